This design comes from an exercise in tuning for small area, a short achievable clock period and few clock cycles on the open sky130 flow, not from production work. Only simulation tests tie the RTL to the original design; equivalence was not proved. The runs stand in the order in which they began. Some may have run side by side, so a run need not build on the results above it, and the first need not be the original design. The series may have gaps, and a smaller design here may also do less where the tests do not look.

<file path="design/flow/design.v">
module CHIP(clk,
            rst_n,
            mem_wen_D,
            mem_addr_D,
            mem_wdata_D,
            mem_rdata_D,
            mem_addr_I,
            mem_rdata_I
    );
    input         clk, rst_n ;
    output        mem_wen_D  ;   
    output [31:0] mem_addr_D ;   
    output [31:0] mem_wdata_D;   
    input  [31:0] mem_rdata_D;   
    output [31:0] mem_addr_I ;
    input  [31:0] mem_rdata_I;
    reg    [31:0] PC          ;              
    wire   [31:0] PC_nxt      ;              
    wire          regWrite    ;              
    wire   [ 4:0] rs1, rs2, rd;              
    wire   [31:0] rs1_data    ;              
    wire   [31:0] rs2_data    ;              
    wire   [31:0] rd_data     ;              
    wire [31:0] imme, imme_shifted;
    wire [ 6:0] opcode;
    wire [ 9:0] control;
    wire [ 1:0] ALUOp;
    wire [31:0] ALU_rs1, ALU_rs2;
    wire ALUSrc, MemtoReg, RegWrite, Branch, AUIPC;
    wire [ 3:0] ALU_ctrl;
    wire [31:0] ALU_result_single, ALU_result_multi, ALU_result;
    wire branch_ctrl;
    wire ready;
    wire multi;        
    wire Jal, Jalr;
    wire [ 1:0] mul_mode;   
    reg_file reg0(                           
        .clk(clk),                           
        .rst_n(rst_n),                       
        .wen(regWrite),                      
        .a1(rs1),                            
        .a2(rs2),                            
        .aw(rd),                             
        .d(rd_data),                         
        .q1(rs1_data),                       
        .q2(rs2_data));                      
    InstructionDecoder U0 (.instruction(mem_rdata_I), .opcode(opcode), .R1(rs1), .R2(rs2), .RD(rd));
    Control            U1 (.opcode(opcode), .control(control));
    ImmediateGenerator U2 (.In(mem_rdata_I), .Out(imme));
    ALUControl         U3 (.ALUOp(ALUOp), .funct7({mem_rdata_I[30], mem_rdata_I[25]}), .funct3(mem_rdata_I[14:12]), .Control(ALU_ctrl));
    ALU_Single_Cycle   U4 (.a(ALU_rs1), .b(ALU_rs2), .ALU_ctrl(ALU_ctrl), .ALU_result(ALU_result_single), .branch_ctrl(branch_ctrl));   
    ALU_Multi_Cycle    U5 (.clk(clk), .rst_n(rst_n), .valid(multi), .ready(ready), .mode(mul_mode), .in_A(rs1_data), .in_B(rs2_data), .out(ALU_result_multi));  
    assign mem_addr_I = PC;
    assign ALUSrc = control[9];
    assign MemtoReg = control[8];
    assign regWrite = (ready || control[7]);
    assign mem_wen_D = control[6];
    assign Branch = control[5];
    assign Jal = control[4];
    assign Jalr = control[3];
    assign AUIPC = control[2];
    assign ALUOp[1] = control[1];
    assign ALUOp[0] = control[0];
    assign ALU_rs1 = (Jal || Jalr || AUIPC) ? PC : rs1_data;
    assign ALU_rs2 = ALUSrc ? imme : ((Jal || Jalr) ? 32'd4 : rs2_data);
    assign multi = ((ALU_ctrl == 4'b0111 || ALU_ctrl == 4'b1000) && (!ready));
    assign mul_mode = (ALU_ctrl == 4'b1000) ? 2'd1 : 2'd0;
    assign ALU_result = (ready)? ALU_result_multi : ALU_result_single;
    assign rd_data = MemtoReg ? mem_rdata_D : ALU_result;
    assign PC_nxt = ((Branch && branch_ctrl) || Jal) ? (PC + imme_shifted) : (Jalr ? (rs1_data + imme) : (multi ? PC : PC + 32'd4));
    assign imme_shifted = imme << 1;
    assign mem_addr_D = ALU_result;
    assign mem_wdata_D = rs2_data;
    always @(posedge clk or negedge rst_n) begin
        if (!rst_n) begin
            PC <= 32'h00400000;  
        end
        else begin
            PC <= PC_nxt; 
        end
    end
endmodule
module InstructionDecoder(
 input  [31:0] instruction,
 output [6:0]  opcode,
 output [4:0]  R1,
 output [4:0]  R2,
 output [4:0]  RD
);
 assign opcode = instruction[6:0];
 assign R1     = instruction[19:15];
 assign R2     = instruction[24:20];
 assign RD     = instruction[11:7];
endmodule
module Control(
    input [6:0] opcode,
    output reg [9:0] control
);
    always @(*) begin
        case(opcode)
        7'b0110011 : control = 10'b0010000010;  
        7'b0010111 : control = 10'b1010000100;  
        7'b0100011 : control = 10'b1001000000;  
        7'b0000011 : control = 10'b1110000000;  
        7'b1100011 : control = 10'b0000100001;  
        7'b1100111 : control = 10'b0010001000;  
        7'b1101111 : control = 10'b0010010000;  
        7'b0010011 : control = 10'b1010000011;  
        default :    control = 10'b0000000000;
        endcase
    end
endmodule
module ImmediateGenerator(
    input [31:0] In,
    output reg [31:0] Out);
    always @(*) begin
        case(In[6:0]) 
            7'b0010111 : Out = {In[31:12], 12'b0};   
            7'b1101111 : Out = {{12{In[31]}} ,In[31], In[19:12], In[20], In[30:21]};  
            7'b1100111 : Out = {{20{In[31]}},In[31:20]}; 
            7'b1100011 : Out = {{20{In[31]}},In[31], In[7], In[30:25], In[11:8]};  
            7'b0000011 : Out = {{20{In[31]}},In[31:20]}; 
            7'b0100011 : Out = {{20{In[31]}},In[31:25],In[11:7]}; 
            7'b0010011 : 
                begin
                case (In[12])
                    1'b0 : Out = {{20{In[31]}},In[31:20]};
                    1'b1 : Out = {27'b0, In[24:20]};
                    default : Out = 32'b0;
                endcase                  
                end
            default : Out = {32'b0};
        endcase
    end
endmodule
module ALUControl(
    input [1:0] ALUOp,
    input [1:0]funct7,
    input [2:0] funct3, 
    output reg [3:0] Control
    );
    always @(*) begin
        case (ALUOp)
            2'b00 : Control = 4'b0000;  
            2'b01 : begin
                case(funct3)
                    3'b000 : Control = 4'b0010; 
                    3'b101 : Control = 4'b0011; 
                    default : Control = 4'bxxxx;
                endcase
            end
            2'b10 : begin 
                case({funct7,funct3})
                    5'b00000 : Control = 4'b0000; 
                    5'b10000 : Control = 4'b0010; 
                    5'b00100 : Control = 4'b0100; 
                    5'b01000 : Control = 4'b0111; 
                    5'b01100 : Control = 4'b1000; 
                    default : Control = 4'bxxxx;
                endcase
            end
            2'b11 : begin
                case(funct3)
                    3'b000 : Control = 4'b0000; 
                    3'b010 : Control = 4'b0001; 
                    3'b001 : Control = 4'b0110; 
                    3'b101 : Control = 4'b0101; 
                    default : Control = 4'bxxxx;
                endcase
            end
            default: Control = 4'bxxxx;
        endcase
    end
endmodule
module ALU_Single_Cycle(a, b, ALU_ctrl, ALU_result, branch_ctrl);
    input  [31:0] a, b;
    input  [ 3:0] ALU_ctrl;
    output reg [31:0] ALU_result;
    output branch_ctrl;
    parameter add  = 4'b0000;
    parameter slti = 4'b0001;
    parameter sub1 = 4'b0010;
    parameter sub2 = 4'b0011;
    parameter xor1 = 4'b0100;
    parameter srai = 4'b0101;
    parameter slli = 4'b0110;
    parameter mul  = 4'b0111;
    parameter auipc = 4'b1000;
    always @(*) begin
        case (ALU_ctrl)
            add:  ALU_result = a + b;
            sub1: ALU_result = a - b;
            xor1: ALU_result = a ^ b;
            srai: ALU_result = $signed(a) >>> b[4:0];
            slli: ALU_result = a << b[4:0];
            slti: ALU_result = ($signed(a) < $signed(b)) ? 32'b1 : 32'b0;              
            sub2: ALU_result = a - b;
            auipc: ALU_result = b + a;
            default: ALU_result = 32'b0;
        endcase
    end
    assign branch_ctrl = ((ALU_ctrl == sub1 && a == b) || (ALU_ctrl == sub2 && $signed(a) >= $signed(b)));
endmodule
module ALU_Multi_Cycle(clk, rst_n, valid, ready, mode, in_A, in_B, out);
    input         clk, rst_n;
    input         valid;
    input  [1:0]  mode;  
    output        ready;
    input  [31:0] in_A, in_B;
    output [63:0] out;
    parameter IDLE = 3'd0;
    parameter MUL  = 3'd1;
    parameter DIV  = 3'd2;
    parameter SHIFT = 3'd3;
    parameter AVG = 3'd4;
    parameter OUT  = 3'd5;
    reg  [ 2:0] state, state_nxt;
    reg  [ 4:0] counter, counter_nxt;
    reg  [63:0] shreg, shreg_nxt;
    reg  [31:0] alu_in, alu_in_nxt;
    reg  [32:0] alu_out;
    wire [63:0] out;
    assign out = shreg;
    assign ready = (state == OUT) ? 1 : 0;
    always @(*) begin
        case(state)
            IDLE: begin
                if      (valid == 0)              state_nxt = IDLE;
                else if (valid == 1 && mode == 0) state_nxt = MUL;
                else if (valid == 1 && mode == 1) state_nxt = DIV;
                else if (valid == 1 && mode == 2) state_nxt = SHIFT;
                else                              state_nxt = AVG;    
            end
            MUL :
                if (counter == 31) state_nxt = OUT;
                else               state_nxt = MUL;
            DIV :
                if (counter == 31) state_nxt = OUT;
                else               state_nxt = DIV;
            SHIFT :
                state_nxt = OUT;
            AVG : 
                state_nxt = OUT;
            OUT : 
                state_nxt = IDLE;
            default :
                state_nxt = IDLE;
        endcase
    end
    always @(*) begin
        if (state == MUL || state == DIV) counter_nxt = counter + 1'b1;
        else                              counter_nxt = 0; 
        end
    always @(*) begin
        case(state)
            IDLE: begin
                if (valid) alu_in_nxt = in_B;
                else       alu_in_nxt = 0;
            end
            OUT : alu_in_nxt = 0;
            default: alu_in_nxt = alu_in;
        endcase
    end
    wire [32:0] MUL_tmp;
    assign MUL_tmp = (shreg[0] == 1) ? (shreg[63:32] + alu_in) : shreg[63:32];
    always @(*) begin
        if      (state == MUL)   alu_out = MUL_tmp;
        else if (state == DIV)   alu_out = shreg[62:31] - alu_in;
        else                     alu_out = alu_in;
    end
    wire [32:0] AVG_tmp;
    wire [63:0] DIV_tmp;
    assign AVG_tmp = shreg[31:0] + alu_in;
    assign DIV_tmp = (alu_out[32] == 1) ? (shreg << 1) : {alu_out[31:0],shreg[30:0], 1'b1};
    always @(*) begin
        if      (state == IDLE && valid == 1) shreg_nxt = {32'b0, in_A};
        else if (state == MUL)                shreg_nxt = {alu_out, shreg[31:1]};
        else if (state == DIV)                shreg_nxt = DIV_tmp;
        else if (state == SHIFT)              shreg_nxt = {32'b0, shreg[31:0] >> alu_in[2:0]};
        else if (state == AVG)                shreg_nxt = {32'b0, AVG_tmp >> 1};
        else                                  shreg_nxt = 64'b0;
    end
    always @(posedge clk or negedge rst_n) begin
        if (!rst_n) begin
            state   <= IDLE;
            counter <= 0;
            alu_in  <= 0; 
            shreg   <= 0;
        end
        else begin
            state   <= state_nxt;
            counter <= counter_nxt;
            alu_in  <= alu_in_nxt;
            shreg   <= shreg_nxt;
        end
    end
endmodule
module reg_file(clk, rst_n, wen, a1, a2, aw, d, q1, q2);
    parameter BITS = 32;
    parameter word_depth = 32;
    parameter addr_width = 5;  
    input clk, rst_n, wen;  
    input [BITS-1:0] d;
    input [addr_width-1:0] a1, a2, aw;
    output [BITS-1:0] q1, q2;
    reg [BITS-1:0] mem [0:word_depth-1];
    reg [BITS-1:0] mem_nxt [0:word_depth-1];
    integer i;
    assign q1 = mem[a1];
    assign q2 = mem[a2];
    always @(*) begin
        for (i=0; i<word_depth; i=i+1)
            mem_nxt[i] = (wen && (aw == i)) ? d : mem[i];
    end
    always @(posedge clk or negedge rst_n) begin
        if (!rst_n) begin
            mem[0] <= 0;  
            for (i=1; i<word_depth; i=i+1) begin
                case(i)
                    32'd2: mem[i] <= 32'h7fffeffc;  
                    32'd3: mem[i] <= 32'h10008000;  
                    default: mem[i] <= 32'h0;
                endcase
            end
        end
        else begin
            mem[0] <= 0;
            for (i=1; i<word_depth; i=i+1)
                mem[i] <= mem_nxt[i];
        end
    end
endmodule
</file>
<file path="design/flow/run.sh">
#!/bin/bash
# synth_recipe.tcl (not shown) runs the flow's synth.tcl, then flattens the netlist and writes it again
# the make line also repeats each setting of config.mk as NAME=value (left out here)
make -C /OpenROAD-flow-scripts/flow DESIGN_CONFIG=/design/flow/config.mk WORK_HOME=/design/flow/orfs CLKGATE_MAP_FILE= SYNTH_SCRIPT=/design/flow/synth_recipe.tcl finish
</file>
<file path="design/flow/config.mk">
export PLATFORM = sky130hd
export DESIGN_NAME = CHIP
export DESIGN_NICKNAME = CHIP
export VERILOG_FILES = /design/flow/design.v
export SDC_FILE = /design/flow/constraint.sdc
export NUM_CORES = 8
export LEC_CHECK = 0
export CAP_MARGIN = 20
export CORE_MARGIN = 2
export CORE_UTILIZATION = 40
export SLEW_MARGIN = 20
</file>
<file path="design/flow/constraint.sdc">
create_clock -name core_clock -period 16.5 [get_ports {clk}]
set_input_delay 3.3000 -clock core_clock [delete_from_list [all_inputs] [get_ports {clk}]]
set_output_delay 3.3000 -clock core_clock [all_outputs]
set_load 0.01 [all_outputs]
</file>
==> reports/qor.csv, run 1 <==
stage;metric;value;unit
outcome;status;complete, no violations;
global_route;grt_pass1_wl;650000;um
yosys;yosysSeqAreaShare;37.6;%
floorplan;ioPinCount;163;
setup_path;crit_type;in2out;
global_route;grt_pass1_vias;75600;
floorplan;placementRows;159;
clock_tree;cts_setup_buffers;0;
setup_path;crit_path_start;mem_rdata_I[23];
global_route;grt_max_degree;159;
yosys;synth_cell_types;122;
clock_tree;numCtsBuffers;134;
timing;final.setup.tns;0;ns
global_route;track_usage;48.8;%
setup_path;cp_data_arrival_time;13.01;ns
clock_tree;clk_latency;0.87;ns
yosys;syn_area;75100;um2
yosys;netlist_instances;9028;
placed_design;portBuffers;162;
floorplan;coreArea;187000;um2
setup_path;critical_path.max_fanout;16;
clock_tree;tritoncts;built;
routing;ant_nets;0;
clock_tree;hold_buffers;0;
yosys;synth-edff-count;0;
run;drv_cap;0;
finish;fill_cells;18500;
clock_tree;cts.sinks;1128;
routing;num_vias;82500;
finish;most-common-layout-cells;1,245 x nand2_1, 1,096 x dfrtp_1, 890 x o21ai_0;
timing;period_share;98.9;%
timing;finalSetupViolations;0;
setup_path;end_kind;primary output;
hold_path;hp-class;reg2reg;
routing;first_pass_iters;12;
setup_path;required;13.20;ns
setup_path;r2r_slack;8.13;ns
floorplan;die_h;437;um
timing;worst_slew_pin_slew;1.29;ns
clock_tree;cts_max_level;4;
finish;synthToLayoutAreaGrowth;13.6;%
finish;nets;9242;
clock_tree;cts_resized;0;
setup_path;r2r-start;reg0.mem[26][18]$_DFFE_PN0P_;
timing;slew_viol_final;0;
yosys;synth_ff_type;dfrtp_1;
global_route;grt_overflow;0;
yosys;ys_seq_elements;1128;
global_route;antenna_found_initial;35;
routing;drt_iter0_drc;14200;
timing;relSlewSlack;13.7;%
setup_path;critPathLaunchType;primary input;
timing;finalCriticalPeriod;16.31;ns
timing;max_freq;61.3;MHz
timing;whs;0.472;ns
routing;post_drt_wl_per_cell;41.6;um
routing;avgViaCountPerCell;7.13;
yosys;yosys_warnings;10;
placed_design;finalWeightedCongestion;1.09;
yosys;synth_nets;9325;
floorplan;die_w;437;um
timing;finalClockSkew;0.0914;ns
timing;hold_viol_final;0;
hold_path;min_from;U5.counter[0]$_DFF_PN0_;
floorplan;start_util;40.1;%
clock_tree;root_buffer;clkbuf_16;
finish;drive_gt1_share;11.0;%
placed_design;dp_hpwl;344000;um
clock_tree;clk_pin_slew;0.05;ns
routing;routed_wl;482000;um
floorplan;dieArea;191000;um2
yosys;syn_area_per_cell;8.32;um2
routing;drc;0;
clock_tree;cts_buffer_depth;3;
yosys;synthArstFlopShare;100;%
timing;rsz0062_at_grt;false;
finish;layout.cells.most_common;nand2_1;
## cell families after synthesis
group           Yosys count  synth area share [%]
simple gates           3193                  20.5
mux                     201                  3.08
fa+ha+maj               231                  3.92
buf+inv                 946                  5.25
xor+xnor                161                  1.88
flops                  1128                  37.6
compound gates         3168                  27.8
## flip-flops by register name, indices dropped and copies added, names as in the netlist
| signal | cells |
|---|---|
| U5.state | 3 |
| U5.counter | 5 |
| U5.alu_in | 32 |
| U5.shreg | 64 |
| PC | 32 |
| reg0.mem | 992 |
## layer usage
layer  track usage (%)  vias up  share of wire [%]
met4              40.6       22                 10
li1                  -    33300                  -
met5             0.277        -              0.042
met2              69.3     6909                 41
met1              60.0    40200                 37
met3              16.0     2101                 12
## through the flow
step	area (um2)	instances	util (%)	setup slack (ns)
floorplan	75100	9028	-	4.72
global placement	80400	11300	43.0	0.624
detailed placement	80600	11300	43.0	1.03
CTS	85200	11500	45.5	0.982
global route	85300	11600	45.6	0.662
finish	85400	11600	45.6	0.185
## layout make-up
class | instances | area [um2] | area share, %
diodes | 32 | 80.1 | 0.0938
clock buffers | 187 | 3840 | 4.50
clock inverters | 59 | 792 | 0.928
inverters | 173 | 656 | 0.768
multi-input cells | 6954 | 43800 | 51.3
flip-flops and latches | 1128 | 28300 | 33.1
well taps | 2495 | 3120 | 3.66
repair buffers | 554 | 4790 | 5.61
## critical path, cell delays in order
cell	delay, ns
clkdlybuf4s50_1	0.89
or3b_2	0.81
nor2_4	0.90
buf_4	0.48
a22oi_1	0.14
nand4_1	0.15
or4_1	0.98
nand2_1	0.10
o21ai_0	0.42
ha_1	0.50
nor2_1	0.52
a21oi_1	0.33
nor3b_1	0.62
nor4b_1	0.16
or2_2	0.40
o21ai_0	0.71
nor4_1	0.19
a31oi_1	0.66
clkdlybuf4s50_1	0.68
## synthesized netlist by cell type (41+ instances only)
library cell | instances | area (um2)
a31oi_1 | 62 | 388
a21oi_1 | 511 | 2560
a221oi_1 | 83 | 727
clkbuf_1 | 535 | 2010
and3_1 | 472 | 2950
inv_1 | 162 | 608
o21ai_0 | 890 | 4450
nand3_1 | 195 | 976
a211oi_1 | 47 | 353
xor2_1 | 65 | 569
a21o_1 | 127 | 953
a22oi_1 | 550 | 4130
nand2b_1 | 46 | 288
o21ai_1 | 121 | 606
and2_1 | 47 | 294
nand2_1 | 1262 | 4740
nor2_1 | 616 | 2310
mux2i_1 | 142 | 1420
nand4_1 | 122 | 763
o22ai_1 | 77 | 482
ha_1 | 224 | 2800
o211ai_1 | 95 | 713
buf_2 | 118 | 591
and4_1 | 41 | 359
a22o_1 | 74 | 648
nor3_1 | 79 | 395
xnor2_1 | 96 | 841
nor4_1 | 49 | 307
a2111oi_0 | 98 | 858
dfrtp_1 | 1097 | 27500
buf_1 | 55 | 206
## path summary, 6_finish.rpt
path	endpoint	cells past startpoint
worst min-delay path	U5.counter[0]$_DFF_PN0_	1
min in group asynchronous	reg0.mem[18][20]$_DFFE_PN0P_	1
worst max-delay path	mem_addr_D[30]	19
worst max register to register	reg0.mem[14][30]$_DFFE_PN0P_	19
worst min register to register	U5.counter[0]$_DFF_PN0_	1
max in group asynchronous	reg0.mem[25][8]$_DFFE_PN0P_	4
Testbench counts, summed over its fixed seeds: cycles 66,991.
Power of run 1 is not shown: the default activity estimate is doubtful for this run.
==> run 2, diff against run 1 <==
==> design/flow/design.v (replaced) <==
module CHIP(clk,
            rst_n,
            mem_wen_D,
            mem_addr_D,
            mem_wdata_D,
            mem_rdata_D,
            mem_addr_I,
            mem_rdata_I
    );
    input         clk, rst_n ;
    output        mem_wen_D  ;
    output [31:0] mem_addr_D ;
    output [31:0] mem_wdata_D;
    input  [31:0] mem_rdata_D;
    output [31:0] mem_addr_I ;
    input  [31:0] mem_rdata_I;
    reg  [31:0] pcF;
    reg  [31:0] irD;
    reg         vD;
    reg  [32:0] A;
    reg  [31:0] B, S;
    reg  [ 4:0] rdE;
    reg         wE, eAdd, eSub, eXor, eSlt, eSll, eSra, eLnk;
    reg         ldE, stE, brE, geE, jrE, mulE, divE;
    reg         dRun;           
    reg  [ 4:0] dCnt;
    reg  [31:0] R, WD;
    reg  [ 4:0] rdM;
    reg         wM, stM, ldM, mulM;
    assign mem_addr_I  = pcF;
    assign mem_addr_D  = R;
    assign mem_wdata_D = WD;
    assign mem_wen_D   = stM;
    wire [6:0] op  = irD[6:0];
    wire [2:0] f3  = irD[14:12];
    wire [4:0] rs1 = irD[19:15];
    wire [4:0] rs2 = irD[24:20];
    wire [4:0] rd  = irD[11:7];
    wire dJal   = op[3];
    wire dJalr  = op[6] & op[2] & ~op[3];
    wire dBr    = op[6] & ~op[2];
    wire dAuipc = ~op[6] & op[2];
    wire dR     = ~op[6] & op[5] & op[4];
    wire dSt    = ~op[6] & op[5] & ~op[4];
    wire dI     = ~op[6] & ~op[5] & op[4] & ~op[2];
    wire dLd    = ~op[6] & ~op[5] & ~op[4] & ~op[2];
    wire dMD    = dR & irD[25];
    wire dMul   = dMD & ~f3[2];
    wire dDiv   = dMD & f3[2];
    wire useRs1 = ~(dJal | dAuipc);
    wire useRs2 = dR | dSt | dBr;
    wire dWr    = ~(dSt | dBr) & (rd != 5'd0);
    wire [31:0] immI = {{20{irD[31]}}, irD[31:20]};
    wire [31:0] immS = {{20{irD[31]}}, irD[31:25], irD[11:7]};
    wire [31:0] immB = {{20{irD[31]}}, irD[7], irD[30:25], irD[11:8], 1'b0};
    wire [31:0] immJ = {{12{irD[31]}}, irD[19:12], irD[20], irD[30:21], 1'b0};
    wire [31:0] immU = {irD[31:12], 12'b0};
    wire [31:0] pcD  = pcF - 32'd4;
    wire [31:0] immP = dBr ? immB : (dJal ? immJ : immU);
    wire [31:0] tgtD = pcD + immP;
    reg  [31:0] rf [1:31];
    reg  [31:1] rfv;
    wire [31:0] mres;
    function [31:0] rfread;
        input [4:0] a;
        input [31:0] q;
        input        v;
        begin
            if (v)                 rfread = q;
            else if (a == 5'd2)    rfread = 32'h7fffeffc;
            else if (a == 5'd3)    rfread = 32'h10008000;
            else                   rfread = 32'd0;
        end
    endfunction
    wire [31:0] rfq1 = (rs1 == 5'd0) ? 32'd0 : rf[rs1];
    wire [31:0] rfq2 = (rs2 == 5'd0) ? 32'd0 : rf[rs2];
    wire        rfv1 = (rs1 == 5'd0) ? 1'b0 : rfv[rs1];
    wire        rfv2 = (rs2 == 5'd0) ? 1'b0 : rfv[rs2];
    wire [31:0] q1 = rfread(rs1, rfq1, rfv1);
    wire [31:0] q2 = rfread(rs2, rfq2, rfv2);
    wire [31:0] eRes;
    wire e1 = wE & (rdE == rs1);
    wire e2 = wE & (rdE == rs2);
    wire m1 = wM & (rdM == rs1);
    wire m2 = wM & (rdM == rs2);
    wire [31:0] rs1v = e1 ? eRes : (m1 ? mres : q1);
    wire [31:0] rs2v = e2 ? eRes : (m2 ? mres : q2);
    wire eSlow   = ldE | mulE;
    wire dHaz    = vD & ((useRs1 & e1 & eSlow) | (useRs2 & e2 & eSlow));
    wire divLast;
    wire eHold   = divE & ~divLast;
    wire stallD  = eHold | dHaz;
    wire redirE;
    wire [31:0] tgtE;
    wire redirD  = vD & dJal & ~stallD & ~redirE;
    wire issue   = vD & ~stallD & ~redirE;      
    always @(posedge clk or negedge rst_n) begin
        if (!rst_n) begin
            pcF <= 32'h00400000;
            vD  <= 1'b0;
        end else begin
            if (redirE) begin
                pcF <= tgtE;
                vD  <= 1'b0;
            end else if (!stallD) begin
                if (redirD) begin
                    pcF <= tgtD;
                    vD  <= 1'b0;
                end else begin
                    pcF <= pcF + 32'd4;
                    vD  <= 1'b1;
                end
            end
        end
    end
    always @(posedge clk) begin
        if (!stallD) irD <= mem_rdata_I;
    end
    wire [33:0] sum = {1'b0, A} + {1'b0, eSub ? ~{1'b0, B} : {1'b0, B}} + {33'd0, eSub};
    wire [31:0] xorv = A[31:0] ^ B;
    wire        eq   = (xorv == 32'd0);
    wire        lt   = (A[31] ^ B[31]) ? A[31] : sum[31];
    wire [31:0] sll  = A[31:0] << B[4:0];
    wire [31:0] sra  = $signed(A[31:0]) >>> B[4:0];
    assign redirE = brE & (geE ? ~lt : eq) | jrE;
    assign tgtE   = jrE ? sum[31:0] : S;
    function [5:0] clz;
        input [31:0] x;
        integer k;
        begin
            clz = 6'd32;
            for (k = 0; k < 32; k = k + 1)
                if (x[k]) clz = 6'd31 - k[5:0];
        end
    endfunction
    wire [5:0]  za    = clz(A[31:0]);
    wire [5:0]  zb    = clz(B);
    wire [5:0]  dsh   = zb - za;
    wire        bZero = zb[5];
    wire        aLess = (za > zb);
    wire        dFast = ~dRun & (bZero | aLess);
    assign      divLast = dRun ? (dCnt == 5'd0) : dFast;
    wire        ge    = sum[33];
    wire [31:0] divRes = dRun ? {S[30:0], ge} : {32{bZero}};
    assign eRes = ({32{eAdd}} & sum[31:0])
                | ({32{eXor}} & xorv)
                | ({32{eSlt}} & {31'd0, lt})
                | ({32{eSll}} & sll)
                | ({32{eSra}} & sra)
                | ({32{eLnk}} & S)
                | ({32{divE}} & divRes);
    wire [31:0] ms, mc;
    mul_cs u_mul(.a(A[31:0]), .b(B), .s(ms), .c(mc));
    wire [31:0] nB = (dI | dLd | dSt | dJalr) ? (dSt ? immS : immI) : rs2v;
    wire [31:0] nS = (dBr | dAuipc) ? tgtD : ((dJal | dJalr) ? pcF : rs2v);
    always @(posedge clk or negedge rst_n) begin
        if (!rst_n) begin
            wE <= 1'b0; eAdd <= 1'b0; eSub <= 1'b0; eXor <= 1'b0; eSlt <= 1'b0;
            eSll <= 1'b0; eSra <= 1'b0; eLnk <= 1'b0; ldE <= 1'b0; stE <= 1'b0;
            brE <= 1'b0; geE <= 1'b0; jrE <= 1'b0; mulE <= 1'b0; divE <= 1'b0;
            dRun <= 1'b0;
        end else if (eHold) begin
            dRun <= 1'b1;
        end else begin
            dRun <= 1'b0;
            wE   <= issue & dWr;
            eAdd <= issue & ((dR & ~irD[25] & ~f3[2]) | (dI & f3 == 3'b000) | dLd | dSt);
            eSub <= issue & ((dR & irD[30]) | (dI & f3 == 3'b010) | dBr | dDiv);
            eXor <= issue & dR & ~irD[25] & f3[2];
            eSlt <= issue & dI & (f3 == 3'b010);
            eSll <= issue & dI & (f3 == 3'b001);
            eSra <= issue & dI & (f3 == 3'b101);
            eLnk <= issue & (dJal | dJalr | dAuipc);
            ldE  <= issue & dLd;
            stE  <= issue & dSt;
            brE  <= issue & dBr;
            geE  <= f3[0];
            jrE  <= issue & dJalr;
            mulE <= issue & dMul;
            divE <= issue & dDiv;
        end
    end
    always @(posedge clk) begin
        if (eHold) begin
            if (!dRun) begin
                B    <= B << dsh[4:0];
                A    <= {1'b0, A[31:0]};
                S    <= 32'd0;
                dCnt <= dsh[4:0];
            end else begin
                A    <= {(ge ? sum[31:0] : A[31:0]), 1'b0};
                S    <= {S[30:0], ge};
                dCnt <= dCnt - 5'd1;
            end
        end else begin
            rdE <= rd;
            A   <= {1'b0, rs1v};
            B   <= nB;
            S   <= nS;
        end
    end
    always @(posedge clk or negedge rst_n) begin
        if (!rst_n) begin
            wM <= 1'b0; stM <= 1'b0; ldM <= 1'b0; mulM <= 1'b0;
        end else begin
            wM   <= wE & ~eHold;
            stM  <= stE;
            ldM  <= ldE;
            mulM <= mulE;
        end
    end
    always @(posedge clk) begin
        rdM <= rdE;
        R   <= mulE ? ms : eRes;
        WD  <= mulE ? mc : S;
    end
    assign mres = ldM ? mem_rdata_D : (mulM ? (R + WD) : R);
    integer i;
    always @(posedge clk or negedge rst_n) begin
        if (!rst_n) begin
            rfv <= 31'd0;
        end else if (wM) begin
            rfv[rdM] <= 1'b1;
        end
    end
    always @(posedge clk) begin
        if (wM) rf[rdM] <= mres;
    end
endmodule
module mul_cs(input [31:0] a, input [31:0] b, output [31:0] s, output [31:0] c);
  wire p0_0 = a[0] & b[0];
  wire p0_1 = a[0] & b[1];
  wire p0_2 = a[0] & b[2];
  wire p0_3 = a[0] & b[3];
  wire p0_4 = a[0] & b[4];
  wire p0_5 = a[0] & b[5];
  wire p0_6 = a[0] & b[6];
  wire p0_7 = a[0] & b[7];
  wire p0_8 = a[0] & b[8];
  wire p0_9 = a[0] & b[9];
  wire p0_10 = a[0] & b[10];
  wire p0_11 = a[0] & b[11];
  wire p0_12 = a[0] & b[12];
  wire p0_13 = a[0] & b[13];
  wire p0_14 = a[0] & b[14];
  wire p0_15 = a[0] & b[15];
  wire p0_16 = a[0] & b[16];
  wire p0_17 = a[0] & b[17];
  wire p0_18 = a[0] & b[18];
  wire p0_19 = a[0] & b[19];
  wire p0_20 = a[0] & b[20];
  wire p0_21 = a[0] & b[21];
  wire p0_22 = a[0] & b[22];
  wire p0_23 = a[0] & b[23];
  wire p0_24 = a[0] & b[24];
  wire p0_25 = a[0] & b[25];
  wire p0_26 = a[0] & b[26];
  wire p0_27 = a[0] & b[27];
  wire p0_28 = a[0] & b[28];
  wire p0_29 = a[0] & b[29];
  wire p0_30 = a[0] & b[30];
  wire p0_31 = a[0] & b[31];
  wire p1_0 = a[1] & b[0];
  wire p1_1 = a[1] & b[1];
  wire p1_2 = a[1] & b[2];
  wire p1_3 = a[1] & b[3];
  wire p1_4 = a[1] & b[4];
  wire p1_5 = a[1] & b[5];
  wire p1_6 = a[1] & b[6];
  wire p1_7 = a[1] & b[7];
  wire p1_8 = a[1] & b[8];
  wire p1_9 = a[1] & b[9];
  wire p1_10 = a[1] & b[10];
  wire p1_11 = a[1] & b[11];
  wire p1_12 = a[1] & b[12];
  wire p1_13 = a[1] & b[13];
  wire p1_14 = a[1] & b[14];
  wire p1_15 = a[1] & b[15];
  wire p1_16 = a[1] & b[16];
  wire p1_17 = a[1] & b[17];
  wire p1_18 = a[1] & b[18];
  wire p1_19 = a[1] & b[19];
  wire p1_20 = a[1] & b[20];
  wire p1_21 = a[1] & b[21];
  wire p1_22 = a[1] & b[22];
  wire p1_23 = a[1] & b[23];
  wire p1_24 = a[1] & b[24];
  wire p1_25 = a[1] & b[25];
  wire p1_26 = a[1] & b[26];
  wire p1_27 = a[1] & b[27];
  wire p1_28 = a[1] & b[28];
  wire p1_29 = a[1] & b[29];
  wire p1_30 = a[1] & b[30];
  wire p2_0 = a[2] & b[0];
  wire p2_1 = a[2] & b[1];
  wire p2_2 = a[2] & b[2];
  wire p2_3 = a[2] & b[3];
  wire p2_4 = a[2] & b[4];
  wire p2_5 = a[2] & b[5];
  wire p2_6 = a[2] & b[6];
  wire p2_7 = a[2] & b[7];
  wire p2_8 = a[2] & b[8];
  wire p2_9 = a[2] & b[9];
  wire p2_10 = a[2] & b[10];
  wire p2_11 = a[2] & b[11];
  wire p2_12 = a[2] & b[12];
  wire p2_13 = a[2] & b[13];
  wire p2_14 = a[2] & b[14];
  wire p2_15 = a[2] & b[15];
  wire p2_16 = a[2] & b[16];
  wire p2_17 = a[2] & b[17];
  wire p2_18 = a[2] & b[18];
  wire p2_19 = a[2] & b[19];
  wire p2_20 = a[2] & b[20];
  wire p2_21 = a[2] & b[21];
  wire p2_22 = a[2] & b[22];
  wire p2_23 = a[2] & b[23];
  wire p2_24 = a[2] & b[24];
  wire p2_25 = a[2] & b[25];
  wire p2_26 = a[2] & b[26];
  wire p2_27 = a[2] & b[27];
  wire p2_28 = a[2] & b[28];
  wire p2_29 = a[2] & b[29];
  wire p3_0 = a[3] & b[0];
  wire p3_1 = a[3] & b[1];
  wire p3_2 = a[3] & b[2];
  wire p3_3 = a[3] & b[3];
  wire p3_4 = a[3] & b[4];
  wire p3_5 = a[3] & b[5];
  wire p3_6 = a[3] & b[6];
  wire p3_7 = a[3] & b[7];
  wire p3_8 = a[3] & b[8];
  wire p3_9 = a[3] & b[9];
  wire p3_10 = a[3] & b[10];
  wire p3_11 = a[3] & b[11];
  wire p3_12 = a[3] & b[12];
  wire p3_13 = a[3] & b[13];
  wire p3_14 = a[3] & b[14];
  wire p3_15 = a[3] & b[15];
  wire p3_16 = a[3] & b[16];
  wire p3_17 = a[3] & b[17];
  wire p3_18 = a[3] & b[18];
  wire p3_19 = a[3] & b[19];
  wire p3_20 = a[3] & b[20];
  wire p3_21 = a[3] & b[21];
  wire p3_22 = a[3] & b[22];
  wire p3_23 = a[3] & b[23];
  wire p3_24 = a[3] & b[24];
  wire p3_25 = a[3] & b[25];
  wire p3_26 = a[3] & b[26];
  wire p3_27 = a[3] & b[27];
  wire p3_28 = a[3] & b[28];
  wire p4_0 = a[4] & b[0];
  wire p4_1 = a[4] & b[1];
  wire p4_2 = a[4] & b[2];
  wire p4_3 = a[4] & b[3];
  wire p4_4 = a[4] & b[4];
  wire p4_5 = a[4] & b[5];
  wire p4_6 = a[4] & b[6];
  wire p4_7 = a[4] & b[7];
  wire p4_8 = a[4] & b[8];
  wire p4_9 = a[4] & b[9];
  wire p4_10 = a[4] & b[10];
  wire p4_11 = a[4] & b[11];
  wire p4_12 = a[4] & b[12];
  wire p4_13 = a[4] & b[13];
  wire p4_14 = a[4] & b[14];
  wire p4_15 = a[4] & b[15];
  wire p4_16 = a[4] & b[16];
  wire p4_17 = a[4] & b[17];
  wire p4_18 = a[4] & b[18];
  wire p4_19 = a[4] & b[19];
  wire p4_20 = a[4] & b[20];
  wire p4_21 = a[4] & b[21];
  wire p4_22 = a[4] & b[22];
  wire p4_23 = a[4] & b[23];
  wire p4_24 = a[4] & b[24];
  wire p4_25 = a[4] & b[25];
  wire p4_26 = a[4] & b[26];
  wire p4_27 = a[4] & b[27];
  wire p5_0 = a[5] & b[0];
  wire p5_1 = a[5] & b[1];
  wire p5_2 = a[5] & b[2];
  wire p5_3 = a[5] & b[3];
  wire p5_4 = a[5] & b[4];
  wire p5_5 = a[5] & b[5];
  wire p5_6 = a[5] & b[6];
  wire p5_7 = a[5] & b[7];
  wire p5_8 = a[5] & b[8];
  wire p5_9 = a[5] & b[9];
  wire p5_10 = a[5] & b[10];
  wire p5_11 = a[5] & b[11];
  wire p5_12 = a[5] & b[12];
  wire p5_13 = a[5] & b[13];
  wire p5_14 = a[5] & b[14];
  wire p5_15 = a[5] & b[15];
  wire p5_16 = a[5] & b[16];
  wire p5_17 = a[5] & b[17];
  wire p5_18 = a[5] & b[18];
  wire p5_19 = a[5] & b[19];
  wire p5_20 = a[5] & b[20];
  wire p5_21 = a[5] & b[21];
  wire p5_22 = a[5] & b[22];
  wire p5_23 = a[5] & b[23];
  wire p5_24 = a[5] & b[24];
  wire p5_25 = a[5] & b[25];
  wire p5_26 = a[5] & b[26];
  wire p6_0 = a[6] & b[0];
  wire p6_1 = a[6] & b[1];
  wire p6_2 = a[6] & b[2];
  wire p6_3 = a[6] & b[3];
  wire p6_4 = a[6] & b[4];
  wire p6_5 = a[6] & b[5];
  wire p6_6 = a[6] & b[6];
  wire p6_7 = a[6] & b[7];
  wire p6_8 = a[6] & b[8];
  wire p6_9 = a[6] & b[9];
  wire p6_10 = a[6] & b[10];
  wire p6_11 = a[6] & b[11];
  wire p6_12 = a[6] & b[12];
  wire p6_13 = a[6] & b[13];
  wire p6_14 = a[6] & b[14];
  wire p6_15 = a[6] & b[15];
  wire p6_16 = a[6] & b[16];
  wire p6_17 = a[6] & b[17];
  wire p6_18 = a[6] & b[18];
  wire p6_19 = a[6] & b[19];
  wire p6_20 = a[6] & b[20];
  wire p6_21 = a[6] & b[21];
  wire p6_22 = a[6] & b[22];
  wire p6_23 = a[6] & b[23];
  wire p6_24 = a[6] & b[24];
  wire p6_25 = a[6] & b[25];
  wire p7_0 = a[7] & b[0];
  wire p7_1 = a[7] & b[1];
  wire p7_2 = a[7] & b[2];
  wire p7_3 = a[7] & b[3];
  wire p7_4 = a[7] & b[4];
  wire p7_5 = a[7] & b[5];
  wire p7_6 = a[7] & b[6];
  wire p7_7 = a[7] & b[7];
  wire p7_8 = a[7] & b[8];
  wire p7_9 = a[7] & b[9];
  wire p7_10 = a[7] & b[10];
  wire p7_11 = a[7] & b[11];
  wire p7_12 = a[7] & b[12];
  wire p7_13 = a[7] & b[13];
  wire p7_14 = a[7] & b[14];
  wire p7_15 = a[7] & b[15];
  wire p7_16 = a[7] & b[16];
  wire p7_17 = a[7] & b[17];
  wire p7_18 = a[7] & b[18];
  wire p7_19 = a[7] & b[19];
  wire p7_20 = a[7] & b[20];
  wire p7_21 = a[7] & b[21];
  wire p7_22 = a[7] & b[22];
  wire p7_23 = a[7] & b[23];
  wire p7_24 = a[7] & b[24];
  wire p8_0 = a[8] & b[0];
  wire p8_1 = a[8] & b[1];
  wire p8_2 = a[8] & b[2];
  wire p8_3 = a[8] & b[3];
  wire p8_4 = a[8] & b[4];
  wire p8_5 = a[8] & b[5];
  wire p8_6 = a[8] & b[6];
  wire p8_7 = a[8] & b[7];
  wire p8_8 = a[8] & b[8];
  wire p8_9 = a[8] & b[9];
  wire p8_10 = a[8] & b[10];
  wire p8_11 = a[8] & b[11];
  wire p8_12 = a[8] & b[12];
  wire p8_13 = a[8] & b[13];
  wire p8_14 = a[8] & b[14];
  wire p8_15 = a[8] & b[15];
  wire p8_16 = a[8] & b[16];
  wire p8_17 = a[8] & b[17];
  wire p8_18 = a[8] & b[18];
  wire p8_19 = a[8] & b[19];
  wire p8_20 = a[8] & b[20];
  wire p8_21 = a[8] & b[21];
  wire p8_22 = a[8] & b[22];
  wire p8_23 = a[8] & b[23];
  wire p9_0 = a[9] & b[0];
  wire p9_1 = a[9] & b[1];
  wire p9_2 = a[9] & b[2];
  wire p9_3 = a[9] & b[3];
  wire p9_4 = a[9] & b[4];
  wire p9_5 = a[9] & b[5];
  wire p9_6 = a[9] & b[6];
  wire p9_7 = a[9] & b[7];
  wire p9_8 = a[9] & b[8];
  wire p9_9 = a[9] & b[9];
  wire p9_10 = a[9] & b[10];
  wire p9_11 = a[9] & b[11];
  wire p9_12 = a[9] & b[12];
  wire p9_13 = a[9] & b[13];
  wire p9_14 = a[9] & b[14];
  wire p9_15 = a[9] & b[15];
  wire p9_16 = a[9] & b[16];
  wire p9_17 = a[9] & b[17];
  wire p9_18 = a[9] & b[18];
  wire p9_19 = a[9] & b[19];
  wire p9_20 = a[9] & b[20];
  wire p9_21 = a[9] & b[21];
  wire p9_22 = a[9] & b[22];
  wire p10_0 = a[10] & b[0];
  wire p10_1 = a[10] & b[1];
  wire p10_2 = a[10] & b[2];
  wire p10_3 = a[10] & b[3];
  wire p10_4 = a[10] & b[4];
  wire p10_5 = a[10] & b[5];
  wire p10_6 = a[10] & b[6];
  wire p10_7 = a[10] & b[7];
  wire p10_8 = a[10] & b[8];
  wire p10_9 = a[10] & b[9];
  wire p10_10 = a[10] & b[10];
  wire p10_11 = a[10] & b[11];
  wire p10_12 = a[10] & b[12];
  wire p10_13 = a[10] & b[13];
  wire p10_14 = a[10] & b[14];
  wire p10_15 = a[10] & b[15];
  wire p10_16 = a[10] & b[16];
  wire p10_17 = a[10] & b[17];
  wire p10_18 = a[10] & b[18];
  wire p10_19 = a[10] & b[19];
  wire p10_20 = a[10] & b[20];
  wire p10_21 = a[10] & b[21];
  wire p11_0 = a[11] & b[0];
  wire p11_1 = a[11] & b[1];
  wire p11_2 = a[11] & b[2];
  wire p11_3 = a[11] & b[3];
  wire p11_4 = a[11] & b[4];
  wire p11_5 = a[11] & b[5];
  wire p11_6 = a[11] & b[6];
  wire p11_7 = a[11] & b[7];
  wire p11_8 = a[11] & b[8];
  wire p11_9 = a[11] & b[9];
  wire p11_10 = a[11] & b[10];
  wire p11_11 = a[11] & b[11];
  wire p11_12 = a[11] & b[12];
  wire p11_13 = a[11] & b[13];
  wire p11_14 = a[11] & b[14];
  wire p11_15 = a[11] & b[15];
  wire p11_16 = a[11] & b[16];
  wire p11_17 = a[11] & b[17];
  wire p11_18 = a[11] & b[18];
  wire p11_19 = a[11] & b[19];
  wire p11_20 = a[11] & b[20];
  wire p12_0 = a[12] & b[0];
  wire p12_1 = a[12] & b[1];
  wire p12_2 = a[12] & b[2];
  wire p12_3 = a[12] & b[3];
  wire p12_4 = a[12] & b[4];
  wire p12_5 = a[12] & b[5];
  wire p12_6 = a[12] & b[6];
  wire p12_7 = a[12] & b[7];
  wire p12_8 = a[12] & b[8];
  wire p12_9 = a[12] & b[9];
  wire p12_10 = a[12] & b[10];
  wire p12_11 = a[12] & b[11];
  wire p12_12 = a[12] & b[12];
  wire p12_13 = a[12] & b[13];
  wire p12_14 = a[12] & b[14];
  wire p12_15 = a[12] & b[15];
  wire p12_16 = a[12] & b[16];
  wire p12_17 = a[12] & b[17];
  wire p12_18 = a[12] & b[18];
  wire p12_19 = a[12] & b[19];
  wire p13_0 = a[13] & b[0];
  wire p13_1 = a[13] & b[1];
  wire p13_2 = a[13] & b[2];
  wire p13_3 = a[13] & b[3];
  wire p13_4 = a[13] & b[4];
  wire p13_5 = a[13] & b[5];
  wire p13_6 = a[13] & b[6];
  wire p13_7 = a[13] & b[7];
  wire p13_8 = a[13] & b[8];
  wire p13_9 = a[13] & b[9];
  wire p13_10 = a[13] & b[10];
  wire p13_11 = a[13] & b[11];
  wire p13_12 = a[13] & b[12];
  wire p13_13 = a[13] & b[13];
  wire p13_14 = a[13] & b[14];
  wire p13_15 = a[13] & b[15];
  wire p13_16 = a[13] & b[16];
  wire p13_17 = a[13] & b[17];
  wire p13_18 = a[13] & b[18];
  wire p14_0 = a[14] & b[0];
  wire p14_1 = a[14] & b[1];
  wire p14_2 = a[14] & b[2];
  wire p14_3 = a[14] & b[3];
  wire p14_4 = a[14] & b[4];
  wire p14_5 = a[14] & b[5];
  wire p14_6 = a[14] & b[6];
  wire p14_7 = a[14] & b[7];
  wire p14_8 = a[14] & b[8];
  wire p14_9 = a[14] & b[9];
  wire p14_10 = a[14] & b[10];
  wire p14_11 = a[14] & b[11];
  wire p14_12 = a[14] & b[12];
  wire p14_13 = a[14] & b[13];
  wire p14_14 = a[14] & b[14];
  wire p14_15 = a[14] & b[15];
  wire p14_16 = a[14] & b[16];
  wire p14_17 = a[14] & b[17];
  wire p15_0 = a[15] & b[0];
  wire p15_1 = a[15] & b[1];
  wire p15_2 = a[15] & b[2];
  wire p15_3 = a[15] & b[3];
  wire p15_4 = a[15] & b[4];
  wire p15_5 = a[15] & b[5];
  wire p15_6 = a[15] & b[6];
  wire p15_7 = a[15] & b[7];
  wire p15_8 = a[15] & b[8];
  wire p15_9 = a[15] & b[9];
  wire p15_10 = a[15] & b[10];
  wire p15_11 = a[15] & b[11];
  wire p15_12 = a[15] & b[12];
  wire p15_13 = a[15] & b[13];
  wire p15_14 = a[15] & b[14];
  wire p15_15 = a[15] & b[15];
  wire p15_16 = a[15] & b[16];
  wire p16_0 = a[16] & b[0];
  wire p16_1 = a[16] & b[1];
  wire p16_2 = a[16] & b[2];
  wire p16_3 = a[16] & b[3];
  wire p16_4 = a[16] & b[4];
  wire p16_5 = a[16] & b[5];
  wire p16_6 = a[16] & b[6];
  wire p16_7 = a[16] & b[7];
  wire p16_8 = a[16] & b[8];
  wire p16_9 = a[16] & b[9];
  wire p16_10 = a[16] & b[10];
  wire p16_11 = a[16] & b[11];
  wire p16_12 = a[16] & b[12];
  wire p16_13 = a[16] & b[13];
  wire p16_14 = a[16] & b[14];
  wire p16_15 = a[16] & b[15];
  wire p17_0 = a[17] & b[0];
  wire p17_1 = a[17] & b[1];
  wire p17_2 = a[17] & b[2];
  wire p17_3 = a[17] & b[3];
  wire p17_4 = a[17] & b[4];
  wire p17_5 = a[17] & b[5];
  wire p17_6 = a[17] & b[6];
  wire p17_7 = a[17] & b[7];
  wire p17_8 = a[17] & b[8];
  wire p17_9 = a[17] & b[9];
  wire p17_10 = a[17] & b[10];
  wire p17_11 = a[17] & b[11];
  wire p17_12 = a[17] & b[12];
  wire p17_13 = a[17] & b[13];
  wire p17_14 = a[17] & b[14];
  wire p18_0 = a[18] & b[0];
  wire p18_1 = a[18] & b[1];
  wire p18_2 = a[18] & b[2];
  wire p18_3 = a[18] & b[3];
  wire p18_4 = a[18] & b[4];
  wire p18_5 = a[18] & b[5];
  wire p18_6 = a[18] & b[6];
  wire p18_7 = a[18] & b[7];
  wire p18_8 = a[18] & b[8];
  wire p18_9 = a[18] & b[9];
  wire p18_10 = a[18] & b[10];
  wire p18_11 = a[18] & b[11];
  wire p18_12 = a[18] & b[12];
  wire p18_13 = a[18] & b[13];
  wire p19_0 = a[19] & b[0];
  wire p19_1 = a[19] & b[1];
  wire p19_2 = a[19] & b[2];
  wire p19_3 = a[19] & b[3];
  wire p19_4 = a[19] & b[4];
  wire p19_5 = a[19] & b[5];
  wire p19_6 = a[19] & b[6];
  wire p19_7 = a[19] & b[7];
  wire p19_8 = a[19] & b[8];
  wire p19_9 = a[19] & b[9];
  wire p19_10 = a[19] & b[10];
  wire p19_11 = a[19] & b[11];
  wire p19_12 = a[19] & b[12];
  wire p20_0 = a[20] & b[0];
  wire p20_1 = a[20] & b[1];
  wire p20_2 = a[20] & b[2];
  wire p20_3 = a[20] & b[3];
  wire p20_4 = a[20] & b[4];
  wire p20_5 = a[20] & b[5];
  wire p20_6 = a[20] & b[6];
  wire p20_7 = a[20] & b[7];
  wire p20_8 = a[20] & b[8];
  wire p20_9 = a[20] & b[9];
  wire p20_10 = a[20] & b[10];
  wire p20_11 = a[20] & b[11];
  wire p21_0 = a[21] & b[0];
  wire p21_1 = a[21] & b[1];
  wire p21_2 = a[21] & b[2];
  wire p21_3 = a[21] & b[3];
  wire p21_4 = a[21] & b[4];
  wire p21_5 = a[21] & b[5];
  wire p21_6 = a[21] & b[6];
  wire p21_7 = a[21] & b[7];
  wire p21_8 = a[21] & b[8];
  wire p21_9 = a[21] & b[9];
  wire p21_10 = a[21] & b[10];
  wire p22_0 = a[22] & b[0];
  wire p22_1 = a[22] & b[1];
  wire p22_2 = a[22] & b[2];
  wire p22_3 = a[22] & b[3];
  wire p22_4 = a[22] & b[4];
  wire p22_5 = a[22] & b[5];
  wire p22_6 = a[22] & b[6];
  wire p22_7 = a[22] & b[7];
  wire p22_8 = a[22] & b[8];
  wire p22_9 = a[22] & b[9];
  wire p23_0 = a[23] & b[0];
  wire p23_1 = a[23] & b[1];
  wire p23_2 = a[23] & b[2];
  wire p23_3 = a[23] & b[3];
  wire p23_4 = a[23] & b[4];
  wire p23_5 = a[23] & b[5];
  wire p23_6 = a[23] & b[6];
  wire p23_7 = a[23] & b[7];
  wire p23_8 = a[23] & b[8];
  wire p24_0 = a[24] & b[0];
  wire p24_1 = a[24] & b[1];
  wire p24_2 = a[24] & b[2];
  wire p24_3 = a[24] & b[3];
  wire p24_4 = a[24] & b[4];
  wire p24_5 = a[24] & b[5];
  wire p24_6 = a[24] & b[6];
  wire p24_7 = a[24] & b[7];
  wire p25_0 = a[25] & b[0];
  wire p25_1 = a[25] & b[1];
  wire p25_2 = a[25] & b[2];
  wire p25_3 = a[25] & b[3];
  wire p25_4 = a[25] & b[4];
  wire p25_5 = a[25] & b[5];
  wire p25_6 = a[25] & b[6];
  wire p26_0 = a[26] & b[0];
  wire p26_1 = a[26] & b[1];
  wire p26_2 = a[26] & b[2];
  wire p26_3 = a[26] & b[3];
  wire p26_4 = a[26] & b[4];
  wire p26_5 = a[26] & b[5];
  wire p27_0 = a[27] & b[0];
  wire p27_1 = a[27] & b[1];
  wire p27_2 = a[27] & b[2];
  wire p27_3 = a[27] & b[3];
  wire p27_4 = a[27] & b[4];
  wire p28_0 = a[28] & b[0];
  wire p28_1 = a[28] & b[1];
  wire p28_2 = a[28] & b[2];
  wire p28_3 = a[28] & b[3];
  wire p29_0 = a[29] & b[0];
  wire p29_1 = a[29] & b[1];
  wire p29_2 = a[29] & b[2];
  wire p30_0 = a[30] & b[0];
  wire p30_1 = a[30] & b[1];
  wire p31_0 = a[31] & b[0];
  wire hs1 = p0_28 ^ p1_27;
  wire hc2 = p0_28 & p1_27;
  wire fs3 = p0_29 ^ p1_28 ^ p2_27;
  wire fc4 = (p0_29 & p1_28) | (p0_29 & p2_27) | (p1_28 & p2_27);
  wire hs5 = p3_26 ^ p4_25;
  wire hc6 = p3_26 & p4_25;
  wire fs7 = p0_30 ^ p1_29 ^ p2_28;
  wire fc8 = (p0_30 & p1_29) | (p0_30 & p2_28) | (p1_29 & p2_28);
  wire fs9 = p3_27 ^ p4_26 ^ p5_25;
  wire fc10 = (p3_27 & p4_26) | (p3_27 & p5_25) | (p4_26 & p5_25);
  wire hs11 = p6_24 ^ p7_23;
  wire hc12 = p6_24 & p7_23;
  wire fs13 = p0_31 ^ p1_30 ^ p2_29;
  wire fc14 = (p0_31 & p1_30) | (p0_31 & p2_29) | (p1_30 & p2_29);
  wire fs15 = p3_28 ^ p4_27 ^ p5_26;
  wire fc16 = (p3_28 & p4_27) | (p3_28 & p5_26) | (p4_27 & p5_26);
  wire fs17 = p6_25 ^ p7_24 ^ p8_23;
  wire fc18 = (p6_25 & p7_24) | (p6_25 & p8_23) | (p7_24 & p8_23);
  wire hs19 = p9_22 ^ p10_21;
  wire hc20 = p9_22 & p10_21;
  wire hs21 = p0_19 ^ p1_18;
  wire hc22 = p0_19 & p1_18;
  wire fs23 = p0_20 ^ p1_19 ^ p2_18;
  wire fc24 = (p0_20 & p1_19) | (p0_20 & p2_18) | (p1_19 & p2_18);
  wire hs25 = p3_17 ^ p4_16;
  wire hc26 = p3_17 & p4_16;
  wire fs27 = p0_21 ^ p1_20 ^ p2_19;
  wire fc28 = (p0_21 & p1_20) | (p0_21 & p2_19) | (p1_20 & p2_19);
  wire fs29 = p3_18 ^ p4_17 ^ p5_16;
  wire fc30 = (p3_18 & p4_17) | (p3_18 & p5_16) | (p4_17 & p5_16);
  wire hs31 = p6_15 ^ p7_14;
  wire hc32 = p6_15 & p7_14;
  wire fs33 = p0_22 ^ p1_21 ^ p2_20;
  wire fc34 = (p0_22 & p1_21) | (p0_22 & p2_20) | (p1_21 & p2_20);
  wire fs35 = p3_19 ^ p4_18 ^ p5_17;
  wire fc36 = (p3_19 & p4_18) | (p3_19 & p5_17) | (p4_18 & p5_17);
  wire fs37 = p6_16 ^ p7_15 ^ p8_14;
  wire fc38 = (p6_16 & p7_15) | (p6_16 & p8_14) | (p7_15 & p8_14);
  wire hs39 = p9_13 ^ p10_12;
  wire hc40 = p9_13 & p10_12;
  wire fs41 = p0_23 ^ p1_22 ^ p2_21;
  wire fc42 = (p0_23 & p1_22) | (p0_23 & p2_21) | (p1_22 & p2_21);
  wire fs43 = p3_20 ^ p4_19 ^ p5_18;
  wire fc44 = (p3_20 & p4_19) | (p3_20 & p5_18) | (p4_19 & p5_18);
  wire fs45 = p6_17 ^ p7_16 ^ p8_15;
  wire fc46 = (p6_17 & p7_16) | (p6_17 & p8_15) | (p7_16 & p8_15);
  wire fs47 = p9_14 ^ p10_13 ^ p11_12;
  wire fc48 = (p9_14 & p10_13) | (p9_14 & p11_12) | (p10_13 & p11_12);
  wire hs49 = p12_11 ^ p13_10;
  wire hc50 = p12_11 & p13_10;
  wire fs51 = p0_24 ^ p1_23 ^ p2_22;
  wire fc52 = (p0_24 & p1_23) | (p0_24 & p2_22) | (p1_23 & p2_22);
  wire fs53 = p3_21 ^ p4_20 ^ p5_19;
  wire fc54 = (p3_21 & p4_20) | (p3_21 & p5_19) | (p4_20 & p5_19);
  wire fs55 = p6_18 ^ p7_17 ^ p8_16;
  wire fc56 = (p6_18 & p7_17) | (p6_18 & p8_16) | (p7_17 & p8_16);
  wire fs57 = p9_15 ^ p10_14 ^ p11_13;
  wire fc58 = (p9_15 & p10_14) | (p9_15 & p11_13) | (p10_14 & p11_13);
  wire fs59 = p12_12 ^ p13_11 ^ p14_10;
  wire fc60 = (p12_12 & p13_11) | (p12_12 & p14_10) | (p13_11 & p14_10);
  wire hs61 = p15_9 ^ p16_8;
  wire hc62 = p15_9 & p16_8;
  wire fs63 = p0_25 ^ p1_24 ^ p2_23;
  wire fc64 = (p0_25 & p1_24) | (p0_25 & p2_23) | (p1_24 & p2_23);
  wire fs65 = p3_22 ^ p4_21 ^ p5_20;
  wire fc66 = (p3_22 & p4_21) | (p3_22 & p5_20) | (p4_21 & p5_20);
  wire fs67 = p6_19 ^ p7_18 ^ p8_17;
  wire fc68 = (p6_19 & p7_18) | (p6_19 & p8_17) | (p7_18 & p8_17);
  wire fs69 = p9_16 ^ p10_15 ^ p11_14;
  wire fc70 = (p9_16 & p10_15) | (p9_16 & p11_14) | (p10_15 & p11_14);
  wire fs71 = p12_13 ^ p13_12 ^ p14_11;
  wire fc72 = (p12_13 & p13_12) | (p12_13 & p14_11) | (p13_12 & p14_11);
  wire fs73 = p15_10 ^ p16_9 ^ p17_8;
  wire fc74 = (p15_10 & p16_9) | (p15_10 & p17_8) | (p16_9 & p17_8);
  wire hs75 = p18_7 ^ p19_6;
  wire hc76 = p18_7 & p19_6;
  wire fs77 = p0_26 ^ p1_25 ^ p2_24;
  wire fc78 = (p0_26 & p1_25) | (p0_26 & p2_24) | (p1_25 & p2_24);
  wire fs79 = p3_23 ^ p4_22 ^ p5_21;
  wire fc80 = (p3_23 & p4_22) | (p3_23 & p5_21) | (p4_22 & p5_21);
  wire fs81 = p6_20 ^ p7_19 ^ p8_18;
  wire fc82 = (p6_20 & p7_19) | (p6_20 & p8_18) | (p7_19 & p8_18);
  wire fs83 = p9_17 ^ p10_16 ^ p11_15;
  wire fc84 = (p9_17 & p10_16) | (p9_17 & p11_15) | (p10_16 & p11_15);
  wire fs85 = p12_14 ^ p13_13 ^ p14_12;
  wire fc86 = (p12_14 & p13_13) | (p12_14 & p14_12) | (p13_13 & p14_12);
  wire fs87 = p15_11 ^ p16_10 ^ p17_9;
  wire fc88 = (p15_11 & p16_10) | (p15_11 & p17_9) | (p16_10 & p17_9);
  wire fs89 = p18_8 ^ p19_7 ^ p20_6;
  wire fc90 = (p18_8 & p19_7) | (p18_8 & p20_6) | (p19_7 & p20_6);
  wire hs91 = p21_5 ^ p22_4;
  wire hc92 = p21_5 & p22_4;
  wire fs93 = p0_27 ^ p1_26 ^ p2_25;
  wire fc94 = (p0_27 & p1_26) | (p0_27 & p2_25) | (p1_26 & p2_25);
  wire fs95 = p3_24 ^ p4_23 ^ p5_22;
  wire fc96 = (p3_24 & p4_23) | (p3_24 & p5_22) | (p4_23 & p5_22);
  wire fs97 = p6_21 ^ p7_20 ^ p8_19;
  wire fc98 = (p6_21 & p7_20) | (p6_21 & p8_19) | (p7_20 & p8_19);
  wire fs99 = p9_18 ^ p10_17 ^ p11_16;
  wire fc100 = (p9_18 & p10_17) | (p9_18 & p11_16) | (p10_17 & p11_16);
  wire fs101 = p12_15 ^ p13_14 ^ p14_13;
  wire fc102 = (p12_15 & p13_14) | (p12_15 & p14_13) | (p13_14 & p14_13);
  wire fs103 = p15_12 ^ p16_11 ^ p17_10;
  wire fc104 = (p15_12 & p16_11) | (p15_12 & p17_10) | (p16_11 & p17_10);
  wire fs105 = p18_9 ^ p19_8 ^ p20_7;
  wire fc106 = (p18_9 & p19_8) | (p18_9 & p20_7) | (p19_8 & p20_7);
  wire fs107 = p21_6 ^ p22_5 ^ p23_4;
  wire fc108 = (p21_6 & p22_5) | (p21_6 & p23_4) | (p22_5 & p23_4);
  wire hs109 = p24_3 ^ p25_2;
  wire hc110 = p24_3 & p25_2;
  wire fs111 = p2_26 ^ p3_25 ^ p4_24;
  wire fc112 = (p2_26 & p3_25) | (p2_26 & p4_24) | (p3_25 & p4_24);
  wire fs113 = p5_23 ^ p6_22 ^ p7_21;
  wire fc114 = (p5_23 & p6_22) | (p5_23 & p7_21) | (p6_22 & p7_21);
  wire fs115 = p8_20 ^ p9_19 ^ p10_18;
  wire fc116 = (p8_20 & p9_19) | (p8_20 & p10_18) | (p9_19 & p10_18);
  wire fs117 = p11_17 ^ p12_16 ^ p13_15;
  wire fc118 = (p11_17 & p12_16) | (p11_17 & p13_15) | (p12_16 & p13_15);
  wire fs119 = p14_14 ^ p15_13 ^ p16_12;
  wire fc120 = (p14_14 & p15_13) | (p14_14 & p16_12) | (p15_13 & p16_12);
  wire fs121 = p17_11 ^ p18_10 ^ p19_9;
  wire fc122 = (p17_11 & p18_10) | (p17_11 & p19_9) | (p18_10 & p19_9);
  wire fs123 = p20_8 ^ p21_7 ^ p22_6;
  wire fc124 = (p20_8 & p21_7) | (p20_8 & p22_6) | (p21_7 & p22_6);
  wire fs125 = p23_5 ^ p24_4 ^ p25_3;
  wire fc126 = (p23_5 & p24_4) | (p23_5 & p25_3) | (p24_4 & p25_3);
  wire fs127 = p26_2 ^ p27_1 ^ p28_0;
  wire fc128 = (p26_2 & p27_1) | (p26_2 & p28_0) | (p27_1 & p28_0);
  wire fs129 = p5_24 ^ p6_23 ^ p7_22;
  wire fc130 = (p5_24 & p6_23) | (p5_24 & p7_22) | (p6_23 & p7_22);
  wire fs131 = p8_21 ^ p9_20 ^ p10_19;
  wire fc132 = (p8_21 & p9_20) | (p8_21 & p10_19) | (p9_20 & p10_19);
  wire fs133 = p11_18 ^ p12_17 ^ p13_16;
  wire fc134 = (p11_18 & p12_17) | (p11_18 & p13_16) | (p12_17 & p13_16);
  wire fs135 = p14_15 ^ p15_14 ^ p16_13;
  wire fc136 = (p14_15 & p15_14) | (p14_15 & p16_13) | (p15_14 & p16_13);
  wire fs137 = p17_12 ^ p18_11 ^ p19_10;
  wire fc138 = (p17_12 & p18_11) | (p17_12 & p19_10) | (p18_11 & p19_10);
  wire fs139 = p20_9 ^ p21_8 ^ p22_7;
  wire fc140 = (p20_9 & p21_8) | (p20_9 & p22_7) | (p21_8 & p22_7);
  wire fs141 = p23_6 ^ p24_5 ^ p25_4;
  wire fc142 = (p23_6 & p24_5) | (p23_6 & p25_4) | (p24_5 & p25_4);
  wire fs143 = p26_3 ^ p27_2 ^ p28_1;
  wire fc144 = (p26_3 & p27_2) | (p26_3 & p28_1) | (p27_2 & p28_1);
  wire fs145 = p29_0 ^ hc2 ^ fs3;
  wire fc146 = (p29_0 & hc2) | (p29_0 & fs3) | (hc2 & fs3);
  wire fs147 = p8_22 ^ p9_21 ^ p10_20;
  wire fc148 = (p8_22 & p9_21) | (p8_22 & p10_20) | (p9_21 & p10_20);
  wire fs149 = p11_19 ^ p12_18 ^ p13_17;
  wire fc150 = (p11_19 & p12_18) | (p11_19 & p13_17) | (p12_18 & p13_17);
  wire fs151 = p14_16 ^ p15_15 ^ p16_14;
  wire fc152 = (p14_16 & p15_15) | (p14_16 & p16_14) | (p15_15 & p16_14);
  wire fs153 = p17_13 ^ p18_12 ^ p19_11;
  wire fc154 = (p17_13 & p18_12) | (p17_13 & p19_11) | (p18_12 & p19_11);
  wire fs155 = p20_10 ^ p21_9 ^ p22_8;
  wire fc156 = (p20_10 & p21_9) | (p20_10 & p22_8) | (p21_9 & p22_8);
  wire fs157 = p23_7 ^ p24_6 ^ p25_5;
  wire fc158 = (p23_7 & p24_6) | (p23_7 & p25_5) | (p24_6 & p25_5);
  wire fs159 = p26_4 ^ p27_3 ^ p28_2;
  wire fc160 = (p26_4 & p27_3) | (p26_4 & p28_2) | (p27_3 & p28_2);
  wire fs161 = p29_1 ^ p30_0 ^ fc4;
  wire fc162 = (p29_1 & p30_0) | (p29_1 & fc4) | (p30_0 & fc4);
  wire fs163 = hc6 ^ fs7 ^ fs9;
  wire fc164 = (hc6 & fs7) | (hc6 & fs9) | (fs7 & fs9);
  wire fs165 = p11_20 ^ p12_19 ^ p13_18;
  wire fc166 = (p11_20 & p12_19) | (p11_20 & p13_18) | (p12_19 & p13_18);
  wire fs167 = p14_17 ^ p15_16 ^ p16_15;
  wire fc168 = (p14_17 & p15_16) | (p14_17 & p16_15) | (p15_16 & p16_15);
  wire fs169 = p17_14 ^ p18_13 ^ p19_12;
  wire fc170 = (p17_14 & p18_13) | (p17_14 & p19_12) | (p18_13 & p19_12);
  wire fs171 = p20_11 ^ p21_10 ^ p22_9;
  wire fc172 = (p20_11 & p21_10) | (p20_11 & p22_9) | (p21_10 & p22_9);
  wire fs173 = p23_8 ^ p24_7 ^ p25_6;
  wire fc174 = (p23_8 & p24_7) | (p23_8 & p25_6) | (p24_7 & p25_6);
  wire fs175 = p26_5 ^ p27_4 ^ p28_3;
  wire fc176 = (p26_5 & p27_4) | (p26_5 & p28_3) | (p27_4 & p28_3);
  wire fs177 = p29_2 ^ p30_1 ^ p31_0;
  wire fc178 = (p29_2 & p30_1) | (p29_2 & p31_0) | (p30_1 & p31_0);
  wire fs179 = fc8 ^ fc10 ^ hc12;
  wire fc180 = (fc8 & fc10) | (fc8 & hc12) | (fc10 & hc12);
  wire fs181 = fs13 ^ fs15 ^ fs17;
  wire fc182 = (fs13 & fs15) | (fs13 & fs17) | (fs15 & fs17);
  wire hs183 = p0_13 ^ p1_12;
  wire hc184 = p0_13 & p1_12;
  wire fs185 = p0_14 ^ p1_13 ^ p2_12;
  wire fc186 = (p0_14 & p1_13) | (p0_14 & p2_12) | (p1_13 & p2_12);
  wire hs187 = p3_11 ^ p4_10;
  wire hc188 = p3_11 & p4_10;
  wire fs189 = p0_15 ^ p1_14 ^ p2_13;
  wire fc190 = (p0_15 & p1_14) | (p0_15 & p2_13) | (p1_14 & p2_13);
  wire fs191 = p3_12 ^ p4_11 ^ p5_10;
  wire fc192 = (p3_12 & p4_11) | (p3_12 & p5_10) | (p4_11 & p5_10);
  wire hs193 = p6_9 ^ p7_8;
  wire hc194 = p6_9 & p7_8;
  wire fs195 = p0_16 ^ p1_15 ^ p2_14;
  wire fc196 = (p0_16 & p1_15) | (p0_16 & p2_14) | (p1_15 & p2_14);
  wire fs197 = p3_13 ^ p4_12 ^ p5_11;
  wire fc198 = (p3_13 & p4_12) | (p3_13 & p5_11) | (p4_12 & p5_11);
  wire fs199 = p6_10 ^ p7_9 ^ p8_8;
  wire fc200 = (p6_10 & p7_9) | (p6_10 & p8_8) | (p7_9 & p8_8);
  wire hs201 = p9_7 ^ p10_6;
  wire hc202 = p9_7 & p10_6;
  wire fs203 = p0_17 ^ p1_16 ^ p2_15;
  wire fc204 = (p0_17 & p1_16) | (p0_17 & p2_15) | (p1_16 & p2_15);
  wire fs205 = p3_14 ^ p4_13 ^ p5_12;
  wire fc206 = (p3_14 & p4_13) | (p3_14 & p5_12) | (p4_13 & p5_12);
  wire fs207 = p6_11 ^ p7_10 ^ p8_9;
  wire fc208 = (p6_11 & p7_10) | (p6_11 & p8_9) | (p7_10 & p8_9);
  wire fs209 = p9_8 ^ p10_7 ^ p11_6;
  wire fc210 = (p9_8 & p10_7) | (p9_8 & p11_6) | (p10_7 & p11_6);
  wire hs211 = p12_5 ^ p13_4;
  wire hc212 = p12_5 & p13_4;
  wire fs213 = p0_18 ^ p1_17 ^ p2_16;
  wire fc214 = (p0_18 & p1_17) | (p0_18 & p2_16) | (p1_17 & p2_16);
  wire fs215 = p3_15 ^ p4_14 ^ p5_13;
  wire fc216 = (p3_15 & p4_14) | (p3_15 & p5_13) | (p4_14 & p5_13);
  wire fs217 = p6_12 ^ p7_11 ^ p8_10;
  wire fc218 = (p6_12 & p7_11) | (p6_12 & p8_10) | (p7_11 & p8_10);
  wire fs219 = p9_9 ^ p10_8 ^ p11_7;
  wire fc220 = (p9_9 & p10_8) | (p9_9 & p11_7) | (p10_8 & p11_7);
  wire fs221 = p12_6 ^ p13_5 ^ p14_4;
  wire fc222 = (p12_6 & p13_5) | (p12_6 & p14_4) | (p13_5 & p14_4);
  wire hs223 = p15_3 ^ p16_2;
  wire hc224 = p15_3 & p16_2;
  wire fs225 = p2_17 ^ p3_16 ^ p4_15;
  wire fc226 = (p2_17 & p3_16) | (p2_17 & p4_15) | (p3_16 & p4_15);
  wire fs227 = p5_14 ^ p6_13 ^ p7_12;
  wire fc228 = (p5_14 & p6_13) | (p5_14 & p7_12) | (p6_13 & p7_12);
  wire fs229 = p8_11 ^ p9_10 ^ p10_9;
  wire fc230 = (p8_11 & p9_10) | (p8_11 & p10_9) | (p9_10 & p10_9);
  wire fs231 = p11_8 ^ p12_7 ^ p13_6;
  wire fc232 = (p11_8 & p12_7) | (p11_8 & p13_6) | (p12_7 & p13_6);
  wire fs233 = p14_5 ^ p15_4 ^ p16_3;
  wire fc234 = (p14_5 & p15_4) | (p14_5 & p16_3) | (p15_4 & p16_3);
  wire fs235 = p17_2 ^ p18_1 ^ p19_0;
  wire fc236 = (p17_2 & p18_1) | (p17_2 & p19_0) | (p18_1 & p19_0);
  wire fs237 = p5_15 ^ p6_14 ^ p7_13;
  wire fc238 = (p5_15 & p6_14) | (p5_15 & p7_13) | (p6_14 & p7_13);
  wire fs239 = p8_12 ^ p9_11 ^ p10_10;
  wire fc240 = (p8_12 & p9_11) | (p8_12 & p10_10) | (p9_11 & p10_10);
  wire fs241 = p11_9 ^ p12_8 ^ p13_7;
  wire fc242 = (p11_9 & p12_8) | (p11_9 & p13_7) | (p12_8 & p13_7);
  wire fs243 = p14_6 ^ p15_5 ^ p16_4;
  wire fc244 = (p14_6 & p15_5) | (p14_6 & p16_4) | (p15_5 & p16_4);
  wire fs245 = p17_3 ^ p18_2 ^ p19_1;
  wire fc246 = (p17_3 & p18_2) | (p17_3 & p19_1) | (p18_2 & p19_1);
  wire fs247 = p20_0 ^ hc22 ^ fs23;
  wire fc248 = (p20_0 & hc22) | (p20_0 & fs23) | (hc22 & fs23);
  wire fs249 = p8_13 ^ p9_12 ^ p10_11;
  wire fc250 = (p8_13 & p9_12) | (p8_13 & p10_11) | (p9_12 & p10_11);
  wire fs251 = p11_10 ^ p12_9 ^ p13_8;
  wire fc252 = (p11_10 & p12_9) | (p11_10 & p13_8) | (p12_9 & p13_8);
  wire fs253 = p14_7 ^ p15_6 ^ p16_5;
  wire fc254 = (p14_7 & p15_6) | (p14_7 & p16_5) | (p15_6 & p16_5);
  wire fs255 = p17_4 ^ p18_3 ^ p19_2;
  wire fc256 = (p17_4 & p18_3) | (p17_4 & p19_2) | (p18_3 & p19_2);
  wire fs257 = p20_1 ^ p21_0 ^ fc24;
  wire fc258 = (p20_1 & p21_0) | (p20_1 & fc24) | (p21_0 & fc24);
  wire fs259 = hc26 ^ fs27 ^ fs29;
  wire fc260 = (hc26 & fs27) | (hc26 & fs29) | (fs27 & fs29);
  wire fs261 = p11_11 ^ p12_10 ^ p13_9;
  wire fc262 = (p11_11 & p12_10) | (p11_11 & p13_9) | (p12_10 & p13_9);
  wire fs263 = p14_8 ^ p15_7 ^ p16_6;
  wire fc264 = (p14_8 & p15_7) | (p14_8 & p16_6) | (p15_7 & p16_6);
  wire fs265 = p17_5 ^ p18_4 ^ p19_3;
  wire fc266 = (p17_5 & p18_4) | (p17_5 & p19_3) | (p18_4 & p19_3);
  wire fs267 = p20_2 ^ p21_1 ^ p22_0;
  wire fc268 = (p20_2 & p21_1) | (p20_2 & p22_0) | (p21_1 & p22_0);
  wire fs269 = fc28 ^ fc30 ^ hc32;
  wire fc270 = (fc28 & fc30) | (fc28 & hc32) | (fc30 & hc32);
  wire fs271 = fs33 ^ fs35 ^ fs37;
  wire fc272 = (fs33 & fs35) | (fs33 & fs37) | (fs35 & fs37);
  wire fs273 = p14_9 ^ p15_8 ^ p16_7;
  wire fc274 = (p14_9 & p15_8) | (p14_9 & p16_7) | (p15_8 & p16_7);
  wire fs275 = p17_6 ^ p18_5 ^ p19_4;
  wire fc276 = (p17_6 & p18_5) | (p17_6 & p19_4) | (p18_5 & p19_4);
  wire fs277 = p20_3 ^ p21_2 ^ p22_1;
  wire fc278 = (p20_3 & p21_2) | (p20_3 & p22_1) | (p21_2 & p22_1);
  wire fs279 = p23_0 ^ fc34 ^ fc36;
  wire fc280 = (p23_0 & fc34) | (p23_0 & fc36) | (fc34 & fc36);
  wire fs281 = fc38 ^ hc40 ^ fs41;
  wire fc282 = (fc38 & hc40) | (fc38 & fs41) | (hc40 & fs41);
  wire fs283 = fs43 ^ fs45 ^ fs47;
  wire fc284 = (fs43 & fs45) | (fs43 & fs47) | (fs45 & fs47);
  wire fs285 = p17_7 ^ p18_6 ^ p19_5;
  wire fc286 = (p17_7 & p18_6) | (p17_7 & p19_5) | (p18_6 & p19_5);
  wire fs287 = p20_4 ^ p21_3 ^ p22_2;
  wire fc288 = (p20_4 & p21_3) | (p20_4 & p22_2) | (p21_3 & p22_2);
  wire fs289 = p23_1 ^ p24_0 ^ fc42;
  wire fc290 = (p23_1 & p24_0) | (p23_1 & fc42) | (p24_0 & fc42);
  wire fs291 = fc44 ^ fc46 ^ fc48;
  wire fc292 = (fc44 & fc46) | (fc44 & fc48) | (fc46 & fc48);
  wire fs293 = hc50 ^ fs51 ^ fs53;
  wire fc294 = (hc50 & fs51) | (hc50 & fs53) | (fs51 & fs53);
  wire fs295 = fs55 ^ fs57 ^ fs59;
  wire fc296 = (fs55 & fs57) | (fs55 & fs59) | (fs57 & fs59);
  wire fs297 = p20_5 ^ p21_4 ^ p22_3;
  wire fc298 = (p20_5 & p21_4) | (p20_5 & p22_3) | (p21_4 & p22_3);
  wire fs299 = p23_2 ^ p24_1 ^ p25_0;
  wire fc300 = (p23_2 & p24_1) | (p23_2 & p25_0) | (p24_1 & p25_0);
  wire fs301 = fc52 ^ fc54 ^ fc56;
  wire fc302 = (fc52 & fc54) | (fc52 & fc56) | (fc54 & fc56);
  wire fs303 = fc58 ^ fc60 ^ hc62;
  wire fc304 = (fc58 & fc60) | (fc58 & hc62) | (fc60 & hc62);
  wire fs305 = fs63 ^ fs65 ^ fs67;
  wire fc306 = (fs63 & fs65) | (fs63 & fs67) | (fs65 & fs67);
  wire fs307 = fs69 ^ fs71 ^ fs73;
  wire fc308 = (fs69 & fs71) | (fs69 & fs73) | (fs71 & fs73);
  wire fs309 = p23_3 ^ p24_2 ^ p25_1;
  wire fc310 = (p23_3 & p24_2) | (p23_3 & p25_1) | (p24_2 & p25_1);
  wire fs311 = p26_0 ^ fc64 ^ fc66;
  wire fc312 = (p26_0 & fc64) | (p26_0 & fc66) | (fc64 & fc66);
  wire fs313 = fc68 ^ fc70 ^ fc72;
  wire fc314 = (fc68 & fc70) | (fc68 & fc72) | (fc70 & fc72);
  wire fs315 = fc74 ^ hc76 ^ fs77;
  wire fc316 = (fc74 & hc76) | (fc74 & fs77) | (hc76 & fs77);
  wire fs317 = fs79 ^ fs81 ^ fs83;
  wire fc318 = (fs79 & fs81) | (fs79 & fs83) | (fs81 & fs83);
  wire fs319 = fs85 ^ fs87 ^ fs89;
  wire fc320 = (fs85 & fs87) | (fs85 & fs89) | (fs87 & fs89);
  wire fs321 = p26_1 ^ p27_0 ^ fc78;
  wire fc322 = (p26_1 & p27_0) | (p26_1 & fc78) | (p27_0 & fc78);
  wire fs323 = fc80 ^ fc82 ^ fc84;
  wire fc324 = (fc80 & fc82) | (fc80 & fc84) | (fc82 & fc84);
  wire fs325 = fc86 ^ fc88 ^ fc90;
  wire fc326 = (fc86 & fc88) | (fc86 & fc90) | (fc88 & fc90);
  wire fs327 = hc92 ^ fs93 ^ fs95;
  wire fc328 = (hc92 & fs93) | (hc92 & fs95) | (fs93 & fs95);
  wire fs329 = fs97 ^ fs99 ^ fs101;
  wire fc330 = (fs97 & fs99) | (fs97 & fs101) | (fs99 & fs101);
  wire fs331 = fs103 ^ fs105 ^ fs107;
  wire fc332 = (fs103 & fs105) | (fs103 & fs107) | (fs105 & fs107);
  wire fs333 = hs1 ^ fc94 ^ fc96;
  wire fc334 = (hs1 & fc94) | (hs1 & fc96) | (fc94 & fc96);
  wire fs335 = fc98 ^ fc100 ^ fc102;
  wire fc336 = (fc98 & fc100) | (fc98 & fc102) | (fc100 & fc102);
  wire fs337 = fc104 ^ fc106 ^ fc108;
  wire fc338 = (fc104 & fc106) | (fc104 & fc108) | (fc106 & fc108);
  wire fs339 = hc110 ^ fs111 ^ fs113;
  wire fc340 = (hc110 & fs111) | (hc110 & fs113) | (fs111 & fs113);
  wire fs341 = fs115 ^ fs117 ^ fs119;
  wire fc342 = (fs115 & fs117) | (fs115 & fs119) | (fs117 & fs119);
  wire fs343 = fs121 ^ fs123 ^ fs125;
  wire fc344 = (fs121 & fs123) | (fs121 & fs125) | (fs123 & fs125);
  wire fs345 = hs5 ^ fc112 ^ fc114;
  wire fc346 = (hs5 & fc112) | (hs5 & fc114) | (fc112 & fc114);
  wire fs347 = fc116 ^ fc118 ^ fc120;
  wire fc348 = (fc116 & fc118) | (fc116 & fc120) | (fc118 & fc120);
  wire fs349 = fc122 ^ fc124 ^ fc126;
  wire fc350 = (fc122 & fc124) | (fc122 & fc126) | (fc124 & fc126);
  wire fs351 = fc128 ^ fs129 ^ fs131;
  wire fc352 = (fc128 & fs129) | (fc128 & fs131) | (fs129 & fs131);
  wire fs353 = fs133 ^ fs135 ^ fs137;
  wire fc354 = (fs133 & fs135) | (fs133 & fs137) | (fs135 & fs137);
  wire fs355 = fs139 ^ fs141 ^ fs143;
  wire fc356 = (fs139 & fs141) | (fs139 & fs143) | (fs141 & fs143);
  wire fs357 = hs11 ^ fc130 ^ fc132;
  wire fc358 = (hs11 & fc130) | (hs11 & fc132) | (fc130 & fc132);
  wire fs359 = fc134 ^ fc136 ^ fc138;
  wire fc360 = (fc134 & fc136) | (fc134 & fc138) | (fc136 & fc138);
  wire fs361 = fc140 ^ fc142 ^ fc144;
  wire fc362 = (fc140 & fc142) | (fc140 & fc144) | (fc142 & fc144);
  wire fs363 = fc146 ^ fs147 ^ fs149;
  wire fc364 = (fc146 & fs147) | (fc146 & fs149) | (fs147 & fs149);
  wire fs365 = fs151 ^ fs153 ^ fs155;
  wire fc366 = (fs151 & fs153) | (fs151 & fs155) | (fs153 & fs155);
  wire fs367 = fs157 ^ fs159 ^ fs161;
  wire fc368 = (fs157 & fs159) | (fs157 & fs161) | (fs159 & fs161);
  wire fs369 = hs19 ^ fc148 ^ fc150;
  wire fc370 = (hs19 & fc148) | (hs19 & fc150) | (fc148 & fc150);
  wire fs371 = fc152 ^ fc154 ^ fc156;
  wire fc372 = (fc152 & fc154) | (fc152 & fc156) | (fc154 & fc156);
  wire fs373 = fc158 ^ fc160 ^ fc162;
  wire fc374 = (fc158 & fc160) | (fc158 & fc162) | (fc160 & fc162);
  wire fs375 = fc164 ^ fs165 ^ fs167;
  wire fc376 = (fc164 & fs165) | (fc164 & fs167) | (fs165 & fs167);
  wire fs377 = fs169 ^ fs171 ^ fs173;
  wire fc378 = (fs169 & fs171) | (fs169 & fs173) | (fs171 & fs173);
  wire fs379 = fs175 ^ fs177 ^ fs179;
  wire fc380 = (fs175 & fs177) | (fs175 & fs179) | (fs177 & fs179);
  wire hs381 = p0_9 ^ p1_8;
  wire hc382 = p0_9 & p1_8;
  wire fs383 = p0_10 ^ p1_9 ^ p2_8;
  wire fc384 = (p0_10 & p1_9) | (p0_10 & p2_8) | (p1_9 & p2_8);
  wire hs385 = p3_7 ^ p4_6;
  wire hc386 = p3_7 & p4_6;
  wire fs387 = p0_11 ^ p1_10 ^ p2_9;
  wire fc388 = (p0_11 & p1_10) | (p0_11 & p2_9) | (p1_10 & p2_9);
  wire fs389 = p3_8 ^ p4_7 ^ p5_6;
  wire fc390 = (p3_8 & p4_7) | (p3_8 & p5_6) | (p4_7 & p5_6);
  wire hs391 = p6_5 ^ p7_4;
  wire hc392 = p6_5 & p7_4;
  wire fs393 = p0_12 ^ p1_11 ^ p2_10;
  wire fc394 = (p0_12 & p1_11) | (p0_12 & p2_10) | (p1_11 & p2_10);
  wire fs395 = p3_9 ^ p4_8 ^ p5_7;
  wire fc396 = (p3_9 & p4_8) | (p3_9 & p5_7) | (p4_8 & p5_7);
  wire fs397 = p6_6 ^ p7_5 ^ p8_4;
  wire fc398 = (p6_6 & p7_5) | (p6_6 & p8_4) | (p7_5 & p8_4);
  wire hs399 = p9_3 ^ p10_2;
  wire hc400 = p9_3 & p10_2;
  wire fs401 = p2_11 ^ p3_10 ^ p4_9;
  wire fc402 = (p2_11 & p3_10) | (p2_11 & p4_9) | (p3_10 & p4_9);
  wire fs403 = p5_8 ^ p6_7 ^ p7_6;
  wire fc404 = (p5_8 & p6_7) | (p5_8 & p7_6) | (p6_7 & p7_6);
  wire fs405 = p8_5 ^ p9_4 ^ p10_3;
  wire fc406 = (p8_5 & p9_4) | (p8_5 & p10_3) | (p9_4 & p10_3);
  wire fs407 = p11_2 ^ p12_1 ^ p13_0;
  wire fc408 = (p11_2 & p12_1) | (p11_2 & p13_0) | (p12_1 & p13_0);
  wire fs409 = p5_9 ^ p6_8 ^ p7_7;
  wire fc410 = (p5_9 & p6_8) | (p5_9 & p7_7) | (p6_8 & p7_7);
  wire fs411 = p8_6 ^ p9_5 ^ p10_4;
  wire fc412 = (p8_6 & p9_5) | (p8_6 & p10_4) | (p9_5 & p10_4);
  wire fs413 = p11_3 ^ p12_2 ^ p13_1;
  wire fc414 = (p11_3 & p12_2) | (p11_3 & p13_1) | (p12_2 & p13_1);
  wire fs415 = p14_0 ^ hc184 ^ fs185;
  wire fc416 = (p14_0 & hc184) | (p14_0 & fs185) | (hc184 & fs185);
  wire fs417 = p8_7 ^ p9_6 ^ p10_5;
  wire fc418 = (p8_7 & p9_6) | (p8_7 & p10_5) | (p9_6 & p10_5);
  wire fs419 = p11_4 ^ p12_3 ^ p13_2;
  wire fc420 = (p11_4 & p12_3) | (p11_4 & p13_2) | (p12_3 & p13_2);
  wire fs421 = p14_1 ^ p15_0 ^ fc186;
  wire fc422 = (p14_1 & p15_0) | (p14_1 & fc186) | (p15_0 & fc186);
  wire fs423 = hc188 ^ fs189 ^ fs191;
  wire fc424 = (hc188 & fs189) | (hc188 & fs191) | (fs189 & fs191);
  wire fs425 = p11_5 ^ p12_4 ^ p13_3;
  wire fc426 = (p11_5 & p12_4) | (p11_5 & p13_3) | (p12_4 & p13_3);
  wire fs427 = p14_2 ^ p15_1 ^ p16_0;
  wire fc428 = (p14_2 & p15_1) | (p14_2 & p16_0) | (p15_1 & p16_0);
  wire fs429 = fc190 ^ fc192 ^ hc194;
  wire fc430 = (fc190 & fc192) | (fc190 & hc194) | (fc192 & hc194);
  wire fs431 = fs195 ^ fs197 ^ fs199;
  wire fc432 = (fs195 & fs197) | (fs195 & fs199) | (fs197 & fs199);
  wire fs433 = p14_3 ^ p15_2 ^ p16_1;
  wire fc434 = (p14_3 & p15_2) | (p14_3 & p16_1) | (p15_2 & p16_1);
  wire fs435 = p17_0 ^ fc196 ^ fc198;
  wire fc436 = (p17_0 & fc196) | (p17_0 & fc198) | (fc196 & fc198);
  wire fs437 = fc200 ^ hc202 ^ fs203;
  wire fc438 = (fc200 & hc202) | (fc200 & fs203) | (hc202 & fs203);
  wire fs439 = fs205 ^ fs207 ^ fs209;
  wire fc440 = (fs205 & fs207) | (fs205 & fs209) | (fs207 & fs209);
  wire fs441 = p17_1 ^ p18_0 ^ fc204;
  wire fc442 = (p17_1 & p18_0) | (p17_1 & fc204) | (p18_0 & fc204);
  wire fs443 = fc206 ^ fc208 ^ fc210;
  wire fc444 = (fc206 & fc208) | (fc206 & fc210) | (fc208 & fc210);
  wire fs445 = hc212 ^ fs213 ^ fs215;
  wire fc446 = (hc212 & fs213) | (hc212 & fs215) | (fs213 & fs215);
  wire fs447 = fs217 ^ fs219 ^ fs221;
  wire fc448 = (fs217 & fs219) | (fs217 & fs221) | (fs219 & fs221);
  wire fs449 = hs21 ^ fc214 ^ fc216;
  wire fc450 = (hs21 & fc214) | (hs21 & fc216) | (fc214 & fc216);
  wire fs451 = fc218 ^ fc220 ^ fc222;
  wire fc452 = (fc218 & fc220) | (fc218 & fc222) | (fc220 & fc222);
  wire fs453 = hc224 ^ fs225 ^ fs227;
  wire fc454 = (hc224 & fs225) | (hc224 & fs227) | (fs225 & fs227);
  wire fs455 = fs229 ^ fs231 ^ fs233;
  wire fc456 = (fs229 & fs231) | (fs229 & fs233) | (fs231 & fs233);
  wire fs457 = hs25 ^ fc226 ^ fc228;
  wire fc458 = (hs25 & fc226) | (hs25 & fc228) | (fc226 & fc228);
  wire fs459 = fc230 ^ fc232 ^ fc234;
  wire fc460 = (fc230 & fc232) | (fc230 & fc234) | (fc232 & fc234);
  wire fs461 = fc236 ^ fs237 ^ fs239;
  wire fc462 = (fc236 & fs237) | (fc236 & fs239) | (fs237 & fs239);
  wire fs463 = fs241 ^ fs243 ^ fs245;
  wire fc464 = (fs241 & fs243) | (fs241 & fs245) | (fs243 & fs245);
  wire fs465 = hs31 ^ fc238 ^ fc240;
  wire fc466 = (hs31 & fc238) | (hs31 & fc240) | (fc238 & fc240);
  wire fs467 = fc242 ^ fc244 ^ fc246;
  wire fc468 = (fc242 & fc244) | (fc242 & fc246) | (fc244 & fc246);
  wire fs469 = fc248 ^ fs249 ^ fs251;
  wire fc470 = (fc248 & fs249) | (fc248 & fs251) | (fs249 & fs251);
  wire fs471 = fs253 ^ fs255 ^ fs257;
  wire fc472 = (fs253 & fs255) | (fs253 & fs257) | (fs255 & fs257);
  wire fs473 = hs39 ^ fc250 ^ fc252;
  wire fc474 = (hs39 & fc250) | (hs39 & fc252) | (fc250 & fc252);
  wire fs475 = fc254 ^ fc256 ^ fc258;
  wire fc476 = (fc254 & fc256) | (fc254 & fc258) | (fc256 & fc258);
  wire fs477 = fc260 ^ fs261 ^ fs263;
  wire fc478 = (fc260 & fs261) | (fc260 & fs263) | (fs261 & fs263);
  wire fs479 = fs265 ^ fs267 ^ fs269;
  wire fc480 = (fs265 & fs267) | (fs265 & fs269) | (fs267 & fs269);
  wire fs481 = hs49 ^ fc262 ^ fc264;
  wire fc482 = (hs49 & fc262) | (hs49 & fc264) | (fc262 & fc264);
  wire fs483 = fc266 ^ fc268 ^ fc270;
  wire fc484 = (fc266 & fc268) | (fc266 & fc270) | (fc268 & fc270);
  wire fs485 = fc272 ^ fs273 ^ fs275;
  wire fc486 = (fc272 & fs273) | (fc272 & fs275) | (fs273 & fs275);
  wire fs487 = fs277 ^ fs279 ^ fs281;
  wire fc488 = (fs277 & fs279) | (fs277 & fs281) | (fs279 & fs281);
  wire fs489 = hs61 ^ fc274 ^ fc276;
  wire fc490 = (hs61 & fc274) | (hs61 & fc276) | (fc274 & fc276);
  wire fs491 = fc278 ^ fc280 ^ fc282;
  wire fc492 = (fc278 & fc280) | (fc278 & fc282) | (fc280 & fc282);
  wire fs493 = fc284 ^ fs285 ^ fs287;
  wire fc494 = (fc284 & fs285) | (fc284 & fs287) | (fs285 & fs287);
  wire fs495 = fs289 ^ fs291 ^ fs293;
  wire fc496 = (fs289 & fs291) | (fs289 & fs293) | (fs291 & fs293);
  wire fs497 = hs75 ^ fc286 ^ fc288;
  wire fc498 = (hs75 & fc286) | (hs75 & fc288) | (fc286 & fc288);
  wire fs499 = fc290 ^ fc292 ^ fc294;
  wire fc500 = (fc290 & fc292) | (fc290 & fc294) | (fc292 & fc294);
  wire fs501 = fc296 ^ fs297 ^ fs299;
  wire fc502 = (fc296 & fs297) | (fc296 & fs299) | (fs297 & fs299);
  wire fs503 = fs301 ^ fs303 ^ fs305;
  wire fc504 = (fs301 & fs303) | (fs301 & fs305) | (fs303 & fs305);
  wire fs505 = hs91 ^ fc298 ^ fc300;
  wire fc506 = (hs91 & fc298) | (hs91 & fc300) | (fc298 & fc300);
  wire fs507 = fc302 ^ fc304 ^ fc306;
  wire fc508 = (fc302 & fc304) | (fc302 & fc306) | (fc304 & fc306);
  wire fs509 = fc308 ^ fs309 ^ fs311;
  wire fc510 = (fc308 & fs309) | (fc308 & fs311) | (fs309 & fs311);
  wire fs511 = fs313 ^ fs315 ^ fs317;
  wire fc512 = (fs313 & fs315) | (fs313 & fs317) | (fs315 & fs317);
  wire fs513 = hs109 ^ fc310 ^ fc312;
  wire fc514 = (hs109 & fc310) | (hs109 & fc312) | (fc310 & fc312);
  wire fs515 = fc314 ^ fc316 ^ fc318;
  wire fc516 = (fc314 & fc316) | (fc314 & fc318) | (fc316 & fc318);
  wire fs517 = fc320 ^ fs321 ^ fs323;
  wire fc518 = (fc320 & fs321) | (fc320 & fs323) | (fs321 & fs323);
  wire fs519 = fs325 ^ fs327 ^ fs329;
  wire fc520 = (fs325 & fs327) | (fs325 & fs329) | (fs327 & fs329);
  wire fs521 = fs127 ^ fc322 ^ fc324;
  wire fc522 = (fs127 & fc322) | (fs127 & fc324) | (fc322 & fc324);
  wire fs523 = fc326 ^ fc328 ^ fc330;
  wire fc524 = (fc326 & fc328) | (fc326 & fc330) | (fc328 & fc330);
  wire fs525 = fc332 ^ fs333 ^ fs335;
  wire fc526 = (fc332 & fs333) | (fc332 & fs335) | (fs333 & fs335);
  wire fs527 = fs337 ^ fs339 ^ fs341;
  wire fc528 = (fs337 & fs339) | (fs337 & fs341) | (fs339 & fs341);
  wire fs529 = fs145 ^ fc334 ^ fc336;
  wire fc530 = (fs145 & fc334) | (fs145 & fc336) | (fc334 & fc336);
  wire fs531 = fc338 ^ fc340 ^ fc342;
  wire fc532 = (fc338 & fc340) | (fc338 & fc342) | (fc340 & fc342);
  wire fs533 = fc344 ^ fs345 ^ fs347;
  wire fc534 = (fc344 & fs345) | (fc344 & fs347) | (fs345 & fs347);
  wire fs535 = fs349 ^ fs351 ^ fs353;
  wire fc536 = (fs349 & fs351) | (fs349 & fs353) | (fs351 & fs353);
  wire fs537 = fs163 ^ fc346 ^ fc348;
  wire fc538 = (fs163 & fc346) | (fs163 & fc348) | (fc346 & fc348);
  wire fs539 = fc350 ^ fc352 ^ fc354;
  wire fc540 = (fc350 & fc352) | (fc350 & fc354) | (fc352 & fc354);
  wire fs541 = fc356 ^ fs357 ^ fs359;
  wire fc542 = (fc356 & fs357) | (fc356 & fs359) | (fs357 & fs359);
  wire fs543 = fs361 ^ fs363 ^ fs365;
  wire fc544 = (fs361 & fs363) | (fs361 & fs365) | (fs363 & fs365);
  wire fs545 = fs181 ^ fc358 ^ fc360;
  wire fc546 = (fs181 & fc358) | (fs181 & fc360) | (fc358 & fc360);
  wire fs547 = fc362 ^ fc364 ^ fc366;
  wire fc548 = (fc362 & fc364) | (fc362 & fc366) | (fc364 & fc366);
  wire fs549 = fc368 ^ fs369 ^ fs371;
  wire fc550 = (fc368 & fs369) | (fc368 & fs371) | (fs369 & fs371);
  wire fs551 = fs373 ^ fs375 ^ fs377;
  wire fc552 = (fs373 & fs375) | (fs373 & fs377) | (fs375 & fs377);
  wire hs553 = p0_6 ^ p1_5;
  wire hc554 = p0_6 & p1_5;
  wire fs555 = p0_7 ^ p1_6 ^ p2_5;
  wire fc556 = (p0_7 & p1_6) | (p0_7 & p2_5) | (p1_6 & p2_5);
  wire hs557 = p3_4 ^ p4_3;
  wire hc558 = p3_4 & p4_3;
  wire fs559 = p0_8 ^ p1_7 ^ p2_6;
  wire fc560 = (p0_8 & p1_7) | (p0_8 & p2_6) | (p1_7 & p2_6);
  wire fs561 = p3_5 ^ p4_4 ^ p5_3;
  wire fc562 = (p3_5 & p4_4) | (p3_5 & p5_3) | (p4_4 & p5_3);
  wire hs563 = p6_2 ^ p7_1;
  wire hc564 = p6_2 & p7_1;
  wire fs565 = p2_7 ^ p3_6 ^ p4_5;
  wire fc566 = (p2_7 & p3_6) | (p2_7 & p4_5) | (p3_6 & p4_5);
  wire fs567 = p5_4 ^ p6_3 ^ p7_2;
  wire fc568 = (p5_4 & p6_3) | (p5_4 & p7_2) | (p6_3 & p7_2);
  wire fs569 = p8_1 ^ p9_0 ^ hs381;
  wire fc570 = (p8_1 & p9_0) | (p8_1 & hs381) | (p9_0 & hs381);
  wire fs571 = p5_5 ^ p6_4 ^ p7_3;
  wire fc572 = (p5_5 & p6_4) | (p5_5 & p7_3) | (p6_4 & p7_3);
  wire fs573 = p8_2 ^ p9_1 ^ p10_0;
  wire fc574 = (p8_2 & p9_1) | (p8_2 & p10_0) | (p9_1 & p10_0);
  wire fs575 = hc382 ^ fs383 ^ hs385;
  wire fc576 = (hc382 & fs383) | (hc382 & hs385) | (fs383 & hs385);
  wire fs577 = p8_3 ^ p9_2 ^ p10_1;
  wire fc578 = (p8_3 & p9_2) | (p8_3 & p10_1) | (p9_2 & p10_1);
  wire fs579 = p11_0 ^ fc384 ^ hc386;
  wire fc580 = (p11_0 & fc384) | (p11_0 & hc386) | (fc384 & hc386);
  wire fs581 = fs387 ^ fs389 ^ hs391;
  wire fc582 = (fs387 & fs389) | (fs387 & hs391) | (fs389 & hs391);
  wire fs583 = p11_1 ^ p12_0 ^ fc388;
  wire fc584 = (p11_1 & p12_0) | (p11_1 & fc388) | (p12_0 & fc388);
  wire fs585 = fc390 ^ hc392 ^ fs393;
  wire fc586 = (fc390 & hc392) | (fc390 & fs393) | (hc392 & fs393);
  wire fs587 = fs395 ^ fs397 ^ hs399;
  wire fc588 = (fs395 & fs397) | (fs395 & hs399) | (fs397 & hs399);
  wire fs589 = hs183 ^ fc394 ^ fc396;
  wire fc590 = (hs183 & fc394) | (hs183 & fc396) | (fc394 & fc396);
  wire fs591 = fc398 ^ hc400 ^ fs401;
  wire fc592 = (fc398 & hc400) | (fc398 & fs401) | (hc400 & fs401);
  wire fs593 = fs403 ^ fs405 ^ fs407;
  wire fc594 = (fs403 & fs405) | (fs403 & fs407) | (fs405 & fs407);
  wire fs595 = hs187 ^ fc402 ^ fc404;
  wire fc596 = (hs187 & fc402) | (hs187 & fc404) | (fc402 & fc404);
  wire fs597 = fc406 ^ fc408 ^ fs409;
  wire fc598 = (fc406 & fc408) | (fc406 & fs409) | (fc408 & fs409);
  wire fs599 = fs411 ^ fs413 ^ fs415;
  wire fc600 = (fs411 & fs413) | (fs411 & fs415) | (fs413 & fs415);
  wire fs601 = hs193 ^ fc410 ^ fc412;
  wire fc602 = (hs193 & fc410) | (hs193 & fc412) | (fc410 & fc412);
  wire fs603 = fc414 ^ fc416 ^ fs417;
  wire fc604 = (fc414 & fc416) | (fc414 & fs417) | (fc416 & fs417);
  wire fs605 = fs419 ^ fs421 ^ fs423;
  wire fc606 = (fs419 & fs421) | (fs419 & fs423) | (fs421 & fs423);
  wire fs607 = hs201 ^ fc418 ^ fc420;
  wire fc608 = (hs201 & fc418) | (hs201 & fc420) | (fc418 & fc420);
  wire fs609 = fc422 ^ fc424 ^ fs425;
  wire fc610 = (fc422 & fc424) | (fc422 & fs425) | (fc424 & fs425);
  wire fs611 = fs427 ^ fs429 ^ fs431;
  wire fc612 = (fs427 & fs429) | (fs427 & fs431) | (fs429 & fs431);
  wire fs613 = hs211 ^ fc426 ^ fc428;
  wire fc614 = (hs211 & fc426) | (hs211 & fc428) | (fc426 & fc428);
  wire fs615 = fc430 ^ fc432 ^ fs433;
  wire fc616 = (fc430 & fc432) | (fc430 & fs433) | (fc432 & fs433);
  wire fs617 = fs435 ^ fs437 ^ fs439;
  wire fc618 = (fs435 & fs437) | (fs435 & fs439) | (fs437 & fs439);
  wire fs619 = hs223 ^ fc434 ^ fc436;
  wire fc620 = (hs223 & fc434) | (hs223 & fc436) | (fc434 & fc436);
  wire fs621 = fc438 ^ fc440 ^ fs441;
  wire fc622 = (fc438 & fc440) | (fc438 & fs441) | (fc440 & fs441);
  wire fs623 = fs443 ^ fs445 ^ fs447;
  wire fc624 = (fs443 & fs445) | (fs443 & fs447) | (fs445 & fs447);
  wire fs625 = fs235 ^ fc442 ^ fc444;
  wire fc626 = (fs235 & fc442) | (fs235 & fc444) | (fc442 & fc444);
  wire fs627 = fc446 ^ fc448 ^ fs449;
  wire fc628 = (fc446 & fc448) | (fc446 & fs449) | (fc448 & fs449);
  wire fs629 = fs451 ^ fs453 ^ fs455;
  wire fc630 = (fs451 & fs453) | (fs451 & fs455) | (fs453 & fs455);
  wire fs631 = fs247 ^ fc450 ^ fc452;
  wire fc632 = (fs247 & fc450) | (fs247 & fc452) | (fc450 & fc452);
  wire fs633 = fc454 ^ fc456 ^ fs457;
  wire fc634 = (fc454 & fc456) | (fc454 & fs457) | (fc456 & fs457);
  wire fs635 = fs459 ^ fs461 ^ fs463;
  wire fc636 = (fs459 & fs461) | (fs459 & fs463) | (fs461 & fs463);
  wire fs637 = fs259 ^ fc458 ^ fc460;
  wire fc638 = (fs259 & fc458) | (fs259 & fc460) | (fc458 & fc460);
  wire fs639 = fc462 ^ fc464 ^ fs465;
  wire fc640 = (fc462 & fc464) | (fc462 & fs465) | (fc464 & fs465);
  wire fs641 = fs467 ^ fs469 ^ fs471;
  wire fc642 = (fs467 & fs469) | (fs467 & fs471) | (fs469 & fs471);
  wire fs643 = fs271 ^ fc466 ^ fc468;
  wire fc644 = (fs271 & fc466) | (fs271 & fc468) | (fc466 & fc468);
  wire fs645 = fc470 ^ fc472 ^ fs473;
  wire fc646 = (fc470 & fc472) | (fc470 & fs473) | (fc472 & fs473);
  wire fs647 = fs475 ^ fs477 ^ fs479;
  wire fc648 = (fs475 & fs477) | (fs475 & fs479) | (fs477 & fs479);
  wire fs649 = fs283 ^ fc474 ^ fc476;
  wire fc650 = (fs283 & fc474) | (fs283 & fc476) | (fc474 & fc476);
  wire fs651 = fc478 ^ fc480 ^ fs481;
  wire fc652 = (fc478 & fc480) | (fc478 & fs481) | (fc480 & fs481);
  wire fs653 = fs483 ^ fs485 ^ fs487;
  wire fc654 = (fs483 & fs485) | (fs483 & fs487) | (fs485 & fs487);
  wire fs655 = fs295 ^ fc482 ^ fc484;
  wire fc656 = (fs295 & fc482) | (fs295 & fc484) | (fc482 & fc484);
  wire fs657 = fc486 ^ fc488 ^ fs489;
  wire fc658 = (fc486 & fc488) | (fc486 & fs489) | (fc488 & fs489);
  wire fs659 = fs491 ^ fs493 ^ fs495;
  wire fc660 = (fs491 & fs493) | (fs491 & fs495) | (fs493 & fs495);
  wire fs661 = fs307 ^ fc490 ^ fc492;
  wire fc662 = (fs307 & fc490) | (fs307 & fc492) | (fc490 & fc492);
  wire fs663 = fc494 ^ fc496 ^ fs497;
  wire fc664 = (fc494 & fc496) | (fc494 & fs497) | (fc496 & fs497);
  wire fs665 = fs499 ^ fs501 ^ fs503;
  wire fc666 = (fs499 & fs501) | (fs499 & fs503) | (fs501 & fs503);
  wire fs667 = fs319 ^ fc498 ^ fc500;
  wire fc668 = (fs319 & fc498) | (fs319 & fc500) | (fc498 & fc500);
  wire fs669 = fc502 ^ fc504 ^ fs505;
  wire fc670 = (fc502 & fc504) | (fc502 & fs505) | (fc504 & fs505);
  wire fs671 = fs507 ^ fs509 ^ fs511;
  wire fc672 = (fs507 & fs509) | (fs507 & fs511) | (fs509 & fs511);
  wire fs673 = fs331 ^ fc506 ^ fc508;
  wire fc674 = (fs331 & fc506) | (fs331 & fc508) | (fc506 & fc508);
  wire fs675 = fc510 ^ fc512 ^ fs513;
  wire fc676 = (fc510 & fc512) | (fc510 & fs513) | (fc512 & fs513);
  wire fs677 = fs515 ^ fs517 ^ fs519;
  wire fc678 = (fs515 & fs517) | (fs515 & fs519) | (fs517 & fs519);
  wire fs679 = fs343 ^ fc514 ^ fc516;
  wire fc680 = (fs343 & fc514) | (fs343 & fc516) | (fc514 & fc516);
  wire fs681 = fc518 ^ fc520 ^ fs521;
  wire fc682 = (fc518 & fc520) | (fc518 & fs521) | (fc520 & fs521);
  wire fs683 = fs523 ^ fs525 ^ fs527;
  wire fc684 = (fs523 & fs525) | (fs523 & fs527) | (fs525 & fs527);
  wire fs685 = fs355 ^ fc522 ^ fc524;
  wire fc686 = (fs355 & fc522) | (fs355 & fc524) | (fc522 & fc524);
  wire fs687 = fc526 ^ fc528 ^ fs529;
  wire fc688 = (fc526 & fc528) | (fc526 & fs529) | (fc528 & fs529);
  wire fs689 = fs531 ^ fs533 ^ fs535;
  wire fc690 = (fs531 & fs533) | (fs531 & fs535) | (fs533 & fs535);
  wire fs691 = fs367 ^ fc530 ^ fc532;
  wire fc692 = (fs367 & fc530) | (fs367 & fc532) | (fc530 & fc532);
  wire fs693 = fc534 ^ fc536 ^ fs537;
  wire fc694 = (fc534 & fc536) | (fc534 & fs537) | (fc536 & fs537);
  wire fs695 = fs539 ^ fs541 ^ fs543;
  wire fc696 = (fs539 & fs541) | (fs539 & fs543) | (fs541 & fs543);
  wire fs697 = fs379 ^ fc538 ^ fc540;
  wire fc698 = (fs379 & fc538) | (fs379 & fc540) | (fc538 & fc540);
  wire fs699 = fc542 ^ fc544 ^ fs545;
  wire fc700 = (fc542 & fc544) | (fc542 & fs545) | (fc544 & fs545);
  wire fs701 = fs547 ^ fs549 ^ fs551;
  wire fc702 = (fs547 & fs549) | (fs547 & fs551) | (fs549 & fs551);
  wire hs703 = p0_4 ^ p1_3;
  wire hc704 = p0_4 & p1_3;
  wire fs705 = p0_5 ^ p1_4 ^ p2_3;
  wire fc706 = (p0_5 & p1_4) | (p0_5 & p2_3) | (p1_4 & p2_3);
  wire hs707 = p3_2 ^ p4_1;
  wire hc708 = p3_2 & p4_1;
  wire fs709 = p2_4 ^ p3_3 ^ p4_2;
  wire fc710 = (p2_4 & p3_3) | (p2_4 & p4_2) | (p3_3 & p4_2);
  wire fs711 = p5_1 ^ p6_0 ^ hs553;
  wire fc712 = (p5_1 & p6_0) | (p5_1 & hs553) | (p6_0 & hs553);
  wire fs713 = p5_2 ^ p6_1 ^ p7_0;
  wire fc714 = (p5_2 & p6_1) | (p5_2 & p7_0) | (p6_1 & p7_0);
  wire fs715 = hc554 ^ fs555 ^ hs557;
  wire fc716 = (hc554 & fs555) | (hc554 & hs557) | (fs555 & hs557);
  wire fs717 = p8_0 ^ fc556 ^ hc558;
  wire fc718 = (p8_0 & fc556) | (p8_0 & hc558) | (fc556 & hc558);
  wire fs719 = fs559 ^ fs561 ^ hs563;
  wire fc720 = (fs559 & fs561) | (fs559 & hs563) | (fs561 & hs563);
  wire fs721 = fc560 ^ fc562 ^ hc564;
  wire fc722 = (fc560 & fc562) | (fc560 & hc564) | (fc562 & hc564);
  wire fs723 = fs565 ^ fs567 ^ fs569;
  wire fc724 = (fs565 & fs567) | (fs565 & fs569) | (fs567 & fs569);
  wire fs725 = fc566 ^ fc568 ^ fc570;
  wire fc726 = (fc566 & fc568) | (fc566 & fc570) | (fc568 & fc570);
  wire fs727 = fs571 ^ fs573 ^ fs575;
  wire fc728 = (fs571 & fs573) | (fs571 & fs575) | (fs573 & fs575);
  wire fs729 = fc572 ^ fc574 ^ fc576;
  wire fc730 = (fc572 & fc574) | (fc572 & fc576) | (fc574 & fc576);
  wire fs731 = fs577 ^ fs579 ^ fs581;
  wire fc732 = (fs577 & fs579) | (fs577 & fs581) | (fs579 & fs581);
  wire fs733 = fc578 ^ fc580 ^ fc582;
  wire fc734 = (fc578 & fc580) | (fc578 & fc582) | (fc580 & fc582);
  wire fs735 = fs583 ^ fs585 ^ fs587;
  wire fc736 = (fs583 & fs585) | (fs583 & fs587) | (fs585 & fs587);
  wire fs737 = fc584 ^ fc586 ^ fc588;
  wire fc738 = (fc584 & fc586) | (fc584 & fc588) | (fc586 & fc588);
  wire fs739 = fs589 ^ fs591 ^ fs593;
  wire fc740 = (fs589 & fs591) | (fs589 & fs593) | (fs591 & fs593);
  wire fs741 = fc590 ^ fc592 ^ fc594;
  wire fc742 = (fc590 & fc592) | (fc590 & fc594) | (fc592 & fc594);
  wire fs743 = fs595 ^ fs597 ^ fs599;
  wire fc744 = (fs595 & fs597) | (fs595 & fs599) | (fs597 & fs599);
  wire fs745 = fc596 ^ fc598 ^ fc600;
  wire fc746 = (fc596 & fc598) | (fc596 & fc600) | (fc598 & fc600);
  wire fs747 = fs601 ^ fs603 ^ fs605;
  wire fc748 = (fs601 & fs603) | (fs601 & fs605) | (fs603 & fs605);
  wire fs749 = fc602 ^ fc604 ^ fc606;
  wire fc750 = (fc602 & fc604) | (fc602 & fc606) | (fc604 & fc606);
  wire fs751 = fs607 ^ fs609 ^ fs611;
  wire fc752 = (fs607 & fs609) | (fs607 & fs611) | (fs609 & fs611);
  wire fs753 = fc608 ^ fc610 ^ fc612;
  wire fc754 = (fc608 & fc610) | (fc608 & fc612) | (fc610 & fc612);
  wire fs755 = fs613 ^ fs615 ^ fs617;
  wire fc756 = (fs613 & fs615) | (fs613 & fs617) | (fs615 & fs617);
  wire fs757 = fc614 ^ fc616 ^ fc618;
  wire fc758 = (fc614 & fc616) | (fc614 & fc618) | (fc616 & fc618);
  wire fs759 = fs619 ^ fs621 ^ fs623;
  wire fc760 = (fs619 & fs621) | (fs619 & fs623) | (fs621 & fs623);
  wire fs761 = fc620 ^ fc622 ^ fc624;
  wire fc762 = (fc620 & fc622) | (fc620 & fc624) | (fc622 & fc624);
  wire fs763 = fs625 ^ fs627 ^ fs629;
  wire fc764 = (fs625 & fs627) | (fs625 & fs629) | (fs627 & fs629);
  wire fs765 = fc626 ^ fc628 ^ fc630;
  wire fc766 = (fc626 & fc628) | (fc626 & fc630) | (fc628 & fc630);
  wire fs767 = fs631 ^ fs633 ^ fs635;
  wire fc768 = (fs631 & fs633) | (fs631 & fs635) | (fs633 & fs635);
  wire fs769 = fc632 ^ fc634 ^ fc636;
  wire fc770 = (fc632 & fc634) | (fc632 & fc636) | (fc634 & fc636);
  wire fs771 = fs637 ^ fs639 ^ fs641;
  wire fc772 = (fs637 & fs639) | (fs637 & fs641) | (fs639 & fs641);
  wire fs773 = fc638 ^ fc640 ^ fc642;
  wire fc774 = (fc638 & fc640) | (fc638 & fc642) | (fc640 & fc642);
  wire fs775 = fs643 ^ fs645 ^ fs647;
  wire fc776 = (fs643 & fs645) | (fs643 & fs647) | (fs645 & fs647);
  wire fs777 = fc644 ^ fc646 ^ fc648;
  wire fc778 = (fc644 & fc646) | (fc644 & fc648) | (fc646 & fc648);
  wire fs779 = fs649 ^ fs651 ^ fs653;
  wire fc780 = (fs649 & fs651) | (fs649 & fs653) | (fs651 & fs653);
  wire fs781 = fc650 ^ fc652 ^ fc654;
  wire fc782 = (fc650 & fc652) | (fc650 & fc654) | (fc652 & fc654);
  wire fs783 = fs655 ^ fs657 ^ fs659;
  wire fc784 = (fs655 & fs657) | (fs655 & fs659) | (fs657 & fs659);
  wire fs785 = fc656 ^ fc658 ^ fc660;
  wire fc786 = (fc656 & fc658) | (fc656 & fc660) | (fc658 & fc660);
  wire fs787 = fs661 ^ fs663 ^ fs665;
  wire fc788 = (fs661 & fs663) | (fs661 & fs665) | (fs663 & fs665);
  wire fs789 = fc662 ^ fc664 ^ fc666;
  wire fc790 = (fc662 & fc664) | (fc662 & fc666) | (fc664 & fc666);
  wire fs791 = fs667 ^ fs669 ^ fs671;
  wire fc792 = (fs667 & fs669) | (fs667 & fs671) | (fs669 & fs671);
  wire fs793 = fc668 ^ fc670 ^ fc672;
  wire fc794 = (fc668 & fc670) | (fc668 & fc672) | (fc670 & fc672);
  wire fs795 = fs673 ^ fs675 ^ fs677;
  wire fc796 = (fs673 & fs675) | (fs673 & fs677) | (fs675 & fs677);
  wire fs797 = fc674 ^ fc676 ^ fc678;
  wire fc798 = (fc674 & fc676) | (fc674 & fc678) | (fc676 & fc678);
  wire fs799 = fs679 ^ fs681 ^ fs683;
  wire fc800 = (fs679 & fs681) | (fs679 & fs683) | (fs681 & fs683);
  wire fs801 = fc680 ^ fc682 ^ fc684;
  wire fc802 = (fc680 & fc682) | (fc680 & fc684) | (fc682 & fc684);
  wire fs803 = fs685 ^ fs687 ^ fs689;
  wire fc804 = (fs685 & fs687) | (fs685 & fs689) | (fs687 & fs689);
  wire fs805 = fc686 ^ fc688 ^ fc690;
  wire fc806 = (fc686 & fc688) | (fc686 & fc690) | (fc688 & fc690);
  wire fs807 = fs691 ^ fs693 ^ fs695;
  wire fc808 = (fs691 & fs693) | (fs691 & fs695) | (fs693 & fs695);
  wire fs809 = fc692 ^ fc694 ^ fc696;
  wire fc810 = (fc692 & fc694) | (fc692 & fc696) | (fc694 & fc696);
  wire fs811 = fs697 ^ fs699 ^ fs701;
  wire fc812 = (fs697 & fs699) | (fs697 & fs701) | (fs699 & fs701);
  wire hs813 = p0_3 ^ p1_2;
  wire hc814 = p0_3 & p1_2;
  wire fs815 = p2_2 ^ p3_1 ^ p4_0;
  wire fc816 = (p2_2 & p3_1) | (p2_2 & p4_0) | (p3_1 & p4_0);
  wire fs817 = p5_0 ^ hc704 ^ fs705;
  wire fc818 = (p5_0 & hc704) | (p5_0 & fs705) | (hc704 & fs705);
  wire fs819 = fc706 ^ hc708 ^ fs709;
  wire fc820 = (fc706 & hc708) | (fc706 & fs709) | (hc708 & fs709);
  wire fs821 = fc710 ^ fc712 ^ fs713;
  wire fc822 = (fc710 & fc712) | (fc710 & fs713) | (fc712 & fs713);
  wire fs823 = fc714 ^ fc716 ^ fs717;
  wire fc824 = (fc714 & fc716) | (fc714 & fs717) | (fc716 & fs717);
  wire fs825 = fc718 ^ fc720 ^ fs721;
  wire fc826 = (fc718 & fc720) | (fc718 & fs721) | (fc720 & fs721);
  wire fs827 = fc722 ^ fc724 ^ fs725;
  wire fc828 = (fc722 & fc724) | (fc722 & fs725) | (fc724 & fs725);
  wire fs829 = fc726 ^ fc728 ^ fs729;
  wire fc830 = (fc726 & fc728) | (fc726 & fs729) | (fc728 & fs729);
  wire fs831 = fc730 ^ fc732 ^ fs733;
  wire fc832 = (fc730 & fc732) | (fc730 & fs733) | (fc732 & fs733);
  wire fs833 = fc734 ^ fc736 ^ fs737;
  wire fc834 = (fc734 & fc736) | (fc734 & fs737) | (fc736 & fs737);
  wire fs835 = fc738 ^ fc740 ^ fs741;
  wire fc836 = (fc738 & fc740) | (fc738 & fs741) | (fc740 & fs741);
  wire fs837 = fc742 ^ fc744 ^ fs745;
  wire fc838 = (fc742 & fc744) | (fc742 & fs745) | (fc744 & fs745);
  wire fs839 = fc746 ^ fc748 ^ fs749;
  wire fc840 = (fc746 & fc748) | (fc746 & fs749) | (fc748 & fs749);
  wire fs841 = fc750 ^ fc752 ^ fs753;
  wire fc842 = (fc750 & fc752) | (fc750 & fs753) | (fc752 & fs753);
  wire fs843 = fc754 ^ fc756 ^ fs757;
  wire fc844 = (fc754 & fc756) | (fc754 & fs757) | (fc756 & fs757);
  wire fs845 = fc758 ^ fc760 ^ fs761;
  wire fc846 = (fc758 & fc760) | (fc758 & fs761) | (fc760 & fs761);
  wire fs847 = fc762 ^ fc764 ^ fs765;
  wire fc848 = (fc762 & fc764) | (fc762 & fs765) | (fc764 & fs765);
  wire fs849 = fc766 ^ fc768 ^ fs769;
  wire fc850 = (fc766 & fc768) | (fc766 & fs769) | (fc768 & fs769);
  wire fs851 = fc770 ^ fc772 ^ fs773;
  wire fc852 = (fc770 & fc772) | (fc770 & fs773) | (fc772 & fs773);
  wire fs853 = fc774 ^ fc776 ^ fs777;
  wire fc854 = (fc774 & fc776) | (fc774 & fs777) | (fc776 & fs777);
  wire fs855 = fc778 ^ fc780 ^ fs781;
  wire fc856 = (fc778 & fc780) | (fc778 & fs781) | (fc780 & fs781);
  wire fs857 = fc782 ^ fc784 ^ fs785;
  wire fc858 = (fc782 & fc784) | (fc782 & fs785) | (fc784 & fs785);
  wire fs859 = fc786 ^ fc788 ^ fs789;
  wire fc860 = (fc786 & fc788) | (fc786 & fs789) | (fc788 & fs789);
  wire fs861 = fc790 ^ fc792 ^ fs793;
  wire fc862 = (fc790 & fc792) | (fc790 & fs793) | (fc792 & fs793);
  wire fs863 = fc794 ^ fc796 ^ fs797;
  wire fc864 = (fc794 & fc796) | (fc794 & fs797) | (fc796 & fs797);
  wire fs865 = fc798 ^ fc800 ^ fs801;
  wire fc866 = (fc798 & fc800) | (fc798 & fs801) | (fc800 & fs801);
  wire fs867 = fc802 ^ fc804 ^ fs805;
  wire fc868 = (fc802 & fc804) | (fc802 & fs805) | (fc804 & fs805);
  wire fs869 = fc806 ^ fc808 ^ fs809;
  wire fc870 = (fc806 & fc808) | (fc806 & fs809) | (fc808 & fs809);
  wire hs871 = p0_2 ^ p1_1;
  wire hc872 = p0_2 & p1_1;
  wire fs873 = p2_1 ^ p3_0 ^ hs813;
  wire fc874 = (p2_1 & p3_0) | (p2_1 & hs813) | (p3_0 & hs813);
  wire fs875 = hs703 ^ hc814 ^ fs815;
  wire fc876 = (hs703 & hc814) | (hs703 & fs815) | (hc814 & fs815);
  wire fs877 = hs707 ^ fc816 ^ fs817;
  wire fc878 = (hs707 & fc816) | (hs707 & fs817) | (fc816 & fs817);
  wire fs879 = fs711 ^ fc818 ^ fs819;
  wire fc880 = (fs711 & fc818) | (fs711 & fs819) | (fc818 & fs819);
  wire fs881 = fs715 ^ fc820 ^ fs821;
  wire fc882 = (fs715 & fc820) | (fs715 & fs821) | (fc820 & fs821);
  wire fs883 = fs719 ^ fc822 ^ fs823;
  wire fc884 = (fs719 & fc822) | (fs719 & fs823) | (fc822 & fs823);
  wire fs885 = fs723 ^ fc824 ^ fs825;
  wire fc886 = (fs723 & fc824) | (fs723 & fs825) | (fc824 & fs825);
  wire fs887 = fs727 ^ fc826 ^ fs827;
  wire fc888 = (fs727 & fc826) | (fs727 & fs827) | (fc826 & fs827);
  wire fs889 = fs731 ^ fc828 ^ fs829;
  wire fc890 = (fs731 & fc828) | (fs731 & fs829) | (fc828 & fs829);
  wire fs891 = fs735 ^ fc830 ^ fs831;
  wire fc892 = (fs735 & fc830) | (fs735 & fs831) | (fc830 & fs831);
  wire fs893 = fs739 ^ fc832 ^ fs833;
  wire fc894 = (fs739 & fc832) | (fs739 & fs833) | (fc832 & fs833);
  wire fs895 = fs743 ^ fc834 ^ fs835;
  wire fc896 = (fs743 & fc834) | (fs743 & fs835) | (fc834 & fs835);
  wire fs897 = fs747 ^ fc836 ^ fs837;
  wire fc898 = (fs747 & fc836) | (fs747 & fs837) | (fc836 & fs837);
  wire fs899 = fs751 ^ fc838 ^ fs839;
  wire fc900 = (fs751 & fc838) | (fs751 & fs839) | (fc838 & fs839);
  wire fs901 = fs755 ^ fc840 ^ fs841;
  wire fc902 = (fs755 & fc840) | (fs755 & fs841) | (fc840 & fs841);
  wire fs903 = fs759 ^ fc842 ^ fs843;
  wire fc904 = (fs759 & fc842) | (fs759 & fs843) | (fc842 & fs843);
  wire fs905 = fs763 ^ fc844 ^ fs845;
  wire fc906 = (fs763 & fc844) | (fs763 & fs845) | (fc844 & fs845);
  wire fs907 = fs767 ^ fc846 ^ fs847;
  wire fc908 = (fs767 & fc846) | (fs767 & fs847) | (fc846 & fs847);
  wire fs909 = fs771 ^ fc848 ^ fs849;
  wire fc910 = (fs771 & fc848) | (fs771 & fs849) | (fc848 & fs849);
  wire fs911 = fs775 ^ fc850 ^ fs851;
  wire fc912 = (fs775 & fc850) | (fs775 & fs851) | (fc850 & fs851);
  wire fs913 = fs779 ^ fc852 ^ fs853;
  wire fc914 = (fs779 & fc852) | (fs779 & fs853) | (fc852 & fs853);
  wire fs915 = fs783 ^ fc854 ^ fs855;
  wire fc916 = (fs783 & fc854) | (fs783 & fs855) | (fc854 & fs855);
  wire fs917 = fs787 ^ fc856 ^ fs857;
  wire fc918 = (fs787 & fc856) | (fs787 & fs857) | (fc856 & fs857);
  wire fs919 = fs791 ^ fc858 ^ fs859;
  wire fc920 = (fs791 & fc858) | (fs791 & fs859) | (fc858 & fs859);
  wire fs921 = fs795 ^ fc860 ^ fs861;
  wire fc922 = (fs795 & fc860) | (fs795 & fs861) | (fc860 & fs861);
  wire fs923 = fs799 ^ fc862 ^ fs863;
  wire fc924 = (fs799 & fc862) | (fs799 & fs863) | (fc862 & fs863);
  wire fs925 = fs803 ^ fc864 ^ fs865;
  wire fc926 = (fs803 & fc864) | (fs803 & fs865) | (fc864 & fs865);
  wire fs927 = fs807 ^ fc866 ^ fs867;
  wire fc928 = (fs807 & fc866) | (fs807 & fs867) | (fc866 & fs867);
  wire fs929 = fs811 ^ fc868 ^ fs869;
  wire fc930 = (fs811 & fc868) | (fs811 & fs869) | (fc868 & fs869);
  assign s[0] = p0_0;
  assign c[0] = 1'b0;
  assign s[1] = p0_1;
  assign c[1] = p1_0;
  assign s[2] = p2_0;
  assign c[2] = hs871;
  assign s[3] = hc872;
  assign c[3] = fs873;
  assign s[4] = fc874;
  assign c[4] = fs875;
  assign s[5] = fc876;
  assign c[5] = fs877;
  assign s[6] = fc878;
  assign c[6] = fs879;
  assign s[7] = fc880;
  assign c[7] = fs881;
  assign s[8] = fc882;
  assign c[8] = fs883;
  assign s[9] = fc884;
  assign c[9] = fs885;
  assign s[10] = fc886;
  assign c[10] = fs887;
  assign s[11] = fc888;
  assign c[11] = fs889;
  assign s[12] = fc890;
  assign c[12] = fs891;
  assign s[13] = fc892;
  assign c[13] = fs893;
  assign s[14] = fc894;
  assign c[14] = fs895;
  assign s[15] = fc896;
  assign c[15] = fs897;
  assign s[16] = fc898;
  assign c[16] = fs899;
  assign s[17] = fc900;
  assign c[17] = fs901;
  assign s[18] = fc902;
  assign c[18] = fs903;
  assign s[19] = fc904;
  assign c[19] = fs905;
  assign s[20] = fc906;
  assign c[20] = fs907;
  assign s[21] = fc908;
  assign c[21] = fs909;
  assign s[22] = fc910;
  assign c[22] = fs911;
  assign s[23] = fc912;
  assign c[23] = fs913;
  assign s[24] = fc914;
  assign c[24] = fs915;
  assign s[25] = fc916;
  assign c[25] = fs917;
  assign s[26] = fc918;
  assign c[26] = fs919;
  assign s[27] = fc920;
  assign c[27] = fs921;
  assign s[28] = fc922;
  assign c[28] = fs923;
  assign s[29] = fc924;
  assign c[29] = fs925;
  assign s[30] = fc926;
  assign c[30] = fs927;
  assign s[31] = fc928;
  assign c[31] = fs929;
endmodule
==> run 2 against run 1 <==
  * Die area is 19% higher
  * Sequential share of layout area is 4.4 points higher
  * Critical path depth is 3 higher
==> reports/qor.csv, run 2 <==
stage;metric;value;unit;change
routing;post_drt_wl_per_cell;34.7;um;-17%
clock_tree;clk_latency;0.84;ns;-0.03 ns
floorplan;die_h;477;um;+9.1%
outcome;status;complete, no violations;;
setup_path;end_kind;flop;;
clock_tree;cts_max_level;4;;unchanged
yosys;yosys_warnings;1;;-9
timing;hold_viol_final;0;;unchanged
finish;nets;7955;;-14%
yosys;syn_area;89600;um2;+19%
placed_design;portBuffers;160;;-1.2%
timing;period_share;49.9;%;-49 points
global_route;grt_max_degree;115;;-28%
yosys;synth_top_area_share;36.7;%;+0.21 points
yosys;synth_nets;7972;;-15%
routing;drt_iter0_drc;8799;;-38%
yosys;netlist_instances;7295;;-19%
setup_path;slowest_stage;o41ai_2;;
yosys;syn_area_per_cell;12.3;um2;+48%
routing;drc;0;;unchanged
setup_path;required;17.01;ns;+3.81 ns
clock_tree;clk_pin_slew;0.07;ns;+0.02 ns
yosys;yosysMostFrequentCell;edfxtp_1;;
yosys;synth-edff-count;1096;;+1,096
clock_tree;tritoncts;built;;
floorplan;start_util;40.2;%;+0.11 points
placed_design;finalWeightedCongestion;1.04;;-4.4%
timing;relSlewSlack;11.6;%;-2.1 points
finish;most-common-layout-cells;1,096 x edfxtp_1, 657 x mux4_2, 566 x inv_1;;
setup_path;cp_data_arrival_time;8.74;ns;-4.27 ns
clock_tree;cts_setup_buffers;0;;unchanged
setup_path;crit_type;reg2reg;;
yosys;yosys-top-cells-count;1,096 x edfxtp_1, 657 x mux4_2, 568 x inv_1, 516 x nand2_1, 410 x fa_1;;
hold_path;min_path_cells;0;;-1
timing;finalSetupViolations;0;;unchanged
timing;max_freq;122;MHz;+98%
yosys;synth_cell_types;104;;-15%
routing;first_pass_iters;10;;-2
yosys;yosysSeqAreaShare;41.6;%;+4.0 points
yosys;yosys.area.top_type;edfxtp_1;;
timing;final.setup.tns;0;ns;unchanged
clock_tree;root_buffer;clkbuf_16;;
setup_path;path_cells;buf_4 -> inv_1 -> a21oi_1 -> o21bai_1 -> a211oi_1 -> o41ai_2 -> a21oi_1 -> o21a_1 -> ha_1 -> buf_4 -> inv_1 -> or3_1 -> o21ai_0 -> nand2_1 -> buf_4 -> nand2_2 -> clkinv_2 -> buf_4 -> buf_4 -> o211ai_1 -> a21oi_1 -> a211oi_1;;
setup_path;cpMostUsedCell;buf_4;;
setup_path;worst-path-buf-inv;8;;+5
timing;finalCriticalPeriod;8.23;ns;-8.09 ns
setup_path;r2r-start;A[8]$_DFFE_PP_;;
global_route;track_usage;31.2;%;-18 points
hold_path;min_from;stE$_DFFE_PN0P_;;
finish;fill_cells;20200;;+9.5%
finish;synthToLayoutAreaGrowth;11.1;%;
placed_design;dp_hpwl;236000;um;-31%
clock_tree;cts_buffer_depth;3;;unchanged
finish;top_regs;rf: 992 flops, A: 33 flops;;
setup_path;r2r_slack;8.27;ns;+0.14 ns
floorplan;placementRows;173;;+8.8%
clock_tree;hold_buffers;0;;unchanged
setup_path;critPathLaunchType;flop;;
clock_tree;cts_resized;0;;unchanged
timing;slew_viol_final;0;;unchanged
clock_tree;cts.sinks;1292;;+15%
global_route;grt_pass1_vias;67000;;-11%
routing;avgViaCountPerCell;6.47;;-9.2%
clock_tree;numCtsBuffers;140;;+4.5%
setup_path;r2r-end;A[20]$_DFFE_PP_;;
routing;routed_wl;360000;um;-25%
floorplan;die_w;477;um;+9.1%
setup_path;path_delay_family;buffers and inverters;;
hold_path;hp-class;reg2reg;;
floorplan;coreArea;223000;um2;+19%
hold_path;min_to;stM$_DFF_PN0_;;
floorplan;dieArea;228000;um2;+19%
yosys;synthTopCellsByArea;edfxtp_1 37%, mux4_2 17%, fa_1 9.2%, mux2i_1 3.1%, ha_1 2.8%;;
setup_path;critPathMaxStageDelay;0.89;ns;-0.09 ns
global_route;grt_overflow;0;;unchanged
setup_path;critical_path.max_fanout;64;;+48
finish;layout.cells.most_common;edfxtp_1;;
timing;worst_slew_pin_slew;1.33;ns;+0.0320 ns
timing;finalClockSkew;0.0697;ns;-0.0217 ns
yosys;synth_ff_type;edfxtp_1;;
timing;rsz0062_at_grt;false;;
yosys;synthArstFlopShare;6.50;%;-93 points
global_route;antenna_found_initial;15;;-57%
finish;largest_reg_flops;992;;unchanged
setup_path;ff2ff_path_depth;22;;+3
run;drv_cap;0;;unchanged
finish;drive_gt1_share;17.7;%;+6.7 points
routing;num_vias;67100;;-19%
yosys;ys_seq_elements;1292;;+15%
finish;top_register;rf;;
routing;ant_nets;0;;unchanged
floorplan;ioPinCount;163;;unchanged
global_route;grt_pass1_wl;505000;um;-22%
==> run 2: cell types whose count changed after synthesis, moves of 317 or more <==
cell	delta
fa_1	+403
o21ai_0	-615
and3_1	-438
mux4_2	+644
inv_1	+406
edfxtp_1	+1096
and2_1	+317
nand2_1	-746
a22oi_1	-524
dfrtp_1	-1014
==> run 2: layout make-up <==
type / count / area (um2) / area share [%]
antenna: 14 / 35.0 / 0.0352
clock buffer: 184 / 3780 / 3.80
clock inverter: 68 / 773 / 0.777
inverter: 576 / 2160 / 2.17
multi-input combinational: 4867 / 48200 / 48.5
sequential: 1292 / 37300 / 37.5
tap: 2975 / 3720 / 3.74
timing repair buffer: 401 / 3480 / 3.50
==> run 2: worst max-delay path by stage <==
stage / from / to / depth (start not counted)
3_5_place_dp: A[0]$_SDFFCE_PN0P_ / A[20]$_DFFE_PP_ / 24
3_3_place_gp: A[0]$_SDFFCE_PN0P_ / A[20]$_DFFE_PP_ / 24
4_1_cts: A[8]$_DFFE_PP_ / A[20]$_DFFE_PP_ / 22
2_1_floorplan: B[1]$_DFFE_PP_ / WD[31]$_DFF_P_ / 23
6_report: A[8]$_DFFE_PP_ / A[20]$_DFFE_PP_ / 22
5_1_grt: A[0]$_SDFFCE_PN0P_ / A[20]$_DFFE_PP_ / 24
==> run 2: through the flow <==
stage | worst slack [ns] | hold slack, ns | area, um2 | utilization [%] | std cells
final | 8.27 | 0.384 | 99500 | 44.7 | 10400
after global routing | 8.27 | 0.402 | 99500 | 44.7 | 10400
after CTS | 8.68 | 0.386 | 99400 | 44.7 | 10400
after detailed placement | 8.73 | 0.376 | 94900 | 42.6 | 10100
after global placement | 8.73 | 0.368 | 94900 | 42.6 | 10100
after floorplan | 10.40 | 0.354 | 89600 | - | 7295
==> run 2: layer usage <==
metal	global-route usage [%]	routed length, um	vias to the layer above
met5	0	183	-
met4	20.1	28200	22
met3	7.41	35500	1139
met2	49.2	166000	4267
met1	38.4	130000	34600
li1	-	-	27100
==> run 2: logic make-up after synthesis <==
group / Yosys count / share of synthesized area [%]
XOR/XNOR: 210 / 2.06
buffers and inverters: 1136 / 4.98
AND/OR/NAND/NOR: 1740 / 9.43
AO/OA/AOI/OAI: 1301 / 9.45
flip-flops: 1292 / 41.6
multiplexers: 1005 / 20.5
adder cells (fa/ha/maj): 611 / 12.0
Testbench counts for the RTL of run 2, summed over its fixed seeds: cycles 30,122.
Power of run 2 is not shown: the default activity estimate is doubtful for this run.
==> run 3, diff against run 2 <==
==> design/flow/design.v (replaced) <==
module CHIP(clk,
            rst_n,
            mem_wen_D,
            mem_addr_D,
            mem_wdata_D,
            mem_rdata_D,
            mem_addr_I,
            mem_rdata_I
    );
    input         clk, rst_n ;
    output        mem_wen_D  ;
    output [31:0] mem_addr_D ;
    output [31:0] mem_wdata_D;
    input  [31:0] mem_rdata_D;
    output [31:0] mem_addr_I ;
    input  [31:0] mem_rdata_I;
    reg  [31:0] pcF;
    reg  [31:0] irD;
    reg         vD;
    reg  [32:0] A;
    reg  [31:0] B, S;
    reg  [ 4:0] rdE;
    reg         wE, eAdd, eSub, eXor, eSlt, eSll, eSra, eLnk;
    reg         ldE, stE, brE, geE, jrE, mulE, divE;
    reg         fA, fB, fS;     
    reg         fA2, fB2;       
    reg         kE;             
    reg         dRun;           
    reg         dLast;          
    reg         dFast;          
    reg         dZero;          
    reg         dAl;            
    reg  [ 4:0] dCnt;
    reg  [31:0] R, AD, WD;      
    reg  [ 4:0] rdM;
    reg         wM, stM, ldM, mulM;
    assign mem_addr_I  = pcF;
    assign mem_addr_D  = AD;
    assign mem_wdata_D = WD;
    assign mem_wen_D   = stM;
    wire [6:0] op  = irD[6:0];
    wire [2:0] f3  = irD[14:12];
    wire [4:0] rs1 = irD[19:15];
    wire [4:0] rs2 = irD[24:20];
    wire [4:0] rd  = irD[11:7];
    wire dJal   = op[3];
    wire dJalr  = op[6] & op[2] & ~op[3];
    wire dBr    = op[6] & ~op[2];
    wire dAuipc = ~op[6] & op[2];
    wire dR     = ~op[6] & op[5] & op[4];
    wire dSt    = ~op[6] & op[5] & ~op[4];
    wire dI     = ~op[6] & ~op[5] & op[4] & ~op[2];
    wire dLd    = ~op[6] & ~op[5] & ~op[4] & ~op[2];
    wire dMD    = dR & irD[25];
    wire dMul   = dMD & ~f3[2];
    wire dDiv   = dMD & f3[2];
    wire useRs1 = ~(dJal | dAuipc);
    wire useRs2 = dR | dSt | dBr;
    wire dImm   = dI | dLd | dSt | dJalr;
    wire dWr    = ~(dSt | dBr) & (rd != 5'd0);
    wire [31:0] immI = {{20{irD[31]}}, irD[31:20]};
    wire [31:0] immS = {{20{irD[31]}}, irD[31:25], irD[11:7]};
    wire [31:0] immB = {{20{irD[31]}}, irD[7], irD[30:25], irD[11:8], 1'b0};
    wire [31:0] immJ = {{12{irD[31]}}, irD[19:12], irD[20], irD[30:21], 1'b0};
    wire [31:0] immU = {irD[31:12], 12'b0};
    wire [31:0] pcD  = pcF - 32'd4;
    wire [31:0] immP = dBr ? immB : (dJal ? immJ : immU);
    wire [31:0] tgtD = pcD + immP;
    reg  [31:0] rf [1:31];
    reg  [31:1] rfv;            
    wire [31:0] mres;
    reg [31:0] q1, q2;
    integer j;
    always @(*) begin
        q1 = 32'd0;
        q2 = 32'd0;
        for (j = 1; j < 32; j = j + 1) begin
            q1 = q1 | ({32{(rs1 == j) & rfv[j]}} & rf[j]);
            q2 = q2 | ({32{(rs2 == j) & rfv[j]}} & rf[j]);
        end
        q1 = q1 | ({32{(rs1 == 5'd2) & ~rfv[2]}} & 32'h7fffeffc)
                | ({32{(rs1 == 5'd3) & ~rfv[3]}} & 32'h10008000);
        q2 = q2 | ({32{(rs2 == 5'd2) & ~rfv[2]}} & 32'h7fffeffc)
                | ({32{(rs2 == 5'd3) & ~rfv[3]}} & 32'h10008000);
    end
    wire m1 = wM & (rdM == rs1);
    wire m2 = wM & (rdM == rs2);
    wire mm1 = m1 & mulM & useRs1;
    wire mm2 = m2 & mulM & useRs2;
    wire wEk = wE & ~kE;
    wire eL1 = wEk & (rdE == rs1);
    wire eL2 = wEk & (rdE == rs2);
    wire s1  = eL1 & eLnk;
    wire s2  = eL2 & eLnk;
    wire [31:0] rs1v = s1 ? S : (m1 ? mres : q1);
    wire [31:0] rs2v = s2 ? S : (m2 ? mres : q2);
    wire e1 = eL1 & ~eLnk & useRs1;             
    wire e2 = eL2 & ~eLnk & useRs2;
    wire dHaz    = vD & (((e1 | e2) & (ldE | mulE | dMD | dJalr)) | mm1 | mm2);
    wire eHold   = divE & ~kE & ~(dRun & dLast);
    wire stallD  = eHold | dHaz;
    wire redirE;
    wire [31:0] tgtE;
    wire redirD  = vD & dJal & ~stallD;
    wire issue   = vD & ~stallD;                
    always @(posedge clk or negedge rst_n) begin
        if (!rst_n) begin
            pcF <= 32'h00400000;
            vD  <= 1'b0;
        end else begin
            if (redirE) begin
                pcF <= tgtE;
                vD  <= 1'b0;
            end else if (!stallD) begin
                if (redirD) begin
                    pcF <= tgtD;
                    vD  <= 1'b0;
                end else begin
                    pcF <= pcF + 32'd4;
                    vD  <= 1'b1;
                end
            end
        end
    end
    always @(posedge clk) begin
        if (!stallD) irD <= mem_rdata_I;
    end
    wire [31:0] opA = {fA2 ? R[31:16] : A[31:16], fA ? R[15:0] : A[15:0]};
    wire [31:0] opB = {fB2 ? R[31:16] : B[31:16], fB ? R[15:0] : B[15:0]};
    wire [32:0] sum  = {1'b0, opA} + {1'b0, eSub ? ~opB : opB} + {32'd0, eSub};
    wire [31:0] xorv = opA ^ opB;
    wire        lt   = (opA[31] ^ opB[31]) ? opA[31] : sum[31];
    wire        eqAB = (A[31:0] == B);
    wire        eqRB = (R == B);
    wire        eqAR = (A[31:0] == R);
    wire        ltAB = $signed(A[31:0]) < $signed(B);
    wire        ltRB = $signed(R) < $signed(B);
    wire        ltAR = $signed(A[31:0]) < $signed(R);
    wire        bEq  = fA ? (fB | eqRB) : (fB ? eqAR : eqAB);
    wire        bLt  = fA ? (~fB & ltRB) : (fB ? ltAR : ltAB);
    wire [31:0] jt   = A[31:0] + B;
    wire [31:0] sll  = opA << opB[4:0];
    wire [31:0] sra  = $signed(opA) >>> opB[4:0];
    assign redirE = ~kE & (brE & (geE ? ~bLt : bEq) | jrE);
    assign tgtE   = jrE ? jt : S;
    function [5:0] clz;
        input [31:0] x;
        reg [15:0] u16;
        reg [7:0]  u8;
        reg [3:0]  u4;
        reg [1:0]  u2;
        reg z16, z8, z4, z2;
        begin
            z16 = ~|x[31:16]; u16 = z16 ? x[15:0]  : x[31:16];
            z8  = ~|u16[15:8]; u8 = z8  ? u16[7:0] : u16[15:8];
            z4  = ~|u8[7:4];   u4 = z4  ? u8[3:0]  : u8[7:4];
            z2  = ~|u4[3:2];   u2 = z2  ? u4[1:0]  : u4[3:2];
            clz = (x == 32'd0) ? 6'd32 : {1'b0, z16, z8, z4, z2, ~u2[1]};
        end
    endfunction
    wire [5:0]  za    = clz(A[31:0]);
    wire [5:0]  zb    = clz(B);
    wire [5:0]  dsh   = zb - za;
    wire        bZero = zb[5];
    wire        aLess = (za > zb);
    wire [32:0] dd    = A - {1'b0, B};       
    wire        ge    = ~dd[32];
    wire [31:0] divRes = dFast ? {32{dZero}} : {S[30:0], ge};
    wire [31:0] eRes = ({32{eAdd}} & sum[31:0])
                     | ({32{eXor}} & xorv)
                     | ({32{eSlt}} & {31'd0, lt})
                     | ({32{eSll}} & sll)
                     | ({32{eSra}} & sra)
                     | ({32{eLnk}} & S)
                     | ({32{divE}} & divRes);
    wire [31:0] ms, mc;
    mul_cs u_mul(.a(A[31:0]), .b(B), .s(ms), .c(mc));
    wire [31:0] nB = dImm ? (dSt ? immS : immI) : rs2v;
    wire [31:0] nS = (dBr | dAuipc) ? tgtD : ((dJal | dJalr) ? pcF : rs2v);
    always @(posedge clk or negedge rst_n) begin
        if (!rst_n) begin
            wE <= 1'b0; eAdd <= 1'b0; eSub <= 1'b0; eXor <= 1'b0; eSlt <= 1'b0;
            eSll <= 1'b0; eSra <= 1'b0; eLnk <= 1'b0; ldE <= 1'b0; stE <= 1'b0;
            brE <= 1'b0; geE <= 1'b0; jrE <= 1'b0; mulE <= 1'b0; divE <= 1'b0;
            fA <= 1'b0; fB <= 1'b0; fS <= 1'b0; kE <= 1'b0;
            fA2 <= 1'b1; fB2 <= 1'b1;
            dRun <= 1'b0; dLast <= 1'b0; dFast <= 1'b0; dZero <= 1'b0; dAl <= 1'b0;
        end else if (eHold) begin
            dRun <= 1'b1;
            if (!dRun) begin
                dFast <= bZero | aLess;
                dZero <= bZero;
                dLast <= bZero | aLess;
                dAl   <= ~(bZero | aLess);
            end else if (dAl) begin
                dAl   <= 1'b0;
                dLast <= (dCnt == 5'd0);
            end else begin
                dLast <= (dCnt == 5'd1);
            end
        end else begin
            dRun <= 1'b0;
            wE   <= issue & dWr;
            eAdd <= issue & ((dR & ~irD[25] & ~f3[2]) | (dI & f3 == 3'b000) | dLd | dSt);
            eSub <= issue & ((dR & irD[30]) | (dI & f3 == 3'b010));
            eXor <= issue & dR & ~irD[25] & f3[2];
            eSlt <= issue & dI & (f3 == 3'b010);
            eSll <= issue & dI & (f3 == 3'b001);
            eSra <= issue & dI & (f3 == 3'b101);
            eLnk <= issue & (dJal | dJalr | dAuipc);
            ldE  <= issue & dLd;
            stE  <= issue & dSt;
            brE  <= issue & dBr;
            geE  <= f3[0];
            jrE  <= issue & dJalr;
            mulE <= issue & dMul;
            divE <= issue & dDiv;
            kE   <= redirE;
            fA   <= e1;
            fB   <= e2 & ~dImm;
            fA2  <= e1;
            fB2  <= e2 & ~dImm;
            fS   <= e2 & dSt;
        end
    end
    always @(posedge clk) begin
        if (eHold) begin
            if (!dRun) begin
                dCnt <= dsh[4:0];
            end else if (dAl) begin
                B    <= B << dCnt;
                S    <= 32'd0;
            end else begin
                A    <= {(ge ? dd[31:0] : A[31:0]), 1'b0};
                S    <= {S[30:0], ge};
                dCnt <= dCnt - 5'd1;
            end
        end else begin
            rdE <= rd;
            A   <= {1'b0, rs1v};
            B   <= nB;
            S   <= nS;
        end
    end
    always @(posedge clk or negedge rst_n) begin
        if (!rst_n) begin
            wM <= 1'b0; stM <= 1'b0; ldM <= 1'b0; mulM <= 1'b0;
        end else begin
            wM   <= wEk & ~eHold;
            stM  <= stE & ~kE;
            ldM  <= ldE;
            mulM <= mulE;
        end
    end
    always @(posedge clk) begin
        rdM <= rdE;
        R   <= mulE ? ms : eRes;
        AD  <= mulE ? mc : eRes;
        WD  <= fS ? R : S;
    end
    assign mres = ldM ? mem_rdata_D : R;
    wire [31:0] wres = mulM ? (R + AD) : mres;
    always @(posedge clk or negedge rst_n) begin
        if (!rst_n) begin
            rfv <= 31'd0;
        end else if (wM) begin
            rfv[rdM] <= 1'b1;
        end
    end
    always @(posedge clk) begin
        if (wM) rf[rdM] <= wres;
    end
endmodule
module mul_cs(input [31:0] a, input [31:0] b, output [31:0] s, output [31:0] c);
  wire p0_0 = a[0] & b[0];
  wire p0_1 = a[0] & b[1];
  wire p0_2 = a[0] & b[2];
  wire p0_3 = a[0] & b[3];
  wire p0_4 = a[0] & b[4];
  wire p0_5 = a[0] & b[5];
  wire p0_6 = a[0] & b[6];
  wire p0_7 = a[0] & b[7];
  wire p0_8 = a[0] & b[8];
  wire p0_9 = a[0] & b[9];
  wire p0_10 = a[0] & b[10];
  wire p0_11 = a[0] & b[11];
  wire p0_12 = a[0] & b[12];
  wire p0_13 = a[0] & b[13];
  wire p0_14 = a[0] & b[14];
  wire p0_15 = a[0] & b[15];
  wire p0_16 = a[0] & b[16];
  wire p0_17 = a[0] & b[17];
  wire p0_18 = a[0] & b[18];
  wire p0_19 = a[0] & b[19];
  wire p0_20 = a[0] & b[20];
  wire p0_21 = a[0] & b[21];
  wire p0_22 = a[0] & b[22];
  wire p0_23 = a[0] & b[23];
  wire p0_24 = a[0] & b[24];
  wire p0_25 = a[0] & b[25];
  wire p0_26 = a[0] & b[26];
  wire p0_27 = a[0] & b[27];
  wire p0_28 = a[0] & b[28];
  wire p0_29 = a[0] & b[29];
  wire p0_30 = a[0] & b[30];
  wire p0_31 = a[0] & b[31];
  wire p1_0 = a[1] & b[0];
  wire p1_1 = a[1] & b[1];
  wire p1_2 = a[1] & b[2];
  wire p1_3 = a[1] & b[3];
  wire p1_4 = a[1] & b[4];
  wire p1_5 = a[1] & b[5];
  wire p1_6 = a[1] & b[6];
  wire p1_7 = a[1] & b[7];
  wire p1_8 = a[1] & b[8];
  wire p1_9 = a[1] & b[9];
  wire p1_10 = a[1] & b[10];
  wire p1_11 = a[1] & b[11];
  wire p1_12 = a[1] & b[12];
  wire p1_13 = a[1] & b[13];
  wire p1_14 = a[1] & b[14];
  wire p1_15 = a[1] & b[15];
  wire p1_16 = a[1] & b[16];
  wire p1_17 = a[1] & b[17];
  wire p1_18 = a[1] & b[18];
  wire p1_19 = a[1] & b[19];
  wire p1_20 = a[1] & b[20];
  wire p1_21 = a[1] & b[21];
  wire p1_22 = a[1] & b[22];
  wire p1_23 = a[1] & b[23];
  wire p1_24 = a[1] & b[24];
  wire p1_25 = a[1] & b[25];
  wire p1_26 = a[1] & b[26];
  wire p1_27 = a[1] & b[27];
  wire p1_28 = a[1] & b[28];
  wire p1_29 = a[1] & b[29];
  wire p1_30 = a[1] & b[30];
  wire p2_0 = a[2] & b[0];
  wire p2_1 = a[2] & b[1];
  wire p2_2 = a[2] & b[2];
  wire p2_3 = a[2] & b[3];
  wire p2_4 = a[2] & b[4];
  wire p2_5 = a[2] & b[5];
  wire p2_6 = a[2] & b[6];
  wire p2_7 = a[2] & b[7];
  wire p2_8 = a[2] & b[8];
  wire p2_9 = a[2] & b[9];
  wire p2_10 = a[2] & b[10];
  wire p2_11 = a[2] & b[11];
  wire p2_12 = a[2] & b[12];
  wire p2_13 = a[2] & b[13];
  wire p2_14 = a[2] & b[14];
  wire p2_15 = a[2] & b[15];
  wire p2_16 = a[2] & b[16];
  wire p2_17 = a[2] & b[17];
  wire p2_18 = a[2] & b[18];
  wire p2_19 = a[2] & b[19];
  wire p2_20 = a[2] & b[20];
  wire p2_21 = a[2] & b[21];
  wire p2_22 = a[2] & b[22];
  wire p2_23 = a[2] & b[23];
  wire p2_24 = a[2] & b[24];
  wire p2_25 = a[2] & b[25];
  wire p2_26 = a[2] & b[26];
  wire p2_27 = a[2] & b[27];
  wire p2_28 = a[2] & b[28];
  wire p2_29 = a[2] & b[29];
  wire p3_0 = a[3] & b[0];
  wire p3_1 = a[3] & b[1];
  wire p3_2 = a[3] & b[2];
  wire p3_3 = a[3] & b[3];
  wire p3_4 = a[3] & b[4];
  wire p3_5 = a[3] & b[5];
  wire p3_6 = a[3] & b[6];
  wire p3_7 = a[3] & b[7];
  wire p3_8 = a[3] & b[8];
  wire p3_9 = a[3] & b[9];
  wire p3_10 = a[3] & b[10];
  wire p3_11 = a[3] & b[11];
  wire p3_12 = a[3] & b[12];
  wire p3_13 = a[3] & b[13];
  wire p3_14 = a[3] & b[14];
  wire p3_15 = a[3] & b[15];
  wire p3_16 = a[3] & b[16];
  wire p3_17 = a[3] & b[17];
  wire p3_18 = a[3] & b[18];
  wire p3_19 = a[3] & b[19];
  wire p3_20 = a[3] & b[20];
  wire p3_21 = a[3] & b[21];
  wire p3_22 = a[3] & b[22];
  wire p3_23 = a[3] & b[23];
  wire p3_24 = a[3] & b[24];
  wire p3_25 = a[3] & b[25];
  wire p3_26 = a[3] & b[26];
  wire p3_27 = a[3] & b[27];
  wire p3_28 = a[3] & b[28];
  wire p4_0 = a[4] & b[0];
  wire p4_1 = a[4] & b[1];
  wire p4_2 = a[4] & b[2];
  wire p4_3 = a[4] & b[3];
  wire p4_4 = a[4] & b[4];
  wire p4_5 = a[4] & b[5];
  wire p4_6 = a[4] & b[6];
  wire p4_7 = a[4] & b[7];
  wire p4_8 = a[4] & b[8];
  wire p4_9 = a[4] & b[9];
  wire p4_10 = a[4] & b[10];
  wire p4_11 = a[4] & b[11];
  wire p4_12 = a[4] & b[12];
  wire p4_13 = a[4] & b[13];
  wire p4_14 = a[4] & b[14];
  wire p4_15 = a[4] & b[15];
  wire p4_16 = a[4] & b[16];
  wire p4_17 = a[4] & b[17];
  wire p4_18 = a[4] & b[18];
  wire p4_19 = a[4] & b[19];
  wire p4_20 = a[4] & b[20];
  wire p4_21 = a[4] & b[21];
  wire p4_22 = a[4] & b[22];
  wire p4_23 = a[4] & b[23];
  wire p4_24 = a[4] & b[24];
  wire p4_25 = a[4] & b[25];
  wire p4_26 = a[4] & b[26];
  wire p4_27 = a[4] & b[27];
  wire p5_0 = a[5] & b[0];
  wire p5_1 = a[5] & b[1];
  wire p5_2 = a[5] & b[2];
  wire p5_3 = a[5] & b[3];
  wire p5_4 = a[5] & b[4];
  wire p5_5 = a[5] & b[5];
  wire p5_6 = a[5] & b[6];
  wire p5_7 = a[5] & b[7];
  wire p5_8 = a[5] & b[8];
  wire p5_9 = a[5] & b[9];
  wire p5_10 = a[5] & b[10];
  wire p5_11 = a[5] & b[11];
  wire p5_12 = a[5] & b[12];
  wire p5_13 = a[5] & b[13];
  wire p5_14 = a[5] & b[14];
  wire p5_15 = a[5] & b[15];
  wire p5_16 = a[5] & b[16];
  wire p5_17 = a[5] & b[17];
  wire p5_18 = a[5] & b[18];
  wire p5_19 = a[5] & b[19];
  wire p5_20 = a[5] & b[20];
  wire p5_21 = a[5] & b[21];
  wire p5_22 = a[5] & b[22];
  wire p5_23 = a[5] & b[23];
  wire p5_24 = a[5] & b[24];
  wire p5_25 = a[5] & b[25];
  wire p5_26 = a[5] & b[26];
  wire p6_0 = a[6] & b[0];
  wire p6_1 = a[6] & b[1];
  wire p6_2 = a[6] & b[2];
  wire p6_3 = a[6] & b[3];
  wire p6_4 = a[6] & b[4];
  wire p6_5 = a[6] & b[5];
  wire p6_6 = a[6] & b[6];
  wire p6_7 = a[6] & b[7];
  wire p6_8 = a[6] & b[8];
  wire p6_9 = a[6] & b[9];
  wire p6_10 = a[6] & b[10];
  wire p6_11 = a[6] & b[11];
  wire p6_12 = a[6] & b[12];
  wire p6_13 = a[6] & b[13];
  wire p6_14 = a[6] & b[14];
  wire p6_15 = a[6] & b[15];
  wire p6_16 = a[6] & b[16];
  wire p6_17 = a[6] & b[17];
  wire p6_18 = a[6] & b[18];
  wire p6_19 = a[6] & b[19];
  wire p6_20 = a[6] & b[20];
  wire p6_21 = a[6] & b[21];
  wire p6_22 = a[6] & b[22];
  wire p6_23 = a[6] & b[23];
  wire p6_24 = a[6] & b[24];
  wire p6_25 = a[6] & b[25];
  wire p7_0 = a[7] & b[0];
  wire p7_1 = a[7] & b[1];
  wire p7_2 = a[7] & b[2];
  wire p7_3 = a[7] & b[3];
  wire p7_4 = a[7] & b[4];
  wire p7_5 = a[7] & b[5];
  wire p7_6 = a[7] & b[6];
  wire p7_7 = a[7] & b[7];
  wire p7_8 = a[7] & b[8];
  wire p7_9 = a[7] & b[9];
  wire p7_10 = a[7] & b[10];
  wire p7_11 = a[7] & b[11];
  wire p7_12 = a[7] & b[12];
  wire p7_13 = a[7] & b[13];
  wire p7_14 = a[7] & b[14];
  wire p7_15 = a[7] & b[15];
  wire p7_16 = a[7] & b[16];
  wire p7_17 = a[7] & b[17];
  wire p7_18 = a[7] & b[18];
  wire p7_19 = a[7] & b[19];
  wire p7_20 = a[7] & b[20];
  wire p7_21 = a[7] & b[21];
  wire p7_22 = a[7] & b[22];
  wire p7_23 = a[7] & b[23];
  wire p7_24 = a[7] & b[24];
  wire p8_0 = a[8] & b[0];
  wire p8_1 = a[8] & b[1];
  wire p8_2 = a[8] & b[2];
  wire p8_3 = a[8] & b[3];
  wire p8_4 = a[8] & b[4];
  wire p8_5 = a[8] & b[5];
  wire p8_6 = a[8] & b[6];
  wire p8_7 = a[8] & b[7];
  wire p8_8 = a[8] & b[8];
  wire p8_9 = a[8] & b[9];
  wire p8_10 = a[8] & b[10];
  wire p8_11 = a[8] & b[11];
  wire p8_12 = a[8] & b[12];
  wire p8_13 = a[8] & b[13];
  wire p8_14 = a[8] & b[14];
  wire p8_15 = a[8] & b[15];
  wire p8_16 = a[8] & b[16];
  wire p8_17 = a[8] & b[17];
  wire p8_18 = a[8] & b[18];
  wire p8_19 = a[8] & b[19];
  wire p8_20 = a[8] & b[20];
  wire p8_21 = a[8] & b[21];
  wire p8_22 = a[8] & b[22];
  wire p8_23 = a[8] & b[23];
  wire p9_0 = a[9] & b[0];
  wire p9_1 = a[9] & b[1];
  wire p9_2 = a[9] & b[2];
  wire p9_3 = a[9] & b[3];
  wire p9_4 = a[9] & b[4];
  wire p9_5 = a[9] & b[5];
  wire p9_6 = a[9] & b[6];
  wire p9_7 = a[9] & b[7];
  wire p9_8 = a[9] & b[8];
  wire p9_9 = a[9] & b[9];
  wire p9_10 = a[9] & b[10];
  wire p9_11 = a[9] & b[11];
  wire p9_12 = a[9] & b[12];
  wire p9_13 = a[9] & b[13];
  wire p9_14 = a[9] & b[14];
  wire p9_15 = a[9] & b[15];
  wire p9_16 = a[9] & b[16];
  wire p9_17 = a[9] & b[17];
  wire p9_18 = a[9] & b[18];
  wire p9_19 = a[9] & b[19];
  wire p9_20 = a[9] & b[20];
  wire p9_21 = a[9] & b[21];
  wire p9_22 = a[9] & b[22];
  wire p10_0 = a[10] & b[0];
  wire p10_1 = a[10] & b[1];
  wire p10_2 = a[10] & b[2];
  wire p10_3 = a[10] & b[3];
  wire p10_4 = a[10] & b[4];
  wire p10_5 = a[10] & b[5];
  wire p10_6 = a[10] & b[6];
  wire p10_7 = a[10] & b[7];
  wire p10_8 = a[10] & b[8];
  wire p10_9 = a[10] & b[9];
  wire p10_10 = a[10] & b[10];
  wire p10_11 = a[10] & b[11];
  wire p10_12 = a[10] & b[12];
  wire p10_13 = a[10] & b[13];
  wire p10_14 = a[10] & b[14];
  wire p10_15 = a[10] & b[15];
  wire p10_16 = a[10] & b[16];
  wire p10_17 = a[10] & b[17];
  wire p10_18 = a[10] & b[18];
  wire p10_19 = a[10] & b[19];
  wire p10_20 = a[10] & b[20];
  wire p10_21 = a[10] & b[21];
  wire p11_0 = a[11] & b[0];
  wire p11_1 = a[11] & b[1];
  wire p11_2 = a[11] & b[2];
  wire p11_3 = a[11] & b[3];
  wire p11_4 = a[11] & b[4];
  wire p11_5 = a[11] & b[5];
  wire p11_6 = a[11] & b[6];
  wire p11_7 = a[11] & b[7];
  wire p11_8 = a[11] & b[8];
  wire p11_9 = a[11] & b[9];
  wire p11_10 = a[11] & b[10];
  wire p11_11 = a[11] & b[11];
  wire p11_12 = a[11] & b[12];
  wire p11_13 = a[11] & b[13];
  wire p11_14 = a[11] & b[14];
  wire p11_15 = a[11] & b[15];
  wire p11_16 = a[11] & b[16];
  wire p11_17 = a[11] & b[17];
  wire p11_18 = a[11] & b[18];
  wire p11_19 = a[11] & b[19];
  wire p11_20 = a[11] & b[20];
  wire p12_0 = a[12] & b[0];
  wire p12_1 = a[12] & b[1];
  wire p12_2 = a[12] & b[2];
  wire p12_3 = a[12] & b[3];
  wire p12_4 = a[12] & b[4];
  wire p12_5 = a[12] & b[5];
  wire p12_6 = a[12] & b[6];
  wire p12_7 = a[12] & b[7];
  wire p12_8 = a[12] & b[8];
  wire p12_9 = a[12] & b[9];
  wire p12_10 = a[12] & b[10];
  wire p12_11 = a[12] & b[11];
  wire p12_12 = a[12] & b[12];
  wire p12_13 = a[12] & b[13];
  wire p12_14 = a[12] & b[14];
  wire p12_15 = a[12] & b[15];
  wire p12_16 = a[12] & b[16];
  wire p12_17 = a[12] & b[17];
  wire p12_18 = a[12] & b[18];
  wire p12_19 = a[12] & b[19];
  wire p13_0 = a[13] & b[0];
  wire p13_1 = a[13] & b[1];
  wire p13_2 = a[13] & b[2];
  wire p13_3 = a[13] & b[3];
  wire p13_4 = a[13] & b[4];
  wire p13_5 = a[13] & b[5];
  wire p13_6 = a[13] & b[6];
  wire p13_7 = a[13] & b[7];
  wire p13_8 = a[13] & b[8];
  wire p13_9 = a[13] & b[9];
  wire p13_10 = a[13] & b[10];
  wire p13_11 = a[13] & b[11];
  wire p13_12 = a[13] & b[12];
  wire p13_13 = a[13] & b[13];
  wire p13_14 = a[13] & b[14];
  wire p13_15 = a[13] & b[15];
  wire p13_16 = a[13] & b[16];
  wire p13_17 = a[13] & b[17];
  wire p13_18 = a[13] & b[18];
  wire p14_0 = a[14] & b[0];
  wire p14_1 = a[14] & b[1];
  wire p14_2 = a[14] & b[2];
  wire p14_3 = a[14] & b[3];
  wire p14_4 = a[14] & b[4];
  wire p14_5 = a[14] & b[5];
  wire p14_6 = a[14] & b[6];
  wire p14_7 = a[14] & b[7];
  wire p14_8 = a[14] & b[8];
  wire p14_9 = a[14] & b[9];
  wire p14_10 = a[14] & b[10];
  wire p14_11 = a[14] & b[11];
  wire p14_12 = a[14] & b[12];
  wire p14_13 = a[14] & b[13];
  wire p14_14 = a[14] & b[14];
  wire p14_15 = a[14] & b[15];
  wire p14_16 = a[14] & b[16];
  wire p14_17 = a[14] & b[17];
  wire p15_0 = a[15] & b[0];
  wire p15_1 = a[15] & b[1];
  wire p15_2 = a[15] & b[2];
  wire p15_3 = a[15] & b[3];
  wire p15_4 = a[15] & b[4];
  wire p15_5 = a[15] & b[5];
  wire p15_6 = a[15] & b[6];
  wire p15_7 = a[15] & b[7];
  wire p15_8 = a[15] & b[8];
  wire p15_9 = a[15] & b[9];
  wire p15_10 = a[15] & b[10];
  wire p15_11 = a[15] & b[11];
  wire p15_12 = a[15] & b[12];
  wire p15_13 = a[15] & b[13];
  wire p15_14 = a[15] & b[14];
  wire p15_15 = a[15] & b[15];
  wire p15_16 = a[15] & b[16];
  wire p16_0 = a[16] & b[0];
  wire p16_1 = a[16] & b[1];
  wire p16_2 = a[16] & b[2];
  wire p16_3 = a[16] & b[3];
  wire p16_4 = a[16] & b[4];
  wire p16_5 = a[16] & b[5];
  wire p16_6 = a[16] & b[6];
  wire p16_7 = a[16] & b[7];
  wire p16_8 = a[16] & b[8];
  wire p16_9 = a[16] & b[9];
  wire p16_10 = a[16] & b[10];
  wire p16_11 = a[16] & b[11];
  wire p16_12 = a[16] & b[12];
  wire p16_13 = a[16] & b[13];
  wire p16_14 = a[16] & b[14];
  wire p16_15 = a[16] & b[15];
  wire p17_0 = a[17] & b[0];
  wire p17_1 = a[17] & b[1];
  wire p17_2 = a[17] & b[2];
  wire p17_3 = a[17] & b[3];
  wire p17_4 = a[17] & b[4];
  wire p17_5 = a[17] & b[5];
  wire p17_6 = a[17] & b[6];
  wire p17_7 = a[17] & b[7];
  wire p17_8 = a[17] & b[8];
  wire p17_9 = a[17] & b[9];
  wire p17_10 = a[17] & b[10];
  wire p17_11 = a[17] & b[11];
  wire p17_12 = a[17] & b[12];
  wire p17_13 = a[17] & b[13];
  wire p17_14 = a[17] & b[14];
  wire p18_0 = a[18] & b[0];
  wire p18_1 = a[18] & b[1];
  wire p18_2 = a[18] & b[2];
  wire p18_3 = a[18] & b[3];
  wire p18_4 = a[18] & b[4];
  wire p18_5 = a[18] & b[5];
  wire p18_6 = a[18] & b[6];
  wire p18_7 = a[18] & b[7];
  wire p18_8 = a[18] & b[8];
  wire p18_9 = a[18] & b[9];
  wire p18_10 = a[18] & b[10];
  wire p18_11 = a[18] & b[11];
  wire p18_12 = a[18] & b[12];
  wire p18_13 = a[18] & b[13];
  wire p19_0 = a[19] & b[0];
  wire p19_1 = a[19] & b[1];
  wire p19_2 = a[19] & b[2];
  wire p19_3 = a[19] & b[3];
  wire p19_4 = a[19] & b[4];
  wire p19_5 = a[19] & b[5];
  wire p19_6 = a[19] & b[6];
  wire p19_7 = a[19] & b[7];
  wire p19_8 = a[19] & b[8];
  wire p19_9 = a[19] & b[9];
  wire p19_10 = a[19] & b[10];
  wire p19_11 = a[19] & b[11];
  wire p19_12 = a[19] & b[12];
  wire p20_0 = a[20] & b[0];
  wire p20_1 = a[20] & b[1];
  wire p20_2 = a[20] & b[2];
  wire p20_3 = a[20] & b[3];
  wire p20_4 = a[20] & b[4];
  wire p20_5 = a[20] & b[5];
  wire p20_6 = a[20] & b[6];
  wire p20_7 = a[20] & b[7];
  wire p20_8 = a[20] & b[8];
  wire p20_9 = a[20] & b[9];
  wire p20_10 = a[20] & b[10];
  wire p20_11 = a[20] & b[11];
  wire p21_0 = a[21] & b[0];
  wire p21_1 = a[21] & b[1];
  wire p21_2 = a[21] & b[2];
  wire p21_3 = a[21] & b[3];
  wire p21_4 = a[21] & b[4];
  wire p21_5 = a[21] & b[5];
  wire p21_6 = a[21] & b[6];
  wire p21_7 = a[21] & b[7];
  wire p21_8 = a[21] & b[8];
  wire p21_9 = a[21] & b[9];
  wire p21_10 = a[21] & b[10];
  wire p22_0 = a[22] & b[0];
  wire p22_1 = a[22] & b[1];
  wire p22_2 = a[22] & b[2];
  wire p22_3 = a[22] & b[3];
  wire p22_4 = a[22] & b[4];
  wire p22_5 = a[22] & b[5];
  wire p22_6 = a[22] & b[6];
  wire p22_7 = a[22] & b[7];
  wire p22_8 = a[22] & b[8];
  wire p22_9 = a[22] & b[9];
  wire p23_0 = a[23] & b[0];
  wire p23_1 = a[23] & b[1];
  wire p23_2 = a[23] & b[2];
  wire p23_3 = a[23] & b[3];
  wire p23_4 = a[23] & b[4];
  wire p23_5 = a[23] & b[5];
  wire p23_6 = a[23] & b[6];
  wire p23_7 = a[23] & b[7];
  wire p23_8 = a[23] & b[8];
  wire p24_0 = a[24] & b[0];
  wire p24_1 = a[24] & b[1];
  wire p24_2 = a[24] & b[2];
  wire p24_3 = a[24] & b[3];
  wire p24_4 = a[24] & b[4];
  wire p24_5 = a[24] & b[5];
  wire p24_6 = a[24] & b[6];
  wire p24_7 = a[24] & b[7];
  wire p25_0 = a[25] & b[0];
  wire p25_1 = a[25] & b[1];
  wire p25_2 = a[25] & b[2];
  wire p25_3 = a[25] & b[3];
  wire p25_4 = a[25] & b[4];
  wire p25_5 = a[25] & b[5];
  wire p25_6 = a[25] & b[6];
  wire p26_0 = a[26] & b[0];
  wire p26_1 = a[26] & b[1];
  wire p26_2 = a[26] & b[2];
  wire p26_3 = a[26] & b[3];
  wire p26_4 = a[26] & b[4];
  wire p26_5 = a[26] & b[5];
  wire p27_0 = a[27] & b[0];
  wire p27_1 = a[27] & b[1];
  wire p27_2 = a[27] & b[2];
  wire p27_3 = a[27] & b[3];
  wire p27_4 = a[27] & b[4];
  wire p28_0 = a[28] & b[0];
  wire p28_1 = a[28] & b[1];
  wire p28_2 = a[28] & b[2];
  wire p28_3 = a[28] & b[3];
  wire p29_0 = a[29] & b[0];
  wire p29_1 = a[29] & b[1];
  wire p29_2 = a[29] & b[2];
  wire p30_0 = a[30] & b[0];
  wire p30_1 = a[30] & b[1];
  wire p31_0 = a[31] & b[0];
  wire hs1 = p0_28 ^ p1_27;
  wire hc2 = p0_28 & p1_27;
  wire fs3 = p0_29 ^ p1_28 ^ p2_27;
  wire fc4 = (p0_29 & p1_28) | (p0_29 & p2_27) | (p1_28 & p2_27);
  wire hs5 = p3_26 ^ p4_25;
  wire hc6 = p3_26 & p4_25;
  wire fs7 = p0_30 ^ p1_29 ^ p2_28;
  wire fc8 = (p0_30 & p1_29) | (p0_30 & p2_28) | (p1_29 & p2_28);
  wire fs9 = p3_27 ^ p4_26 ^ p5_25;
  wire fc10 = (p3_27 & p4_26) | (p3_27 & p5_25) | (p4_26 & p5_25);
  wire hs11 = p6_24 ^ p7_23;
  wire hc12 = p6_24 & p7_23;
  wire hs13 = p0_19 ^ p1_18;
  wire hc14 = p0_19 & p1_18;
  wire fs15 = p0_20 ^ p1_19 ^ p2_18;
  wire fc16 = (p0_20 & p1_19) | (p0_20 & p2_18) | (p1_19 & p2_18);
  wire hs17 = p3_17 ^ p4_16;
  wire hc18 = p3_17 & p4_16;
  wire fs19 = p0_21 ^ p1_20 ^ p2_19;
  wire fc20 = (p0_21 & p1_20) | (p0_21 & p2_19) | (p1_20 & p2_19);
  wire fs21 = p3_18 ^ p4_17 ^ p5_16;
  wire fc22 = (p3_18 & p4_17) | (p3_18 & p5_16) | (p4_17 & p5_16);
  wire hs23 = p6_15 ^ p7_14;
  wire hc24 = p6_15 & p7_14;
  wire fs25 = p0_22 ^ p1_21 ^ p2_20;
  wire fc26 = (p0_22 & p1_21) | (p0_22 & p2_20) | (p1_21 & p2_20);
  wire fs27 = p3_19 ^ p4_18 ^ p5_17;
  wire fc28 = (p3_19 & p4_18) | (p3_19 & p5_17) | (p4_18 & p5_17);
  wire fs29 = p6_16 ^ p7_15 ^ p8_14;
  wire fc30 = (p6_16 & p7_15) | (p6_16 & p8_14) | (p7_15 & p8_14);
  wire hs31 = p9_13 ^ p10_12;
  wire hc32 = p9_13 & p10_12;
  wire fs33 = p0_23 ^ p1_22 ^ p2_21;
  wire fc34 = (p0_23 & p1_22) | (p0_23 & p2_21) | (p1_22 & p2_21);
  wire fs35 = p3_20 ^ p4_19 ^ p5_18;
  wire fc36 = (p3_20 & p4_19) | (p3_20 & p5_18) | (p4_19 & p5_18);
  wire fs37 = p6_17 ^ p7_16 ^ p8_15;
  wire fc38 = (p6_17 & p7_16) | (p6_17 & p8_15) | (p7_16 & p8_15);
  wire fs39 = p9_14 ^ p10_13 ^ p11_12;
  wire fc40 = (p9_14 & p10_13) | (p9_14 & p11_12) | (p10_13 & p11_12);
  wire hs41 = p12_11 ^ p13_10;
  wire hc42 = p12_11 & p13_10;
  wire fs43 = p0_24 ^ p1_23 ^ p2_22;
  wire fc44 = (p0_24 & p1_23) | (p0_24 & p2_22) | (p1_23 & p2_22);
  wire fs45 = p3_21 ^ p4_20 ^ p5_19;
  wire fc46 = (p3_21 & p4_20) | (p3_21 & p5_19) | (p4_20 & p5_19);
  wire fs47 = p6_18 ^ p7_17 ^ p8_16;
  wire fc48 = (p6_18 & p7_17) | (p6_18 & p8_16) | (p7_17 & p8_16);
  wire fs49 = p9_15 ^ p10_14 ^ p11_13;
  wire fc50 = (p9_15 & p10_14) | (p9_15 & p11_13) | (p10_14 & p11_13);
  wire fs51 = p12_12 ^ p13_11 ^ p14_10;
  wire fc52 = (p12_12 & p13_11) | (p12_12 & p14_10) | (p13_11 & p14_10);
  wire hs53 = p15_9 ^ p16_8;
  wire hc54 = p15_9 & p16_8;
  wire fs55 = p0_25 ^ p1_24 ^ p2_23;
  wire fc56 = (p0_25 & p1_24) | (p0_25 & p2_23) | (p1_24 & p2_23);
  wire fs57 = p3_22 ^ p4_21 ^ p5_20;
  wire fc58 = (p3_22 & p4_21) | (p3_22 & p5_20) | (p4_21 & p5_20);
  wire fs59 = p6_19 ^ p7_18 ^ p8_17;
  wire fc60 = (p6_19 & p7_18) | (p6_19 & p8_17) | (p7_18 & p8_17);
  wire fs61 = p9_16 ^ p10_15 ^ p11_14;
  wire fc62 = (p9_16 & p10_15) | (p9_16 & p11_14) | (p10_15 & p11_14);
  wire fs63 = p12_13 ^ p13_12 ^ p14_11;
  wire fc64 = (p12_13 & p13_12) | (p12_13 & p14_11) | (p13_12 & p14_11);
  wire fs65 = p15_10 ^ p16_9 ^ p17_8;
  wire fc66 = (p15_10 & p16_9) | (p15_10 & p17_8) | (p16_9 & p17_8);
  wire hs67 = p18_7 ^ p19_6;
  wire hc68 = p18_7 & p19_6;
  wire fs69 = p0_26 ^ p1_25 ^ p2_24;
  wire fc70 = (p0_26 & p1_25) | (p0_26 & p2_24) | (p1_25 & p2_24);
  wire fs71 = p3_23 ^ p4_22 ^ p5_21;
  wire fc72 = (p3_23 & p4_22) | (p3_23 & p5_21) | (p4_22 & p5_21);
  wire fs73 = p6_20 ^ p7_19 ^ p8_18;
  wire fc74 = (p6_20 & p7_19) | (p6_20 & p8_18) | (p7_19 & p8_18);
  wire fs75 = p9_17 ^ p10_16 ^ p11_15;
  wire fc76 = (p9_17 & p10_16) | (p9_17 & p11_15) | (p10_16 & p11_15);
  wire fs77 = p12_14 ^ p13_13 ^ p14_12;
  wire fc78 = (p12_14 & p13_13) | (p12_14 & p14_12) | (p13_13 & p14_12);
  wire fs79 = p15_11 ^ p16_10 ^ p17_9;
  wire fc80 = (p15_11 & p16_10) | (p15_11 & p17_9) | (p16_10 & p17_9);
  wire fs81 = p18_8 ^ p19_7 ^ p20_6;
  wire fc82 = (p18_8 & p19_7) | (p18_8 & p20_6) | (p19_7 & p20_6);
  wire hs83 = p21_5 ^ p22_4;
  wire hc84 = p21_5 & p22_4;
  wire fs85 = p0_27 ^ p1_26 ^ p2_25;
  wire fc86 = (p0_27 & p1_26) | (p0_27 & p2_25) | (p1_26 & p2_25);
  wire fs87 = p3_24 ^ p4_23 ^ p5_22;
  wire fc88 = (p3_24 & p4_23) | (p3_24 & p5_22) | (p4_23 & p5_22);
  wire fs89 = p6_21 ^ p7_20 ^ p8_19;
  wire fc90 = (p6_21 & p7_20) | (p6_21 & p8_19) | (p7_20 & p8_19);
  wire fs91 = p9_18 ^ p10_17 ^ p11_16;
  wire fc92 = (p9_18 & p10_17) | (p9_18 & p11_16) | (p10_17 & p11_16);
  wire fs93 = p12_15 ^ p13_14 ^ p14_13;
  wire fc94 = (p12_15 & p13_14) | (p12_15 & p14_13) | (p13_14 & p14_13);
  wire fs95 = p15_12 ^ p16_11 ^ p17_10;
  wire fc96 = (p15_12 & p16_11) | (p15_12 & p17_10) | (p16_11 & p17_10);
  wire fs97 = p18_9 ^ p19_8 ^ p20_7;
  wire fc98 = (p18_9 & p19_8) | (p18_9 & p20_7) | (p19_8 & p20_7);
  wire fs99 = p21_6 ^ p22_5 ^ p23_4;
  wire fc100 = (p21_6 & p22_5) | (p21_6 & p23_4) | (p22_5 & p23_4);
  wire hs101 = p24_3 ^ p25_2;
  wire hc102 = p24_3 & p25_2;
  wire fs103 = p2_26 ^ p3_25 ^ p4_24;
  wire fc104 = (p2_26 & p3_25) | (p2_26 & p4_24) | (p3_25 & p4_24);
  wire fs105 = p5_23 ^ p6_22 ^ p7_21;
  wire fc106 = (p5_23 & p6_22) | (p5_23 & p7_21) | (p6_22 & p7_21);
  wire fs107 = p8_20 ^ p9_19 ^ p10_18;
  wire fc108 = (p8_20 & p9_19) | (p8_20 & p10_18) | (p9_19 & p10_18);
  wire fs109 = p11_17 ^ p12_16 ^ p13_15;
  wire fc110 = (p11_17 & p12_16) | (p11_17 & p13_15) | (p12_16 & p13_15);
  wire fs111 = p14_14 ^ p15_13 ^ p16_12;
  wire fc112 = (p14_14 & p15_13) | (p14_14 & p16_12) | (p15_13 & p16_12);
  wire fs113 = p17_11 ^ p18_10 ^ p19_9;
  wire fc114 = (p17_11 & p18_10) | (p17_11 & p19_9) | (p18_10 & p19_9);
  wire fs115 = p20_8 ^ p21_7 ^ p22_6;
  wire fc116 = (p20_8 & p21_7) | (p20_8 & p22_6) | (p21_7 & p22_6);
  wire fs117 = p23_5 ^ p24_4 ^ p25_3;
  wire fc118 = (p23_5 & p24_4) | (p23_5 & p25_3) | (p24_4 & p25_3);
  wire fs119 = p26_2 ^ p27_1 ^ p28_0;
  wire fc120 = (p26_2 & p27_1) | (p26_2 & p28_0) | (p27_1 & p28_0);
  wire fs121 = p5_24 ^ p6_23 ^ p7_22;
  wire fc122 = (p5_24 & p6_23) | (p5_24 & p7_22) | (p6_23 & p7_22);
  wire fs123 = p8_21 ^ p9_20 ^ p10_19;
  wire fc124 = (p8_21 & p9_20) | (p8_21 & p10_19) | (p9_20 & p10_19);
  wire fs125 = p11_18 ^ p12_17 ^ p13_16;
  wire fc126 = (p11_18 & p12_17) | (p11_18 & p13_16) | (p12_17 & p13_16);
  wire fs127 = p14_15 ^ p15_14 ^ p16_13;
  wire fc128 = (p14_15 & p15_14) | (p14_15 & p16_13) | (p15_14 & p16_13);
  wire fs129 = p17_12 ^ p18_11 ^ p19_10;
  wire fc130 = (p17_12 & p18_11) | (p17_12 & p19_10) | (p18_11 & p19_10);
  wire fs131 = p20_9 ^ p21_8 ^ p22_7;
  wire fc132 = (p20_9 & p21_8) | (p20_9 & p22_7) | (p21_8 & p22_7);
  wire fs133 = p23_6 ^ p24_5 ^ p25_4;
  wire fc134 = (p23_6 & p24_5) | (p23_6 & p25_4) | (p24_5 & p25_4);
  wire fs135 = p26_3 ^ p27_2 ^ p28_1;
  wire fc136 = (p26_3 & p27_2) | (p26_3 & p28_1) | (p27_2 & p28_1);
  wire fs137 = p29_0 ^ hc2 ^ fs3;
  wire fc138 = (p29_0 & hc2) | (p29_0 & fs3) | (hc2 & fs3);
  wire fs139 = p8_22 ^ p9_21 ^ p10_20;
  wire fc140 = (p8_22 & p9_21) | (p8_22 & p10_20) | (p9_21 & p10_20);
  wire fs141 = p11_19 ^ p12_18 ^ p13_17;
  wire fc142 = (p11_19 & p12_18) | (p11_19 & p13_17) | (p12_18 & p13_17);
  wire fs143 = p14_16 ^ p15_15 ^ p16_14;
  wire fc144 = (p14_16 & p15_15) | (p14_16 & p16_14) | (p15_15 & p16_14);
  wire fs145 = p17_13 ^ p18_12 ^ p19_11;
  wire fc146 = (p17_13 & p18_12) | (p17_13 & p19_11) | (p18_12 & p19_11);
  wire fs147 = p20_10 ^ p21_9 ^ p22_8;
  wire fc148 = (p20_10 & p21_9) | (p20_10 & p22_8) | (p21_9 & p22_8);
  wire fs149 = p23_7 ^ p24_6 ^ p25_5;
  wire fc150 = (p23_7 & p24_6) | (p23_7 & p25_5) | (p24_6 & p25_5);
  wire fs151 = p26_4 ^ p27_3 ^ p28_2;
  wire fc152 = (p26_4 & p27_3) | (p26_4 & p28_2) | (p27_3 & p28_2);
  wire fs153 = p29_1 ^ p30_0 ^ fc4;
  wire fc154 = (p29_1 & p30_0) | (p29_1 & fc4) | (p30_0 & fc4);
  wire fs155 = hc6 ^ fs7 ^ fs9;
  wire fc156 = (hc6 & fs7) | (hc6 & fs9) | (fs7 & fs9);
  wire hs157 = p0_13 ^ p1_12;
  wire hc158 = p0_13 & p1_12;
  wire fs159 = p0_14 ^ p1_13 ^ p2_12;
  wire fc160 = (p0_14 & p1_13) | (p0_14 & p2_12) | (p1_13 & p2_12);
  wire hs161 = p3_11 ^ p4_10;
  wire hc162 = p3_11 & p4_10;
  wire fs163 = p0_15 ^ p1_14 ^ p2_13;
  wire fc164 = (p0_15 & p1_14) | (p0_15 & p2_13) | (p1_14 & p2_13);
  wire fs165 = p3_12 ^ p4_11 ^ p5_10;
  wire fc166 = (p3_12 & p4_11) | (p3_12 & p5_10) | (p4_11 & p5_10);
  wire hs167 = p6_9 ^ p7_8;
  wire hc168 = p6_9 & p7_8;
  wire fs169 = p0_16 ^ p1_15 ^ p2_14;
  wire fc170 = (p0_16 & p1_15) | (p0_16 & p2_14) | (p1_15 & p2_14);
  wire fs171 = p3_13 ^ p4_12 ^ p5_11;
  wire fc172 = (p3_13 & p4_12) | (p3_13 & p5_11) | (p4_12 & p5_11);
  wire fs173 = p6_10 ^ p7_9 ^ p8_8;
  wire fc174 = (p6_10 & p7_9) | (p6_10 & p8_8) | (p7_9 & p8_8);
  wire hs175 = p9_7 ^ p10_6;
  wire hc176 = p9_7 & p10_6;
  wire fs177 = p0_17 ^ p1_16 ^ p2_15;
  wire fc178 = (p0_17 & p1_16) | (p0_17 & p2_15) | (p1_16 & p2_15);
  wire fs179 = p3_14 ^ p4_13 ^ p5_12;
  wire fc180 = (p3_14 & p4_13) | (p3_14 & p5_12) | (p4_13 & p5_12);
  wire fs181 = p6_11 ^ p7_10 ^ p8_9;
  wire fc182 = (p6_11 & p7_10) | (p6_11 & p8_9) | (p7_10 & p8_9);
  wire fs183 = p9_8 ^ p10_7 ^ p11_6;
  wire fc184 = (p9_8 & p10_7) | (p9_8 & p11_6) | (p10_7 & p11_6);
  wire hs185 = p12_5 ^ p13_4;
  wire hc186 = p12_5 & p13_4;
  wire fs187 = p0_18 ^ p1_17 ^ p2_16;
  wire fc188 = (p0_18 & p1_17) | (p0_18 & p2_16) | (p1_17 & p2_16);
  wire fs189 = p3_15 ^ p4_14 ^ p5_13;
  wire fc190 = (p3_15 & p4_14) | (p3_15 & p5_13) | (p4_14 & p5_13);
  wire fs191 = p6_12 ^ p7_11 ^ p8_10;
  wire fc192 = (p6_12 & p7_11) | (p6_12 & p8_10) | (p7_11 & p8_10);
  wire fs193 = p9_9 ^ p10_8 ^ p11_7;
  wire fc194 = (p9_9 & p10_8) | (p9_9 & p11_7) | (p10_8 & p11_7);
  wire fs195 = p12_6 ^ p13_5 ^ p14_4;
  wire fc196 = (p12_6 & p13_5) | (p12_6 & p14_4) | (p13_5 & p14_4);
  wire hs197 = p15_3 ^ p16_2;
  wire hc198 = p15_3 & p16_2;
  wire fs199 = p2_17 ^ p3_16 ^ p4_15;
  wire fc200 = (p2_17 & p3_16) | (p2_17 & p4_15) | (p3_16 & p4_15);
  wire fs201 = p5_14 ^ p6_13 ^ p7_12;
  wire fc202 = (p5_14 & p6_13) | (p5_14 & p7_12) | (p6_13 & p7_12);
  wire fs203 = p8_11 ^ p9_10 ^ p10_9;
  wire fc204 = (p8_11 & p9_10) | (p8_11 & p10_9) | (p9_10 & p10_9);
  wire fs205 = p11_8 ^ p12_7 ^ p13_6;
  wire fc206 = (p11_8 & p12_7) | (p11_8 & p13_6) | (p12_7 & p13_6);
  wire fs207 = p14_5 ^ p15_4 ^ p16_3;
  wire fc208 = (p14_5 & p15_4) | (p14_5 & p16_3) | (p15_4 & p16_3);
  wire fs209 = p17_2 ^ p18_1 ^ p19_0;
  wire fc210 = (p17_2 & p18_1) | (p17_2 & p19_0) | (p18_1 & p19_0);
  wire fs211 = p5_15 ^ p6_14 ^ p7_13;
  wire fc212 = (p5_15 & p6_14) | (p5_15 & p7_13) | (p6_14 & p7_13);
  wire fs213 = p8_12 ^ p9_11 ^ p10_10;
  wire fc214 = (p8_12 & p9_11) | (p8_12 & p10_10) | (p9_11 & p10_10);
  wire fs215 = p11_9 ^ p12_8 ^ p13_7;
  wire fc216 = (p11_9 & p12_8) | (p11_9 & p13_7) | (p12_8 & p13_7);
  wire fs217 = p14_6 ^ p15_5 ^ p16_4;
  wire fc218 = (p14_6 & p15_5) | (p14_6 & p16_4) | (p15_5 & p16_4);
  wire fs219 = p17_3 ^ p18_2 ^ p19_1;
  wire fc220 = (p17_3 & p18_2) | (p17_3 & p19_1) | (p18_2 & p19_1);
  wire fs221 = p20_0 ^ hc14 ^ fs15;
  wire fc222 = (p20_0 & hc14) | (p20_0 & fs15) | (hc14 & fs15);
  wire fs223 = p8_13 ^ p9_12 ^ p10_11;
  wire fc224 = (p8_13 & p9_12) | (p8_13 & p10_11) | (p9_12 & p10_11);
  wire fs225 = p11_10 ^ p12_9 ^ p13_8;
  wire fc226 = (p11_10 & p12_9) | (p11_10 & p13_8) | (p12_9 & p13_8);
  wire fs227 = p14_7 ^ p15_6 ^ p16_5;
  wire fc228 = (p14_7 & p15_6) | (p14_7 & p16_5) | (p15_6 & p16_5);
  wire fs229 = p17_4 ^ p18_3 ^ p19_2;
  wire fc230 = (p17_4 & p18_3) | (p17_4 & p19_2) | (p18_3 & p19_2);
  wire fs231 = p20_1 ^ p21_0 ^ fc16;
  wire fc232 = (p20_1 & p21_0) | (p20_1 & fc16) | (p21_0 & fc16);
  wire fs233 = hc18 ^ fs19 ^ fs21;
  wire fc234 = (hc18 & fs19) | (hc18 & fs21) | (fs19 & fs21);
  wire fs235 = p11_11 ^ p12_10 ^ p13_9;
  wire fc236 = (p11_11 & p12_10) | (p11_11 & p13_9) | (p12_10 & p13_9);
  wire fs237 = p14_8 ^ p15_7 ^ p16_6;
  wire fc238 = (p14_8 & p15_7) | (p14_8 & p16_6) | (p15_7 & p16_6);
  wire fs239 = p17_5 ^ p18_4 ^ p19_3;
  wire fc240 = (p17_5 & p18_4) | (p17_5 & p19_3) | (p18_4 & p19_3);
  wire fs241 = p20_2 ^ p21_1 ^ p22_0;
  wire fc242 = (p20_2 & p21_1) | (p20_2 & p22_0) | (p21_1 & p22_0);
  wire fs243 = fc20 ^ fc22 ^ hc24;
  wire fc244 = (fc20 & fc22) | (fc20 & hc24) | (fc22 & hc24);
  wire fs245 = fs25 ^ fs27 ^ fs29;
  wire fc246 = (fs25 & fs27) | (fs25 & fs29) | (fs27 & fs29);
  wire fs247 = p14_9 ^ p15_8 ^ p16_7;
  wire fc248 = (p14_9 & p15_8) | (p14_9 & p16_7) | (p15_8 & p16_7);
  wire fs249 = p17_6 ^ p18_5 ^ p19_4;
  wire fc250 = (p17_6 & p18_5) | (p17_6 & p19_4) | (p18_5 & p19_4);
  wire fs251 = p20_3 ^ p21_2 ^ p22_1;
  wire fc252 = (p20_3 & p21_2) | (p20_3 & p22_1) | (p21_2 & p22_1);
  wire fs253 = p23_0 ^ fc26 ^ fc28;
  wire fc254 = (p23_0 & fc26) | (p23_0 & fc28) | (fc26 & fc28);
  wire fs255 = fc30 ^ hc32 ^ fs33;
  wire fc256 = (fc30 & hc32) | (fc30 & fs33) | (hc32 & fs33);
  wire fs257 = fs35 ^ fs37 ^ fs39;
  wire fc258 = (fs35 & fs37) | (fs35 & fs39) | (fs37 & fs39);
  wire fs259 = p17_7 ^ p18_6 ^ p19_5;
  wire fc260 = (p17_7 & p18_6) | (p17_7 & p19_5) | (p18_6 & p19_5);
  wire fs261 = p20_4 ^ p21_3 ^ p22_2;
  wire fc262 = (p20_4 & p21_3) | (p20_4 & p22_2) | (p21_3 & p22_2);
  wire fs263 = p23_1 ^ p24_0 ^ fc34;
  wire fc264 = (p23_1 & p24_0) | (p23_1 & fc34) | (p24_0 & fc34);
  wire fs265 = fc36 ^ fc38 ^ fc40;
  wire fc266 = (fc36 & fc38) | (fc36 & fc40) | (fc38 & fc40);
  wire fs267 = hc42 ^ fs43 ^ fs45;
  wire fc268 = (hc42 & fs43) | (hc42 & fs45) | (fs43 & fs45);
  wire fs269 = fs47 ^ fs49 ^ fs51;
  wire fc270 = (fs47 & fs49) | (fs47 & fs51) | (fs49 & fs51);
  wire fs271 = p20_5 ^ p21_4 ^ p22_3;
  wire fc272 = (p20_5 & p21_4) | (p20_5 & p22_3) | (p21_4 & p22_3);
  wire fs273 = p23_2 ^ p24_1 ^ p25_0;
  wire fc274 = (p23_2 & p24_1) | (p23_2 & p25_0) | (p24_1 & p25_0);
  wire fs275 = fc44 ^ fc46 ^ fc48;
  wire fc276 = (fc44 & fc46) | (fc44 & fc48) | (fc46 & fc48);
  wire fs277 = fc50 ^ fc52 ^ hc54;
  wire fc278 = (fc50 & fc52) | (fc50 & hc54) | (fc52 & hc54);
  wire fs279 = fs55 ^ fs57 ^ fs59;
  wire fc280 = (fs55 & fs57) | (fs55 & fs59) | (fs57 & fs59);
  wire fs281 = fs61 ^ fs63 ^ fs65;
  wire fc282 = (fs61 & fs63) | (fs61 & fs65) | (fs63 & fs65);
  wire fs283 = p23_3 ^ p24_2 ^ p25_1;
  wire fc284 = (p23_3 & p24_2) | (p23_3 & p25_1) | (p24_2 & p25_1);
  wire fs285 = p26_0 ^ fc56 ^ fc58;
  wire fc286 = (p26_0 & fc56) | (p26_0 & fc58) | (fc56 & fc58);
  wire fs287 = fc60 ^ fc62 ^ fc64;
  wire fc288 = (fc60 & fc62) | (fc60 & fc64) | (fc62 & fc64);
  wire fs289 = fc66 ^ hc68 ^ fs69;
  wire fc290 = (fc66 & hc68) | (fc66 & fs69) | (hc68 & fs69);
  wire fs291 = fs71 ^ fs73 ^ fs75;
  wire fc292 = (fs71 & fs73) | (fs71 & fs75) | (fs73 & fs75);
  wire fs293 = fs77 ^ fs79 ^ fs81;
  wire fc294 = (fs77 & fs79) | (fs77 & fs81) | (fs79 & fs81);
  wire fs295 = p26_1 ^ p27_0 ^ fc70;
  wire fc296 = (p26_1 & p27_0) | (p26_1 & fc70) | (p27_0 & fc70);
  wire fs297 = fc72 ^ fc74 ^ fc76;
  wire fc298 = (fc72 & fc74) | (fc72 & fc76) | (fc74 & fc76);
  wire fs299 = fc78 ^ fc80 ^ fc82;
  wire fc300 = (fc78 & fc80) | (fc78 & fc82) | (fc80 & fc82);
  wire fs301 = hc84 ^ fs85 ^ fs87;
  wire fc302 = (hc84 & fs85) | (hc84 & fs87) | (fs85 & fs87);
  wire fs303 = fs89 ^ fs91 ^ fs93;
  wire fc304 = (fs89 & fs91) | (fs89 & fs93) | (fs91 & fs93);
  wire fs305 = fs95 ^ fs97 ^ fs99;
  wire fc306 = (fs95 & fs97) | (fs95 & fs99) | (fs97 & fs99);
  wire fs307 = hs1 ^ fc86 ^ fc88;
  wire fc308 = (hs1 & fc86) | (hs1 & fc88) | (fc86 & fc88);
  wire fs309 = fc90 ^ fc92 ^ fc94;
  wire fc310 = (fc90 & fc92) | (fc90 & fc94) | (fc92 & fc94);
  wire fs311 = fc96 ^ fc98 ^ fc100;
  wire fc312 = (fc96 & fc98) | (fc96 & fc100) | (fc98 & fc100);
  wire fs313 = hc102 ^ fs103 ^ fs105;
  wire fc314 = (hc102 & fs103) | (hc102 & fs105) | (fs103 & fs105);
  wire fs315 = fs107 ^ fs109 ^ fs111;
  wire fc316 = (fs107 & fs109) | (fs107 & fs111) | (fs109 & fs111);
  wire fs317 = fs113 ^ fs115 ^ fs117;
  wire fc318 = (fs113 & fs115) | (fs113 & fs117) | (fs115 & fs117);
  wire fs319 = hs5 ^ fc104 ^ fc106;
  wire fc320 = (hs5 & fc104) | (hs5 & fc106) | (fc104 & fc106);
  wire fs321 = fc108 ^ fc110 ^ fc112;
  wire fc322 = (fc108 & fc110) | (fc108 & fc112) | (fc110 & fc112);
  wire fs323 = fc114 ^ fc116 ^ fc118;
  wire fc324 = (fc114 & fc116) | (fc114 & fc118) | (fc116 & fc118);
  wire fs325 = fc120 ^ fs121 ^ fs123;
  wire fc326 = (fc120 & fs121) | (fc120 & fs123) | (fs121 & fs123);
  wire fs327 = fs125 ^ fs127 ^ fs129;
  wire fc328 = (fs125 & fs127) | (fs125 & fs129) | (fs127 & fs129);
  wire fs329 = fs131 ^ fs133 ^ fs135;
  wire fc330 = (fs131 & fs133) | (fs131 & fs135) | (fs133 & fs135);
  wire fs331 = hs11 ^ fc122 ^ fc124;
  wire fc332 = (hs11 & fc122) | (hs11 & fc124) | (fc122 & fc124);
  wire fs333 = fc126 ^ fc128 ^ fc130;
  wire fc334 = (fc126 & fc128) | (fc126 & fc130) | (fc128 & fc130);
  wire fs335 = fc132 ^ fc134 ^ fc136;
  wire fc336 = (fc132 & fc134) | (fc132 & fc136) | (fc134 & fc136);
  wire fs337 = fc138 ^ fs139 ^ fs141;
  wire fc338 = (fc138 & fs139) | (fc138 & fs141) | (fs139 & fs141);
  wire fs339 = fs143 ^ fs145 ^ fs147;
  wire fc340 = (fs143 & fs145) | (fs143 & fs147) | (fs145 & fs147);
  wire fs341 = fs149 ^ fs151 ^ fs153;
  wire fc342 = (fs149 & fs151) | (fs149 & fs153) | (fs151 & fs153);
  wire hs343 = p0_9 ^ p1_8;
  wire hc344 = p0_9 & p1_8;
  wire fs345 = p0_10 ^ p1_9 ^ p2_8;
  wire fc346 = (p0_10 & p1_9) | (p0_10 & p2_8) | (p1_9 & p2_8);
  wire hs347 = p3_7 ^ p4_6;
  wire hc348 = p3_7 & p4_6;
  wire fs349 = p0_11 ^ p1_10 ^ p2_9;
  wire fc350 = (p0_11 & p1_10) | (p0_11 & p2_9) | (p1_10 & p2_9);
  wire fs351 = p3_8 ^ p4_7 ^ p5_6;
  wire fc352 = (p3_8 & p4_7) | (p3_8 & p5_6) | (p4_7 & p5_6);
  wire hs353 = p6_5 ^ p7_4;
  wire hc354 = p6_5 & p7_4;
  wire fs355 = p0_12 ^ p1_11 ^ p2_10;
  wire fc356 = (p0_12 & p1_11) | (p0_12 & p2_10) | (p1_11 & p2_10);
  wire fs357 = p3_9 ^ p4_8 ^ p5_7;
  wire fc358 = (p3_9 & p4_8) | (p3_9 & p5_7) | (p4_8 & p5_7);
  wire fs359 = p6_6 ^ p7_5 ^ p8_4;
  wire fc360 = (p6_6 & p7_5) | (p6_6 & p8_4) | (p7_5 & p8_4);
  wire hs361 = p9_3 ^ p10_2;
  wire hc362 = p9_3 & p10_2;
  wire fs363 = p2_11 ^ p3_10 ^ p4_9;
  wire fc364 = (p2_11 & p3_10) | (p2_11 & p4_9) | (p3_10 & p4_9);
  wire fs365 = p5_8 ^ p6_7 ^ p7_6;
  wire fc366 = (p5_8 & p6_7) | (p5_8 & p7_6) | (p6_7 & p7_6);
  wire fs367 = p8_5 ^ p9_4 ^ p10_3;
  wire fc368 = (p8_5 & p9_4) | (p8_5 & p10_3) | (p9_4 & p10_3);
  wire fs369 = p11_2 ^ p12_1 ^ p13_0;
  wire fc370 = (p11_2 & p12_1) | (p11_2 & p13_0) | (p12_1 & p13_0);
  wire fs371 = p5_9 ^ p6_8 ^ p7_7;
  wire fc372 = (p5_9 & p6_8) | (p5_9 & p7_7) | (p6_8 & p7_7);
  wire fs373 = p8_6 ^ p9_5 ^ p10_4;
  wire fc374 = (p8_6 & p9_5) | (p8_6 & p10_4) | (p9_5 & p10_4);
  wire fs375 = p11_3 ^ p12_2 ^ p13_1;
  wire fc376 = (p11_3 & p12_2) | (p11_3 & p13_1) | (p12_2 & p13_1);
  wire fs377 = p14_0 ^ hc158 ^ fs159;
  wire fc378 = (p14_0 & hc158) | (p14_0 & fs159) | (hc158 & fs159);
  wire fs379 = p8_7 ^ p9_6 ^ p10_5;
  wire fc380 = (p8_7 & p9_6) | (p8_7 & p10_5) | (p9_6 & p10_5);
  wire fs381 = p11_4 ^ p12_3 ^ p13_2;
  wire fc382 = (p11_4 & p12_3) | (p11_4 & p13_2) | (p12_3 & p13_2);
  wire fs383 = p14_1 ^ p15_0 ^ fc160;
  wire fc384 = (p14_1 & p15_0) | (p14_1 & fc160) | (p15_0 & fc160);
  wire fs385 = hc162 ^ fs163 ^ fs165;
  wire fc386 = (hc162 & fs163) | (hc162 & fs165) | (fs163 & fs165);
  wire fs387 = p11_5 ^ p12_4 ^ p13_3;
  wire fc388 = (p11_5 & p12_4) | (p11_5 & p13_3) | (p12_4 & p13_3);
  wire fs389 = p14_2 ^ p15_1 ^ p16_0;
  wire fc390 = (p14_2 & p15_1) | (p14_2 & p16_0) | (p15_1 & p16_0);
  wire fs391 = fc164 ^ fc166 ^ hc168;
  wire fc392 = (fc164 & fc166) | (fc164 & hc168) | (fc166 & hc168);
  wire fs393 = fs169 ^ fs171 ^ fs173;
  wire fc394 = (fs169 & fs171) | (fs169 & fs173) | (fs171 & fs173);
  wire fs395 = p14_3 ^ p15_2 ^ p16_1;
  wire fc396 = (p14_3 & p15_2) | (p14_3 & p16_1) | (p15_2 & p16_1);
  wire fs397 = p17_0 ^ fc170 ^ fc172;
  wire fc398 = (p17_0 & fc170) | (p17_0 & fc172) | (fc170 & fc172);
  wire fs399 = fc174 ^ hc176 ^ fs177;
  wire fc400 = (fc174 & hc176) | (fc174 & fs177) | (hc176 & fs177);
  wire fs401 = fs179 ^ fs181 ^ fs183;
  wire fc402 = (fs179 & fs181) | (fs179 & fs183) | (fs181 & fs183);
  wire fs403 = p17_1 ^ p18_0 ^ fc178;
  wire fc404 = (p17_1 & p18_0) | (p17_1 & fc178) | (p18_0 & fc178);
  wire fs405 = fc180 ^ fc182 ^ fc184;
  wire fc406 = (fc180 & fc182) | (fc180 & fc184) | (fc182 & fc184);
  wire fs407 = hc186 ^ fs187 ^ fs189;
  wire fc408 = (hc186 & fs187) | (hc186 & fs189) | (fs187 & fs189);
  wire fs409 = fs191 ^ fs193 ^ fs195;
  wire fc410 = (fs191 & fs193) | (fs191 & fs195) | (fs193 & fs195);
  wire fs411 = hs13 ^ fc188 ^ fc190;
  wire fc412 = (hs13 & fc188) | (hs13 & fc190) | (fc188 & fc190);
  wire fs413 = fc192 ^ fc194 ^ fc196;
  wire fc414 = (fc192 & fc194) | (fc192 & fc196) | (fc194 & fc196);
  wire fs415 = hc198 ^ fs199 ^ fs201;
  wire fc416 = (hc198 & fs199) | (hc198 & fs201) | (fs199 & fs201);
  wire fs417 = fs203 ^ fs205 ^ fs207;
  wire fc418 = (fs203 & fs205) | (fs203 & fs207) | (fs205 & fs207);
  wire fs419 = hs17 ^ fc200 ^ fc202;
  wire fc420 = (hs17 & fc200) | (hs17 & fc202) | (fc200 & fc202);
  wire fs421 = fc204 ^ fc206 ^ fc208;
  wire fc422 = (fc204 & fc206) | (fc204 & fc208) | (fc206 & fc208);
  wire fs423 = fc210 ^ fs211 ^ fs213;
  wire fc424 = (fc210 & fs211) | (fc210 & fs213) | (fs211 & fs213);
  wire fs425 = fs215 ^ fs217 ^ fs219;
  wire fc426 = (fs215 & fs217) | (fs215 & fs219) | (fs217 & fs219);
  wire fs427 = hs23 ^ fc212 ^ fc214;
  wire fc428 = (hs23 & fc212) | (hs23 & fc214) | (fc212 & fc214);
  wire fs429 = fc216 ^ fc218 ^ fc220;
  wire fc430 = (fc216 & fc218) | (fc216 & fc220) | (fc218 & fc220);
  wire fs431 = fc222 ^ fs223 ^ fs225;
  wire fc432 = (fc222 & fs223) | (fc222 & fs225) | (fs223 & fs225);
  wire fs433 = fs227 ^ fs229 ^ fs231;
  wire fc434 = (fs227 & fs229) | (fs227 & fs231) | (fs229 & fs231);
  wire fs435 = hs31 ^ fc224 ^ fc226;
  wire fc436 = (hs31 & fc224) | (hs31 & fc226) | (fc224 & fc226);
  wire fs437 = fc228 ^ fc230 ^ fc232;
  wire fc438 = (fc228 & fc230) | (fc228 & fc232) | (fc230 & fc232);
  wire fs439 = fc234 ^ fs235 ^ fs237;
  wire fc440 = (fc234 & fs235) | (fc234 & fs237) | (fs235 & fs237);
  wire fs441 = fs239 ^ fs241 ^ fs243;
  wire fc442 = (fs239 & fs241) | (fs239 & fs243) | (fs241 & fs243);
  wire fs443 = hs41 ^ fc236 ^ fc238;
  wire fc444 = (hs41 & fc236) | (hs41 & fc238) | (fc236 & fc238);
  wire fs445 = fc240 ^ fc242 ^ fc244;
  wire fc446 = (fc240 & fc242) | (fc240 & fc244) | (fc242 & fc244);
  wire fs447 = fc246 ^ fs247 ^ fs249;
  wire fc448 = (fc246 & fs247) | (fc246 & fs249) | (fs247 & fs249);
  wire fs449 = fs251 ^ fs253 ^ fs255;
  wire fc450 = (fs251 & fs253) | (fs251 & fs255) | (fs253 & fs255);
  wire fs451 = hs53 ^ fc248 ^ fc250;
  wire fc452 = (hs53 & fc248) | (hs53 & fc250) | (fc248 & fc250);
  wire fs453 = fc252 ^ fc254 ^ fc256;
  wire fc454 = (fc252 & fc254) | (fc252 & fc256) | (fc254 & fc256);
  wire fs455 = fc258 ^ fs259 ^ fs261;
  wire fc456 = (fc258 & fs259) | (fc258 & fs261) | (fs259 & fs261);
  wire fs457 = fs263 ^ fs265 ^ fs267;
  wire fc458 = (fs263 & fs265) | (fs263 & fs267) | (fs265 & fs267);
  wire fs459 = hs67 ^ fc260 ^ fc262;
  wire fc460 = (hs67 & fc260) | (hs67 & fc262) | (fc260 & fc262);
  wire fs461 = fc264 ^ fc266 ^ fc268;
  wire fc462 = (fc264 & fc266) | (fc264 & fc268) | (fc266 & fc268);
  wire fs463 = fc270 ^ fs271 ^ fs273;
  wire fc464 = (fc270 & fs271) | (fc270 & fs273) | (fs271 & fs273);
  wire fs465 = fs275 ^ fs277 ^ fs279;
  wire fc466 = (fs275 & fs277) | (fs275 & fs279) | (fs277 & fs279);
  wire fs467 = hs83 ^ fc272 ^ fc274;
  wire fc468 = (hs83 & fc272) | (hs83 & fc274) | (fc272 & fc274);
  wire fs469 = fc276 ^ fc278 ^ fc280;
  wire fc470 = (fc276 & fc278) | (fc276 & fc280) | (fc278 & fc280);
  wire fs471 = fc282 ^ fs283 ^ fs285;
  wire fc472 = (fc282 & fs283) | (fc282 & fs285) | (fs283 & fs285);
  wire fs473 = fs287 ^ fs289 ^ fs291;
  wire fc474 = (fs287 & fs289) | (fs287 & fs291) | (fs289 & fs291);
  wire fs475 = hs101 ^ fc284 ^ fc286;
  wire fc476 = (hs101 & fc284) | (hs101 & fc286) | (fc284 & fc286);
  wire fs477 = fc288 ^ fc290 ^ fc292;
  wire fc478 = (fc288 & fc290) | (fc288 & fc292) | (fc290 & fc292);
  wire fs479 = fc294 ^ fs295 ^ fs297;
  wire fc480 = (fc294 & fs295) | (fc294 & fs297) | (fs295 & fs297);
  wire fs481 = fs299 ^ fs301 ^ fs303;
  wire fc482 = (fs299 & fs301) | (fs299 & fs303) | (fs301 & fs303);
  wire fs483 = fs119 ^ fc296 ^ fc298;
  wire fc484 = (fs119 & fc296) | (fs119 & fc298) | (fc296 & fc298);
  wire fs485 = fc300 ^ fc302 ^ fc304;
  wire fc486 = (fc300 & fc302) | (fc300 & fc304) | (fc302 & fc304);
  wire fs487 = fc306 ^ fs307 ^ fs309;
  wire fc488 = (fc306 & fs307) | (fc306 & fs309) | (fs307 & fs309);
  wire fs489 = fs311 ^ fs313 ^ fs315;
  wire fc490 = (fs311 & fs313) | (fs311 & fs315) | (fs313 & fs315);
  wire fs491 = fs137 ^ fc308 ^ fc310;
  wire fc492 = (fs137 & fc308) | (fs137 & fc310) | (fc308 & fc310);
  wire fs493 = fc312 ^ fc314 ^ fc316;
  wire fc494 = (fc312 & fc314) | (fc312 & fc316) | (fc314 & fc316);
  wire fs495 = fc318 ^ fs319 ^ fs321;
  wire fc496 = (fc318 & fs319) | (fc318 & fs321) | (fs319 & fs321);
  wire fs497 = fs323 ^ fs325 ^ fs327;
  wire fc498 = (fs323 & fs325) | (fs323 & fs327) | (fs325 & fs327);
  wire fs499 = fs155 ^ fc320 ^ fc322;
  wire fc500 = (fs155 & fc320) | (fs155 & fc322) | (fc320 & fc322);
  wire fs501 = fc324 ^ fc326 ^ fc328;
  wire fc502 = (fc324 & fc326) | (fc324 & fc328) | (fc326 & fc328);
  wire fs503 = fc330 ^ fs331 ^ fs333;
  wire fc504 = (fc330 & fs331) | (fc330 & fs333) | (fs331 & fs333);
  wire fs505 = fs335 ^ fs337 ^ fs339;
  wire fc506 = (fs335 & fs337) | (fs335 & fs339) | (fs337 & fs339);
  wire hs507 = p0_6 ^ p1_5;
  wire hc508 = p0_6 & p1_5;
  wire fs509 = p0_7 ^ p1_6 ^ p2_5;
  wire fc510 = (p0_7 & p1_6) | (p0_7 & p2_5) | (p1_6 & p2_5);
  wire hs511 = p3_4 ^ p4_3;
  wire hc512 = p3_4 & p4_3;
  wire fs513 = p0_8 ^ p1_7 ^ p2_6;
  wire fc514 = (p0_8 & p1_7) | (p0_8 & p2_6) | (p1_7 & p2_6);
  wire fs515 = p3_5 ^ p4_4 ^ p5_3;
  wire fc516 = (p3_5 & p4_4) | (p3_5 & p5_3) | (p4_4 & p5_3);
  wire hs517 = p6_2 ^ p7_1;
  wire hc518 = p6_2 & p7_1;
  wire fs519 = p2_7 ^ p3_6 ^ p4_5;
  wire fc520 = (p2_7 & p3_6) | (p2_7 & p4_5) | (p3_6 & p4_5);
  wire fs521 = p5_4 ^ p6_3 ^ p7_2;
  wire fc522 = (p5_4 & p6_3) | (p5_4 & p7_2) | (p6_3 & p7_2);
  wire fs523 = p8_1 ^ p9_0 ^ hs343;
  wire fc524 = (p8_1 & p9_0) | (p8_1 & hs343) | (p9_0 & hs343);
  wire fs525 = p5_5 ^ p6_4 ^ p7_3;
  wire fc526 = (p5_5 & p6_4) | (p5_5 & p7_3) | (p6_4 & p7_3);
  wire fs527 = p8_2 ^ p9_1 ^ p10_0;
  wire fc528 = (p8_2 & p9_1) | (p8_2 & p10_0) | (p9_1 & p10_0);
  wire fs529 = hc344 ^ fs345 ^ hs347;
  wire fc530 = (hc344 & fs345) | (hc344 & hs347) | (fs345 & hs347);
  wire fs531 = p8_3 ^ p9_2 ^ p10_1;
  wire fc532 = (p8_3 & p9_2) | (p8_3 & p10_1) | (p9_2 & p10_1);
  wire fs533 = p11_0 ^ fc346 ^ hc348;
  wire fc534 = (p11_0 & fc346) | (p11_0 & hc348) | (fc346 & hc348);
  wire fs535 = fs349 ^ fs351 ^ hs353;
  wire fc536 = (fs349 & fs351) | (fs349 & hs353) | (fs351 & hs353);
  wire fs537 = p11_1 ^ p12_0 ^ fc350;
  wire fc538 = (p11_1 & p12_0) | (p11_1 & fc350) | (p12_0 & fc350);
  wire fs539 = fc352 ^ hc354 ^ fs355;
  wire fc540 = (fc352 & hc354) | (fc352 & fs355) | (hc354 & fs355);
  wire fs541 = fs357 ^ fs359 ^ hs361;
  wire fc542 = (fs357 & fs359) | (fs357 & hs361) | (fs359 & hs361);
  wire fs543 = hs157 ^ fc356 ^ fc358;
  wire fc544 = (hs157 & fc356) | (hs157 & fc358) | (fc356 & fc358);
  wire fs545 = fc360 ^ hc362 ^ fs363;
  wire fc546 = (fc360 & hc362) | (fc360 & fs363) | (hc362 & fs363);
  wire fs547 = fs365 ^ fs367 ^ fs369;
  wire fc548 = (fs365 & fs367) | (fs365 & fs369) | (fs367 & fs369);
  wire fs549 = hs161 ^ fc364 ^ fc366;
  wire fc550 = (hs161 & fc364) | (hs161 & fc366) | (fc364 & fc366);
  wire fs551 = fc368 ^ fc370 ^ fs371;
  wire fc552 = (fc368 & fc370) | (fc368 & fs371) | (fc370 & fs371);
  wire fs553 = fs373 ^ fs375 ^ fs377;
  wire fc554 = (fs373 & fs375) | (fs373 & fs377) | (fs375 & fs377);
  wire fs555 = hs167 ^ fc372 ^ fc374;
  wire fc556 = (hs167 & fc372) | (hs167 & fc374) | (fc372 & fc374);
  wire fs557 = fc376 ^ fc378 ^ fs379;
  wire fc558 = (fc376 & fc378) | (fc376 & fs379) | (fc378 & fs379);
  wire fs559 = fs381 ^ fs383 ^ fs385;
  wire fc560 = (fs381 & fs383) | (fs381 & fs385) | (fs383 & fs385);
  wire fs561 = hs175 ^ fc380 ^ fc382;
  wire fc562 = (hs175 & fc380) | (hs175 & fc382) | (fc380 & fc382);
  wire fs563 = fc384 ^ fc386 ^ fs387;
  wire fc564 = (fc384 & fc386) | (fc384 & fs387) | (fc386 & fs387);
  wire fs565 = fs389 ^ fs391 ^ fs393;
  wire fc566 = (fs389 & fs391) | (fs389 & fs393) | (fs391 & fs393);
  wire fs567 = hs185 ^ fc388 ^ fc390;
  wire fc568 = (hs185 & fc388) | (hs185 & fc390) | (fc388 & fc390);
  wire fs569 = fc392 ^ fc394 ^ fs395;
  wire fc570 = (fc392 & fc394) | (fc392 & fs395) | (fc394 & fs395);
  wire fs571 = fs397 ^ fs399 ^ fs401;
  wire fc572 = (fs397 & fs399) | (fs397 & fs401) | (fs399 & fs401);
  wire fs573 = hs197 ^ fc396 ^ fc398;
  wire fc574 = (hs197 & fc396) | (hs197 & fc398) | (fc396 & fc398);
  wire fs575 = fc400 ^ fc402 ^ fs403;
  wire fc576 = (fc400 & fc402) | (fc400 & fs403) | (fc402 & fs403);
  wire fs577 = fs405 ^ fs407 ^ fs409;
  wire fc578 = (fs405 & fs407) | (fs405 & fs409) | (fs407 & fs409);
  wire fs579 = fs209 ^ fc404 ^ fc406;
  wire fc580 = (fs209 & fc404) | (fs209 & fc406) | (fc404 & fc406);
  wire fs581 = fc408 ^ fc410 ^ fs411;
  wire fc582 = (fc408 & fc410) | (fc408 & fs411) | (fc410 & fs411);
  wire fs583 = fs413 ^ fs415 ^ fs417;
  wire fc584 = (fs413 & fs415) | (fs413 & fs417) | (fs415 & fs417);
  wire fs585 = fs221 ^ fc412 ^ fc414;
  wire fc586 = (fs221 & fc412) | (fs221 & fc414) | (fc412 & fc414);
  wire fs587 = fc416 ^ fc418 ^ fs419;
  wire fc588 = (fc416 & fc418) | (fc416 & fs419) | (fc418 & fs419);
  wire fs589 = fs421 ^ fs423 ^ fs425;
  wire fc590 = (fs421 & fs423) | (fs421 & fs425) | (fs423 & fs425);
  wire fs591 = fs233 ^ fc420 ^ fc422;
  wire fc592 = (fs233 & fc420) | (fs233 & fc422) | (fc420 & fc422);
  wire fs593 = fc424 ^ fc426 ^ fs427;
  wire fc594 = (fc424 & fc426) | (fc424 & fs427) | (fc426 & fs427);
  wire fs595 = fs429 ^ fs431 ^ fs433;
  wire fc596 = (fs429 & fs431) | (fs429 & fs433) | (fs431 & fs433);
  wire fs597 = fs245 ^ fc428 ^ fc430;
  wire fc598 = (fs245 & fc428) | (fs245 & fc430) | (fc428 & fc430);
  wire fs599 = fc432 ^ fc434 ^ fs435;
  wire fc600 = (fc432 & fc434) | (fc432 & fs435) | (fc434 & fs435);
  wire fs601 = fs437 ^ fs439 ^ fs441;
  wire fc602 = (fs437 & fs439) | (fs437 & fs441) | (fs439 & fs441);
  wire fs603 = fs257 ^ fc436 ^ fc438;
  wire fc604 = (fs257 & fc436) | (fs257 & fc438) | (fc436 & fc438);
  wire fs605 = fc440 ^ fc442 ^ fs443;
  wire fc606 = (fc440 & fc442) | (fc440 & fs443) | (fc442 & fs443);
  wire fs607 = fs445 ^ fs447 ^ fs449;
  wire fc608 = (fs445 & fs447) | (fs445 & fs449) | (fs447 & fs449);
  wire fs609 = fs269 ^ fc444 ^ fc446;
  wire fc610 = (fs269 & fc444) | (fs269 & fc446) | (fc444 & fc446);
  wire fs611 = fc448 ^ fc450 ^ fs451;
  wire fc612 = (fc448 & fc450) | (fc448 & fs451) | (fc450 & fs451);
  wire fs613 = fs453 ^ fs455 ^ fs457;
  wire fc614 = (fs453 & fs455) | (fs453 & fs457) | (fs455 & fs457);
  wire fs615 = fs281 ^ fc452 ^ fc454;
  wire fc616 = (fs281 & fc452) | (fs281 & fc454) | (fc452 & fc454);
  wire fs617 = fc456 ^ fc458 ^ fs459;
  wire fc618 = (fc456 & fc458) | (fc456 & fs459) | (fc458 & fs459);
  wire fs619 = fs461 ^ fs463 ^ fs465;
  wire fc620 = (fs461 & fs463) | (fs461 & fs465) | (fs463 & fs465);
  wire fs621 = fs293 ^ fc460 ^ fc462;
  wire fc622 = (fs293 & fc460) | (fs293 & fc462) | (fc460 & fc462);
  wire fs623 = fc464 ^ fc466 ^ fs467;
  wire fc624 = (fc464 & fc466) | (fc464 & fs467) | (fc466 & fs467);
  wire fs625 = fs469 ^ fs471 ^ fs473;
  wire fc626 = (fs469 & fs471) | (fs469 & fs473) | (fs471 & fs473);
  wire fs627 = fs305 ^ fc468 ^ fc470;
  wire fc628 = (fs305 & fc468) | (fs305 & fc470) | (fc468 & fc470);
  wire fs629 = fc472 ^ fc474 ^ fs475;
  wire fc630 = (fc472 & fc474) | (fc472 & fs475) | (fc474 & fs475);
  wire fs631 = fs477 ^ fs479 ^ fs481;
  wire fc632 = (fs477 & fs479) | (fs477 & fs481) | (fs479 & fs481);
  wire fs633 = fs317 ^ fc476 ^ fc478;
  wire fc634 = (fs317 & fc476) | (fs317 & fc478) | (fc476 & fc478);
  wire fs635 = fc480 ^ fc482 ^ fs483;
  wire fc636 = (fc480 & fc482) | (fc480 & fs483) | (fc482 & fs483);
  wire fs637 = fs485 ^ fs487 ^ fs489;
  wire fc638 = (fs485 & fs487) | (fs485 & fs489) | (fs487 & fs489);
  wire fs639 = fs329 ^ fc484 ^ fc486;
  wire fc640 = (fs329 & fc484) | (fs329 & fc486) | (fc484 & fc486);
  wire fs641 = fc488 ^ fc490 ^ fs491;
  wire fc642 = (fc488 & fc490) | (fc488 & fs491) | (fc490 & fs491);
  wire fs643 = fs493 ^ fs495 ^ fs497;
  wire fc644 = (fs493 & fs495) | (fs493 & fs497) | (fs495 & fs497);
  wire fs645 = fs341 ^ fc492 ^ fc494;
  wire fc646 = (fs341 & fc492) | (fs341 & fc494) | (fc492 & fc494);
  wire fs647 = fc496 ^ fc498 ^ fs499;
  wire fc648 = (fc496 & fc498) | (fc496 & fs499) | (fc498 & fs499);
  wire fs649 = fs501 ^ fs503 ^ fs505;
  wire fc650 = (fs501 & fs503) | (fs501 & fs505) | (fs503 & fs505);
  wire hs651 = p0_4 ^ p1_3;
  wire hc652 = p0_4 & p1_3;
  wire fs653 = p0_5 ^ p1_4 ^ p2_3;
  wire fc654 = (p0_5 & p1_4) | (p0_5 & p2_3) | (p1_4 & p2_3);
  wire hs655 = p3_2 ^ p4_1;
  wire hc656 = p3_2 & p4_1;
  wire fs657 = p2_4 ^ p3_3 ^ p4_2;
  wire fc658 = (p2_4 & p3_3) | (p2_4 & p4_2) | (p3_3 & p4_2);
  wire fs659 = p5_1 ^ p6_0 ^ hs507;
  wire fc660 = (p5_1 & p6_0) | (p5_1 & hs507) | (p6_0 & hs507);
  wire fs661 = p5_2 ^ p6_1 ^ p7_0;
  wire fc662 = (p5_2 & p6_1) | (p5_2 & p7_0) | (p6_1 & p7_0);
  wire fs663 = hc508 ^ fs509 ^ hs511;
  wire fc664 = (hc508 & fs509) | (hc508 & hs511) | (fs509 & hs511);
  wire fs665 = p8_0 ^ fc510 ^ hc512;
  wire fc666 = (p8_0 & fc510) | (p8_0 & hc512) | (fc510 & hc512);
  wire fs667 = fs513 ^ fs515 ^ hs517;
  wire fc668 = (fs513 & fs515) | (fs513 & hs517) | (fs515 & hs517);
  wire fs669 = fc514 ^ fc516 ^ hc518;
  wire fc670 = (fc514 & fc516) | (fc514 & hc518) | (fc516 & hc518);
  wire fs671 = fs519 ^ fs521 ^ fs523;
  wire fc672 = (fs519 & fs521) | (fs519 & fs523) | (fs521 & fs523);
  wire fs673 = fc520 ^ fc522 ^ fc524;
  wire fc674 = (fc520 & fc522) | (fc520 & fc524) | (fc522 & fc524);
  wire fs675 = fs525 ^ fs527 ^ fs529;
  wire fc676 = (fs525 & fs527) | (fs525 & fs529) | (fs527 & fs529);
  wire fs677 = fc526 ^ fc528 ^ fc530;
  wire fc678 = (fc526 & fc528) | (fc526 & fc530) | (fc528 & fc530);
  wire fs679 = fs531 ^ fs533 ^ fs535;
  wire fc680 = (fs531 & fs533) | (fs531 & fs535) | (fs533 & fs535);
  wire fs681 = fc532 ^ fc534 ^ fc536;
  wire fc682 = (fc532 & fc534) | (fc532 & fc536) | (fc534 & fc536);
  wire fs683 = fs537 ^ fs539 ^ fs541;
  wire fc684 = (fs537 & fs539) | (fs537 & fs541) | (fs539 & fs541);
  wire fs685 = fc538 ^ fc540 ^ fc542;
  wire fc686 = (fc538 & fc540) | (fc538 & fc542) | (fc540 & fc542);
  wire fs687 = fs543 ^ fs545 ^ fs547;
  wire fc688 = (fs543 & fs545) | (fs543 & fs547) | (fs545 & fs547);
  wire fs689 = fc544 ^ fc546 ^ fc548;
  wire fc690 = (fc544 & fc546) | (fc544 & fc548) | (fc546 & fc548);
  wire fs691 = fs549 ^ fs551 ^ fs553;
  wire fc692 = (fs549 & fs551) | (fs549 & fs553) | (fs551 & fs553);
  wire fs693 = fc550 ^ fc552 ^ fc554;
  wire fc694 = (fc550 & fc552) | (fc550 & fc554) | (fc552 & fc554);
  wire fs695 = fs555 ^ fs557 ^ fs559;
  wire fc696 = (fs555 & fs557) | (fs555 & fs559) | (fs557 & fs559);
  wire fs697 = fc556 ^ fc558 ^ fc560;
  wire fc698 = (fc556 & fc558) | (fc556 & fc560) | (fc558 & fc560);
  wire fs699 = fs561 ^ fs563 ^ fs565;
  wire fc700 = (fs561 & fs563) | (fs561 & fs565) | (fs563 & fs565);
  wire fs701 = fc562 ^ fc564 ^ fc566;
  wire fc702 = (fc562 & fc564) | (fc562 & fc566) | (fc564 & fc566);
  wire fs703 = fs567 ^ fs569 ^ fs571;
  wire fc704 = (fs567 & fs569) | (fs567 & fs571) | (fs569 & fs571);
  wire fs705 = fc568 ^ fc570 ^ fc572;
  wire fc706 = (fc568 & fc570) | (fc568 & fc572) | (fc570 & fc572);
  wire fs707 = fs573 ^ fs575 ^ fs577;
  wire fc708 = (fs573 & fs575) | (fs573 & fs577) | (fs575 & fs577);
  wire fs709 = fc574 ^ fc576 ^ fc578;
  wire fc710 = (fc574 & fc576) | (fc574 & fc578) | (fc576 & fc578);
  wire fs711 = fs579 ^ fs581 ^ fs583;
  wire fc712 = (fs579 & fs581) | (fs579 & fs583) | (fs581 & fs583);
  wire fs713 = fc580 ^ fc582 ^ fc584;
  wire fc714 = (fc580 & fc582) | (fc580 & fc584) | (fc582 & fc584);
  wire fs715 = fs585 ^ fs587 ^ fs589;
  wire fc716 = (fs585 & fs587) | (fs585 & fs589) | (fs587 & fs589);
  wire fs717 = fc586 ^ fc588 ^ fc590;
  wire fc718 = (fc586 & fc588) | (fc586 & fc590) | (fc588 & fc590);
  wire fs719 = fs591 ^ fs593 ^ fs595;
  wire fc720 = (fs591 & fs593) | (fs591 & fs595) | (fs593 & fs595);
  wire fs721 = fc592 ^ fc594 ^ fc596;
  wire fc722 = (fc592 & fc594) | (fc592 & fc596) | (fc594 & fc596);
  wire fs723 = fs597 ^ fs599 ^ fs601;
  wire fc724 = (fs597 & fs599) | (fs597 & fs601) | (fs599 & fs601);
  wire fs725 = fc598 ^ fc600 ^ fc602;
  wire fc726 = (fc598 & fc600) | (fc598 & fc602) | (fc600 & fc602);
  wire fs727 = fs603 ^ fs605 ^ fs607;
  wire fc728 = (fs603 & fs605) | (fs603 & fs607) | (fs605 & fs607);
  wire fs729 = fc604 ^ fc606 ^ fc608;
  wire fc730 = (fc604 & fc606) | (fc604 & fc608) | (fc606 & fc608);
  wire fs731 = fs609 ^ fs611 ^ fs613;
  wire fc732 = (fs609 & fs611) | (fs609 & fs613) | (fs611 & fs613);
  wire fs733 = fc610 ^ fc612 ^ fc614;
  wire fc734 = (fc610 & fc612) | (fc610 & fc614) | (fc612 & fc614);
  wire fs735 = fs615 ^ fs617 ^ fs619;
  wire fc736 = (fs615 & fs617) | (fs615 & fs619) | (fs617 & fs619);
  wire fs737 = fc616 ^ fc618 ^ fc620;
  wire fc738 = (fc616 & fc618) | (fc616 & fc620) | (fc618 & fc620);
  wire fs739 = fs621 ^ fs623 ^ fs625;
  wire fc740 = (fs621 & fs623) | (fs621 & fs625) | (fs623 & fs625);
  wire fs741 = fc622 ^ fc624 ^ fc626;
  wire fc742 = (fc622 & fc624) | (fc622 & fc626) | (fc624 & fc626);
  wire fs743 = fs627 ^ fs629 ^ fs631;
  wire fc744 = (fs627 & fs629) | (fs627 & fs631) | (fs629 & fs631);
  wire fs745 = fc628 ^ fc630 ^ fc632;
  wire fc746 = (fc628 & fc630) | (fc628 & fc632) | (fc630 & fc632);
  wire fs747 = fs633 ^ fs635 ^ fs637;
  wire fc748 = (fs633 & fs635) | (fs633 & fs637) | (fs635 & fs637);
  wire fs749 = fc634 ^ fc636 ^ fc638;
  wire fc750 = (fc634 & fc636) | (fc634 & fc638) | (fc636 & fc638);
  wire fs751 = fs639 ^ fs641 ^ fs643;
  wire fc752 = (fs639 & fs641) | (fs639 & fs643) | (fs641 & fs643);
  wire fs753 = fc640 ^ fc642 ^ fc644;
  wire fc754 = (fc640 & fc642) | (fc640 & fc644) | (fc642 & fc644);
  wire fs755 = fs645 ^ fs647 ^ fs649;
  wire fc756 = (fs645 & fs647) | (fs645 & fs649) | (fs647 & fs649);
  wire hs757 = p0_3 ^ p1_2;
  wire hc758 = p0_3 & p1_2;
  wire fs759 = p2_2 ^ p3_1 ^ p4_0;
  wire fc760 = (p2_2 & p3_1) | (p2_2 & p4_0) | (p3_1 & p4_0);
  wire fs761 = p5_0 ^ hc652 ^ fs653;
  wire fc762 = (p5_0 & hc652) | (p5_0 & fs653) | (hc652 & fs653);
  wire fs763 = fc654 ^ hc656 ^ fs657;
  wire fc764 = (fc654 & hc656) | (fc654 & fs657) | (hc656 & fs657);
  wire fs765 = fc658 ^ fc660 ^ fs661;
  wire fc766 = (fc658 & fc660) | (fc658 & fs661) | (fc660 & fs661);
  wire fs767 = fc662 ^ fc664 ^ fs665;
  wire fc768 = (fc662 & fc664) | (fc662 & fs665) | (fc664 & fs665);
  wire fs769 = fc666 ^ fc668 ^ fs669;
  wire fc770 = (fc666 & fc668) | (fc666 & fs669) | (fc668 & fs669);
  wire fs771 = fc670 ^ fc672 ^ fs673;
  wire fc772 = (fc670 & fc672) | (fc670 & fs673) | (fc672 & fs673);
  wire fs773 = fc674 ^ fc676 ^ fs677;
  wire fc774 = (fc674 & fc676) | (fc674 & fs677) | (fc676 & fs677);
  wire fs775 = fc678 ^ fc680 ^ fs681;
  wire fc776 = (fc678 & fc680) | (fc678 & fs681) | (fc680 & fs681);
  wire fs777 = fc682 ^ fc684 ^ fs685;
  wire fc778 = (fc682 & fc684) | (fc682 & fs685) | (fc684 & fs685);
  wire fs779 = fc686 ^ fc688 ^ fs689;
  wire fc780 = (fc686 & fc688) | (fc686 & fs689) | (fc688 & fs689);
  wire fs781 = fc690 ^ fc692 ^ fs693;
  wire fc782 = (fc690 & fc692) | (fc690 & fs693) | (fc692 & fs693);
  wire fs783 = fc694 ^ fc696 ^ fs697;
  wire fc784 = (fc694 & fc696) | (fc694 & fs697) | (fc696 & fs697);
  wire fs785 = fc698 ^ fc700 ^ fs701;
  wire fc786 = (fc698 & fc700) | (fc698 & fs701) | (fc700 & fs701);
  wire fs787 = fc702 ^ fc704 ^ fs705;
  wire fc788 = (fc702 & fc704) | (fc702 & fs705) | (fc704 & fs705);
  wire fs789 = fc706 ^ fc708 ^ fs709;
  wire fc790 = (fc706 & fc708) | (fc706 & fs709) | (fc708 & fs709);
  wire fs791 = fc710 ^ fc712 ^ fs713;
  wire fc792 = (fc710 & fc712) | (fc710 & fs713) | (fc712 & fs713);
  wire fs793 = fc714 ^ fc716 ^ fs717;
  wire fc794 = (fc714 & fc716) | (fc714 & fs717) | (fc716 & fs717);
  wire fs795 = fc718 ^ fc720 ^ fs721;
  wire fc796 = (fc718 & fc720) | (fc718 & fs721) | (fc720 & fs721);
  wire fs797 = fc722 ^ fc724 ^ fs725;
  wire fc798 = (fc722 & fc724) | (fc722 & fs725) | (fc724 & fs725);
  wire fs799 = fc726 ^ fc728 ^ fs729;
  wire fc800 = (fc726 & fc728) | (fc726 & fs729) | (fc728 & fs729);
  wire fs801 = fc730 ^ fc732 ^ fs733;
  wire fc802 = (fc730 & fc732) | (fc730 & fs733) | (fc732 & fs733);
  wire fs803 = fc734 ^ fc736 ^ fs737;
  wire fc804 = (fc734 & fc736) | (fc734 & fs737) | (fc736 & fs737);
  wire fs805 = fc738 ^ fc740 ^ fs741;
  wire fc806 = (fc738 & fc740) | (fc738 & fs741) | (fc740 & fs741);
  wire fs807 = fc742 ^ fc744 ^ fs745;
  wire fc808 = (fc742 & fc744) | (fc742 & fs745) | (fc744 & fs745);
  wire fs809 = fc746 ^ fc748 ^ fs749;
  wire fc810 = (fc746 & fc748) | (fc746 & fs749) | (fc748 & fs749);
  wire fs811 = fc750 ^ fc752 ^ fs753;
  wire fc812 = (fc750 & fc752) | (fc750 & fs753) | (fc752 & fs753);
  wire hs813 = p0_2 ^ p1_1;
  wire hc814 = p0_2 & p1_1;
  wire fs815 = p2_1 ^ p3_0 ^ hs757;
  wire fc816 = (p2_1 & p3_0) | (p2_1 & hs757) | (p3_0 & hs757);
  wire fs817 = hs651 ^ hc758 ^ fs759;
  wire fc818 = (hs651 & hc758) | (hs651 & fs759) | (hc758 & fs759);
  wire fs819 = hs655 ^ fc760 ^ fs761;
  wire fc820 = (hs655 & fc760) | (hs655 & fs761) | (fc760 & fs761);
  wire fs821 = fs659 ^ fc762 ^ fs763;
  wire fc822 = (fs659 & fc762) | (fs659 & fs763) | (fc762 & fs763);
  wire fs823 = fs663 ^ fc764 ^ fs765;
  wire fc824 = (fs663 & fc764) | (fs663 & fs765) | (fc764 & fs765);
  wire fs825 = fs667 ^ fc766 ^ fs767;
  wire fc826 = (fs667 & fc766) | (fs667 & fs767) | (fc766 & fs767);
  wire fs827 = fs671 ^ fc768 ^ fs769;
  wire fc828 = (fs671 & fc768) | (fs671 & fs769) | (fc768 & fs769);
  wire fs829 = fs675 ^ fc770 ^ fs771;
  wire fc830 = (fs675 & fc770) | (fs675 & fs771) | (fc770 & fs771);
  wire fs831 = fs679 ^ fc772 ^ fs773;
  wire fc832 = (fs679 & fc772) | (fs679 & fs773) | (fc772 & fs773);
  wire fs833 = fs683 ^ fc774 ^ fs775;
  wire fc834 = (fs683 & fc774) | (fs683 & fs775) | (fc774 & fs775);
  wire fs835 = fs687 ^ fc776 ^ fs777;
  wire fc836 = (fs687 & fc776) | (fs687 & fs777) | (fc776 & fs777);
  wire fs837 = fs691 ^ fc778 ^ fs779;
  wire fc838 = (fs691 & fc778) | (fs691 & fs779) | (fc778 & fs779);
  wire fs839 = fs695 ^ fc780 ^ fs781;
  wire fc840 = (fs695 & fc780) | (fs695 & fs781) | (fc780 & fs781);
  wire fs841 = fs699 ^ fc782 ^ fs783;
  wire fc842 = (fs699 & fc782) | (fs699 & fs783) | (fc782 & fs783);
  wire fs843 = fs703 ^ fc784 ^ fs785;
  wire fc844 = (fs703 & fc784) | (fs703 & fs785) | (fc784 & fs785);
  wire fs845 = fs707 ^ fc786 ^ fs787;
  wire fc846 = (fs707 & fc786) | (fs707 & fs787) | (fc786 & fs787);
  wire fs847 = fs711 ^ fc788 ^ fs789;
  wire fc848 = (fs711 & fc788) | (fs711 & fs789) | (fc788 & fs789);
  wire fs849 = fs715 ^ fc790 ^ fs791;
  wire fc850 = (fs715 & fc790) | (fs715 & fs791) | (fc790 & fs791);
  wire fs851 = fs719 ^ fc792 ^ fs793;
  wire fc852 = (fs719 & fc792) | (fs719 & fs793) | (fc792 & fs793);
  wire fs853 = fs723 ^ fc794 ^ fs795;
  wire fc854 = (fs723 & fc794) | (fs723 & fs795) | (fc794 & fs795);
  wire fs855 = fs727 ^ fc796 ^ fs797;
  wire fc856 = (fs727 & fc796) | (fs727 & fs797) | (fc796 & fs797);
  wire fs857 = fs731 ^ fc798 ^ fs799;
  wire fc858 = (fs731 & fc798) | (fs731 & fs799) | (fc798 & fs799);
  wire fs859 = fs735 ^ fc800 ^ fs801;
  wire fc860 = (fs735 & fc800) | (fs735 & fs801) | (fc800 & fs801);
  wire fs861 = fs739 ^ fc802 ^ fs803;
  wire fc862 = (fs739 & fc802) | (fs739 & fs803) | (fc802 & fs803);
  wire fs863 = fs743 ^ fc804 ^ fs805;
  wire fc864 = (fs743 & fc804) | (fs743 & fs805) | (fc804 & fs805);
  wire fs865 = fs747 ^ fc806 ^ fs807;
  wire fc866 = (fs747 & fc806) | (fs747 & fs807) | (fc806 & fs807);
  wire fs867 = fs751 ^ fc808 ^ fs809;
  wire fc868 = (fs751 & fc808) | (fs751 & fs809) | (fc808 & fs809);
  wire fs869 = fs755 ^ fc810 ^ fs811;
  wire fc870 = (fs755 & fc810) | (fs755 & fs811) | (fc810 & fs811);
  wire t_early = ^{p0_31, p1_30, p2_29, p3_28, p4_27, p5_26, p6_25, p7_24, p8_23, p9_22, p10_21, p11_20, p12_19, p13_18, p14_17, p15_16, p16_15, p17_14, p18_13, p19_12, p20_11, p21_10, p22_9, p23_8, p24_7, p25_6, p26_5, p27_4, p28_3, p29_2, p30_1, p31_0, fc8, fc10, hc12, fc140, fc142, fc144, fc146, fc148, fc150, fc152, fc154, fc156, fc332, fc334, fc336, fc338, fc340, fc342, fc500, fc502, fc504, fc506, fc646, fc648, fc650};
  wire t_late = ^{fc754, fc756, fc812, fc870};
  assign s[0] = p0_0;
  assign c[0] = 1'b0;
  assign s[1] = p0_1;
  assign c[1] = p1_0;
  assign s[2] = p2_0;
  assign c[2] = hs813;
  assign s[3] = hc814;
  assign c[3] = fs815;
  assign s[4] = fc816;
  assign c[4] = fs817;
  assign s[5] = fc818;
  assign c[5] = fs819;
  assign s[6] = fc820;
  assign c[6] = fs821;
  assign s[7] = fc822;
  assign c[7] = fs823;
  assign s[8] = fc824;
  assign c[8] = fs825;
  assign s[9] = fc826;
  assign c[9] = fs827;
  assign s[10] = fc828;
  assign c[10] = fs829;
  assign s[11] = fc830;
  assign c[11] = fs831;
  assign s[12] = fc832;
  assign c[12] = fs833;
  assign s[13] = fc834;
  assign c[13] = fs835;
  assign s[14] = fc836;
  assign c[14] = fs837;
  assign s[15] = fc838;
  assign c[15] = fs839;
  assign s[16] = fc840;
  assign c[16] = fs841;
  assign s[17] = fc842;
  assign c[17] = fs843;
  assign s[18] = fc844;
  assign c[18] = fs845;
  assign s[19] = fc846;
  assign c[19] = fs847;
  assign s[20] = fc848;
  assign c[20] = fs849;
  assign s[21] = fc850;
  assign c[21] = fs851;
  assign s[22] = fc852;
  assign c[22] = fs853;
  assign s[23] = fc854;
  assign c[23] = fs855;
  assign s[24] = fc856;
  assign c[24] = fs857;
  assign s[25] = fc858;
  assign c[25] = fs859;
  assign s[26] = fc860;
  assign c[26] = fs861;
  assign s[27] = fc862;
  assign c[27] = fs863;
  assign s[28] = fc864;
  assign c[28] = fs865;
  assign s[29] = fc866;
  assign c[29] = fs867;
  assign s[30] = fc868;
  assign c[30] = fs869;
  assign s[31] = t_early;
  assign c[31] = t_late;
endmodule
--- a/design/flow/config.mk
+++ b/design/flow/config.mk
@@ -6,6 +6,6 @@
 export NUM_CORES = 8
 export LEC_CHECK = 0
-export CAP_MARGIN = 20
+export CAP_MARGIN = 60
 export CORE_MARGIN = 2
 export CORE_UTILIZATION = 40
-export SLEW_MARGIN = 20
+export SLEW_MARGIN = 60
==> run 3 against run 2 <==
  * Still clean
  * Worst setup slack gained 2.5 ns
  * Count of clock-buffer cells in the layout fell by 1
  * Via count grew 24%
  * Cell area grew 3.3%
  * Clock skew rose by 0.021 ns
  * Die area hardly changed
  * Register-to-register slack improved by 2.5 ns
  * Sequential share of layout area fell by 0.21 points
  * Global-route usage increased by 10 points
  * Core utilization rose by 1.5 points
  * Largest cell class unchanged
  * Highest routed layer unchanged
==> reports/qor.csv, run 3 <==
stage;metric;value;unit;change
outcome;status;complete, no violations;;
yosys;yosysMostFrequentCell;edfxtp_1;;
clock_tree;clk_latency;0.89;ns;+0.05 ns
finish;synthToLayoutAreaGrowth;14.7;%;
global_route;grt_pass1_wl;655000;um;+30%
timing;finalSetupViolations;0;;unchanged
clock_tree;cts_setup_buffers;0;;unchanged
clock_tree;hold_buffers;0;;unchanged
finish;most-common-layout-cells;1,128 x edfxtp_1, 717 x inv_1, 575 x nand2_1;;
setup_path;r2r-end;AD[31]$_DFF_P_;;
timing;relSlewSlack;53.4;%;+42 points
placed_design;dp_hpwl;319000;um;+35%
yosys;ys_seq_elements;1324;;+2.5%
finish;fill_cells;20700;;+2.3%
floorplan;dieArea;228000;um2;about the same
yosys;synth_ff_type;edfxtp_1;;
timing;worst_slew_pin_slew;0.692;ns;-0.634 ns
timing;max_freq;175;MHz;+44%
run;drv_cap;0;;unchanged
setup_path;r2r-start;A[19]$_DFFE_PP_;;
yosys;yosysSeqAreaShare;42.7;%;+1.1 points
yosys;yosys-top-cells-count;1,128 x edfxtp_1, 725 x inv_1, 582 x nand2_1, 519 x clkbuf_1, 482 x a21oi_1;;
yosys;netlist_instances;8621;;+18%
floorplan;die_h;477;um;about the same
yosys;synth_nets;9405;;+18%
clock_tree;cts_buffer_depth;3;;unchanged
timing;period_share;34.5;%;-15 points
clock_tree;cts_resized;0;;unchanged
timing;rsz0062_at_grt;false;;
hold_path;hp-class;reg2reg;;
placed_design;finalWeightedCongestion;1.02;;-1.9%
floorplan;ioPinCount;163;;unchanged
global_route;grt_pass1_vias;79800;;+19%
clock_tree;cts.sinks;1324;;+2.5%
finish;drive_gt1_share;11.6;%;-6.2 points
finish;largest_reg_flops;992;;unchanged
clock_tree;tritoncts;built;;
routing;ant_nets;0;;unchanged
clock_tree;root_buffer;clkbuf_16;;
yosys;yosys.area.top_type;edfxtp_1;;
routing;first_pass_iters;11;;+1
setup_path;critPathLaunchType;flop;;
yosys;synthArstFlopShare;7.10;%;+0.60 points
global_route;track_usage;41.3;%;+10 points
timing;final.setup.tns;0;ns;unchanged
yosys;synth-edff-count;1128;;+2.9%
routing;post_drt_wl_per_cell;41.1;um;+19%
finish;fin_cells;11800;;+14%
yosys;syn_area_per_cell;10.4;um2;-15%
yosys;synthTopCellsByArea;edfxtp_1 38%, fa_1 9.2%, ha_1 4.3%, inv_1 3.0%, a221oi_1 3.0%;;
setup_path;r2r_slack;10.80;ns;+2.53 ns
routing;routed_wl;485000;um;+35%
yosys;synth_top_area_share;37.8;%;+1.1 points
timing;hold_viol_final;0;;unchanged
hold_path;min_path_cells;0;;unchanged
placed_design;dp.cells;11500;;+14%
finish;top_register;rf;;
placed_design;portBuffers;160;;unchanged
yosys;yosys_warnings;1;;unchanged
floorplan;die_w;477;um;about the same
global_route;grt_max_degree;65;;-43%
hold_path;min_from;ldE$_DFFE_PN0N_;;
timing;finalClockSkew;0.0908;ns;+0.0211 ns
hold_path;min_to;ldM$_DFF_PN0_;;
finish;seq_area;38300;um2;+2.7%
routing;drt_iter0_drc;16400;;+86%
finish;multi_input_area;47600;um2;-1.3%
setup_path;end_kind;flop;;
clock_tree;numCtsBuffers;145;;+3.6%
global_route;grt_overflow;0;;unchanged
floorplan;placementRows;173;;unchanged
floorplan;start_util;40.3;%;about the same
timing;finalCriticalPeriod;5.70;ns;-2.53 ns
clock_tree;clk_pin_slew;0.07;ns;about the same
setup_path;required;17.23;ns;+0.22 ns
clock_tree;cts_max_level;4;;unchanged
finish;layout.cells.most_common;edfxtp_1;;
setup_path;crit_type;reg2reg;;
yosys;synth_cell_types;97;;-6.7%
timing;whs;0.408;ns;+0.0241 ns
routing;drc;0;;unchanged
routing;num_vias;83500;;+24%
setup_path;cp_data_arrival_time;6.44;ns;-2.30 ns
floorplan;coreArea;223000;um2;unchanged
routing;avgViaCountPerCell;7.08;;+9.4%
finish;nets;9458;;+19%
timing;slew_viol_final;0;;unchanged
setup_path;critical_path.max_fanout;16;;-75%
setup_path;ff2ff_path_depth;14;;-36%
yosys;syn_area;89600;um2;about the same
finish;top_regs;rf: 992 flops, A: 33 flops;;
global_route;antenna_found_initial;52;;+37
run 3: changes by cell type after synthesis, moves of 80 or more:
cell / delta
a221oi_1: +292
a22oi_1: +335
ha_1: +105
nand4_1: +99
a22o_1: +270
clkbuf_1: +120
mux4_2: -641
xnor2_1: +95
mux2i_1: -80
o21ai_0: +91
a21oi_1: +125
inv_1: +157
run 3: area by class of cell:
cell class / count / area share [%]
multi-input combinational: 5908 / 46.3
tap: 2975 / 3.62
inverter: 733 / 2.68
clock inverter: 82 / 0.938
sequential: 1324 / 37.3
clock buffer: 183 / 3.76
timing repair buffer: 562 / 5.31
antenna: 26 / 0.0633
run 3: worst max-delay path, stage by stage (launching register included):
cell and delay (ns):
edfxtp_1 0.68, buf_4 0.37, and2_1 0.20, fa_1 0.53
inv_1 0.05, fa_1 0.53, fa_1 0.55, fa_1 0.49
fa_1 0.54, fa_1 0.55, inv_1 0.05, fa_1 0.42
xor2_1 0.18, xnor2_1 0.26, a21boi_0 0.13
run 3: kinds of logic after synthesis:
| kind of cell | share of synthesized area [%] |
|---|---|
| AO/OA/AOI/OAI | 20.4 |
| AND/OR/NAND/NOR | 11.7 |
| buffers and inverters | 5.94 |
| flip-flops | 42.7 |
| adder cells (fa/ha/maj) | 13.5 |
| XOR/XNOR | 2.77 |
| multiplexers | 2.99 |
run 3: metrics by stage:
step | util (%) | setup slack, ns | instance area [um2]
after detailed placement | 43.7 | 10.53 | 97300
after floorplan | - | 11.05 | 89600
after global routing | 46.2 | 10.69 | 103000
after CTS | 45.9 | 10.86 | 102000
final | 46.2 | 10.80 | 103000
after global placement | 42.8 | 10.15 | 95200
run 3: worst max path at each step:
stage | cells past startpoint | slack (ns) | to | startpoint
detailed placement | 10 | 10.53 | S[12]$_DFFE_PN_ | mem_rdata_D[12]
floorplan | 4 | 11.05 | rf[10][24]$_DFFE_PP_ | mem_rdata_D[24]
global placement | 10 | 10.15 | S[12]$_DFFE_PN_ | mem_rdata_D[12]
finish | 14 | 10.80 | AD[31]$_DFF_P_ | A[19]$_DFFE_PP_
CTS | 14 | 10.86 | AD[31]$_DFF_P_ | A[19]$_DFFE_PP_
global route | 14 | 10.69 | AD[31]$_DFF_P_ | A[19]$_DFFE_PP_
run 3: per-layer routing:
metal	GRT usage, %	vias to the layer above	share of wire (%)
li1	-	32200	-
met5	0.693	-	0.11
met3	15.2	2566	14
met2	60.1	7842	42
met1	48.3	40800	33
met4	34.4	49	11
Testbench counts for the RTL of run 3, summed over its fixed seeds: cycles 30,522.
Power of run 3 is not shown: the default activity estimate is doubtful for this run.
==> run 4, diff against run 3 <==
--- a/design/flow/design.v
+++ b/design/flow/design.v
@@ -17,4 +17,5 @@
     reg  [31:0] pcF;
     reg  [31:0] irD;
+    reg  [7:0]  pdD;            
     reg         vD;
     reg  [32:0] A;
@@ -33,4 +34,5 @@
     reg  [ 4:0] dCnt;
     reg  [31:0] R, AD, WD;      
+    reg  [31:0] MC;             
     reg  [ 4:0] rdM;
     reg         wM, stM, ldM, mulM;
@@ -44,12 +46,25 @@
     wire [4:0] rs2 = irD[24:20];
     wire [4:0] rd  = irD[11:7];
-    wire dJal   = op[3];
-    wire dJalr  = op[6] & op[2] & ~op[3];
-    wire dBr    = op[6] & ~op[2];
-    wire dAuipc = ~op[6] & op[2];
-    wire dR     = ~op[6] & op[5] & op[4];
-    wire dSt    = ~op[6] & op[5] & ~op[4];
-    wire dI     = ~op[6] & ~op[5] & op[4] & ~op[2];
-    wire dLd    = ~op[6] & ~op[5] & ~op[4] & ~op[2];
+    function [7:0] predecode;
+        input [6:0] o;
+        begin
+            predecode = {o[3],                               
+                         o[6] & o[2] & ~o[3],                
+                         o[6] & ~o[2],                       
+                         ~o[6] & o[2],                       
+                         ~o[6] & o[5] & o[4],                
+                         ~o[6] & o[5] & ~o[4],               
+                         ~o[6] & ~o[5] & o[4] & ~o[2],       
+                         ~o[6] & ~o[5] & ~o[4] & ~o[2]};     
+        end
+    endfunction
+    wire dJal   = pdD[7];
+    wire dJalr  = pdD[6];
+    wire dBr    = pdD[5];
+    wire dAuipc = pdD[4];
+    wire dR     = pdD[3];
+    wire dSt    = pdD[2];
+    wire dI     = pdD[1];
+    wire dLd    = pdD[0];
     wire dMD    = dR & irD[25];
     wire dMul   = dMD & ~f3[2];
@@ -64,7 +79,9 @@
     wire [31:0] immJ = {{12{irD[31]}}, irD[19:12], irD[20], irD[30:21], 1'b0};
     wire [31:0] immU = {irD[31:12], 12'b0};
-    wire [31:0] pcD  = pcF - 32'd4;
     wire [31:0] immP = dBr ? immB : (dJal ? immJ : immU);
-    wire [31:0] tgtD = pcD + immP;
+    wire [31:0] tK   = 32'hfffffffc;
+    wire [31:0] tS   = pcF ^ immP ^ tK;
+    wire [31:0] tC   = (pcF & immP) | (tK & (pcF | immP));
+    wire [31:0] tgtD = tS + {tC[30:0], 1'b0};
     reg  [31:0] rf [1:31];
     reg  [31:1] rfv;            
@@ -124,5 +141,8 @@
     end
     always @(posedge clk) begin
-        if (!stallD) irD <= mem_rdata_I;
+        if (!stallD) begin
+            irD <= mem_rdata_I;
+            pdD <= predecode(mem_rdata_I[6:0]);
+        end
     end
     wire [31:0] opA = {fA2 ? R[31:16] : A[31:16], fA ? R[15:0] : A[15:0]};
@@ -140,6 +160,17 @@
     wire        bLt  = fA ? (~fB & ltRB) : (fB ? ltAR : ltAB);
     wire [31:0] jt   = A[31:0] + B;
-    wire [31:0] sll  = opA << opB[4:0];
-    wire [31:0] sra  = $signed(opA) >>> opB[4:0];
+    function [31:0] rev;
+        input [31:0] x;
+        integer k;
+        begin
+            for (k = 0; k < 32; k = k + 1) rev[k] = x[31 - k];
+        end
+    endfunction
+    wire [31:0] shIn  = eSra ? opA : rev(dAl ? B : opA);
+    wire [4:0]  shAmt = dAl ? dCnt : opB[4:0];
+    wire [63:0] shExt = {{32{eSra & opA[31]}}, shIn};
+    wire [63:0] shOut = shExt >> shAmt;
+    wire [31:0] sra   = shOut[31:0];
+    wire [31:0] sll   = rev(shOut[31:0]);
     assign redirE = ~kE & (brE & (geE ? ~bLt : bEq) | jrE);
     assign tgtE   = jrE ? jt : S;
@@ -164,6 +195,7 @@
     wire        bZero = zb[5];
     wire        aLess = (za > zb);
-    wire [32:0] dd    = A - {1'b0, B};       
-    wire        ge    = ~dd[32];
+    wire [32:0] dd;                          
+    wire        ge;                          
+    bk_add #(33, 6) u_dd(.a(A), .b(~{1'b0, B}), .ci(1'b1), .s(dd), .co(ge));
     wire [31:0] divRes = dFast ? {32{dZero}} : {S[30:0], ge};
     wire [31:0] eRes = ({32{eAdd}} & sum[31:0])
@@ -174,6 +206,6 @@
                      | ({32{eLnk}} & S)
                      | ({32{divE}} & divRes);
-    wire [31:0] ms, mc;
-    mul_cs u_mul(.a(A[31:0]), .b(B), .s(ms), .c(mc));
+    wire [31:0] ms, mc, mx;
+    mul_cs u_mul(.a(A[31:0]), .b(B), .s(ms), .c(mc), .x(mx));
     wire [31:0] nB = dImm ? (dSt ? immS : immI) : rs2v;
     wire [31:0] nS = (dBr | dAuipc) ? tgtD : ((dJal | dJalr) ? pcF : rs2v);
@@ -229,5 +261,5 @@
                 dCnt <= dsh[4:0];
             end else if (dAl) begin
-                B    <= B << dCnt;
+                B    <= sll;
                 S    <= 32'd0;
             end else begin
@@ -257,8 +289,12 @@
         R   <= mulE ? ms : eRes;
         AD  <= mulE ? mc : eRes;
+        MC  <= mx;
         WD  <= fS ? R : S;
     end
     assign mres = ldM ? mem_rdata_D : R;
-    wire [31:0] wres = mulM ? (R + AD) : mres;
+    wire [31:0] pS   = R ^ AD ^ MC;
+    wire [31:0] pC   = (R & AD) | (R & MC) | (AD & MC);
+    wire [31:0] prod = pS + {pC[30:0], 1'b0};
+    wire [31:0] wres = mulM ? prod : mres;
     always @(posedge clk or negedge rst_n) begin
         if (!rst_n) begin
@@ -272,5 +308,42 @@
     end
 endmodule
-module mul_cs(input [31:0] a, input [31:0] b, output [31:0] s, output [31:0] c);
+module bk_add #(parameter N = 32, parameter L = 5) (input [N-1:0] a, input [N-1:0] b, input ci, output [N-1:0] s, output co);
+    wire [N-1:0] p = a ^ b;
+    wire [N-1:0] g = a & b;
+    wire [N-1:0] g0 = {g[N-1:1], g[0] | (p[0] & ci)};
+    wire [N-1:0] G [0:2*L];
+    wire [N-1:0] P [0:2*L];
+    assign G[0] = g0;
+    assign P[0] = p;
+    genvar l, i;
+    generate
+        for (l = 0; l < L; l = l + 1) begin : up
+            for (i = 0; i < N; i = i + 1) begin : b
+                if (((i + 1) % (2 << l)) == 0) begin
+                    assign G[l+1][i] = G[l][i] | (P[l][i] & G[l][i - (1 << l)]);
+                    assign P[l+1][i] = P[l][i] & P[l][i - (1 << l)];
+                end else begin
+                    assign G[l+1][i] = G[l][i];
+                    assign P[l+1][i] = P[l][i];
+                end
+            end
+        end
+        for (l = L - 2; l >= 0; l = l - 1) begin : dn
+            for (i = 0; i < N; i = i + 1) begin : b
+                if (((i + 1) % (2 << l)) == (1 << l) && i >= (2 << l)) begin
+                    assign G[2*L-1-l][i] = G[2*L-2-l][i] | (P[2*L-2-l][i] & G[2*L-2-l][i - (1 << l)]);
+                    assign P[2*L-1-l][i] = P[2*L-2-l][i] & P[2*L-2-l][i - (1 << l)];
+                end else begin
+                    assign G[2*L-1-l][i] = G[2*L-2-l][i];
+                    assign P[2*L-1-l][i] = P[2*L-2-l][i];
+                end
+            end
+        end
+    endgenerate
+    wire [N-1:0] Gf = G[2*L-1];
+    assign s = p ^ {Gf[N-2:0], ci};
+    assign co = Gf[N-1];
+endmodule
+module mul_cs(input [31:0] a, input [31:0] b, output [31:0] s, output [31:0] c, output [31:0] x);
   wire p0_0 = a[0] & b[0];
   wire p0_1 = a[0] & b[1];
@@ -1613,127 +1686,102 @@
   wire fs811 = fc750 ^ fc752 ^ fs753;
   wire fc812 = (fc750 & fc752) | (fc750 & fs753) | (fc752 & fs753);
-  wire hs813 = p0_2 ^ p1_1;
-  wire hc814 = p0_2 & p1_1;
-  wire fs815 = p2_1 ^ p3_0 ^ hs757;
-  wire fc816 = (p2_1 & p3_0) | (p2_1 & hs757) | (p3_0 & hs757);
-  wire fs817 = hs651 ^ hc758 ^ fs759;
-  wire fc818 = (hs651 & hc758) | (hs651 & fs759) | (hc758 & fs759);
-  wire fs819 = hs655 ^ fc760 ^ fs761;
-  wire fc820 = (hs655 & fc760) | (hs655 & fs761) | (fc760 & fs761);
-  wire fs821 = fs659 ^ fc762 ^ fs763;
-  wire fc822 = (fs659 & fc762) | (fs659 & fs763) | (fc762 & fs763);
-  wire fs823 = fs663 ^ fc764 ^ fs765;
-  wire fc824 = (fs663 & fc764) | (fs663 & fs765) | (fc764 & fs765);
-  wire fs825 = fs667 ^ fc766 ^ fs767;
-  wire fc826 = (fs667 & fc766) | (fs667 & fs767) | (fc766 & fs767);
-  wire fs827 = fs671 ^ fc768 ^ fs769;
-  wire fc828 = (fs671 & fc768) | (fs671 & fs769) | (fc768 & fs769);
-  wire fs829 = fs675 ^ fc770 ^ fs771;
-  wire fc830 = (fs675 & fc770) | (fs675 & fs771) | (fc770 & fs771);
-  wire fs831 = fs679 ^ fc772 ^ fs773;
-  wire fc832 = (fs679 & fc772) | (fs679 & fs773) | (fc772 & fs773);
-  wire fs833 = fs683 ^ fc774 ^ fs775;
-  wire fc834 = (fs683 & fc774) | (fs683 & fs775) | (fc774 & fs775);
-  wire fs835 = fs687 ^ fc776 ^ fs777;
-  wire fc836 = (fs687 & fc776) | (fs687 & fs777) | (fc776 & fs777);
-  wire fs837 = fs691 ^ fc778 ^ fs779;
-  wire fc838 = (fs691 & fc778) | (fs691 & fs779) | (fc778 & fs779);
-  wire fs839 = fs695 ^ fc780 ^ fs781;
-  wire fc840 = (fs695 & fc780) | (fs695 & fs781) | (fc780 & fs781);
-  wire fs841 = fs699 ^ fc782 ^ fs783;
-  wire fc842 = (fs699 & fc782) | (fs699 & fs783) | (fc782 & fs783);
-  wire fs843 = fs703 ^ fc784 ^ fs785;
-  wire fc844 = (fs703 & fc784) | (fs703 & fs785) | (fc784 & fs785);
-  wire fs845 = fs707 ^ fc786 ^ fs787;
-  wire fc846 = (fs707 & fc786) | (fs707 & fs787) | (fc786 & fs787);
-  wire fs847 = fs711 ^ fc788 ^ fs789;
-  wire fc848 = (fs711 & fc788) | (fs711 & fs789) | (fc788 & fs789);
-  wire fs849 = fs715 ^ fc790 ^ fs791;
-  wire fc850 = (fs715 & fc790) | (fs715 & fs791) | (fc790 & fs791);
-  wire fs851 = fs719 ^ fc792 ^ fs793;
-  wire fc852 = (fs719 & fc792) | (fs719 & fs793) | (fc792 & fs793);
-  wire fs853 = fs723 ^ fc794 ^ fs795;
-  wire fc854 = (fs723 & fc794) | (fs723 & fs795) | (fc794 & fs795);
-  wire fs855 = fs727 ^ fc796 ^ fs797;
-  wire fc856 = (fs727 & fc796) | (fs727 & fs797) | (fc796 & fs797);
-  wire fs857 = fs731 ^ fc798 ^ fs799;
-  wire fc858 = (fs731 & fc798) | (fs731 & fs799) | (fc798 & fs799);
-  wire fs859 = fs735 ^ fc800 ^ fs801;
-  wire fc860 = (fs735 & fc800) | (fs735 & fs801) | (fc800 & fs801);
-  wire fs861 = fs739 ^ fc802 ^ fs803;
-  wire fc862 = (fs739 & fc802) | (fs739 & fs803) | (fc802 & fs803);
-  wire fs863 = fs743 ^ fc804 ^ fs805;
-  wire fc864 = (fs743 & fc804) | (fs743 & fs805) | (fc804 & fs805);
-  wire fs865 = fs747 ^ fc806 ^ fs807;
-  wire fc866 = (fs747 & fc806) | (fs747 & fs807) | (fc806 & fs807);
-  wire fs867 = fs751 ^ fc808 ^ fs809;
-  wire fc868 = (fs751 & fc808) | (fs751 & fs809) | (fc808 & fs809);
-  wire fs869 = fs755 ^ fc810 ^ fs811;
-  wire fc870 = (fs755 & fc810) | (fs755 & fs811) | (fc810 & fs811);
-  wire t_early = ^{p0_31, p1_30, p2_29, p3_28, p4_27, p5_26, p6_25, p7_24, p8_23, p9_22, p10_21, p11_20, p12_19, p13_18, p14_17, p15_16, p16_15, p17_14, p18_13, p19_12, p20_11, p21_10, p22_9, p23_8, p24_7, p25_6, p26_5, p27_4, p28_3, p29_2, p30_1, p31_0, fc8, fc10, hc12, fc140, fc142, fc144, fc146, fc148, fc150, fc152, fc154, fc156, fc332, fc334, fc336, fc338, fc340, fc342, fc500, fc502, fc504, fc506, fc646, fc648, fc650};
-  wire t_late = ^{fc754, fc756, fc812, fc870};
+  wire t_top0 = ^{p0_31, p1_30, p2_29, p3_28, p4_27, p5_26, p6_25, p7_24, p8_23, p9_22, p10_21, p11_20, p12_19, p13_18, p14_17, p15_16, p16_15, p17_14, p18_13, p19_12, p20_11, p21_10, p22_9, p23_8, p24_7, p25_6, p26_5, p27_4, p28_3, p29_2, p30_1, p31_0};
+  wire t_top1 = ^{fc8, fc10, hc12, fc140, fc142, fc144, fc146, fc148, fc150, fc152, fc154, fc156, fc332, fc334, fc336, fc338, fc340, fc342, fc500, fc502, fc504, fc506, fc646, fc648, fc650};
+  wire t_top2 = ^{fc754, fc756, fc812};
   assign s[0] = p0_0;
   assign c[0] = 1'b0;
+  assign x[0] = 1'b0;
   assign s[1] = p0_1;
   assign c[1] = p1_0;
-  assign s[2] = p2_0;
-  assign c[2] = hs813;
-  assign s[3] = hc814;
-  assign c[3] = fs815;
-  assign s[4] = fc816;
-  assign c[4] = fs817;
-  assign s[5] = fc818;
-  assign c[5] = fs819;
-  assign s[6] = fc820;
-  assign c[6] = fs821;
-  assign s[7] = fc822;
-  assign c[7] = fs823;
-  assign s[8] = fc824;
-  assign c[8] = fs825;
-  assign s[9] = fc826;
-  assign c[9] = fs827;
-  assign s[10] = fc828;
-  assign c[10] = fs829;
-  assign s[11] = fc830;
-  assign c[11] = fs831;
-  assign s[12] = fc832;
-  assign c[12] = fs833;
-  assign s[13] = fc834;
-  assign c[13] = fs835;
-  assign s[14] = fc836;
-  assign c[14] = fs837;
-  assign s[15] = fc838;
-  assign c[15] = fs839;
-  assign s[16] = fc840;
-  assign c[16] = fs841;
-  assign s[17] = fc842;
-  assign c[17] = fs843;
-  assign s[18] = fc844;
-  assign c[18] = fs845;
-  assign s[19] = fc846;
-  assign c[19] = fs847;
-  assign s[20] = fc848;
-  assign c[20] = fs849;
-  assign s[21] = fc850;
-  assign c[21] = fs851;
-  assign s[22] = fc852;
-  assign c[22] = fs853;
-  assign s[23] = fc854;
-  assign c[23] = fs855;
-  assign s[24] = fc856;
-  assign c[24] = fs857;
-  assign s[25] = fc858;
-  assign c[25] = fs859;
-  assign s[26] = fc860;
-  assign c[26] = fs861;
-  assign s[27] = fc862;
-  assign c[27] = fs863;
-  assign s[28] = fc864;
-  assign c[28] = fs865;
-  assign s[29] = fc866;
-  assign c[29] = fs867;
-  assign s[30] = fc868;
-  assign c[30] = fs869;
-  assign s[31] = t_early;
-  assign c[31] = t_late;
+  assign x[1] = 1'b0;
+  assign s[2] = p0_2;
+  assign c[2] = p1_1;
+  assign x[2] = p2_0;
+  assign s[3] = p2_1;
+  assign c[3] = p3_0;
+  assign x[3] = hs757;
+  assign s[4] = hs651;
+  assign c[4] = hc758;
+  assign x[4] = fs759;
+  assign s[5] = hs655;
+  assign c[5] = fc760;
+  assign x[5] = fs761;
+  assign s[6] = fs659;
+  assign c[6] = fc762;
+  assign x[6] = fs763;
+  assign s[7] = fs663;
+  assign c[7] = fc764;
+  assign x[7] = fs765;
+  assign s[8] = fs667;
+  assign c[8] = fc766;
+  assign x[8] = fs767;
+  assign s[9] = fs671;
+  assign c[9] = fc768;
+  assign x[9] = fs769;
+  assign s[10] = fs675;
+  assign c[10] = fc770;
+  assign x[10] = fs771;
+  assign s[11] = fs679;
+  assign c[11] = fc772;
+  assign x[11] = fs773;
+  assign s[12] = fs683;
+  assign c[12] = fc774;
+  assign x[12] = fs775;
+  assign s[13] = fs687;
+  assign c[13] = fc776;
+  assign x[13] = fs777;
+  assign s[14] = fs691;
+  assign c[14] = fc778;
+  assign x[14] = fs779;
+  assign s[15] = fs695;
+  assign c[15] = fc780;
+  assign x[15] = fs781;
+  assign s[16] = fs699;
+  assign c[16] = fc782;
+  assign x[16] = fs783;
+  assign s[17] = fs703;
+  assign c[17] = fc784;
+  assign x[17] = fs785;
+  assign s[18] = fs707;
+  assign c[18] = fc786;
+  assign x[18] = fs787;
+  assign s[19] = fs711;
+  assign c[19] = fc788;
+  assign x[19] = fs789;
+  assign s[20] = fs715;
+  assign c[20] = fc790;
+  assign x[20] = fs791;
+  assign s[21] = fs719;
+  assign c[21] = fc792;
+  assign x[21] = fs793;
+  assign s[22] = fs723;
+  assign c[22] = fc794;
+  assign x[22] = fs795;
+  assign s[23] = fs727;
+  assign c[23] = fc796;
+  assign x[23] = fs797;
+  assign s[24] = fs731;
+  assign c[24] = fc798;
+  assign x[24] = fs799;
+  assign s[25] = fs735;
+  assign c[25] = fc800;
+  assign x[25] = fs801;
+  assign s[26] = fs739;
+  assign c[26] = fc802;
+  assign x[26] = fs803;
+  assign s[27] = fs743;
+  assign c[27] = fc804;
+  assign x[27] = fs805;
+  assign s[28] = fs747;
+  assign c[28] = fc806;
+  assign x[28] = fs807;
+  assign s[29] = fs751;
+  assign c[29] = fc808;
+  assign x[29] = fs809;
+  assign s[30] = fs755;
+  assign c[30] = fc810;
+  assign x[30] = fs811;
+  assign s[31] = t_top0;
+  assign c[31] = t_top1;
+  assign x[31] = t_top2;
 endmodule
--- a/design/flow/config.mk
+++ b/design/flow/config.mk
@@ -9,3 +9,5 @@
 export CORE_MARGIN = 2
 export CORE_UTILIZATION = 40
+export CTS_CLUSTER_DIAMETER = 80
+export CTS_CLUSTER_SIZE = 30
 export SLEW_MARGIN = 60
==> run 4 against run 3 <==
  * Still clean
  * Wire length shrank 3.8%
  * Critical path depth is 7 lower
  * First-iteration DRC count increased by 1.3%
  * Register-to-register slack improved by 0.27 ns
  * Worst hold slack gained 0.019 ns
  * Core utilization shrank 0.64 points
  * Count of clock-buffer cells in the layout decreased by 83
  * Global-route usage down 0.75 points
  * Clock skew increased by 0.017 ns
  * Critical endpoint is now S[24]$_DFFE_PN_
==> reports/qor.csv, run 4 <==
stage;metric;value;unit;change
outcome;status;complete, no violations;;
timing;finalCriticalPeriod;5.44;ns;-0.257 ns
routing;first_pass_iters;14;;+3
floorplan;dieArea;224000;um2;-1.5%
global_route;use_met2;57.7;%;-2.4 points
timing;final.setup.tns;0;ns;unchanged
yosys;syn_area_per_cell;10.5;um2;+1.4%
timing;slew_viol_final;0;;unchanged
setup_path;critical_path.max_fanout;3;;-13
global_route;grt_use_met3;16.1;%;+0.96 points
global_route;track_usage;40.5;%;-0.75 points
clock_tree;hold_buffers;0;;unchanged
clock_tree;tritoncts;built;;
yosys;synth_cell_types;99;;+2.1%
yosys;synth_ff_type;edfxtp_1;;
floorplan;placementRows;172;;-0.58%
yosys;synth-edff-count;1131;;+0.27%
timing;finalSetupViolations;0;;unchanged
hold_path;hp-class;reg2reg;;
global_route;grt_use_met1;47.4;%;-0.94 points
global_route;grt_max_degree;65;;unchanged
yosys;synth_nets;9171;;-2.5%
timing;finalClockSkew;0.107;ns;+0.0165 ns
global_route;top_usage_layer;met2;;
routing;drc;0;;unchanged
yosys;synthArstFlopShare;6.93;%;-0.17 points
yosys;yosysSeqAreaShare;44.1;%;+1.4 points
routing;ant_nets;0;;unchanged
timing;rsz0062_at_grt;false;;
clock_tree;cts_buffer_depth;3;;unchanged
finish;seq_area;39000;um2;+1.8%
clock_tree;clk_latency;0.85;ns;-0.04 ns
setup_path;critPathLaunchType;primary input;;
yosys;syn_area;88300;um2;-1.5%
finish;top_regs;rf: 992 flops, A: 33 flops;;
setup_path;critPathMaxStageDelay;0.69;ns;about the same
run;drv_cap;0;;unchanged
routing;routed_wl;466000;um;-3.8%
placed_design;dp_hpwl;308000;um;-3.4%
timing;max_freq;184;MHz;+4.7%
timing;hold_viol_final;0;;unchanged
clock_tree;cts_setup_buffers;0;;unchanged
clock_tree;cts_max_level;3;;-1
placed_design;portBuffers;160;;unchanged
yosys;synthTopCellsByArea;edfxtp_1 38%, fa_1 9.7%, a22oi_1 5.6%, ha_1 4.3%, inv_1 3.1%;;
setup_path;slowest_stage;a22o_1;;
global_route;grt_pass1_wl;631000;um;-3.7%
setup_path;required;17.04;ns;-0.19 ns
routing;avgViaCountPerCell;7.12;;+0.66%
finish;nets;9224;;-2.5%
yosys;yosysMostFrequentCell;edfxtp_1;;
placed_design;finalWeightedCongestion;1.06;;+4.0%
timing;worst_slew_pin_slew;0.719;ns;+0.0271 ns
floorplan;ioPinCount;163;;unchanged
yosys;ys_seq_elements;1357;;+2.5%
finish;synthToLayoutAreaGrowth;13.2;%;
finish;largest_reg_flops;992;;unchanged
yosys;yosys_warnings;2;;+1
yosys;synth_top_area_share;38.5;%;+0.66 points
setup_path;end_kind;flop;;
floorplan;start_util;40.2;%;-0.046 points
global_route;grt_overflow;0;;unchanged
floorplan;die_w;474;um;-0.73%
clock_tree;cts.sinks;1357;;+2.5%
yosys;netlist_instances;8374;;-2.9%
yosys;yosys-top-cells-count;1,131 x edfxtp_1, 722 x inv_1, 659 x a22oi_1, 579 x nand2_1, 545 x nor2_1;;
finish;drive_gt1_share;11.9;%;+0.33 points
clock_tree;numCtsBuffers;90;;-38%
setup_path;cp_data_arrival_time;5.99;ns;-0.45 ns
clock_tree;cts_resized;0;;unchanged
floorplan;die_h;474;um;-0.73%
finish;most-common-layout-cells;1,131 x edfxtp_1, 715 x inv_1, 657 x a22oi_1;;
global_route;grt_pass1_vias;77200;;-3.3%
finish;fill_cells;20300;;-1.7%
finish;top_register;rf;;
clock_tree;clk_pin_slew;0.09;ns;+0.02 ns
yosys;yosys.area.top_type;edfxtp_1;;
finish;multi_input_area;46100;um2;-3.1%
setup_path;path_cells;clkdlybuf4s50_1 -> mux2i_1 -> a22o_1 -> nor2_1 -> a21oi_1 -> a211oi_1 -> a221o_1;;
floorplan;coreArea;220000;um2;-1.4%
timing;relSlewSlack;52.0;%;-1.3 points
setup_path;crit_type;in2reg;;
routing;drt_iter0_drc;16600;;+1.3%
routing;post_drt_wl_per_cell;41.0;um;-0.39%
finish;layout.cells.most_common;edfxtp_1;;
clock_tree;root_buffer;clkbuf_16;;
routing;num_vias;81100;;-2.8%
timing;period_share;33.0;%;-1.6 points
global_route;antenna_found_initial;22;;-58%
-- run 4: changes by cell type after synthesis, sizes merged, moves of 31 or more --
| cell | change |
|---|---|
| o21bai | +47 |
| a22oi | +298 |
| a22o | -159 |
| a221oi | -144 |
| o21ai | -67 |
| a21oi | -111 |
| nand3 | +47 |
| and2 | -148 |
| nor2 | +72 |
| mux2i | -35 |
| a31oi | -33 |
| nor4 | +32 |
| a221o | +31 |
-- run 4: through the flow --
step	cells	util (%)	instance area [um2]	setup slack (ns)	hold slack (ns)
after global routing	11400	45.5	99900	11.05	0.427
final	11400	45.5	99900	11.06	0.427
after detailed placement	11200	43.8	96200	10.56	0.400
after CTS	11400	45.3	99400	11.15	0.420
after global placement	11100	42.9	94100	10.11	0.396
after floorplan	8374	-	88300	11.06	0.352
-- run 4: layer usage --
metal | wire, um | vias to the layer above
li1 | - | 31100
met1 | 152000 | 39500
met2 | 189000 | 8030
met3 | 71600 | 2505
met4 | 53000 | 22
met5 | 242 | -
-- run 4: layout make-up --
class	instances	area share (%)
Inverter	736	2.77
Timing Repair Buffer	573	5.17
Clock buffer	100	2.35
Sequential cell	1357	39.0
Antenna cell	14	0.0351
Multi-Input combinational cell	5669	46.2
Clock inverter	66	0.889
Tap cell	2871	3.59
-- run 4: path summary, 6_finish.rpt --
path | start | endpoint | slack, ns | depth (start not counted)
worst min register to register | ldE$_DFFE_PN0N_ | ldM$_DFF_PN0_ | 0.43 | 0
worst min-delay path | ldE$_DFFE_PN0N_ | ldM$_DFF_PN0_ | 0.43 | 0
min in group asynchronous | rst_n | stM$_DFF_PN0_ | 2.43 | 1
worst max-delay path | mem_rdata_D[24] | S[24]$_DFFE_PN_ | 11.06 | 7
worst max register to register | fA$_DFFE_PN0N_ | AD[28]$_DFF_P_ | 11.07 | 15
max in group asynchronous | rst_n | rfv[7]$_DFFE_PN0P_ | 13.24 | 3
-- run 4: worst max-delay path, delay by kind of cell --
kind                   cells  cell delay [ns]
and+or+nand+nor            1             0.27
muxes                      1             0.46
AOI/OAI and AO/OA          4             1.50
buffers and inverters      1             0.45
-- run 4: cells by family (layout without fill, tap and decap cells) --
family | Yosys count | after routing | synth area share [%]
other | 0 | 14 | 0
buffers and inverters | 1348 | 1475 | 5.88
AOI/OAI and AO/OA | 2376 | 2376 | 19.3
and+or+nand+nor | 2086 | 2086 | 11.4
adders and majority gates | 731 | 731 | 14.0
muxes | 213 | 213 | 2.59
DFF | 1357 | 1357 | 44.1
xor gates and xnor gates | 263 | 263 | 2.63
Testbench counts for the RTL of run 4, summed over its fixed seeds: cycles 30,522.
Power of run 4 is not shown: the default activity estimate is doubtful for this run.
==> run 5, diff against run 4 <==
==> design/flow/flow/run.sh (new file) <==
#!/bin/bash
# The standard layout, except that the input and output ports are buffered
# with buf_4 cells rather than the weakest buffer the placer would pick.
# Each ORFS step keeps its own log under orfs/logs/; make's whole output is
# also kept in flow_make.log here.
set -euo pipefail
bash standard.sh finish "BUFFER_PORTS_ARGS=-buffer_cell sky130_fd_sc_hd__buf_4" > flow_make.log 2>&1
==> design/flow/standard.sh (new file) <==
#!/bin/bash
# synth_recipe.tcl (not shown) runs the flow's synth.tcl, then flattens the netlist and writes it again
# the make line also repeats each setting of config.mk as NAME=value (left out here)
make -C /OpenROAD-flow-scripts/flow DESIGN_CONFIG=/design/flow/config.mk WORK_HOME=/design/flow/orfs CLKGATE_MAP_FILE= SYNTH_SCRIPT=/design/flow/synth_recipe.tcl "${@:-finish}"
removed: design/flow/run.sh
==> run 5 against run 4 <==
  * Still clean on timing, DRC and antenna
  * Core utilization is 0.076 points lower
  * Global-route usage is 0.14 points higher
  * Worst hold slack worse by 0.0094 ns
  * Worst setup slack worse by 0.26 ns
  * Clock skew is 0.035 ns lower
  * Critical path type is now reg2reg
==> reports/qor.csv, run 5 <==
stage;metric;value;unit;change
outcome;status;complete, no violations;;
clock_tree;clk_latency;0.83;ns;-0.02 ns
yosys;yosys.area.top_type;edfxtp_1;;
yosys;syn_area_per_cell;10.5;um2;unchanged
routing;avgViaCountPerCell;7.13;;about the same
setup_path;critPathLaunchType;flop;;
finish;fin_area;99800;um2;-0.17%
routing;ant_nets;0;;unchanged
finish;largest_reg_flops;992;;unchanged
floorplan;placementRows;172;;unchanged
placed_design;finalWeightedCongestion;1.06;;-0.38%
timing;relSlewSlack;51.5;%;-0.55 points
clock_tree;cts_setup_buffers;0;;unchanged
yosys;synthTopCellsByArea;edfxtp_1 38%, fa_1 9.7%, a22oi_1 5.6%, ha_1 4.3%, inv_1 3.1%;;
routing;post_drt_wl_per_cell;41.0;um;about the same
finish;top_register;rf;;
yosys;synth_cell_types;99;;unchanged
global_route;grt_pass1_wl;633000;um;+0.29%
setup_path;cp_data_arrival_time;6.36;ns;+0.37 ns
clock_tree;cts.sinks;1357;;unchanged
timing;max_freq;175;MHz;-4.6%
clock_tree;numCtsBuffers;93;;+3.3%
hold_path;hp-class;reg2reg;;
finish;synthToLayoutAreaGrowth;13.0;%;
clock_tree;root_buffer;clkbuf_16;;
placed_design;placed_area;95900;um2;-0.32%
finish;layout.cells.most_common;edfxtp_1;;
setup_path;required;17.15;ns;+0.11 ns
floorplan;die_w;474;um;unchanged
finish;nets;9238;;+0.15%
floorplan;dieArea;224000;um2;unchanged
floorplan;coreArea;220000;um2;unchanged
routing;top_layer;met5;;
clock_tree;hold_buffers;0;;unchanged
yosys;synth_nets;9171;;unchanged
yosys;syn_area;88300;um2;unchanged
clock_tree;cts_buffer_depth;3;;unchanged
clock_tree;clk_pin_slew;0.10;ns;about the same
routing;drt_iter0_drc;16600;;+0.38%
routing;met2WireLength;191000;um;+1.2%
floorplan;ioPinCount;163;;unchanged
setup_path;r2r_slack;10.79;ns;-0.28 ns
finish;top_regs;rf: 992 flops, A: 33 flops;;
finish;drive_gt1_share;14.0;%;+2.1 points
floorplan;die_h;474;um;unchanged
timing;slew_viol_final;0;;unchanged
yosys;netlist_instances;8374;;unchanged
floorplan;start_util;40.2;%;unchanged
global_route;track_usage;40.7;%;+0.14 points
routing;wl_met1;151000;um;-0.65%
timing;finalClockSkew;0.0723;ns;-0.0350 ns
placed_design;portBuffers;160;;unchanged
yosys;yosys_warnings;2;;unchanged
timing;worst_slew_pin_slew;0.728;ns;+0.00823 ns
timing;rsz0062_at_grt;false;;
global_route;grt_overflow;0;;unchanged
setup_path;crit_type;reg2reg;;
clock_tree;cts_resized;0;;unchanged
yosys;synth_ff_type;edfxtp_1;;
yosys;yosysMostFrequentCell;edfxtp_1;;
routing;routed_wl;468000;um;+0.32%
clock_tree;cts_max_level;3;;unchanged
timing;finalSetupViolations;0;;unchanged
yosys;synth-edff-count;1131;;unchanged
placed_design;dp_hpwl;315000;um;+2.3%
global_route;grt_max_degree;70;;+7.7%
yosys;ys_seq_elements;1357;;unchanged
global_route;antenna_found_initial;40;;+82%
finish;most-common-layout-cells;1,131 x edfxtp_1, 713 x inv_1, 656 x a22oi_1;;
yosys;yosys-top-cells-count;1,131 x edfxtp_1, 722 x inv_1, 659 x a22oi_1, 579 x nand2_1, 545 x nor2_1;;
routing;drc;0;;unchanged
setup_path;critical_path.max_fanout;26;;+23
routing;num_vias;81300;;+0.27%
yosys;synthArstFlopShare;6.93;%;unchanged
routing;wl_met3;69900;um;-2.4%
setup_path;end_kind;flop;;
timing;final.setup.tns;0;ns;unchanged
timing;hold_viol_final;0;;unchanged
run;drv_cap;0;;unchanged
timing;period_share;34.6;%;+1.6 points
timing;finalCriticalPeriod;5.71;ns;+0.263 ns
global_route;grt_pass1_vias;77300;;+0.13%
clock_tree;tritoncts;built;;
yosys;yosysSeqAreaShare;44.1;%;unchanged
yosys;synth_top_area_share;38.5;%;unchanged
routing;first_pass_iters;11;;-3
run 5: per-layer routing:
layer	track usage, %	vias to the layer above
li1	-	31100
met5	0.216	-
met4	35.7	20
met2	58.3	8110
met1	46.9	39500
met3	16.1	2579
run 5: cell type report:
cell class / count / area [um2]
Clock inverter: 72 / 1040
Sequential cell: 1357 / 39000
Clock buffer: 100 / 2350
Inverter: 736 / 2780
Timing Repair Buffer: 584 / 4840
Antenna cell: 26 / 65.1
Multi-Input combinational cell: 5669 / 46100
Fill cell: 20400 / 120000
Tap cell: 2871 / 3590
run 5: path summary, 6_finish.rpt:
check | startpoint | to | cells after the start
max | B[0]$_DFFE_PP_ | R[26]$_DFF_P_ | 17
min | ldE$_DFFE_PN0N_ | ldM$_DFF_PN0_ | 0
max reg2reg | B[0]$_DFFE_PP_ | R[26]$_DFF_P_ | 17
min reg2reg | ldE$_DFFE_PN0N_ | ldM$_DFF_PN0_ | 0
max in group asynchronous | rst_n | rfv[31]$_DFFE_PN0P_ | 3
min in group asynchronous | rst_n | pcF[26]$_DFFE_PN0P_ | 1
run 5: logic make-up after synthesis:
family                     synth area share [%]
AOI/OAI and AO/OA                          19.3
and+or+nand+nor                            11.4
DFF                                        44.1
buffers and inverters                      5.88
adders and majority gates                  14.0
xor gates and xnor gates                   2.63
muxes                                      2.59
run 5: metrics by stage:
stage	std cells	utilization (%)	worst slack, ns	hold WS (ns)
after floorplan	8374	-	11.06	0.352
after global routing	11400	45.4	10.92	0.428
after global placement	11100	42.7	10.41	0.395
final	11400	45.5	10.79	0.418
after CTS	11400	45.2	11.20	0.414
after detailed placement	11200	43.7	10.94	0.396
run 5: critical path: stages, from the launching register on:
cell	delay [ns]
edfxtp_1	0.38
buf_4	0.24
buf_4	0.30
mux2_4	0.40
a31oi_1	0.49
nand2_1	0.20
fa_1	0.48
nor2b_1	0.19
o21ai_0	0.16
a21oi_1	0.30
o31ai_1	0.19
a21oi_1	0.49
o311a_1	0.44
a21oi_1	0.22
xnor2_1	0.19
a221oi_2	0.48
buf_4	0.25
a21oi_1	0.05
Power of run 5 is not shown: the default activity estimate is doubtful for this run.
==> run 6, diff against run 5 <==
--- a/design/flow/design.v
+++ b/design/flow/design.v
@@ -25,5 +25,4 @@
     reg         ldE, stE, brE, geE, jrE, mulE, divE;
     reg         fA, fB, fS;     
-    reg         fA2, fB2;       
     reg         kE;             
     reg         dRun;           
@@ -114,5 +113,5 @@
     wire e1 = eL1 & ~eLnk & useRs1;             
     wire e2 = eL2 & ~eLnk & useRs2;
-    wire dHaz    = vD & (((e1 | e2) & (ldE | mulE | dMD | dJalr)) | mm1 | mm2);
+    wire dHaz    = vD & (((e1 | e2) & (ldE | mulE)) | (e1 & ~dBr) | (e2 & ~(dBr | dSt)) | mm1 | mm2);
     wire eHold   = divE & ~kE & ~(dRun & dLast);
     wire stallD  = eHold | dHaz;
@@ -146,6 +145,6 @@
         end
     end
-    wire [31:0] opA = {fA2 ? R[31:16] : A[31:16], fA ? R[15:0] : A[15:0]};
-    wire [31:0] opB = {fB2 ? R[31:16] : B[31:16], fB ? R[15:0] : B[15:0]};
+    wire [31:0] opA = A[31:0];
+    wire [31:0] opB = B;
     wire [32:0] sum  = {1'b0, opA} + {1'b0, eSub ? ~opB : opB} + {32'd0, eSub};
     wire [31:0] xorv = opA ^ opB;
@@ -216,5 +215,4 @@
             brE <= 1'b0; geE <= 1'b0; jrE <= 1'b0; mulE <= 1'b0; divE <= 1'b0;
             fA <= 1'b0; fB <= 1'b0; fS <= 1'b0; kE <= 1'b0;
-            fA2 <= 1'b1; fB2 <= 1'b1;
             dRun <= 1'b0; dLast <= 1'b0; dFast <= 1'b0; dZero <= 1'b0; dAl <= 1'b0;
         end else if (eHold) begin
@@ -250,7 +248,5 @@
             kE   <= redirE;
             fA   <= e1;
-            fB   <= e2 & ~dImm;
-            fA2  <= e1;
-            fB2  <= e2 & ~dImm;
+            fB   <= e2;
             fS   <= e2 & dSt;
         end
==> design/flow/run.sh (new file) <==
#!/bin/bash
# synth_recipe.tcl (not shown) runs the flow's synth.tcl, then flattens the netlist and writes it again
# the make line also repeats each setting of config.mk as NAME=value (left out here)
make -C /OpenROAD-flow-scripts/flow DESIGN_CONFIG=/design/flow/config.mk WORK_HOME=/design/flow/orfs CLKGATE_MAP_FILE= SYNTH_SCRIPT=/design/flow/synth_recipe.tcl finish
--- a/design/flow/config.mk
+++ b/design/flow/config.mk
@@ -9,5 +9,5 @@
 export CORE_MARGIN = 2
 export CORE_UTILIZATION = 40
-export CTS_CLUSTER_DIAMETER = 80
-export CTS_CLUSTER_SIZE = 30
+export CTS_CLUSTER_DIAMETER = 60
+export CTS_CLUSTER_SIZE = 20
 export SLEW_MARGIN = 60
removed: design/flow/flow/run.sh
removed: design/flow/standard.sh
==> run 6 against run 5 <==
  * Die area shrank 1.5%
  * Final cell count shrank 2.7%
  * Sequential share of layout area grew 0.33 points
  * Core utilization grew 0.10 points
  * Clock skew grew 0.025 ns
  * Via count shrank 2.0%
  * Maximum frequency grew 2.3%
  * Non-clock buffer count shrank 53
  * Synthesized area shrank 1.5%
  * Largest cell class unchanged
==> reports/qor.csv, run 6 <==
stage;metric;value;unit;change
run;drv_cap;0;;unchanged
yosys;yosys-top-cells-count;1,131 x edfxtp_1, 681 x inv_1, 547 x nor2_1, 470 x clkbuf_1, 470 x nand2_1;;
clock_tree;cts_resized;0;;unchanged
finish;fill_cells;19900;;-2.0%
clock_tree;hold_buffers;0;;unchanged
timing;final.setup.tns;0;ns;unchanged
routing;drt_iter0_drc;16000;;-3.8%
setup_path;cp_data_arrival_time;2.28;ns;-4.08 ns
yosys;syn_area;87000;um2;-1.5%
timing;hold_viol_final;0;;unchanged
placed_design;finalWeightedCongestion;1.05;;-0.62%
global_route;grt_use_met1;46.2;%;-0.72 points
placed_design;portBuffers;160;;unchanged
timing;slew_viol_final;0;;unchanged
clock_tree;cts_max_level;3;;unchanged
placed_design;dp_hpwl;300000;um;-4.7%
finish;layout.cells.most_common;edfxtp_1;;
clock_tree;cts.sinks;1355;;-0.15%
floorplan;start_util;40.1;%;-0.084 points
timing;setup_ws;10.92;ns;+0.127 ns
global_route;grt_max_degree;72;;+2.9%
routing;post_drt_wl_per_cell;41.7;um;+1.8%
timing;max_freq;179;MHz;+2.3%
floorplan;coreArea;217000;um2;-1.3%
routing;ant_nets;0;;unchanged
finish;nets;8937;;-3.3%
hold_path;hp-class;reg2reg;;
yosys;synth_ff_type;edfxtp_1;;
yosys;synth_nets;8879;;-3.2%
routing;routed_wl;463000;um;-0.96%
placed_design;dpl_worst_slack;10.76;ns;-0.186 ns
clock_tree;cts_buffer_depth;3;;unchanged
global_route;use_met2;57.8;%;-0.51 points
hold_path;min_path_cells;0;;unchanged
finish;most-common-layout-cells;1,131 x edfxtp_1, 673 x inv_1, 512 x nor2_1;;
routing;num_vias;79700;;-2.0%
setup_path;crit_type;reg2out;;
routing;avgViaCountPerCell;7.18;;+0.69%
timing;whs;0.435;ns;+0.0177 ns
finish;final_core_util;45.6;%;+0.10 points
global_route;grt_pass1_vias;75800;;-1.8%
yosys;netlist_instances;8081;;-3.5%
global_route;track_usage;40.5;%;-0.11 points
setup_path;r2r-start;B[12]$_DFFE_PP_;;
yosys;synthTopCellsByArea;edfxtp_1 39%, fa_1 9.9%, ha_1 4.4%, a221oi_1 3.7%, a22o_1 3.5%;;
routing;drc;0;;unchanged
global_route;antenna_found_initial;34;;-15%
floorplan;die_w;470;um;-0.73%
yosys;synth-edff-count;1131;;unchanged
yosys;yosys_warnings;2;;unchanged
global_route;grt_use_met3;17.3;%;+1.2 points
hold_path;min_to;ldM$_DFF_PN0_;;
floorplan;ioPinCount;163;;unchanged
setup_path;critical_path.max_fanout;2;;-92%
finish;drive_gt1_share;12.3;%;-1.7 points
setup_path;r2r_slack;11.14;ns;+0.35 ns
yosys;synthArstFlopShare;6.79;%;-0.14 points
setup_path;ff2ff_path_depth;19;;+2
floorplan;die_h;470;um;-0.73%
yosys;synth_top_area_share;39.1;%;+0.57 points
setup_path;critPathLaunchType;flop;;
floorplan;placementRows;171;;-0.58%
setup_path;worst-path-buf-inv;1;;-2
setup_path;required;13.20;ns;-3.95 ns
global_route;grt_pass1_wl;624000;um;-1.5%
setup_path;path_delay_family;flip-flops;;
clock_tree;clk_latency;0.90;ns;+0.07 ns
yosys;syn_area_per_cell;10.8;um2;+2.1%
finish;top_register;rf;;
outcome;status;complete, no violations;;
routing;first_pass_iters;13;;+2
clock_tree;root_buffer;clkbuf_16;;
clock_tree;tritoncts;built;;
yosys;ys_seq_elements;1355;;-0.15%
clock_tree;numCtsBuffers;119;;+28%
yosys;yosysMostFrequentCell;edfxtp_1;;
finish;synthToLayoutAreaGrowth;13.5;%;
setup_path;r2r-end;A[32]$_SDFFE_PN0P_;;
setup_path;slowest_stage;dfxtp_1;;
timing;finalCriticalPeriod;5.58;ns;-0.127 ns
hold_path;min_from;ldE$_DFFE_PN0N_;;
timing;rsz0062_at_grt;false;;
yosys;synth_cell_types;103;;+4.0%
global_route;grt_overflow;0;;unchanged
finish;largest_reg_flops;992;;unchanged
timing;finalSetupViolations;0;;unchanged
setup_path;end_kind;primary output;;
timing;period_share;33.8;%;-0.77 points
floorplan;dieArea;221000;um2;-1.5%
yosys;yosysSeqAreaShare;44.7;%;+0.60 points
yosys;yosys.area.top_type;edfxtp_1;;
clock_tree;clk_pin_slew;0.08;ns;-0.02 ns
timing;finalClockSkew;0.0971;ns;+0.0248 ns
timing;relSlewSlack;52.4;%;+0.87 points
timing;worst_slew_pin_slew;0.712;ns;-0.0153 ns
finish;top_regs;rf: 992 flops, A: 33 flops;;
clock_tree;cts_setup_buffers;0;;unchanged
global_route;top_usage_layer;met2;;
setup_path;path_cells;clkdlybuf4s50_1;;
setup_path;critPathMaxStageDelay;0.75;ns;+0.26 ns
-- run 6: final cells by class --
| cell class | instances | area, um2 | share of cell area, % |
|---|---|---|---|
| multi-input combinational | 5432 | 44600 | 45.2 |
| clock buffer | 129 | 3070 | 3.11 |
| timing repair buffer | 531 | 4900 | 4.96 |
| antenna | 25 | 62.6 | 0.0634 |
| clock inverter | 81 | 923 | 0.935 |
| tap | 2854 | 3570 | 3.62 |
| inverter | 700 | 2650 | 2.69 |
| sequential | 1355 | 38900 | 39.4 |
-- run 6: worst max-delay path by stage --
stage	start	endpoint	depth (start not counted)
4_1_cts	AD[2]$_DFF_P_	mem_addr_D[2]	1
6_report	AD[2]$_DFF_P_	mem_addr_D[2]	1
2_1_floorplan	mem_rdata_D[30]	rf[10][30]$_DFFE_PP_	4
3_5_place_dp	mem_rdata_D[23]	S[23]$_DFFE_PN_	7
5_1_grt	AD[2]$_DFF_P_	mem_addr_D[2]	1
3_3_place_gp	divE$_DFFE_PN0N_	pcF[11]$_DFFE_PN0P_	13
-- run 6: cell families (layout without fill, tap and decap cells) --
family,count (synthesis),count (layout),synth area share [%]
AO/OA/AOI/OAI,2344,2344,19.6
AND/OR/NAND/NOR,1917,1917,10.7
flip-flops,1355,1355,44.7
buffers and inverters,1294,1441,5.74
adder cells (fa/ha/maj),732,732,14.2
XOR/XNOR,236,236,2.38
multiplexers,203,203,2.60
other,0,25,0
-- run 6: through the flow --
stage	instances	cell area [um2]
after detailed placement	10900	94200
after floorplan	8081	87000
after global placement	10800	92600
after global routing	11100	98700
final	11100	98700
after CTS	11100	98200
-- run 6: routing by layer --
layer	up-vias	routed length, um
li1	30300	-
met1	38700	150000
met2	8005	188000
met3	2678	71400
met4	40	53500
met5	-	648
Testbench counts for the RTL of run 6, summed over its fixed seeds: cycles 30,761.
Power of run 6 is not shown: the default activity estimate is doubtful for this run.
==> run 7, diff against run 6 <==
==> design/flow/flow/run.sh (new file) <==
#!/bin/bash
# The standard layout, except that the input and output ports are buffered
# with buf_4 cells rather than the weakest buffer the placer would pick.
# Each ORFS step keeps its own log under orfs/logs/; make's whole output is
# also kept in flow_make.log here.
set -euo pipefail
bash standard.sh finish "BUFFER_PORTS_ARGS=-buffer_cell sky130_fd_sc_hd__buf_4" > flow_make.log 2>&1
==> design/flow/standard.sh (new file) <==
#!/bin/bash
# synth_recipe.tcl (not shown) runs the flow's synth.tcl, then flattens the netlist and writes it again
# the make line also repeats each setting of config.mk as NAME=value (left out here)
make -C /OpenROAD-flow-scripts/flow DESIGN_CONFIG=/design/flow/config.mk WORK_HOME=/design/flow/orfs CLKGATE_MAP_FILE= SYNTH_SCRIPT=/design/flow/synth_recipe.tcl "${@:-finish}"
removed: design/flow/run.sh
==> run 7 against run 6 <==
  * Final cell count is 0.15% higher
  * Maximum frequency is 0.65% higher
  * Highest routed layer unchanged
  * Synthesized area stayed put
  * Global-route usage is 0.18 points lower
  * Clock skew is 0.040 ns higher
  * Worst setup slack better by 0.036 ns
  * Critical path depth is 20 higher
  * Sequential share of layout area is 0.058 points higher
==> reports/qor.csv, run 7 <==
stage;metric;value;unit;change
yosys;yosysMostFrequentCell;edfxtp_1;;
routing;drt_iter0_drc;16500;;+3.1%
floorplan;ioPinCount;163;;unchanged
clock_tree;hold_buffers;0;;unchanged
yosys;syn_area_per_cell;10.8;um2;unchanged
setup_path;r2r-start;B[8]$_DFFE_PP_;;
floorplan;die_h;470;um;unchanged
routing;first_pass_iters;14;;+1
timing;finalSetupViolations;0;;unchanged
routing;post_drt_wl_per_cell;41.4;um;-0.72%
timing;relSlewSlack;51.6;%;-0.76 points
yosys;ys_seq_elements;1355;;unchanged
hold_path;min_from;ldE$_DFFE_PN0N_;;
finish;synthToLayoutAreaGrowth;13.4;%;
setup_path;ff2ff_path_depth;21;;+2
routing;avgViaCountPerCell;7.17;;about the same
hold_path;hp-class;reg2reg;;
timing;slew_viol_final;0;;unchanged
yosys;synthArstFlopShare;6.79;%;unchanged
timing;hold_viol_final;0;;unchanged
yosys;yosys.area_share.simple;10.7;%;unchanged
clock_tree;cts.sinks;1355;;unchanged
routing;routed_wl;461000;um;-0.56%
timing;rsz0062_at_grt;false;;
yosys;netlist_instances;8081;;unchanged
setup_path;end_kind;flop;;
setup_path;slowest_stage;o21bai_1;;
global_route;grt_max_degree;65;;-9.7%
setup_path;crit_path_start;B[8]$_DFFE_PP_;;
timing;period_share;33.6;%;-0.22 points
setup_path;cp_num_cells;21;;+20
yosys;yosysSeqAreaShare;44.7;%;unchanged
setup_path;worst-path-buf-inv;5;;+4
yosys;synth_ff_type;edfxtp_1;;
clock_tree;tritoncts;built;;
finish;top_regs;rf: 992 flops, A: 33 flops;;
finish;drive_gt1_share;14.1;%;+1.8 points
finish;largest_reg_flops;992;;unchanged
routing;num_vias;79800;;+0.099%
yosys;syn_area;87000;um2;unchanged
setup_path;cp_data_arrival_time;6.20;ns;+3.92 ns
global_route;grt_overflow;0;;unchanged
run;drv_cap;0;;unchanged
finish;layout.cells.most_common;edfxtp_1;;
clock_tree;clk_latency;0.91;ns;about the same
clock_tree;cts_resized;0;;unchanged
setup_path;crit_type;reg2reg;;
global_route;track_usage;40.4;%;-0.18 points
placed_design;dp_hpwl;299000;um;-0.40%
clock_tree;root_buffer;clkbuf_16;;
timing;finalClockSkew;0.137;ns;+0.0400 ns
finish;fill_cells;19800;;-0.54%
hold_path;min_path_cells;0;;unchanged
clock_tree;numCtsBuffers;119;;unchanged
yosys;synth_nets;8879;;unchanged
floorplan;die_w;470;um;unchanged
yosys;yosys-top-cells-count;1,131 x edfxtp_1, 681 x inv_1, 547 x nor2_1, 470 x clkbuf_1, 470 x nand2_1;;
yosys;synth-xor-area-share;2.38;%;unchanged
timing;finalCriticalPeriod;5.54;ns;-0.0358 ns
yosys;synth-edff-count;1131;;unchanged
clock_tree;cts_buffer_depth;3;;unchanged
clock_tree;clk_pin_slew;0.07;ns;about the same
finish;nets;8947;;+0.11%
routing;ant_nets;0;;unchanged
yosys;synthTopCellsByArea;edfxtp_1 39%, fa_1 9.9%, ha_1 4.4%, a221oi_1 3.7%, a22o_1 3.5%;;
setup_path;path_delay_family;compound AO/OA/AOI/OAI gates;;
routing;drc;0;;unchanged
clock_tree;cts_max_level;3;;unchanged
setup_path;path_cells;buf_4 -> inv_1 -> buf_4 -> nand4_1 -> nor2_1 -> o21bai_1 -> o21ai_0 -> or2_2 -> o21ai_0 -> inv_1 -> ha_1 -> nor2b_1 -> o21a_1 -> o21a_1 -> o21ai_0 -> nand2b_1 -> a21oi_1 -> o21ai_0 -> buf_4 -> mux2i_1 -> o21ai_0;;
global_route;antenna_found_initial;37;;+8.8%
timing;max_freq;180;MHz;+0.65%
finish;top_register;rf;;
yosys;synth_adder_area_share;14.2;%;unchanged
setup_path;cpMostUsedCell;o21ai_0;;
floorplan;start_util;40.1;%;unchanged
placed_design;portBuffers;160;;unchanged
floorplan;coreArea;217000;um2;unchanged
setup_path;critical_path.max_fanout;18;;+16
yosys;synth_top_area_share;39.1;%;unchanged
clock_tree;cts_setup_buffers;0;;unchanged
yosys;synth_top_family_by_area;compound AO/OA/AOI/OAI gates;;
finish;most-common-layout-cells;1,131 x edfxtp_1, 673 x inv_1, 513 x nor2_1;;
global_route;grt_pass1_wl;622000;um;-0.26%
yosys;synthMuxAreaShare;2.60;%;unchanged
floorplan;placementRows;171;;unchanged
global_route;grt_pass1_vias;75900;;+0.15%
placed_design;finalWeightedCongestion;1.04;;-1.1%
yosys;synth_cell_types;103;;unchanged
setup_path;required;17.15;ns;+3.95 ns
setup_path;critPathLaunchType;flop;;
yosys;yosys_warnings;2;;unchanged
outcome;status;complete, no violations;;
timing;final.setup.tns;0;ns;unchanged
floorplan;dieArea;221000;um2;unchanged
timing;worst_slew_pin_slew;0.726;ns;+0.0136 ns
finish;seq_area;38900;um2;about the same
finish;multi_input_area;44500;um2;-0.24%
yosys;synth_compound_area_share;19.6;%;unchanged
setup_path;critPathMaxStageDelay;0.51;ns;-0.24 ns
yosys;yosys.area.top_type;edfxtp_1;;
run 7: cells by family after synthesis:
kind of cell | Yosys count
AOI/OAI and AO/OA | 2344
and+or+nand+nor | 1917
DFF | 1355
buffers and inverters | 1294
adders and majority gates | 732
xor gates and xnor gates | 236
muxes | 203
run 7: cell type report:
class,count,area share (%)
timing repair buffer,541,4.79
sequential,1355,39.5
multi-input combinational,5432,45.2
antenna,27,0.0685
clock inverter,88,1.12
clock buffer,127,3.07
inverter,700,2.69
tap,2854,3.62
run 7: path summary, 6_finish.rpt:
path	slack, ns	endpoint
hold / removal	0.41	ldM$_DFF_PN0_
setup / recovery	10.96	dLast$_DFFE_PN0P_
hold reg to reg	0.41	ldM$_DFF_PN0_
max in group asynchronous	13.20	rfv[8]$_DFFE_PN0P_
min in group asynchronous	2.39	stM$_DFF_PN0_
setup reg to reg	10.96	dLast$_DFFE_PN0P_
run 7: per-stage QoR:
| stage | cell area, um2 | utilization, % | hold slack [ns] | setup WS, ns | cells |
|---|---|---|---|---|---|
| 3_5_place_dp | 93900 | 43.3 | 0.408 | 11.11 | 10900 |
| 4_1_cts | 98000 | 45.2 | 0.401 | 11.23 | 11100 |
| 2_1_floorplan | 87000 | - | 0.352 | 11.13 | 8081 |
| 5_1_grt | 98600 | 45.5 | 0.432 | 10.97 | 11100 |
| 6_report | 98600 | 45.5 | 0.407 | 10.96 | 11100 |
| 3_3_place_gp | 92200 | 42.5 | 0.393 | 10.66 | 10800 |
run 7: routing by layer:
layer	wire length, um	GRT usage (%)	vias to the layer above	share of wire (%)
met4	53200	35.5	40	12
met1	148000	46.0	38600	32
li1	-	-	30300	-
met3	72900	17.9	2694	16
met2	186000	57.1	8076	40
met5	434	0.476	-	0.094
Power of run 7 is not shown: the default activity estimate is doubtful for this run.
==> run 8, diff against run 7 <==
--- a/design/flow/design.v
+++ b/design/flow/design.v
@@ -32,10 +32,10 @@
     reg         dAl;            
     reg  [ 4:0] dCnt;
-    reg  [31:0] R, AD, WD;      
+    reg  [31:0] R, WD;          
     reg  [31:0] MC;             
     reg  [ 4:0] rdM;
     reg         wM, stM, ldM, mulM;
     assign mem_addr_I  = pcF;
-    assign mem_addr_D  = AD;
+    assign mem_addr_D  = R;
     assign mem_wdata_D = WD;
     assign mem_wen_D   = stM;
@@ -147,5 +147,5 @@
     wire [31:0] opA = A[31:0];
     wire [31:0] opB = B;
-    wire [32:0] sum  = {1'b0, opA} + {1'b0, eSub ? ~opB : opB} + {32'd0, eSub};
+    wire [33:0] sum  = {1'b0, A} + {1'b0, eSub ? ~{1'b0, opB} : {1'b0, opB}} + {33'd0, eSub};
     wire [31:0] xorv = opA ^ opB;
     wire        lt   = (opA[31] ^ opB[31]) ? opA[31] : sum[31];
@@ -158,5 +158,5 @@
     wire        bEq  = fA ? (fB | eqRB) : (fB ? eqAR : eqAB);
     wire        bLt  = fA ? (~fB & ltRB) : (fB ? ltAR : ltAB);
-    wire [31:0] jt   = A[31:0] + B;
+    wire [31:0] jt   = sum[31:0];
     function [31:0] rev;
         input [31:0] x;
@@ -194,7 +194,6 @@
     wire        bZero = zb[5];
     wire        aLess = (za > zb);
-    wire [32:0] dd;                          
-    wire        ge;                          
-    bk_add #(33, 6) u_dd(.a(A), .b(~{1'b0, B}), .ci(1'b1), .s(dd), .co(ge));
+    wire [32:0] dd    = sum[32:0];           
+    wire        ge    = sum[33];             
     wire [31:0] divRes = dFast ? {32{dZero}} : {S[30:0], ge};
     wire [31:0] eRes = ({32{eAdd}} & sum[31:0])
@@ -233,5 +232,5 @@
             wE   <= issue & dWr;
             eAdd <= issue & ((dR & ~irD[25] & ~f3[2]) | (dI & f3 == 3'b000) | dLd | dSt);
-            eSub <= issue & ((dR & irD[30]) | (dI & f3 == 3'b010));
+            eSub <= issue & ((dR & irD[30]) | (dI & f3 == 3'b010) | dDiv);
             eXor <= issue & dR & ~irD[25] & f3[2];
             eSlt <= issue & dI & (f3 == 3'b010);
@@ -284,11 +283,10 @@
         rdM <= rdE;
         R   <= mulE ? ms : eRes;
-        AD  <= mulE ? mc : eRes;
+        WD  <= mulE ? mc : (fS ? R : S);
         MC  <= mx;
-        WD  <= fS ? R : S;
     end
     assign mres = ldM ? mem_rdata_D : R;
-    wire [31:0] pS   = R ^ AD ^ MC;
-    wire [31:0] pC   = (R & AD) | (R & MC) | (AD & MC);
+    wire [31:0] pS   = R ^ WD ^ MC;
+    wire [31:0] pC   = (R & WD) | (R & MC) | (WD & MC);
     wire [31:0] prod = pS + {pC[30:0], 1'b0};
     wire [31:0] wres = mulM ? prod : mres;
@@ -304,41 +302,4 @@
     end
 endmodule
-module bk_add #(parameter N = 32, parameter L = 5) (input [N-1:0] a, input [N-1:0] b, input ci, output [N-1:0] s, output co);
-    wire [N-1:0] p = a ^ b;
-    wire [N-1:0] g = a & b;
-    wire [N-1:0] g0 = {g[N-1:1], g[0] | (p[0] & ci)};
-    wire [N-1:0] G [0:2*L];
-    wire [N-1:0] P [0:2*L];
-    assign G[0] = g0;
-    assign P[0] = p;
-    genvar l, i;
-    generate
-        for (l = 0; l < L; l = l + 1) begin : up
-            for (i = 0; i < N; i = i + 1) begin : b
-                if (((i + 1) % (2 << l)) == 0) begin
-                    assign G[l+1][i] = G[l][i] | (P[l][i] & G[l][i - (1 << l)]);
-                    assign P[l+1][i] = P[l][i] & P[l][i - (1 << l)];
-                end else begin
-                    assign G[l+1][i] = G[l][i];
-                    assign P[l+1][i] = P[l][i];
-                end
-            end
-        end
-        for (l = L - 2; l >= 0; l = l - 1) begin : dn
-            for (i = 0; i < N; i = i + 1) begin : b
-                if (((i + 1) % (2 << l)) == (1 << l) && i >= (2 << l)) begin
-                    assign G[2*L-1-l][i] = G[2*L-2-l][i] | (P[2*L-2-l][i] & G[2*L-2-l][i - (1 << l)]);
-                    assign P[2*L-1-l][i] = P[2*L-2-l][i] & P[2*L-2-l][i - (1 << l)];
-                end else begin
-                    assign G[2*L-1-l][i] = G[2*L-2-l][i];
-                    assign P[2*L-1-l][i] = P[2*L-2-l][i];
-                end
-            end
-        end
-    endgenerate
-    wire [N-1:0] Gf = G[2*L-1];
-    assign s = p ^ {Gf[N-2:0], ci};
-    assign co = Gf[N-1];
-endmodule
 module mul_cs(input [31:0] a, input [31:0] b, output [31:0] s, output [31:0] c, output [31:0] x);
   wire p0_0 = a[0] & b[0];
==> design/flow/run.sh (new file) <==
#!/bin/bash
# synth_recipe.tcl (not shown) runs the flow's synth.tcl, then flattens the netlist and writes it again
# the make line also repeats each setting of config.mk as NAME=value (left out here)
make -C /OpenROAD-flow-scripts/flow DESIGN_CONFIG=/design/flow/config.mk WORK_HOME=/design/flow/orfs CLKGATE_MAP_FILE= SYNTH_SCRIPT=/design/flow/synth_recipe.tcl finish
removed: design/flow/flow/run.sh
removed: design/flow/standard.sh
==> run 8 against run 7 <==
  * Worst setup slack got worse by 0.062 ns
  * Flip-flop and latch count is 32 lower
  * Register-to-register slack improved by 0.30 ns
  * Maximum frequency down 1.1%
  * Count of clock-buffer cells in the layout fell by 9
  * Sequential share of layout area increased by 0.062 points
  * Synthesized area decreased by 2.0%
==> reports/qor.csv, run 8 <==
stage;metric;value;unit;change
timing;final.setup.tns;0;ns;unchanged
placed_design;placed_area;92400;um2;-1.6%
yosys;syn_area_per_cell;10.9;um2;+1.3%
yosys;yosys-top-cells-count;1,131 x edfxtp_1, 655 x inv_1, 555 x a22oi_1, 471 x nand2_1, 434 x clkbuf_1;;
clock_tree;cts_setup_buffers;0;;unchanged
timing;hold_viol_final;0;;unchanged
finish;synthToLayoutAreaGrowth;13.7;%;
clock_tree;cts_buffer_depth;3;;unchanged
setup_path;required;13.20;ns;-3.95 ns
floorplan;die_h;466;um;-1.0%
floorplan;dieArea;217000;um2;-2.0%
setup_path;slowest_stage;clkdlybuf4s50_1;;
floorplan;ioPinCount;163;;unchanged
clock_tree;clk_latency;0.87;ns;-0.04 ns
setup_path;critPathMaxStageDelay;0.86;ns;+0.35 ns
finish;top_regs;rf: 992 flops, A: 33 flops;;
floorplan;placementRows;169;;-1.2%
finish;largest_reg_flops;992;;unchanged
global_route;grt_pass1_wl;596000;um;-4.2%
setup_path;crit_type;reg2out;;
yosys;synthArstFlopShare;6.95;%;+0.16 points
yosys;synth_cell_types;96;;-6.8%
floorplan;coreArea;212000;um2;-2.2%
finish;seq_area;38300;um2;-1.6%
finish;most-common-layout-cells;1,131 x edfxtp_1, 652 x inv_1, 555 x a22oi_1;;
clock_tree;root_buffer;clkbuf_16;;
timing;rsz0062_at_grt;false;;
yosys;yosysSeqAreaShare;44.9;%;+0.17 points
yosys;ys_seq_elements;1323;;-2.4%
floorplan;start_util;40.2;%;+0.096 points
finish;top_register;rf;;
outcome;status;complete, no violations;;
yosys;synth_nets;8582;;-3.3%
floorplan;die_w;466;um;-1.0%
yosys;synth-edff-count;1131;;unchanged
yosys;synth_ff_type;edfxtp_1;;
routing;routed_wl;440000;um;-4.5%
clock_tree;numCtsBuffers;111;;-6.7%
yosys;netlist_instances;7815;;-3.3%
yosys;synth_top_area_share;39.9;%;+0.80 points
setup_path;critical_path.max_fanout;5;;-13
yosys;yosys.area.top_type;edfxtp_1;;
setup_path;end_kind;primary output;;
run;drv_cap;0;;unchanged
timing;finalClockSkew;0.0832;ns;-0.0539 ns
yosys;yosysMostFrequentCell;edfxtp_1;;
routing;drc;0;;unchanged
yosys;yosys_warnings;1;;-1
hold_path;hp-class;reg2reg;;
timing;finalCriticalPeriod;5.61;ns;+0.0617 ns
global_route;track_usage;39.5;%;-0.86 points
setup_path;path_delay_family;buffers and inverters;;
clock_tree;hold_buffers;0;;unchanged
routing;avgViaCountPerCell;7.05;;-1.7%
finish;fill_cells;19500;;-1.7%
placed_design;finalWeightedCongestion;1.03;;-1.2%
yosys;syn_area;85200;um2;-2.0%
clock_tree;cts_max_level;3;;unchanged
placed_design;portBuffers;160;;unchanged
finish;final_core_util;45.7;%;+0.22 points
global_route;grt_pass1_vias;73200;;-3.7%
global_route;grt_max_degree;87;;+34%
routing;first_pass_iters;11;;-3
setup_path;path_cells;clkdlybuf4s50_1;;
routing;ant_nets;0;;unchanged
yosys;synthTopCellsByArea;edfxtp_1 40%, fa_1 9.7%, a22oi_1 4.9%, ha_1 4.3%, inv_1 2.9%;;
finish;layout.cells.most_common;edfxtp_1;;
finish;fin_area;96900;um2;-1.8%
routing;post_drt_wl_per_cell;40.9;um;-1.3%
clock_tree;cts.sinks;1323;;-2.4%
finish;drive_gt1_share;11.2;%;-2.9 points
routing;drt_iter0_drc;14500;;-12%
setup_path;critPathLaunchType;flop;;
placed_design;dp_hpwl;282000;um;-5.6%
clock_tree;tritoncts;built;;
placed_design;dp.cells;10500;;-3.2%
finish;nets;8598;;-3.9%
timing;relSlewSlack;53.1;%;+1.5 points
clock_tree;cts_resized;0;;unchanged
timing;slew_viol_final;0;;unchanged
routing;num_vias;75900;;-4.9%
setup_path;worst-path-buf-inv;1;;-4
timing;worst_slew_pin_slew;0.689;ns;-0.0367 ns
setup_path;cp_data_arrival_time;2.31;ns;-3.89 ns
timing;finalSetupViolations;0;;unchanged
finish;fin_cells;10800;;-3.3%
timing;max_freq;178;MHz;-1.1%
finish;multi_input_area;43600;um2;-2.1%
clock_tree;clk_pin_slew;0.08;ns;about the same
global_route;grt_overflow;0;;unchanged
global_route;antenna_found_initial;32;;-14%
timing;period_share;34.0;%;+0.37 points
[run 8: changes by cell type in the layout (fill, tap and decap cells not counted), moves of 53 or more]
cell / delta
o21ai_0: -53
and2_1: +151
buf_4: -235
a22oi_1: +384
a22o_1: -178
and3_1: +67
nor2_1: -222
clkdlybuf4s50_1: +158
a21oi_1: -117
mux2i_1: +112
a221oi_1: -168
[run 8: cells by family (layout without fill, tap and decap cells)]
family                     after synthesis  count (layout)  synth area share, %
AOI/OAI and AO/OA                     2166            2166                 18.5
DFF                                   1323            1323                 44.9
adders and majority gates              701             701                 13.9
buffers and inverters                 1252            1353                 5.70
muxes                                  284             284                 3.49
and+or+nand+nor                       1893            1893                 11.5
xor gates and xnor gates               196             196                 2.01
other                                    0              20                    0
[run 8: final cells by class]
type,count,area share [%]
Inverter,660,2.56
Antenna cell,20,0.0517
Multi-Input combinational cell,5240,45.0
Clock inverter,80,1.18
Sequential cell,1323,39.5
Tap cell,2821,3.64
Timing Repair Buffer,495,5.08
Clock buffer,118,2.92
[run 8: metrics by stage]
step           worst slack (ns)  hold slack [ns]
6_report                  10.89            0.413
4_1_cts                   10.95            0.418
3_5_place_dp              10.71            0.398
2_1_floorplan             11.28            0.352
3_3_place_gp              10.45            0.384
5_1_grt                   10.95            0.438
[run 8: path summary, 6_finish.rpt]
kind | start | to | slack, ns | cells after the start
hold reg to reg | ldE$_DFFE_PN0N_ | ldM$_DFF_PN0_ | 0.41 | 0
hold / removal | ldE$_DFFE_PN0N_ | ldM$_DFF_PN0_ | 0.41 | 0
max in group asynchronous | rst_n | rfv[20]$_DFFE_PN0P_ | 13.23 | 3
setup reg to reg | A[18]$_DFFE_PP_ | dLast$_DFFE_PN0P_ | 11.26 | 21
setup / recovery | R[1]$_DFF_P_ | mem_addr_D[1] | 10.89 | 1
min in group asynchronous | rst_n | pcF[25]$_DFFE_PN0P_ | 2.40 | 1
[run 8: metal layers]
metal  wire length (um)  share of wire (%)  vias up  GRT usage (%)
met5                563               0.13        -          0.988
met4              47400                 11       38           34.0
met3              64000                 15     2345           15.4
met2             184000                 42     7078           57.6
met1             144000                 33    37200           45.2
li1                   -                  -    29200              -
[run 8: worst reg2reg max path: stages (launching register included)]
cell      delay, ns
edfxtp_1       0.36
buf_4          0.31
or4_1          0.52
nor4_4         0.36
buf_2          0.29
a211o_1        0.29
o21ai_1        0.13
or3_1          0.43
o21a_1         0.25
a31oi_1        0.17
nor2_1         0.07
a211o_1        0.27
ha_1           0.20
nor2b_1        0.10
o21a_1         0.12
o21a_1         0.11
o21ai_0        0.07
nand2b_1       0.08
a21oi_1        0.07
o21ai_1        0.46
mux2i_1        0.25
o21ai_0        0.22
Testbench counts for the RTL of run 8, summed over its fixed seeds: cycles 30,761.
Power of run 8 is not shown: the default activity estimate is doubtful for this run.
==> run 9, diff against run 8 <==
==> design/flow/flow/run.sh (new file) <==
#!/bin/bash
# The standard layout, except that the input and output ports are buffered
# with buf_4 cells rather than the weakest buffer the placer would pick.
# Each ORFS step keeps its own log under orfs/logs/; make's whole output is
# also kept in flow_make.log here.
set -euo pipefail
bash standard.sh finish "BUFFER_PORTS_ARGS=-buffer_cell sky130_fd_sc_hd__buf_4" > flow_make.log 2>&1
==> design/flow/standard.sh (new file) <==
#!/bin/bash
# synth_recipe.tcl (not shown) runs the flow's synth.tcl, then flattens the netlist and writes it again
# the make line also repeats each setting of config.mk as NAME=value (left out here)
make -C /OpenROAD-flow-scripts/flow DESIGN_CONFIG=/design/flow/config.mk WORK_HOME=/design/flow/orfs CLKGATE_MAP_FILE= SYNTH_SCRIPT=/design/flow/synth_recipe.tcl "${@:-finish}"
removed: design/flow/run.sh
==> run 9 against run 8 <==
  * Still clean on timing, DRC and antenna
  * Cell area down 0.16%
  * Maximum frequency up 7.9%
  * Wire length up 0.76%
  * Worst hold slack better by 0.0083 ns
  * Global-route usage up 0.37 points
  * Final cell count up 0.12%
  * Synthesized area unchanged
  * Non-clock buffer count unchanged
  * Critical path type is now reg2reg
  * Critical endpoint is now R[30]$_DFF_P_
==> reports/qor.csv, run 9 <==
stage;metric;value;unit;change
yosys;synth_top_area_share;39.9;%;unchanged
clock_tree;cts_max_level;3;;unchanged
global_route;track_usage;39.9;%;+0.37 points
yosys;yosys-top-cells-count;1,131 x edfxtp_1, 655 x inv_1, 555 x a22oi_1, 471 x nand2_1, 434 x clkbuf_1;;
floorplan;ioPinCount;163;;unchanged
timing;final.setup.tns;0;ns;unchanged
timing;slew_viol_final;0;;unchanged
finish;synthToLayoutAreaGrowth;13.5;%;
yosys;netlist_instances;7815;;unchanged
setup_path;end_kind;flop;;
yosys;synthTopCellsByArea;edfxtp_1 40%, fa_1 9.7%, a22oi_1 4.9%, ha_1 4.3%, inv_1 2.9%;;
routing;met2WireLength;186000;um;+1.4%
outcome;status;complete, no violations;;
yosys;yosys.area.top_type;edfxtp_1;;
routing;drt_iter0_drc;14500;;+0.069%
setup_path;slowest_stage;fa_1;;
setup_path;crit_type;reg2reg;;
placed_design;portBuffers;160;;unchanged
setup_path;critPathMaxStageDelay;0.58;ns;-0.28 ns
routing;wl_met3;64900;um;+1.3%
global_route;grt_overflow;0;;unchanged
placed_design;dp_hpwl;288000;um;+2.0%
routing;drc;0;;unchanged
routing;first_pass_iters;10;;-1
timing;finalSetupViolations;0;;unchanged
timing;relSlewSlack;53.5;%;+0.31 points
yosys;synth_ff_type;edfxtp_1;;
routing;ant_nets;0;;unchanged
clock_tree;root_buffer;clkbuf_16;;
routing;top_layer;met5;;
clock_tree;clk_pin_slew;0.07;ns;about the same
clock_tree;cts.sinks;1323;;unchanged
yosys;syn_area_per_cell;10.9;um2;unchanged
yosys;synth-edff-count;1131;;unchanged
timing;finalClockSkew;0.122;ns;+0.0392 ns
routing;avgViaCountPerCell;7.11;;+0.86%
setup_path;critPathLaunchType;flop;;
floorplan;coreArea;212000;um2;unchanged
setup_path;cpMostUsedCell;fa_1;;
clock_tree;clk_latency;0.91;ns;+0.04 ns
floorplan;die_w;466;um;unchanged
yosys;syn_area;85200;um2;unchanged
floorplan;placementRows;169;;unchanged
routing;post_drt_wl_per_cell;41.1;um;+0.64%
routing;routed_wl;443000;um;+0.76%
timing;finalCriticalPeriod;5.20;ns;-0.409 ns
global_route;grt_pass1_wl;601000;um;+0.87%
floorplan;start_util;40.2;%;unchanged
routing;wl_met1;145000;um;+0.61%
finish;top_register;rf;;
setup_path;r2r-start;A[0]$_SDFFCE_PP0P_;;
clock_tree;numCtsBuffers;117;;+5.4%
routing;num_vias;76600;;+0.98%
floorplan;die_h;466;um;unchanged
finish;top_regs;rf: 992 flops, A: 33 flops;;
global_route;grt_pass1_vias;73900;;+1.0%
yosys;synthArstFlopShare;6.95;%;unchanged
global_route;antenna_found_initial;36;;+13%
timing;max_freq;192;MHz;+7.9%
yosys;ys_seq_elements;1323;;unchanged
setup_path;required;17.28;ns;+4.08 ns
timing;rsz0062_at_grt;false;;
global_route;grt_max_degree;66;;-24%
finish;layout.cells.most_common;edfxtp_1;;
clock_tree;cts_buffer_depth;3;;unchanged
placed_design;finalWeightedCongestion;1.02;;-0.64%
hold_path;min_from;ldE$_DFFE_PN0N_;;
timing;period_share;31.5;%;-2.5 points
setup_path;path_cells;buf_4 -> clkinv_1 -> nor2_1 -> fa_1 -> fa_1 -> inv_1 -> fa_1 -> fa_1 -> fa_1 -> inv_1 -> fa_1 -> inv_1 -> a32oi_1;;
timing;hold_viol_final;0;;unchanged
finish;largest_reg_flops;992;;unchanged
setup_path;cp_data_arrival_time;5.98;ns;+3.67 ns
yosys;yosysSeqAreaShare;44.9;%;unchanged
clock_tree;cts_resized;0;;unchanged
clock_tree;hold_buffers;0;;unchanged
floorplan;dieArea;217000;um2;unchanged
clock_tree;tritoncts;built;;
run;drv_cap;0;;unchanged
setup_path;critical_path.max_fanout;14;;+9
yosys;synth_nets;8582;;unchanged
finish;nets;8604;;+0.070%
setup_path;crit_path_start;A[0]$_SDFFCE_PP0P_;;
hold_path;hp-class;reg2reg;;
yosys;synth_cell_types;96;;unchanged
finish;drive_gt1_share;13.5;%;+2.3 points
clock_tree;cts_setup_buffers;0;;unchanged
yosys;yosys_warnings;1;;unchanged
finish;most-common-layout-cells;1,131 x edfxtp_1, 651 x inv_1, 555 x a22oi_1;;
yosys;yosysMostFrequentCell;edfxtp_1;;
timing;worst_slew_pin_slew;0.697;ns;+0.00751 ns
==> run 9: cell counts after synthesis <==
No cell type changed its count.
==> run 9: cells by family after synthesis <==
logic type	count (synthesis)	synth area share [%]
DFF	1323	44.9
xor gates and xnor gates	196	2.01
and+or+nand+nor	1893	11.5
adders and majority gates	701	13.9
muxes	284	3.49
buffers and inverters	1252	5.70
AOI/OAI and AO/OA	2166	18.5
==> run 9: final cells by class <==
class | count | area (um2)
repair buffers | 495 | 4490
flip-flops and latches | 1323 | 38300
fillers | 19600 | 115000
inverters | 660 | 2490
clock inverters | 81 | 1220
well taps | 2821 | 3530
clock buffers | 124 | 2960
diodes | 26 | 65.1
multi-input cells | 5240 | 43700
==> run 9: metal layers <==
layer	up-vias	GRT usage [%]
li1	29300	-
met1	37600	45.6
met2	7305	58.1
met3	2412	16.2
met4	35	33.5
met5	-	0.307
==> run 9: path summary, 6_finish.rpt <==
check,endpoint,cells after the start,slack (ns)
max,R[30]$_DFF_P_,13,11.30
min,ldM$_DFF_PN0_,0,0.42
max reg2reg,R[30]$_DFF_P_,13,11.30
min reg2reg,ldM$_DFF_PN0_,0,0.42
max in group asynchronous,rfv[1]$_DFFE_PN0P_,2,13.24
min in group asynchronous,mulE$_DFFE_PN0N_,1,2.35
==> run 9: worst max-delay path: cells and delay by family, from the launching register on <==
kind                     cells  cell delay [ns]
buffers and inverters        5             1.24
AO/OA/AOI/OAI                1             0.21
adder cells (fa/ha/maj)      6             3.04
flip-flops                   1             0.32
AND/OR/NAND/NOR              1             0.26
==> run 9: stage by stage <==
step	hold slack, ns	std cells	setup WS, ns	utilization [%]	instance area (um2)
floorplan	0.352	7815	11.28	-	85200
global placement	0.389	10500	10.71	42.5	90100
detailed placement	0.398	10500	11.06	43.4	92000
CTS	0.414	10700	11.37	45.4	96200
global route	0.427	10700	11.29	45.6	96700
finish	0.421	10800	11.30	45.6	96700
Power of run 9 is not shown: the default activity estimate is doubtful for this run.
==> run 10, diff against run 9 <==
--- a/design/flow/design.v
+++ b/design/flow/design.v
@@ -28,7 +28,6 @@
     reg         dRun;           
     reg         dLast;          
-    reg         dFast;          
-    reg         dZero;          
     reg         dAl;            
+    reg  [ 5:0] zaR, zbR;       
     reg  [ 4:0] dCnt;
     reg  [31:0] R, WD;          
@@ -114,5 +113,6 @@
     wire e2 = eL2 & ~eLnk & useRs2;
     wire dHaz    = vD & (((e1 | e2) & (ldE | mulE)) | (e1 & ~dBr) | (e2 & ~(dBr | dSt)) | mm1 | mm2);
-    wire eHold   = divE & ~kE & ~(dRun & dLast);
+    wire dFast;
+    wire eHold   = divE & ~kE & ~(dRun & (dLast | (dAl & dFast)));
     wire stallD  = eHold | dHaz;
     wire redirE;
@@ -167,5 +167,6 @@
     endfunction
     wire [31:0] shIn  = eSra ? opA : rev(dAl ? B : opA);
-    wire [4:0]  shAmt = dAl ? dCnt : opB[4:0];
+    wire [5:0]  dsh   = zbR - zaR;
+    wire [4:0]  shAmt = dAl ? dsh[4:0] : opB[4:0];
     wire [63:0] shExt = {{32{eSra & opA[31]}}, shIn};
     wire [63:0] shOut = shExt >> shAmt;
@@ -189,12 +190,8 @@
         end
     endfunction
-    wire [5:0]  za    = clz(A[31:0]);
-    wire [5:0]  zb    = clz(B);
-    wire [5:0]  dsh   = zb - za;
-    wire        bZero = zb[5];
-    wire        aLess = (za > zb);
+    assign      dFast = zbR[5] | (zaR > zbR);
     wire [32:0] dd    = sum[32:0];           
     wire        ge    = sum[33];             
-    wire [31:0] divRes = dFast ? {32{dZero}} : {S[30:0], ge};
+    wire [31:0] divRes = dAl ? {32{zbR[5]}} : {S[30:0], ge};
     wire [31:0] eRes = ({32{eAdd}} & sum[31:0])
                      | ({32{eXor}} & xorv)
@@ -214,15 +211,13 @@
             brE <= 1'b0; geE <= 1'b0; jrE <= 1'b0; mulE <= 1'b0; divE <= 1'b0;
             fA <= 1'b0; fB <= 1'b0; fS <= 1'b0; kE <= 1'b0;
-            dRun <= 1'b0; dLast <= 1'b0; dFast <= 1'b0; dZero <= 1'b0; dAl <= 1'b0;
+            dRun <= 1'b0; dLast <= 1'b0; dAl <= 1'b0;
         end else if (eHold) begin
             dRun <= 1'b1;
             if (!dRun) begin
-                dFast <= bZero | aLess;
-                dZero <= bZero;
-                dLast <= bZero | aLess;
-                dAl   <= ~(bZero | aLess);
+                dAl   <= 1'b1;
+                dLast <= 1'b0;
             end else if (dAl) begin
                 dAl   <= 1'b0;
-                dLast <= (dCnt == 5'd0);
+                dLast <= (dsh == 6'd0);
             end else begin
                 dLast <= (dCnt == 5'd1);
@@ -230,4 +225,5 @@
         end else begin
             dRun <= 1'b0;
+            dAl  <= 1'b0;
             wE   <= issue & dWr;
             eAdd <= issue & ((dR & ~irD[25] & ~f3[2]) | (dI & f3 == 3'b000) | dLd | dSt);
@@ -254,8 +250,10 @@
         if (eHold) begin
             if (!dRun) begin
-                dCnt <= dsh[4:0];
+                zaR  <= clz(A[31:0]);
+                zbR  <= clz(B);
             end else if (dAl) begin
                 B    <= sll;
                 S    <= 32'd0;
+                dCnt <= dsh[4:0];
             end else begin
                 A    <= {(ge ? dd[31:0] : A[31:0]), 1'b0};
==> run 10 against run 9 <==
  * Clock skew is 0.010 ns lower
  * Maximum frequency is 0.63% higher
  * Worst setup slack improved by 0.033 ns
  * Non-clock buffer count is 26 higher
  * Final cell count decreased by 1.5%
  * Largest cell class unchanged
  * Wire length is 3.3% lower
  * Critical endpoint is now mem_addr_D[3]
  * Flip-flop and latch count rose by 10
==> reports/qor.csv, run 10 <==
stage;metric;value;unit;change
global_route;grt_pass1_wl;583000;um;-3.0%
global_route;grt_pass1_vias;72400;;-2.0%
setup_path;critPathMaxStageDelay;0.74;ns;+0.16 ns
timing;finalCriticalPeriod;5.16;ns;-0.0325 ns
finish;final_core_util;45.6;%;-0.090 points
finish;top_regs;rf: 992 flops, A: 33 flops;;
setup_path;critPathLaunchType;flop;;
timing;final.setup.tns;0;ns;unchanged
floorplan;ioPinCount;163;;unchanged
timing;relSlewSlack;52.7;%;-0.73 points
timing;rsz0062_at_grt;false;;
routing;drt_iter0_drc;15000;;+3.3%
routing;ant_nets;0;;unchanged
yosys;synth_top_area_share;40.6;%;+0.71 points
clock_tree;numCtsBuffers;116;;-0.85%
yosys;yosysMostFrequentCell;edfxtp_1;;
timing;slew_viol_final;0;;unchanged
clock_tree;tritoncts;built;;
yosys;syn_area_per_cell;11.1;um2;+1.7%
setup_path;cp_data_arrival_time;1.86;ns;-4.12 ns
yosys;yosys_warnings;1;;unchanged
setup_path;worst-path-buf-inv;1;;-4
yosys;synth_nets;8393;;-2.2%
setup_path;path_delay_family;flip-flops;;
placed_design;portBuffers;160;;unchanged
finish;synthToLayoutAreaGrowth;13.1;%;
yosys;yosysSeqAreaShare;45.6;%;+0.69 points
timing;hold_viol_final;0;;unchanged
floorplan;die_h;464;um;-0.35%
hold_path;hp-class;reg2reg;;
floorplan;dieArea;215000;um2;-0.71%
routing;routed_wl;428000;um;-3.3%
floorplan;placementRows;168;;-0.59%
floorplan;start_util;40.3;%;+0.071 points
yosys;synthArstFlopShare;6.75;%;-0.20 points
clock_tree;hold_buffers;0;;unchanged
routing;post_drt_wl_per_cell;40.4;um;-1.8%
routing;first_pass_iters;11;;+1
global_route;track_usage;38.7;%;-1.2 points
routing;avgViaCountPerCell;7.10;;-0.13%
clock_tree;cts_setup_buffers;0;;unchanged
finish;most-common-layout-cells;1,143 x edfxtp_1, 618 x inv_1, 494 x nand2_1;;
timing;finalClockSkew;0.112;ns;-0.0104 ns
setup_path;r2r_slack;11.42;ns;+0.12 ns
setup_path;slowest_stage;dfxtp_1;;
setup_path;path_cells;buf_4;;
clock_tree;cts_resized;0;;unchanged
yosys;synth_cell_types;98;;+2.1%
setup_path;crit_path_start;R[3]$_DFF_P_;;
routing;drc;0;;unchanged
clock_tree;clk_latency;0.88;ns;-0.03 ns
setup_path;critical_path.max_fanout;5;;-9
finish;fin_cells;10600;;-1.5%
finish;top_register;rf;;
setup_path;r2r-start;R[3]$_DFF_P_;;
timing;period_share;31.3;%;-0.20 points
yosys;syn_area;84600;um2;-0.71%
routing;num_vias;75300;;-1.7%
run;drv_cap;0;;unchanged
finish;nets;8448;;-1.8%
timing;finalSetupViolations;0;;unchanged
setup_path;cp_num_cells;1;;-12
yosys;synth_ff_type;edfxtp_1;;
global_route;antenna_found_initial;36;;unchanged
setup_path;ff2ff_path_depth;13;;unchanged
finish;drive_gt1_share;13.7;%;+0.23 points
yosys;synthTopCellsByArea;edfxtp_1 41%, fa_1 9.7%, a221oi_1 4.4%, ha_1 4.2%, a22o_1 4.1%;;
finish;largest_reg_flops;992;;unchanged
yosys;ys_seq_elements;1333;;+0.76%
clock_tree;cts.sinks;1333;;+0.76%
finish;layout.cells.most_common;edfxtp_1;;
yosys;yosys-top-cells-count;1,143 x edfxtp_1, 620 x inv_1, 499 x nand2_1, 425 x a221oi_1, 416 x clkbuf_1;;
setup_path;crit_type;reg2out;;
placed_design;dp.cells;10400;;-1.6%
yosys;netlist_instances;7631;;-2.4%
floorplan;die_w;464;um;-0.35%
timing;max_freq;194;MHz;+0.63%
clock_tree;cts_buffer_depth;3;;unchanged
yosys;synth-edff-count;1143;;+1.1%
global_route;grt_overflow;0;;unchanged
global_route;grt_max_degree;78;;+18%
floorplan;coreArea;210000;um2;-0.89%
placed_design;dp_hpwl;276000;um;-4.1%
setup_path;crit_path_end;mem_addr_D[3];;
setup_path;end_kind;primary output;;
yosys;yosys.area.top_type;edfxtp_1;;
outcome;status;complete, no violations;;
setup_path;r2r-end;rf[23][30]$_DFFE_PP_;;
setup_path;required;13.20;ns;-4.08 ns
clock_tree;root_buffer;clkbuf_16;;
placed_design;finalWeightedCongestion;1.02;;-0.43%
clock_tree;clk_pin_slew;0.08;ns;about the same
clock_tree;cts_max_level;3;;unchanged
timing;worst_slew_pin_slew;0.709;ns;+0.0125 ns
[run 10: changes by cell type in the layout (fill, tap and decap cells not counted), moves of 57 or more]
| cell | before | now |
|---|---|---|
| a21o_1 | 128 | 71 |
| a221oi_1 | 190 | 424 |
| a22o_1 | 174 | 394 |
| a22oi_1 | 555 | 149 |
| and3_1 | 94 | 24 |
| mux2i_1 | 227 | 167 |
| nand3_1 | 169 | 83 |
[run 10: cell type report]
| cell class | count | area (um2) |
|---|---|---|
| fill | 19100 | 114000 |
| multi-input combinational | 5090 | 42700 |
| sequential | 1333 | 38600 |
| timing repair buffer | 521 | 4530 |
| tap | 2805 | 3510 |
| clock buffer | 132 | 3050 |
| inverter | 624 | 2350 |
| clock inverter | 76 | 826 |
| antenna | 25 | 62.6 |
[run 10: worst min-delay path by stage]
stage,end,start,slack [ns],cells after the start
floorplan,ldM$_DFF_PN0_,ldE$_DFFE_PN0N_,0.38,0
global placement,ldM$_DFF_PN0_,ldE$_DFFE_PN0N_,0.38,0
detailed placement,ldM$_DFF_PN0_,ldE$_DFFE_PN0N_,0.39,0
CTS,ldM$_DFF_PN0_,ldE$_DFFE_PN0N_,0.41,0
global route,ldM$_DFF_PN0_,ldE$_DFFE_PN0N_,0.43,0
finish,ldM$_DFF_PN0_,ldE$_DFFE_PN0N_,0.42,0
[run 10: kinds of logic after synthesis]
family | share of synthesized area [%]
and+or+nand+nor | 10.5
adders and majority gates | 13.9
xor gates and xnor gates | 2.14
muxes | 2.94
DFF | 45.6
buffers and inverters | 5.68
AOI/OAI and AO/OA | 19.2
[run 10: stage by stage]
step | setup slack, ns | instance area, um2 | hold WS, ns
after detailed placement | 11.10 | 91300 | 0.392
after global routing | 11.38 | 95600 | 0.431
final | 11.34 | 95700 | 0.415
after floorplan | 11.40 | 84600 | 0.375
after CTS | 11.40 | 95100 | 0.409
after global placement | 10.77 | 89400 | 0.385
[run 10: routing by layer]
layer	vias to the layer above	part of all wire (%)	global-route usage, %
li1	28800	-	-
met1	36700	33	44.1
met2	7365	41	55.8
met3	2480	15	16.2
met4	22	11	32.9
met5	-	0.084	1.20
Testbench counts for the RTL of run 10, summed over its fixed seeds: cycles 30,761.
Power of run 10 is not shown: the default activity estimate is doubtful for this run.
==> run 11, diff against run 10 <==
--- a/design/flow/config.mk
+++ b/design/flow/config.mk
@@ -8,5 +8,5 @@
 export CAP_MARGIN = 60
 export CORE_MARGIN = 2
-export CORE_UTILIZATION = 40
+export CORE_UTILIZATION = 60
 export CTS_CLUSTER_DIAMETER = 60
 export CTS_CLUSTER_SIZE = 20
==> run 11 against run 10 <==
  * Non-clock buffer count fell by 26
  * Sequential share of layout area grew 0.48 points
  * Clock skew shrank 0.0077 ns
  * Worst hold slack gained 0.040 ns
  * Still clean
  * Count of clock-buffer cells in the layout shrank 9
  * Cell area down 1.2%
  * Global-route usage is 18 points higher
  * Core utilization grew 22 points
==> reports/qor.csv, run 11 <==
stage;metric;value;unit;change
floorplan;die_h;380;um;-18%
yosys;synth_nets;8393;;unchanged
yosys;synth_cell_types;98;;unchanged
floorplan;coreArea;140000;um2;-33%
timing;rsz0062_at_grt;false;;
setup_path;slowest_stage;fa_1;;
timing;worst_slew_pin_slew;0.744;ns;+0.0348 ns
routing;ant_nets;0;;unchanged
clock_tree;clk_pin_slew;0.08;ns;about the same
setup_path;cp_data_arrival_time;5.81;ns;+3.95 ns
setup_path;crit_type;reg2reg;;
floorplan;ioPinCount;163;;unchanged
timing;relSlewSlack;50.4;%;-2.3 points
global_route;track_usage;56.9;%;+18 points
routing;drc;0;;unchanged
finish;nets;8416;;-0.38%
setup_path;required;17.16;ns;+3.96 ns
clock_tree;cts_max_level;3;;unchanged
timing;finalSetupViolations;0;;unchanged
timing;finalCriticalPeriod;5.15;ns;-0.00920 ns
setup_path;critical_path.max_fanout;11;;+6
clock_tree;tritoncts;built;;
finish;synthToLayoutAreaGrowth;11.8;%;
global_route;grt_max_degree;82;;+5.1%
global_route;antenna_found_initial;37;;+2.8%
timing;period_share;31.2;%;-0.056 points
floorplan;placementRows;137;;-18%
floorplan;dieArea;144000;um2;-33%
yosys;syn_area;84600;um2;unchanged
setup_path;path_cells;buf_4 -> clkinv_2 -> nor2_1 -> fa_1 -> inv_1 -> fa_1 -> fa_1 -> fa_1 -> fa_1 -> inv_1 -> fa_1 -> nand2_1 -> o21ai_0;;
timing;hold_viol_final;0;;unchanged
clock_tree;cts_buffer_depth;3;;unchanged
timing;max_freq;194;MHz;+0.18%
finish;largest_reg_flops;992;;unchanged
yosys;synthTopCellsByArea;edfxtp_1 41%, fa_1 9.7%, a221oi_1 4.4%, ha_1 4.2%, a22o_1 4.1%;;
routing;num_vias;77800;;+3.3%
placed_design;finalWeightedCongestion;1.08;;+6.4%
finish;drive_gt1_share;13.8;%;+0.095 points
timing;final.setup.tns;0;ns;unchanged
yosys;synth_top_area_share;40.6;%;unchanged
yosys;synth-edff-count;1143;;unchanged
yosys;netlist_instances;7631;;unchanged
finish;fill_cells;10600;;-45%
clock_tree;hold_buffers;0;;unchanged
finish;top_regs;rf: 992 flops, A: 33 flops;;
setup_path;cpMostUsedCell;fa_1;;
hold_path;hp-class;reg2reg;;
timing;finalClockSkew;0.104;ns;-0.00768 ns
clock_tree;cts_setup_buffers;0;;unchanged
finish;most-common-layout-cells;1,143 x edfxtp_1, 619 x inv_1, 494 x nand2_1;;
clock_tree;cts_resized;0;;unchanged
clock_tree;numCtsBuffers;110;;-5.2%
yosys;ys_seq_elements;1333;;unchanged
clock_tree;clk_latency;0.84;ns;-0.04 ns
routing;routed_wl;418000;um;-2.3%
yosys;yosys-top-cells-count;1,143 x edfxtp_1, 620 x inv_1, 499 x nand2_1, 425 x a221oi_1, 416 x clkbuf_1;;
yosys;yosys_warnings;1;;unchanged
routing;first_pass_iters;15;;+4
yosys;yosys.area.top_type;edfxtp_1;;
yosys;yosysSeqAreaShare;45.6;%;unchanged
setup_path;critPathLaunchType;flop;;
yosys;syn_area_per_cell;11.1;um2;unchanged
setup_path;end_kind;flop;;
floorplan;start_util;60.6;%;+20 points
routing;avgViaCountPerCell;8.08;;+14%
run;drv_cap;0;;unchanged
yosys;synthArstFlopShare;6.75;%;unchanged
placed_design;dp_hpwl;266000;um;-3.8%
global_route;grt_pass1_vias;74100;;+2.3%
finish;top_register;rf;;
timing;slew_viol_final;0;;unchanged
floorplan;die_w;380;um;-18%
global_route;grt_pass1_wl;572000;um;-2.0%
clock_tree;cts.sinks;1333;;unchanged
finish;layout.cells.most_common;edfxtp_1;;
routing;post_drt_wl_per_cell;43.4;um;+7.5%
outcome;status;complete, no violations;;
clock_tree;root_buffer;clkbuf_16;;
routing;drt_iter0_drc;17600;;+17%
setup_path;critPathMaxStageDelay;0.55;ns;-0.19 ns
yosys;yosysMostFrequentCell;edfxtp_1;;
placed_design;portBuffers;160;;unchanged
global_route;grt_overflow;0;;unchanged
yosys;synth_ff_type;edfxtp_1;;
## run 11: cell counts after synthesis
Identical to the previous run, type by type.
## run 11: stage by stage
| step | utilization [%] | hold WS, ns | setup slack (ns) | cells | area [um2] |
|---|---|---|---|---|---|
| 6_report | 67.7 | 0.455 | 11.35 | 9633 | 94600 |
| 5_1_grt | 67.7 | 0.485 | 11.25 | 9615 | 94500 |
| 4_1_cts | 67.2 | 0.459 | 11.50 | 9588 | 93900 |
| 3_5_place_dp | 64.5 | 0.419 | 11.13 | 9393 | 90200 |
| 3_3_place_gp | 63.0 | 0.400 | 10.52 | 9321 | 88000 |
| 2_1_floorplan | - | 0.375 | 11.40 | 7631 | 84600 |
## run 11: kinds of logic after synthesis
logic type | Yosys count | synth area share (%)
multiplexers | 234 | 2.94
flip-flops | 1333 | 45.6
XOR/XNOR | 207 | 2.14
buffers and inverters | 1208 | 5.68
AND/OR/NAND/NOR | 1774 | 10.5
adder cells (fa/ha/maj) | 696 | 13.9
AO/OA/AOI/OAI | 2179 | 19.2
## run 11: per-layer routing
layer	track usage [%]	routed length [um]	part of all wire [%]	vias up
met1	64.6	126000	30	37000
met5	4.03	1220	0.29	-
met4	51.0	51700	12	44
met3	29.8	76900	18	3195
met2	76.9	162000	39	8907
li1	-	-	-	28700
## run 11: worst max-delay path: cells and delay by family (launching register included)
family,cells,cell delay [ns]
adder cells (fa/ha/maj),6,3.05
buffers and inverters,4,0.95
flip-flops,1,0.52
AND/OR/NAND/NOR,2,0.43
AO/OA/AOI/OAI,1,0.09
## run 11: final timing paths
check / depth (start not counted) / end / from / slack (ns)
min in group asynchronous: 1 / rfv[28]$_DFFE_PN0P_ / rst_n / 2.31
min: 0 / rdM[4]$_DFF_P_ / rdE[4]$_DFFE_PN_ / 0.45
max reg2reg: 13 / WD[27]$_DFF_P_ / A[1]$_DFFE_PP_ / 11.35
max: 13 / WD[27]$_DFF_P_ / A[1]$_DFFE_PP_ / 11.35
min reg2reg: 0 / rdM[4]$_DFF_P_ / rdE[4]$_DFFE_PN_ / 0.45
max in group asynchronous: 3 / mulM$_DFF_PN0_ / rst_n / 13.16
## run 11: cell type report
class                      count  area, um2  area share (%)
antenna                       20       50.0          0.0529
sequential                  1333      38600            40.8
multi-input combinational   5090      43100            45.6
inverter                     624       2350            2.48
tap                         1876       2350            2.48
timing repair buffer         495       4390            4.64
clock buffer                 123       2840            3.01
clock inverter                72        867           0.917
Power of run 11 is not shown: the default activity estimate is doubtful for this run.
==> run 12, diff against run 11 <==
--- a/design/flow/config.mk
+++ b/design/flow/config.mk
@@ -8,5 +8,5 @@
 export CAP_MARGIN = 60
 export CORE_MARGIN = 2
-export CORE_UTILIZATION = 60
+export CORE_UTILIZATION = 80
 export CTS_CLUSTER_DIAMETER = 60
 export CTS_CLUSTER_SIZE = 20
==> run 12 against run 11 <==
  * The run now fails in global routing
  * Synthesized cell count stayed put
  * Synthesized area stayed put
==> reports/qor.csv, run 12 <==
stage;metric;value;unit;change
outcome;status;stopped before the end;;
outcome;stop_stage;global routing;;
outcome;error_message;[ERROR GRT-0116] Global routing finished with congestion. Check the congestion regions in the DRC Viewer.;;
yosys;yosys.area.top_type;edfxtp_1;;
yosys;synthArstFlopShare;6.75;%;unchanged
yosys;synth_ff_type;edfxtp_1;;
clock_tree;root_buffer;clkbuf_16;;
global_route;grt_pass1_vias;90500;;
placed_design;finalWeightedCongestion;1.14;;+5.6%
placed_design;portBuffers;160;;unchanged
yosys;synth_nets;8393;;unchanged
yosys;yosys-top-cells-count;1,143 x edfxtp_1, 620 x inv_1, 499 x nand2_1, 425 x a221oi_1, 416 x clkbuf_1;;
yosys;synth_cell_types;98;;unchanged
yosys;synthTopCellsByArea;edfxtp_1 41%, fa_1 9.7%, a221oi_1 4.4%, ha_1 4.2%, a22o_1 4.1%;;
global_route;grt_pass1_wl;680000;um;
yosys;synth_top_area_share;40.6;%;unchanged
placed_design;dp_hpwl;256000;um;-3.8%
yosys;syn_area_per_cell;11.1;um2;unchanged
global_route;grt_overflow;532;;
clock_tree;numCtsBuffers;99;;-10%
clock_tree;hold_buffers;0;;unchanged
yosys;synth-edff-count;1143;;unchanged
floorplan;placementRows;119;;-13%
yosys;yosysMostFrequentCell;edfxtp_1;;
yosys;netlist_instances;7631;;unchanged
yosys;syn_area;84600;um2;unchanged
global_route;grt_max_degree;84;;
clock_tree;cts.sinks;1333;;unchanged
yosys;ys_seq_elements;1333;;unchanged
floorplan;die_h;329;um;-13%
clock_tree;cts_buffer_depth;3;;unchanged
yosys;yosysSeqAreaShare;45.6;%;unchanged
floorplan;ioPinCount;163;;unchanged
yosys;yosys_warnings;1;;unchanged
floorplan;start_util;80.5;%;+20 points
clock_tree;cts_max_level;3;;unchanged
global_route;track_usage;87.3;%;
clock_tree;cts_resized;0;;unchanged
clock_tree;cts_setup_buffers;0;;unchanged
floorplan;die_w;329;um;-13%
==> run 12: worst max-delay path by stage <==
stage	start	end	slack, ns	cells after the start
floorplan	mem_rdata_D[12]	rf[10][12]$_DFFE_PP_	11.40	2
global placement	mem_rdata_D[20]	S[20]$_DFFE_PN_	10.72	9
detailed placement	mem_rdata_D[20]	S[20]$_DFFE_PN_	11.06	9
CTS	R[3]$_DFF_P_	rf[18][30]$_DFFE_PP_	11.46	13
==> run 12: cell families after synthesis <==
kind of cell,Yosys count,synth area share (%)
muxes,234,2.94
buffers and inverters,1208,5.68
xor gates and xnor gates,207,2.14
AOI/OAI and AO/OA,2179,19.2
adders and majority gates,696,13.9
DFF,1333,45.6
and+or+nand+nor,1774,10.5
==> run 12: metal layers <==
| layer | track usage (%) | overflow |
|---|---|---|
| met1 | 87.4 | 56 |
| met2 | 95.9 | 195 |
| met3 | 80.4 | 73 |
| met4 | 84.8 | 190 |
| met5 | 63.0 | 18 |
==> run 12: through the flow <==
step	util [%]	setup slack [ns]	area, um2	cells	hold slack [ns]
floorplan	-	11.40	84600	7631	0.375
global placement	82.9	10.72	87200	8812	0.384
detailed placement	84.8	11.06	89100	8886	0.396
CTS	87.8	11.46	92300	9045	0.429

## what the ideal ports hide
The results above use ideal ports. As a check the final layouts listed here were re-extracted and re-timed, cells and wires unchanged. Step 1 (the two cells are an assumption about what drives the block):
set clk [get_ports {clk}]
set_driving_cell -lib_cell sky130_fd_sc_hd__clkbuf_16 $clk
set_driving_cell -lib_cell sky130_fd_sc_hd__buf_2 [delete_from_list [all_inputs] $clk]
Step 2 times the ports against the registers' clock, not the clock port: input delays grow and output delays shrink by t, the midpoint of the rising clock arrivals with the driver on. Three values: ideal, step 1, step 2; two values: the first two.
run | shift t [ns] | setup WS [ns] | worst data-port slew with drivers (ns)
run 1 | 0.916 | 0.185 / 0.155 / 0.155 | 0.10
run 2 | 0.878 | 8.274 / 8.274 / 8.274 | 0.06
run 3 | 0.946 | 10.799 / 10.789 / 10.329 | 0.05
run 4 | 0.892 | 11.057 / 10.990 / 10.237 | 0.07
run 5 | 0.895 | 10.794 / 10.794 / 10.778 | 0.06
run 6 | 0.945 | 10.921 / 10.823 / 10.612 | 0.05
run 7 | 0.933 | 10.957 / 10.957 / 10.878 | 0.06
run 8 | 0.914 | 10.895 / 10.809 / 10.647 | 0.07
run 9 | 0.948 | 11.304 / 11.226 / 10.946 | 0.07
run 10 | 0.911 | 11.336 / 11.247 / 10.874 | 0.05
run 11 | 0.879 | 11.345 / 11.339 / 11.041 | 0.08
After both steps setup and hold are still met in every run listed. The setup slack of run 4, which loses most, moves by -0.067 ns with the drivers and by -0.820 ns with both steps.
